This design comes from an exercise in tuning for small area on the open sky130 flow, not from production work. At most, simulation tests tie the RTL to the original design; equivalence was not proved. Order is by start time. A run may have started before the one above it ended, and the first run may already hold edits. Not every run is shown, and edits may drop behaviour that the tests do not exercise. The RTL of runs 3 and 4 was laid out without a check of its function. Power figures rest on the tool's default switching activity, not on a simulated workload.

$ cat flow/design.v
`timescale 1ns / 10ps
module flex_counter #(
    parameter SIZE = 4
) (
    input logic clk,
    input logic n_rst,
    input logic clear,
    input logic count_enable,
    input logic [SIZE-1:0] rollover_val,
    output logic rollover_flag,
    output logic [SIZE-1:0] count_out
);
logic [SIZE-1:0] next_count;
logic next_rollover_flag;
always_comb begin 
    if(clear) begin
        next_count = 0;
    end
    else if (count_enable) begin
        if (count_out >= rollover_val) begin
            next_count = 1;
        end
        else begin
            next_count = count_out + 1;
        end
    end
    else begin
        next_count = count_out;
    end
    next_rollover_flag = (rollover_val == next_count) ? 1'b1 : 1'b0;
end
always_ff @ (posedge clk, negedge n_rst) begin
    if(~n_rst) begin
        count_out <= 0;
        rollover_flag <= 0;
    end
    else begin
        count_out <= next_count;
        rollover_flag <= next_rollover_flag;
    end
end
endmodule
`timescale 1ns / 10ps
module flex_sr #(
    parameter SIZE = 8,
    parameter MSB_FIRST = 0
) (
    input logic clk,
    input logic n_rst,
    input logic shift_enable,
    input logic load_enable,
    input logic serial_in,
    input logic [SIZE-1:0] parallel_in,
    output logic serial_out,
    output logic [SIZE-1:0] parallel_out
);
logic [SIZE-1:0] next_parallel_out;
always_comb begin 
    if (load_enable) begin
        next_parallel_out = parallel_in;
    end
    else if (shift_enable) begin 
        if(!MSB_FIRST) begin
            next_parallel_out = {serial_in, parallel_out[SIZE-1:1]};
        end
        else begin
            next_parallel_out = {parallel_out[SIZE-2:0], serial_in};
        end 
    end
    else begin
        next_parallel_out = parallel_out;
    end
end
always_ff @ ( posedge clk, negedge n_rst) begin
    if (!n_rst) begin 
        parallel_out <= {(SIZE){1'b1}};
        serial_out <= 1;
    end
    else begin
        parallel_out <= next_parallel_out;
        serial_out <= (!MSB_FIRST) ? next_parallel_out[0] : next_parallel_out[SIZE-1];
    end
end
endmodule
`timescale 1ns / 10ps
module sync #(
    parameter RST_VAL = 1'b0
) (
    input logic clk,
    input logic n_rst,
    input logic async_in,
    output logic sync_out
);
logic ff_out;
always_ff @ ( posedge clk, negedge n_rst )
begin
    if(!n_rst) begin
        ff_out <= RST_VAL;
        sync_out <= RST_VAL;
    end
    else begin
        ff_out <= async_in;
        sync_out <= ff_out;
    end
end
endmodule
`timescale 1ns / 10ps
module EOP_det #(
) (
    input logic clk, n_rst,en,
    input logic dp_in, dm_in, clear,
    output logic eop, eop_error
);
logic [1:0] eop_count, next_eop_count;
logic prev_dp_in,prev_dm_in;
always_ff @(posedge clk, negedge n_rst) begin   
    if(~n_rst) begin
        eop_count <= 0;        
        prev_dm_in <= 0;
        prev_dp_in <= 1;
    end
    else if(clear) begin;
        eop_count <= 0; 
    end
    else if(en) begin
        eop_count <= next_eop_count;
        prev_dm_in <= dm_in;
        prev_dp_in <= dp_in;
    end
end
always_comb begin
    if(~prev_dp_in && ~prev_dm_in) begin
        next_eop_count = eop_count + 1;
    end
    else begin
        next_eop_count = 0;
    end
end
always_comb begin
    if(eop_count == 2'b10 && next_eop_count != 2'b11) begin
        eop = 1;
        eop_error = 0;
    end
    else if((eop_count == 2'b01 && next_eop_count == 2'b00) || (next_eop_count == 2'b11)) begin
        eop_error = 1;
        eop = 0;
    end
    else begin
        eop = 0;
        eop_error = 0;
    end
end
endmodule
`timescale 1ns / 10ps
module NRZI_decoder  (
    input logic clk, n_rst, en,
    input logic dp_in,
    output logic d_orig, d_edge
);
logic dp_in_prev;
logic dp_in_r;
always_ff @(posedge clk, negedge n_rst) begin
    if(~n_rst) begin
        dp_in_prev <= 1;
    end
    else begin
        dp_in_prev <= dp_in_r;
    end
end
always_comb begin
    d_orig =  ~(dp_in ^ dp_in_prev);  
    d_edge = dp_in ^ dp_in_prev;  
end
always_comb begin
    dp_in_r = dp_in_prev;
    if(en)
        dp_in_r = dp_in;
end
endmodule
`timescale 1ns / 10ps
module clk_div (
    input logic clk, n_rst, counter_clear,
    input logic en_clk_div,
    output logic clk_divider
);
    logic c8_rollover_flag, c3_rollover_flag, cnt_en, n_cnt_en, tx_packet_flag;
    logic [3:0] zero;
    flex_counter #(4) counter8 (.clk(clk), .n_rst(n_rst), .clear(counter_clear), .count_enable(cnt_en), .rollover_val(4'd8), .count_out(zero), .rollover_flag(c8_rollover_flag));
    flex_counter #(3) counter3 (.clk(clk), .n_rst(n_rst), .clear(counter_clear), .count_enable(c8_rollover_flag), .rollover_val(3'd3), .count_out(), .rollover_flag(c3_rollover_flag));
    always_ff @( posedge clk, negedge n_rst ) begin
        if (n_rst == 0) begin
            cnt_en <= 0;
        end
        else begin
            cnt_en <= n_cnt_en;
        end
    end
    always_comb begin : counter_enable
        if (en_clk_div != 0) begin
            if (cnt_en == 0) begin
                n_cnt_en = 1;
            end
            else begin
                if ((c8_rollover_flag == 1) & (c3_rollover_flag == 1)) begin
                    n_cnt_en = 0;
                end
                else begin
                    n_cnt_en = 1;
                end
            end
        end
        else begin
            n_cnt_en = 0;
        end
        clk_divider = ((c8_rollover_flag && !c3_rollover_flag) || !cnt_en) && en_clk_div && (zero != 0);
    end
endmodule
`timescale 1ns / 10ps
module clk_div_rx (
    input logic clk, n_rst, counter_clear,
    input logic en_clk_div, readjust,
    output logic clk_divider
);
    logic c8_rollover_flag, c3_rollover_flag, cnt_en, n_cnt_en, last_readjust;
    logic [3:0] zero;
    flex_counter #(4) counter8 (.clk(clk), .n_rst(n_rst), .clear(counter_clear), .count_enable(cnt_en), .rollover_val(4'd8), .count_out(zero), .rollover_flag(c8_rollover_flag));
    flex_counter #(3) counter3 (.clk(clk), .n_rst(n_rst), .clear(counter_clear), .count_enable(c8_rollover_flag), .rollover_val(3'd3), .count_out(), .rollover_flag(c3_rollover_flag));
    always_ff @( posedge clk, negedge n_rst ) begin
        if (n_rst == 0) begin
            cnt_en <= 0;
        end
        else begin
            cnt_en <= n_cnt_en;
        end
    end
    always_ff @( posedge clk, negedge n_rst ) begin
        if (n_rst == 0) begin
            last_readjust <= 0;
        end
        else begin
            last_readjust <= readjust;
        end
    end
    always_comb begin : counter_enable
        if (en_clk_div != 0) begin
            if (cnt_en == 0) begin
                n_cnt_en = 1;
            end
            else begin
                if ((c8_rollover_flag == 1) & (c3_rollover_flag == 1)) begin
                    n_cnt_en = 0;
                end
                else begin
                    n_cnt_en = 1;
                end
            end
        end
        else begin
            n_cnt_en = 0;
        end
        clk_divider = ((c8_rollover_flag && !c3_rollover_flag) || !cnt_en) && en_clk_div  && (zero != 0) && ~last_readjust;
    end
endmodule
`timescale 1ns / 10ps
module data_reg (
    input  logic clk, n_rst,
    input  logic shift_in, store_data, flush, send_packet,store_packet, addr_check,
    input  logic [7:0] packet_data,
    output logic [2:0] rx_packet,
    output logic [7:0] rx_packet_data,
    output logic addr_right, addr_wrong
);
    logic [15:0] data_register, next_data_register;
    logic [7:0] rx_packet_data_r, next_rx_packet_data;
    logic [2:0] rx_packet_r, next_rx_packet;
    assign rx_packet_data = rx_packet_data_r;
    assign rx_packet = send_packet ? rx_packet_r : rx_packet_r;
    always_ff @(posedge clk or negedge n_rst) begin
        if (~n_rst) begin
            data_register <= 16'b0;
            rx_packet_data_r <= 8'b0;
            rx_packet_r <= 3'b0;
        end 
        else begin
            data_register <= next_data_register;
            rx_packet_data_r <= next_rx_packet_data;
            rx_packet_r <= next_rx_packet;
        end
    end
    always_comb begin
         if (shift_in) begin
            next_data_register = {packet_data, data_register[15:8]};
        end
        else
            next_data_register = data_register;
    end
always_comb begin
    if (store_data) begin
        next_rx_packet_data = data_register[7:0];
    end
    else
        next_rx_packet_data = rx_packet_data_r;
end
always_comb begin
    next_rx_packet = rx_packet_r;
    if(store_packet) begin
            case (next_data_register[11:8])
            4'b0001: next_rx_packet = 3'b001;  
            4'b1001: next_rx_packet = 3'b010;  
            4'b0010: next_rx_packet = 3'b011;  
            4'b0011: next_rx_packet = 3'b100;  
            4'b1011: next_rx_packet = 3'b101;  
            default: next_rx_packet = 3'b000;
        endcase
    end
end
always_comb begin
    if(addr_check) begin
        if(data_register[10:0] == 11'b10111010101) begin
            addr_right = 1;
            addr_wrong = 0;
        end
        else begin
            addr_wrong = 1;
            addr_right = 0;
        end
    end
    else begin
        addr_right = 0;
        addr_wrong = 0;
    end
end
endmodule
`timescale 1ns / 10ps
module nrzi_encoder(
    input logic [7:0] data,
    output logic [7:0] encoded_data
);
    assign encoded_data[7] = data[7] ? 1 : 0;
    assign encoded_data[6] = data[6] ? encoded_data[7] : ~encoded_data[7];
    assign encoded_data[5] = data[5] ? encoded_data[6] : ~encoded_data[6];
    assign encoded_data[4] = data[4] ? encoded_data[5] : ~encoded_data[5];
    assign encoded_data[3] = data[3] ? encoded_data[4] : ~encoded_data[4];
    assign encoded_data[2] = data[2] ? encoded_data[3] : ~encoded_data[3];
    assign encoded_data[1] = data[1] ? encoded_data[2] : ~encoded_data[2];
    assign encoded_data[0] = data[0] ? encoded_data[1] : ~encoded_data[1];
endmodule
`timescale 1ns / 10ps
module rx_controller #(
) (
    input logic clk, n_rst, clk_div,
    input logic byte_strobe ,bitstuff_error, d_edge,
    input logic [6:0] buffer_occupancy,
    input logic [7:0] packet_data, 
    input logic  eop, eop_error,crc_right,crc_wrong,addr_right, addr_wrong,rollover_flag_3,
    output logic flush, rx_error, rx_dr, rx_busy, store_rx_data, crc_check, en_clk_div, addr_check, clk_4_en,
    output logic store_data, shift_in, send_packet, store_packet, clear, shift_en, clear_clk, count_en, EOP_en, NRZI_en, clear_4clk
);
logic buffer_full;  
typedef enum logic [5:0]  {IDLE,START, SAMPLE, SYNC_WAIT, SYNC, PID_WAIT, PID,FLUSH,FLUSH_WAIT, START_SHIFT, DATA_WAIT, DATA_WAIT2, DATA_SHIFT, STORE_DATA, DATA_CRC,
                           CRC_WAIT, DATA_EOP, DATA_IDLE, DATA_ERROR, TOKEN_SHIFT,TOKEN_WAIT1,TOKEN_WAIT2,TOKEN_WAIT3, TOKEN_DATA1, TOKEN_DATA2,TOKEN_ADDR_WAIT, TOKEN_ADDR, TOKEN_CRC, TOKEN_CRC_WAIT, TOKEN_EOP,
                           ACK_SHIFT,ACK_WAIT,ACK_SEND, EIDLE, EOP_CHECK} state_t;
state_t state, next_state;
always_ff @(posedge clk, negedge n_rst) begin
    if(~n_rst) begin
        state <= IDLE;
    end
    else begin
        state <= next_state;
    end
end
always_comb begin
    next_state = state;
    case(state)
    IDLE: next_state = eop ? EIDLE : d_edge ? START : IDLE ; 
    START: next_state = eop ? EIDLE : rollover_flag_3 ? SAMPLE : START;
    SAMPLE: next_state = eop? EIDLE : SYNC_WAIT;
    SYNC_WAIT: next_state = eop ? EIDLE : byte_strobe ? SYNC : SYNC_WAIT ; 
    SYNC: next_state = eop ? EIDLE: (packet_data == 8'h80) ? PID_WAIT : EIDLE ;
    PID_WAIT: next_state = eop  ? EIDLE : byte_strobe? PID : PID_WAIT;
    PID: begin
        if(eop)
            next_state = EIDLE;
        case(packet_data)
        8'b11100001, 8'b01101001: next_state = TOKEN_SHIFT;  
        8'b11000011, 8'b01001011: next_state = FLUSH;  
        8'b11010010: next_state = ACK_SHIFT;  
        default: next_state = EIDLE;
        endcase
    end
    FLUSH: next_state = (eop ||bitstuff_error) ? EIDLE : FLUSH_WAIT; 
    FLUSH_WAIT: next_state = (eop ||bitstuff_error) ? EIDLE : byte_strobe ? START_SHIFT : FLUSH_WAIT;
    START_SHIFT: next_state = (eop || bitstuff_error) ? EIDLE : byte_strobe ? DATA_WAIT : START_SHIFT;
    DATA_WAIT: next_state = (eop_error ||bitstuff_error) ? EIDLE : eop ? DATA_CRC : byte_strobe ? DATA_SHIFT : DATA_WAIT;
    DATA_SHIFT: next_state = (eop_error || bitstuff_error || buffer_full) ? DATA_ERROR : eop ? DATA_CRC : DATA_WAIT2;
    DATA_WAIT2: next_state = (eop_error || bitstuff_error) ? DATA_ERROR : eop ? DATA_CRC : byte_strobe ? STORE_DATA : DATA_WAIT2;
    STORE_DATA: next_state = (eop_error || bitstuff_error || buffer_full) ? DATA_ERROR : eop ? DATA_CRC : DATA_SHIFT;
    DATA_ERROR: next_state = EIDLE;
    DATA_CRC: next_state = eop_error ? DATA_ERROR : CRC_WAIT;
    CRC_WAIT: next_state = crc_wrong ? EIDLE : crc_right ? DATA_EOP : CRC_WAIT; 
    DATA_EOP: next_state = DATA_IDLE; 
    DATA_IDLE : next_state = d_edge ? START : DATA_IDLE;
    TOKEN_SHIFT: next_state =  (eop || bitstuff_error) ? EIDLE : TOKEN_WAIT1;
    TOKEN_WAIT1:next_state = (eop || bitstuff_error) ? EIDLE : byte_strobe ? TOKEN_DATA1 : TOKEN_WAIT1;
    TOKEN_DATA1: next_state = (eop|| bitstuff_error) ? EIDLE : TOKEN_WAIT2;
    TOKEN_WAIT2: next_state = (eop || bitstuff_error) ? EIDLE : byte_strobe ? TOKEN_DATA2 : TOKEN_WAIT2;
    TOKEN_DATA2: next_state = (eop || bitstuff_error) ? EIDLE : TOKEN_WAIT3;
    TOKEN_WAIT3: next_state = (eop_error || bitstuff_error || addr_wrong) ? EIDLE : eop ? TOKEN_ADDR_WAIT : TOKEN_WAIT3;
    TOKEN_ADDR_WAIT: next_state = (eop_error) ? EIDLE : TOKEN_ADDR;
    TOKEN_ADDR: next_state = (eop_error || addr_wrong) ? EIDLE : addr_right ?  TOKEN_CRC : TOKEN_ADDR;
    TOKEN_CRC: next_state = TOKEN_CRC_WAIT;
    TOKEN_CRC_WAIT: next_state = (crc_wrong || eop_error || bitstuff_error) ? EIDLE : crc_right ? TOKEN_EOP : TOKEN_CRC_WAIT;
    TOKEN_EOP: next_state = IDLE;
    ACK_SHIFT: next_state = (eop_error ||bitstuff_error) ? EIDLE: ACK_WAIT;
    ACK_WAIT: next_state = (eop_error ||bitstuff_error) ? EIDLE: eop? ACK_SEND : ACK_WAIT;
    ACK_SEND: next_state = EOP_CHECK;
    EOP_CHECK: next_state = eop_error ? EIDLE : eop? EOP_CHECK : IDLE;
    EIDLE: next_state = d_edge ? START : EIDLE;
    default: next_state = IDLE;
    endcase
end
always_comb begin
    flush = 0;
    rx_error = 0; 
    rx_dr = 0;
    rx_busy = 1;
    store_rx_data = 0;
    store_data = 0;
    crc_check = 0;
    send_packet = 0;
    shift_in = 0;
    clear = 0;
    en_clk_div = 1;
    store_packet = 0;
    addr_check = 0;
    shift_en = ((clk_div == 1) || (rollover_flag_3 == 1 ));
    NRZI_en = ((clk_div == 1)) || (rollover_flag_3 == 1);
    count_en = ((clk_div == 1)) || (rollover_flag_3 == 1);
    EOP_en = clk_div;
    clear_clk = 0;
    clk_4_en = 0;
    clear_4clk = 0;
    case(state)
    IDLE: begin
        en_clk_div = 0;
        rx_busy = 0;
        clear = 1;
        clear_4clk = 1;
        send_packet = 1;
        shift_en = 0;
        count_en = 0;
        clear_clk = 1;
    end
    START: begin
        en_clk_div = 0;
        clk_4_en = 1;
    end
    SAMPLE: begin
        en_clk_div = 1;
        clear_4clk = 1;
    end
    SYNC_WAIT: begin
        en_clk_div = 1;
    end
    SYNC: begin
        en_clk_div = 1;
        clear = 1;    
    end
    PID_WAIT: begin
        en_clk_div = 1; 
    end
    PID: begin  
        en_clk_div = 1;
        clear = 1;
    end
    FLUSH: begin
        flush = 1;
        shift_in  = 1;
        en_clk_div = 1;        
    end
    FLUSH_WAIT: begin
        flush = 0;
        shift_in = 0;
        store_packet = 1;
    end
    START_SHIFT: begin
        en_clk_div = 1;
        shift_in = 1;
        store_data = 0;
        clear = 1;
    end
    DATA_WAIT: begin 
        en_clk_div = 1;
        shift_in = 0;
    end
    DATA_SHIFT: begin
        en_clk_div = 1;
        store_data = 0;
        shift_in = 1;
        clear = 1;
    end
    DATA_WAIT2: begin 
        en_clk_div = 1;
        shift_in = 0;
    end
    STORE_DATA: begin
        en_clk_div = 1;
        store_data = 1;
        shift_in  = 0;
        store_rx_data = 1;
        clear = 1;
    end
    DATA_ERROR: begin
        rx_error = 1;
        flush = 1;  
        clear = 1;
    end
    DATA_CRC: begin
        en_clk_div = 1;
        store_data = 0;
        crc_check = 1;
        shift_in = 0;
        store_data = 0; 
    end
    CRC_WAIT: begin
        en_clk_div = 1;
        crc_check = 0;
    end
    DATA_EOP: begin
        en_clk_div = 1;
        rx_dr = 1;  
        clear = 1;
    end
    DATA_IDLE: begin
        rx_dr = 1;
        rx_busy = 0;
        clear = 1;
        send_packet = 1;
        clear_clk = 1;
        clear_4clk = 1;
        en_clk_div = 0;
    end
    TOKEN_SHIFT:begin
        en_clk_div = 1;
        shift_in = 1;
        store_packet  = 1;
        clear = 1;
    end
    TOKEN_WAIT1:begin
        en_clk_div = 1;
        shift_in = 0;
    end
    TOKEN_DATA1: begin
        en_clk_div = 1;
        shift_in= 1;
        clear = 1;
    end
    TOKEN_WAIT2:begin
        en_clk_div = 1;
        shift_in = 0;
    end
    TOKEN_DATA2: begin
        en_clk_div = 1;
        shift_in= 1;
        clear = 1;
    end
    TOKEN_WAIT3:begin
        en_clk_div = 1;
        shift_in = 0;
    end
    TOKEN_ADDR_WAIT: begin
        en_clk_div = 1;
        addr_check = 1;
    end
    TOKEN_ADDR: begin
        en_clk_div = 1;
        addr_check = 1;
    end
    TOKEN_CRC: begin
        en_clk_div = 1;
        crc_check = 1;
    end
    TOKEN_CRC_WAIT: begin 
        en_clk_div = 1;
        crc_check = 0;
    end
    TOKEN_EOP: begin
        send_packet = 1;
        clear = 1;
    end
    ACK_SHIFT: begin
        shift_in = 1; 
    end
    ACK_WAIT: begin
        store_packet = 1;
    end
    ACK_SEND: begin
        send_packet = 1;
    end
    EOP_CHECK: begin
        clear = 1;
    end
    EIDLE: begin
        rx_error = 1;
        rx_busy = 0;  
        clear = 1;
        clear_clk = 1;
        clear_4clk = 1;
        en_clk_div = 0;
    end
    endcase
end
always_comb begin
    if(buffer_occupancy == 7'd64)
        buffer_full = 1;
    else 
        buffer_full = 0;
end
endmodule
`timescale 1ns / 10ps
module usb_rx #(
) (
    input logic clk, n_rst, 
    input logic dp_in, dm_in, crc_right, crc_wrong,bitstuff_error,
    input logic [6:0] buffer_occupancy,
    output logic RX_data_ready, RX_transfer_active, RX_error,
    output logic flush, store_RX_packet_data,
    output logic [2:0] RX_packet,
    output logic [7:0] RX_packet_data
);
    logic dp_in_sync, dm_in_sync;
    logic clk_div; 
    logic d_edge; 
    logic  d_orig; 
    logic [7:0]  packet_data; 
    logic eop, eop_error; 
    logic EOP_en;
    logic crc_check;
    logic clear; 
    logic byte_strobe;
    logic en_clk_div;
    logic shift_in;
    logic store_data;
    logic send_packet;
    logic NRZI_en;
    logic rollover_flag_3;
    logic clear_4clk;
    logic clear_clk;
    logic addr_right;
    logic addr_wrong;
    logic store_packet;
    logic shift_enable;
    logic clk_4_en;
    logic count_en;
    logic readjust;
    logic clear_diff_count;
    logic addr_check;
sync #(1)DPIN (.clk(clk), .n_rst(n_rst), .async_in(dp_in), .sync_out(dp_in_sync));
sync #(0)DMIN(.clk(clk), .n_rst(n_rst), .async_in(dm_in), .sync_out(dm_in_sync));
EOP_det EOP(.clk(clk), .n_rst(n_rst), .dp_in(dp_in_sync) , .dm_in(dm_in_sync), .eop(eop), .eop_error(eop_error), .clear(clear), .en(EOP_en));
clk_div_rx TWLV_MHZ(.clk(clk), .n_rst(n_rst), .counter_clear(clear_clk), .en_clk_div(en_clk_div & ~readjust), .readjust(readjust), .clk_divider(clk_div) );
NRZI_decoder NRZI(.clk(clk), .n_rst(n_rst), .dp_in(dp_in_sync), .d_edge(d_edge), .d_orig(d_orig)  ,.en(NRZI_en));
data_reg BUFF(.clk(clk) , .n_rst(n_rst), .shift_in(shift_in), .store_data(store_data), .send_packet(send_packet), .addr_right(addr_right),.addr_wrong(addr_wrong),.addr_check(addr_check) ,
              .packet_data(packet_data) ,.rx_packet(RX_packet), .rx_packet_data(RX_packet_data), .store_packet(store_packet), .flush(flush));
rx_controller   RX_CONTROLLER(
    .clk                 (clk),
    .clk_div             (clk_div),
    .n_rst               (n_rst),
    .byte_strobe         (byte_strobe),
    .bitstuff_error      (bitstuff_error),
    .d_edge              (d_edge),
    .buffer_occupancy    (buffer_occupancy),
    .packet_data         (packet_data),
    .eop                 (eop),
    .eop_error           (eop_error),
    .EOP_en              (EOP_en),
    .crc_right           (crc_right),
    .crc_wrong           (crc_wrong),
    .flush               (flush),
    .rx_error            (RX_error),
    .rx_dr               (RX_data_ready),
    .rx_busy             (RX_transfer_active),
    .store_rx_data       (store_RX_packet_data),
    .crc_check           (crc_check),
    .en_clk_div          (en_clk_div),
    .store_data          (store_data),
    .shift_in            (shift_in),
    .send_packet         (send_packet),
    .clear               (clear),
    .addr_right(addr_right),
    .addr_wrong(addr_wrong),
    .addr_check(addr_check),
    .shift_en(shift_enable),
    .clear_clk(clear_clk),
    .count_en(count_en),
    .store_packet(store_packet),
    .rollover_flag_3 (rollover_flag_3),
    .clk_4_en (clk_4_en),
    .NRZI_en(NRZI_en),
    .clear_4clk (clear_4clk)
);
always_ff @(posedge clk, negedge n_rst) begin
    if(~n_rst) begin
        clear_diff_count <= 0 ;
    end
    else begin
        clear_diff_count <= readjust;
    end
end
flex_sr STP8(.clk(clk), .n_rst(n_rst), .shift_enable(shift_enable), .load_enable(1'b0), .serial_in(d_orig) , .parallel_in(8'h00) , .serial_out(), .parallel_out(packet_data));
flex_counter #(4) BYTE_COUNTS(.clk(clk), .n_rst(n_rst) ,.clear(clear), .count_enable(count_en), .rollover_val(4'd8), .count_out() ,.rollover_flag(byte_strobe));
flex_counter #(3) FOUR_clk(.clk(clk), .n_rst(n_rst) ,.clear(clear_4clk), .count_enable(clk_4_en), .rollover_val(3'd2), .count_out() ,.rollover_flag(rollover_flag_3));
flex_counter #(8) DIV_COUNT(.clk(clk), .n_rst(n_rst), .clear(clear_diff_count), .count_enable(clk_div) , .rollover_val(8'd45) , .rollover_flag(readjust));
endmodule
`timescale 1ns / 10ps
module usb_tx_fsm (
    input logic clk, n_rst, c8bit_rollover_flag, clk_div,
    input logic [2:0] tx_packet,
    input logic [6:0] buff_occupancy,
    input logic [7:0] encoded_tx_packet_data, pidbyte,
    output logic packet_done, get_tx_packet_data, tx_transfer_active, clear, counter_clear, bit_counter_en,
    output logic DP_OUT, DM_OUT
);
    logic [7:0] syncbyte, crcbyte1, crcbyte2, parallel_in;
    logic shift_enable, load_enable;
    logic serial_out;
    logic serial_out_dp, serial_out_sr;
    assign syncbyte = 8'b01010100;
    assign crcbyte1 = 8'b00010001;
    assign crcbyte2 = 8'b00100010;
    typedef enum logic [4:0] {
        IDLE,
        LoadSYNC,
        ShiftSYNC,
        SYNCWait,
        LoadPID,
        PIDWait,
        ShiftPID,
        LoadCRC1,
        CRC1Wait,
        ShiftCRC1,
        LoadCRC2,
        CRC2Wait,
        ShiftCRC2,
        LoadDATA,
        DATAWait,
        ShiftDATA,
        LoadEOP,
        ShiftEOP,
        EOPWait,
        PacketDone
    } tx_states;
    tx_states state, n_state;
    always_ff @( posedge clk, negedge n_rst ) begin
        if (n_rst == 0) begin
            state <= IDLE;
        end
        else begin
            state <= n_state;
        end
    end
    always_comb begin : Transition
        case (state)
            IDLE : begin
                if ((tx_packet > 0) && (tx_packet < 6)) begin
                    n_state = LoadSYNC;
                end
                else begin
                    n_state = IDLE;
                end
            end
            LoadSYNC : begin
                n_state = SYNCWait;
            end
            ShiftSYNC : begin
                n_state = SYNCWait;
            end
            SYNCWait : begin
                if ((clk_div == 1) && (c8bit_rollover_flag != 1)) begin
                    n_state = ShiftSYNC;
                end
                else if (((clk_div == 1) && (c8bit_rollover_flag == 1))) begin
                    n_state = LoadPID;
                end
                else begin
                    n_state = SYNCWait;
                end
            end
            LoadPID : begin
                n_state = PIDWait;
            end
            ShiftPID : begin
                    n_state = PIDWait;
            end
            PIDWait : begin
                if ((clk_div == 1) && (c8bit_rollover_flag != 1)) begin
                    n_state = ShiftPID;
                end
                else if ((clk_div == 1) && (c8bit_rollover_flag == 1) && ((tx_packet == 1) || (tx_packet == 2)) ) begin
                    n_state = LoadDATA;
                end
                else if ((clk_div == 1) && (c8bit_rollover_flag == 1))begin
                    n_state = LoadCRC1;
                end
                else begin
                    n_state = PIDWait;
                end
            end
            LoadDATA : begin
                n_state = DATAWait;
            end
            ShiftDATA : begin
                n_state = DATAWait;
            end
            DATAWait : begin
                if ((clk_div == 1) && (c8bit_rollover_flag != 1)) begin
                    n_state = ShiftDATA;
                end
                else if ((clk_div == 1) && (c8bit_rollover_flag == 1) && (buff_occupancy != 0)) begin
                    n_state = LoadDATA;
                end
                else if ((clk_div == 1) && (c8bit_rollover_flag == 1) && (buff_occupancy == 0))begin
                    n_state = LoadCRC1;
                end
                else begin
                    n_state = DATAWait;
                end
            end
            LoadCRC1 : begin
                n_state = CRC1Wait;
            end
            ShiftCRC1 : begin
                n_state = CRC1Wait;
            end
            CRC1Wait : begin
                if ((clk_div == 1) && (c8bit_rollover_flag != 1)) begin
                    n_state = ShiftCRC1;
                end
                else if ((clk_div == 1) && (c8bit_rollover_flag == 1)) begin
                    n_state = LoadCRC2;
                end
                else begin
                    n_state = CRC1Wait;
                end
            end
            LoadCRC2 : begin
                n_state = CRC2Wait;
            end
            ShiftCRC2 : begin
                n_state = CRC2Wait;
            end
            CRC2Wait : begin
                if ((clk_div == 1) && (c8bit_rollover_flag != 1)) begin
                    n_state = ShiftCRC2;
                end
                else if ((clk_div == 1) && (c8bit_rollover_flag == 1)) begin
                    n_state = LoadEOP;
                end
                else begin
                    n_state = CRC2Wait;
                end
            end
            LoadEOP : begin
                if (clk_div == 1) begin
                    n_state = ShiftEOP;
                end
                else begin
                    n_state = state;
                end
            end
            ShiftEOP : n_state = EOPWait;
            EOPWait : begin
                if (clk_div == 1) begin
                    n_state = PacketDone;
                end
                else begin
                    n_state = state;
                end
            end
            PacketDone : n_state = IDLE;
            default: n_state = IDLE;
        endcase
    end
    always_comb begin : Output
        parallel_in = '0;
        serial_out_dp = 0;
        case (state)
            IDLE : begin
                clear = 0;
                counter_clear = 1;
                tx_transfer_active = 0;
                packet_done = 0;
                shift_enable = 0;
                load_enable = 1;
                bit_counter_en = 0;
                parallel_in = 8'h80;
                get_tx_packet_data = 0;
            end
            LoadSYNC : begin
                clear = 0;
                counter_clear = 0;
                tx_transfer_active = 1;
                packet_done = 0;
                shift_enable = 1;
                load_enable = 1;
                bit_counter_en = 0;
                parallel_in = syncbyte;  
                get_tx_packet_data = 0;
            end
            ShiftSYNC : begin
                clear = 0;
                counter_clear = 0;
                tx_transfer_active = 1;
                packet_done = 0;
                shift_enable = 1;
                load_enable = 0;
                bit_counter_en = 1;
                get_tx_packet_data = 0;
            end
            SYNCWait : begin
                clear = 0;
                counter_clear = 0;
                tx_transfer_active = 1;
                packet_done = 0;
                shift_enable = 0;
                load_enable = 0;
                bit_counter_en = 0;
                get_tx_packet_data = 0;
            end
            LoadPID : begin
                clear = 0;
                counter_clear = 1;
                tx_transfer_active = 1;
                packet_done = 0;
                shift_enable = 1;
                load_enable = 1;
                bit_counter_en = 0;
                parallel_in = pidbyte;
                get_tx_packet_data = 0;
            end
            PIDWait : begin
                clear = 0;
                counter_clear = 0;
                tx_transfer_active = 1;
                packet_done = 0;
                shift_enable = 0;
                load_enable = 0;
                bit_counter_en = 0;
                get_tx_packet_data = 0;
            end
            ShiftPID : begin
                clear = 0;
                counter_clear = 0;
                tx_transfer_active = 1;
                packet_done = 0;
                shift_enable = 1;
                load_enable = 0;
                bit_counter_en = 1;
                get_tx_packet_data = 0;
            end
            LoadDATA : begin
                clear = 0;
                counter_clear = 1;
                tx_transfer_active = 1;
                packet_done = 0;
                shift_enable = 1;
                load_enable = 1;
                bit_counter_en = 0;
                parallel_in = encoded_tx_packet_data;
                get_tx_packet_data = 1;
            end
            DATAWait : begin
                clear = 0;
                counter_clear = 0;
                tx_transfer_active = 1;
                packet_done = 0;
                shift_enable = 0;
                load_enable = 0;
                bit_counter_en = 0;
                get_tx_packet_data = 0;
            end
            ShiftDATA : begin
                clear = 0;
                counter_clear = 0;
                tx_transfer_active = 1;
                packet_done = 0;
                shift_enable = 1;
                load_enable = 0;
                bit_counter_en = 1;
                get_tx_packet_data = 0;
            end
            LoadCRC1 : begin
                clear = 0;
                counter_clear = 1;
                tx_transfer_active = 1;
                packet_done = 0;
                shift_enable = 1;
                load_enable = 1;
                bit_counter_en = 0;
                parallel_in = crcbyte1;
                get_tx_packet_data = 0;
            end
            CRC1Wait : begin
                clear = 0;
                counter_clear = 0;
                tx_transfer_active = 1;
                packet_done = 0;
                shift_enable = 0;
                load_enable = 0;
                bit_counter_en = 0;
                get_tx_packet_data = 0;
            end
            ShiftCRC1 : begin
                clear = 0;
                counter_clear = 0;
                tx_transfer_active = 1;
                packet_done = 0;
                shift_enable = 1;
                load_enable = 0;
                bit_counter_en = 1;
                get_tx_packet_data = 0;
            end
            LoadCRC2 : begin
                clear = 0;
                counter_clear = 1;
                tx_transfer_active = 1;
                packet_done = 0;
                shift_enable = 1;
                load_enable = 1;
                bit_counter_en = 1;
                parallel_in = crcbyte2;
                get_tx_packet_data = 0;
            end
            CRC2Wait : begin
                clear = 0;
                counter_clear = 0;
                tx_transfer_active = 1;
                packet_done = 0;
                shift_enable = 0;
                load_enable = 0;
                bit_counter_en = 0;
                get_tx_packet_data = 0;
            end
            ShiftCRC2 : begin
                clear = 0;
                counter_clear = 0;
                tx_transfer_active = 1;
                packet_done = 0;
                shift_enable = 1;
                load_enable = 0;
                bit_counter_en = 1;
                get_tx_packet_data = 0;
            end
            LoadEOP : begin
                clear = 0;
                counter_clear = 1;
                tx_transfer_active = 1;
                packet_done = 0;
                shift_enable = 1;
                load_enable = 1;
                bit_counter_en = 0;
                get_tx_packet_data = 0;
            end
            ShiftEOP : begin
                clear = 0;
                counter_clear = 0;
                tx_transfer_active = 1;
                packet_done = 0;
                shift_enable = 1;
                load_enable = 0;
                bit_counter_en = 1;
                get_tx_packet_data = 0;
            end
            EOPWait : begin
                clear = 0;
                counter_clear = 0;
                tx_transfer_active = 1;
                packet_done = 0;
                shift_enable = 0;
                load_enable = 0;
                bit_counter_en = 0;
                get_tx_packet_data = 0;
            end
            PacketDone : begin
                clear = 1;
                counter_clear = 1;
                tx_transfer_active = 0;
                packet_done = 1;
                shift_enable = 0;
                load_enable = 1;
                bit_counter_en = 0;
                get_tx_packet_data = 0;
                parallel_in = 8'h80;
                serial_out_dp = 1;
            end
            default: begin
                clear = 1;
                counter_clear = 1;
                tx_transfer_active = 0;
                packet_done = 0;
                shift_enable = 0;
                load_enable = 1;
                bit_counter_en = 0;
                get_tx_packet_data = 0;
            end
        endcase
    end
    flex_sr #(.MSB_FIRST(1)) bit8sr (.clk(clk), .n_rst(n_rst), .shift_enable(shift_enable), .load_enable(load_enable), .serial_in(1'b0), .parallel_in(parallel_in), .serial_out(serial_out_sr), .parallel_out());
    assign serial_out = serial_out_sr || serial_out_dp;
    assign DP_OUT = serial_out;
    always_comb begin
        if ((state == LoadEOP) || (state == ShiftEOP) || (state == EOPWait)) begin
            DM_OUT = 0;
        end
        else begin
            DM_OUT = ~serial_out;
        end
    end
endmodule
`timescale 1ns / 10ps
module usb_tx_wrapper (
    input logic clk, n_rst,
    input logic [6:0] buffer_occupancy,
    input logic [2:0] TX_packet,
    input logic [7:0] TX_packet_data,
    output logic TX_error, packet_done, get_TX_packet_data, TX_transfer_active, dp_out, dm_out
);
    logic [7:0] encoded_TX_packet_data, parallel_in, pidbyte;
    logic c8bit_rollover_flag, clk_div, shift_enable, load_enable, clear, counter_clear, bit_counter_en, serial_out;
    logic en_clk_div;
    always_comb begin
        pidbyte = 8'h01;  
        case (TX_packet)
            1 : pidbyte = 8'b11010111;
            2 : pidbyte = 8'b00100111;
            3 : pidbyte = 8'b11001001;
            4 : pidbyte = 8'b00111001;
            5 : pidbyte = 8'b01000001;
            default: pidbyte = 8'h01;
        endcase
    end
    assign en_clk_div = (TX_packet < 6) && (TX_packet != 0);
    flex_counter #(4) bit_counter (.clk(clk), .n_rst(n_rst), .clear(counter_clear), .count_enable(bit_counter_en), .rollover_val(4'd8), .count_out(), .rollover_flag(c8bit_rollover_flag));
    clk_div divider (.clk(clk), .n_rst(n_rst), .counter_clear(clear), .en_clk_div(en_clk_div), .clk_divider(clk_div));
    nrzi_encoder encoder (.data(TX_packet_data), .encoded_data(encoded_TX_packet_data));
    usb_tx_fsm fsm (.clk(clk), .n_rst(n_rst), .c8bit_rollover_flag(c8bit_rollover_flag), .clk_div(clk_div), .tx_packet(TX_packet), .buff_occupancy(buffer_occupancy), .encoded_tx_packet_data(encoded_TX_packet_data), .pidbyte(pidbyte), .packet_done(packet_done), .get_tx_packet_data(get_TX_packet_data), .tx_transfer_active(TX_transfer_active), .clear(clear), .counter_clear(counter_clear), .bit_counter_en(bit_counter_en), .DP_OUT(dp_out), .DM_OUT(dm_out));
    always_comb begin
        if (TX_packet > 5) begin
            TX_error = 1;
        end
        else begin
            TX_error = 0;
        end
    end
endmodule
`timescale 1ns / 10ps
module data_buffer (
    input logic clk, n_rst, clear, flush, store_TX_data, store_RX_packet_data, get_RX_data, get_TX_packet_data,
    input logic [7:0] TX_data, RX_packet_data,
    output logic clear_done,
    output logic [7:0] RX_data, TX_packet_data,
    output logic [6:0] buffer_occupancy
);
    logic wcnt_enable, last_store_TX_data, last_store_RX_data;
    logic [6:0] waddr;
    logic [7:0] wdata;
    logic [63:0] wen;
    logic [63:0] [7:0] data_out;
    logic clear_flag;
    assign clear_flag = clear | flush;
    always_ff @( posedge clk, negedge n_rst ) begin
        if(~n_rst) begin
            last_store_TX_data <= 0;
            last_store_RX_data <= 0;
        end else begin
            last_store_TX_data <= store_TX_data;
            last_store_RX_data <= store_RX_packet_data;
        end
    end
    always_comb begin : writeCounter
        if (waddr < 64) begin
            wcnt_enable = last_store_RX_data | last_store_TX_data;
        end
        else begin
            wcnt_enable = 0;
        end
    end
    flex_counter #(7) wcounter (.clk(clk), .n_rst(n_rst), .clear(clear_flag), .count_enable(wcnt_enable), .rollover_val(7'd64), .count_out(waddr), .rollover_flag());
    always_comb begin
        if (last_store_RX_data == 1) begin
            wdata = RX_packet_data;
        end
        else begin
            wdata = TX_data;
        end
    end
    always_comb begin : writeEnable
        if (waddr < 64) begin
            if ((last_store_TX_data == 1) || (last_store_RX_data == 1)) begin
                wen = '0;
                wen[waddr[5:0]] = 1;
            end
            else begin
                wen = '0;
            end
        end
        else begin
            wen = '0;
        end
    end
    bit8x64_data_reg dataregs (.clk(clk), .n_rst(n_rst), .clear(clear), .flush(flush), .waddr(waddr), .wen(wen), .wdata(wdata), .data_out(data_out));
    logic rcnt_enable;
    logic [6:0] raddr_temp;
    flex_counter #(7) rcounter (.clk(clk), .n_rst(n_rst), .clear(clear_flag) , .count_enable(rcnt_enable), .rollover_val(7'd64), .count_out(raddr_temp), .rollover_flag());
    always_comb begin : readEnable
        if (raddr_temp < waddr) begin
            rcnt_enable = get_TX_packet_data || get_RX_data;
        end
        else begin
            rcnt_enable = 0;
        end
    end
    logic [7:0] rdata, data, n_data;
    assign rdata = raddr_temp[6] ? 8'h00 : data_out[raddr_temp[5:0]];
    always_comb begin
        TX_packet_data = '0;
        RX_data = '0;
        if ((get_RX_data == 1)) begin
            RX_data = rdata; 
        end
        else if (get_TX_packet_data == 1)begin
            TX_packet_data = rdata; 
        end
        else begin
            TX_packet_data = '0;
            RX_data = '0;
        end
    end
    logic [6:0] buff_temp;
    logic count_en;
    always_comb begin
        if (buff_temp < 64) begin
            if ((last_store_RX_data == 1) || (last_store_TX_data == 1)) begin
                count_en = 1;
            end
            else begin
                count_en = 0;
            end
        end
        else begin
            count_en = 0;
        end
        if ((clear == 1) || (flush == 1)) begin
            clear_done = 1;
        end
        else begin
            clear_done = 0;
        end
    end
    flex_counter #(7) buff_counter (.clk(clk), .n_rst(n_rst), .clear(clear_flag), .count_enable(count_en), .rollover_val(7'd64), .count_out(buff_temp), .rollover_flag());
    assign buffer_occupancy = buff_temp - raddr_temp;
endmodule
`timescale 1ns / 10ps
module bit8x64_data_reg (
    input logic clk, n_rst, clear, flush,
    input logic [6:0] waddr,
    input logic [63:0] wen,
    input logic [7:0] wdata,
    output logic [63:0] [7:0]  data_out 
);
    logic [7:0] n_data;
    logic [63:0] [7:0]  data ;
    always_ff @( posedge clk, negedge n_rst ) begin : blockName
        if (n_rst == 0) begin
            data <= '0;
        end
        else begin
            if (!waddr[6]) data[waddr[5:0]] <= n_data;
        end
    end
    always_comb begin
        if ((clear == 1) || (flush == 1)) begin
            n_data = '0;
        end
        else if (wen[waddr[5:0]] == 1) begin
            n_data = wdata;
        end
        else begin
            n_data = data[waddr[5:0]];
        end
    end
    assign data_out = data;
endmodule
`timescale 1ns / 10ps
module ahb_lite_satellite (
    input logic clk,
    input logic n_rst,
    input logic [2:0] RX_packet,
    input logic RX_data_ready,
    input logic RX_transfer_active,
    input logic RX_error,
    input logic [6:0] buffer_occupancy, raddr,
    input logic [7:0] RX_data,
    input logic clear_done,
    output logic d_mode,
    output logic get_RX_data,
    output logic store_TX_data,
    output logic [7:0] TX_data,
    output logic clear,
    input logic TX_error,
    input logic TX_transfer_active,
    input logic packet_done,
    output logic [2:0] TX_packet,
    input logic hsel,
    input logic [3:0] haddr,
    input logic [2:0] hsize,
    input logic [1:0] htrans,
    input logic hwrite,
    input logic [2:0] hburst,
    input logic [31:0] hwdata,
    output logic hready,
    output logic [31:0] hrdata,
    output logic hresp
);
    logic stall, error, last_hwrite, RX_transfer_ready, last_hwrite_RAW;
    logic [31:0] data_buffer_reg;
    logic [31:0] next_data_buffer_reg;
    logic [7:0] next_tx_packet_control_reg, next_flush_buffer_control_reg;
    logic [15:0] error_reg, status_reg;
    logic [7:0] buffer_occupancy_reg, tx_packet_control_reg, flush_buffer_control_reg;
    logic [3:0] last_haddr, last_haddr_RAW;
    logic TX_transfer_ready;
    logic w_error, r_error;
    logic [2:0] last_hsize;
    typedef enum logic [4:0] {TX_IDLE, LOAD0, LOAD1, LOAD2, LOAD3, WAIT0, WAIT1, WAIT2, WAIT3} TX_state_t; 
    TX_state_t TX_state, next_TX_state;
    logic [1:0] TX_current_hsize, next_TX_current_hsize;
    typedef enum logic [4:0] {WAIT_RX_READY, RX_IDLE, ADDR0, ADDR1, ADDR2, ADDR3, WAIT_ADDR0, WAIT_ADDR1, WAIT_ADDR2, WAIT_ADDR3} RX_state_t; 
    RX_state_t RX_state, next_RX_state;
    logic [1:0] RX_current_hsize, next_RX_current_hsize;
    typedef enum logic [1:0] {WAIT, ERROR1, ERROR2, HIGH} hready_state_t;
    hready_state_t hready_state, next_hready_state;
    assign d_mode = TX_transfer_active;
    assign error = w_error || r_error;
    typedef enum logic [1:0] {
        IDLE = 0,
        BUSY = 1, 
        NONSEQ = 2, 
        SEQ = 3
    }state_t;
    state_t state, last_state, last_state_RX;
    assign state = (htrans <= 3) ? state_t'(htrans) : IDLE;
    always_ff @( posedge clk, negedge n_rst ) begin
        if (~n_rst) begin
            last_hwrite <= 0;
            last_haddr <= 0;
            last_hsize <= 0;
            last_state_RX <= IDLE;
        end else if (hready) begin
            last_hwrite <= hwrite;
            last_haddr <= haddr;
            last_hsize <= hsize;
            last_state_RX <= state;
        end 
    end
    always_ff @( posedge clk, negedge n_rst ) begin
        if (~n_rst) begin
            last_hwrite_RAW <= 0;
            last_haddr_RAW <= 0;
            last_state <= IDLE;
        end else begin
            last_hwrite_RAW <= hwrite;
            last_haddr_RAW<= haddr;
            last_state <= state;
        end 
    end
    assign TX_transfer_ready = (hsel && (state == NONSEQ || state == SEQ) && hwrite && (haddr == 0 || haddr == 1 || haddr == 2 || haddr == 3)) ? 1 : 0;
    assign RX_transfer_ready = (hsel && (state == NONSEQ || state == SEQ) && ~hwrite && (haddr == 0 || haddr == 1 || haddr == 2 || haddr == 3)) ? 1 : 0;
    always_comb begin
    next_hready_state = hready_state;
    case(hready_state)
        HIGH: begin
            hready = 1;
            hresp = 0;
            if(error) next_hready_state = ERROR1;
            else if (stall) next_hready_state = WAIT;
            else next_hready_state = HIGH;
        end
        ERROR1: begin
            hready = 0;
            hresp = 1;
            next_hready_state = ERROR2;
        end
        ERROR2: begin
            hready = 1;
            hresp = 1;
            if(error) next_hready_state = ERROR1;
            else if (stall) next_hready_state = WAIT;
            else next_hready_state = HIGH;
        end
        WAIT: begin
            hready = 0;
            hresp = 0;
            if(error) next_hready_state = ERROR1;
            else if (stall) next_hready_state = WAIT;
            else next_hready_state = HIGH;
        end
        default: begin
            hready = 1;
            hresp = 0;
            if(error) next_hready_state = ERROR1;
            else if (stall) next_hready_state = WAIT;
            else next_hready_state = HIGH;
        end
    endcase
    if(hsel && (state == NONSEQ || state == SEQ) && ~hwrite && last_hwrite_RAW && (last_haddr_RAW == haddr)) hready = 0;
    end
    assign TX_packet = tx_packet_control_reg[2:0];
    assign status_reg = {7'b0, TX_transfer_active, RX_transfer_active, 3'b0, RX_packet, RX_data_ready}; 
    assign error_reg = {7'b0, TX_error, 7'b0,RX_error};
    assign buffer_occupancy_reg = {1'b0, buffer_occupancy};
    assign clear = flush_buffer_control_reg[0];
    always_ff @( posedge clk, negedge n_rst ) begin
        if(~n_rst)begin
            data_buffer_reg <= 0;
            tx_packet_control_reg <= 0;
            flush_buffer_control_reg <= 0;
            hready_state <= HIGH;
        end else begin
            hready_state <= next_hready_state;
            data_buffer_reg <= next_data_buffer_reg;
            tx_packet_control_reg <= next_tx_packet_control_reg;
            flush_buffer_control_reg <= next_flush_buffer_control_reg;
        end
    end
    always_comb begin
        next_data_buffer_reg = data_buffer_reg;
        next_flush_buffer_control_reg = flush_buffer_control_reg;
        next_tx_packet_control_reg = tx_packet_control_reg;
        stall = 0;
        if(hsel && (last_state == NONSEQ || last_state == SEQ)) begin 
            if(last_hwrite) begin
                case(last_hsize)
                    0: begin
                        case(last_haddr)
                            4'h0: next_data_buffer_reg[7:0] = hwdata[7:0];
                            4'h1: next_data_buffer_reg[15:8] = hwdata[15:8];
                            4'h2: next_data_buffer_reg[23:16] = hwdata[23:16];
                            4'h3: next_data_buffer_reg[31:24] = hwdata[31:24];
                            4'hC: next_tx_packet_control_reg[7:0] = hwdata[7:0];
                            4'hD: next_flush_buffer_control_reg[7:0] = hwdata[15:8];
                        endcase
                    end
                    1: begin
                        case(last_haddr)
                            4'h0: next_data_buffer_reg[15:0] = hwdata[15:0];
                            4'h2: next_data_buffer_reg[31:16] = hwdata[31:16];
                            4'hC: begin
                                next_tx_packet_control_reg[7:0] = hwdata[7:0];
                                next_flush_buffer_control_reg[7:0] = hwdata[15:8];
                            end
                            4'hD: next_flush_buffer_control_reg[7:0] = hwdata[15:8];
                        endcase
                    end
                    2: begin
                        case(last_haddr)
                            4'h0: next_data_buffer_reg = hwdata;
                            4'hC: begin
                                next_tx_packet_control_reg[7:0] = hwdata[7:0];
                                next_flush_buffer_control_reg[7:0] = hwdata[15:8];
                            end
                            4'hD: next_flush_buffer_control_reg[7:0] = hwdata[15:8];
                        endcase
                    end
                endcase
            end
        end
        TX_data = 0;
        store_TX_data = 0;
        case(TX_state)
            TX_IDLE: begin
                stall = (TX_transfer_ready) ? 1 : 0;
                store_TX_data = 0;
            end
            LOAD0: begin
                stall = 1;
                TX_data = data_buffer_reg[7:0];
                store_TX_data = 1;  
            end
            LOAD1: begin 
                stall = 1;
                TX_data = data_buffer_reg[15:8];
                store_TX_data = 1;
            end
            LOAD2: begin
                stall = 1;
                TX_data = data_buffer_reg[23:16];
                store_TX_data = 1;
            end
            LOAD3: begin 
                stall = 1;
                TX_data = data_buffer_reg[31:24];
                store_TX_data = 1;
            end
            WAIT0: begin
                if (TX_current_hsize == 1) stall = 1;
                else if (TX_current_hsize == 2) stall = 1;
                else stall = 0;
                TX_data = data_buffer_reg[7:0];
                store_TX_data = 0;
            end
            WAIT1: begin
                if (TX_current_hsize == 2) stall = 1;
                else stall = 0;
                TX_data = data_buffer_reg[15:8];
                store_TX_data = 0;
            end
            WAIT2: begin
                if (TX_current_hsize == 1) stall = 1;
                else if (TX_current_hsize == 2) stall = 1;
                else stall = 0;
                TX_data = data_buffer_reg[23:16];
                store_TX_data = 0;
            end
            WAIT3: begin 
                stall = 0;
                TX_data = data_buffer_reg[31:24];
                store_TX_data = 0;
            end
        endcase   
        get_RX_data = 0;
        case(RX_state)
            RX_IDLE: begin 
                stall = (RX_transfer_ready) ? 1 : (stall);
                get_RX_data = 0;
            end
            WAIT_RX_READY: begin
                stall = 1;
                get_RX_data = 0;
            end
            ADDR0:begin 
                stall = 1;
                next_data_buffer_reg[7:0] = RX_data;
                get_RX_data = 1;
            end
            ADDR1:begin
                stall = 1;
                get_RX_data = 1; 
                next_data_buffer_reg[15:8] = RX_data;
            end
            ADDR2:begin 
                stall = 1;
                get_RX_data = 1;
                next_data_buffer_reg[23:16] = RX_data;
            end
            ADDR3:begin 
                stall = 1;
                get_RX_data = 1;
                next_data_buffer_reg[31:24] = RX_data;
            end
            WAIT_ADDR0: begin 
                if (RX_current_hsize == 1) stall = 1;
                else if (RX_current_hsize == 2) stall = 1;
                else stall = 0;
                get_RX_data = 0;
            end
            WAIT_ADDR1: begin 
                if (RX_current_hsize == 2) stall = 1;
                else stall = 0;
                get_RX_data = 0;
            end
            WAIT_ADDR2: begin 
                if (RX_current_hsize == 1) stall = 1;
                else if (RX_current_hsize == 2) stall = 1;
                else stall = 0;
                get_RX_data = 0;
            end
            WAIT_ADDR3: begin
                stall = 0;
                get_RX_data = 0;
            end
            default: begin
                stall = (RX_transfer_ready) ? 1 : 0; 
                get_RX_data = 0;
            end
        endcase
        if(clear_done) next_flush_buffer_control_reg = 0;
        if(packet_done) next_tx_packet_control_reg = 0;
    end
    always_comb begin
        r_error = 0;
        w_error = 0;
        hrdata = 0;
        if(hsel && (state == NONSEQ || state == SEQ) && ~hresp) begin 
            if(~hwrite) begin
                case(hsize)
                    0: begin
                        case(haddr)
                            4'h0: r_error = 0;
                            4'h1: r_error = 0;
                            4'h2: r_error = 0;
                            4'h3: r_error = 0;
                            4'h4: r_error = 0;
                            4'h5: r_error = 0;
                            4'h6: r_error = 0;
                            4'h7: r_error = 0;
                            4'h8: r_error = 0;
                            4'hC: r_error = 0;
                            4'hD: r_error = 0;
                            default: r_error = 1;
                        endcase
                    end
                    1: begin
                        case(haddr)
                            4'h0: r_error = 0;
                            4'h2: r_error = 0;
                            4'h4: r_error = 0;
                            4'h6: r_error = 0;
                            4'h8: r_error = 0;
                            4'hC: begin
                                r_error = 0;
                            end
                            4'hD: r_error = 0;
                            default: r_error = 1;
                        endcase
                    end
                    2: begin
                        case(haddr)
                            4'h0: r_error = 0;
                            4'h4: r_error = 0;
                            4'h6: r_error = 0;
                            4'h8: r_error = 0;
                            4'hC: begin
                                r_error = 0;
                                r_error = 0;
                            end
                            4'hD: r_error = 0;
                            default: r_error = 1;
                        endcase
                    end
                endcase 
            end
            if(hwrite) begin
                case(hsize)
                    0: begin
                        case(haddr)
                            4'h0: w_error = 0;
                            4'h1: w_error = 0;
                            4'h2: w_error = 0;
                            4'h3: w_error = 0;
                            4'hC: w_error = 0;
                            4'hD: w_error = 0;
                            default: w_error = 1;
                        endcase
                    end
                    1: begin
                        case(haddr)
                            4'h0: w_error = 0;
                            4'h2: w_error = 0;
                            4'hC: w_error = 0;
                            4'hD: w_error = 0;
                            default: w_error = 1;
                        endcase
                    end
                    2: begin
                        case(haddr)
                            4'h0: w_error = 0;
                            4'hC: w_error = 0;
                            4'hD: w_error = 0;
                            default: w_error = 1;
                        endcase
                    end
                endcase
            end
        end
        if(hsel && (last_state_RX == NONSEQ || last_state_RX == SEQ) && ~hresp) begin 
            if(~last_hwrite) begin
                case(last_hsize)
                    0: begin
                        case(last_haddr)
                            4'h0: hrdata[7:0] = data_buffer_reg[7:0];
                            4'h1: hrdata[15:8] = data_buffer_reg[15:8];
                            4'h2: hrdata[23:16] = data_buffer_reg[23:16];
                            4'h3: hrdata[31:24] = data_buffer_reg[31:24];
                            4'h4: hrdata[7:0] = status_reg[7:0];
                            4'h5: hrdata[15:8] = status_reg[15:8];
                            4'h6: hrdata[23:16] = error_reg[7:0];
                            4'h7: hrdata[31:24] = error_reg[15:8];
                            4'h8: hrdata[7:0] = buffer_occupancy_reg[7:0];
                            4'hC: hrdata[7:0] = tx_packet_control_reg[7:0];
                            4'hD: hrdata[15:8] = flush_buffer_control_reg[7:0];
                        endcase
                    end
                    1: begin
                        case(last_haddr)
                            4'h0: hrdata[15:0] = data_buffer_reg[15:0];
                            4'h2: hrdata[31:16] = data_buffer_reg[31:16];
                            4'h4: hrdata[15:0] = status_reg[15:0];
                            4'h6: hrdata[31:16] = error_reg[15:0];
                            4'h8: hrdata[7:0] = buffer_occupancy_reg[7:0];
                            4'hC: begin
                                hrdata[7:0] = tx_packet_control_reg[7:0];
                                hrdata[15:8] = flush_buffer_control_reg[7:0];
                            end
                            4'hD: hrdata[15:8] = flush_buffer_control_reg[7:0];
                        endcase
                    end
                    2: begin
                        case(last_haddr)
                            4'h0: hrdata[31:0] = data_buffer_reg[31:0];
                            4'h4: hrdata[15:0] = status_reg[15:0];
                            4'h6: hrdata[31:16] = error_reg[15:0];
                            4'h8: hrdata[7:0] = buffer_occupancy_reg[7:0];
                            4'hC: begin
                                hrdata[7:0] = tx_packet_control_reg[7:0];
                                hrdata[15:8] = flush_buffer_control_reg[7:0];
                            end
                            4'hD: hrdata[15:8] = flush_buffer_control_reg[7:0];
                        endcase
                    end
                endcase 
            end
        end
    end
    always_ff @( posedge clk, negedge n_rst ) begin
        if (~n_rst) begin
            TX_state <= TX_IDLE;
            TX_current_hsize <= 0;
        end else begin
            TX_state <= next_TX_state;
            TX_current_hsize <= next_TX_current_hsize;
        end
    end
    always_comb begin
        next_TX_current_hsize = TX_current_hsize;
        case(TX_state)
            TX_IDLE: begin
                if (TX_transfer_ready && ~hresp) begin
                    next_TX_current_hsize = hsize;
                    case(haddr)
                        0: next_TX_state = LOAD0;
                        1: next_TX_state = LOAD1;
                        2: next_TX_state = LOAD2;
                        3: next_TX_state = LOAD3;
                        default: next_TX_state = TX_IDLE;
                    endcase
                end else begin
                    next_TX_state = TX_IDLE;
                    next_TX_current_hsize = 0;
                end
            end
            LOAD0: begin
                next_TX_state = WAIT0;
            end
            LOAD1: next_TX_state = WAIT1;
            LOAD2: next_TX_state = WAIT2;
            LOAD3: next_TX_state = WAIT3;
            WAIT0: begin
                if (TX_current_hsize == 1) next_TX_state = LOAD1;
                else if (TX_current_hsize == 2) next_TX_state = LOAD1;
                else next_TX_state = TX_IDLE;
            end
            WAIT1: begin
                if (TX_current_hsize == 2) next_TX_state = LOAD2;
                else next_TX_state = TX_IDLE;
            end
            WAIT2: begin
                if (TX_current_hsize == 1) next_TX_state = LOAD3;
                else if (TX_current_hsize == 2) next_TX_state = LOAD3;
                else next_TX_state = TX_IDLE;
            end
            WAIT3: next_TX_state = TX_IDLE;
            default: next_TX_state = TX_IDLE;
        endcase        
    end
    always_ff @( posedge clk, negedge n_rst ) begin
        if (~n_rst) begin
            RX_state <= RX_IDLE;
            RX_current_hsize <= 0;
        end else begin
            RX_state <= next_RX_state;
            RX_current_hsize <= next_RX_current_hsize;
        end
    end
    always_comb begin
        next_RX_current_hsize = RX_current_hsize;
        case(RX_state)
            RX_IDLE: begin 
                if (RX_transfer_ready && ~hresp) begin
                    next_RX_state = WAIT_RX_READY;
                end else begin
                    next_RX_state = RX_IDLE;
                end
                next_RX_current_hsize = hsize;
            end
            WAIT_RX_READY: begin
                if (RX_data_ready) begin
                    case(last_haddr)
                        0: next_RX_state = ADDR0;
                        1: next_RX_state = ADDR1;
                        2: next_RX_state = ADDR2;
                        3: next_RX_state = ADDR3;
                        default: next_RX_state = RX_IDLE;
                    endcase
                end else begin
                    next_RX_state = WAIT_RX_READY;
                end
            end
            ADDR0:begin 
                next_RX_state = WAIT_ADDR0;
            end
            ADDR1:begin 
                next_RX_state = WAIT_ADDR1;
            end
            ADDR2:begin 
                next_RX_state = WAIT_ADDR2;
            end
            ADDR3:begin 
                next_RX_state = WAIT_ADDR3;
            end
            WAIT_ADDR0: begin 
                if((RX_current_hsize == 1) || (RX_current_hsize == 2))next_RX_state = ADDR1;
                else next_RX_state = RX_IDLE;
            end
            WAIT_ADDR1: begin 
                if((RX_current_hsize == 2))next_RX_state = ADDR2;
                else next_RX_state = RX_IDLE;
            end
            WAIT_ADDR2: begin 
                if((RX_current_hsize == 1) || (RX_current_hsize == 2))next_RX_state = ADDR3;
                else next_RX_state = RX_IDLE;
            end
            WAIT_ADDR3: begin
                next_RX_state = RX_IDLE;
            end
            default: begin 
                next_RX_state = RX_IDLE; 
            end
        endcase
    end
endmodule
`timescale 1ns / 10ps
module ahb_usb #(
) (
    input clk, n_rst,
    input logic hsel,
    input logic [3:0] haddr,
    input logic [2:0] hsize,
    input logic [1:0] htrans,
    input logic hwrite,
    input logic [2:0] hburst,
    input logic [31:0] hwdata,
    output logic hready,
    output logic [31:0] hrdata,
    output logic hresp,
    input logic dp_in,
    input logic dm_in,
    output logic dp_out,
    output logic dm_out,
    output logic d_mode
);
    logic [2:0] RX_packet, TX_packet;
    logic RX_data_ready, RX_transfer_active, RX_error;
    logic [6:0] buffer_occupancy, raddr;
    logic [7:0] RX_data, TX_data;
    logic clear_done, get_RX_data, store_TX_data, clear, TX_error, TX_transfer_active, packet_done;
    logic flush, store_RX_packet_data, get_TX_packet_data;
    logic [7:0] RX_packet_data, TX_packet_data;
    logic crc_right, crc_wrong, bitstuff_error;
    assign crc_right = 1;
    assign crc_wrong = 0;
    assign bitstuff_error = 0;
    ahb_lite_satellite AHB (.*);
    data_buffer DB (.*);
    usb_tx_wrapper TX (.*);
    usb_rx RX (.*);
endmodule
$ cat flow/run.sh
#!/bin/bash
# synth_recipe.tcl (not shown) runs the flow's synth.tcl, then flattens the netlist and writes it again
# the make line also repeats each setting of config.mk as NAME=value (left out here)
make -C /OpenROAD-flow-scripts/flow DESIGN_CONFIG=/design/flow/config.mk WORK_HOME=/design/flow/orfs CLKGATE_MAP_FILE= SYNTH_SCRIPT=/design/flow/synth_recipe.tcl finish
$ cat flow/config.mk
export PLATFORM = sky130hd
export DESIGN_NAME = ahb_usb
export DESIGN_NICKNAME = ahb_usb
export VERILOG_FILES = /design/flow/design.v
export SDC_FILE = /design/flow/constraint.sdc
export NUM_CORES = 4
export LEC_CHECK = 0
export CAP_MARGIN = 20
export CORE_MARGIN = 2
export CORE_UTILIZATION = 40
export SLEW_MARGIN = 20
$ cat flow/constraint.sdc
create_clock -name core_clock -period 10.0 [get_ports {clk}]
set_input_delay 2.0000 -clock core_clock [delete_from_list [all_inputs] [get_ports {clk}]]
set_output_delay 2.0000 -clock core_clock [all_outputs]
set_load 0.01 [all_outputs]
==> results.yml, run 1 <==
outcome:
  outcome: "no timing/DRC/antenna violations"
logic_synthesis:
  syn_area_per_cell_sq_um: 10.0
  yosysWarnings: 20
  yosysMostFrequentCell: "nand2_1"
  synth_edf_count: 0
  synth_ff_type: "dfrtp_1"
  synth_area_sq_um: 40900
  synth_compound_area_share_pct: 15.4
  yosys.area_share.simple_pct: 15.4
  synthCells: 4083
  synth_area_leader_cell: "dfrtp_1"
  netlist_top_cells_count: "846 x nand2_1, 696 x dfrtp_1, 466 x o21ai_0"
  muxShareOfSynthArea_pct: 18.6
  synth_xor_area_share_pct: 1.10
  ys_seq_elements: 719
  yosysTopAreaCellShare_pct: 42.6
  synth_top_family_by_area: "multiplexers"
  async_flop_share_pct: 100
  synth_area_leaders: "dfrtp_1 43%, mux4_2 13%, nand2_1 7.8%"
  synthAdderAreaFrac_pct: 1.36
  ys_seq_area_share_pct: 44.0
  yosysUniqueCellTypes: 96
grt:
  grt_antenna_before_repair: 4
  grt_pass1_wl_um: 205000
  grtUsageTotal_pct: 25.7
  gr-total-overflow: 0
  grt_pass1_vias: 32304
  grt_max_degree: 177
clock_tree:
  cts_tree: "done"
  cts.htree.levels: 3
  cts.sinks: 719
  cts-resized-gates: 0
  cts_hold_buffers: 0
  ctsLongestPathBuffers: 3
  cts_setup_buffers: 0
  clkTransAtPathRegs_ps: 60
  cts_buffers: 84
  cts_root_buf: "clkbuf_16"
  clk-insertion-delay-late_ps: 690
worst_setup_path:
  crit_path_start_kind: "register"
  path_common_cell: "o21ai_0"
  slowest_delay_ps: 650
  crit_chain: "buf_4 > clkinv_1 > ha_1 > nor2b_1 > o21ai_0 > nand2b_1 > a21o_1 > a21oi_1 > xnor2_1 > o21ai_0 > a22oi_1 > nor2_1 > clkdlybuf4s50_1"
  worstPathRequired_ps: 8000
  critical_path_arrival_ps: 4590
  end_kind: "output port"
  path_class: "reg2out"
  cp_max_fo: 19
  slowest_stage: "clkinv_1"
die:
  fp.dieW_um: 324
  core_sq_um: 102000
  floorplan.die_area_sq_um: 105000
  io_pins: 87
  die_h_um: 324
  fp-row-count: 117
  start_util_pct: 40.3
timing:
  skew_ps: 28.6
  setup_violations: 0
  period_minus_slack_ps: 6590
  slew_violations: 0
  max_freq_mhz: 152
  tightest_slew_ps: 1110
  rsz0062_at_grt: "no"
  hold_violations: 0
  relSlewSlack_pct: 25.8
  final.period_utilization_pct: 65.9
  fin_tns_setup_ps: 0
routing:
  drt-pass1-iter-count: 6
  drt-initial-drc-count: 3668
  drc: 0
  wl_um: 135000
  wire_per_inst_um: 24.7
  avgViaCountPerCell: 6.07
  ant_nets: 0
  num_vias: 33058
power_and_ir_drop:
  power_density_nw_per_um2: 234
  irDropWorstVdd_uv: 182
  power.total_mw: 10.7
  leakage_nw: 18.2
finish:
  largest_reg_flops: 512
  area_growth_pct: 11.4
  final_nets: 4103
  drive_above_1_share_pct: 13.3
  final_util_pct: 44.9
placed_design:
  port_buffers: 82
  dpl.hpwl_um: 90100
  gp_congestion: 0.959
min_path:
  min_path_type: "reg2reg"
job:
  maxCapViolations: 0
[metal layers]
layer  GRT usage, %  share of wire, %
met5              0             0.025
met3           5.25               8.2
met4           11.6               4.5
met2           39.3                45
met1           35.4                43
[layout make-up]
cell class / instances / area [sq um]
Clock inverter: 31 / 498
Fill cell: 9703 / 56000
Clock buffer: 125 / 2460
Inverter: 68 / 255
Antenna cell: 3 / 7.51
Multi-Input combinational cell: 2995 / 21300
Tap cell: 1368 / 1710
Sequential cell: 719 / 18000
Timing Repair Buffer: 141 / 1330
[per-stage QoR]
stage	hold slack (ps)	area [sq um]	cells	worst slack, ps
3_5_place_dp	336	42600	5290	3120
2_1_floorplan	331	40900	4083	5010
6_report	344	45600	5450	3410
5_1_grt	364	45600	5447	3170
4_1_cts	349	45500	5446	3100
3_3_place_gp	333	42600	5289	3100
[cells by family after synthesis]
kind of cell	Yosys count
compound gates	1032
xor+xnor	48
fa+ha+maj	44
buf+inv	369
flops	719
mux	433
simple gates	1438
[layout by cell type (no fill, tap or decap), types with 11 or more instances in the layout]
cell type	netlist	routed
nor2b_1	54	53
clkbuf_8	0	18
a22oi_1	32	32
a21o_1	11	11
clkdlybuf4s50_1	0	81
nor2_1	224	224
xnor2_1	25	25
a211oi_1	34	34
ha_1	43	43
dfrtp_1	696	691
mux2i_1	138	133
inv_1	60	60
a21oi_1	148	147
nand4_1	18	18
dfstp_2	23	23
clkinv_2	0	13
and3_1	22	22
clkbuf_16	0	85
nand2b_1	30	29
o221ai_1	44	44
and2_1	28	28
a31oi_1	27	27
o21ai_0	466	466
nand3_1	42	42
xor2_1	21	21
mux2_2	41	41
o22ai_1	36	36
nor3_1	70	70
nand2_1	846	845
o31ai_1	135	135
nor4_1	23	21
mux4_2	238	238
or3_1	13	13
or2_2	12	12
buf_4	15	52
clkbuf_1	204	22
[worst max-delay path, delay by kind of cell, from the launching register on]
kind / cells / cell delay, ps
buffers and inverters: 3 / 1470
XOR/XNOR: 1 / 630
AO/OA/AOI/OAI: 5 / 600
adder cells (fa/ha/maj): 1 / 580
flip-flops: 1 / 320
AND/OR/NAND/NOR: 3 / 300
[where the power goes]
part           leakage (nW)  internal, mW  switching, mW
Combinational          7.00          1.30           2.31
Clock                  1.44          1.93           1.35
Sequential             9.79          3.28          0.487
[worst paths after layout]
check / start / endpoint / slack [ps] / cells after the start
max: DB.rcounter.count_out[2]$_DFFE_PN0P_ / hrdata[6] / 3410 / 13
min: RX.DMIN.ff_out$_DFF_PN0_ / RX.DMIN.sync_out$_DFF_PN0_ / 340 / 0
max reg2reg: DB.wcounter.count_out[1]$_DFFE_PN0P_ / DB.dataregs.data[6]$_DFFE_PN0N_ / 3420 / 14
min reg2reg: RX.DMIN.ff_out$_DFF_PN0_ / RX.DMIN.sync_out$_DFF_PN0_ / 340 / 0
max in group asynchronous: n_rst / RX.DIV_COUNT.count_out[5]$_DFF_PN0_ / 6600 / 3
min in group asynchronous: n_rst / TX.divider.counter8.count_out[3]$_DFF_PN0_ / 1290 / 1
==> run 2, diff against run 1 <==
--- a/flow/design.v
+++ b/flow/design.v
@@ -1161,135 +1161,45 @@
     output logic [7:0] RX_data, TX_packet_data,
     output logic [6:0] buffer_occupancy
 );
-    logic wcnt_enable, last_store_TX_data, last_store_RX_data;
-    logic [6:0] waddr;
-    logic [7:0] wdata;
-    logic [63:0] wen;
-    logic [63:0] [7:0] data_out;
-    logic clear_flag;
+    logic last_store_TX_data, last_store_RX_data;
+    logic [6:0] waddr, raddr, hw;
+    logic [63:0][7:0] mem;
+    logic clear_flag, any_store, wr, rd;
+    logic [7:0] wval, rdata;
     assign clear_flag = clear | flush;
-    always_ff @( posedge clk, negedge n_rst ) begin
-        if(~n_rst) begin
+    assign clear_done = clear_flag;
+    assign any_store = last_store_TX_data | last_store_RX_data;
+    assign wr = (clear_flag | any_store) & ~waddr[6];
+    assign wval = clear_flag ? 8'h00 : (last_store_RX_data ? RX_packet_data : TX_data);
+    assign rd = (raddr < waddr) & (get_TX_packet_data | get_RX_data);
+    always_ff @(posedge clk, negedge n_rst) begin
+        if (~n_rst) begin
             last_store_TX_data <= 0;
             last_store_RX_data <= 0;
+            waddr <= 0;
+            raddr <= 0;
+            hw <= 0;
         end else begin
             last_store_TX_data <= store_TX_data;
             last_store_RX_data <= store_RX_packet_data;
-        end
-    end
-    always_comb begin : writeCounter
-        if (waddr < 64) begin
-            wcnt_enable = last_store_RX_data | last_store_TX_data;
-        end
-        else begin
-            wcnt_enable = 0;
-        end
-    end
-    flex_counter #(7) wcounter (.clk(clk), .n_rst(n_rst), .clear(clear_flag), .count_enable(wcnt_enable), .rollover_val(7'd64), .count_out(waddr), .rollover_flag());
-    always_comb begin
-        if (last_store_RX_data == 1) begin
-            wdata = RX_packet_data;
-        end
-        else begin
-            wdata = TX_data;
-        end
-    end
-    always_comb begin : writeEnable
-        if (waddr < 64) begin
-            if ((last_store_TX_data == 1) || (last_store_RX_data == 1)) begin
-                wen = '0;
-                wen[waddr[5:0]] = 1;
-            end
-            else begin
-                wen = '0;
-            end
-        end
-        else begin
-            wen = '0;
-        end
-    end
-    bit8x64_data_reg dataregs (.clk(clk), .n_rst(n_rst), .clear(clear), .flush(flush), .waddr(waddr), .wen(wen), .wdata(wdata), .data_out(data_out));
-    logic rcnt_enable;
-    logic [6:0] raddr_temp;
-    flex_counter #(7) rcounter (.clk(clk), .n_rst(n_rst), .clear(clear_flag) , .count_enable(rcnt_enable), .rollover_val(7'd64), .count_out(raddr_temp), .rollover_flag());
-    always_comb begin : readEnable
-        if (raddr_temp < waddr) begin
-            rcnt_enable = get_TX_packet_data || get_RX_data;
-        end
-        else begin
-            rcnt_enable = 0;
-        end
-    end
-    logic [7:0] rdata, data, n_data;
-    assign rdata = raddr_temp[6] ? 8'h00 : data_out[raddr_temp[5:0]];
-    always_comb begin
-        TX_packet_data = '0;
-        RX_data = '0;
-        if ((get_RX_data == 1)) begin
-            RX_data = rdata; 
-        end
-        else if (get_TX_packet_data == 1)begin
-            TX_packet_data = rdata; 
-        end
-        else begin
-            TX_packet_data = '0;
-            RX_data = '0;
-        end
-    end
-    logic [6:0] buff_temp;
-    logic count_en;
-    always_comb begin
-        if (buff_temp < 64) begin
-            if ((last_store_RX_data == 1) || (last_store_TX_data == 1)) begin
-                count_en = 1;
-            end
-            else begin
-                count_en = 0;
-            end
-        end
-        else begin
-            count_en = 0;
-        end
-        if ((clear == 1) || (flush == 1)) begin
-            clear_done = 1;
-        end
-        else begin
-            clear_done = 0;
-        end
-    end
-    flex_counter #(7) buff_counter (.clk(clk), .n_rst(n_rst), .clear(clear_flag), .count_enable(count_en), .rollover_val(7'd64), .count_out(buff_temp), .rollover_flag());
-    assign buffer_occupancy = buff_temp - raddr_temp;
-endmodule
-`timescale 1ns / 10ps
-module bit8x64_data_reg (
-    input logic clk, n_rst, clear, flush,
-    input logic [6:0] waddr,
-    input logic [63:0] wen,
-    input logic [7:0] wdata,
-    output logic [63:0] [7:0]  data_out 
-);
-    logic [7:0] n_data;
-    logic [63:0] [7:0]  data ;
-    always_ff @( posedge clk, negedge n_rst ) begin : blockName
-        if (n_rst == 0) begin
-            data <= '0;
-        end
-        else begin
-            if (!waddr[6]) data[waddr[5:0]] <= n_data;
-        end
-    end
-    always_comb begin
-        if ((clear == 1) || (flush == 1)) begin
-            n_data = '0;
-        end
-        else if (wen[waddr[5:0]] == 1) begin
-            n_data = wdata;
-        end
-        else begin
-            n_data = data[waddr[5:0]];
-        end
-    end
-    assign data_out = data;
+            if (clear_flag) waddr <= 0;
+            else if (any_store & ~waddr[6]) waddr <= waddr + 1;
+            if (clear_flag) raddr <= 0;
+            else if (rd) raddr <= raddr + 1;
+            if (wr && (waddr == hw)) hw <= hw + 1;
+        end
+    end
+    logic [63:0] we;
+    always_comb
+        for (int i = 0; i < 64; i++) we[i] = wr & (waddr[5:0] == i[5:0]);
+    always_ff @(posedge clk) begin
+        for (int i = 0; i < 64; i++)
+            mem[i] <= mem[i] ^ ({8{we[i]}} & (mem[i] ^ wval));
+    end
+    assign rdata = (raddr < hw) ? mem[raddr[5:0]] : 8'h00;
+    assign RX_data = get_RX_data ? rdata : 8'h00;
+    assign TX_packet_data = (~get_RX_data & get_TX_packet_data) ? rdata : 8'h00;
+    assign buffer_occupancy = waddr - raddr;
 endmodule
 `timescale 1ns / 10ps
 module ahb_lite_satellite (
==> results.yml, run 2 <==
outcome:
  outcome: "no timing/DRC/antenna violations"
finish:
  drive_above_1_share_pct: 15.7
  nFillCells: 7240
  final_common_cell: "edfxtp_1"
  final_nets: 2631
  area_growth_pct: 13.5
  final_cell_mix: "512 x edfxtp_1, 267 x nor2_1, 181 x dfrtp_1, 164 x nand2_1, 132 x mux4_2"
  n_antenna_cell: 0
  final_cell_area_sq_um: 37900
  layout.cells.non_filler: 3677
  final_util_pct: 46.0
min_path:
  holdPathStages: 0
  min_path_type: "reg2reg"
  hold_start: "RX.DPIN.ff_out$_DFF_PN1_"
  hold_end: "RX.DPIN.sync_out$_DFF_PN1_"
timing:
  whs_ps: 350
  fin_tns_setup_ps: 0
  skew_ps: 52.1
  tightest_slew_ps: 1140
  final.period_utilization_pct: 63.8
  setup_violations: 0
  max_freq_mhz: 157
  rsz0062_at_grt: "no"
  slew_violations: 0
  period_minus_slack_ps: 6380
  hold_violations: 0
  relSlewSlack_pct: 23.2
logic_synthesis:
  synth_compound_area_share_pct: 8.38
  async_flop_share_pct: 28.8
  syn_area_per_cell_sq_um: 13.5
  yosysMostFrequentCell: "edfxtp_1"
  synth_top_family_by_area: "multiplexers"
  synth_area_leader_cell: "edfxtp_1"
  yosys.area_share.simple_pct: 10.9
  synth_ff_type: "edfxtp_1"
  synth_xor_area_share_pct: 1.47
  netlist_top_cells_count: "512 x edfxtp_1, 276 x nor2_1, 184 x dfrtp_1"
  ys_seq_elements: 719
  muxShareOfSynthArea_pct: 13.3
  synthCells: 2482
  synth_area_sq_um: 33400
  yosysWarnings: 18
  yosysUniqueCellTypes: 83
  yosysTopAreaCellShare_pct: 46.0
  ys_seq_area_share_pct: 61.6
  synthAdderAreaFrac_pct: 1.56
  synth_edf_count: 512
  synth_area_leaders: "edfxtp_1 46%, dfrtp_1 14%, mux4_2 8.9%"
clock_tree:
  cts-resized-gates: 0
  cts_buffers: 80
  clk-insertion-delay-late_ps: 670
  cts.sinks: 719
  ctsLongestPathBuffers: 3
  cts_tree: "done"
  cts_root_buf: "clkbuf_16"
  cts.htree.levels: 3
  cts_setup_buffers: 0
  clkTransAtPathRegs_ps: 70
  cts_hold_buffers: 0
worst_setup_path:
  end_kind: "output port"
  r2r_end: "TX.fsm.bit8sr.parallel_out[0]$_DFFE_PN1P_"
  crit_path_start_kind: "register"
  rr_startpoint: "DB.raddr[1]$_DFFE_PN0P_"
  path_class: "reg2out"
  rr_worst_depth: 11
  cp_max_fo: 22
  worstPathRequired_ps: 8000
  critical_path_arrival_ps: 4380
  r2r_setup_slack_ps: 4970
placed_design:
  dpl_cell_area_sq_um: 35200
  dpl.hpwl_um: 58700
  port_buffers: 82
  gp_congestion: 0.894
  place_inst: 3528
power_and_ir_drop:
  power_switching_mw: 2.78
  irDropWorstVdd_uv: 121
  p_clk_share_pct: 33.8
  power_density_nw_per_um2: 227
  intPower_mw: 5.84
  seq_power_share_pct: 45.0
  leakage_nw: 12.9
  swShare_pct: 32.2
  combPwrFrac_pct: 21.2
die:
  fp-row-count: 105
  floorplan.die_area_sq_um: 85800
  core_sq_um: 82400
  io_pins: 87
  fp.dieW_um: 293
  die_h_um: 293
  start_util_pct: 40.5
grt:
  grt_max_degree: 101
  gr-total-overflow: 0
  grt_pass1_wl_um: 135000
  met1_usage_pct: 28.3
  grt_use_met2_pct: 33.3
  grtUsageTotal_pct: 20.6
  grt_pass1_vias: 21511
  grt_antenna_before_repair: 0
  grt-busiest-layer: "met2"
  grt_use_met3_pct: 3.56
routing:
  wl_um: 88600
  drt-pass1-iter-count: 5
  num_vias: 21539
  wire_per_inst_um: 24.1
  drc: 0
  drt-initial-drc-count: 2164
  avgViaCountPerCell: 5.86
  ant_nets: 0
job:
  maxCapViolations: 0
## run 2: cell count changes in the layout (fill, tap and decap cells not counted), sizes merged, moves of 43 or more
cell	delta
nand2	-682
dfrtp	-512
edfxtp	+512
o21ai	-372
o31ai	-125
mux4	-109
mux2i	-89
nor2	+51
o221ai	-43
## run 2: per-stage QoR
step / power (mW) / setup WS (ps)
final: 8.61 / 3620
after detailed placement: 5.73 / 3670
after global placement: 5.66 / 3680
after floorplan: 5.04 / 4710
after global routing: 9.00 / 3360
after CTS: 8.64 / 3650
## run 2: logic make-up (layout without fill, tap and decap cells)
group                      Yosys count  in the layout
AOI/OAI and AO/OA                  439            439
xor gates and xnor gates            56             56
adders and majority gates           41             41
buffers and inverters              209            334
DFF                                719            719
muxes                              253            253
and+or+nand+nor                    765            765
## run 2: how the worst max path moves through the flow
stage | from | endpoint | slack, ps
finish | DB.raddr[4]$_DFFE_PN0P_ | hrdata[6] | 3620
floorplan | haddr[1] | hready | 4710
detailed placement | hsel | hrdata[29] | 3670
CTS | hsel | hrdata[29] | 3650
global placement | hsel | hrdata[25] | 3680
global route | DB.raddr[1]$_DFFE_PN0P_ | hrdata[5] | 3360
## run 2: power groups by stage
stage                     combinational, mW  sequential (mW)  clock [mW]
after detailed placement               1.80             3.93           0
after global placement                 1.75             3.92           0
after global routing                   2.00             3.92        3.08
after floorplan                        1.29             3.75           0
final                                  1.83             3.88        2.91
after CTS                              1.81             3.87        2.95
## run 2: routing by layer
metal | up-vias | part of all wire [%] | wire (um)
met5 | - | 0 | 0
met4 | 0 | 2.8 | 2520
met3 | 139 | 6.5 | 5800
met2 | 779 | 48 | 42300
met1 | 11075 | 43 | 38000
li1 | 9546 | - | -
## run 2: cell type report
cell class              instances  area [sq um]  area share (%)
flip-flops and latches        719         20600            54.3
multi-input cells            1554         12000            31.6
clock buffers                 100          2140            5.64
well taps                    1070          1340            3.53
repair buffers                120          1120            2.96
clock inverters                49           500            1.32
inverters                      65           244           0.644
## run 2: worst max-delay path, cell delays in order (launching register included)
cell and delay (ps):
dfrtp_1 1000, inv_1 620, ha_1 520, a21o_1 180
a21oi_1 190, xor2_1 280, o21ai_0 120, a22oi_1 220
nor2_1 80, clkdlybuf4s50_1 500
==> run 3, diff against run 2 <==
--- a/flow/design.v
+++ b/flow/design.v
@@ -10,35 +10,15 @@
     output logic rollover_flag,
     output logic [SIZE-1:0] count_out
 );
-logic [SIZE-1:0] next_count;
-logic next_rollover_flag;
-always_comb begin 
-    if(clear) begin
-        next_count = 0;
-    end
-    else if (count_enable) begin
-        if (count_out >= rollover_val) begin
-            next_count = 1;
-        end
-        else begin
-            next_count = count_out + 1;
-        end
-    end
-    else begin
-        next_count = count_out;
-    end
-    next_rollover_flag = (rollover_val == next_count) ? 1'b1 : 1'b0;
-end
 always_ff @ (posedge clk, negedge n_rst) begin
-    if(~n_rst) begin
+    if(~n_rst)
         count_out <= 0;
-        rollover_flag <= 0;
-    end
-    else begin
-        count_out <= next_count;
-        rollover_flag <= next_rollover_flag;
-    end
+    else if (clear)
+        count_out <= 0;
+    else if (count_enable)
+        count_out <= (count_out == rollover_val) ? 1 : count_out + 1;
 end
+assign rollover_flag = (count_out == rollover_val);
 endmodule
 `timescale 1ns / 10ps
 module flex_sr #(
@@ -54,33 +34,19 @@
     output logic serial_out,
     output logic [SIZE-1:0] parallel_out
 );
-logic [SIZE-1:0] next_parallel_out;
-always_comb begin 
-    if (load_enable) begin
-        next_parallel_out = parallel_in;
-    end
-    else if (shift_enable) begin 
-        if(!MSB_FIRST) begin
-            next_parallel_out = {serial_in, parallel_out[SIZE-1:1]};
-        end
-        else begin
-            next_parallel_out = {parallel_out[SIZE-2:0], serial_in};
-        end 
-    end
-    else begin
-        next_parallel_out = parallel_out;
-    end
-end
 always_ff @ ( posedge clk, negedge n_rst) begin
-    if (!n_rst) begin 
+    if (!n_rst)
         parallel_out <= {(SIZE){1'b1}};
-        serial_out <= 1;
-    end
-    else begin
-        parallel_out <= next_parallel_out;
-        serial_out <= (!MSB_FIRST) ? next_parallel_out[0] : next_parallel_out[SIZE-1];
+    else if (load_enable)
+        parallel_out <= parallel_in;
+    else if (shift_enable) begin
+        if (!MSB_FIRST)
+            parallel_out <= {serial_in, parallel_out[SIZE-1:1]};
+        else
+            parallel_out <= {parallel_out[SIZE-2:0], serial_in};
     end
 end
+assign serial_out = MSB_FIRST ? parallel_out[SIZE-1] : parallel_out[0];
 endmodule
 `timescale 1ns / 10ps
 module sync #(
@@ -186,7 +152,7 @@
     logic c8_rollover_flag, c3_rollover_flag, cnt_en, n_cnt_en, tx_packet_flag;
     logic [3:0] zero;
     flex_counter #(4) counter8 (.clk(clk), .n_rst(n_rst), .clear(counter_clear), .count_enable(cnt_en), .rollover_val(4'd8), .count_out(zero), .rollover_flag(c8_rollover_flag));
-    flex_counter #(3) counter3 (.clk(clk), .n_rst(n_rst), .clear(counter_clear), .count_enable(c8_rollover_flag), .rollover_val(3'd3), .count_out(), .rollover_flag(c3_rollover_flag));
+    flex_counter #(2) counter3 (.clk(clk), .n_rst(n_rst), .clear(counter_clear), .count_enable(c8_rollover_flag), .rollover_val(2'd3), .count_out(), .rollover_flag(c3_rollover_flag));
     always_ff @( posedge clk, negedge n_rst ) begin
         if (n_rst == 0) begin
             cnt_en <= 0;
@@ -218,13 +184,13 @@
 `timescale 1ns / 10ps
 module clk_div_rx (
     input logic clk, n_rst, counter_clear,
-    input logic en_clk_div, readjust,
+    input logic en_clk_div, last_readjust,
     output logic clk_divider
 );
-    logic c8_rollover_flag, c3_rollover_flag, cnt_en, n_cnt_en, last_readjust;
+    logic c8_rollover_flag, c3_rollover_flag, cnt_en, n_cnt_en;
     logic [3:0] zero;
     flex_counter #(4) counter8 (.clk(clk), .n_rst(n_rst), .clear(counter_clear), .count_enable(cnt_en), .rollover_val(4'd8), .count_out(zero), .rollover_flag(c8_rollover_flag));
-    flex_counter #(3) counter3 (.clk(clk), .n_rst(n_rst), .clear(counter_clear), .count_enable(c8_rollover_flag), .rollover_val(3'd3), .count_out(), .rollover_flag(c3_rollover_flag));
+    flex_counter #(2) counter3 (.clk(clk), .n_rst(n_rst), .clear(counter_clear), .count_enable(c8_rollover_flag), .rollover_val(2'd3), .count_out(), .rollover_flag(c3_rollover_flag));
     always_ff @( posedge clk, negedge n_rst ) begin
         if (n_rst == 0) begin
             cnt_en <= 0;
@@ -233,14 +199,6 @@
             cnt_en <= n_cnt_en;
         end
     end
-    always_ff @( posedge clk, negedge n_rst ) begin
-        if (n_rst == 0) begin
-            last_readjust <= 0;
-        end
-        else begin
-            last_readjust <= readjust;
-        end
-    end
     always_comb begin : counter_enable
         if (en_clk_div != 0) begin
             if (cnt_en == 0) begin
@@ -271,19 +229,16 @@
     output logic addr_right, addr_wrong
 );
     logic [15:0] data_register, next_data_register;
-    logic [7:0] rx_packet_data_r, next_rx_packet_data;
     logic [2:0] rx_packet_r, next_rx_packet;
-    assign rx_packet_data = rx_packet_data_r;
+    assign rx_packet_data = data_register[7:0];
     assign rx_packet = send_packet ? rx_packet_r : rx_packet_r;
     always_ff @(posedge clk or negedge n_rst) begin
         if (~n_rst) begin
             data_register <= 16'b0;
-            rx_packet_data_r <= 8'b0;
             rx_packet_r <= 3'b0;
         end 
         else begin
             data_register <= next_data_register;
-            rx_packet_data_r <= next_rx_packet_data;
             rx_packet_r <= next_rx_packet;
         end
     end
@@ -295,13 +250,6 @@
             next_data_register = data_register;
     end
 always_comb begin
-    if (store_data) begin
-        next_rx_packet_data = data_register[7:0];
-    end
-    else
-        next_rx_packet_data = rx_packet_data_r;
-end
-always_comb begin
     next_rx_packet = rx_packet_r;
     if(store_packet) begin
             case (next_data_register[11:8])
@@ -658,7 +606,7 @@
 sync #(1)DPIN (.clk(clk), .n_rst(n_rst), .async_in(dp_in), .sync_out(dp_in_sync));
 sync #(0)DMIN(.clk(clk), .n_rst(n_rst), .async_in(dm_in), .sync_out(dm_in_sync));
 EOP_det EOP(.clk(clk), .n_rst(n_rst), .dp_in(dp_in_sync) , .dm_in(dm_in_sync), .eop(eop), .eop_error(eop_error), .clear(clear), .en(EOP_en));
-clk_div_rx TWLV_MHZ(.clk(clk), .n_rst(n_rst), .counter_clear(clear_clk), .en_clk_div(en_clk_div & ~readjust), .readjust(readjust), .clk_divider(clk_div) );
+clk_div_rx TWLV_MHZ(.clk(clk), .n_rst(n_rst), .counter_clear(clear_clk), .en_clk_div(en_clk_div & ~readjust), .last_readjust(clear_diff_count), .clk_divider(clk_div) );
 NRZI_decoder NRZI(.clk(clk), .n_rst(n_rst), .dp_in(dp_in_sync), .d_edge(d_edge), .d_orig(d_orig)  ,.en(NRZI_en));
 data_reg BUFF(.clk(clk) , .n_rst(n_rst), .shift_in(shift_in), .store_data(store_data), .send_packet(send_packet), .addr_right(addr_right),.addr_wrong(addr_wrong),.addr_check(addr_check) ,
               .packet_data(packet_data) ,.rx_packet(RX_packet), .rx_packet_data(RX_packet_data), .store_packet(store_packet), .flush(flush));
@@ -709,8 +657,8 @@
 end
 flex_sr STP8(.clk(clk), .n_rst(n_rst), .shift_enable(shift_enable), .load_enable(1'b0), .serial_in(d_orig) , .parallel_in(8'h00) , .serial_out(), .parallel_out(packet_data));
 flex_counter #(4) BYTE_COUNTS(.clk(clk), .n_rst(n_rst) ,.clear(clear), .count_enable(count_en), .rollover_val(4'd8), .count_out() ,.rollover_flag(byte_strobe));
-flex_counter #(3) FOUR_clk(.clk(clk), .n_rst(n_rst) ,.clear(clear_4clk), .count_enable(clk_4_en), .rollover_val(3'd2), .count_out() ,.rollover_flag(rollover_flag_3));
-flex_counter #(8) DIV_COUNT(.clk(clk), .n_rst(n_rst), .clear(clear_diff_count), .count_enable(clk_div) , .rollover_val(8'd45) , .rollover_flag(readjust));
+flex_counter #(2) FOUR_clk(.clk(clk), .n_rst(n_rst) ,.clear(clear_4clk), .count_enable(clk_4_en), .rollover_val(2'd2), .count_out() ,.rollover_flag(rollover_flag_3));
+flex_counter #(6) DIV_COUNT(.clk(clk), .n_rst(n_rst), .clear(clear_diff_count), .count_enable(clk_div) , .rollover_val(6'd45) , .rollover_flag(readjust));
 endmodule
 `timescale 1ns / 10ps
 module usb_tx_fsm (
@@ -1232,521 +1180,216 @@
     output logic [31:0] hrdata,
     output logic hresp
 );
-    logic stall, error, last_hwrite, RX_transfer_ready, last_hwrite_RAW;
-    logic [31:0] data_buffer_reg;
-    logic [31:0] next_data_buffer_reg;
-    logic [7:0] next_tx_packet_control_reg, next_flush_buffer_control_reg;
-    logic [15:0] error_reg, status_reg;
-    logic [7:0] buffer_occupancy_reg, tx_packet_control_reg, flush_buffer_control_reg;
-    logic [3:0] last_haddr, last_haddr_RAW;
-    logic TX_transfer_ready;
-    logic w_error, r_error;
-    logic [2:0] last_hsize;
-    typedef enum logic [4:0] {TX_IDLE, LOAD0, LOAD1, LOAD2, LOAD3, WAIT0, WAIT1, WAIT2, WAIT3} TX_state_t; 
-    TX_state_t TX_state, next_TX_state;
-    logic [1:0] TX_current_hsize, next_TX_current_hsize;
-    typedef enum logic [4:0] {WAIT_RX_READY, RX_IDLE, ADDR0, ADDR1, ADDR2, ADDR3, WAIT_ADDR0, WAIT_ADDR1, WAIT_ADDR2, WAIT_ADDR3} RX_state_t; 
-    RX_state_t RX_state, next_RX_state;
-    logic [1:0] RX_current_hsize, next_RX_current_hsize;
-    typedef enum logic [1:0] {WAIT, ERROR1, ERROR2, HIGH} hready_state_t;
-    hready_state_t hready_state, next_hready_state;
+    logic act;
+    assign act = hsel & htrans[1];
+    logic l_wr, l_t1;
+    logic [3:0] l_addr;
+    logic [1:0] l_sz;
+    logic r_wr, r_t1;
+    logic [3:0] r_addr;
+    logic [1:0] hr_state, next_hr_state;
+    logic [31:0] dbr;
+    logic [7:0] tx_ctl, flush_ctl;
+    logic tx_busy, tx_wait;
+    logic [1:0] tx_n, tx_hs;
+    localparam logic [1:0] RX_IDLE = 2'd0, RX_WRDY = 2'd1, RX_ADDR = 2'd2, RX_WADDR = 2'd3;
+    logic [1:0] rx_st, rx_n, rx_hs;
+    logic error, stall, raw, tx_ready, rx_ready, tx_cont, rx_cont, tx_stall;
+    logic r_error, w_error;
+    assign hresp = hr_state[1];
+    assign raw = act & ~hwrite & r_wr & (r_addr == haddr);
+    assign hready = ~hr_state[0] & ~raw;
     assign d_mode = TX_transfer_active;
-    assign error = w_error || r_error;
-    typedef enum logic [1:0] {
-        IDLE = 0,
-        BUSY = 1, 
-        NONSEQ = 2, 
-        SEQ = 3
-    }state_t;
-    state_t state, last_state, last_state_RX;
-    assign state = (htrans <= 3) ? state_t'(htrans) : IDLE;
-    always_ff @( posedge clk, negedge n_rst ) begin
-        if (~n_rst) begin
-            last_hwrite <= 0;
-            last_haddr <= 0;
-            last_hsize <= 0;
-            last_state_RX <= IDLE;
-        end else if (hready) begin
-            last_hwrite <= hwrite;
-            last_haddr <= haddr;
-            last_hsize <= hsize;
-            last_state_RX <= state;
-        end 
-    end
-    always_ff @( posedge clk, negedge n_rst ) begin
-        if (~n_rst) begin
-            last_hwrite_RAW <= 0;
-            last_haddr_RAW <= 0;
-            last_state <= IDLE;
-        end else begin
-            last_hwrite_RAW <= hwrite;
-            last_haddr_RAW<= haddr;
-            last_state <= state;
-        end 
-    end
-    assign TX_transfer_ready = (hsel && (state == NONSEQ || state == SEQ) && hwrite && (haddr == 0 || haddr == 1 || haddr == 2 || haddr == 3)) ? 1 : 0;
-    assign RX_transfer_ready = (hsel && (state == NONSEQ || state == SEQ) && ~hwrite && (haddr == 0 || haddr == 1 || haddr == 2 || haddr == 3)) ? 1 : 0;
+    assign TX_packet = tx_ctl[2:0];
+    assign clear = flush_ctl[0];
+    assign tx_ready = act & hwrite & (haddr[3:2] == 2'b00);
+    assign rx_ready = act & ~hwrite & (haddr[3:2] == 2'b00);
+    function automatic logic cont(input logic [1:0] n, input logic [1:0] hs);
+        case (n)
+            2'd0, 2'd2: cont = (hs == 2'd1) || (hs == 2'd2);
+            2'd1: cont = (hs == 2'd2);
+            default: cont = 1'b0;
+        endcase
+    endfunction
+    assign tx_cont = cont(tx_n, tx_hs);
+    assign rx_cont = cont(rx_n, rx_hs);
+    assign tx_stall = tx_busy ? (~tx_wait | tx_cont) : tx_ready;
     always_comb begin
-    next_hready_state = hready_state;
-    case(hready_state)
-        HIGH: begin
-            hready = 1;
-            hresp = 0;
-            if(error) next_hready_state = ERROR1;
-            else if (stall) next_hready_state = WAIT;
-            else next_hready_state = HIGH;
-        end
-        ERROR1: begin
-            hready = 0;
-            hresp = 1;
-            next_hready_state = ERROR2;
-        end
-        ERROR2: begin
-            hready = 1;
-            hresp = 1;
-            if(error) next_hready_state = ERROR1;
-            else if (stall) next_hready_state = WAIT;
-            else next_hready_state = HIGH;
-        end
-        WAIT: begin
-            hready = 0;
-            hresp = 0;
-            if(error) next_hready_state = ERROR1;
-            else if (stall) next_hready_state = WAIT;
-            else next_hready_state = HIGH;
-        end
-        default: begin
-            hready = 1;
-            hresp = 0;
-            if(error) next_hready_state = ERROR1;
-            else if (stall) next_hready_state = WAIT;
-            else next_hready_state = HIGH;
-        end
-    endcase
-    if(hsel && (state == NONSEQ || state == SEQ) && ~hwrite && last_hwrite_RAW && (last_haddr_RAW == haddr)) hready = 0;
-    end
-    assign TX_packet = tx_packet_control_reg[2:0];
-    assign status_reg = {7'b0, TX_transfer_active, RX_transfer_active, 3'b0, RX_packet, RX_data_ready}; 
-    assign error_reg = {7'b0, TX_error, 7'b0,RX_error};
-    assign buffer_occupancy_reg = {1'b0, buffer_occupancy};
-    assign clear = flush_buffer_control_reg[0];
-    always_ff @( posedge clk, negedge n_rst ) begin
-        if(~n_rst)begin
-            data_buffer_reg <= 0;
-            tx_packet_control_reg <= 0;
-            flush_buffer_control_reg <= 0;
-            hready_state <= HIGH;
-        end else begin
-            hready_state <= next_hready_state;
-            data_buffer_reg <= next_data_buffer_reg;
-            tx_packet_control_reg <= next_tx_packet_control_reg;
-            flush_buffer_control_reg <= next_flush_buffer_control_reg;
-        end
+        case (rx_st)
+            RX_IDLE: stall = rx_ready | tx_stall;
+            RX_WADDR: stall = rx_cont;
+            default: stall = 1'b1;
+        endcase
     end
     always_comb begin
-        next_data_buffer_reg = data_buffer_reg;
-        next_flush_buffer_control_reg = flush_buffer_control_reg;
-        next_tx_packet_control_reg = tx_packet_control_reg;
-        stall = 0;
-        if(hsel && (last_state == NONSEQ || last_state == SEQ)) begin 
-            if(last_hwrite) begin
-                case(last_hsize)
-                    0: begin
-                        case(last_haddr)
-                            4'h0: next_data_buffer_reg[7:0] = hwdata[7:0];
-                            4'h1: next_data_buffer_reg[15:8] = hwdata[15:8];
-                            4'h2: next_data_buffer_reg[23:16] = hwdata[23:16];
-                            4'h3: next_data_buffer_reg[31:24] = hwdata[31:24];
-                            4'hC: next_tx_packet_control_reg[7:0] = hwdata[7:0];
-                            4'hD: next_flush_buffer_control_reg[7:0] = hwdata[15:8];
-                        endcase
-                    end
-                    1: begin
-                        case(last_haddr)
-                            4'h0: next_data_buffer_reg[15:0] = hwdata[15:0];
-                            4'h2: next_data_buffer_reg[31:16] = hwdata[31:16];
-                            4'hC: begin
-                                next_tx_packet_control_reg[7:0] = hwdata[7:0];
-                                next_flush_buffer_control_reg[7:0] = hwdata[15:8];
-                            end
-                            4'hD: next_flush_buffer_control_reg[7:0] = hwdata[15:8];
-                        endcase
-                    end
-                    2: begin
-                        case(last_haddr)
-                            4'h0: next_data_buffer_reg = hwdata;
-                            4'hC: begin
-                                next_tx_packet_control_reg[7:0] = hwdata[7:0];
-                                next_flush_buffer_control_reg[7:0] = hwdata[15:8];
-                            end
-                            4'hD: next_flush_buffer_control_reg[7:0] = hwdata[15:8];
-                        endcase
-                    end
-                endcase
-            end
-        end
-        TX_data = 0;
-        store_TX_data = 0;
-        case(TX_state)
-            TX_IDLE: begin
-                stall = (TX_transfer_ready) ? 1 : 0;
-                store_TX_data = 0;
-            end
-            LOAD0: begin
-                stall = 1;
-                TX_data = data_buffer_reg[7:0];
-                store_TX_data = 1;  
-            end
-            LOAD1: begin 
-                stall = 1;
-                TX_data = data_buffer_reg[15:8];
-                store_TX_data = 1;
-            end
-            LOAD2: begin
-                stall = 1;
-                TX_data = data_buffer_reg[23:16];
-                store_TX_data = 1;
-            end
-            LOAD3: begin 
-                stall = 1;
-                TX_data = data_buffer_reg[31:24];
-                store_TX_data = 1;
-            end
-            WAIT0: begin
-                if (TX_current_hsize == 1) stall = 1;
-                else if (TX_current_hsize == 2) stall = 1;
-                else stall = 0;
-                TX_data = data_buffer_reg[7:0];
-                store_TX_data = 0;
-            end
-            WAIT1: begin
-                if (TX_current_hsize == 2) stall = 1;
-                else stall = 0;
-                TX_data = data_buffer_reg[15:8];
-                store_TX_data = 0;
-            end
-            WAIT2: begin
-                if (TX_current_hsize == 1) stall = 1;
-                else if (TX_current_hsize == 2) stall = 1;
-                else stall = 0;
-                TX_data = data_buffer_reg[23:16];
-                store_TX_data = 0;
-            end
-            WAIT3: begin 
-                stall = 0;
-                TX_data = data_buffer_reg[31:24];
-                store_TX_data = 0;
-            end
-        endcase   
-        get_RX_data = 0;
-        case(RX_state)
-            RX_IDLE: begin 
-                stall = (RX_transfer_ready) ? 1 : (stall);
-                get_RX_data = 0;
-            end
-            WAIT_RX_READY: begin
-                stall = 1;
-                get_RX_data = 0;
-            end
-            ADDR0:begin 
-                stall = 1;
-                next_data_buffer_reg[7:0] = RX_data;
-                get_RX_data = 1;
-            end
-            ADDR1:begin
-                stall = 1;
-                get_RX_data = 1; 
-                next_data_buffer_reg[15:8] = RX_data;
-            end
-            ADDR2:begin 
-                stall = 1;
-                get_RX_data = 1;
-                next_data_buffer_reg[23:16] = RX_data;
-            end
-            ADDR3:begin 
-                stall = 1;
-                get_RX_data = 1;
-                next_data_buffer_reg[31:24] = RX_data;
-            end
-            WAIT_ADDR0: begin 
-                if (RX_current_hsize == 1) stall = 1;
-                else if (RX_current_hsize == 2) stall = 1;
-                else stall = 0;
-                get_RX_data = 0;
-            end
-            WAIT_ADDR1: begin 
-                if (RX_current_hsize == 2) stall = 1;
-                else stall = 0;
-                get_RX_data = 0;
-            end
-            WAIT_ADDR2: begin 
-                if (RX_current_hsize == 1) stall = 1;
-                else if (RX_current_hsize == 2) stall = 1;
-                else stall = 0;
-                get_RX_data = 0;
-            end
-            WAIT_ADDR3: begin
-                stall = 0;
-                get_RX_data = 0;
-            end
-            default: begin
-                stall = (RX_transfer_ready) ? 1 : 0; 
-                get_RX_data = 0;
-            end
+        case (hsize)
+            3'd0: r_error = ~((haddr <= 4'h8) || (haddr == 4'hC) || (haddr == 4'hD));
+            3'd1: r_error = ~((haddr == 4'h0) || (haddr == 4'h2) || (haddr == 4'h4) || (haddr == 4'h6) || (haddr == 4'h8) || (haddr == 4'hC) || (haddr == 4'hD));
+            3'd2: r_error = ~((haddr == 4'h0) || (haddr == 4'h4) || (haddr == 4'h6) || (haddr == 4'h8) || (haddr == 4'hC) || (haddr == 4'hD));
+            default: r_error = 1'b0;
+        endcase
+        case (hsize)
+            3'd0: w_error = ~((haddr[3:2] == 2'b00) || (haddr == 4'hC) || (haddr == 4'hD));
+            3'd1: w_error = ~((haddr == 4'h0) || (haddr == 4'h2) || (haddr == 4'hC) || (haddr == 4'hD));
+            3'd2: w_error = ~((haddr == 4'h0) || (haddr == 4'hC) || (haddr == 4'hD));
+            default: w_error = 1'b0;
         endcase
-        if(clear_done) next_flush_buffer_control_reg = 0;
-        if(packet_done) next_tx_packet_control_reg = 0;
     end
+    assign error = act & ~hresp & (hwrite ? w_error : r_error);
+    always_comb begin
+        if (hr_state == 2'b11) next_hr_state = 2'b10;
+        else if (error) next_hr_state = 2'b11;
+        else if (stall) next_hr_state = 2'b01;
+        else next_hr_state = 2'b00;
+    end
+    logic we;
+    logic [3:0] lane_we;
+    logic tx_we, flush_we;
+    assign we = hsel & r_t1 & l_wr;
     always_comb begin
-        r_error = 0;
-        w_error = 0;
-        hrdata = 0;
-        if(hsel && (state == NONSEQ || state == SEQ) && ~hresp) begin 
-            if(~hwrite) begin
-                case(hsize)
-                    0: begin
-                        case(haddr)
-                            4'h0: r_error = 0;
-                            4'h1: r_error = 0;
-                            4'h2: r_error = 0;
-                            4'h3: r_error = 0;
-                            4'h4: r_error = 0;
-                            4'h5: r_error = 0;
-                            4'h6: r_error = 0;
-                            4'h7: r_error = 0;
-                            4'h8: r_error = 0;
-                            4'hC: r_error = 0;
-                            4'hD: r_error = 0;
-                            default: r_error = 1;
-                        endcase
-                    end
-                    1: begin
-                        case(haddr)
-                            4'h0: r_error = 0;
-                            4'h2: r_error = 0;
-                            4'h4: r_error = 0;
-                            4'h6: r_error = 0;
-                            4'h8: r_error = 0;
-                            4'hC: begin
-                                r_error = 0;
-                            end
-                            4'hD: r_error = 0;
-                            default: r_error = 1;
-                        endcase
-                    end
-                    2: begin
-                        case(haddr)
-                            4'h0: r_error = 0;
-                            4'h4: r_error = 0;
-                            4'h6: r_error = 0;
-                            4'h8: r_error = 0;
-                            4'hC: begin
-                                r_error = 0;
-                                r_error = 0;
-                            end
-                            4'hD: r_error = 0;
-                            default: r_error = 1;
-                        endcase
-                    end
-                endcase 
-            end
-            if(hwrite) begin
-                case(hsize)
-                    0: begin
-                        case(haddr)
-                            4'h0: w_error = 0;
-                            4'h1: w_error = 0;
-                            4'h2: w_error = 0;
-                            4'h3: w_error = 0;
-                            4'hC: w_error = 0;
-                            4'hD: w_error = 0;
-                            default: w_error = 1;
-                        endcase
-                    end
-                    1: begin
-                        case(haddr)
-                            4'h0: w_error = 0;
-                            4'h2: w_error = 0;
-                            4'hC: w_error = 0;
-                            4'hD: w_error = 0;
-                            default: w_error = 1;
-                        endcase
-                    end
-                    2: begin
-                        case(haddr)
-                            4'h0: w_error = 0;
-                            4'hC: w_error = 0;
-                            4'hD: w_error = 0;
-                            default: w_error = 1;
-                        endcase
-                    end
-                endcase
-            end
-        end
-        if(hsel && (last_state_RX == NONSEQ || last_state_RX == SEQ) && ~hresp) begin 
-            if(~last_hwrite) begin
-                case(last_hsize)
-                    0: begin
-                        case(last_haddr)
-                            4'h0: hrdata[7:0] = data_buffer_reg[7:0];
-                            4'h1: hrdata[15:8] = data_buffer_reg[15:8];
-                            4'h2: hrdata[23:16] = data_buffer_reg[23:16];
-                            4'h3: hrdata[31:24] = data_buffer_reg[31:24];
-                            4'h4: hrdata[7:0] = status_reg[7:0];
-                            4'h5: hrdata[15:8] = status_reg[15:8];
-                            4'h6: hrdata[23:16] = error_reg[7:0];
-                            4'h7: hrdata[31:24] = error_reg[15:8];
-                            4'h8: hrdata[7:0] = buffer_occupancy_reg[7:0];
-                            4'hC: hrdata[7:0] = tx_packet_control_reg[7:0];
-                            4'hD: hrdata[15:8] = flush_buffer_control_reg[7:0];
-                        endcase
-                    end
-                    1: begin
-                        case(last_haddr)
-                            4'h0: hrdata[15:0] = data_buffer_reg[15:0];
-                            4'h2: hrdata[31:16] = data_buffer_reg[31:16];
-                            4'h4: hrdata[15:0] = status_reg[15:0];
-                            4'h6: hrdata[31:16] = error_reg[15:0];
-                            4'h8: hrdata[7:0] = buffer_occupancy_reg[7:0];
-                            4'hC: begin
-                                hrdata[7:0] = tx_packet_control_reg[7:0];
-                                hrdata[15:8] = flush_buffer_control_reg[7:0];
-                            end
-                            4'hD: hrdata[15:8] = flush_buffer_control_reg[7:0];
-                        endcase
-                    end
-                    2: begin
-                        case(last_haddr)
-                            4'h0: hrdata[31:0] = data_buffer_reg[31:0];
-                            4'h4: hrdata[15:0] = status_reg[15:0];
-                            4'h6: hrdata[31:16] = error_reg[15:0];
-                            4'h8: hrdata[7:0] = buffer_occupancy_reg[7:0];
-                            4'hC: begin
-                                hrdata[7:0] = tx_packet_control_reg[7:0];
-                                hrdata[15:8] = flush_buffer_control_reg[7:0];
-                            end
-                            4'hD: hrdata[15:8] = flush_buffer_control_reg[7:0];
-                        endcase
-                    end
-                endcase 
+        lane_we = 4'b0000;
+        tx_we = 1'b0;
+        flush_we = 1'b0;
+        case (l_sz)
+            2'd0: begin
+                if (l_addr[3:2] == 2'b00) lane_we[l_addr[1:0]] = 1'b1;
+                tx_we = (l_addr == 4'hC);
+                flush_we = (l_addr == 4'hD);
+            end
+            2'd1: begin
+                if (l_addr == 4'h0) lane_we = 4'b0011;
+                if (l_addr == 4'h2) lane_we = 4'b1100;
+                tx_we = (l_addr == 4'hC);
+                flush_we = (l_addr == 4'hC) || (l_addr == 4'hD);
+            end
+            2'd2: begin
+                if (l_addr == 4'h0) lane_we = 4'b1111;
+                tx_we = (l_addr == 4'hC);
+                flush_we = (l_addr == 4'hC) || (l_addr == 4'hD);
             end
-        end
+            default: ;
+        endcase
     end
-    always_ff @( posedge clk, negedge n_rst ) begin
+    always_ff @(posedge clk, negedge n_rst) begin
         if (~n_rst) begin
-            TX_state <= TX_IDLE;
-            TX_current_hsize <= 0;
+            l_wr <= 0;
+            l_t1 <= 0;
+            l_addr <= 0;
+            l_sz <= 0;
+            r_wr <= 0;
+            r_t1 <= 0;
+            r_addr <= 0;
+            hr_state <= 2'b00;
+            dbr <= 0;
+            tx_ctl <= 0;
+            flush_ctl <= 0;
+            tx_busy <= 0;
+            tx_wait <= 0;
+            tx_n <= 0;
+            tx_hs <= 0;
+            rx_st <= RX_IDLE;
+            rx_n <= 0;
+            rx_hs <= 0;
         end else begin
-            TX_state <= next_TX_state;
-            TX_current_hsize <= next_TX_current_hsize;
-        end
-    end
+            if (hready) begin
+                l_wr <= hwrite;
+                l_t1 <= htrans[1];
+                l_addr <= haddr;
+                l_sz <= (hsize[2] | (hsize[1] & hsize[0])) ? 2'd3 : hsize[1:0];
+            end
+            r_wr <= hwrite;
+            r_t1 <= htrans[1];
+            r_addr <= haddr;
+            hr_state <= next_hr_state;
+            for (int k = 0; k < 4; k++) begin
+                if (rx_st == RX_ADDR && rx_n == k[1:0]) dbr[8*k +: 8] <= RX_data;
+                else if (we & lane_we[k]) dbr[8*k +: 8] <= hwdata[8*k +: 8];
+            end
+            if (packet_done) tx_ctl <= 0;
+            else if (we & tx_we) tx_ctl <= hwdata[7:0];
+            if (clear_done) flush_ctl <= 0;
+            else if (we & flush_we) flush_ctl <= hwdata[15:8];
+            if (!tx_busy) begin
+                tx_hs <= hsize[1:0];
+                tx_n <= haddr[1:0];
+                tx_wait <= 1'b0;
+                tx_busy <= tx_ready & ~hresp;
+            end else if (!tx_wait) begin
+                tx_wait <= 1'b1;
+            end else begin
+                tx_wait <= 1'b0;
+                tx_n <= tx_n + 2'd1;
+                tx_busy <= tx_cont;
+            end
+            case (rx_st)
+                RX_IDLE: begin
+                    rx_hs <= hsize[1:0];
+                    if (rx_ready & ~hresp) rx_st <= RX_WRDY;
+                end
+                RX_WRDY: begin
+                    rx_n <= l_addr[1:0];
+                    if (RX_data_ready) rx_st <= (l_addr[3:2] == 2'b00) ? RX_ADDR : RX_IDLE;
+                end
+                RX_ADDR: rx_st <= RX_WADDR;
+                default: begin
+                    rx_n <= rx_n + 2'd1;
+                    rx_st <= rx_cont ? RX_ADDR : RX_IDLE;
+                end
+            endcase
+        end
+    end
+    assign store_TX_data = tx_busy & ~tx_wait;
+    assign get_RX_data = (rx_st == RX_ADDR);
+    assign TX_data = dbr[8*tx_n +: 8];
+    logic [15:0] status_reg, error_reg;
+    assign status_reg = {7'b0, TX_transfer_active, RX_transfer_active, 3'b0, RX_packet, RX_data_ready};
+    assign error_reg = {7'b0, TX_error, 7'b0, RX_error};
     always_comb begin
-        next_TX_current_hsize = TX_current_hsize;
-        case(TX_state)
-            TX_IDLE: begin
-                if (TX_transfer_ready && ~hresp) begin
-                    next_TX_current_hsize = hsize;
-                    case(haddr)
-                        0: next_TX_state = LOAD0;
-                        1: next_TX_state = LOAD1;
-                        2: next_TX_state = LOAD2;
-                        3: next_TX_state = LOAD3;
-                        default: next_TX_state = TX_IDLE;
+        hrdata = 32'h0;
+        if (hsel && l_t1 && ~hresp && ~l_wr) begin
+            case (l_sz)
+                2'd0: begin
+                    case (l_addr)
+                        4'h0: hrdata[7:0] = dbr[7:0];
+                        4'h1: hrdata[15:8] = dbr[15:8];
+                        4'h2: hrdata[23:16] = dbr[23:16];
+                        4'h3: hrdata[31:24] = dbr[31:24];
+                        4'h4: hrdata[7:0] = status_reg[7:0];
+                        4'h5: hrdata[15:8] = status_reg[15:8];
+                        4'h6: hrdata[23:16] = error_reg[7:0];
+                        4'h7: hrdata[31:24] = error_reg[15:8];
+                        4'h8: hrdata[7:0] = {1'b0, buffer_occupancy};
+                        4'hC: hrdata[7:0] = tx_ctl;
+                        4'hD: hrdata[15:8] = flush_ctl;
+                        default: ;
                     endcase
-                end else begin
-                    next_TX_state = TX_IDLE;
-                    next_TX_current_hsize = 0;
-                end
-            end
-            LOAD0: begin
-                next_TX_state = WAIT0;
-            end
-            LOAD1: next_TX_state = WAIT1;
-            LOAD2: next_TX_state = WAIT2;
-            LOAD3: next_TX_state = WAIT3;
-            WAIT0: begin
-                if (TX_current_hsize == 1) next_TX_state = LOAD1;
-                else if (TX_current_hsize == 2) next_TX_state = LOAD1;
-                else next_TX_state = TX_IDLE;
-            end
-            WAIT1: begin
-                if (TX_current_hsize == 2) next_TX_state = LOAD2;
-                else next_TX_state = TX_IDLE;
-            end
-            WAIT2: begin
-                if (TX_current_hsize == 1) next_TX_state = LOAD3;
-                else if (TX_current_hsize == 2) next_TX_state = LOAD3;
-                else next_TX_state = TX_IDLE;
-            end
-            WAIT3: next_TX_state = TX_IDLE;
-            default: next_TX_state = TX_IDLE;
-        endcase        
-    end
-    always_ff @( posedge clk, negedge n_rst ) begin
-        if (~n_rst) begin
-            RX_state <= RX_IDLE;
-            RX_current_hsize <= 0;
-        end else begin
-            RX_state <= next_RX_state;
-            RX_current_hsize <= next_RX_current_hsize;
-        end
-    end
-    always_comb begin
-        next_RX_current_hsize = RX_current_hsize;
-        case(RX_state)
-            RX_IDLE: begin 
-                if (RX_transfer_ready && ~hresp) begin
-                    next_RX_state = WAIT_RX_READY;
-                end else begin
-                    next_RX_state = RX_IDLE;
-                end
-                next_RX_current_hsize = hsize;
-            end
-            WAIT_RX_READY: begin
-                if (RX_data_ready) begin
-                    case(last_haddr)
-                        0: next_RX_state = ADDR0;
-                        1: next_RX_state = ADDR1;
-                        2: next_RX_state = ADDR2;
-                        3: next_RX_state = ADDR3;
-                        default: next_RX_state = RX_IDLE;
+                end
+                2'd1: begin
+                    case (l_addr)
+                        4'h0: hrdata[15:0] = dbr[15:0];
+                        4'h2: hrdata[31:16] = dbr[31:16];
+                        4'h4: hrdata[15:0] = status_reg;
+                        4'h6: hrdata[31:16] = error_reg;
+                        4'h8: hrdata[7:0] = {1'b0, buffer_occupancy};
+                        4'hC: hrdata[15:0] = {flush_ctl, tx_ctl};
+                        4'hD: hrdata[15:8] = flush_ctl;
+                        default: ;
                     endcase
-                end else begin
-                    next_RX_state = WAIT_RX_READY;
                 end
-            end
-            ADDR0:begin 
-                next_RX_state = WAIT_ADDR0;
-            end
-            ADDR1:begin 
-                next_RX_state = WAIT_ADDR1;
-            end
-            ADDR2:begin 
-                next_RX_state = WAIT_ADDR2;
-            end
-            ADDR3:begin 
-                next_RX_state = WAIT_ADDR3;
-            end
-            WAIT_ADDR0: begin 
-                if((RX_current_hsize == 1) || (RX_current_hsize == 2))next_RX_state = ADDR1;
-                else next_RX_state = RX_IDLE;
-            end
-            WAIT_ADDR1: begin 
-                if((RX_current_hsize == 2))next_RX_state = ADDR2;
-                else next_RX_state = RX_IDLE;
-            end
-            WAIT_ADDR2: begin 
-                if((RX_current_hsize == 1) || (RX_current_hsize == 2))next_RX_state = ADDR3;
-                else next_RX_state = RX_IDLE;
-            end
-            WAIT_ADDR3: begin
-                next_RX_state = RX_IDLE;
-            end
-            default: begin 
-                next_RX_state = RX_IDLE; 
-            end
-        endcase
+                2'd2: begin
+                    case (l_addr)
+                        4'h0: hrdata = dbr;
+                        4'h4: hrdata[15:0] = status_reg;
+                        4'h6: hrdata[31:16] = error_reg;
+                        4'h8: hrdata[7:0] = {1'b0, buffer_occupancy};
+                        4'hC: hrdata[15:0] = {flush_ctl, tx_ctl};
+                        4'hD: hrdata[15:8] = flush_ctl;
+                        default: ;
+                    endcase
+                end
+                default: ;
+            endcase
+        end
     end
 endmodule
 `timescale 1ns / 10ps
--- a/flow/config.mk
+++ b/flow/config.mk
@@ -7,5 +7,8 @@
 export LEC_CHECK = 0
 export CAP_MARGIN = 20
 export CORE_MARGIN = 2
-export CORE_UTILIZATION = 40
+export CORE_UTILIZATION = 60
+export CTS_BUF_LIST = sky130_fd_sc_hd__clkbuf_16
+export CTS_CLUSTER_DIAMETER = 60
+export CTS_CLUSTER_SIZE = 30
 export SLEW_MARGIN = 20
==> results.yml, run 3 <==
outcome:
  outcome: "no timing/DRC/antenna violations"
grt:
  gr-total-overflow: 0
  grt_pass1_wl_um: 121000
  grt_pass1_vias: 19260
  grtUsageTotal_pct: 28.9
  grt_antenna_before_repair: 1
  grt_max_degree: 113
die:
  io_pins: 87
  fp-row-count: 84
  core_sq_um: 52800
  die_h_um: 236
  floorplan.die_area_sq_um: 55500
  fp.dieW_um: 236
  start_util_pct: 61.0
clock_tree:
  clkTransAtPathRegs_ps: 70
  cts.sinks: 696
  cts-resized-gates: 0
  cts_root_buf: "clkbuf_16"
  cts.htree.levels: 2
  cts_tree: "done"
  cts_hold_buffers: 0
  cts_setup_buffers: 0
  cts_buffers: 44
  ctsLongestPathBuffers: 3
  clk-insertion-delay-late_ps: 620
power_and_ir_drop:
  leakage_nw: 12.1
  irDropWorstVdd_uv: 304
  power_density_nw_per_um2: 285
  power.total_mw: 10.0
finish:
  drive_above_1_share_pct: 14.7
  final_cell_mix: "512 x edfxtp_1, 286 x nor2_1, 161 x dfrtp_1, 151 x mux4_2, 144 x nand2_1"
  layout.cells.non_filler: 3054
  final_nets: 2437
  nFillCells: 3741
  area_growth_pct: 9.18
  register_area_sq_um: 20000
  final_common_cell: "edfxtp_1"
  multiInputGateArea_sq_um: 11500
logic_synthesis:
  muxShareOfSynthArea_pct: 15.1
  yosysUniqueCellTypes: 82
  synth_area_leaders: "edfxtp_1 48%, dfrtp_1 13%, mux4_2 11%"
  yosysTopAreaCellShare_pct: 47.8
  yosys.area_share.simple_pct: 9.15
  async_flop_share_pct: 26.4
  yosysMostFrequentCell: "edfxtp_1"
  synth_compound_area_share_pct: 7.34
  syn_area_per_cell_sq_um: 14.0
  synthAdderAreaFrac_pct: 2.24
  synth_xor_area_share_pct: 1.54
  ys_seq_area_share_pct: 62.1
  synth_top_family_by_area: "multiplexers"
  synth_edf_count: 512
  synth_area_leader_cell: "edfxtp_1"
  yosysWarnings: 18
  synthCells: 2295
  synth_area_sq_um: 32200
  synth_ff_type: "edfxtp_1"
  netlist_top_cells_count: "512 x edfxtp_1, 294 x nor2_1, 164 x dfrtp_1"
  ys_seq_elements: 696
worst_setup_path:
  slowest_stage: "dfrtp_4"
  cp_max_fo: 28
  crit_path_start_kind: "register"
  worstPathRequired_ps: 8000
  rr_startpoint: "DB.raddr[0]$_DFFE_PN0P_"
  path_class: "reg2out"
  end_kind: "output port"
  slowest_delay_ps: 740
  crit_chain: "clkinv_1 > ha_1 > nor2b_1 > o21ai_0 > a21oi_1 > o21ai_0 > a21boi_0 > o31ai_1 > nand2_1 > a21oi_1 > clkdlybuf4s50_1"
  critPathLaunch: "DB.raddr[1]$_DFFE_PN0P_"
  critical_path_arrival_ps: 4620
routing:
  drt-initial-drc-count: 2194
  wire_per_inst_um: 26.0
  ant_nets: 0
  wl_um: 79400
  num_vias: 19966
  drt-pass1-iter-count: 6
  avgViaCountPerCell: 6.54
  drc: 0
timing:
  fin_tns_setup_ps: 0
  worst_slack_ps: 3380
  tightest_slew_ps: 1040
  slew_violations: 0
  max_freq_mhz: 151
  skew_ps: 39.4
  hold_violations: 0
  setup_violations: 0
  final.period_utilization_pct: 66.2
  relSlewSlack_pct: 29.5
  rsz0062_at_grt: "no"
  period_minus_slack_ps: 6620
placed_design:
  place_inst: 2972
  port_buffers: 82
  gp_congestion: 0.902
  dp_slack_ps: 3490
  dpl.hpwl_um: 52900
min_path:
  hold_start: "RX.DPIN.ff_out$_DFF_PN1_"
  min_path_type: "reg2reg"
job:
  maxCapViolations: 0
run 3: cell count changes after synthesis, sizes merged, moves of 19 or more:
cell	previous run	this run
mux2i	51	89
nor2b	54	25
mux2	60	33
o21ai	101	77
dfrtp	184	164
nand2	164	144
nand3	63	43
a211oi	37	18
run 3: power breakdown:
| part | switching, mW | total [mW] | internal [mW] |
|---|---|---|---|
| sequential | 0.458 | 4.37 | 3.91 |
| clock | 1.08 | 1.99 | 0.913 |
| combinational | 2.24 | 3.67 | 1.43 |
| total | 3.78 | 10.0 | 6.25 |
run 3: final cells by class:
class                   instances  area share, %
well taps                     688           2.45
clock buffers                  45           3.20
inverters                      67          0.716
clock inverters                36           1.14
multi-input cells            1411           32.6
flip-flops and latches        696           56.9
diodes                          1        0.00712
repair buffers                110           2.94
run 3: final timing paths:
kind | endpoint | slack, ps | cells past startpoint
setup / recovery | hrdata[5] | 3380 | 11
hold / removal | RX.DPIN.sync_out$_DFF_PN1_ | 360 | 0
max in group asynchronous | DB.raddr[0]$_DFFE_PN0P_ | 6830 | 2
hold reg to reg | RX.DPIN.sync_out$_DFF_PN1_ | 360 | 0
setup reg to reg | TX.fsm.bit8sr.parallel_out[1]$_DFFE_PN1P_ | 4480 | 12
min in group asynchronous | AHB.l_t1$_DFFE_PN0P_ | 1550 | 1
run 3: logic make-up (layout without fill, tap and decap cells):
group,count (synthesis),count (layout)
AO/OA/AOI/OAI,371,371
XOR/XNOR,51,51
adder cells (fa/ha/maj),57,57
buffers and inverters,188,258
flip-flops,696,696
multiplexers,280,280
other,0,1
AND/OR/NAND/NOR,652,652
run 3: metrics by stage:
| step | cell area [sq um] | hold slack, ps | utilization, % |
|---|---|---|---|
| global placement | 33600 | 334 | 63.7 |
| CTS | 35100 | 364 | 66.6 |
| detailed placement | 33600 | 348 | 63.7 |
| floorplan | 32200 | 331 | - |
| finish | 35100 | 363 | 66.6 |
| global route | 35100 | 365 | 66.6 |
run 3: per-layer routing:
layer | vias up | part of all wire, % | track usage, %
met1 | 10270 | 42 | 41.5
met5 | - | 0 | 0
li1 | 8793 | - | -
met3 | 120 | 6.2 | 4.02
met4 | 0 | 2.5 | 7.28
met2 | 783 | 50 | 47.6
run 3: critical path, delay by kind of cell, from the launching register on:
family                     cells  cell delay [ps]
AOI/OAI and AO/OA              6             1450
adders and majority gates      1              470
buffers and inverters          2             1120
DFF                            1              740
and+or+nand+nor                2              240
==> run 4, diff against run 3 <==
--- a/flow/config.mk
+++ b/flow/config.mk
@@ -8,7 +8,7 @@
 export CAP_MARGIN = 20
 export CORE_MARGIN = 2
 export CORE_UTILIZATION = 60
-export CTS_BUF_LIST = sky130_fd_sc_hd__clkbuf_16
-export CTS_CLUSTER_DIAMETER = 60
-export CTS_CLUSTER_SIZE = 30
+export CTS_BUF_LIST = sky130_fd_sc_hd__clkbuf_8
+export CTS_CLUSTER_DIAMETER = 50
+export CTS_CLUSTER_SIZE = 20
 export SLEW_MARGIN = 20
==> results.yml, run 4 <==
grt:
  gr-total-overflow: 0
  grt_pass1_wl_um: 122000
  grt_pass1_vias: 19515
  grt_max_degree: 113
  grt_antenna_before_repair: 1
  grtUsageTotal_pct: 29.3
routing:
  num_vias: 20144
  drt-pass1-iter-count: 5
  wl_um: 80400
  wire_per_inst_um: 25.9
  ant_nets: 0
  drc: 0
  drt-initial-drc-count: 2269
  avgViaCountPerCell: 6.49
timing:
  period_minus_slack_ps: 6680
  fin_tns_setup_ps: 0
  relSlewSlack_pct: 31.9
  final.period_utilization_pct: 66.8
  rsz0062_at_grt: "no"
  slew_violations: 0
  hold_violations: 0
  max_freq_mhz: 150
  skew_ps: 53.1
  tightest_slew_ps: 1010
  setup_violations: 0
die:
  floorplan.die_area_sq_um: 55500
  core_sq_um: 52800
  io_pins: 87
  die_h_um: 236
  fp.dieW_um: 236
  fp-row-count: 84
  start_util_pct: 61.0
outcome:
  outcome: "no timing/DRC/antenna violations"
finish:
  area_growth_pct: 9.91
  final_cell_mix: "512 x edfxtp_1, 286 x nor2_1, 161 x dfrtp_1, 151 x mux4_2, 144 x nand2_1"
  final_nets: 2464
  drive_above_1_share_pct: 16.4
  final_common_cell: "edfxtp_1"
  final_cell_area_sq_um: 35400
  nFillCells: 3735
logic_synthesis:
  synth_area_leaders: "edfxtp_1 48%, dfrtp_1 13%, mux4_2 11%"
  ys_seq_elements: 696
  synth_edf_count: 512
  synth_area_sq_um: 32200
  synthCells: 2295
  yosysWarnings: 18
  yosysTopAreaCellShare_pct: 47.8
  async_flop_share_pct: 26.4
  ys_seq_area_share_pct: 62.1
  synth_ff_type: "edfxtp_1"
  yosysUniqueCellTypes: 82
  synth_area_leader_cell: "edfxtp_1"
  netlist_top_cells_count: "512 x edfxtp_1, 294 x nor2_1, 164 x dfrtp_1"
  syn_area_per_cell_sq_um: 14.0
  yosysMostFrequentCell: "edfxtp_1"
clock_tree:
  cts_hold_buffers: 0
  cts_tree: "done"
  cts-resized-gates: 0
  cts_root_buf: "clkbuf_8"
  cts_setup_buffers: 0
  ctsLongestPathBuffers: 3
  cts.sinks: 696
  cts.htree.levels: 3
  cts_buffers: 71
  clk-insertion-delay-late_ps: 700
  clkTransAtPathRegs_ps: 90
worst_setup_path:
  crit_path_start_kind: "register"
  end_kind: "output port"
  worstPathRequired_ps: 8000
  critPathLaunch: "DB.raddr[1]$_DFFE_PN0P_"
  r2r_setup_slack_ps: 4390
  cp_max_fo: 28
  rr_startpoint: "DB.raddr[0]$_DFFE_PN0P_"
  critical_path_arrival_ps: 4680
  path_class: "reg2out"
power_and_ir_drop:
  p_clk_share_pct: 21.0
  seq_power_share_pct: 42.9
  intPower_mw: 6.30
  power_density_nw_per_um2: 288
  swShare_pct: 38.2
  leakage_nw: 12.2
  irDropWorstVdd_uv: 318
  combPwrFrac_pct: 36.1
  power_switching_mw: 3.89
job:
  maxCapViolations: 0
placed_design:
  dpl.hpwl_um: 52900
  dpl_cell_area_sq_um: 33600
  gp_congestion: 0.902
  port_buffers: 82
min_path:
  min_path_type: "reg2reg"
  hold_start: "RX.DPIN.ff_out$_DFF_PN1_"
==> run 4: changes by cell type in the layout (fill, tap and decap cells not counted) <==
cell        previous run  this run
clkinvlp_4             1         4
clkbuf_16             45         0
inv_12                 2         4
inv_6                  9        11
inv_1                 63        64
clkinv_2               1         3
clkinv_8               8        14
clkbuf_8               1        74
bufinv_16              1         7
clkinv_4               4         3
==> run 4: metal layers <==
| layer | GRT usage (%) | part of all wire [%] |
|---|---|---|
| met5 | 0 | 0 |
| met4 | 9.52 | 2.9 |
| met3 | 4.28 | 6.8 |
| met1 | 41.5 | 41 |
| met2 | 47.5 | 49 |
==> run 4: worst max-delay path: stages, from the launching register on <==
cell,delay [ps]
dfrtp_4,730
clkinv_1,530
ha_1,470
nor2b_1,130
o21ai_0,230
a21oi_1,120
o21ai_0,190
a21boi_0,240
o31ai_1,420
nand2_1,110
a21oi_1,240
clkdlybuf4s50_1,590
==> run 4: kinds of logic (layout without fill, tap and decap cells) <==
| logic type | count (synthesis) | count (layout) | share of synthesized area (%) |
|---|---|---|---|
| compound gates | 371 | 371 | 7.34 |
| flops | 696 | 696 | 62.1 |
| simple gates | 652 | 652 | 9.15 |
| xor+xnor | 51 | 51 | 1.54 |
| fa+ha+maj | 57 | 57 | 2.24 |
| buf+inv | 188 | 307 | 2.53 |
| other cells | 0 | 1 | 0 |
| mux | 280 | 280 | 15.1 |
==> run 4: area by class of cell <==
| cell class | count | area [sq um] | share of cell area, % |
|---|---|---|---|
| inverters | 67 | 251 | 0.711 |
| repair buffers | 110 | 1030 | 2.92 |
| clock inverters | 57 | 757 | 2.14 |
| diodes | 1 | 2.50 | 0.00707 |
| well taps | 688 | 861 | 2.43 |
| flip-flops and latches | 696 | 20000 | 56.6 |
| multi-input cells | 1411 | 11500 | 32.4 |
| clock buffers | 73 | 1000 | 2.84 |
==> run 4: through the flow <==
step	util [%]	cells	worst slack (ps)	power, mW	hold WS (ps)
after CTS	67.0	3102	3340	10.2	367
final	67.1	3103	3320	10.2	365
after detailed placement	63.7	2972	3490	8.07	348
after global placement	63.7	2972	3610	7.95	334
after floorplan	-	2295	5140	6.84	331
after global routing	67.1	3102	3080	10.7	369
==> run 4: worst paths after layout <==
check	to	cells after the start
setup reg to reg	TX.fsm.bit8sr.parallel_out[1]$_DFFE_PN1P_	12
max in group asynchronous	DB.raddr[1]$_DFFE_PN0P_	2
setup / recovery	hrdata[5]	11
min in group asynchronous	AHB.l_t1$_DFFE_PN0P_	1
hold reg to reg	RX.DPIN.sync_out$_DFF_PN1_	0
hold / removal	RX.DPIN.sync_out$_DFF_PN1_	0
==> run 4: power by group through the flow <==
| stage | logic (mW) | registers [mW] | clock network (mW) |
|---|---|---|---|
| after floorplan | 2.69 | 4.16 | 0 |
| after global placement | 3.54 | 4.41 | 0 |
| after detailed placement | 3.65 | 4.42 | 0 |
| after CTS | 3.66 | 4.36 | 2.18 |
| after global routing | 3.97 | 4.42 | 2.28 |
| final | 3.68 | 4.37 | 2.14 |
==> run 5, diff against run 4 <==
--- a/flow/design.v
+++ b/flow/design.v
@@ -1119,7 +1119,10 @@
     assign any_store = last_store_TX_data | last_store_RX_data;
     assign wr = (clear_flag | any_store) & ~waddr[6];
     assign wval = clear_flag ? 8'h00 : (last_store_RX_data ? RX_packet_data : TX_data);
-    assign rd = (raddr < waddr) & (get_TX_packet_data | get_RX_data);
+    logic eq_rw, at_hw;
+    assign eq_rw = (raddr == waddr);
+    assign at_hw = (waddr == hw);
+    assign rd = ~eq_rw & (get_TX_packet_data | get_RX_data);
     always_ff @(posedge clk, negedge n_rst) begin
         if (~n_rst) begin
             last_store_TX_data <= 0;
@@ -1134,7 +1137,7 @@
             else if (any_store & ~waddr[6]) waddr <= waddr + 1;
             if (clear_flag) raddr <= 0;
             else if (rd) raddr <= raddr + 1;
-            if (wr && (waddr == hw)) hw <= hw + 1;
+            if (wr && at_hw) hw <= hw + 1;
         end
     end
     logic [63:0] we;
@@ -1144,7 +1147,7 @@
         for (int i = 0; i < 64; i++)
             mem[i] <= mem[i] ^ ({8{we[i]}} & (mem[i] ^ wval));
     end
-    assign rdata = (raddr < hw) ? mem[raddr[5:0]] : 8'h00;
+    assign rdata = (eq_rw & at_hw) ? 8'h00 : mem[raddr[5:0]];
     assign RX_data = get_RX_data ? rdata : 8'h00;
     assign TX_packet_data = (~get_RX_data & get_TX_packet_data) ? rdata : 8'h00;
     assign buffer_occupancy = waddr - raddr;
--- a/flow/config.mk
+++ b/flow/config.mk
@@ -8,7 +8,7 @@
 export CAP_MARGIN = 20
 export CORE_MARGIN = 2
 export CORE_UTILIZATION = 60
-export CTS_BUF_LIST = sky130_fd_sc_hd__clkbuf_8
-export CTS_CLUSTER_DIAMETER = 50
-export CTS_CLUSTER_SIZE = 20
+export CTS_BUF_LIST = sky130_fd_sc_hd__clkbuf_16
+export CTS_CLUSTER_DIAMETER = 60
+export CTS_CLUSTER_SIZE = 30
 export SLEW_MARGIN = 20
==> results.yml, run 5 <==
outcome:
  outcome: "no timing/DRC/antenna violations"
finish:
  register_area_sq_um: 20000
  final_util_pct: 66.5
  drive_above_1_share_pct: 15.2
  n_antenna_cell: 0
  area_growth_pct: 9.04
  final_nets: 2434
  nFillCells: 3745
  multiInputGateArea_sq_um: 11400
  final_common_cell: "edfxtp_1"
  final_cell_mix: "512 x edfxtp_1, 254 x nor2_1, 162 x dfrtp_1, 141 x nand2_1, 141 x mux4_2"
grt:
  grt_pass1_vias: 19645
  grtUsageTotal_pct: 29.2
  grt_max_degree: 111
  grt_pass1_wl_um: 123000
  gr-total-overflow: 0
  grt_antenna_before_repair: 0
routing:
  wl_um: 79900
  drc: 0
  drt-pass1-iter-count: 6
  num_vias: 20131
  ant_nets: 0
  wire_per_inst_um: 26.1
  avgViaCountPerCell: 6.58
  drt-initial-drc-count: 2529
die:
  io_pins: 87
  fp-row-count: 84
  start_util_pct: 61.0
  core_sq_um: 52800
  fp.dieW_um: 236
  floorplan.die_area_sq_um: 55500
  die_h_um: 236
clock_tree:
  cts-resized-gates: 0
  cts_tree: "done"
  clk-insertion-delay-late_ps: 630
  cts_setup_buffers: 0
  clkTransAtPathRegs_ps: 80
  ctsLongestPathBuffers: 3
  cts_buffers: 44
  cts.htree.levels: 2
  cts_hold_buffers: 0
  cts.sinks: 696
  cts_root_buf: "clkbuf_16"
power_and_ir_drop:
  swShare_pct: 39.9
  combPwrFrac_pct: 41.0
  power_switching_mw: 4.48
  irDropWorstVdd_uv: 274
  seq_power_share_pct: 41.1
  leakage_nw: 12.2
  power_density_nw_per_um2: 320
  p_clk_share_pct: 17.9
  intPower_mw: 6.75
logic_synthesis:
  syn_area_per_cell_sq_um: 14.0
  synth_area_sq_um: 32200
  netlist_top_cells_count: "512 x edfxtp_1, 262 x nor2_1, 164 x dfrtp_1"
  ys_seq_area_share_pct: 62.1
  yosysTopAreaCellShare_pct: 47.8
  synth_edf_count: 512
  synth_area_leaders: "edfxtp_1 48%, dfrtp_1 13%, mux4_2 9.9%"
  synth_ff_type: "edfxtp_1"
  synth_area_leader_cell: "edfxtp_1"
  yosysMostFrequentCell: "edfxtp_1"
  ys_seq_elements: 696
  yosysUniqueCellTypes: 85
  async_flop_share_pct: 26.4
  synthCells: 2307
  yosysWarnings: 18
timing:
  skew_ps: 53.5
  hold_violations: 0
  period_minus_slack_ps: 6590
  rsz0062_at_grt: "no"
  setup_violations: 0
  tightest_slew_ps: 1120
  slew_violations: 0
  relSlewSlack_pct: 25.0
  fin_tns_setup_ps: 0
  final.period_utilization_pct: 65.9
  max_freq_mhz: 152
worst_setup_path:
  critical_path_arrival_ps: 4590
  path_class: "in2out"
  crit_path_start_kind: "input pin"
  worstPathRequired_ps: 8000
  cp_max_fo: 12
  end_kind: "output port"
placed_design:
  gp_congestion: 0.890
  port_buffers: 82
  dpl.hpwl_um: 52800
job:
  maxCapViolations: 0
min_path:
  min_path_type: "reg2reg"
[run 5: path summary, 6_finish.rpt]
kind	to	depth (start not counted)	from	slack, ps
setup reg to reg	TX.fsm.bit8sr.parallel_out[0]$_DFFE_PN1P_	10	DB.raddr[0]$_DFFE_PN0P_	4590
hold reg to reg	RX.DMIN.sync_out$_DFF_PN0_	0	RX.DMIN.ff_out$_DFF_PN0_	360
max in group asynchronous	TX.divider.counter3.count_out[0]$_DFFE_PN0P_	2	n_rst	6860
min in group asynchronous	RX.TWLV_MHZ.counter8.count_out[3]$_DFFE_PN0P_	1	n_rst	1420
setup / recovery	hrdata[19]	6	hsel	3410
hold / removal	RX.DMIN.sync_out$_DFF_PN0_	0	RX.DMIN.ff_out$_DFF_PN0_	360
[run 5: area by class of cell]
type | instances | area share, %
flip-flops and latches | 696 | 57.0
multi-input cells | 1429 | 32.5
clock buffers | 46 | 3.28
repair buffers | 114 | 3.03
well taps | 688 | 2.45
clock inverters | 36 | 1.19
inverters | 50 | 0.535
[run 5: per-layer routing]
layer  global-route usage (%)  share of wire, %  up-vias
met1                     42.1                42    10215
li1                         -                 -     8892
met3                     3.60               6.9      123
met5                        0                 0        -
met4                     8.45               2.9        0
met2                     47.5                48      901
[run 5: kinds of logic after synthesis]
logic type	after synthesis	share of synthesized area, %
and+or+nand+nor	656	9.53
DFF	696	62.1
muxes	278	14.3
adders and majority gates	50	1.96
xor gates and xnor gates	47	1.34
AOI/OAI and AO/OA	398	8.04
buffers and inverters	182	2.65
[run 5: power groups by stage]
stage	Combinational (mW)	Clock [mW]	Sequential (mW)
final	4.61	2.01	4.62
after global routing	4.96	2.15	4.68
after CTS	4.56	2.04	4.62
after detailed placement	4.54	0	4.68
after global placement	4.43	0	4.66
after floorplan	3.34	0	4.37
[run 5: metrics by stage]
stage          hold WS, ps  instances  instance area, sq um  setup slack (ps)  total power [mW]
4_1_cts                360       3059                 35100              3460              11.2
6_report               357       3059                 35100              3410              11.2
2_1_floorplan          331       2307                 32200              5060              7.71
5_1_grt                363       3059                 35100              3340              11.8
3_3_place_gp           332       2977                 33500              3550              9.09
3_5_place_dp           342       2977                 33500              3470              9.22
[run 5: critical path: stages]
cell and delay, ps:
clkdlybuf4s50_1 520, nor2b_1 250, nand3_1 400, nor2_1 630, and2_1 230, clkdlybuf4s50_1 550
==> run 6, diff against run 5 <==
==> flow/flow/run.sh (new file) <==
#!/bin/bash
# Standard ORFS layout (standard.sh, standard synthesis unchanged) with
# a few layout-only knobs:
#  - remove the buffers ABC put into the netlist; the resizer re-buffers
#    where timing or slew needs it
#  - buffer the ports with the smallest buffer
#  - clock tree from clkbuf_16 with larger sink clusters and no dummy loads
#  - power recovery (downsizing of cells off the critical paths) after
#    global routing
set -euo pipefail
export REMOVE_ABC_BUFFERS=1
export RECOVER_POWER=100
export BUFFER_PORTS_ARGS="-buffer_cell sky130_fd_sc_hd__buf_1"
export CTS_ARGS="-sink_clustering_enable -repair_clock_nets -sink_clustering_size 30 -sink_clustering_max_diameter 60 -buf_list sky130_fd_sc_hd__clkbuf_16 -dont_use_dummy_load"
bash standard.sh > standard.log 2>&1
==> flow/standard.sh (new file) <==
#!/bin/bash
# synth_recipe.tcl (not shown) runs the flow's synth.tcl, then flattens the netlist and writes it again
# the make line also repeats each setting of config.mk as NAME=value (left out here)
make -C /OpenROAD-flow-scripts/flow DESIGN_CONFIG=/design/flow/config.mk WORK_HOME=/design/flow/orfs CLKGATE_MAP_FILE= SYNTH_SCRIPT=/design/flow/synth_recipe.tcl "${@:-finish}"
removed: flow/run.sh
==> results.yml, run 6 <==
outcome:
  outcome: "complete, but fails checks"
  violatedChecks: "capacitance limit, slew limit"
timing:
  slew_violations: 626
  relSlewSlack_pct: -113
  tightest_slew_ps: 3190
  rsz0062_at_grt: "no"
  skew_ps: 103
  max_freq_mhz: 132
  final.period_utilization_pct: 75.7
  fin_tns_setup_ps: 0
  setup_violations: 0
  hold_violations: 0
  worst_slack_ps: 2430
  period_minus_slack_ps: 7570
placed_design:
  port_buffers: 82
  dp_slack_ps: 4220
  dpl.hpwl_um: 53600
  gp_congestion: 0.909
finish:
  final_nets: 2432
  n_antenna_cell: 0
  area_growth_pct: 5.76
  final_common_cell: "edfxtp_1"
  final_cell_mix: "512 x edfxtp_1, 254 x nor2_1, 162 x dfrtp_1, 141 x nand2_1, 141 x mux4_2"
  drive_above_1_share_pct: 13.3
logic_synthesis:
  synth_ff_type: "edfxtp_1"
  synth_top_family_by_area: "multiplexers"
  async_flop_share_pct: 26.4
  yosysWarnings: 18
  yosysMostFrequentCell: "edfxtp_1"
  netlist_top_cells_count: "512 x edfxtp_1, 262 x nor2_1, 164 x dfrtp_1"
  synth_compound_area_share_pct: 8.04
  synth_area_leader_cell: "edfxtp_1"
  ys_seq_area_share_pct: 62.1
  synth_edf_count: 512
  yosys.area_share.simple_pct: 9.53
  synth_area_sq_um: 32200
  muxShareOfSynthArea_pct: 14.3
  yosysTopAreaCellShare_pct: 47.8
  synth_area_leaders: "edfxtp_1 48%, dfrtp_1 13%, mux4_2 9.9%"
  syn_area_per_cell_sq_um: 14.0
  synthCells: 2307
  yosysUniqueCellTypes: 85
  synthAdderAreaFrac_pct: 1.96
  synth_xor_area_share_pct: 1.34
  ys_seq_elements: 696
clock_tree:
  cts_root_buf: "clkbuf_16"
  cts_tree: "done"
  cts.htree.levels: 2
  cts_buffers: 43
  cts.sinks: 696
  cts_hold_buffers: 0
  cts_setup_buffers: 0
  ctsLongestPathBuffers: 3
  cts-resized-gates: 0
  clkTransAtPathRegs_ps: 70
  clk-insertion-delay-late_ps: 650
power_and_ir_drop:
  leakage_nw: 11.7
  power_density_nw_per_um2: 320
  irDropWorstVdd_uv: 461
  power.total_mw: 10.9
worst_setup_path:
  worstPathRequired_ps: 8000
  path_class: "reg2out"
  cp_max_fo: 28
  crit_path_start_kind: "register"
  critical_path_arrival_ps: 5570
  end_kind: "output port"
min_path:
  min_path_type: "reg2reg"
die:
  fp.dieW_um: 236
  floorplan.die_area_sq_um: 55500
  fp-row-count: 84
  start_util_pct: 61.0
  die_h_um: 236
  core_sq_um: 52800
  io_pins: 87
routing:
  wire_per_inst_um: 26.6
  ant_nets: 0
  num_vias: 20057
  drc: 0
  avgViaCountPerCell: 6.64
  wl_um: 80300
  drt-pass1-iter-count: 9
  drt-initial-drc-count: 2380
grt:
  grt_pass1_vias: 19494
  grt_antenna_before_repair: 0
  grt_max_degree: 78
  grtUsageTotal_pct: 29.2
  grt_pass1_wl_um: 122000
  gr-total-overflow: 0
job:
  maxCapViolations: 11
-- run 6: worst max-delay path, stage by stage, from the launching register on --
cell and delay, ps:
dfrtp_1 320, clkbuf_1 1380, inv_1 910, ha_1 600, a21oi_1 160, o21bai_1 110, a21o_1 200, a21o_1 180
xor2_1 400, o21ai_0 150, a22oi_1 290, nor2_1 100, buf_1 140
-- run 6: layout make-up --
type                       count  area (sq um)
clock buffer                  43          1080
multi-input combinational   1429         11400
tap                          688           861
timing repair buffer         113           503
fill                        3902         18700
inverter                      50           188
sequential                   696         20000
-- run 6: cell families after synthesis --
family,Yosys count
flip-flops,696
AND/OR/NAND/NOR,656
AO/OA/AOI/OAI,398
multiplexers,278
buffers and inverters,182
adder cells (fa/ha/maj),50
XOR/XNOR,47
-- run 6: report_power, final --
part           switching [mW]  internal (mW)  total, mW
logic                    2.90           1.65       4.55
registers               0.497           4.21       4.71
clock network           0.886          0.763       1.65
total                    4.29           6.62       10.9
-- run 6: layer usage --
metal	up-vias	share of wire, %	global-route usage [%]
met5	-	0	0
met4	0	3.5	9.82
met3	163	6.7	3.96
met2	840	49	48.2
met1	10198	41	40.6
li1	8856	-	-
-- run 6: path summary, 6_finish.rpt --
check	from	slack, ps	end	depth (start not counted)
setup / recovery	DB.raddr[2]$_DFFE_PN0P_	2430	hrdata[6]	12
hold / removal	RX.DPIN.ff_out$_DFF_PN1_	370	RX.DPIN.sync_out$_DFF_PN1_	0
setup reg to reg	RX.RX_CONTROLLER.state[5]$_DFF_PN0_	3710	register	8
hold reg to reg	RX.DPIN.ff_out$_DFF_PN1_	370	RX.DPIN.sync_out$_DFF_PN1_	0
max in group asynchronous	n_rst	5700	DB.raddr[0]$_DFFE_PN0P_	2
min in group asynchronous	n_rst	2280	AHB.r_addr[0]$_DFF_PN0_	1
-- run 6: through the flow --
| step | cells | hold WS [ps] | instance area [sq um] | utilization (%) |
|---|---|---|---|---|
| floorplan | 2175 | 331 | 31500 | - |
| global placement | 2976 | 333 | 33000 | 62.6 |
| detailed placement | 2976 | 351 | 33000 | 62.6 |
| CTS | 3019 | 368 | 34100 | 64.6 |
| global route | 3019 | 373 | 34000 | 64.5 |
| finish | 3019 | 368 | 34000 | 64.5 |
==> run 7, diff against run 6 <==
==> flow/flow/run.sh (replaced) <==
#!/bin/bash
# Standard ORFS layout (standard.sh, standard synthesis unchanged) with
# a few layout-only knobs:


#  - buffer the ports with the smallest buffer
#  - clock tree from clkbuf_16 with larger sink clusters and no dummy loads
#  - power recovery (downsizing of cells off the critical paths) after
#    global routing
set -euo pipefail

export RECOVER_POWER=100
export BUFFER_PORTS_ARGS="-buffer_cell sky130_fd_sc_hd__buf_1"
export CTS_ARGS="-sink_clustering_enable -repair_clock_nets -sink_clustering_size 30 -sink_clustering_max_diameter 60 -buf_list sky130_fd_sc_hd__clkbuf_16 -dont_use_dummy_load"
bash standard.sh > standard.log 2>&1
==> results.yml, run 7 <==
outcome:
  outcome: "complete, but fails checks"
  violatedChecks: "capacitance limit, slew limit"
routing:
  ant_nets: 0
  wire_per_inst_um: 26.3
  avgViaCountPerCell: 6.61
  drt-initial-drc-count: 2209
  num_vias: 19989
  drt-pass1-iter-count: 6
  drc: 0
  wl_um: 79600
clock_tree:
  cts_hold_buffers: 0
  cts_setup_buffers: 0
  cts-resized-gates: 0
  cts_tree: "done"
  cts_root_buf: "clkbuf_16"
  cts.htree.levels: 2
  ctsLongestPathBuffers: 3
  cts.sinks: 696
  clk-insertion-delay-late_ps: 610
  clkTransAtPathRegs_ps: 90
  cts_buffers: 44
timing:
  fin_tns_setup_ps: 0
  hold_violations: 0
  max_freq_mhz: 137
  slew_violations: 662
  relSlewSlack_pct: -111
  rsz0062_at_grt: "no"
  skew_ps: 69.1
  final.period_utilization_pct: 72.9
  period_minus_slack_ps: 7290
  tightest_slew_ps: 3160
  setup_violations: 0
die:
  die_h_um: 236
  start_util_pct: 61.0
  floorplan.die_area_sq_um: 55500
  fp.dieW_um: 236
  io_pins: 87
  fp-row-count: 84
  core_sq_um: 52800
power_and_ir_drop:
  leakage_nw: 11.7
  power.total_mw: 10.9
  power_density_nw_per_um2: 321
  irDropWorstVdd_uv: 444
finish:
  n_antenna_cell: 0
  nFillCells: 3843
  final_cell_mix: "512 x edfxtp_1, 254 x nor2_1, 163 x dfrtp_1, 141 x nand2_1, 141 x mux4_2"
  final_common_cell: "edfxtp_1"
  area_growth_pct: 5.86
  final_cell_area_sq_um: 34100
  final_nets: 2435
  drive_above_1_share_pct: 13.3
logic_synthesis:
  synth_area_leader_cell: "edfxtp_1"
  synth_compound_area_share_pct: 8.04
  yosysWarnings: 18
  synth_top_family_by_area: "multiplexers"
  muxShareOfSynthArea_pct: 14.3
  synth_ff_type: "edfxtp_1"
  synthCells: 2307
  synth_edf_count: 512
  netlist_top_cells_count: "512 x edfxtp_1, 262 x nor2_1, 164 x dfrtp_1"
  yosysTopAreaCellShare_pct: 47.8
  ys_seq_elements: 696
  syn_area_per_cell_sq_um: 14.0
  synth_area_leaders: "edfxtp_1 48%, dfrtp_1 13%, mux4_2 9.9%"
  synth_xor_area_share_pct: 1.34
  ys_seq_area_share_pct: 62.1
  yosysMostFrequentCell: "edfxtp_1"
  async_flop_share_pct: 26.4
  synthAdderAreaFrac_pct: 1.96
  yosys.area_share.simple_pct: 9.53
  yosysUniqueCellTypes: 85
  synth_area_sq_um: 32200
grt:
  gr-total-overflow: 0
  grtUsageTotal_pct: 28.8
  grt_pass1_vias: 19257
  grt_antenna_before_repair: 0
  grt_pass1_wl_um: 121000
  grt_max_degree: 101
worst_setup_path:
  slowest_delay_ps: 2070
  path_class: "reg2out"
  slowest_stage: "dfrtp_1"
  path_common_cell: "o21ai_0"
  crit_chain: "inv_1 > ha_1 > nor2b_1 > o21ai_0 > a21oi_1 > o21ai_0 > nor3b_1 > o31ai_1 > a22oi_1 > nor2_1 > buf_1"
  end_kind: "output port"
  cp_max_fo: 51
  crit_path_start_kind: "register"
  worstPathRequired_ps: 8000
  timing.critical_path.buf_inv: 2
  critical_path_arrival_ps: 5290
  crit_family: "flip-flops"
job:
  maxCapViolations: 11
placed_design:
  dpl_cell_area_sq_um: 33000
  port_buffers: 82
  dpl.hpwl_um: 52600
  gp_congestion: 0.930
min_path:
  min_path_type: "reg2reg"
[run 7: path summary, 6_finish.rpt]
path,startpoint,endpoint,slack (ps),cells past startpoint
worst min-delay path,RX.DPIN.ff_out$_DFF_PN1_,RX.DPIN.sync_out$_DFF_PN1_,360,0
worst min register to register,RX.DPIN.ff_out$_DFF_PN1_,RX.DPIN.sync_out$_DFF_PN1_,360,0
worst max register to register,DB.raddr[1]$_DFFE_PN0P_,TX.fsm.bit8sr.parallel_out[0]$_DFFE_PN1P_,2980,11
min in group asynchronous,n_rst,RX.BYTE_COUNTS.count_out[1]$_DFFE_PN0P_,2440,1
worst max-delay path,DB.raddr[1]$_DFFE_PN0P_,hrdata[5],2710,11
max in group asynchronous,n_rst,DB.raddr[0]$_DFFE_PN0P_,5360,1
[run 7: worst reg2reg max path, cell delays in order, from the launching register on]
cell and delay, ps:
dfrtp_1 2070, buf_4 750, buf_4 710, mux4_2 480, a22o_1 260, o32ai_1 550
and3_1 250, nor3_1 60, nor3_1 500, xnor3_1 580, or4_1 520, o211a_1 140
[run 7: final cells by class]
type	count	area, sq um	area share (%)
inverter	50	188	0.551
timing repair buffer	115	531	1.56
tap	688	861	2.53
clock buffer	44	1100	3.23
multi-input combinational	1429	11400	33.4
sequential	696	20000	58.7
[run 7: logic make-up after synthesis]
logic type	Yosys count
AOI/OAI and AO/OA	398
xor gates and xnor gates	47
adders and majority gates	50
buffers and inverters	182
DFF	696
muxes	278
and+or+nand+nor	656
[run 7: power by group]
part	switching [mW]	internal, mW
Sequential	0.503	4.20
Clock	0.894	0.780
Combinational	2.88	1.67
[run 7: layer usage]
metal	part of all wire, %	up-vias	GRT usage (%)
met5	0	-	0
met2	48	799	46.6
met4	2.8	0	8.51
li1	-	8856	-
met3	6.5	117	3.67
met1	43	10217	41.7
[run 7: through the flow]
stage | worst slack (ps) | instances | hold slack (ps) | util (%)
final | 2710 | 3022 | 363 | 64.6
after global routing | 2360 | 3022 | 365 | 64.6
after CTS | 4120 | 3022 | 368 | 64.7
after detailed placement | 4190 | 2978 | 351 | 62.6
after global placement | 4250 | 2978 | 332 | 62.6
after floorplan | 5060 | 2307 | 331 | -
==> run 8, diff against run 7 <==
==> flow/design.v (replaced) <==
`timescale 1ns / 10ps
module ahb_usb #(
) (
    input clk, n_rst,
    input logic hsel,
    input logic [3:0] haddr,
    input logic [2:0] hsize,
    input logic [1:0] htrans,
    input logic hwrite,
    input logic [2:0] hburst,
    input logic [31:0] hwdata,
    output logic hready,
    output logic [31:0] hrdata,
    output logic hresp,
    input logic dp_in,
    input logic dm_in,
    output logic dp_out,
    output logic dm_out,
    output logic d_mode
);
    logic [2:0] RX_packet, TX_packet;
    logic RX_data_ready, RX_transfer_active, RX_error;
    logic [6:0] buffer_occupancy;
    logic [7:0] RX_data, TX_data;
    logic clear_done, get_RX_data, store_TX_data, clear, TX_error, TX_transfer_active, packet_done;
    logic flush, store_RX_packet_data, get_TX_packet_data;
    logic [7:0] RX_packet_data, TX_packet_data;
    logic last_store_TX_data, last_store_RX_data;
    logic [6:0] waddr, raddr, hw;
    logic [63:0][7:0] mem, mem_d;
    logic clear_flag, any_store, wr, rd;
    logic [7:0] wval, nwval, rdata;
    assign clear_flag = clear | flush;
    assign clear_done = clear_flag;
    assign any_store = last_store_TX_data | last_store_RX_data;
    assign wr = (clear_flag | any_store) & ~waddr[6];
    assign wval = clear_flag ? 8'h00 : (last_store_RX_data ? RX_packet_data : TX_data);
    assign nwval = ~wval;
    logic eq_rw, at_hw;
    assign eq_rw = (raddr == waddr);
    assign at_hw = (waddr == hw);
    assign rd = ~eq_rw & (get_TX_packet_data | get_RX_data);
    always_ff @(posedge clk, negedge n_rst) begin
        if (~n_rst) begin
            last_store_TX_data <= 0;
            last_store_RX_data <= 0;
            waddr <= 0;
            raddr <= 0;
            hw <= 0;
        end else begin
            last_store_TX_data <= store_TX_data;
            last_store_RX_data <= store_RX_packet_data;
            if (clear_flag) waddr <= 0;
            else if (any_store & ~waddr[6]) waddr <= waddr + 1;
            if (clear_flag) raddr <= 0;
            else if (rd) raddr <= raddr + 1;
            if (wr && at_hw) hw <= hw + 1;
        end
    end
    logic [63:0] we;
    always_comb
        for (int i = 0; i < 64; i++) we[i] = wr & (waddr[5:0] == i[5:0]);
    logic [63:0] nwe;
    assign nwe = ~we;
    genvar gi, gb;
    generate
        for (gi = 0; gi < 64; gi++) begin : g_byte
            for (gb = 0; gb < 8; gb++) begin : g_bit
                logic hold_n;
                db_nand2 u_h (.a(mem[gi][gb]), .b(nwe[gi]), .y(hold_n));
                db_o21ai u_d (.a1(nwval[gb]), .a2(nwe[gi]), .b1(hold_n), .y(mem_d[gi][gb]));
            end
        end
    endgenerate
    always_ff @(posedge clk)
        mem <= mem_d;
    logic rvalid;
    logic [7:0] rs_lo, rs_hi;
    logic [63:0] rsel;
    assign rvalid = ~(eq_rw & at_hw);
    always_comb begin
        for (int i = 0; i < 8; i++) begin
            rs_lo[i] = (raddr[2:0] == i[2:0]);
            rs_hi[i] = (raddr[5:3] == i[2:0]) & rvalid;
        end
        for (int i = 0; i < 64; i++) rsel[i] = rs_lo[i % 8] & rs_hi[i / 8];
    end
    generate
        for (gb = 0; gb < 8; gb++) begin : g_rd
            logic [21:0] t_n;
            logic [5:0] u;
            logic [2:0] v_n;
            for (gi = 0; gi < 21; gi++) begin : g_t
                db_a222oi u_t (.a1(rsel[3*gi]), .a2(mem[3*gi][gb]),
                               .b1(rsel[3*gi+1]), .b2(mem[3*gi+1][gb]),
                               .c1(rsel[3*gi+2]), .c2(mem[3*gi+2][gb]), .y(t_n[gi]));
            end
            db_nand2 u_t21 (.a(rsel[63]), .b(mem[63][gb]), .y(t_n[21]));
            for (gi = 0; gi < 5; gi++) begin : g_u
                db_nand4 u_u (.a(t_n[4*gi]), .b(t_n[4*gi+1]), .c(t_n[4*gi+2]), .d(t_n[4*gi+3]), .y(u[gi]));
            end
            db_nand2 u_u5 (.a(t_n[20]), .b(t_n[21]), .y(u[5]));
            db_nor2 u_v0 (.a(u[0]), .b(u[1]), .y(v_n[0]));
            db_nor2 u_v1 (.a(u[2]), .b(u[3]), .y(v_n[1]));
            db_nor2 u_v2 (.a(u[4]), .b(u[5]), .y(v_n[2]));
            db_nand3 u_w (.a(v_n[0]), .b(v_n[1]), .c(v_n[2]), .y(rdata[gb]));
        end
    endgenerate
    assign RX_data = get_RX_data ? rdata : 8'h00;
    assign TX_packet_data = (~get_RX_data & get_TX_packet_data) ? rdata : 8'h00;
    assign buffer_occupancy = waddr - raddr;
    if (1) begin : g_ahb
    logic act;
    assign act = hsel & htrans[1];
    logic l_wr, l_t1;
    logic [3:0] l_addr;
    logic [1:0] l_sz;
    logic r_wr, r_t1;
    logic [3:0] r_addr;
    logic [1:0] hr_state, next_hr_state;
    logic [31:0] dbr;
    logic [7:0] tx_ctl, flush_ctl;
    logic tx_busy, tx_wait;
    logic [1:0] tx_n, tx_hs;
    localparam logic [1:0] RX_IDLE = 2'd0, RX_WRDY = 2'd1, RX_ADDR = 2'd2, RX_WADDR = 2'd3;
    logic [1:0] rx_st, rx_n, rx_hs;
    logic error, stall, raw, tx_ready, rx_ready, tx_cont, rx_cont, tx_stall;
    logic r_error, w_error;
    assign hresp = hr_state[1];
    assign raw = act & ~hwrite & r_wr & (r_addr == haddr);
    assign hready = ~hr_state[0] & ~raw;
    assign d_mode = TX_transfer_active;
    assign TX_packet = tx_ctl[2:0];
    assign clear = flush_ctl[0];
    assign tx_ready = act & hwrite & (haddr[3:2] == 2'b00);
    assign rx_ready = act & ~hwrite & (haddr[3:2] == 2'b00);
    assign tx_cont = ~tx_n[0] ? ((tx_hs == 2'd1) || (tx_hs == 2'd2)) : (~tx_n[1] & (tx_hs == 2'd2));
    assign rx_cont = ~rx_n[0] ? ((rx_hs == 2'd1) || (rx_hs == 2'd2)) : (~rx_n[1] & (rx_hs == 2'd2));
    assign tx_stall = tx_busy ? (~tx_wait | tx_cont) : tx_ready;
    always_comb begin
        case (rx_st)
            RX_IDLE: stall = rx_ready | tx_stall;
            RX_WADDR: stall = rx_cont;
            default: stall = 1'b1;
        endcase
    end
    always_comb begin
        case (hsize)
            3'd0: r_error = ~((haddr <= 4'h8) || (haddr == 4'hC) || (haddr == 4'hD));
            3'd1: r_error = ~((haddr == 4'h0) || (haddr == 4'h2) || (haddr == 4'h4) || (haddr == 4'h6) || (haddr == 4'h8) || (haddr == 4'hC) || (haddr == 4'hD));
            3'd2: r_error = ~((haddr == 4'h0) || (haddr == 4'h4) || (haddr == 4'h6) || (haddr == 4'h8) || (haddr == 4'hC) || (haddr == 4'hD));
            default: r_error = 1'b0;
        endcase
        case (hsize)
            3'd0: w_error = ~((haddr[3:2] == 2'b00) || (haddr == 4'hC) || (haddr == 4'hD));
            3'd1: w_error = ~((haddr == 4'h0) || (haddr == 4'h2) || (haddr == 4'hC) || (haddr == 4'hD));
            3'd2: w_error = ~((haddr == 4'h0) || (haddr == 4'hC) || (haddr == 4'hD));
            default: w_error = 1'b0;
        endcase
    end
    assign error = act & ~hresp & (hwrite ? w_error : r_error);
    always_comb begin
        if (hr_state == 2'b11) next_hr_state = 2'b10;
        else if (error) next_hr_state = 2'b11;
        else if (stall) next_hr_state = 2'b01;
        else next_hr_state = 2'b00;
    end
    logic we;
    logic [3:0] lane_we;
    logic tx_we, flush_we;
    assign we = hsel & r_t1 & l_wr;
    always_comb begin
        lane_we = 4'b0000;
        tx_we = 1'b0;
        flush_we = 1'b0;
        case (l_sz)
            2'd0: begin
                if (l_addr[3:2] == 2'b00) lane_we[l_addr[1:0]] = 1'b1;
                tx_we = (l_addr == 4'hC);
                flush_we = (l_addr == 4'hD);
            end
            2'd1: begin
                if (l_addr == 4'h0) lane_we = 4'b0011;
                if (l_addr == 4'h2) lane_we = 4'b1100;
                tx_we = (l_addr == 4'hC);
                flush_we = (l_addr == 4'hC) || (l_addr == 4'hD);
            end
            2'd2: begin
                if (l_addr == 4'h0) lane_we = 4'b1111;
                tx_we = (l_addr == 4'hC);
                flush_we = (l_addr == 4'hC) || (l_addr == 4'hD);
            end
            default: ;
        endcase
    end
    always_ff @(posedge clk, negedge n_rst) begin
        if (~n_rst) begin
            l_wr <= 0;
            l_t1 <= 0;
            l_addr <= 0;
            l_sz <= 0;
            r_wr <= 0;
            r_t1 <= 0;
            r_addr <= 0;
            hr_state <= 2'b00;
            dbr <= 0;
            tx_ctl <= 0;
            flush_ctl <= 0;
            tx_busy <= 0;
            tx_wait <= 0;
            tx_n <= 0;
            tx_hs <= 0;
            rx_st <= RX_IDLE;
            rx_n <= 0;
            rx_hs <= 0;
        end else begin
            if (hready) begin
                l_wr <= hwrite;
                l_t1 <= htrans[1];
                l_addr <= haddr;
                l_sz <= (hsize[2] | (hsize[1] & hsize[0])) ? 2'd3 : hsize[1:0];
            end
            r_wr <= hwrite;
            r_t1 <= htrans[1];
            r_addr <= haddr;
            hr_state <= next_hr_state;
            for (int k = 0; k < 4; k++) begin
                if (rx_st == RX_ADDR && rx_n == k[1:0]) dbr[8*k +: 8] <= RX_data;
                else if (we & lane_we[k]) dbr[8*k +: 8] <= hwdata[8*k +: 8];
            end
            if (packet_done) tx_ctl <= 0;
            else if (we & tx_we) tx_ctl <= hwdata[7:0];
            if (clear_done) flush_ctl <= 0;
            else if (we & flush_we) flush_ctl <= hwdata[15:8];
            if (!tx_busy) begin
                tx_hs <= hsize[1:0];
                tx_n <= haddr[1:0];
                tx_wait <= 1'b0;
                tx_busy <= tx_ready & ~hresp;
            end else if (!tx_wait) begin
                tx_wait <= 1'b1;
            end else begin
                tx_wait <= 1'b0;
                tx_n <= tx_n + 2'd1;
                tx_busy <= tx_cont;
            end
            case (rx_st)
                RX_IDLE: begin
                    rx_hs <= hsize[1:0];
                    if (rx_ready & ~hresp) rx_st <= RX_WRDY;
                end
                RX_WRDY: begin
                    rx_n <= l_addr[1:0];
                    if (RX_data_ready) rx_st <= (l_addr[3:2] == 2'b00) ? RX_ADDR : RX_IDLE;
                end
                RX_ADDR: rx_st <= RX_WADDR;
                default: begin
                    rx_n <= rx_n + 2'd1;
                    rx_st <= rx_cont ? RX_ADDR : RX_IDLE;
                end
            endcase
        end
    end
    assign store_TX_data = tx_busy & ~tx_wait;
    assign get_RX_data = (rx_st == RX_ADDR);
    assign TX_data = dbr[8*tx_n +: 8];
    logic [15:0] status_reg, error_reg;
    assign status_reg = {7'b0, TX_transfer_active, RX_transfer_active, 3'b0, RX_packet, RX_data_ready};
    assign error_reg = {7'b0, TX_error, 7'b0, RX_error};
    always_comb begin
        hrdata = 32'h0;
        if (hsel && l_t1 && ~hresp && ~l_wr) begin
            case (l_sz)
                2'd0: begin
                    case (l_addr)
                        4'h0: hrdata[7:0] = dbr[7:0];
                        4'h1: hrdata[15:8] = dbr[15:8];
                        4'h2: hrdata[23:16] = dbr[23:16];
                        4'h3: hrdata[31:24] = dbr[31:24];
                        4'h4: hrdata[7:0] = status_reg[7:0];
                        4'h5: hrdata[15:8] = status_reg[15:8];
                        4'h6: hrdata[23:16] = error_reg[7:0];
                        4'h7: hrdata[31:24] = error_reg[15:8];
                        4'h8: hrdata[7:0] = {1'b0, buffer_occupancy};
                        4'hC: hrdata[7:0] = tx_ctl;
                        4'hD: hrdata[15:8] = flush_ctl;
                        default: ;
                    endcase
                end
                2'd1: begin
                    case (l_addr)
                        4'h0: hrdata[15:0] = dbr[15:0];
                        4'h2: hrdata[31:16] = dbr[31:16];
                        4'h4: hrdata[15:0] = status_reg;
                        4'h6: hrdata[31:16] = error_reg;
                        4'h8: hrdata[7:0] = {1'b0, buffer_occupancy};
                        4'hC: hrdata[15:0] = {flush_ctl, tx_ctl};
                        4'hD: hrdata[15:8] = flush_ctl;
                        default: ;
                    endcase
                end
                2'd2: begin
                    case (l_addr)
                        4'h0: hrdata = dbr;
                        4'h4: hrdata[15:0] = status_reg;
                        4'h6: hrdata[31:16] = error_reg;
                        4'h8: hrdata[7:0] = {1'b0, buffer_occupancy};
                        4'hC: hrdata[15:0] = {flush_ctl, tx_ctl};
                        4'hD: hrdata[15:8] = flush_ctl;
                        default: ;
                    endcase
                end
                default: ;
            endcase
        end
    end
    end
    logic [7:0] encoded_TX_packet_data, pidbyte;
    logic c8bit_rollover_flag, tx_clk_div, tx_clear, counter_clear, bit_counter_en;
    logic en_clk_div_tx;
    always_comb begin
        case (TX_packet)
            1 : pidbyte = 8'b11010111;
            2 : pidbyte = 8'b00100111;
            3 : pidbyte = 8'b11001001;
            4 : pidbyte = 8'b00111001;
            5 : pidbyte = 8'b01000001;
            default: pidbyte = 8'h01;
        endcase
    end
    assign en_clk_div_tx = (TX_packet < 6) && (TX_packet != 0);
    assign TX_error = (TX_packet > 5);
    logic [3:0] tx_bitc;
    always_ff @(posedge clk, negedge n_rst) begin
        if (~n_rst) tx_bitc <= 0;
        else if (counter_clear) tx_bitc <= 0;
        else if (bit_counter_en) tx_bitc <= (tx_bitc == 4'd8) ? 4'd1 : tx_bitc + 4'd1;
    end
    assign c8bit_rollover_flag = (tx_bitc == 4'd8);
    logic [3:0] tx_c8;
    logic [1:0] tx_c3;
    logic tx_cnt_en, tx_c8f, tx_c3f;
    assign tx_c8f = (tx_c8 == 4'd8);
    assign tx_c3f = (tx_c3 == 2'd3);
    always_ff @(posedge clk, negedge n_rst) begin
        if (~n_rst) begin
            tx_c8 <= 0;
            tx_c3 <= 0;
            tx_cnt_en <= 0;
        end else begin
            if (tx_clear) tx_c8 <= 0;
            else if (tx_cnt_en) tx_c8 <= tx_c8f ? 4'd1 : tx_c8 + 4'd1;
            if (tx_clear) tx_c3 <= 0;
            else if (tx_c8f) tx_c3 <= tx_c3f ? 2'd1 : tx_c3 + 2'd1;
            tx_cnt_en <= en_clk_div_tx & (~tx_cnt_en | ~(tx_c8f & tx_c3f));
        end
    end
    assign tx_clk_div = ((tx_c8f & ~tx_c3f) | ~tx_cnt_en) & en_clk_div_tx & (tx_c8 != 4'd0);
    assign encoded_TX_packet_data[7] = TX_packet_data[7];
    always_comb
        for (int i = 6; i >= 0; i--)
            encoded_TX_packet_data[i] = TX_packet_data[i] ? encoded_TX_packet_data[i+1] : ~encoded_TX_packet_data[i+1];
    if (1) begin : g_txf
        logic  clk_div;
        assign clk_div = tx_clk_div;
        logic [2:0] tx_packet;
        assign tx_packet = TX_packet;
        logic  buff_empty;
        assign buff_empty = (buffer_occupancy == 7'd0);
        logic [7:0] encoded_tx_packet_data;
        assign encoded_tx_packet_data = encoded_TX_packet_data;
        logic  get_tx_packet_data;
        assign get_TX_packet_data = get_tx_packet_data;
        logic  tx_transfer_active;
        assign TX_transfer_active = tx_transfer_active;
        logic  clear;
        assign tx_clear = clear;
        logic  DP_OUT;
        assign dp_out = DP_OUT;
        logic  DM_OUT;
        assign dm_out = DM_OUT;
    logic [7:0] syncbyte, crcbyte1, crcbyte2, parallel_in;
    logic shift_enable, load_enable;
    logic serial_out;
    logic serial_out_dp, serial_out_sr;
    assign syncbyte = 8'b01010100;
    assign crcbyte1 = 8'b00010001;
    assign crcbyte2 = 8'b00100010;
        localparam logic [4:0] IDLE = 5'd0;
    localparam logic [4:0] LoadSYNC = 5'd1;
    localparam logic [4:0] ShiftSYNC = 5'd2;
    localparam logic [4:0] SYNCWait = 5'd3;
    localparam logic [4:0] LoadPID = 5'd4;
    localparam logic [4:0] PIDWait = 5'd5;
    localparam logic [4:0] ShiftPID = 5'd6;
    localparam logic [4:0] LoadCRC1 = 5'd7;
    localparam logic [4:0] CRC1Wait = 5'd8;
    localparam logic [4:0] ShiftCRC1 = 5'd9;
    localparam logic [4:0] LoadCRC2 = 5'd10;
    localparam logic [4:0] CRC2Wait = 5'd11;
    localparam logic [4:0] ShiftCRC2 = 5'd12;
    localparam logic [4:0] LoadDATA = 5'd13;
    localparam logic [4:0] DATAWait = 5'd14;
    localparam logic [4:0] ShiftDATA = 5'd15;
    localparam logic [4:0] LoadEOP = 5'd16;
    localparam logic [4:0] ShiftEOP = 5'd17;
    localparam logic [4:0] EOPWait = 5'd18;
    localparam logic [4:0] PacketDone = 5'd19;
    logic [4:0] state, n_state;
    always_ff @( posedge clk, negedge n_rst ) begin
        if (n_rst == 0) begin
            state <= IDLE;
        end
        else begin
            state <= n_state;
        end
    end
    always_comb begin : Transition
        case (state)
            IDLE : begin
                if ((tx_packet > 0) && (tx_packet < 6)) begin
                    n_state = LoadSYNC;
                end
                else begin
                    n_state = IDLE;
                end
            end
            LoadSYNC : begin
                n_state = SYNCWait;
            end
            ShiftSYNC : begin
                n_state = SYNCWait;
            end
            SYNCWait : begin
                if ((clk_div == 1) && (c8bit_rollover_flag != 1)) begin
                    n_state = ShiftSYNC;
                end
                else if (((clk_div == 1) && (c8bit_rollover_flag == 1))) begin
                    n_state = LoadPID;
                end
                else begin
                    n_state = SYNCWait;
                end
            end
            LoadPID : begin
                n_state = PIDWait;
            end
            ShiftPID : begin
                    n_state = PIDWait;
            end
            PIDWait : begin
                if ((clk_div == 1) && (c8bit_rollover_flag != 1)) begin
                    n_state = ShiftPID;
                end
                else if ((clk_div == 1) && (c8bit_rollover_flag == 1) && ((tx_packet == 1) || (tx_packet == 2)) ) begin
                    n_state = LoadDATA;
                end
                else if ((clk_div == 1) && (c8bit_rollover_flag == 1))begin
                    n_state = LoadCRC1;
                end
                else begin
                    n_state = PIDWait;
                end
            end
            LoadDATA : begin
                n_state = DATAWait;
            end
            ShiftDATA : begin
                n_state = DATAWait;
            end
            DATAWait : begin
                if ((clk_div == 1) && (c8bit_rollover_flag != 1)) begin
                    n_state = ShiftDATA;
                end
                else if ((clk_div == 1) && (c8bit_rollover_flag == 1) && (!buff_empty)) begin
                    n_state = LoadDATA;
                end
                else if ((clk_div == 1) && (c8bit_rollover_flag == 1) && (buff_empty))begin
                    n_state = LoadCRC1;
                end
                else begin
                    n_state = DATAWait;
                end
            end
            LoadCRC1 : begin
                n_state = CRC1Wait;
            end
            ShiftCRC1 : begin
                n_state = CRC1Wait;
            end
            CRC1Wait : begin
                if ((clk_div == 1) && (c8bit_rollover_flag != 1)) begin
                    n_state = ShiftCRC1;
                end
                else if ((clk_div == 1) && (c8bit_rollover_flag == 1)) begin
                    n_state = LoadCRC2;
                end
                else begin
                    n_state = CRC1Wait;
                end
            end
            LoadCRC2 : begin
                n_state = CRC2Wait;
            end
            ShiftCRC2 : begin
                n_state = CRC2Wait;
            end
            CRC2Wait : begin
                if ((clk_div == 1) && (c8bit_rollover_flag != 1)) begin
                    n_state = ShiftCRC2;
                end
                else if ((clk_div == 1) && (c8bit_rollover_flag == 1)) begin
                    n_state = LoadEOP;
                end
                else begin
                    n_state = CRC2Wait;
                end
            end
            LoadEOP : begin
                if (clk_div == 1) begin
                    n_state = ShiftEOP;
                end
                else begin
                    n_state = state;
                end
            end
            ShiftEOP : n_state = EOPWait;
            EOPWait : begin
                if (clk_div == 1) begin
                    n_state = PacketDone;
                end
                else begin
                    n_state = state;
                end
            end
            PacketDone : n_state = IDLE;
            default: n_state = IDLE;
        endcase
    end
    always_comb begin : Output
        parallel_in = '0;
        serial_out_dp = 0;
        case (state)
            IDLE : begin
                clear = 0;
                counter_clear = 1;
                tx_transfer_active = 0;
                packet_done = 0;
                shift_enable = 0;
                load_enable = 1;
                bit_counter_en = 0;
                parallel_in = 8'h80;
                get_tx_packet_data = 0;
            end
            LoadSYNC : begin
                clear = 0;
                counter_clear = 0;
                tx_transfer_active = 1;
                packet_done = 0;
                shift_enable = 1;
                load_enable = 1;
                bit_counter_en = 0;
                parallel_in = syncbyte;  
                get_tx_packet_data = 0;
            end
            ShiftSYNC : begin
                clear = 0;
                counter_clear = 0;
                tx_transfer_active = 1;
                packet_done = 0;
                shift_enable = 1;
                load_enable = 0;
                bit_counter_en = 1;
                get_tx_packet_data = 0;
            end
            SYNCWait : begin
                clear = 0;
                counter_clear = 0;
                tx_transfer_active = 1;
                packet_done = 0;
                shift_enable = 0;
                load_enable = 0;
                bit_counter_en = 0;
                get_tx_packet_data = 0;
            end
            LoadPID : begin
                clear = 0;
                counter_clear = 1;
                tx_transfer_active = 1;
                packet_done = 0;
                shift_enable = 1;
                load_enable = 1;
                bit_counter_en = 0;
                parallel_in = pidbyte;
                get_tx_packet_data = 0;
            end
            PIDWait : begin
                clear = 0;
                counter_clear = 0;
                tx_transfer_active = 1;
                packet_done = 0;
                shift_enable = 0;
                load_enable = 0;
                bit_counter_en = 0;
                get_tx_packet_data = 0;
            end
            ShiftPID : begin
                clear = 0;
                counter_clear = 0;
                tx_transfer_active = 1;
                packet_done = 0;
                shift_enable = 1;
                load_enable = 0;
                bit_counter_en = 1;
                get_tx_packet_data = 0;
            end
            LoadDATA : begin
                clear = 0;
                counter_clear = 1;
                tx_transfer_active = 1;
                packet_done = 0;
                shift_enable = 1;
                load_enable = 1;
                bit_counter_en = 0;
                parallel_in = encoded_tx_packet_data;
                get_tx_packet_data = 1;
            end
            DATAWait : begin
                clear = 0;
                counter_clear = 0;
                tx_transfer_active = 1;
                packet_done = 0;
                shift_enable = 0;
                load_enable = 0;
                bit_counter_en = 0;
                get_tx_packet_data = 0;
            end
            ShiftDATA : begin
                clear = 0;
                counter_clear = 0;
                tx_transfer_active = 1;
                packet_done = 0;
                shift_enable = 1;
                load_enable = 0;
                bit_counter_en = 1;
                get_tx_packet_data = 0;
            end
            LoadCRC1 : begin
                clear = 0;
                counter_clear = 1;
                tx_transfer_active = 1;
                packet_done = 0;
                shift_enable = 1;
                load_enable = 1;
                bit_counter_en = 0;
                parallel_in = crcbyte1;
                get_tx_packet_data = 0;
            end
            CRC1Wait : begin
                clear = 0;
                counter_clear = 0;
                tx_transfer_active = 1;
                packet_done = 0;
                shift_enable = 0;
                load_enable = 0;
                bit_counter_en = 0;
                get_tx_packet_data = 0;
            end
            ShiftCRC1 : begin
                clear = 0;
                counter_clear = 0;
                tx_transfer_active = 1;
                packet_done = 0;
                shift_enable = 1;
                load_enable = 0;
                bit_counter_en = 1;
                get_tx_packet_data = 0;
            end
            LoadCRC2 : begin
                clear = 0;
                counter_clear = 1;
                tx_transfer_active = 1;
                packet_done = 0;
                shift_enable = 1;
                load_enable = 1;
                bit_counter_en = 1;
                parallel_in = crcbyte2;
                get_tx_packet_data = 0;
            end
            CRC2Wait : begin
                clear = 0;
                counter_clear = 0;
                tx_transfer_active = 1;
                packet_done = 0;
                shift_enable = 0;
                load_enable = 0;
                bit_counter_en = 0;
                get_tx_packet_data = 0;
            end
            ShiftCRC2 : begin
                clear = 0;
                counter_clear = 0;
                tx_transfer_active = 1;
                packet_done = 0;
                shift_enable = 1;
                load_enable = 0;
                bit_counter_en = 1;
                get_tx_packet_data = 0;
            end
            LoadEOP : begin
                clear = 0;
                counter_clear = 1;
                tx_transfer_active = 1;
                packet_done = 0;
                shift_enable = 1;
                load_enable = 1;
                bit_counter_en = 0;
                get_tx_packet_data = 0;
            end
            ShiftEOP : begin
                clear = 0;
                counter_clear = 0;
                tx_transfer_active = 1;
                packet_done = 0;
                shift_enable = 1;
                load_enable = 0;
                bit_counter_en = 1;
                get_tx_packet_data = 0;
            end
            EOPWait : begin
                clear = 0;
                counter_clear = 0;
                tx_transfer_active = 1;
                packet_done = 0;
                shift_enable = 0;
                load_enable = 0;
                bit_counter_en = 0;
                get_tx_packet_data = 0;
            end
            PacketDone : begin
                clear = 1;
                counter_clear = 1;
                tx_transfer_active = 0;
                packet_done = 1;
                shift_enable = 0;
                load_enable = 1;
                bit_counter_en = 0;
                get_tx_packet_data = 0;
                parallel_in = 8'h80;
                serial_out_dp = 1;
            end
            default: begin
                clear = 1;
                counter_clear = 1;
                tx_transfer_active = 0;
                packet_done = 0;
                shift_enable = 0;
                load_enable = 1;
                bit_counter_en = 0;
                get_tx_packet_data = 0;
            end
        endcase
    end
    logic [7:0] sr;
    always_ff @( posedge clk, negedge n_rst ) begin
        if (!n_rst)
            sr <= 8'hFF;
        else if (load_enable)
            sr <= parallel_in;
        else if (shift_enable)
            sr <= {sr[6:0], 1'b0};
    end
    assign serial_out_sr = sr[7];
    assign serial_out = serial_out_sr || serial_out_dp;
    assign DP_OUT = serial_out;
    always_comb begin
        if ((state == LoadEOP) || (state == ShiftEOP) || (state == EOPWait)) begin
            DM_OUT = 0;
        end
        else begin
            DM_OUT = ~serial_out;
        end
    end
    end
    logic dp_s1, dp_s, dm_s1, dm_s;
    always_ff @(posedge clk, negedge n_rst) begin
        if (~n_rst) begin
            dp_s1 <= 1'b1;
            dp_s <= 1'b1;
            dm_s1 <= 1'b0;
            dm_s <= 1'b0;
        end else begin
            dp_s1 <= dp_in;
            dp_s <= dp_s1;
            dm_s1 <= dm_in;
            dm_s <= dm_s1;
        end
    end
    logic rx_clk_div, d_edge, d_orig, eop, eop_error;
    logic rx_clear, en_clk_div_rx, shift_in, clear_clk, store_packet, shift_enable, count_en;
    logic NRZI_en, clear_4clk, clk_4_en, addr_check, addr_right, addr_wrong;
    logic rollover_flag_3, byte_strobe, readjust, clear_diff_count;
    logic [7:0] packet_data;
    logic [1:0] eop_count;
    logic prev_dp, prev_dm, se0p;
    assign se0p = ~prev_dp & ~prev_dm;
    always_ff @(posedge clk, negedge n_rst) begin
        if (~n_rst) begin
            eop_count <= 0;
            prev_dm <= 0;
            prev_dp <= 1;
        end else if (rx_clear) begin
            eop_count <= 0;
        end else if (rx_clk_div) begin
            eop_count <= se0p ? eop_count + 2'd1 : 2'd0;
            prev_dm <= dm_s;
            prev_dp <= dp_s;
        end
    end
    assign eop = (eop_count == 2'd2) & ~se0p;
    assign eop_error = ((eop_count == 2'd1) & ~se0p) | ((eop_count == 2'd2) & se0p);
    logic [3:0] rx_c8;
    logic [1:0] rx_c3;
    logic rx_cnt_en, rx_c8f, rx_c3f, en_cd_rx;
    assign rx_c8f = (rx_c8 == 4'd8);
    assign rx_c3f = (rx_c3 == 2'd3);
    assign en_cd_rx = en_clk_div_rx & ~readjust;
    always_ff @(posedge clk, negedge n_rst) begin
        if (~n_rst) begin
            rx_c8 <= 0;
            rx_c3 <= 0;
            rx_cnt_en <= 0;
        end else begin
            if (clear_clk) rx_c8 <= 0;
            else if (rx_cnt_en) rx_c8 <= rx_c8f ? 4'd1 : rx_c8 + 4'd1;
            if (clear_clk) rx_c3 <= 0;
            else if (rx_c8f) rx_c3 <= rx_c3f ? 2'd1 : rx_c3 + 2'd1;
            rx_cnt_en <= en_cd_rx & (~rx_cnt_en | ~(rx_c8f & rx_c3f));
        end
    end
    assign rx_clk_div = ((rx_c8f & ~rx_c3f) | ~rx_cnt_en) & en_cd_rx & (rx_c8 != 4'd0) & ~clear_diff_count;
    logic dp_prev;
    always_ff @(posedge clk, negedge n_rst) begin
        if (~n_rst) dp_prev <= 1'b1;
        else if (NRZI_en) dp_prev <= dp_s;
    end
    assign d_orig = ~(dp_s ^ dp_prev);
    assign d_edge = dp_s ^ dp_prev;
    always_ff @(posedge clk, negedge n_rst) begin
        if (~n_rst) packet_data <= 8'hFF;
        else if (shift_enable) packet_data <= {d_orig, packet_data[7:1]};
    end
    logic [15:0] data_register;
    logic [3:0] next_pid;
    logic [2:0] rx_packet_r;
    assign next_pid = shift_in ? packet_data[3:0] : data_register[11:8];
    always_ff @(posedge clk, negedge n_rst) begin
        if (~n_rst) begin
            data_register <= 16'b0;
            rx_packet_r <= 3'b0;
        end else begin
            if (shift_in) data_register <= {packet_data, data_register[15:8]};
            if (store_packet) begin
                case (next_pid)
                    4'b0001: rx_packet_r <= 3'b001;  
                    4'b1001: rx_packet_r <= 3'b010;  
                    4'b0010: rx_packet_r <= 3'b011;  
                    4'b0011: rx_packet_r <= 3'b100;  
                    4'b1011: rx_packet_r <= 3'b101;  
                    default: rx_packet_r <= 3'b000;
                endcase
            end
        end
    end
    assign RX_packet = rx_packet_r;
    assign RX_packet_data = data_register[7:0];
    assign addr_right = addr_check & (data_register[10:0] == 11'b10111010101);
    assign addr_wrong = addr_check & (data_register[10:0] != 11'b10111010101);
    logic [3:0] byte_cnt;
    logic [1:0] four_cnt;
    logic [5:0] div_cnt;
    always_ff @(posedge clk, negedge n_rst) begin
        if (~n_rst) begin
            byte_cnt <= 0;
            four_cnt <= 0;
            div_cnt <= 0;
            clear_diff_count <= 0;
        end else begin
            if (rx_clear) byte_cnt <= 0;
            else if (count_en) byte_cnt <= byte_strobe ? 4'd1 : byte_cnt + 4'd1;
            if (clear_4clk) four_cnt <= 0;
            else if (clk_4_en) four_cnt <= rollover_flag_3 ? 2'd1 : four_cnt + 2'd1;
            if (clear_diff_count) div_cnt <= 0;
            else if (rx_clk_div) div_cnt <= readjust ? 6'd1 : div_cnt + 6'd1;
            clear_diff_count <= readjust;
        end
    end
    assign byte_strobe = (byte_cnt == 4'd8);
    assign rollover_flag_3 = (four_cnt == 2'd2);
    assign readjust = (div_cnt == 6'd45);
    if (1) begin : g_rxc
        logic  clk_div;
        assign clk_div = rx_clk_div;
        logic  buffer_full;
        assign buffer_full = (buffer_occupancy == 7'd64);
        logic  rx_error;
        assign RX_error = rx_error;
        logic  rx_dr;
        assign RX_data_ready = rx_dr;
        logic  rx_busy;
        assign RX_transfer_active = rx_busy;
        logic  store_rx_data;
        assign store_RX_packet_data = store_rx_data;
        logic  en_clk_div;
        assign en_clk_div_rx = en_clk_div;
        logic  clear;
        assign rx_clear = clear;
        logic  shift_en;
        assign shift_enable = shift_en;
localparam logic crc_right = 1'b1, crc_wrong = 1'b0, bitstuff_error = 1'b0;
logic store_data, crc_check, send_packet, EOP_en;
    localparam logic [5:0] IDLE = 6'd0;
    localparam logic [5:0] START = 6'd1;
    localparam logic [5:0] SAMPLE = 6'd2;
    localparam logic [5:0] SYNC_WAIT = 6'd3;
    localparam logic [5:0] SYNC = 6'd4;
    localparam logic [5:0] PID_WAIT = 6'd5;
    localparam logic [5:0] PID = 6'd6;
    localparam logic [5:0] FLUSH = 6'd7;
    localparam logic [5:0] FLUSH_WAIT = 6'd8;
    localparam logic [5:0] START_SHIFT = 6'd9;
    localparam logic [5:0] DATA_WAIT = 6'd10;
    localparam logic [5:0] DATA_WAIT2 = 6'd11;
    localparam logic [5:0] DATA_SHIFT = 6'd12;
    localparam logic [5:0] STORE_DATA = 6'd13;
    localparam logic [5:0] DATA_CRC = 6'd14;
    localparam logic [5:0] CRC_WAIT = 6'd15;
    localparam logic [5:0] DATA_EOP = 6'd16;
    localparam logic [5:0] DATA_IDLE = 6'd17;
    localparam logic [5:0] DATA_ERROR = 6'd18;
    localparam logic [5:0] TOKEN_SHIFT = 6'd19;
    localparam logic [5:0] TOKEN_WAIT1 = 6'd20;
    localparam logic [5:0] TOKEN_WAIT2 = 6'd21;
    localparam logic [5:0] TOKEN_WAIT3 = 6'd22;
    localparam logic [5:0] TOKEN_DATA1 = 6'd23;
    localparam logic [5:0] TOKEN_DATA2 = 6'd24;
    localparam logic [5:0] TOKEN_ADDR_WAIT = 6'd25;
    localparam logic [5:0] TOKEN_ADDR = 6'd26;
    localparam logic [5:0] TOKEN_CRC = 6'd27;
    localparam logic [5:0] TOKEN_CRC_WAIT = 6'd28;
    localparam logic [5:0] TOKEN_EOP = 6'd29;
    localparam logic [5:0] ACK_SHIFT = 6'd30;
    localparam logic [5:0] ACK_WAIT = 6'd31;
    localparam logic [5:0] ACK_SEND = 6'd32;
    localparam logic [5:0] EIDLE = 6'd33;
    localparam logic [5:0] EOP_CHECK = 6'd34;
    logic [5:0] state, next_state;
always_ff @(posedge clk, negedge n_rst) begin
    if(~n_rst) begin
        state <= IDLE;
    end
    else begin
        state <= next_state;
    end
end
always_comb begin
    next_state = state;
    case(state)
    IDLE: next_state = eop ? EIDLE : d_edge ? START : IDLE ; 
    START: next_state = eop ? EIDLE : rollover_flag_3 ? SAMPLE : START;
    SAMPLE: next_state = eop? EIDLE : SYNC_WAIT;
    SYNC_WAIT: next_state = eop ? EIDLE : byte_strobe ? SYNC : SYNC_WAIT ; 
    SYNC: next_state = eop ? EIDLE: (packet_data == 8'h80) ? PID_WAIT : EIDLE ;
    PID_WAIT: next_state = eop  ? EIDLE : byte_strobe? PID : PID_WAIT;
    PID: begin
        if(eop)
            next_state = EIDLE;
        case(packet_data)
        8'b11100001, 8'b01101001: next_state = TOKEN_SHIFT;  
        8'b11000011, 8'b01001011: next_state = FLUSH;  
        8'b11010010: next_state = ACK_SHIFT;  
        default: next_state = EIDLE;
        endcase
    end
    FLUSH: next_state = (eop ||bitstuff_error) ? EIDLE : FLUSH_WAIT; 
    FLUSH_WAIT: next_state = (eop ||bitstuff_error) ? EIDLE : byte_strobe ? START_SHIFT : FLUSH_WAIT;
    START_SHIFT: next_state = (eop || bitstuff_error) ? EIDLE : byte_strobe ? DATA_WAIT : START_SHIFT;
    DATA_WAIT: next_state = (eop_error ||bitstuff_error) ? EIDLE : eop ? DATA_CRC : byte_strobe ? DATA_SHIFT : DATA_WAIT;
    DATA_SHIFT: next_state = (eop_error || bitstuff_error || buffer_full) ? DATA_ERROR : eop ? DATA_CRC : DATA_WAIT2;
    DATA_WAIT2: next_state = (eop_error || bitstuff_error) ? DATA_ERROR : eop ? DATA_CRC : byte_strobe ? STORE_DATA : DATA_WAIT2;
    STORE_DATA: next_state = (eop_error || bitstuff_error || buffer_full) ? DATA_ERROR : eop ? DATA_CRC : DATA_SHIFT;
    DATA_ERROR: next_state = EIDLE;
    DATA_CRC: next_state = eop_error ? DATA_ERROR : CRC_WAIT;
    CRC_WAIT: next_state = crc_wrong ? EIDLE : crc_right ? DATA_EOP : CRC_WAIT; 
    DATA_EOP: next_state = DATA_IDLE; 
    DATA_IDLE : next_state = d_edge ? START : DATA_IDLE;
    TOKEN_SHIFT: next_state =  (eop || bitstuff_error) ? EIDLE : TOKEN_WAIT1;
    TOKEN_WAIT1:next_state = (eop || bitstuff_error) ? EIDLE : byte_strobe ? TOKEN_DATA1 : TOKEN_WAIT1;
    TOKEN_DATA1: next_state = (eop|| bitstuff_error) ? EIDLE : TOKEN_WAIT2;
    TOKEN_WAIT2: next_state = (eop || bitstuff_error) ? EIDLE : byte_strobe ? TOKEN_DATA2 : TOKEN_WAIT2;
    TOKEN_DATA2: next_state = (eop || bitstuff_error) ? EIDLE : TOKEN_WAIT3;
    TOKEN_WAIT3: next_state = (eop_error || bitstuff_error || addr_wrong) ? EIDLE : eop ? TOKEN_ADDR_WAIT : TOKEN_WAIT3;
    TOKEN_ADDR_WAIT: next_state = (eop_error) ? EIDLE : TOKEN_ADDR;
    TOKEN_ADDR: next_state = (eop_error || addr_wrong) ? EIDLE : addr_right ?  TOKEN_CRC : TOKEN_ADDR;
    TOKEN_CRC: next_state = TOKEN_CRC_WAIT;
    TOKEN_CRC_WAIT: next_state = (crc_wrong || eop_error || bitstuff_error) ? EIDLE : crc_right ? TOKEN_EOP : TOKEN_CRC_WAIT;
    TOKEN_EOP: next_state = IDLE;
    ACK_SHIFT: next_state = (eop_error ||bitstuff_error) ? EIDLE: ACK_WAIT;
    ACK_WAIT: next_state = (eop_error ||bitstuff_error) ? EIDLE: eop? ACK_SEND : ACK_WAIT;
    ACK_SEND: next_state = EOP_CHECK;
    EOP_CHECK: next_state = eop_error ? EIDLE : eop? EOP_CHECK : IDLE;
    EIDLE: next_state = d_edge ? START : EIDLE;
    default: next_state = IDLE;
    endcase
end
always_comb begin
    flush = 0;
    rx_error = 0; 
    rx_dr = 0;
    rx_busy = 1;
    store_rx_data = 0;
    store_data = 0;
    crc_check = 0;
    send_packet = 0;
    shift_in = 0;
    clear = 0;
    en_clk_div = 1;
    store_packet = 0;
    addr_check = 0;
    shift_en = ((clk_div == 1) || (rollover_flag_3 == 1 ));
    NRZI_en = ((clk_div == 1)) || (rollover_flag_3 == 1);
    count_en = ((clk_div == 1)) || (rollover_flag_3 == 1);
    EOP_en = clk_div;
    clear_clk = 0;
    clk_4_en = 0;
    clear_4clk = 0;
    case(state)
    IDLE: begin
        en_clk_div = 0;
        rx_busy = 0;
        clear = 1;
        clear_4clk = 1;
        send_packet = 1;
        shift_en = 0;
        count_en = 0;
        clear_clk = 1;
    end
    START: begin
        en_clk_div = 0;
        clk_4_en = 1;
    end
    SAMPLE: begin
        en_clk_div = 1;
        clear_4clk = 1;
    end
    SYNC_WAIT: begin
        en_clk_div = 1;
    end
    SYNC: begin
        en_clk_div = 1;
        clear = 1;    
    end
    PID_WAIT: begin
        en_clk_div = 1; 
    end
    PID: begin  
        en_clk_div = 1;
        clear = 1;
    end
    FLUSH: begin
        flush = 1;
        shift_in  = 1;
        en_clk_div = 1;        
    end
    FLUSH_WAIT: begin
        flush = 0;
        shift_in = 0;
        store_packet = 1;
    end
    START_SHIFT: begin
        en_clk_div = 1;
        shift_in = 1;
        store_data = 0;
        clear = 1;
    end
    DATA_WAIT: begin 
        en_clk_div = 1;
        shift_in = 0;
    end
    DATA_SHIFT: begin
        en_clk_div = 1;
        store_data = 0;
        shift_in = 1;
        clear = 1;
    end
    DATA_WAIT2: begin 
        en_clk_div = 1;
        shift_in = 0;
    end
    STORE_DATA: begin
        en_clk_div = 1;
        store_data = 1;
        shift_in  = 0;
        store_rx_data = 1;
        clear = 1;
    end
    DATA_ERROR: begin
        rx_error = 1;
        flush = 1;  
        clear = 1;
    end
    DATA_CRC: begin
        en_clk_div = 1;
        store_data = 0;
        crc_check = 1;
        shift_in = 0;
        store_data = 0; 
    end
    CRC_WAIT: begin
        en_clk_div = 1;
        crc_check = 0;
    end
    DATA_EOP: begin
        en_clk_div = 1;
        rx_dr = 1;  
        clear = 1;
    end
    DATA_IDLE: begin
        rx_dr = 1;
        rx_busy = 0;
        clear = 1;
        send_packet = 1;
        clear_clk = 1;
        clear_4clk = 1;
        en_clk_div = 0;
    end
    TOKEN_SHIFT:begin
        en_clk_div = 1;
        shift_in = 1;
        store_packet  = 1;
        clear = 1;
    end
    TOKEN_WAIT1:begin
        en_clk_div = 1;
        shift_in = 0;
    end
    TOKEN_DATA1: begin
        en_clk_div = 1;
        shift_in= 1;
        clear = 1;
    end
    TOKEN_WAIT2:begin
        en_clk_div = 1;
        shift_in = 0;
    end
    TOKEN_DATA2: begin
        en_clk_div = 1;
        shift_in= 1;
        clear = 1;
    end
    TOKEN_WAIT3:begin
        en_clk_div = 1;
        shift_in = 0;
    end
    TOKEN_ADDR_WAIT: begin
        en_clk_div = 1;
        addr_check = 1;
    end
    TOKEN_ADDR: begin
        en_clk_div = 1;
        addr_check = 1;
    end
    TOKEN_CRC: begin
        en_clk_div = 1;
        crc_check = 1;
    end
    TOKEN_CRC_WAIT: begin 
        en_clk_div = 1;
        crc_check = 0;
    end
    TOKEN_EOP: begin
        send_packet = 1;
        clear = 1;
    end
    ACK_SHIFT: begin
        shift_in = 1; 
    end
    ACK_WAIT: begin
        store_packet = 1;
    end
    ACK_SEND: begin
        send_packet = 1;
    end
    EOP_CHECK: begin
        clear = 1;
    end
    EIDLE: begin
        rx_error = 1;
        rx_busy = 0;  
        clear = 1;
        clear_clk = 1;
        clear_4clk = 1;
        en_clk_div = 0;
    end
    endcase
end
    end
endmodule
module db_nor2 (input logic a, b, output logic y);
    assign y = ~(a | b);
endmodule
module db_nand2 (input logic a, b, output logic y);
    assign y = ~(a & b);
endmodule
module db_nand3 (input logic a, b, c, output logic y);
    assign y = ~(a & b & c);
endmodule
module db_nand4 (input logic a, b, c, d, output logic y);
    assign y = ~(a & b & c & d);
endmodule
module db_o21ai (input logic a1, a2, b1, output logic y);
    assign y = ~((a1 | a2) & b1);
endmodule
module db_a222oi (input logic a1, a2, b1, b2, c1, c2, output logic y);
    assign y = ~((a1 & a2) | (b1 & b2) | (c1 & c2));
endmodule
==> flow/run.sh (new file) <==
#!/bin/bash
# synth_recipe.tcl (not shown) runs the flow's synth.tcl, then flattens the netlist and writes it again
# the make line also repeats each setting of config.mk as NAME=value (left out here)
make -C /OpenROAD-flow-scripts/flow DESIGN_CONFIG=/design/flow/config.mk WORK_HOME=/design/flow/orfs CLKGATE_MAP_FILE= SYNTH_SCRIPT=/design/flow/synth_recipe.tcl finish
--- a/flow/config.mk
+++ b/flow/config.mk
@@ -12,3 +12,4 @@
 export CTS_CLUSTER_DIAMETER = 60
 export CTS_CLUSTER_SIZE = 30
 export SLEW_MARGIN = 20
+export SYNTH_HIERARCHICAL = 1
removed: flow/flow/run.sh
removed: flow/standard.sh
==> results.yml, run 8 <==
clock_tree:
  cts_buffers: 44
  clk-insertion-delay-late_ps: 610
  cts_tree: "done"
  clkTransAtPathRegs_ps: 80
  cts.sinks: 696
  cts_setup_buffers: 0
  cts_root_buf: "clkbuf_16"
  cts.htree.levels: 2
  cts_hold_buffers: 0
  cts-resized-gates: 0
  ctsLongestPathBuffers: 3
job:
  maxCapViolations: 0
logic_synthesis:
  synth_ff_type: "dfxtp_1"
  syn_area_per_cell_sq_um: 8.92
  yosysWarnings: 7
  yosys.area_share.simple_pct: 18.9
  async_flop_share_pct: 26.4
  synth_area_leader_cell: "dfxtp_1"
  yosysUniqueCellTypes: 95
  netlist_top_cells_count: "736 x nand2_1, 516 x o21ai_1, 512 x dfxtp_1"
  yosysTopAreaCellShare_pct: 34.1
  synth_edf_count: 0
  ys_seq_elements: 696
  synth_top_family_by_area: "compound AO/OA/AOI/OAI gates"
  synth_compound_area_share_pct: 21.1
  ys_seq_area_share_pct: 49.4
  synth_area_sq_um: 30100
  synth_area_leaders: "dfxtp_1 34%, dfrtp_1 14%, nand2_1 9.2%"
  synthAdderAreaFrac_pct: 2.21
  synth_xor_area_share_pct: 1.57
  synthCells: 3374
  yosysMostFrequentCell: "nand2_1"
  muxShareOfSynthArea_pct: 4.69
grt:
  grt_antenna_before_repair: 0
  grt_pass1_wl_um: 139000
  met1_usage_pct: 46.3
  grt_max_degree: 104
  grt_pass1_vias: 24482
  grt_use_met3_pct: 4.34
  gr-total-overflow: 0
  grtUsageTotal_pct: 33.3
  grt_use_met2_pct: 51.9
  grt-busiest-layer: "met2"
routing:
  wire_per_inst_um: 21.4
  drc: 0
  drt-initial-drc-count: 3701
  drt-pass1-iter-count: 9
  num_vias: 26329
  wl_um: 88500
  ant_nets: 0
  avgViaCountPerCell: 6.36
min_path:
  min_path_type: "reg2reg"
finish:
  final_cell_area_sq_um: 33100
  drive_above_1_share_pct: 5.99
  final_nets: 3539
  area_growth_pct: 10.0
  final_common_cell: "nand2_1"
  register_area_sq_um: 14900
  largest_reg_flops: 512
  n_antenna_cell: 0
  multiInputGateArea_sq_um: 14600
  nFillCells: 4154
  final_cell_mix: "728 x nand2_1, 515 x o21ai_1, 512 x dfxtp_1, 278 x nor2_1, 168 x a222oi_1"
  regMostFlops: "mem"
die:
  io_pins: 87
  core_sq_um: 49900
  fp-row-count: 82
  die_h_um: 228
  start_util_pct: 60.4
  fp.dieW_um: 228
  floorplan.die_area_sq_um: 52000
power_and_ir_drop:
  combPwrFrac_pct: 37.4
  seq_power_share_pct: 40.4
  irDropWorstVdd_uv: 326
  intPower_mw: 5.28
  p_clk_share_pct: 22.2
  power_density_nw_per_um2: 278
  power_switching_mw: 3.92
  swShare_pct: 42.6
  leakage_nw: 12.5
timing:
  setup_violations: 0
  final.period_utilization_pct: 66.2
  rsz0062_at_grt: "no"
  relSlewSlack_pct: 19.2
  fin_tns_setup_ps: 0
  slew_violations: 0
  skew_ps: 34.1
  period_minus_slack_ps: 6620
  tightest_slew_ps: 1200
  hold_violations: 0
  max_freq_mhz: 151
worst_setup_path:
  slowest_delay_ps: 600
  timing.critical_path.buf_inv: 2
  crit_family: "simple AND/OR/NAND/NOR gates"
  critical_path_arrival_ps: 4620
  end_kind: "output port"
  crit_path_start_kind: "input pin"
  cp_max_fo: 12
  path_common_cell: "clkdlybuf4s50_1"
  worstPathRequired_ps: 8000
  crit_chain: "clkdlybuf4s50_1 > nor2b_1 > nand3_1 > nor2_1 > nand2_1 > a211oi_1 > clkdlybuf4s50_1"
  slowest_stage: "clkdlybuf4s50_1"
  path_class: "in2out"
placed_design:
  port_buffers: 82
  dpl.hpwl_um: 59600
  dpl_cell_area_sq_um: 31500
  gp_congestion: 0.965
outcome:
  outcome: "no timing/DRC/antenna violations"
run 8: cell types whose count changed after synthesis, moves of 18 or more:
cell	before	now
mux2_2	55	37
edfxtp_1	512	0
o21ai_1	3	516
dfxtp_1	0	512
nand2_1	141	736
nand4_1	13	50
a222oi_1	0	168
mux4_2	141	10
clkbuf_1	81	45
run 8: area by class of cell:
class,count,share of cell area [%]
tap,672,2.54
inverter,58,0.657
multi-input combinational,2535,44.1
clock buffer,46,3.48
sequential,696,44.9
clock inverter,32,1.29
timing repair buffer,103,2.98
run 8: path summary, 6_finish.rpt:
kind | cells past startpoint | startpoint | slack (ps) | end
worst min-delay path | 0 | dp_s1$_DFF_PN1_ | 360 | dp_s$_DFF_PN1_
worst min register to register | 0 | dp_s1$_DFF_PN1_ | 360 | dp_s$_DFF_PN1_
worst max register to register | 19 | raddr[2]$_DFFE_PN0P_ | 3900 | g_txf.sr[2]$_DFFE_PN1P_
min in group asynchronous | 1 | n_rst | 1510 | div_cnt[2]$_DFFE_PN0P_
max in group asynchronous | 2 | n_rst | 7190 | g_ahb.tx_ctl[0]$_DFFE_PN0P_
worst max-delay path | 7 | hsel | 3380 | hrdata[2]
run 8: stage by stage:
| step | power, mW | instances | setup slack [ps] | hold slack (ps) | utilization, % |
|---|---|---|---|---|---|
| final | 9.19 | 4142 | 3380 | 355 | 66.4 |
| after global routing | 9.65 | 4142 | 3200 | 359 | 66.4 |
| after CTS | 9.14 | 4142 | 3440 | 361 | 66.4 |
| after detailed placement | 7.10 | 4064 | 3450 | 354 | 63.2 |
| after global placement | 6.98 | 4064 | 3430 | 338 | 63.2 |
| after floorplan | 5.90 | 3374 | 4940 | 331 | - |
run 8: cells by family after synthesis:
kind of cell               after synthesis
DFF                                    696
buffers and inverters                  143
muxes                                  121
adders and majority gates               53
AOI/OAI and AO/OA                     1003
and+or+nand+nor                       1308
xor gates and xnor gates                50
run 8: per-module statistics from Yosys (local to each module, per instance), a selection:
module	flip-flops and latches	times used
ahb_usb	696	1
db_a222oi	0	168
db_nand4	0	40
db_nand3	0	8
db_nor2	0	24
db_nand2	0	528
run 8: metal layers:
layer	wire length [um]	share of wire (%)	up-vias
li1	-	-	12428
met1	37800	43	12419
met2	39300	44	1263
met3	7010	7.9	219
met4	4420	5.0	0
met5	0	0	-
run 8: power by group through the flow:
stage | Clock [mW] | Combinational [mW] | Sequential (mW)
final | 2.04 | 3.44 | 3.71
after CTS | 2.07 | 3.37 | 3.70
after floorplan | 0 | 2.38 | 3.52
after detailed placement | 0 | 3.34 | 3.76
after global placement | 0 | 3.25 | 3.73
after global routing | 2.17 | 3.71 | 3.77
==> run 9, diff against run 8 <==
==> flow/flow/run.sh (new file) <==
#!/bin/bash
# Standard ORFS layout (standard.sh, standard synthesis unchanged) with
# two layout-only knobs:
#  - buffer the ports with the smallest buffer
#  - clock tree from clkbuf_16 with larger sink clusters and no dummy loads
set -euo pipefail
export BUFFER_PORTS_ARGS="-buffer_cell sky130_fd_sc_hd__buf_1"
export CTS_ARGS="-sink_clustering_enable -repair_clock_nets -sink_clustering_size 30 -sink_clustering_max_diameter 60 -buf_list sky130_fd_sc_hd__clkbuf_16 -dont_use_dummy_load"
bash standard.sh > standard.log 2>&1
==> flow/standard.sh (new file) <==
#!/bin/bash
# synth_recipe.tcl (not shown) runs the flow's synth.tcl, then flattens the netlist and writes it again
# the make line also repeats each setting of config.mk as NAME=value (left out here)
make -C /OpenROAD-flow-scripts/flow DESIGN_CONFIG=/design/flow/config.mk WORK_HOME=/design/flow/orfs CLKGATE_MAP_FILE= SYNTH_SCRIPT=/design/flow/synth_recipe.tcl "${@:-finish}"
removed: flow/run.sh
==> results.yml, run 9 <==
timing:
  period_minus_slack_ps: 6320
  fin_tns_setup_ps: 0
  setup_violations: 0
  hold_violations: 0
  max_freq_mhz: 158
  skew_ps: 90.3
  relSlewSlack_pct: 20.7
  final.period_utilization_pct: 63.2
  slew_violations: 0
  rsz0062_at_grt: "no"
  tightest_slew_ps: 1190
worst_setup_path:
  cp_max_fo: 6
  end_kind: "output port"
  path_class: "reg2out"
  critPathLaunch: "waddr[0]$_DFFE_PN0P_"
  r2r_end: "g_txf.sr[0]$_DFFE_PN1P_"
  critical_path_arrival_ps: 4320
  crit_path_start_kind: "register"
  worstPathRequired_ps: 8000
  r2r_setup_slack_ps: 3820
  rr_worst_depth: 19
  rr_startpoint: "raddr[2]$_DFFE_PN0P_"
grt:
  grt_pass1_wl_um: 139000
  grt_pass1_vias: 24396
  grt_max_degree: 185
  grtUsageTotal_pct: 33.4
  gr-total-overflow: 0
  grt_antenna_before_repair: 1
finish:
  area_growth_pct: 6.81
  drive_above_1_share_pct: 5.12
  final_util_pct: 64.5
  layout.cells.non_filler: 4107
  final_common_cell: "nand2_1"
  final_cell_mix: "728 x nand2_1, 516 x o21ai_1, 512 x dfxtp_1, 278 x nor2_1, 168 x a222oi_1"
  final_cell_area_sq_um: 32100
  largest_reg_flops: 512
  regMostFlops: "mem"
  final_nets: 3538
  n_antenna_cell: 0
placed_design:
  place_inst: 4062
  dpl.hpwl_um: 59700
  gp_congestion: 0.971
  port_buffers: 82
  dpl_cell_area_sq_um: 31000
power_and_ir_drop:
  leakage_nw: 12.0
  power_switching_mw: 3.74
  irDropWorstVdd_uv: 432
  swShare_pct: 42.4
  combPwrFrac_pct: 38.6
  seq_power_share_pct: 42.4
  intPower_mw: 5.07
  power.total_mw: 8.81
  p_clk_share_pct: 19.1
  power_density_nw_per_um2: 274
logic_synthesis:
  syn_area_per_cell_sq_um: 8.92
  ys_seq_elements: 696
  yosysMostFrequentCell: "nand2_1"
  synth_area_sq_um: 30100
  yosys.area_share.simple_pct: 18.9
  synth_top_family_by_area: "compound AO/OA/AOI/OAI gates"
  synth_xor_area_share_pct: 1.57
  synth_area_leader_cell: "dfxtp_1"
  yosysTopAreaCellShare_pct: 34.1
  synthAdderAreaFrac_pct: 2.21
  netlist_top_cells_count: "736 x nand2_1, 516 x o21ai_1, 512 x dfxtp_1"
  synth_ff_type: "dfxtp_1"
  yosysUniqueCellTypes: 95
  yosysWarnings: 7
  synth_area_leaders: "dfxtp_1 34%, dfrtp_1 14%, nand2_1 9.2%"
  ys_seq_area_share_pct: 49.4
  synth_edf_count: 0
  synth_compound_area_share_pct: 21.1
  muxShareOfSynthArea_pct: 4.69
  async_flop_share_pct: 26.4
  synthCells: 3374
job:
  maxCapViolations: 0
die:
  core_sq_um: 49900
  die_h_um: 228
  io_pins: 87
  floorplan.die_area_sq_um: 52000
  fp-row-count: 82
  fp.dieW_um: 228
  start_util_pct: 60.4
clock_tree:
  cts.htree.levels: 2
  clkTransAtPathRegs_ps: 90
  cts_setup_buffers: 0
  cts-resized-gates: 0
  cts_buffers: 44
  cts_hold_buffers: 0
  ctsLongestPathBuffers: 3
  cts_tree: "done"
  cts.sinks: 696
  clk-insertion-delay-late_ps: 620
  cts_root_buf: "clkbuf_16"
routing:
  wire_per_inst_um: 21.7
  ant_nets: 0
  num_vias: 26432
  avgViaCountPerCell: 6.44
  drt-initial-drc-count: 3511
  drt-pass1-iter-count: 9
  wl_um: 89100
  drc: 0
min_path:
  holdPathStages: 0
  hold_start: "dp_s1$_DFF_PN1_"
  min_path_type: "reg2reg"
  hold_end: "dp_s$_DFF_PN1_"
outcome:
  outcome: "no timing/DRC/antenna violations"
[run 9: per-stage QoR]
step	setup slack, ps	hold slack, ps
floorplan	4940	331
global placement	4120	339
detailed placement	4030	352
CTS	3840	361
global route	3560	363
finish	3680	359
[run 9: per-module statistics from Yosys, one instance, submodules excluded]
| module | flip-flops and latches | cell area [sq um] | cells | times used |
|---|---|---|---|---|
| db_o21ai | 0 | 5.00 | 1 | 512 |
| db_nand3 | 0 | 5.00 | 1 | 8 |
| ahb_usb | 696 | 23500 | 2094 | 1 |
| db_nand4 | 0 | 6.26 | 1 | 40 |
| db_nor2 | 0 | 3.75 | 1 | 24 |
| db_a222oi | 0 | 10.0 | 1 | 168 |
| db_nand2 | 0 | 3.75 | 1 | 528 |
[run 9: cell families (layout without fill, tap and decap cells)]
family,Yosys count,count (layout)
AOI/OAI and AO/OA,1003,1003
xor gates and xnor gates,50,50
adders and majority gates,53,53
buffers and inverters,143,204
DFF,696,696
muxes,121,121
and+or+nand+nor,1308,1308
[run 9: layout make-up]
cell class	count	area [sq um]
clock buffers	44	1100
fillers	4194	17700
inverters	58	218
multi-input cells	2535	14600
flip-flops and latches	696	14900
well taps	672	841
repair buffers	102	494
[run 9: power by group through the flow]
stage | Sequential, mW | Clock, mW | Combinational, mW
after global placement | 3.74 | 0 | 3.23
after detailed placement | 3.77 | 0 | 3.31
after global routing | 3.79 | 1.81 | 3.65
final | 3.73 | 1.68 | 3.40
after floorplan | 3.52 | 0 | 2.38
after CTS | 3.71 | 1.71 | 3.32
[run 9: how the worst max path moves through the flow]
stage	slack, ps	end	depth (start not counted)
final	3680	hrdata[6]	12
after global routing	3560	g_txf.sr[2]$_DFFE_PN1P_	19
after CTS	3840	hrdata[6]	12
after detailed placement	4030	g_txf.sr[0]$_DFFE_PN1P_	19
after global placement	4120	g_txf.sr[0]$_DFFE_PN1P_	19
after floorplan	4940	hready	5
[run 9: per-layer routing]
metal / routed length, um / up-vias / track usage (%)
met5: 0 / - / 0
met4: 4540 / 0 / 15.1
met3: 7520 / 236 / 4.64
met2: 39700 / 1229 / 52.2
met1: 37400 / 12587 / 46.4
li1: - / 12380 / -
[run 9: worst max-delay path: stages, from the launching register on]
cell and delay, ps:
dfrtp_1 470, inv_1 200, ha_1 200, inv_1 60
fa_1 400, a21o_1 190, a21oi_1 230, o21bai_1 90
a21oi_1 180, xor2_1 940, nand2_1 150, a221oi_1 430
buf_1 210
==> run 10, diff against run 9 <==
--- a/flow/design.v
+++ b/flow/design.v
@@ -26,12 +26,14 @@
     logic flush, store_RX_packet_data, get_TX_packet_data;
     logic [7:0] RX_packet_data, TX_packet_data;
     logic last_store_TX_data, last_store_RX_data;
+    logic tx_in_wait;
     logic [6:0] waddr, raddr, hw;
     logic [63:0][7:0] mem, mem_d;
     logic clear_flag, any_store, wr, rd;
     logic [7:0] wval, nwval, rdata;
     assign clear_flag = clear | flush;
     assign clear_done = clear_flag;
+    assign last_store_TX_data = tx_in_wait;
     assign any_store = last_store_TX_data | last_store_RX_data;
     assign wr = (clear_flag | any_store) & ~waddr[6];
     assign wval = clear_flag ? 8'h00 : (last_store_RX_data ? RX_packet_data : TX_data);
@@ -42,13 +44,11 @@
     assign rd = ~eq_rw & (get_TX_packet_data | get_RX_data);
     always_ff @(posedge clk, negedge n_rst) begin
         if (~n_rst) begin
-            last_store_TX_data <= 0;
             last_store_RX_data <= 0;
             waddr <= 0;
             raddr <= 0;
             hw <= 0;
         end else begin
-            last_store_TX_data <= store_TX_data;
             last_store_RX_data <= store_RX_packet_data;
             if (clear_flag) waddr <= 0;
             else if (any_store & ~waddr[6]) waddr <= waddr + 1;
@@ -262,6 +262,7 @@
         end
     end
     assign store_TX_data = tx_busy & ~tx_wait;
+    assign tx_in_wait = tx_busy & tx_wait;
     assign get_RX_data = (rx_st == RX_ADDR);
     assign TX_data = dbr[8*tx_n +: 8];
     logic [15:0] status_reg, error_reg;
@@ -366,7 +367,7 @@
         logic [2:0] tx_packet;
         assign tx_packet = TX_packet;
         logic  buff_empty;
-        assign buff_empty = (buffer_occupancy == 7'd0);
+        assign buff_empty = eq_rw;
         logic [7:0] encoded_tx_packet_data;
         assign encoded_tx_packet_data = encoded_TX_packet_data;
         logic  get_tx_packet_data;
@@ -902,7 +903,7 @@
         logic  clk_div;
         assign clk_div = rx_clk_div;
         logic  buffer_full;
-        assign buffer_full = (buffer_occupancy == 7'd64);
+        assign buffer_full = waddr[6] & (raddr == 7'd0);
         logic  rx_error;
         assign RX_error = rx_error;
         logic  rx_dr;
==> flow/flow/run.sh (replaced) <==
#!/bin/bash
# Standard ORFS layout (standard.sh, standard synthesis unchanged) with
# two layout-only knobs:
#  - buffer the ports with the smallest buffer
#  - clock tree from clkbuf_16 with larger sink clusters and no dummy loads
set -euo pipefail
export BUFFER_PORTS_ARGS="-buffer_cell sky130_fd_sc_hd__buf_1"
export CTS_ARGS="-sink_clustering_enable -repair_clock_nets -sink_clustering_size 40 -sink_clustering_max_diameter 45 -buf_list sky130_fd_sc_hd__clkbuf_16 -dont_use_dummy_load"
bash standard.sh > standard.log 2>&1
==> flow/config.mk (replaced) <==
export PLATFORM = sky130hd
export DESIGN_NAME = ahb_usb
export DESIGN_NICKNAME = ahb_usb
export VERILOG_FILES = /design/flow/design.v
export SDC_FILE = /design/flow/constraint.sdc
export NUM_CORES = 4
export LEC_CHECK = 0
export CAP_MARGIN = 20
export CORE_MARGIN = 2
export CORE_UTILIZATION = 70
export SLEW_MARGIN = 20
export SYNTH_HIERARCHICAL = 1
==> results.yml, run 10 <==
clock_tree:
  cts.htree.levels: 3
  cts.sinks: 696
  clkTransAtPathRegs_ps: 70
  cts_hold_buffers: 0
  cts_setup_buffers: 0
  cts_root_buf: "clkbuf_16"
  cts_buffers: 66
  ctsLongestPathBuffers: 3
  clk-insertion-delay-late_ps: 610
  cts_tree: "done"
  cts-resized-gates: 0
power_and_ir_drop:
  power_switching_mw: 3.41
  power.total_mw: 8.50
  power_density_nw_per_um2: 265
  combPwrFrac_pct: 33.8
  leakage_nw: 11.9
  p_clk_share_pct: 24.9
  irDropWorstVdd_uv: 387
  swShare_pct: 40.1
  intPower_mw: 5.10
  seq_power_share_pct: 41.4
worst_setup_path:
  r2r_end: "g_txf.sr[0]$_DFFE_PN1P_"
  slowest_delay_ps: 590
  path_common_cell: "nor2_1"
  r2r_setup_slack_ps: 3690
  path_class: "reg2reg"
  crit_end: "g_txf.sr[0]$_DFFE_PN1P_"
  cp_max_fo: 9
  rr_worst_depth: 18
  crit_path_start_kind: "register"
  slowest_stage: "xnor3_1"
  critPathLaunch: "raddr[2]$_DFFE_PN0P_"
  rr_startpoint: "raddr[2]$_DFFE_PN0P_"
  crit_chain: "inv_1 > ha_1 > nand2_1 > or3_1 > nor2_1 > nor2_1 > nand2_1 > nor2_1 > a222oi_1 > nand4_1 > nor2_1 > nand3_1 > xnor3_1 > xor2_1 > xnor2_1 > xnor2_1 > o21ai_0 > o311ai_0"
  worstPathRequired_ps: 10430
  end_kind: "register"
  critical_path_arrival_ps: 6740
grt:
  grt_antenna_before_repair: 0
  grtUsageTotal_pct: 38.5
  grt_pass1_vias: 24646
  grt_pass1_wl_um: 134000
  grt_max_degree: 185
  gr-total-overflow: 0
routing:
  drc: 0
  ant_nets: 0
  num_vias: 26755
  drt-initial-drc-count: 4072
  wl_um: 85900
  avgViaCountPerCell: 6.79
  drt-pass1-iter-count: 9
  wire_per_inst_um: 21.8
die:
  start_util_pct: 70.6
  fp-row-count: 75
  die_h_um: 210
  fp.dieW_um: 210
  core_sq_um: 41900
  io_pins: 87
  floorplan.die_area_sq_um: 43900
logic_synthesis:
  synthCells: 3318
  yosysWarnings: 7
  synth_area_leaders: "dfxtp_1 35%, dfrtp_1 14%, nand2_1 9.3%"
  synth_ff_type: "dfxtp_1"
  synth_edf_count: 0
  synth_area_sq_um: 29600
  syn_area_per_cell_sq_um: 8.91
  yosysUniqueCellTypes: 80
  ys_seq_area_share_pct: 50.3
  ys_seq_elements: 696
  yosysMostFrequentCell: "nand2_1"
  netlist_top_cells_count: "729 x nand2_1, 515 x o21ai_1, 512 x dfxtp_1"
  async_flop_share_pct: 26.4
  synth_area_leader_cell: "dfxtp_1"
  yosysTopAreaCellShare_pct: 34.7
timing:
  rsz0062_at_grt: "no"
  skew_ps: 69.9
  final.period_utilization_pct: 63.1
  relSlewSlack_pct: 24.1
  hold_violations: 0
  fin_tns_setup_ps: 0
  max_freq_mhz: 159
  slew_violations: 0
  period_minus_slack_ps: 6310
  whs_ps: 345
  setup_violations: 0
  tightest_slew_ps: 1140
  worst_slack_ps: 3690
finish:
  largest_reg_flops: 512
  n_antenna_cell: 0
  drive_above_1_share_pct: 5.47
  regMostFlops: "mem"
  final_nets: 3505
  area_growth_pct: 8.57
  final_cell_mix: "721 x nand2_1, 515 x o21ai_1, 512 x dfxtp_1, 256 x nor2_1, 169 x a222oi_1"
  final_util_pct: 76.7
  final_common_cell: "nand2_1"
placed_design:
  dp_slack_ps: 4100
  dpl.hpwl_um: 57100
  port_buffers: 82
  gp_congestion: 0.983
job:
  maxCapViolations: 0
min_path:
  hold_start: "dm_s1$_DFF_PN0_"
  min_path_type: "reg2reg"
outcome:
  outcome: "no timing/DRC/antenna violations"
run 10: cell types whose count changed after synthesis, moves of 12 or more:
cell / before / now
clkbuf_1: 45 / 70
nor2_1: 278 / 256
buf_2: 21 / 5
and3_1: 27 / 12
nand2b_1: 20 / 32
o22ai_1: 1 / 13
run 10: how the worst min path moves through the flow:
stage / cells after the start / end
2_1_floorplan: 0 / dm_s$_DFF_PN0_
3_3_place_gp: 0 / dm_s$_DFF_PN0_
3_5_place_dp: 0 / dp_s$_DFF_PN1_
4_1_cts: 0 / dm_s$_DFF_PN0_
5_1_grt: 0 / dm_s$_DFF_PN0_
6_report: 0 / dm_s$_DFF_PN0_
run 10: cell type report:
class	instances	area, sq um
clock buffers	66	1650
fillers	2995	9750
inverters	53	199
multi-input cells	2483	14200
flip-flops and latches	696	14900
well taps	539	674
repair buffers	105	497
run 10: logic make-up after synthesis:
family          after synthesis  share of synthesized area [%]
xor+xnor                     48                           1.52
fa+ha+maj                    50                           2.14
simple gates               1259                           18.3
mux                         113                           4.42
buf+inv                     139                           1.82
compound gates             1013                           21.5
flops                       696                           50.3
run 10: layer usage:
layer / track usage (%) / vias up / wire length [um]
met5: 1.00 / - / 57
met4: 22.5 / 2 / 5290
met1: 51.9 / 12586 / 33500
li1: - / 12248 / -
met3: 6.64 / 308 / 9010
met2: 58.9 / 1611 / 38100
run 10: Yosys stat by module, one instance, submodules excluded:
module | copies in the design | cells | cell area (sq um) | flops+latches
ahb_usb | 1 | 2038 | 23000 | 696
db_a222oi | 168 | 1 | 10.0 | 0
db_nand2 | 528 | 1 | 3.75 | 0
db_nand3 | 8 | 1 | 5.00 | 0
db_nand4 | 40 | 1 | 6.26 | 0
db_nor2 | 24 | 1 | 3.75 | 0
db_o21ai | 512 | 1 | 5.00 | 0
run 10: per-stage QoR:
stage	std cells	cell area, sq um
final	3942	32100
after global routing	3942	32100
after CTS	3942	32100
after detailed placement	3876	30400
after global placement	3876	30400
after floorplan	3318	29600
run 10: power groups by stage:
| stage | sequential (mW) | combinational (mW) | clock [mW] |
|---|---|---|---|
| after floorplan | 3.35 | 1.94 | 0 |
| after global placement | 3.54 | 2.67 | 0 |
| after detailed placement | 3.56 | 2.76 | 0 |
| after CTS | 3.50 | 2.78 | 2.13 |
| after global routing | 3.56 | 3.06 | 2.24 |
| final | 3.52 | 2.87 | 2.11 |
run 10: critical path, delay by kind of cell, from the launching register on:
kind                       cells  cell delay (ps)
and+or+nand+nor                9             2970
xor gates and xnor gates       4             1170
AOI/OAI and AO/OA              3             1000
DFF                            1              470
adders and majority gates      1              360
buffers and inverters          1              150
==> run 11, diff against run 10 <==
==> flow/flow/run.sh (replaced) <==
#!/bin/bash
# Standard ORFS layout (standard.sh, standard synthesis unchanged) with
# two layout-only knobs:
#  - buffer the ports with the smallest buffer
#  - clock tree from clkbuf_16 with larger sink clusters and no dummy loads
set -euo pipefail
export BUFFER_PORTS_ARGS="-buffer_cell sky130_fd_sc_hd__buf_1"
export CTS_ARGS="-sink_clustering_enable -repair_clock_nets -sink_clustering_size 33 -sink_clustering_max_diameter 60 -buf_list sky130_fd_sc_hd__clkbuf_16 -dont_use_dummy_load"
bash standard.sh > standard.log 2>&1
==> results.yml, run 11 <==
worst_setup_path:
  path_common_cell: "nor2_1"
  worstPathRequired_ps: 10410
  crit_path_start_kind: "register"
  timing.critical_path.buf_inv: 1
  slowest_stage: "a222oi_1"
  path_class: "reg2reg"
  slowest_delay_ps: 600
  critical_path_arrival_ps: 6770
  crit_chain: "inv_1 > ha_1 > nand2_1 > or3_1 > nor2_1 > nor2_1 > nand2_1 > nor2_1 > a222oi_1 > nand4_1 > nor2_1 > nand3_1 > xor3_1 > xnor3_1 > xor2_1 > xnor2_1 > xnor2_1 > o21ai_0 > o311ai_0"
  r2r_setup_slack_ps: 3640
  cp_max_fo: 9
  crit_family: "simple AND/OR/NAND/NOR gates"
  end_kind: "register"
placed_design:
  dpl.hpwl_um: 57100
  port_buffers: 82
  gp_congestion: 0.983
clock_tree:
  clk-insertion-delay-late_ps: 620
  cts-resized-gates: 0
  clkTransAtPathRegs_ps: 90
  cts_root_buf: "clkbuf_16"
  cts_tree: "done"
  cts_buffers: 40
  ctsLongestPathBuffers: 3
  cts_hold_buffers: 0
  cts_setup_buffers: 0
  cts.sinks: 696
  cts.htree.levels: 2
logic_synthesis:
  yosysWarnings: 7
  ys_seq_elements: 696
  muxShareOfSynthArea_pct: 4.42
  synth_top_family_by_area: "compound AO/OA/AOI/OAI gates"
  synthCells: 3318
  async_flop_share_pct: 26.4
  yosysUniqueCellTypes: 80
  syn_area_per_cell_sq_um: 8.91
  ys_seq_area_share_pct: 50.3
  yosys.area_share.simple_pct: 18.3
  synth_area_leaders: "dfxtp_1 35%, dfrtp_1 14%, nand2_1 9.3%"
  synth_compound_area_share_pct: 21.5
  yosysMostFrequentCell: "nand2_1"
  synth_ff_type: "dfxtp_1"
  synth_edf_count: 0
  synth_xor_area_share_pct: 1.52
  synth_area_leader_cell: "dfxtp_1"
  synth_area_sq_um: 29600
  netlist_top_cells_count: "729 x nand2_1, 515 x o21ai_1, 512 x dfxtp_1"
  synthAdderAreaFrac_pct: 2.14
  yosysTopAreaCellShare_pct: 34.7
die:
  io_pins: 87
  start_util_pct: 70.6
  fp-row-count: 75
  core_sq_um: 41900
  die_h_um: 210
  fp.dieW_um: 210
  floorplan.die_area_sq_um: 43900
timing:
  max_freq_mhz: 157
  skew_ps: 89.5
  rsz0062_at_grt: "no"
  final.period_utilization_pct: 63.6
  relSlewSlack_pct: 23.3
  hold_violations: 0
  tightest_slew_ps: 1150
  setup_violations: 0
  whs_ps: 368
  period_minus_slack_ps: 6360
  slew_violations: 0
  fin_tns_setup_ps: 0
routing:
  wire_per_inst_um: 21.8
  num_vias: 26470
  drc: 0
  drt-pass1-iter-count: 8
  avgViaCountPerCell: 6.76
  ant_nets: 0
  drt-initial-drc-count: 4022
  wl_um: 85400
finish:
  final_cell_mix: "721 x nand2_1, 515 x o21ai_1, 512 x dfxtp_1, 256 x nor2_1, 169 x a222oi_1"
  final_common_cell: "nand2_1"
  n_antenna_cell: 0
  largest_reg_flops: 512
  area_growth_pct: 6.37
  drive_above_1_share_pct: 4.74
  regMostFlops: "mem"
  final_nets: 3479
grt:
  grt_antenna_before_repair: 1
  grt_pass1_vias: 24262
  gr-total-overflow: 0
  grt_pass1_wl_um: 134000
  grt_max_degree: 185
  grtUsageTotal_pct: 38.2
power_and_ir_drop:
  leakage_nw: 11.6
  irDropWorstVdd_uv: 387
  power_density_nw_per_um2: 253
min_path:
  min_path_type: "reg2reg"
job:
  maxCapViolations: 0
outcome:
  outcome: "no timing/DRC/antenna violations"
## run 11: cell counts after synthesis
Identical to the previous run, type by type.
## run 11: worst paths after layout
kind | depth (start not counted) | endpoint | startpoint
max | 19 | g_txf.sr[0]$_DFFE_PN1P_ | raddr[2]$_DFFE_PN0P_
min | 0 | dp_s$_DFF_PN1_ | dp_s1$_DFF_PN1_
max reg2reg | 19 | g_txf.sr[0]$_DFFE_PN1P_ | raddr[2]$_DFFE_PN0P_
min reg2reg | 0 | dp_s$_DFF_PN1_ | dp_s1$_DFF_PN1_
max in group asynchronous | 2 | g_ahb.tx_ctl[0]$_DFFE_PN0P_ | n_rst
min in group asynchronous | 2 | rx_c8[0]$_DFFE_PN0P_ | n_rst
## run 11: cell type report
cell class | instances | area [sq um]
clock buffers | 40 | 1000
fillers | 3114 | 10400
inverters | 53 | 199
multi-input cells | 2483 | 14200
flip-flops and latches | 696 | 14900
well taps | 539 | 674
repair buffers | 105 | 497
## run 11: report_power, final
part | leakage, nW | switching [mW] | internal (mW)
registers | 6.43 | 0.403 | 3.11
clock network | 0.493 | 0.868 | 0.713
logic | 4.69 | 2.05 | 0.820
## run 11: through the flow
step                power [mW]  util, %  instances  area (sq um)  setup WS (ps)
floorplan                 5.29        -       3318         29600           4970
global placement          6.21     72.7       3876         30400           4210
detailed placement        6.32     72.7       3876         30400           4100
CTS                       7.87     75.1       3916         31400           3920
global route              8.30     75.1       3916         31400           3600
finish                    7.96     75.1       3916         31400           3640
## run 11: per-module statistics from Yosys, one instance, submodules excluded
module	cell area, sq um	flops+latches	cells inside	times used
db_nand2	3.75	0	1	528
db_a222oi	10.0	0	1	168
db_nor2	3.75	0	1	24
db_nand4	6.26	0	1	40
ahb_usb	23000	696	2038	1
db_nand3	5.00	0	1	8
db_o21ai	5.00	0	1	512
## run 11: worst register-to-register path, stage by stage, from the launching register on
cell and delay, ps:
dfrtp_1 490, inv_1 150, ha_1 370, nand2_1 60
or3_1 500, nor2_1 290, nor2_1 90, nand2_1 380
nor2_1 270, a222oi_1 600, nand4_1 230, nor2_1 360
nand3_1 480, xor3_1 580, xnor3_1 280, xor2_1 240
xnor2_1 210, xnor2_1 120, o21ai_0 260, o311ai_0 210
## run 11: cell families (layout without fill, tap and decap cells)
group                      Yosys count  count (layout)
xor gates and xnor gates            48              48
adders and majority gates           50              50
and+or+nand+nor                   1259            1259
buffers and inverters              139             198
DFF                                696             696
AOI/OAI and AO/OA                 1013            1013
muxes                              113             113
## run 11: metal layers
metal,wire [um],track usage (%),vias up
met5,17,0,-
met1,33900,51.5,12574
li1,-,-,12190
met3,8170,6.88,272
met4,5130,20.8,2
met2,38200,59.1,1432
==> run 12, diff against run 11 <==
==> flow/flow/run.sh (replaced) <==
#!/bin/bash
# Standard ORFS layout (standard.sh, standard synthesis unchanged) with
# two layout-only knobs:
#  - buffer the ports with the smallest buffer
#  - clock tree: clkbuf_8 drives the sink clusters, clkbuf_16 above them,
#    no dummy loads
set -euo pipefail
export BUFFER_PORTS_ARGS="-buffer_cell sky130_fd_sc_hd__buf_1"
export CTS_ARGS="-sink_clustering_enable -repair_clock_nets -sink_clustering_size 20 -sink_clustering_max_diameter 50 -buf_list {sky130_fd_sc_hd__clkbuf_8 sky130_fd_sc_hd__clkbuf_16} -sink_clustering_buffer sky130_fd_sc_hd__clkbuf_8 -root_buf sky130_fd_sc_hd__clkbuf_16 -dont_use_dummy_load"
bash standard.sh > standard.log 2>&1
==> results.yml, run 12 <==
timing:
  slew_violations: 0
  max_freq_mhz: 160
  relSlewSlack_pct: 25.5
  setup_violations: 0
  skew_ps: 84.5
  fin_tns_setup_ps: 0
  period_minus_slack_ps: 6240
  worst_slack_ps: 3760
  hold_violations: 0
  rsz0062_at_grt: "no"
  tightest_slew_ps: 1100
  final.period_utilization_pct: 62.4
worst_setup_path:
  crit_family: "simple AND/OR/NAND/NOR gates"
  path_class: "reg2reg"
  r2r_setup_slack_ps: 3760
  crit_chain: "inv_1 > ha_1 > nand2_1 > or3_1 > nor2_1 > nor2_1 > nand2_1 > nor2_1 > a222oi_1 > nand4_1 > nor2_1 > nand3_1 > xor3_1 > xnor3_1 > xor2_1 > xnor2_1 > xnor2_1 > o21ai_0 > o311ai_0"
  end_kind: "register"
  path_common_cell: "nor2_1"
  critical_path_arrival_ps: 6670
  timing.critical_path.buf_inv: 1
  slowest_delay_ps: 650
  slowest_stage: "xor3_1"
  crit_path_start_kind: "register"
  worstPathRequired_ps: 10430
  cp_max_fo: 9
placed_design:
  dpl.hpwl_um: 57100
  port_buffers: 82
  gp_congestion: 0.983
  dp_slack_ps: 4100
  place_inst: 3876
finish:
  final_common_cell: "nand2_1"
  final_nets: 3491
  final_cell_mix: "721 x nand2_1, 515 x o21ai_1, 512 x dfxtp_1, 256 x nor2_1, 169 x a222oi_1"
  layout.cells.non_filler: 3929
  area_growth_pct: 5.65
  largest_reg_flops: 512
  regMostFlops: "mem"
  drive_above_1_share_pct: 5.08
logic_synthesis:
  muxShareOfSynthArea_pct: 4.42
  ys_seq_area_share_pct: 50.3
  syn_area_per_cell_sq_um: 8.91
  yosysWarnings: 7
  synth_top_family_by_area: "compound AO/OA/AOI/OAI gates"
  synthAdderAreaFrac_pct: 2.14
  yosysUniqueCellTypes: 80
  synth_area_leaders: "dfxtp_1 35%, dfrtp_1 14%, nand2_1 9.3%"
  async_flop_share_pct: 26.4
  synth_area_sq_um: 29600
  synth_xor_area_share_pct: 1.52
  synth_edf_count: 0
  yosysTopAreaCellShare_pct: 34.7
  synthCells: 3318
  ys_seq_elements: 696
  netlist_top_cells_count: "729 x nand2_1, 515 x o21ai_1, 512 x dfxtp_1"
  yosysMostFrequentCell: "nand2_1"
  synth_ff_type: "dfxtp_1"
  synth_compound_area_share_pct: 21.5
  yosys.area_share.simple_pct: 18.3
  synth_area_leader_cell: "dfxtp_1"
grt:
  grt_antenna_before_repair: 3
  gr-total-overflow: 0
  grtUsageTotal_pct: 38.1
  grt_pass1_wl_um: 133000
  grt_max_degree: 185
  grt_pass1_vias: 24465
die:
  die_h_um: 210
  fp-row-count: 75
  core_sq_um: 41900
  io_pins: 87
  floorplan.die_area_sq_um: 43900
  start_util_pct: 70.6
  fp.dieW_um: 210
power_and_ir_drop:
  leakage_nw: 11.5
  power_density_nw_per_um2: 248
  irDropWorstVdd_uv: 386
routing:
  wl_um: 85100
  ant_nets: 0
  wire_per_inst_um: 21.7
  drt-initial-drc-count: 3795
  drt-pass1-iter-count: 9
  num_vias: 26475
  drc: 0
  avgViaCountPerCell: 6.74
min_path:
  min_path_type: "reg2reg"
clock_tree:
  cts_buffers: 51
  cts_hold_buffers: 0
  cts.sinks: 696
  ctsLongestPathBuffers: 3
  cts_tree: "done"
  cts_root_buf: "clkbuf_16"
  cts.htree.levels: 2
  cts-resized-gates: 0
  cts_setup_buffers: 0
  clkTransAtPathRegs_ps: 120
  clk-insertion-delay-late_ps: 610
outcome:
  outcome: "no timing/DRC/antenna violations"
job:
  maxCapViolations: 0
run 12: logic make-up after synthesis:
family	count (synthesis)
AOI/OAI and AO/OA	1013
xor gates and xnor gates	48
adders and majority gates	50
buffers and inverters	139
DFF	696
muxes	113
and+or+nand+nor	1259
run 12: power by group:
| part | total, mW | switching, mW | internal [mW] |
|---|---|---|---|
| clock network | 1.37 | 0.861 | 0.506 |
| registers | 3.51 | 0.402 | 3.11 |
| logic | 2.87 | 2.04 | 0.822 |
run 12: area by class of cell:
class	count	area [sq um]
well taps	539	674
inverters	53	199
multi-input cells	2483	14200
fillers	3158	10600
clock buffers	51	758
flip-flops and latches	696	14900
diodes	1	2.50
repair buffers	106	524
run 12: routing by layer:
metal | track usage, % | wire length (um) | up-vias | share of wire, %
li1 | - | - | 12195 | -
met1 | 50.7 | 33500 | 12471 | 39
met2 | 58.9 | 37900 | 1509 | 45
met3 | 7.27 | 8620 | 294 | 10
met4 | 21.6 | 5020 | 6 | 5.9
met5 | 0 | 44 | - | 0.052
run 12: per-stage QoR:
step	utilization [%]	power, mW	area, sq um	hold WS (ps)
5_1_grt	74.6	8.09	31200	355
4_1_cts	74.5	7.65	31200	354
6_report	74.6	7.75	31200	352
3_3_place_gp	72.7	6.21	30400	337
3_5_place_dp	72.7	6.32	30400	348
2_1_floorplan	-	5.29	29600	331
run 12: modules after synthesis, one instance, submodules excluded:
module	cells inside	cell area, sq um	flops+latches	times used
db_nand2	1	3.75	0	528
db_a222oi	1	10.0	0	168
db_nor2	1	3.75	0	24
db_nand3	1	5.00	0	8
db_nand4	1	6.26	0	40
db_o21ai	1	5.00	0	512
ahb_usb	2038	23000	696	1
run 12: final timing paths:
kind	startpoint	endpoint	cells after the start
min in group asynchronous	n_rst	g_ahb.tx_wait$_DFF_PN0_	2
min	dm_s1$_DFF_PN0_	dm_s$_DFF_PN0_	0
max	raddr[2]$_DFFE_PN0P_	g_txf.sr[0]$_DFFE_PN1P_	19
min reg2reg	dm_s1$_DFF_PN0_	dm_s$_DFF_PN0_	0
max reg2reg	raddr[2]$_DFFE_PN0P_	g_txf.sr[0]$_DFFE_PN1P_	19
max in group asynchronous	n_rst	g_ahb.tx_ctl[0]$_DFFE_PN0P_	3
==> run 13, diff against run 12 <==
==> flow/flow/run.sh (replaced) <==
#!/bin/bash
# Standard ORFS layout (standard.sh, standard synthesis unchanged) with
# two layout-only knobs:
#  - buffer the ports with the smallest buffer
#  - clock tree from clkbuf_16 with larger sink clusters and no dummy loads
set -euo pipefail
export BUFFER_PORTS_ARGS="-buffer_cell sky130_fd_sc_hd__buf_1"
export CTS_ARGS="-sink_clustering_enable -repair_clock_nets -sink_clustering_size 36 -sink_clustering_max_diameter 70 -buf_list sky130_fd_sc_hd__clkbuf_16 -dont_use_dummy_load"
bash standard.sh > standard.log 2>&1
==> results.yml, run 13 <==
clock_tree:
  cts_tree: "done"
  cts.sinks: 696
  cts_hold_buffers: 0
  cts-resized-gates: 0
  cts_setup_buffers: 0
  cts.htree.levels: 2
  ctsLongestPathBuffers: 3
  clk-insertion-delay-late_ps: 610
  clkTransAtPathRegs_ps: 80
  cts_buffers: 36
  cts_root_buf: "clkbuf_16"
routing:
  ant_nets: 0
  drt-pass1-iter-count: 10
  avgViaCountPerCell: 6.77
  drt-initial-drc-count: 3836
  wl_um: 85200
  num_vias: 26489
  drc: 0
  wire_per_inst_um: 21.8
timing:
  tightest_slew_ps: 1110
  fin_tns_setup_ps: 0
  max_freq_mhz: 161
  rsz0062_at_grt: "no"
  skew_ps: 69.1
  setup_violations: 0
  final.period_utilization_pct: 62.0
  period_minus_slack_ps: 6200
  worst_slack_ps: 3800
  hold_violations: 0
  relSlewSlack_pct: 25.0
  slew_violations: 0
power_and_ir_drop:
  leakage_nw: 11.6
  power_density_nw_per_um2: 251
  irDropWorstVdd_uv: 389
worst_setup_path:
  crit_path_start_kind: "register"
  cp_max_fo: 8
  rr_startpoint: "raddr[5]$_DFFE_PN0P_"
  path_class: "reg2reg"
  critical_path_arrival_ps: 6630
  worstPathRequired_ps: 10430
  end_kind: "register"
  r2r_end: "g_txf.sr[0]$_DFFE_PN1P_"
  r2r_setup_slack_ps: 3800
  rr_worst_depth: 19
  critPathLaunch: "raddr[5]$_DFFE_PN0P_"
finish:
  final_util_pct: 75.0
  final_nets: 3476
  area_growth_pct: 6.12
  final_common_cell: "nand2_1"
  regMostFlops: "mem"
  n_antenna_cell: 0
  largest_reg_flops: 512
  drive_above_1_share_pct: 4.65
  final_cell_mix: "721 x nand2_1, 515 x o21ai_1, 512 x dfxtp_1, 256 x nor2_1, 169 x a222oi_1"
die:
  io_pins: 87
  fp-row-count: 75
  start_util_pct: 70.6
  core_sq_um: 41900
  die_h_um: 210
  floorplan.die_area_sq_um: 43900
  fp.dieW_um: 210
grt:
  grt_antenna_before_repair: 0
  grt_pass1_vias: 24338
  grtUsageTotal_pct: 38.1
  grt_pass1_wl_um: 133000
  grt_max_degree: 185
  gr-total-overflow: 0
logic_synthesis:
  synth_xor_area_share_pct: 1.52
  synth_area_leaders: "dfxtp_1 35%, dfrtp_1 14%, nand2_1 9.3%"
  yosysMostFrequentCell: "nand2_1"
  ys_seq_area_share_pct: 50.3
  synth_edf_count: 0
  yosys.area_share.simple_pct: 18.3
  muxShareOfSynthArea_pct: 4.42
  ys_seq_elements: 696
  synth_top_family_by_area: "compound AO/OA/AOI/OAI gates"
  synth_area_leader_cell: "dfxtp_1"
  syn_area_per_cell_sq_um: 8.91
  netlist_top_cells_count: "729 x nand2_1, 515 x o21ai_1, 512 x dfxtp_1"
  synth_ff_type: "dfxtp_1"
  yosysTopAreaCellShare_pct: 34.7
  synth_compound_area_share_pct: 21.5
  yosysWarnings: 7
  yosysUniqueCellTypes: 80
  async_flop_share_pct: 26.4
  synth_area_sq_um: 29600
  synthCells: 3318
  synthAdderAreaFrac_pct: 2.14
min_path:
  holdPathStages: 0
  hold_start: "dm_s1$_DFF_PN0_"
  min_path_type: "reg2reg"
  hold_end: "dm_s$_DFF_PN0_"
job:
  maxCapViolations: 0
placed_design:
  dpl.hpwl_um: 57100
  port_buffers: 82
  dp_slack_ps: 4100
  gp_congestion: 0.983
outcome:
  outcome: "no timing/DRC/antenna violations"
-- run 13: changes by cell type in the layout (fill, tap and decap cells not counted) --
| cell | change |
|---|---|
| clkbuf_8 | -46 |
| clkbuf_16 | +31 |
| diode_2 | -1 |
-- run 13: worst max path at each step --
stage	depth (start not counted)	slack (ps)	to
after floorplan	4	4970	hrdata[8]
after global placement	19	4210	g_txf.sr[0]$_DFFE_PN1P_
after detailed placement	19	4100	g_txf.sr[0]$_DFFE_PN1P_
after CTS	19	3960	g_txf.sr[0]$_DFFE_PN1P_
after global routing	19	3580	g_txf.sr[0]$_DFFE_PN1P_
final	19	3800	g_txf.sr[0]$_DFFE_PN1P_
-- run 13: critical path: stages (launching register included) --
cell,delay (ps)
dfrtp_1,480
inv_1,150
ha_1,370
nand2_1,60
or3_1,500
nor2_1,290
nor2_1,130
nand3_1,400
nor2_1,290
a222oi_1,550
nand4_1,230
nor2_1,220
nand3_1,430
xor3_1,640
xnor3_1,280
xor2_1,190
xnor2_1,290
xnor2_1,100
o21ai_0,240
o311ai_0,200
-- run 13: area by class of cell --
cell class	count	area, sq um
clock buffers	36	901
fillers	3096	10500
inverters	53	199
multi-input cells	2483	14200
flip-flops and latches	696	14900
well taps	539	674
repair buffers	106	524
-- run 13: logic make-up after synthesis --
kind of cell	count (synthesis)
adders and majority gates	50
AOI/OAI and AO/OA	1013
muxes	113
xor gates and xnor gates	48
buffers and inverters	139
and+or+nand+nor	1259
DFF	696
-- run 13: through the flow --
| stage | hold WS, ps | cells | cell area, sq um | total power [mW] |
|---|---|---|---|---|
| floorplan | 331 | 3318 | 29600 | 5.29 |
| global placement | 337 | 3876 | 30400 | 6.21 |
| detailed placement | 348 | 3876 | 30400 | 6.32 |
| CTS | 353 | 3912 | 31300 | 7.79 |
| global route | 354 | 3913 | 31400 | 8.23 |
| finish | 351 | 3913 | 31400 | 7.89 |
-- run 13: report_power, final --
| part | leakage [nW] | internal (mW) | switching [mW] | total (mW) |
|---|---|---|---|---|
| registers | 6.43 | 3.11 | 0.404 | 3.52 |
| logic | 4.71 | 0.821 | 2.05 | 2.87 |
| clock network | 0.444 | 0.646 | 0.858 | 1.50 |
| total | 11.6 | 4.58 | 3.31 | 7.89 |
-- run 13: per-layer routing --
| layer | routed length [um] | track usage (%) |
|---|---|---|
| met1 | 33500 | 51.0 |
| met2 | 37800 | 58.6 |
| met3 | 8710 | 7.83 |
| met4 | 5210 | 20.7 |
| met5 | 0 | 0 |
-- run 13: Yosys stat by module, one instance, submodules excluded --
module,cells,area [sq um],copies in the design
db_nor2,1,3.75,24
db_a222oi,1,10.0,168
db_nand2,1,3.75,528
db_nand4,1,6.26,40
db_o21ai,1,5.00,512
ahb_usb,2038,23000,1
db_nand3,1,5.00,8
==> run 14, diff against run 13 <==
==> flow/flow/run.sh (replaced) <==
#!/bin/bash
# Standard ORFS layout (standard.sh, standard synthesis unchanged) with
# two layout-only knobs:
#  - buffer the ports with the smallest buffer
#  - clock tree: clkbuf_8 drives the sink clusters, clkbuf_16 above them,
#    no dummy loads
set -euo pipefail
export BUFFER_PORTS_ARGS="-buffer_cell sky130_fd_sc_hd__buf_1"
export CTS_ARGS="-sink_clustering_enable -repair_clock_nets -sink_clustering_size 17 -sink_clustering_max_diameter 45 -buf_list {sky130_fd_sc_hd__clkbuf_8 sky130_fd_sc_hd__clkbuf_16} -sink_clustering_buffer sky130_fd_sc_hd__clkbuf_8 -root_buf sky130_fd_sc_hd__clkbuf_16 -dont_use_dummy_load"
bash standard.sh > standard.log 2>&1
==> results.yml, run 14 <==
placed_design:
  port_buffers: 82
  dpl.hpwl_um: 57100
  dp_slack_ps: 4100
  gp_congestion: 0.983
logic_synthesis:
  synth_ff_type: "dfxtp_1"
  netlist_top_cells_count: "729 x nand2_1, 515 x o21ai_1, 512 x dfxtp_1"
  yosysWarnings: 7
  yosysUniqueCellTypes: 80
  synth_area_sq_um: 29600
  yosys.area_share.simple_pct: 18.3
  synth_compound_area_share_pct: 21.5
  ys_seq_area_share_pct: 50.3
  synthCells: 3318
  synth_xor_area_share_pct: 1.52
  synth_area_leader_cell: "dfxtp_1"
  async_flop_share_pct: 26.4
  muxShareOfSynthArea_pct: 4.42
  synth_top_family_by_area: "compound AO/OA/AOI/OAI gates"
  yosysMostFrequentCell: "nand2_1"
  ys_seq_elements: 696
  synth_area_leaders: "dfxtp_1 35%, dfrtp_1 14%, nand2_1 9.3%"
  synth_edf_count: 0
  yosysTopAreaCellShare_pct: 34.7
  syn_area_per_cell_sq_um: 8.91
  synthAdderAreaFrac_pct: 2.14
power_and_ir_drop:
  power_density_nw_per_um2: 253
  leakage_nw: 11.7
  irDropWorstVdd_uv: 383
finish:
  final_nets: 3507
  nFillCells: 3116
  final_common_cell: "nand2_1"
  drive_above_1_share_pct: 5.52
  multiInputGateArea_sq_um: 14200
  regMostFlops: "mem"
  final_cell_mix: "721 x nand2_1, 515 x o21ai_1, 512 x dfxtp_1, 256 x nor2_1, 169 x a222oi_1"
  area_growth_pct: 6.49
  n_antenna_cell: 0
  largest_reg_flops: 512
  final_util_pct: 75.2
  register_area_sq_um: 14900
routing:
  num_vias: 26416
  drt-pass1-iter-count: 10
  drt-initial-drc-count: 3675
  wl_um: 85100
  ant_nets: 0
  avgViaCountPerCell: 6.70
  drc: 0
  wire_per_inst_um: 21.6
grt:
  grt_antenna_before_repair: 1
  grt_pass1_wl_um: 133000
  gr-total-overflow: 0
  grtUsageTotal_pct: 38.1
  grt_max_degree: 185
  grt_pass1_vias: 24529
clock_tree:
  cts_root_buf: "clkbuf_16"
  clkTransAtPathRegs_ps: 90
  ctsLongestPathBuffers: 3
  cts_setup_buffers: 0
  cts_tree: "done"
  cts_buffers: 68
  cts.sinks: 696
  clk-insertion-delay-late_ps: 600
  cts_hold_buffers: 0
  cts.htree.levels: 3
  cts-resized-gates: 0
job:
  maxCapViolations: 0
worst_setup_path:
  crit_end: "g_txf.sr[0]$_DFFE_PN1P_"
  rr_worst_depth: 19
  end_kind: "register"
  path_class: "reg2reg"
  critPathLaunch: "raddr[2]$_DFFE_PN0P_"
  rr_startpoint: "raddr[2]$_DFFE_PN0P_"
  r2r_end: "g_txf.sr[0]$_DFFE_PN1P_"
  r2r_setup_slack_ps: 3820
  worstPathRequired_ps: 10410
  critical_path_arrival_ps: 6600
  cp_max_fo: 9
  crit_path_start_kind: "register"
min_path:
  holdPathStages: 0
  min_path_type: "reg2reg"
timing:
  final.period_utilization_pct: 61.8
  skew_ps: 86.7
  setup_violations: 0
  rsz0062_at_grt: "no"
  hold_violations: 0
  slew_violations: 0
  worst_slack_ps: 3820
  relSlewSlack_pct: 22.7
  fin_tns_setup_ps: 0
  period_minus_slack_ps: 6180
  tightest_slew_ps: 1160
  max_freq_mhz: 162
die:
  floorplan.die_area_sq_um: 43900
  fp-row-count: 75
  core_sq_um: 41900
  die_h_um: 210
  io_pins: 87
  fp.dieW_um: 210
  start_util_pct: 70.6
outcome:
  outcome: "no timing/DRC/antenna violations"
==> run 14: cell counts after synthesis <==
Identical to the previous run, type by type.
==> run 14: per-layer routing <==
layer  GRT usage (%)  vias to the layer above  part of all wire [%]
li1                -                    12243                     -
met1            51.0                    12403                    40
met2            58.5                     1478                    44
met3            7.63                      288                    10
met4            21.3                        4                   5.8
met5            1.00                        -                 0.072
==> run 14: layout make-up <==
cell class                 count  area share, %
clock buffer                  68           3.29
multi-input combinational   2483           45.1
tap                          539           2.14
sequential                   696           47.3
inverter                      53          0.632
timing repair buffer         105           1.58
==> run 14: power by group <==
| group | internal, mW | total (mW) | leakage (nW) | switching [mW] |
|---|---|---|---|---|
| logic | 0.820 | 2.86 | 4.69 | 2.04 |
| clock network | 0.690 | 1.58 | 0.535 | 0.891 |
| registers | 3.11 | 3.51 | 6.43 | 0.400 |
==> run 14: critical path, stage by stage (launching register included) <==
cell	delay (ps)
dfrtp_1	480
inv_1	160
ha_1	370
nand2_1	60
or3_1	500
nor2_1	290
nor2_1	90
nand2_1	380
nor2_1	250
a222oi_1	560
nand4_1	220
nor2_1	360
nand3_1	470
xor3_1	570
xnor3_1	280
xor2_1	230
xnor2_1	210
xnor2_1	100
o21ai_0	240
o311ai_0	190
==> run 14: how the worst min path moves through the flow <==
stage	slack (ps)	start	endpoint
after global routing	350	dm_s1$_DFF_PN0_	dm_s$_DFF_PN0_
after CTS	350	dm_s1$_DFF_PN0_	dm_s$_DFF_PN0_
after detailed placement	350	dp_s1$_DFF_PN1_	dp_s$_DFF_PN1_
after floorplan	330	dm_s1$_DFF_PN0_	dm_s$_DFF_PN0_
final	350	dm_s1$_DFF_PN0_	dm_s$_DFF_PN0_
after global placement	340	dm_s1$_DFF_PN0_	dm_s$_DFF_PN0_
==> run 14: stage by stage <==
step           cells  power, mW  hold slack (ps)  instance area (sq um)
2_1_floorplan   3318       5.29              331                  29600
3_3_place_gp    3876       6.21              337                  30400
6_report        3944       7.96              349                  31500
3_5_place_dp    3876       6.32              348                  30400
5_1_grt         3944       8.30              351                  31500
4_1_cts         3944       7.87              350                  31500
==> run 14: cell families (layout without fill, tap and decap cells) <==
group                    Yosys count  after routing
AND/OR/NAND/NOR                 1259           1259
AO/OA/AOI/OAI                   1013           1013
flip-flops                       696            696
buffers and inverters            139            226
XOR/XNOR                          48             48
adder cells (fa/ha/maj)           50             50
multiplexers                     113            113
==> run 14: per-module statistics from Yosys (local to each module, per instance) <==
module	flops+latches	copies in the design
ahb_usb	696	1
db_a222oi	0	168
db_nand4	0	40
db_nand3	0	8
db_o21ai	0	512
db_nand2	0	528
db_nor2	0	24
==> run 15, diff against run 14 <==
==> flow/flow/run.sh (replaced) <==
#!/bin/bash
# Standard ORFS layout (standard.sh, standard synthesis unchanged) with
# two layout-only knobs:
#  - buffer the ports with the smallest buffer
#  - clock tree from clkbuf_16 with larger sink clusters and no dummy loads
set -euo pipefail
export BUFFER_PORTS_ARGS="-buffer_cell sky130_fd_sc_hd__buf_1"
export CTS_ARGS="-sink_clustering_enable -repair_clock_nets -sink_clustering_size 36 -sink_clustering_max_diameter 70 -buf_list sky130_fd_sc_hd__clkbuf_16 -dont_use_dummy_load"
bash standard.sh > standard.log 2>&1
--- a/flow/config.mk
+++ b/flow/config.mk
@@ -7,6 +7,6 @@
 export LEC_CHECK = 0
 export CAP_MARGIN = 20
 export CORE_MARGIN = 2
-export CORE_UTILIZATION = 70
+export CORE_UTILIZATION = 80
 export SLEW_MARGIN = 20
 export SYNTH_HIERARCHICAL = 1
==> results.yml, run 15 <==
power_and_ir_drop:
  irDropWorstVdd_uv: 445
  leakage_nw: 11.5
  power_density_nw_per_um2: 255
clock_tree:
  cts.sinks: 696
  cts.htree.levels: 2
  ctsLongestPathBuffers: 3
  cts_buffers: 35
  cts-resized-gates: 0
  cts_root_buf: "clkbuf_16"
  cts_setup_buffers: 0
  clk-insertion-delay-late_ps: 620
  cts_tree: "done"
  cts_hold_buffers: 0
  clkTransAtPathRegs_ps: 110
logic_synthesis:
  yosysMostFrequentCell: "nand2_1"
  synth_area_leader_cell: "dfxtp_1"
  ys_seq_area_share_pct: 50.3
  synth_area_sq_um: 29600
  synth_area_leaders: "dfxtp_1 35%, dfrtp_1 14%, nand2_1 9.3%"
  yosysTopAreaCellShare_pct: 34.7
  yosysWarnings: 7
  yosysUniqueCellTypes: 80
  synth_edf_count: 0
  synth_ff_type: "dfxtp_1"
  async_flop_share_pct: 26.4
  synthCells: 3318
  ys_seq_elements: 696
  netlist_top_cells_count: "729 x nand2_1, 515 x o21ai_1, 512 x dfxtp_1"
  syn_area_per_cell_sq_um: 8.91
timing:
  period_minus_slack_ps: 6440
  rsz0062_at_grt: "no"
  slew_violations: 0
  hold_violations: 0
  fin_tns_setup_ps: 0
  skew_ps: 86.6
  setup_violations: 0
  max_freq_mhz: 155
  tightest_slew_ps: 1190
  final.period_utilization_pct: 64.4
  relSlewSlack_pct: 20.0
finish:
  regMostFlops: "mem"
  n_antenna_cell: 0
  register_area_sq_um: 14900
  final_cell_mix: "721 x nand2_1, 516 x o21ai_1, 512 x dfxtp_1, 256 x nor2_1, 169 x a222oi_1"
  nFillCells: 2044
  final_nets: 3471
  largest_reg_flops: 512
  final_cell_area_sq_um: 31200
  final_common_cell: "nand2_1"
  multiInputGateArea_sq_um: 14200
  area_growth_pct: 5.58
  drive_above_1_share_pct: 4.57
routing:
  wl_um: 89100
  num_vias: 27660
  ant_nets: 0
  drc: 0
  drt-initial-drc-count: 4477
  wire_per_inst_um: 23.2
  drt-pass1-iter-count: 10
  avgViaCountPerCell: 7.21
worst_setup_path:
  rr_worst_depth: 19
  critical_path_arrival_ps: 6870
  path_common_cell: "nor2_1"
  cp_max_fo: 8
  slowest_stage: "a222oi_1"
  r2r_end: "g_txf.sr[0]$_DFFE_PN1P_"
  crit_chain: "inv_1 > ha_1 > nand2_1 > or3_1 > nor2_1 > nor2_1 > nand2_1 > nor2_1 > a222oi_1 > nand4_1 > nor2_1 > nand3_1 > xor3_1 > xnor3_1 > xor2_1 > xnor2_1 > xnor2_1 > o21ai_0 > o311ai_0"
  path_class: "reg2reg"
  critPathLaunch: "raddr[5]$_DFFE_PN0P_"
  worstPathRequired_ps: 10420
  crit_end: "g_txf.sr[0]$_DFFE_PN1P_"
  slowest_delay_ps: 580
  rr_startpoint: "raddr[5]$_DFFE_PN0P_"
  crit_path_start_kind: "register"
  end_kind: "register"
  r2r_setup_slack_ps: 3560
grt:
  grtUsageTotal_pct: 45.5
  gr-total-overflow: 0
  grt_pass1_vias: 26201
  grt_max_degree: 84
  grt_antenna_before_repair: 1
  grt_pass1_wl_um: 139000
die:
  fp.dieW_um: 196
  floorplan.die_area_sq_um: 38500
  core_sq_um: 36500
  io_pins: 87
  die_h_um: 196
  fp-row-count: 70
  start_util_pct: 81.0
placed_design:
  dpl_cell_area_sq_um: 30300
  gp_congestion: 0.985
  dpl.hpwl_um: 58900
  port_buffers: 82
min_path:
  min_path_type: "reg2reg"
outcome:
  outcome: "no timing/DRC/antenna violations"
job:
  maxCapViolations: 0
==> run 15: per-layer routing <==
metal	share of wire [%]	vias to the layer above	GRT usage, %
li1	-	12183	-
met3	13	551	9.99
met5	0.012	-	0
met2	44	2157	71.2
met1	35	12767	57.5
met4	8.0	2	29.8
==> run 15: report_power, final <==
group	internal (mW)	switching (mW)	total (mW)
clock	0.629	0.843	1.47
combinational	0.821	2.11	2.93
sequential	3.11	0.436	3.55
==> run 15: layout make-up <==
| class | count | area share (%) |
|---|---|---|
| Inverter | 53 | 0.637 |
| Tap cell | 468 | 1.88 |
| Multi-Input combinational cell | 2483 | 45.5 |
| Clock buffer | 35 | 2.81 |
| Timing Repair Buffer | 102 | 1.49 |
| Sequential cell | 696 | 47.7 |
==> run 15: modules after synthesis, one instance, submodules excluded <==
module     times used  area, sq um
db_nand2          528         3.75
db_nor2            24         3.75
db_a222oi         168         10.0
db_o21ai          512         5.00
ahb_usb             1        23000
db_nand4           40         6.26
db_nand3            8         5.00
==> run 15: worst max-delay path: cells and delay by family (launching register included) <==
family	cells	cell delay, ps
compound gates	3	940
xor+xnor	5	1380
fa+ha+maj	1	400
buf+inv	1	160
flops	1	470
simple gates	9	2900
==> run 15: how the worst min path moves through the flow <==
stage,startpoint,endpoint,slack [ps],cells after the start
6_report,dm_s1$_DFF_PN0_,dm_s$_DFF_PN0_,360,0
5_1_grt,dm_s1$_DFF_PN0_,dm_s$_DFF_PN0_,370,0
4_1_cts,dm_s1$_DFF_PN0_,dm_s$_DFF_PN0_,360,0
3_5_place_dp,dm_s1$_DFF_PN0_,dm_s$_DFF_PN0_,340,0
3_3_place_gp,dm_s1$_DFF_PN0_,dm_s$_DFF_PN0_,340,0
2_1_floorplan,dm_s1$_DFF_PN0_,dm_s$_DFF_PN0_,330,0
==> run 15: per-stage QoR <==
stage | util, % | cells | power, mW | worst slack (ps) | hold slack (ps)
finish | 85.5 | 3837 | 7.95 | 3560 | 361
global route | 85.5 | 3837 | 8.21 | 3540 | 367
CTS | 85.4 | 3836 | 7.77 | 4070 | 363
detailed placement | 83.0 | 3801 | 6.34 | 4200 | 339
global placement | 83.0 | 3801 | 6.15 | 4240 | 338
floorplan | - | 3318 | 5.29 | 4970 | 331
==> run 15: cell families (layout without fill, tap and decap cells) <==
family,count (synthesis),count (layout),synth area share (%)
AO/OA/AOI/OAI,1013,1013,21.5
adder cells (fa/ha/maj),50,50,2.14
XOR/XNOR,48,48,1.52
multiplexers,113,113,4.42
AND/OR/NAND/NOR,1259,1259,18.3
flip-flops,696,696,50.3
buffers and inverters,139,190,1.82
==> run 16, diff against run 15 <==
==> flow/flow/run.sh (replaced) <==
#!/bin/bash
# Standard ORFS layout (standard.sh, standard synthesis unchanged) with
# two layout-only knobs:
#  - buffer the ports with the smallest buffer
#  - clock tree: clkbuf_8 drives the sink clusters, clkbuf_16 above them,
#    no dummy loads
set -euo pipefail
export BUFFER_PORTS_ARGS="-buffer_cell sky130_fd_sc_hd__buf_1"
export CTS_ARGS="-sink_clustering_enable -repair_clock_nets -sink_clustering_size 18 -sink_clustering_max_diameter 50 -buf_list {sky130_fd_sc_hd__clkbuf_8 sky130_fd_sc_hd__clkbuf_16} -sink_clustering_buffer sky130_fd_sc_hd__clkbuf_8 -root_buf sky130_fd_sc_hd__clkbuf_16 -dont_use_dummy_load"
bash standard.sh > standard.log 2>&1
==> results.yml, run 16 <==
outcome:
  outcome: "no timing/DRC/antenna violations"
timing:
  relSlewSlack_pct: 23.9
  setup_violations: 0
  slew_violations: 0
  period_minus_slack_ps: 6770
  tightest_slew_ps: 1140
  fin_tns_setup_ps: 0
  hold_violations: 0
  final.period_utilization_pct: 67.7
  max_freq_mhz: 148
  rsz0062_at_grt: "no"
  skew_ps: 72.6
finish:
  n_antenna_cell: 0
  layout.cells.non_filler: 3851
  drive_above_1_share_pct: 5.00
  final_common_cell: "nand2_1"
  final_nets: 3485
  nFillCells: 2065
  regMostFlops: "mem"
  largest_reg_flops: 512
  area_growth_pct: 5.12
  final_cell_mix: "721 x nand2_1, 515 x o21ai_1, 512 x dfxtp_1, 256 x nor2_1, 169 x a222oi_1"
worst_setup_path:
  path_class: "reg2reg"
  critPathLaunch: "raddr[5]$_DFFE_PN0P_"
  worstPathRequired_ps: 10430
  critical_path_arrival_ps: 7200
  rr_worst_depth: 19
  r2r_setup_slack_ps: 3230
  rr_startpoint: "raddr[5]$_DFFE_PN0P_"
  end_kind: "register"
  crit_path_start_kind: "register"
  cp_max_fo: 8
  crit_end: "g_txf.sr[0]$_DFFE_PN1P_"
  r2r_end: "g_txf.sr[0]$_DFFE_PN1P_"
logic_synthesis:
  ys_seq_elements: 696
  synth_area_leaders: "dfxtp_1 35%, dfrtp_1 14%, nand2_1 9.3%"
  synthCells: 3318
  async_flop_share_pct: 26.4
  synth_area_leader_cell: "dfxtp_1"
  netlist_top_cells_count: "729 x nand2_1, 515 x o21ai_1, 512 x dfxtp_1"
  yosysUniqueCellTypes: 80
  yosysWarnings: 7
  synth_ff_type: "dfxtp_1"
  yosysTopAreaCellShare_pct: 34.7
  syn_area_per_cell_sq_um: 8.91
  synth_area_sq_um: 29600
  synth_edf_count: 0
  yosysMostFrequentCell: "nand2_1"
  ys_seq_area_share_pct: 50.3
routing:
  drc: 0
  wl_um: 88500
  ant_nets: 0
  drt-pass1-iter-count: 12
  avgViaCountPerCell: 7.13
  wire_per_inst_um: 23.0
  num_vias: 27449
  drt-initial-drc-count: 4306
clock_tree:
  cts-resized-gates: 0
  cts_root_buf: "clkbuf_16"
  cts_hold_buffers: 0
  ctsLongestPathBuffers: 3
  cts_tree: "done"
  cts.htree.levels: 2
  cts_setup_buffers: 0
  clk-insertion-delay-late_ps: 620
  cts.sinks: 696
  clkTransAtPathRegs_ps: 100
  cts_buffers: 50
min_path:
  min_path_type: "reg2reg"
power_and_ir_drop:
  power_density_nw_per_um2: 252
  power.total_mw: 7.83
  irDropWorstVdd_uv: 437
  leakage_nw: 11.5
die:
  start_util_pct: 81.0
  fp-row-count: 70
  die_h_um: 196
  core_sq_um: 36500
  floorplan.die_area_sq_um: 38500
  io_pins: 87
  fp.dieW_um: 196
grt:
  grtUsageTotal_pct: 45.6
  grt_antenna_before_repair: 0
  grt_max_degree: 84
  grt_pass1_vias: 26073
  grt_pass1_wl_um: 139000
  gr-total-overflow: 0
placed_design:
  port_buffers: 82
  place_inst: 3801
  dpl.hpwl_um: 58900
  gp_congestion: 0.985
job:
  maxCapViolations: 0
## run 16: cell counts after synthesis
Identical to the previous run, type by type.
## run 16: metal layers
metal	global-route usage [%]	wire, um	vias up
li1	-	-	12175
met1	56.8	31700	12760
met2	70.2	39100	2002
met3	12.3	10900	512
met4	30.5	6790	0
met5	0	0	-
## run 16: Yosys stat by module, one instance, submodules excluded
module | cells | times used | cell area [sq um]
db_o21ai | 1 | 512 | 5.00
db_nand3 | 1 | 8 | 5.00
db_nor2 | 1 | 24 | 3.75
db_a222oi | 1 | 168 | 10.0
db_nand2 | 1 | 528 | 3.75
db_nand4 | 1 | 40 | 6.26
ahb_usb | 2038 | 1 | 23000
## run 16: layout make-up
cell class | count | area [sq um] | share of cell area [%]
Timing Repair Buffer | 101 | 458 | 1.47
Sequential cell | 696 | 14900 | 47.9
Multi-Input combinational cell | 2483 | 14200 | 45.7
Tap cell | 468 | 586 | 1.88
Clock buffer | 50 | 744 | 2.40
Inverter | 53 | 199 | 0.640
## run 16: logic make-up (layout without fill, tap and decap cells)
group / count (synthesis) / count (layout) / synth area share (%)
DFF: 696 / 696 / 50.3
buffers and inverters: 139 / 204 / 1.82
xor gates and xnor gates: 48 / 48 / 1.52
muxes: 113 / 113 / 4.42
adders and majority gates: 50 / 50 / 2.14
AOI/OAI and AO/OA: 1013 / 1013 / 21.5
and+or+nand+nor: 1259 / 1259 / 18.3
## run 16: worst min path at each step
stage	slack (ps)	depth (start not counted)	to	startpoint
detailed placement	340	0	dm_s$_DFF_PN0_	dm_s1$_DFF_PN0_
global placement	340	0	dm_s$_DFF_PN0_	dm_s1$_DFF_PN0_
finish	360	0	dm_s$_DFF_PN0_	dm_s1$_DFF_PN0_
CTS	360	0	dm_s$_DFF_PN0_	dm_s1$_DFF_PN0_
floorplan	330	0	dm_s$_DFF_PN0_	dm_s1$_DFF_PN0_
global route	370	0	dm_s$_DFF_PN0_	dm_s1$_DFF_PN0_
## run 16: worst max-delay path, cell delays in order, from the launching register on
cell	delay, ps
dfrtp_1	490
inv_1	170
ha_1	400
nand2_1	80
or3_1	530
nor2_1	320
nor2_1	110
nand2_1	380
nor2_1	280
a222oi_1	510
nand4_1	280
nor2_1	530
nand3_1	520
xor3_1	590
xnor3_1	300
xor2_1	270
xnor2_1	250
xnor2_1	150
o21ai_0	270
o311ai_0	190
## run 16: power breakdown
part           switching (mW)  internal, mW  leakage (nW)
Combinational            2.10         0.820          4.67
Clock                   0.861         0.498         0.385
Sequential              0.435          3.11          6.43
Total                    3.40          4.43          11.5
## run 16: metrics by stage
step / util, % / instance area (sq um) / setup slack [ps] / hold slack (ps)
finish: 85.1 / 31100 / 3230 / 358
CTS: 85.0 / 31000 / 3890 / 362
global route: 85.1 / 31100 / 3420 / 365
floorplan: - / 29600 / 4970 / 331
global placement: 83.0 / 30300 / 4240 / 338
detailed placement: 83.0 / 30300 / 4200 / 339
==> run 17, diff against run 16 <==
--- a/flow/design.v
+++ b/flow/design.v
@@ -195,34 +195,20 @@
     end
     always_ff @(posedge clk, negedge n_rst) begin
         if (~n_rst) begin
-            l_wr <= 0;
             l_t1 <= 0;
-            l_addr <= 0;
-            l_sz <= 0;
             r_wr <= 0;
             r_t1 <= 0;
-            r_addr <= 0;
             hr_state <= 2'b00;
             dbr <= 0;
             tx_ctl <= 0;
             flush_ctl <= 0;
             tx_busy <= 0;
             tx_wait <= 0;
-            tx_n <= 0;
-            tx_hs <= 0;
             rx_st <= RX_IDLE;
-            rx_n <= 0;
-            rx_hs <= 0;
         end else begin
-            if (hready) begin
-                l_wr <= hwrite;
-                l_t1 <= htrans[1];
-                l_addr <= haddr;
-                l_sz <= (hsize[2] | (hsize[1] & hsize[0])) ? 2'd3 : hsize[1:0];
-            end
+            if (hready) l_t1 <= htrans[1];
             r_wr <= hwrite;
             r_t1 <= htrans[1];
-            r_addr <= haddr;
             hr_state <= next_hr_state;
             for (int k = 0; k < 4; k++) begin
                 if (rx_st == RX_ADDR && rx_n == k[1:0]) dbr[8*k +: 8] <= RX_data;
@@ -233,34 +219,48 @@
             if (clear_done) flush_ctl <= 0;
             else if (we & flush_we) flush_ctl <= hwdata[15:8];
             if (!tx_busy) begin
-                tx_hs <= hsize[1:0];
-                tx_n <= haddr[1:0];
                 tx_wait <= 1'b0;
                 tx_busy <= tx_ready & ~hresp;
             end else if (!tx_wait) begin
                 tx_wait <= 1'b1;
             end else begin
                 tx_wait <= 1'b0;
-                tx_n <= tx_n + 2'd1;
                 tx_busy <= tx_cont;
             end
             case (rx_st)
                 RX_IDLE: begin
-                    rx_hs <= hsize[1:0];
                     if (rx_ready & ~hresp) rx_st <= RX_WRDY;
                 end
                 RX_WRDY: begin
-                    rx_n <= l_addr[1:0];
                     if (RX_data_ready) rx_st <= (l_addr[3:2] == 2'b00) ? RX_ADDR : RX_IDLE;
                 end
                 RX_ADDR: rx_st <= RX_WADDR;
                 default: begin
-                    rx_n <= rx_n + 2'd1;
                     rx_st <= rx_cont ? RX_ADDR : RX_IDLE;
                 end
             endcase
         end
     end
+    always_ff @(posedge clk) begin
+        if (hready) begin
+            l_wr <= hwrite;
+            l_addr <= haddr;
+            l_sz <= (hsize[2] | (hsize[1] & hsize[0])) ? 2'd3 : hsize[1:0];
+        end
+        r_addr <= haddr;
+        if (!tx_busy) begin
+            tx_hs <= hsize[1:0];
+            tx_n <= haddr[1:0];
+        end else if (tx_wait) begin
+            tx_n <= tx_n + 2'd1;
+        end
+        case (rx_st)
+            RX_IDLE: rx_hs <= hsize[1:0];
+            RX_WRDY: rx_n <= l_addr[1:0];
+            RX_WADDR: rx_n <= rx_n + 2'd1;
+            default: ;
+        endcase
+    end
     assign store_TX_data = tx_busy & ~tx_wait;
     assign tx_in_wait = tx_busy & tx_wait;
     assign get_RX_data = (rx_st == RX_ADDR);
@@ -765,11 +765,17 @@
     logic [7:0] sr;
     always_ff @( posedge clk, negedge n_rst ) begin
         if (!n_rst)
-            sr <= 8'hFF;
+            sr[7] <= 1'b1;
         else if (load_enable)
-            sr <= parallel_in;
+            sr[7] <= parallel_in[7];
         else if (shift_enable)
-            sr <= {sr[6:0], 1'b0};
+            sr[7] <= sr[6];
+    end
+    always_ff @( posedge clk ) begin
+        if (load_enable)
+            sr[6:0] <= parallel_in[6:0];
+        else if (shift_enable)
+            sr[6:0] <= {sr[5:0], 1'b0};
     end
     assign serial_out_sr = sr[7];
     assign serial_out = serial_out_sr || serial_out_dp;
@@ -847,20 +853,20 @@
     end
     assign d_orig = ~(dp_s ^ dp_prev);
     assign d_edge = dp_s ^ dp_prev;
-    always_ff @(posedge clk, negedge n_rst) begin
-        if (~n_rst) packet_data <= 8'hFF;
-        else if (shift_enable) packet_data <= {d_orig, packet_data[7:1]};
+    always_ff @(posedge clk) begin
+        if (shift_enable) packet_data <= {d_orig, packet_data[7:1]};
     end
     logic [15:0] data_register;
     logic [3:0] next_pid;
     logic [2:0] rx_packet_r;
     assign next_pid = shift_in ? packet_data[3:0] : data_register[11:8];
+    always_ff @(posedge clk) begin
+        if (shift_in) data_register <= {packet_data, data_register[15:8]};
+    end
     always_ff @(posedge clk, negedge n_rst) begin
         if (~n_rst) begin
-            data_register <= 16'b0;
             rx_packet_r <= 3'b0;
         end else begin
-            if (shift_in) data_register <= {packet_data, data_register[15:8]};
             if (store_packet) begin
                 case (next_pid)
                     4'b0001: rx_packet_r <= 3'b001;  
==> results.yml, run 17 <==
finish:
  register_area_sq_um: 15100
  final_common_cell: "nand2_1"
  final_util_pct: 85.3
  final_cell_area_sq_um: 31200
  regMostFlops: "mem"
  layout.cells.non_filler: 3810
  largest_reg_flops: 512
  final_nets: 3441
  drive_above_1_share_pct: 4.43
  final_cell_mix: "707 x nand2_1, 520 x o21ai_1, 516 x dfxtp_1, 240 x nor2_1, 168 x a222oi_1"
  multiInputGateArea_sq_um: 14100
  nFillCells: 2074
  area_growth_pct: 4.82
timing:
  worst_slack_ps: 3370
  setup_violations: 0
  final.period_utilization_pct: 66.3
  skew_ps: 81.3
  hold_violations: 0
  fin_tns_setup_ps: 0
  slew_violations: 0
  period_minus_slack_ps: 6630
  whs_ps: 374
  relSlewSlack_pct: 22.2
  tightest_slew_ps: 1170
  rsz0062_at_grt: "no"
  max_freq_mhz: 151
logic_synthesis:
  syn_area_per_cell_sq_um: 9.11
  synth_compound_area_share_pct: 21.1
  yosysUniqueCellTypes: 100
  yosys.area_share.simple_pct: 18.6
  synth_xor_area_share_pct: 1.87
  ys_seq_area_share_pct: 50.6
  synth_area_leader_cell: "dfxtp_1"
  synth_area_sq_um: 29800
  synthAdderAreaFrac_pct: 2.04
  synth_top_family_by_area: "compound AO/OA/AOI/OAI gates"
  async_flop_share_pct: 19.3
  netlist_top_cells_count: "715 x nand2_1, 521 x o21ai_1, 516 x dfxtp_1"
  synth_area_leaders: "dfxtp_1 35%, dfrtp_1 11%, nand2_1 9.0%"
  yosysMostFrequentCell: "nand2_1"
  synth_edf_count: 46
  yosysWarnings: 7
  muxShareOfSynthArea_pct: 3.80
  ys_seq_elements: 696
  yosysTopAreaCellShare_pct: 34.7
  synth_ff_type: "dfxtp_1"
  synthCells: 3269
grt:
  grt_pass1_wl_um: 139000
  gr-total-overflow: 0
  grt_max_degree: 83
  grt_pass1_vias: 25937
  grt_antenna_before_repair: 1
  grtUsageTotal_pct: 45.3
routing:
  wl_met1_um: 31600
  wl_met2_um: 39200
  drt-pass1-iter-count: 13
  avgViaCountPerCell: 7.20
  ant_nets: 0
  dr_wl_met3_um: 11900
  wl_um: 89300
  wire_per_inst_um: 23.4
  drt-initial-drc-count: 4659
  top_layer: "met5"
  num_vias: 27423
  drc: 0
worst_setup_path:
  worstPathRequired_ps: 10290
  critical_path_arrival_ps: 6920
  path_class: "reg2reg"
  end_kind: "register"
  crit_path_start_kind: "register"
  cp_max_fo: 8
placed_design:
  dpl.hpwl_um: 59400
  dp_slack_ps: 3960
  port_buffers: 82
  gp_congestion: 0.953
  dpl_cell_area_sq_um: 30500
  place_inst: 3759
power_and_ir_drop:
  power_density_nw_per_um2: 235
  irDropWorstVdd_uv: 484
  power.total_mw: 7.33
  leakage_nw: 11.5
clock_tree:
  cts-resized-gates: 0
  clk-insertion-delay-late_ps: 610
  clkTransAtPathRegs_ps: 110
  cts.htree.levels: 2
  cts_root_buf: "clkbuf_16"
  cts_buffers: 50
  ctsLongestPathBuffers: 3
  cts_tree: "done"
  cts_setup_buffers: 0
  cts_hold_buffers: 0
  cts.sinks: 696
die:
  floorplan.die_area_sq_um: 38800
  core_sq_um: 36600
  fp-row-count: 70
  die_h_um: 197
  fp.dieW_um: 197
  start_util_pct: 81.3
  io_pins: 87
job:
  maxCapViolations: 0
outcome:
  outcome: "no timing/DRC/antenna violations"
min_path:
  min_path_type: "reg2reg"
run 17: cell type report:
type	count	share of cell area, %
Clock buffer	50	2.39
Multi-Input combinational cell	2439	45.3
Sequential cell	696	48.3
Timing Repair Buffer	101	1.47
Antenna cell	1	0.00802
Tap cell	468	1.88
Inverter	55	0.661
run 17: power by group:
part / switching (mW) / internal (mW)
registers: 0.395 / 3.12
clock network: 0.854 / 0.497
logic: 1.77 / 0.696
run 17: metal layers:
metal,track usage (%),vias up
met5,0,-
met4,29.5,2
met3,10.4,483
met2,70.0,2161
met1,57.8,12658
li1,-,12119
run 17: path summary, 6_finish.rpt:
check	end	cells after the start	slack, ps	startpoint
worst min register to register	dm_s$_DFF_PN0_	0	370	dm_s1$_DFF_PN0_
worst max-delay path	g_txf.sr[0]$_SDFFCE_PP0P_	18	3370	raddr[2]$_DFFE_PN0P_
worst max register to register	g_txf.sr[0]$_SDFFCE_PP0P_	18	3370	raddr[2]$_DFFE_PN0P_
min in group asynchronous	raddr[2]$_DFFE_PN0P_	1	1510	n_rst
max in group asynchronous	tx_cnt_en$_DFF_PN0_	2	7200	n_rst
worst min-delay path	dm_s$_DFF_PN0_	0	370	dm_s1$_DFF_PN0_
run 17: worst max-delay path: stages, from the launching register on:
cell and delay, ps:
dfrtp_1 490, inv_1 170, ha_1 380, nand4_1 130, or3_1 460, nand4b_1 280
and2_1 260, nand2_1 390, nor2_1 260, a222oi_1 690, nand4_1 290, nor2_1 290
nand3_1 480, xor3_1 690, xnor3_1 340, xor2_2 240, xor3_1 260, o21ai_1 120
nand2_1 70
run 17: modules after synthesis, one instance, submodules excluded:
module | area [sq um] | copies in the design
db_nand2 | 3.75 | 528
db_nand4 | 6.26 | 40
db_a222oi | 10.0 | 168
db_o21ai | 5.00 | 512
db_nor2 | 3.75 | 24
db_nand3 | 5.00 | 8
ahb_usb | 23200 | 1
run 17: kinds of logic after synthesis:
logic type               count (synthesis)
AND/OR/NAND/NOR                       1258
AO/OA/AOI/OAI                          981
flip-flops                             696
buffers and inverters                  134
multiplexers                            95
XOR/XNOR                                57
adder cells (fa/ha/maj)                 48
==> run 18, diff against run 17 <==
==> flow/design.v: back to that of run 10 <==
--- a/flow/config.mk
+++ b/flow/config.mk
@@ -7,6 +7,6 @@
 export LEC_CHECK = 0
 export CAP_MARGIN = 20
 export CORE_MARGIN = 2
-export CORE_UTILIZATION = 80
+export CORE_UTILIZATION = 85
 export SLEW_MARGIN = 20
 export SYNTH_HIERARCHICAL = 1
==> results.yml, run 18 <==
logic_synthesis:
  synthCells: 3318
  ys_seq_elements: 696
  netlist_top_cells_count: "729 x nand2_1, 515 x o21ai_1, 512 x dfxtp_1"
  ys_seq_area_share_pct: 50.3
  synth_ff_type: "dfxtp_1"
  synth_area_leaders: "dfxtp_1 35%, dfrtp_1 14%, nand2_1 9.3%"
  async_flop_share_pct: 26.4
  syn_area_per_cell_sq_um: 8.91
  yosysUniqueCellTypes: 80
  yosysWarnings: 7
  synth_area_leader_cell: "dfxtp_1"
  synth_edf_count: 0
  yosysTopAreaCellShare_pct: 34.7
  synth_area_sq_um: 29600
  yosysMostFrequentCell: "nand2_1"
routing:
  drt-pass1-iter-count: 14
  drc: 0
  avgViaCountPerCell: 7.41
  wire_per_inst_um: 24.1
  wl_um: 92500
  ant_nets: 0
  num_vias: 28457
  drt-initial-drc-count: 5738
placed_design:
  gp_congestion: 1.08
  port_buffers: 82
  dpl.hpwl_um: 59700
  dp_slack_ps: 4030
  dpl_cell_area_sq_um: 30300
clock_tree:
  cts.htree.levels: 2
  cts_root_buf: "clkbuf_16"
  clkTransAtPathRegs_ps: 110
  ctsLongestPathBuffers: 3
  cts_buffers: 50
  clk-insertion-delay-late_ps: 610
  cts.sinks: 696
  cts-resized-gates: 0
  cts_hold_buffers: 0
  cts_tree: "done"
  cts_setup_buffers: 0
worst_setup_path:
  crit_path_start_kind: "register"
  crit_chain: "inv_1 > ha_1 > nand2_1 > or3_1 > nor2_1 > nor2_1 > nand2_1 > nor2_1 > a222oi_1 > nand4_1 > nor2_1 > nand3_1 > xor3_1 > xnor3_1 > xor2_1 > xnor2_1 > xnor2_1 > o21ai_0 > o311ai_0"
  slowest_delay_ps: 640
  path_class: "reg2reg"
  crit_end: "g_txf.sr[0]$_DFFE_PN1P_"
  critPathLaunch: "raddr[5]$_DFFE_PN0P_"
  r2r_end: "g_txf.sr[0]$_DFFE_PN1P_"
  slowest_stage: "a222oi_1"
  cp_max_fo: 8
  rr_worst_depth: 19
  r2r_setup_slack_ps: 3320
  critical_path_arrival_ps: 7160
  path_common_cell: "nor2_1"
  worstPathRequired_ps: 10490
  end_kind: "register"
  rr_startpoint: "raddr[5]$_DFFE_PN0P_"
min_path:
  min_path_type: "reg2reg"
timing:
  hold_violations: 0
  setup_violations: 0
  skew_ps: 63.6
  rsz0062_at_grt: "no"
  period_minus_slack_ps: 6680
  tightest_slew_ps: 1190
  slew_violations: 0
  fin_tns_setup_ps: 0
  max_freq_mhz: 150
  final.period_utilization_pct: 66.8
  relSlewSlack_pct: 19.8
  worst_slack_ps: 3320
finish:
  final_cell_mix: "721 x nand2_1, 514 x o21ai_1, 512 x dfxtp_1, 256 x nor2_1, 169 x a222oi_1"
  largest_reg_flops: 512
  final_common_cell: "nand2_1"
  final_util_pct: 90.3
  n_antenna_cell: 0
  regMostFlops: "mem"
  final_cell_area_sq_um: 31000
  drive_above_1_share_pct: 4.91
  final_nets: 3486
  area_growth_pct: 4.98
die:
  fp.dieW_um: 191
  io_pins: 87
  fp-row-count: 68
  floorplan.die_area_sq_um: 36300
  core_sq_um: 34400
  start_util_pct: 86.0
  die_h_um: 191
power_and_ir_drop:
  irDropWorstVdd_uv: 310
  power_density_nw_per_um2: 255
  power.total_mw: 7.92
  leakage_nw: 11.5
grt:
  grt_max_degree: 68
  grt_antenna_before_repair: 3
  grt_pass1_wl_um: 144000
  grtUsageTotal_pct: 50.7
  gr-total-overflow: 0
  grt_pass1_vias: 27188
job:
  maxCapViolations: 0
outcome:
  outcome: "no timing/DRC/antenna violations"
## run 18: cell types whose count changed in the layout (fill, tap and decap cells not counted), moves of 14 or more
cell	delta
dfrtp_1	+35
nand2_1	+14
and3_1	-25
a21oi_1	+15
o21ai_0	+33
nand2b_1	+17
dfstp_2	+15
mux2_2	+22
nor2_1	+16
edfxtp_1	-46
## run 18: kinds of logic (layout without fill, tap and decap cells)
kind of cell / after synthesis / count (layout) / share of synthesized area (%)
AO/OA/AOI/OAI: 1013 / 1013 / 21.5
XOR/XNOR: 48 / 48 / 1.52
adder cells (fa/ha/maj): 50 / 50 / 2.14
buffers and inverters: 139 / 205 / 1.82
flip-flops: 696 / 696 / 50.3
multiplexers: 113 / 113 / 4.42
AND/OR/NAND/NOR: 1259 / 1259 / 18.3
## run 18: per-module statistics from Yosys, one instance, submodules excluded
| module | flip-flops and latches | cells inside | copies in the design | area, sq um |
|---|---|---|---|---|
| db_nand4 | 0 | 1 | 40 | 6.26 |
| db_nand2 | 0 | 1 | 528 | 3.75 |
| db_o21ai | 0 | 1 | 512 | 5.00 |
| db_a222oi | 0 | 1 | 168 | 10.0 |
| db_nor2 | 0 | 1 | 24 | 3.75 |
| ahb_usb | 696 | 2038 | 1 | 23000 |
| db_nand3 | 0 | 1 | 8 | 5.00 |
## run 18: power breakdown
group          switching, mW  internal, mW
clock                  0.868         0.498
combinational           2.17         0.815
sequential             0.451          3.11
total                   3.49          4.43
## run 18: through the flow
stage	hold WS (ps)	std cells
floorplan	331	3318
global placement	337	3788
detailed placement	352	3789
CTS	366	3839
global route	373	3839
finish	363	3839
## run 18: final cells by class
type                    instances  area (sq um)
flip-flops and latches        696         14900
multi-input cells            2483         14200
fillers                      1556          3330
clock buffers                  50           744
well taps                     455           569
repair buffers                102           459
inverters                      53           199
## run 18: layer usage
| layer | GRT usage, % | vias to the layer above | routed length [um] |
|---|---|---|---|
| met5 | 0 | - | 24 |
| met4 | 36.6 | 4 | 7840 |
| met3 | 15.6 | 699 | 13400 |
| met2 | 77.3 | 2518 | 40800 |
| met1 | 61.3 | 13050 | 30400 |
| li1 | - | 12186 | - |
## run 18: critical path, delay by kind of cell, from the launching register on
kind | cells | cell delay [ps]
xor gates and xnor gates | 5 | 1480
DFF | 1 | 550
buffers and inverters | 1 | 230
and+or+nand+nor | 9 | 2850
AOI/OAI and AO/OA | 3 | 1050
adders and majority gates | 1 | 390
## run 18: how the worst min path moves through the flow
stage | start | end | slack [ps] | cells after the start
floorplan | dm_s1$_DFF_PN0_ | dm_s$_DFF_PN0_ | 330 | 0
global placement | dm_s1$_DFF_PN0_ | dm_s$_DFF_PN0_ | 340 | 0
detailed placement | dp_s1$_DFF_PN1_ | dp_s$_DFF_PN1_ | 350 | 0
CTS | dp_s1$_DFF_PN1_ | dp_s$_DFF_PN1_ | 370 | 0
global route | dp_s1$_DFF_PN1_ | dp_s$_DFF_PN1_ | 370 | 0
finish | dp_s1$_DFF_PN1_ | dp_s$_DFF_PN1_ | 360 | 0

separate check: timing with driven ports:
No port has a modelled driver above. Below, the same layouts with a new extraction and two added sets of constraints.
Step 1 (the two cells are an assumption about what drives the block):
set clk [get_ports {clk}]
set_driving_cell -lib_cell sky130_fd_sc_hd__clkbuf_16 $clk
set_driving_cell -lib_cell sky130_fd_sc_hd__buf_2 [delete_from_list [all_inputs] $clk]
Step 2, shift: input delay + t, output delay - t, t = (earliest + latest rising clock arrival at the registers) / 2. This alone moves slack from input paths to output paths.
Slacks: ideal ports / drivers / drivers and shift; pairs: ideal ports / drivers.
| run | t (ns) | slack for setup (ns) | worst hold slack (ns) |
|---|---|---|---|
| run 1 | 0.744 | 3.406 / 3.337 / 3.409 | 0.344 / 0.344 / 0.344 |
| run 2 | 0.704 | 3.618 / 3.554 / 3.612 | 0.350 / 0.350 / 0.350 |
| run 3 | 0.661 | 3.378 / 3.315 / 3.454 | 0.363 / 0.363 / 0.363 |
| run 4 | 0.734 | 3.320 / 3.262 / 3.454 | 0.365 / 0.365 / 0.365 |
| run 5 | 0.659 | 3.415 / 3.385 / 3.385 | 0.357 / 0.357 / 0.357 |
| run 6 | 0.656 | 2.427 / 2.367 / 3.023 | 0.368 / 0.368 / 0.368 |
| run 7 | 0.643 | 2.709 / 2.646 / 2.984 | 0.363 / 0.363 / 0.363 |
| run 8 | 0.661 | 3.381 / 3.349 / 3.349 | 0.355 / 0.355 / 0.355 |
| run 9 | 0.643 | 3.684 / 3.620 / 3.823 | 0.359 / 0.359 / 0.359 |
| run 10 | 0.632 | 3.693 / 3.693 / 3.693 | 0.345 / 0.345 / 0.345 |
| run 11 | 0.635 | 3.643 / 3.643 / 3.643 | 0.368 / 0.368 / 0.368 |
| run 12 | 0.623 | 3.760 / 3.760 / 3.760 | 0.352 / 0.352 / 0.352 |
| run 13 | 0.631 | 3.800 / 3.800 / 3.800 | 0.351 / 0.351 / 0.351 |
| run 14 | 0.616 | 3.817 / 3.817 / 3.817 | 0.349 / 0.349 / 0.349 |
| run 15 | 0.641 | 3.555 / 3.555 / 3.555 | 0.361 / 0.361 / 0.361 |
| run 16 | 0.637 | 3.234 / 3.234 / 3.234 | 0.358 / 0.358 / 0.358 |
| run 17 | 0.616 | 3.374 / 3.374 / 3.374 | 0.374 / 0.374 / 0.374 |
| run 18 | 0.633 | 3.324 / 3.324 / 3.324 | 0.363 / 0.363 / 0.363 |
For run 8, which loses most, drivers alone change the setup slack by -0.032 ns; drivers and shift together by -0.032 ns.
